What follows belongs to an exercise in optimizing a design on an open flow for small area, a short achievable clock period and few clock cycles per item; a production flow would make more cautious choices.
RTL that was checked went through simulation tests only; none was proved equivalent to the original.
Order is by start time. A run may have started before the one above it ended, and the first run may already hold edits.
Not every run is shown, and edits may drop behaviour that the tests do not exercise.
Function not checked in runs 6, 13, 14, 21, 22, 27 to 29, 31, 35 to 38, 44 and 45: the RTL went through the layout flow alone.
Power and IR drop assume default switching activity.

## design/flow/run.sh

```bash
#!/bin/bash
# synth_recipe.tcl (not shown) runs the flow's synth.tcl, then flattens the netlist and writes it again
# the make line also repeats each setting of config.mk as NAME=value (left out here)
make -C /OpenROAD-flow-scripts/flow DESIGN_CONFIG=/design/flow/config.mk WORK_HOME=/design/flow/orfs CLKGATE_MAP_FILE= SYNTH_SCRIPT=/design/flow/synth_recipe.tcl finish
```

## design/flow/config.mk

```make
export PLATFORM = sky130hd
export DESIGN_NAME = dut
export DESIGN_NICKNAME = dut
export VERILOG_FILES = /design/flow/design.v
export SDC_FILE = /design/flow/constraint.sdc
export NUM_CORES = 4
export LEC_CHECK = 0
export CAP_MARGIN = 20
export CORE_MARGIN = 2
export CORE_UTILIZATION = 40
export PLACE_DENSITY = 0.6
export SLEW_MARGIN = 20
```

## design/flow/constraint.sdc

```tcl
create_clock -name core_clock -period 7.5 [get_ports {clk}]
set_input_delay 1.5000 -clock core_clock [delete_from_list [all_inputs] [get_ports {clk}]]
set_output_delay 1.5000 -clock core_clock [all_outputs]
set_load 0.01 [all_outputs]
```

## design/flow/design.v

```verilog
`timescale 1ns/1ps
module dut #(
    parameter int DATAW = 16
)(
    input  wire                 clk,
    input  wire                 rst_n,
    input  wire                 in_valid,
    output wire                 in_ready,
    input  wire signed [DATAW-1:0] in_data,
    output reg                  out_valid,
    input  wire                 out_ready,
    output reg signed [2*DATAW-1:0] out_data
);
    assign in_ready = rst_n && (!out_valid || out_ready);
    always @(posedge clk or negedge rst_n) begin
        if (!rst_n) begin
            out_valid <= 1'b0;
            out_data  <= '0;
        end else begin
            if (in_valid && in_ready) begin
                out_data  <= in_data * in_data;  
                out_valid <= 1'b1;
            end else if (out_valid && out_ready) begin
                out_valid <= 1'b0;
            end
        end
    end
endmodule
```

==> results of run 1 <==
[cells by family (layout without fill, tap and decap cells)]
| group | Yosys count | after routing |
|---|---|---|
| XOR/XNOR | 41 | 41 |
| other | 1 | 1 |
| AO/OA/AOI/OAI | 126 | 126 |
| buffers and inverters | 366 | 464 |
| flip-flops | 32 | 32 |
| adder cells (fa/ha/maj) | 322 | 322 |
| multiplexers | 1 | 1 |
| AND/OR/NAND/NOR | 249 | 249 |
[worst max-delay path by stage]
stage,depth (start not counted),end,start,slack [ns]
2_1_floorplan,22,out_data[30]$_DFFE_PN0P_,in_data[15],0.27
3_3_place_gp,21,out_data[23]$_DFFE_PN0P_,in_data[12],0.02
3_5_place_dp,20,out_data[26]$_DFFE_PN0P_,in_data[15],-0.03
4_1_cts,20,out_data[26]$_DFFE_PN0P_,in_data[15],0.24
5_1_grt,22,out_data[25]$_DFFE_PN0P_,in_data[15],0.02
6_report,21,out_data[23]$_DFFE_PN0P_,in_data[12],0.30
[cells in the final DEF (no fill, tap or decap), drive strengths merged, types with 4 or more instances in the layout]
cell type	Yosys	routed
o21a	5	5
and2	43	43
o31ai	4	4
dfrtp	32	32
a211oi	10	10
nand2	125	125
nand2b	7	7
fa	233	233
xor2	13	13
o21ai	42	42
a31oi	8	8
a21oi	23	23
nand3	7	7
clkdlybuf4s50	0	52
ha	89	89
inv	329	329
buf	5	75
xnor2	28	28
clkbuf	32	7
nand4	7	7
o21bai	6	6
a21o	8	8
nor2	42	42
[flip-flops by register name, indices dropped and copies added, names as in the netlist]
signal and count:
out_valid 1, out_data 31
[routing by layer]
layer,GRT usage,up-vias
li1,-,3570
met1,0.224,3746
met2,0.332,92
met3,0.0151,14
met4,0.0206,0
met5,0,-
[metrics by stage]
| stage | TNS, ns | cells | setup WS (ns) | cell area [um^2] | hold slack, ns |
|---|---|---|---|---|---|
| floorplan | 0 | 1138 | 0.271 | 10300 | 0.514 |
| global placement | 0 | 1558 | 0.0221 | 11700 | 0.460 |
| detailed placement | -0.0313 | 1558 | -0.0313 | 11700 | 0.469 |
| CTS | 0 | 1566 | 0.243 | 11900 | 0.481 |
| global route | 0 | 1566 | 0.0178 | 11900 | 0.500 |
| finish | 0 | 1566 | 0.305 | 11900 | 0.474 |
[worst register-to-register path: stages, from the launching register on]
cell      delay [ns]
dfrtp_1         0.38
nand2b_1        0.10
and2_1          0.15
nand2_1         0.05
buf_4           0.28
or4_1           0.56
nand3_1         0.09
[what timing repair did]
item                                   in CTS  in global routing
buffers inserted                            0                  0
setup endpoints to repair                   0                  5
gates resized for setup                     0                  4
hold buffers                                0                  0
endpoints found under the hold margin       0                  0
[final cells by class]
type	instances	area (um^2)
fill	2445	13300
multi-input combinational	740	8120
inverter	329	1230
timing repair buffer	127	1160
sequential	32	801
tap	330	413
clock buffer	7	153
clock inverter	1	30.0
==> results.py, run 1 <==
metrics = {
    "sta": {
        "finalCriticalPeriod_ns": 7.20,
        "setup_viol": 0,
        "final_hold_viol_count": 0,
        "max_freq_mhz": 139,
        "slew_viol_final": 0,
        "finClkSkew_ns": 0.00377,
        "period_share": 0.959,
        "rsz0062_at_grt": "no",
    },
    "route": {
        "drtAntennaViolNets": 0,
        "drtIter0Drc": 267,
        "wl_met2_um": 12300,
        "drt_pre_antenna_iters": 5,
        "wl_met3_um": 572,
        "routed_wl_um": 22100,
        "wl_met1_um": 9020,
        "vias_per_cell": 4.74,
        "drc": 0,
        "topRoutingLayerUsed": "met4",
        "vias": 7422,
        "avgRoutedWirePerCell_um": 14.1,
    },
    "cts": {
        "cts.clk_slew.worst_paths_ns": 0.05,
        "h-tree-depth": 2,
        "clkLatencyLatePin_ns": 0.28,
        "cts_buffers": 5,
        "cts_sinks": 32,
        "clockBufferDepth": 2,
        "root_buffer": "clkbuf_16",
        "cts_tree": "done",
    },
    "final_layout": {
        "drive_gt1_frac": 0.0793,
        "utilization": 0.473,
        "final_nets": 1577,
        "antenna_cells": 0,
        "syn_to_final_growth_pct": 15.8,
    },
    "global_routing": {
        "grt_use_total": 0.175,
        "antenna_found_initial": 0,
        "grt_max_degree": 57,
        "grt_pass1_wl_um": 37800,
        "grt_pass1_vias": 7953,
        "grt-ovfl-total": 0,
    },
    "synth": {
        "yosys.area_share.adder": 0.562,
        "syn_avg_cell_area_um2": 9.04,
        "synth-main-ff-cell": "dfrtp_1",
        "ys_seq_elements": 32,
        "syn_inst": 1138,
        "synth-simple-area-share": 0.110,
        "synth_compound_gate_area_share": 0.0797,
        "synth_area_um2": 10300,
        "synth_edf_count": 0,
        "synth_most_common_cell": "inv_1",
        "yosysTopAreaCell": "fa_1",
        "synth.top_cell.area_share": 0.453,
        "synth_common_cells": "inv_1, fa_1, nand2_1",
        "synth_top_family_by_area": "adder cells",
        "yosysWarnings": 1,
        "synth_seq_area_share": 0.0778,
        "synthMuxAreaShare": 0.000973,
        "synth_area_leaders": "fa_1, inv_1, ha_1",
        "synth-xor-area-share": 0.0349,
        "synth.distinct_cells": 56,
        "async_flop_share": 1.00,
    },
    "worst_setup_path": {
        "critPathBufInv": 5,
        "cp.arrival_ns": 7.38,
        "crit_slowest_cell": "clkdlybuf4s50_1",
        "worstReg2RegEnd": "out_data[20]$_DFFE_PN0P_",
        "r2r_setup_slack_ns": 5.82,
        "r2r_start": "out_valid$_DFFE_PN0P_",
        "path_class": "in2reg",
        "max_stage_delay_ns": 0.62,
        "critPathMostFrequentCell": "fa_1",
        "worst_setup_path_start_kind": "input port",
        "required_ns": 7.68,
        "reg2reg_depth": 6,
        "path_cells": "clkdlybuf4s50_1 > inv_1 > nor2_1 > ha_1 > xor2_1 > fa_1 > fa_1 > inv_1 > fa_1 > fa_1 > inv_1 > fa_1 > inv_1 > ha_1 > nand2_1 > nor2_1 > o211a_1 > o21bai_1 > a31oi_1 > a311oi_1 > o31ai_1",
        "path_delay_family": "adder cells",
        "crit_fanout": 5,
        "worstSetupEndpointType": "register",
    },
    "hold_path": {
        "hold_depth": 2,
        "hold_path_class": "reg2reg",
        "hold_path_end": "out_data[13]$_DFFE_PN0P_",
        "min-delay-start": "out_data[13]$_DFFE_PN0P_",
    },
    "place": {
        "gp_congestion": 0.862,
        "post-dp-hpwl_um": 19800,
        "io_buffers": 52,
    },
    "floorplanning": {
        "die_y_um": 164,
        "num_io_pins": 54,
        "initial_utilization": 0.409,
        "die_x_um": 164,
        "core_area_um2": 25200,
        "rows": 58,
        "die_area_um2": 27000,
    },
    "job": {
        "max_cap_violations": 0,
    },
    "status": {
        "outcome": "no timing/DRC/antenna violations",
    },
}
Testbench counts, summed over its fixed seeds: cycles 16,008, items 16,000.
Power of run 1 is not shown: default switching activity piles up to over one toggle a cycle in this logic, so the estimate is an artifact.
--- run 2: outline of the changes from run 1 ---
design/flow/design.v: 28 -> 303 lines; modules unchanged: 0
  dut: edited, 27 -> 302 lines, shown in part
==> module dut, changes in run 2, first 30 of 303 lines <==
@@ -10,18 +10,293 @@
     input  wire                 out_ready,
-    output reg signed [2*DATAW-1:0] out_data
+    output wire signed [2*DATAW-1:0] out_data
 );
-    assign in_ready = rst_n && (!out_valid || out_ready);
+    reg         v1;         
+    reg  [15:0] a1;         
+    wire        en2 = !out_valid || out_ready;    
+    wire        en1 = !v1 || en2;                 
+    assign in_ready = en1;
+    wire        s    = in_data[15];
+    wire [15:0] absx = ({16{s}} ^ in_data) + {15'd0, s};
     always @(posedge clk or negedge rst_n) begin
         if (!rst_n) begin
+            v1        <= 1'b0;
             out_valid <= 1'b0;
-            out_data  <= '0;
         end else begin
-            if (in_valid && in_ready) begin
-                out_data  <= in_data * in_data;  
-                out_valid <= 1'b1;
-            end else if (out_valid && out_ready) begin
-                out_valid <= 1'b0;
-            end
+            if (en1) v1 <= in_valid;
+            if (en2) out_valid <= v1;
         end
     end
+    always @(posedge clk) begin
==> results.py, run 2 <==
metrics = {
    "global_routing": {
        "grt_max_degree": 32,
        "grt_pass1_vias": 4366,
        "grt_use_total": 0.162,
        "grt-ovfl-total": 0,
        "grt_pass1_wl_um": 21100,
        "antenna_found_initial": 0,
    },
    "worst_setup_path": {
        "reg2reg_depth": 14,
        "cp.arrival_ns": 5.22,
        "path_class": "reg2reg",
        "worst-path-stages": 14,
        "path_cells": "and2_1 > fa_1 > fa_1 > fa_1 > inv_1 > fa_1 > inv_1 > ha_1 > nand4_1 > or4_1 > a2bb2oi_1 > o211ai_2 > a31oi_2 > o311ai_1",
        "critPathBufInv": 2,
        "required_ns": 7.62,
        "worstSetupEndpointType": "register",
        "worst_setup_path_start_kind": "register",
        "critPathMostFrequentCell": "fa_1",
        "crit_fanout": 15,
        "max_stage_delay_ns": 0.62,
        "path_delay_family": "adder cells",
        "crit_slowest_cell": "edfxtp_1",
    },
    "final_layout": {
        "syn_to_final_growth_pct": 12.6,
        "final_nets": 808,
        "final_cell_mix": "inv_1, and2_1, nand2_1, fa_1, clkdlybuf4s50_1",
        "top_regs": "r2 (30), a1 (16)",
        "top_register": "r2",
        "largest_reg_flops": 30,
        "antenna_cells": 0,
        "drive_gt1_frac": 0.0365,
        "layout_commonest_cell": "inv_1",
    },
    "floorplanning": {
        "die_x_um": 127,
        "core_area_um2": 14600,
        "num_io_pins": 54,
        "die_area_um2": 16100,
        "die_y_um": 127,
        "rows": 44,
        "initial_utilization": 0.412,
    },
    "synth": {
        "synth.distinct_cells": 70,
        "synth.top_cell.area_share": 0.229,
        "synth_most_common_cell": "inv_1",
        "synth_common_cells": "inv_1, and2_1, fa_1, nand2_1",
        "synth_area_um2": 6040,
        "syn_inst": 653,
        "synth-main-ff-cell": "edfxtp_1",
        "synth_seq_area_share": 0.237,
        "yosysWarnings": 1,
        "syn_avg_cell_area_um2": 9.24,
        "synth_edf_count": 46,
        "async_flop_share": 0.0417,
        "synth_area_leaders": "edfxtp_1, fa_1, ha_1",
        "ys_seq_elements": 48,
        "yosysTopAreaCell": "edfxtp_1",
    },
    "hold_path": {
        "hold_depth": 0,
        "hold_path_class": "reg2reg",
    },
    "sta": {
        "tightest_slew_ns": 1.04,
        "max_freq_mhz": 196,
        "setup_viol": 0,
        "slew_headroom": 0.306,
        "final_hold_viol_count": 0,
        "holdWs_ns": 0.421,
        "slew_viol_final": 0,
        "finalCriticalPeriod_ns": 5.10,
        "finalSetupTns_ns": 0,
        "rsz0062_at_grt": "no",
        "finClkSkew_ns": 0.00522,
        "setup_ws_ns": 2.40,
        "period_share": 0.680,
    },
    "job": {
        "max_cap_violations": 0,
    },
    "pwr": {
        "p_switching_mw": 1.13,
        "seq_power_share": 0.204,
        "p_int_mw": 1.34,
        "p_per_area_nw_per_um2": 362,
        "pwr-share-clk": 0.096,
        "ir_drop_uv": 159,
        "swShare": 0.457,
        "combPwrFrac": 0.700,
        "leakage_nw": 3.08,
    },
    "cts": {
        "cts_sinks": 48,
        "h-tree-depth": 2,
        "post_cts.repair.setup_buffers": 0,
        "holdBufCountCts": 0,
        "cts_tree": "done",
        "clockBufferDepth": 2,
        "cts.clk_slew.worst_paths_ns": 0.06,
        "post_cts_resized": 0,
        "root_buffer": "clkbuf_16",
        "clkLatencyLatePin_ns": 0.31,
        "cts_buffers": 5,
    },
    "place": {
        "io_buffers": 51,
        "place_ws_ns": 2.40,
        "post-dp-hpwl_um": 9670,
        "gp_congestion": 0.856,
    },
    "route": {
        "routed_wl_um": 12300,
        "avgRoutedWirePerCell_um": 14.2,
        "drt_pre_antenna_iters": 4,
        "vias_per_cell": 5.00,
        "drtAntennaViolNets": 0,
        "drc": 0,
        "vias": 4339,
        "drtIter0Drc": 293,
    },
    "status": {
        "outcome": "no timing/DRC/antenna violations",
    },
}
==> run 2: path summary, 6_finish.rpt <==
check	end	slack, ns	startpoint
min reg2reg	r2[29]$_DFFE_PP_	0.42	a1[15]$_DFFE_PP_
max	r2[26]$_DFFE_PP_	2.40	a1[14]$_DFFE_PP_
max reg2reg	r2[26]$_DFFE_PP_	2.40	a1[14]$_DFFE_PP_
max in group asynchronous	v1$_DFFE_PN0N_	6.02	rst_n
min	r2[29]$_DFFE_PP_	0.42	a1[15]$_DFFE_PP_
min in group asynchronous	out_valid$_DFFE_PN0P_	1.35	rst_n
==> run 2: cells by family (layout without fill, tap and decap cells) <==
group,after synthesis,after routing,synth area share
AOI/OAI and AO/OA,108,108,0.125
muxes,5,5,0.00850
buffers and inverters,135,165,0.0883
DFF,48,48,0.237
adders and majority gates,105,105,0.291
and+or+nand+nor,204,204,0.181
xor gates and xnor gates,47,47,0.0682
other,1,2,0.000621
==> run 2: layer usage <==
layer	wire [um]	track usage
met1	6170	0.221
met2	5550	0.261
met3	347	0.0270
met4	221	0.0562
met5	0	0
==> run 2: stage by stage <==
step | total power [mW] | cell area [um^2] | std cells | util
finish | 2.46 | 6800 | 868 | 0.464
global route | 2.72 | 6800 | 868 | 0.464
CTS | 2.47 | 6800 | 868 | 0.464
detailed placement | 2.22 | 6650 | 860 | 0.454
global placement | 2.20 | 6650 | 860 | 0.454
floorplan | 1.79 | 6040 | 654 | -
==> run 2: cell type report <==
class | count | area [um^2]
clock buffer | 7 | 143
fill | 1399 | 7850
tap | 184 | 230
timing repair buffer | 52 | 518
sequential | 48 | 1430
clock inverter | 1 | 7.51
multi-input combinational | 471 | 4080
inverter | 105 | 394
==> run 2: worst register-to-register path, delay by kind of cell (launching register included) <==
kind / cells / cell delay [ns]
fa+ha+maj: 5 / 2.46
buf+inv: 2 / 0.09
flops: 1 / 0.62
simple gates: 3 / 1.03
compound gates: 4 / 0.71
==> run 2: power groups by stage <==
stage / registers, mW / clock network [mW] / logic (mW)
final: 0.502 / 0.237 / 1.72
after global routing: 0.513 / 0.253 / 1.96
after CTS: 0.504 / 0.244 / 1.72
after detailed placement: 0.509 / 0 / 1.71
after global placement: 0.506 / 0 / 1.69
after floorplan: 0.523 / 0 / 1.27
Testbench counts for the RTL of run 2, summed over its fixed seeds: cycles 16,016, items 16,000.
==> inputs of run 3 (changes only) <==
--- a/design/flow/config.mk
+++ b/design/flow/config.mk
@@ -11,2 +11,3 @@
 export PLACE_DENSITY = 0.6
+export SETUP_SLACK_MARGIN = 3.0
 export SLEW_MARGIN = 20
==> results.py, run 3 <==
metrics = {
    "global_routing": {
        "globalRouteMet3Util": 0.0219,
        "grt.met2_usage": 0.278,
        "grt-ovfl-total": 0,
        "grt_max_degree": 32,
        "grt_use_total": 0.168,
        "busiest_layer": "met2",
        "antenna_found_initial": 0,
        "met1_usage": 0.224,
        "grt_pass1_wl_um": 21900,
        "grt_pass1_vias": 4611,
    },
    "cts": {
        "cts_buffers": 5,
        "holdBufCountCts": 0,
        "clockBufferDepth": 2,
        "cts.clk_slew.worst_paths_ns": 0.06,
        "root_buffer": "clkbuf_16",
        "cts_tree": "done",
        "h-tree-depth": 2,
        "cts_sinks": 48,
        "clkLatencyLatePin_ns": 0.29,
    },
    "floorplanning": {
        "num_io_pins": 54,
        "die_y_um": 127,
        "initial_utilization": 0.412,
        "die_area_um2": 16100,
        "die_x_um": 127,
        "rows": 44,
        "core_area_um2": 14600,
    },
    "pwr": {
        "power.group.top": "combinational cells",
        "combinationalPower_mw": 2.42,
        "swShare": 0.436,
        "powerClk_uw": 217,
        "leakage_nw": 3.42,
        "p_seq_uw": 484,
        "seq_power_share": 0.155,
        "combPwrFrac": 0.776,
        "finalPower_mw": 3.12,
        "p_switching_mw": 1.36,
        "p_int_mw": 1.76,
        "ir_drop_uv": 219,
        "p_per_area_nw_per_um2": 413,
        "pwr-share-clk": 0.069,
    },
    "worst_setup_path": {
        "cp.arrival_ns": 4.78,
        "crit_slowest_cell": "fa_1",
        "max_stage_delay_ns": 0.55,
        "worst_setup_path_start_kind": "register",
        "critPathMostFrequentCell": "fa_1",
        "path_class": "reg2reg",
        "path_cells": "and2_4 > fa_1 > inv_2 > fa_1 > inv_1 > fa_1 > inv_2 > fa_1 > inv_2 > ha_4 > nand4_1 > or4_4 > a2bb2oi_2 > o211ai_2 > a31oi_2 > o311ai_1",
        "worstSetupEndpointType": "register",
        "crit_fanout": 6,
        "required_ns": 7.61,
    },
    "hold_path": {
        "hold_path_class": "reg2reg",
    },
    "sta": {
        "holdWs_ns": 0.422,
        "max_freq_mhz": 214,
        "tightest_slew_ns": 1.06,
        "slew_viol_final": 0,
        "finalSetupTns_ns": 0,
        "period_share": 0.623,
        "finClkSkew_ns": 0.00523,
        "finalCriticalPeriod_ns": 4.67,
        "rsz0062_at_grt": "yes",
        "final_hold_viol_count": 0,
        "setup_viol": 0,
        "slew_headroom": 0.295,
    },
    "synth": {
        "synth_edf_count": 46,
        "synth_seq_area_share": 0.237,
        "yosysTopAreaCell": "edfxtp_1",
        "yosysWarnings": 1,
        "syn_avg_cell_area_um2": 9.24,
        "synth.distinct_cells": 70,
        "synth_area_um2": 6040,
        "ys_seq_elements": 48,
        "synth.top_cell.area_share": 0.229,
        "synth_common_cells": "inv_1, and2_1, fa_1, nand2_1",
        "syn_inst": 653,
        "async_flop_share": 0.0417,
        "synth-main-ff-cell": "edfxtp_1",
        "synth_area_leaders": "edfxtp_1, fa_1, ha_1",
        "synth_most_common_cell": "inv_1",
    },
    "place": {
        "io_buffers": 51,
        "post-dp-hpwl_um": 9600,
        "dp.cells": 860,
        "gp_congestion": 0.848,
    },
    "final_layout": {
        "largest_reg_flops": 30,
        "antenna_cells": 0,
        "utilization": 0.516,
        "final_cell_mix": "inv_1, and2_1, fa_1",
        "top_regs": "r2 (30), a1 (16)",
        "final_nets": 868,
        "n_fill_cell": 1353,
        "final_cells": 927,
        "syn_to_final_growth_pct": 25.1,
        "drive_gt1_frac": 0.182,
        "top_register": "r2",
        "layout_commonest_cell": "inv_1",
    },
    "route": {
        "routed_wl_um": 13300,
        "vias_per_cell": 5.00,
        "wl_met2_um": 6210,
        "drtAntennaViolNets": 0,
        "drt_pre_antenna_iters": 4,
        "topRoutingLayerUsed": "met4",
        "drtIter0Drc": 250,
        "wl_met3_um": 385,
        "drc": 0,
        "vias": 4633,
        "wl_met1_um": 6380,
        "avgRoutedWirePerCell_um": 14.4,
    },
    "job": {
        "max_cap_violations": 0,
    },
    "status": {
        "outcome": "no timing/DRC/antenna violations",
    },
}
run 3: cell count changes in the layout (fill, tap and decap cells not counted), sizes merged:
| cell | delta |
|---|---|
| dlymetal6s2s | +1 |
| clkinv | +1 |
| buf | +60 |
| clkinvlp | -1 |
| clkdlybuf4s50 | -1 |
| clkbuf | -1 |
run 3: layout make-up:
| class | instances | area [um^2] | share of cell area |
|---|---|---|---|
| Sequential cell | 48 | 1430 | 0.189 |
| Timing Repair Buffer | 112 | 998 | 0.132 |
| Tap cell | 184 | 230 | 0.0305 |
| Inverter | 105 | 394 | 0.0522 |
| Multi-Input combinational cell | 471 | 4370 | 0.578 |
| Clock inverter | 1 | 5.00 | 0.000663 |
| Clock buffer | 6 | 129 | 0.0171 |
run 3: final timing paths:
| check | from | to | slack (ns) | depth (start not counted) |
|---|---|---|---|---|
| min in group asynchronous | rst_n | out_valid$_DFFE_PN0P_ | 1.37 | 1 |
| max | a1[13]$_DFFE_PP_ | r2[26]$_DFFE_PP_ | 2.83 | 16 |
| min reg2reg | a1[15]$_DFFE_PP_ | r2[29]$_DFFE_PP_ | 0.42 | 0 |
| max in group asynchronous | rst_n | v1$_DFFE_PN0N_ | 6.01 | 1 |
| max reg2reg | a1[13]$_DFFE_PP_ | r2[26]$_DFFE_PP_ | 2.83 | 16 |
| min | a1[15]$_DFFE_PP_ | r2[29]$_DFFE_PP_ | 0.42 | 0 |
run 3: per-stage QoR:
step	worst slack (ns)	area (um^2)
CTS	2.87	7210
global placement	2.63	6690
floorplan	2.94	6130
finish	2.83	7550
detailed placement	2.51	6690
global route	2.65	7550
run 3: critical path: cells and delay by family (launching register included):
kind,cells,cell delay [ns]
adders and majority gates,5,2.31
AOI/OAI and AO/OA,4,0.66
DFF,1,0.51
buffers and inverters,4,0.18
and+or+nand+nor,3,0.84
run 3: kinds of logic (layout without fill, tap and decap cells):
kind of cell / Yosys count / after routing / synth area share
other: 1 / 2 / 0.000621
adders and majority gates: 105 / 105 / 0.291
xor gates and xnor gates: 47 / 47 / 0.0682
DFF: 48 / 48 / 0.237
muxes: 5 / 5 / 0.00850
AOI/OAI and AO/OA: 108 / 108 / 0.125
and+or+nand+nor: 204 / 204 / 0.181
buffers and inverters: 135 / 224 / 0.0883
run 3: timing repair:
action	in CTS	in global routing
pin swaps	10	25
gates resized for setup	17	53
setup buffers	40	20
endpoints found under the setup margin	14	15
==> inputs of run 4 (changes only) <==
--- a/design/flow/config.mk
+++ b/design/flow/config.mk
@@ -7,2 +7,3 @@
 export LEC_CHECK = 0
+export ABC_CLOCK_PERIOD_IN_PS = 3500
 export CAP_MARGIN = 20
@@ -11,3 +12,3 @@
 export PLACE_DENSITY = 0.6
-export SETUP_SLACK_MARGIN = 3.0
+export SETUP_SLACK_MARGIN = 3.5
 export SLEW_MARGIN = 20
==> results.py, run 4 <==
metrics = {
    "status": {
        "outcome": "no timing/DRC/antenna violations",
    },
    "synth": {
        "synth_compound_gate_area_share": 0.125,
        "synth-simple-area-share": 0.181,
        "synth-main-ff-cell": "edfxtp_1",
        "synth-xor-area-share": 0.0682,
        "synth_most_common_cell": "inv_1",
        "syn_inst": 653,
        "synth.top_cell.area_share": 0.229,
        "synth_common_cells": "inv_1, and2_1, fa_1, nand2_1",
        "synth_seq_area_share": 0.237,
        "synthMuxAreaShare": 0.00850,
        "synth_edf_count": 46,
        "async_flop_share": 0.0417,
        "synth.distinct_cells": 70,
        "yosysTopAreaCell": "edfxtp_1",
        "synth_top_family_by_area": "adder cells",
        "yosysWarnings": 1,
        "yosys.area_share.adder": 0.291,
        "synth_area_leaders": "edfxtp_1, fa_1, ha_1",
        "synth_area_um2": 6040,
        "ys_seq_elements": 48,
        "syn_avg_cell_area_um2": 9.24,
    },
    "route": {
        "routed_wl_um": 14500,
        "drc": 0,
        "drtAntennaViolNets": 0,
        "drtIter0Drc": 246,
        "vias": 4747,
        "drt_pre_antenna_iters": 4,
        "vias_per_cell": 5.09,
        "avgRoutedWirePerCell_um": 15.5,
    },
    "sta": {
        "slew_headroom": 0.555,
        "rsz0062_at_grt": "yes",
        "finalCriticalPeriod_ns": 4.69,
        "finalSetupTns_ns": 0,
        "finClkSkew_ns": 0.00612,
        "setup_ws_ns": 2.81,
        "final_hold_viol_count": 0,
        "slew_viol_final": 0,
        "period_share": 0.625,
        "setup_viol": 0,
        "tightest_slew_ns": 0.667,
        "max_freq_mhz": 213,
    },
    "global_routing": {
        "grt_use_total": 0.183,
        "grt_pass1_vias": 4897,
        "antenna_found_initial": 0,
        "grt_max_degree": 32,
        "grt-ovfl-total": 0,
        "grt_pass1_wl_um": 23800,
    },
    "cts": {
        "cts_buffers": 5,
        "h-tree-depth": 2,
        "cts.clk_slew.worst_paths_ns": 0.07,
        "root_buffer": "clkbuf_16",
        "holdBufCountCts": 0,
        "cts_tree": "done",
        "clockBufferDepth": 2,
        "cts_sinks": 48,
        "clkLatencyLatePin_ns": 0.30,
    },
    "worst_setup_path": {
        "crit_slowest_cell": "fa_1",
        "cp.arrival_ns": 4.80,
        "path_cells": "buf_6 > and2_4 > fa_1 > inv_2 > fa_1 > inv_2 > fa_1 > inv_1 > fa_1 > inv_2 > ha_4 > nand4_1 > or4_4 > a2bb2oi_2 > o211ai_2 > a31oi_2 > o311ai_1",
        "crit_fanout": 5,
        "path_class": "reg2reg",
        "required_ns": 7.62,
        "critPathMostFrequentCell": "fa_1",
        "critPathBufInv": 5,
        "path_delay_family": "adder cells",
        "max_stage_delay_ns": 0.52,
        "worstSetupEndpointType": "register",
        "worst_setup_path_start_kind": "register",
    },
    "place": {
        "gp_congestion": 0.902,
        "io_buffers": 51,
        "dp.cells": 860,
        "place_ws_ns": 2.41,
        "place_area_um2": 6760,
        "post-dp-hpwl_um": 10100,
    },
    "final_layout": {
        "antenna_cells": 0,
        "final_cell_mix": "inv_1, and2_1, fa_1",
        "drive_gt1_frac": 0.216,
        "top_register": "r2",
        "n_fill_cell": 1287,
        "layout_commonest_cell": "inv_1",
        "syn_to_final_growth_pct": 30.3,
        "final_cells": 933,
        "top_regs": "r2 (30), a1 (16)",
        "final_nets": 873,
        "largest_reg_flops": 30,
        "stdcell_area_um2": 7870,
    },
    "floorplanning": {
        "die_area_um2": 16100,
        "die_x_um": 127,
        "core_area_um2": 14600,
        "rows": 44,
        "num_io_pins": 54,
        "die_y_um": 127,
        "initial_utilization": 0.412,
    },
    "job": {
        "max_cap_violations": 0,
    },
    "hold_path": {
        "hold_path_class": "reg2reg",
    },
}
==> run 4: metal layers <==
metal | part of all wire | wire, um | vias to the layer above | global-route usage
li1 | - | - | 2326 | -
met4 | 0.021 | 301 | 0 | 0.0588
met5 | 0 | 0 | - | 0
met3 | 0.031 | 454 | 22 | 0.0186
met2 | 0.49 | 7060 | 88 | 0.318
met1 | 0.46 | 6650 | 2311 | 0.242
==> run 4: cells by family after synthesis <==
kind of cell	Yosys count
adder cells (fa/ha/maj)	105
flip-flops	48
multiplexers	5
buffers and inverters	135
XOR/XNOR	47
other	1
AO/OA/AOI/OAI	108
AND/OR/NAND/NOR	204
==> run 4: area by class of cell <==
type | count | area [um^2] | share of cell area
Tap cell | 184 | 230 | 0.0293
Clock inverter | 1 | 30.0 | 0.00382
Timing Repair Buffer | 117 | 1060 | 0.135
Inverter | 105 | 397 | 0.0504
Multi-Input combinational cell | 471 | 4560 | 0.580
Sequential cell | 48 | 1430 | 0.182
Clock buffer | 7 | 153 | 0.0194
==> run 4: what timing repair did <==
item / CTS / global route
buffers inserted: 55 / 10
gates resized for setup: 42 / 48
setup endpoints to repair: 24 / 21
pin swaps: 23 / 29
==> run 4: metrics by stage <==
step           hold WS [ns]   util
2_1_floorplan         0.400      -
6_report              0.423  0.537
3_5_place_dp          0.412  0.462
4_1_cts               0.427  0.519
5_1_grt               0.431  0.537
3_3_place_gp          0.411  0.462
==> run 4: worst paths after layout <==
kind                            slack (ns)               endpoint  depth (start not counted)        startpoint
worst max register to register        2.81       r2[26]$_DFFE_PP_                         17  a1[12]$_DFFE_PP_
worst max-delay path                  2.81       r2[26]$_DFFE_PP_                         17  a1[12]$_DFFE_PP_
max in group asynchronous             6.02         v1$_DFFE_PN0N_                          1             rst_n
worst min-delay path                  0.42       r2[29]$_DFFE_PP_                          0  a1[15]$_DFFE_PP_
worst min register to register        0.42       r2[29]$_DFFE_PP_                          0  a1[15]$_DFFE_PP_
min in group asynchronous             1.36  out_valid$_DFFE_PN0P_                          1             rst_n
Power of run 4 is not shown: the default activity estimate is doubtful for this run.
==> inputs of run 5 (changes only) <==
--- a/design/flow/design.v
+++ b/design/flow/design.v
@@ -296,8 +296,60 @@
     wire [29:0] rb = {1'b0, m[14], pp_12_14, fs77, fs76, fs75, fs74, fs73, fs72, fs71, fs70, fs69, fs68, fs67, fs66, fs65, fs64, fs63, fs62, fs61, fs60, fs59, fs58, fs57, hs56, m[2], 1'b0, m[1], 1'b0, 1'b0};
-    wire [29:0] sq = ra + rb;
-    reg [29:0] r2;    
+    reg f_r;    
+    reg [29:0] s_r;    
+    reg [6:0] g_r;    
+    reg [6:1] p_r;    
+    wire [8:0] bs0 = {1'b0, ra[7:0]} + {1'b0, rb[7:0]};
+    wire [4:0] bs1 = {1'b0, ra[11:8]} + {1'b0, rb[11:8]};
+    wire bp1 = &(ra[11:8] ^ rb[11:8]);
+    wire [4:0] bs2 = {1'b0, ra[15:12]} + {1'b0, rb[15:12]};
+    wire bp2 = &(ra[15:12] ^ rb[15:12]);
+    wire [4:0] bs3 = {1'b0, ra[19:16]} + {1'b0, rb[19:16]};
+    wire bp3 = &(ra[19:16] ^ rb[19:16]);
+    wire [4:0] bs4 = {1'b0, ra[23:20]} + {1'b0, rb[23:20]};
+    wire bp4 = &(ra[23:20] ^ rb[23:20]);
+    wire [4:0] bs5 = {1'b0, ra[27:24]} + {1'b0, rb[27:24]};
+    wire bp5 = &(ra[27:24] ^ rb[27:24]);
+    wire [2:0] bs6 = {1'b0, ra[29:28]} + {1'b0, rb[29:28]};
+    wire bp6 = &(ra[29:28] ^ rb[29:28]);
     always @(posedge clk) begin
-        if (v1 && en2) r2 <= {a1[15], sq[29:2], sq[0]};
+        if (v1 && en2) begin
+            f_r <= a1[15];
+            s_r[7:0] <= bs0[7:0];
+            g_r[0] <= bs0[8];
+            s_r[11:8] <= bs1[3:0];
+            g_r[1] <= bs1[4];
+            p_r[1] <= bp1;
+            s_r[15:12] <= bs2[3:0];
+            g_r[2] <= bs2[4];
+            p_r[2] <= bp2;
+            s_r[19:16] <= bs3[3:0];
+            g_r[3] <= bs3[4];
+            p_r[3] <= bp3;
+            s_r[23:20] <= bs4[3:0];
+            g_r[4] <= bs4[4];
+            p_r[4] <= bp4;
+            s_r[27:24] <= bs5[3:0];
+            g_r[5] <= bs5[4];
+            p_r[5] <= bp5;
+            s_r[29:28] <= bs6[1:0];
+            g_r[6] <= bs6[2];
+            p_r[6] <= bp6;
+        end
     end
-    assign out_data = {1'b0, r2[29], r2[28:1], 1'b0, r2[0]};
+    wire [6:1] cin;
+    assign cin[1] = g_r[0];
+    assign cin[2] = g_r[1] | (p_r[1] & cin[1]);
+    assign cin[3] = g_r[2] | (p_r[2] & cin[2]);
+    assign cin[4] = g_r[3] | (p_r[3] & cin[3]);
+    assign cin[5] = g_r[4] | (p_r[4] & cin[4]);
+    assign cin[6] = g_r[5] | (p_r[5] & cin[5]);
+    wire [29:0] sq;
+    assign sq[7:0] = s_r[7:0];
+    assign sq[11:8] = s_r[11:8] + {3'd0, cin[1]};
+    assign sq[15:12] = s_r[15:12] + {3'd0, cin[2]};
+    assign sq[19:16] = s_r[19:16] + {3'd0, cin[3]};
+    assign sq[23:20] = s_r[23:20] + {3'd0, cin[4]};
+    assign sq[27:24] = s_r[27:24] + {3'd0, cin[5]};
+    assign sq[29:28] = s_r[29:28] + {1'd0, cin[6]};
+    assign out_data = {1'b0, f_r, sq[29:2], 1'b0, sq[0]};
 endmodule
--- a/design/flow/config.mk
+++ b/design/flow/config.mk
@@ -7,3 +7,2 @@
 export LEC_CHECK = 0
-export ABC_CLOCK_PERIOD_IN_PS = 3500
 export CAP_MARGIN = 20
@@ -12,3 +11,2 @@
 export PLACE_DENSITY = 0.6
-export SETUP_SLACK_MARGIN = 3.5
 export SLEW_MARGIN = 20
==> results.py, run 5 <==
metrics = {
    "cts": {
        "cts.clk_slew.worst_paths_ns": 0.05,
        "post_cts.repair.setup_buffers": 0,
        "clockBufferDepth": 2,
        "cts_buffers": 9,
        "holdBufCountCts": 0,
        "post_cts_resized": 0,
        "cts_sinks": 59,
        "root_buffer": "clkbuf_16",
        "cts_tree": "done",
        "clkLatencyLatePin_ns": 0.33,
        "h-tree-depth": 3,
    },
    "place": {
        "io_buffers": 51,
        "post-dp-hpwl_um": 7940,
        "gp_congestion": 0.820,
    },
    "worst_setup_path": {
        "path_cells": "a21o_1 > a21o_1 > a21o_1 > a21o_1 > a21o_1 > ha_1 > xor2_1 > clkdlybuf4s50_1",
        "path_delay_family": "compound AO/OA/AOI/OAI gates",
        "crit_slowest_cell": "clkdlybuf4s50_1",
        "cp.arrival_ns": 2.74,
        "worstSetupEndpointType": "primary output",
        "max_stage_delay_ns": 0.56,
        "required_ns": 6.00,
        "worst_setup_path_start_kind": "register",
        "critPathBufInv": 1,
        "crit_fanout": 2,
        "path_class": "reg2out",
        "critPathMostFrequentCell": "a21o_1",
    },
    "floorplanning": {
        "core_area_um2": 15000,
        "num_io_pins": 54,
        "die_area_um2": 16200,
        "die_x_um": 127,
        "initial_utilization": 0.405,
        "die_y_um": 127,
        "rows": 45,
    },
    "synth": {
        "synth-xor-area-share": 0.0734,
        "synth_top_family_by_area": "adder cells",
        "synth.top_cell.area_share": 0.281,
        "synth-simple-area-share": 0.158,
        "synthMuxAreaShare": 0.00493,
        "yosysTopAreaCell": "edfxtp_1",
        "syn_inst": 577,
        "synth_most_common_cell": "inv_1",
        "synth_area_um2": 6090,
        "ys_seq_elements": 59,
        "yosysWarnings": 1,
        "synth_seq_area_share": 0.289,
        "synth_common_cells": "inv_1, and2_1, fa_1",
        "synth_edf_count": 57,
        "synth_compound_gate_area_share": 0.0588,
        "syn_avg_cell_area_um2": 10.5,
        "yosys.area_share.adder": 0.328,
        "synth_area_leaders": "edfxtp_1, fa_1, ha_1",
        "synth.distinct_cells": 49,
        "async_flop_share": 0.0339,
        "synth-main-ff-cell": "edfxtp_1",
    },
    "final_layout": {
        "drive_gt1_frac": 0.0487,
        "top_register": "s_r",
        "antenna_cells": 0,
        "final_nets": 752,
        "largest_reg_flops": 29,
        "final_cell_mix": "inv_1, and2_1, fa_1",
        "layout_commonest_cell": "inv_1",
        "top_regs": "s_r (29), a1 (16), g_r (6)",
        "syn_to_final_growth_pct": 14.8,
    },
    "pwr": {
        "seq_power_share": 0.268,
        "p_int_mw": 1.43,
        "combPwrFrac": 0.539,
        "pwr-share-clk": 0.193,
        "p_switching_uw": 776,
        "p_per_area_nw_per_um2": 316,
        "powerClk_uw": 425,
        "finalPower_mw": 2.21,
        "swShare": 0.352,
        "p_seq_uw": 592,
        "combinationalPower_mw": 1.19,
        "power.group.top": "combinational cells",
        "ir_drop_uv": 106,
        "leakage_nw": 3.10,
    },
    "global_routing": {
        "grt.met2_usage": 0.234,
        "antenna_found_initial": 0,
        "grt_pass1_wl_um": 18400,
        "globalRouteMet3Util": 0.0247,
        "grt_use_total": 0.140,
        "grt_pass1_vias": 4007,
        "met1_usage": 0.185,
        "grt_max_degree": 42,
        "grt-ovfl-total": 0,
        "busiest_layer": "met2",
    },
    "sta": {
        "max_freq_mhz": 236,
        "rsz0062_at_grt": "no",
        "finClkSkew_ns": 0.0105,
        "holdWs_ns": 0.420,
        "period_share": 0.566,
        "slew_viol_final": 0,
        "setup_viol": 0,
        "final_hold_viol_count": 0,
        "tightest_slew_ns": 1.02,
        "finalSetupTns_ns": 0,
        "finalCriticalPeriod_ns": 4.24,
        "slew_headroom": 0.318,
    },
    "route": {
        "drt_pre_antenna_iters": 4,
        "drc": 0,
        "drtIter0Drc": 155,
        "vias_per_cell": 4.75,
        "routed_wl_um": 10300,
        "vias": 3817,
        "avgRoutedWirePerCell_um": 12.8,
        "drtAntennaViolNets": 0,
    },
    "hold_path": {
        "hold_path_class": "reg2reg",
    },
    "job": {
        "max_cap_violations": 0,
    },
    "status": {
        "outcome": "no timing/DRC/antenna violations",
    },
}
run 5: cell count changes in the layout (fill, tap and decap cells not counted), sizes merged, moves of 5 or more:
cell,delta
a21oi,-18
nor2,-17
nor2b,+10
nand4,-7
and4,+6
buf,-66
edfxtp,+11
inv,-7
fa,+5
ha,+11
nand2,-19
o21ai,-10
run 5: logic make-up (layout without fill, tap and decap cells):
family / count (synthesis) / after routing
other: 1 / 2
and+or+nand+nor: 164 / 164
muxes: 3 / 3
xor gates and xnor gates: 51 / 51
buffers and inverters: 127 / 165
AOI/OAI and AO/OA: 51 / 51
DFF: 59 / 59
adders and majority gates: 121 / 121
run 5: per-layer routing:
layer | part of all wire | routed length [um]
met2 | 0.47 | 4870
met5 | 0 | 0
met4 | 0.019 | 193
met1 | 0.48 | 4950
met3 | 0.031 | 319
run 5: final cells by class:
| type | count | area, um^2 |
|---|---|---|
| fill | 1383 | 8050 |
| multi-input combinational | 392 | 3800 |
| sequential | 59 | 1760 |
| timing repair buffer | 51 | 510 |
| inverter | 98 | 368 |
| clock buffer | 12 | 267 |
| tap | 188 | 235 |
| clock inverter | 4 | 47.5 |
run 5: path summary, 6_finish.rpt:
check,start,to,slack (ns),cells past startpoint
worst max-delay path,g_r[0]$_DFFE_PP_,out_data[29],3.26,8
worst min-delay path,a1[15]$_DFFE_PP_,f_r$_DFFE_PP_,0.42,0
worst max register to register,a1[2]$_DFFE_PP_,s_r[19]$_DFFE_PP_,3.56,11
worst min register to register,a1[15]$_DFFE_PP_,f_r$_DFFE_PP_,0.42,0
max in group asynchronous,rst_n,out_valid$_DFFE_PN0P_,6.06,1
min in group asynchronous,rst_n,v1$_DFFE_PN0N_,1.33,1
run 5: metrics by stage:
stage,util,setup slack [ns],area [um^2],instances
2_1_floorplan,-,3.74,6090,578
3_3_place_gp,0.444,3.32,6670,788
3_5_place_dp,0.444,3.16,6670,788
4_1_cts,0.465,3.18,6990,804
5_1_grt,0.465,3.12,6990,804
6_report,0.465,3.26,6990,804
run 5: worst reg2reg max path, cell delays in order, from the launching register on:
cell	delay (ns)
edfxtp_1	0.60
and2_1	0.28
fa_1	0.53
inv_1	0.05
fa_1	0.46
fa_1	0.49
inv_1	0.05
fa_1	0.47
ha_1	0.30
a21o_1	0.19
a21oi_1	0.18
xnor2_1	0.09
Testbench counts for the RTL of run 5, summed over its fixed seeds: cycles 16,016, items 16,000.
==> inputs of run 6 (changes only) <==
--- a/design/flow/design.v
+++ b/design/flow/design.v
@@ -296,19 +296,7 @@
     wire [29:0] rb = {1'b0, m[14], pp_12_14, fs77, fs76, fs75, fs74, fs73, fs72, fs71, fs70, fs69, fs68, fs67, fs66, fs65, fs64, fs63, fs62, fs61, fs60, fs59, fs58, fs57, hs56, m[2], 1'b0, m[1], 1'b0, 1'b0};
-    reg f_r;    
-    reg [29:0] s_r;    
-    reg [6:0] g_r;    
-    reg [6:1] p_r;    
-    wire [8:0] bs0 = {1'b0, ra[7:0]} + {1'b0, rb[7:0]};
-    wire [4:0] bs1 = {1'b0, ra[11:8]} + {1'b0, rb[11:8]};
-    wire bp1 = &(ra[11:8] ^ rb[11:8]);
-    wire [4:0] bs2 = {1'b0, ra[15:12]} + {1'b0, rb[15:12]};
-    wire bp2 = &(ra[15:12] ^ rb[15:12]);
-    wire [4:0] bs3 = {1'b0, ra[19:16]} + {1'b0, rb[19:16]};
-    wire bp3 = &(ra[19:16] ^ rb[19:16]);
-    wire [4:0] bs4 = {1'b0, ra[23:20]} + {1'b0, rb[23:20]};
-    wire bp4 = &(ra[23:20] ^ rb[23:20]);
-    wire [4:0] bs5 = {1'b0, ra[27:24]} + {1'b0, rb[27:24]};
-    wire bp5 = &(ra[27:24] ^ rb[27:24]);
-    wire [2:0] bs6 = {1'b0, ra[29:28]} + {1'b0, rb[29:28]};
-    wire bp6 = &(ra[29:28] ^ rb[29:28]);
+    wire [12:0] lo = {1'b0, ra[11:0]} + {1'b0, rb[11:0]};
+    reg [11:0] lo_r;    
+    reg       c_r;     
+    reg       f_r;     
+    reg [29:12] ha_r, hb_r;   
     always @(posedge clk) begin
@@ -316,40 +304,52 @@
             f_r <= a1[15];
-            s_r[7:0] <= bs0[7:0];
-            g_r[0] <= bs0[8];
-            s_r[11:8] <= bs1[3:0];
-            g_r[1] <= bs1[4];
-            p_r[1] <= bp1;
-            s_r[15:12] <= bs2[3:0];
-            g_r[2] <= bs2[4];
-            p_r[2] <= bp2;
-            s_r[19:16] <= bs3[3:0];
-            g_r[3] <= bs3[4];
-            p_r[3] <= bp3;
-            s_r[23:20] <= bs4[3:0];
-            g_r[4] <= bs4[4];
-            p_r[4] <= bp4;
-            s_r[27:24] <= bs5[3:0];
-            g_r[5] <= bs5[4];
-            p_r[5] <= bp5;
-            s_r[29:28] <= bs6[1:0];
-            g_r[6] <= bs6[2];
-            p_r[6] <= bp6;
+            c_r <= lo[12];
+            lo_r[0] <= lo[0];
+            lo_r[2] <= lo[2];
+            lo_r[3] <= lo[3];
+            lo_r[4] <= lo[4];
+            lo_r[5] <= lo[5];
+            lo_r[6] <= lo[6];
+            lo_r[7] <= lo[7];
+            lo_r[8] <= lo[8];
+            lo_r[9] <= lo[9];
+            lo_r[10] <= lo[10];
+            lo_r[11] <= lo[11];
+            ha_r[12] <= fc62;
+            ha_r[13] <= fc63;
+            ha_r[14] <= fc64;
+            ha_r[15] <= fc65;
+            ha_r[16] <= fc66;
+            ha_r[17] <= fc67;
+            ha_r[18] <= fc68;
+            ha_r[19] <= fc69;
+            ha_r[20] <= fc70;
+            ha_r[21] <= fc71;
+            ha_r[22] <= fc72;
+            ha_r[23] <= fc73;
+            ha_r[24] <= fc74;
+            ha_r[25] <= fc75;
+            ha_r[26] <= fc76;
+            ha_r[27] <= fc77;
+            ha_r[28] <= pp_13_14;
+            hb_r[12] <= fs63;
+            hb_r[13] <= fs64;
+            hb_r[14] <= fs65;
+            hb_r[15] <= fs66;
+            hb_r[16] <= fs67;
+            hb_r[17] <= fs68;
+            hb_r[18] <= fs69;
+            hb_r[19] <= fs70;
+            hb_r[20] <= fs71;
+            hb_r[21] <= fs72;
+            hb_r[22] <= fs73;
+            hb_r[23] <= fs74;
+            hb_r[24] <= fs75;
+            hb_r[25] <= fs76;
+            hb_r[26] <= fs77;
+            hb_r[27] <= pp_12_14;
+            hb_r[28] <= m[14];
         end
     end
-    wire [6:1] cin;
-    assign cin[1] = g_r[0];
-    assign cin[2] = g_r[1] | (p_r[1] & cin[1]);
-    assign cin[3] = g_r[2] | (p_r[2] & cin[2]);
-    assign cin[4] = g_r[3] | (p_r[3] & cin[3]);
-    assign cin[5] = g_r[4] | (p_r[4] & cin[4]);
-    assign cin[6] = g_r[5] | (p_r[5] & cin[5]);
-    wire [29:0] sq;
-    assign sq[7:0] = s_r[7:0];
-    assign sq[11:8] = s_r[11:8] + {3'd0, cin[1]};
-    assign sq[15:12] = s_r[15:12] + {3'd0, cin[2]};
-    assign sq[19:16] = s_r[19:16] + {3'd0, cin[3]};
-    assign sq[23:20] = s_r[23:20] + {3'd0, cin[4]};
-    assign sq[27:24] = s_r[27:24] + {3'd0, cin[5]};
-    assign sq[29:28] = s_r[29:28] + {1'd0, cin[6]};
-    assign out_data = {1'b0, f_r, sq[29:2], 1'b0, sq[0]};
+    wire [29:12] hsum = {1'b0, ha_r[28], ha_r[27], ha_r[26], ha_r[25], ha_r[24], ha_r[23], ha_r[22], ha_r[21], ha_r[20], ha_r[19], ha_r[18], ha_r[17], ha_r[16], ha_r[15], ha_r[14], ha_r[13], ha_r[12]} + {1'b0, hb_r[28], hb_r[27], hb_r[26], hb_r[25], hb_r[24], hb_r[23], hb_r[22], hb_r[21], hb_r[20], hb_r[19], hb_r[18], hb_r[17], hb_r[16], hb_r[15], hb_r[14], hb_r[13], hb_r[12]} + {17'd0, c_r};
+    assign out_data = {1'b0, f_r, hsum[29:12], lo_r[11], lo_r[10], lo_r[9], lo_r[8], lo_r[7], lo_r[6], lo_r[5], lo_r[4], lo_r[3], lo_r[2], 1'b0, lo_r[0]};
 endmodule
==> results.py, run 6 <==
metrics = {
    "cts": {
        "cts_sinks": 65,
        "holdBufCountCts": 0,
        "root_buffer": "clkbuf_16",
        "cts.clk_slew.worst_paths_ns": 0.05,
        "clockBufferDepth": 2,
        "post_cts.repair.setup_buffers": 0,
        "cts_tree": "done",
        "cts_buffers": 9,
        "h-tree-depth": 3,
        "post_cts_resized": 0,
        "clkLatencyLatePin_ns": 0.33,
    },
    "job": {
        "max_cap_violations": 0,
    },
    "sta": {
        "setup_ws_ns": 2.91,
        "finalCriticalPeriod_ns": 4.59,
        "setup_viol": 0,
        "rsz0062_at_grt": "no",
        "finClkSkew_ns": 0.00744,
        "tightest_slew_ns": 0.875,
        "finalSetupTns_ns": 0,
        "max_freq_mhz": 218,
        "period_share": 0.612,
        "final_hold_viol_count": 0,
        "slew_headroom": 0.415,
        "slew_viol_final": 0,
    },
    "worst_setup_path": {
        "worstReg2RegEnd": "lo_r[11]$_DFFE_PP_",
        "crit_fanout": 4,
        "cp.arrival_ns": 3.09,
        "worstSetupEndpointType": "primary output",
        "r2r_setup_slack_ns": 3.82,
        "path_class": "reg2out",
        "required_ns": 6.00,
        "worst_setup_path_start_kind": "register",
        "reg2reg_depth": 11,
        "r2r_start": "a1[8]$_DFFE_PP_",
    },
    "synth": {
        "synth_edf_count": 63,
        "syn_avg_cell_area_um2": 10.5,
        "synth_common_cells": "and2_1, inv_1, edfxtp_1",
        "synth_most_common_cell": "and2_1",
        "synth.top_cell.area_share": 0.303,
        "syn_inst": 596,
        "synth_area_leaders": "edfxtp_1, fa_1, ha_1",
        "ys_seq_elements": 65,
        "synth_seq_area_share": 0.311,
        "yosysTopAreaCell": "edfxtp_1",
        "synth-main-ff-cell": "edfxtp_1",
        "synth.distinct_cells": 56,
        "synth_area_um2": 6240,
        "async_flop_share": 0.0308,
        "yosysWarnings": 1,
    },
    "global_routing": {
        "grt_pass1_wl_um": 19700,
        "grt_use_total": 0.148,
        "grt_pass1_vias": 4218,
        "antenna_found_initial": 0,
        "grt_max_degree": 48,
        "grt-ovfl-total": 0,
    },
    "route": {
        "vias": 4156,
        "drt_pre_antenna_iters": 4,
        "drtAntennaViolNets": 0,
        "routed_wl_um": 11500,
        "avgRoutedWirePerCell_um": 13.9,
        "vias_per_cell": 5.03,
        "drtIter0Drc": 172,
        "drc": 0,
    },
    "pwr": {
        "ir_drop_uv": 105,
        "leakage_nw": 3.04,
        "finalPower_mw": 2.24,
        "p_per_area_nw_per_um2": 310,
    },
    "final_layout": {
        "antenna_cells": 0,
        "syn_to_final_growth_pct": 15.7,
        "stdcell_area_um2": 7220,
        "drive_gt1_frac": 0.0454,
        "final_nets": 761,
        "final_cell_mix": "and2_1, inv_1, edfxtp_1",
        "top_regs": "ha_r (17), hb_r (17), a1 (16)",
        "layout_commonest_cell": "and2_1",
    },
    "floorplanning": {
        "core_area_um2": 15200,
        "die_area_um2": 16600,
        "rows": 45,
        "initial_utilization": 0.411,
        "num_io_pins": 54,
        "die_y_um": 129,
        "die_x_um": 129,
    },
    "place": {
        "io_buffers": 51,
        "place_area_um2": 6880,
        "place_ws_ns": 3.10,
        "gp_congestion": 0.785,
        "post-dp-hpwl_um": 8640,
    },
    "hold_path": {
        "hold_path_class": "reg2reg",
        "hold_path_end": "f_r$_DFFE_PP_",
        "min-delay-start": "a1[15]$_DFFE_PP_",
        "hold_depth": 0,
    },
    "status": {
        "outcome": "no timing/DRC/antenna violations",
    },
}
run 6: worst max path at each step:
stage,from,to,cells past startpoint
after floorplan,c_r$_DFFE_PP_,out_data[26],9
after detailed placement,in_data[15],a1[8]$_DFFE_PP_,8
final,c_r$_DFFE_PP_,out_data[26],10
after global placement,in_data[15],a1[8]$_DFFE_PP_,8
after CTS,ha_r[0]$_DFFE_PP_,out_data[26],10
after global routing,c_r$_DFFE_PP_,out_data[26],10
run 6: per-layer routing:
layer / part of all wire / GRT usage / wire [um]
met5: 0 / 0 / 0
met4: 0.017 / 0.0569 / 193
met3: 0.031 / 0.0208 / 357
met2: 0.47 / 0.251 / 5460
met1: 0.48 / 0.192 / 5490
run 6: worst max-delay path, stage by stage, from the launching register on:
cell	delay, ns
edfxtp_1	0.36
inv_1	0.09
fa_1	0.19
inv_1	0.06
fa_1	0.42
a211oi_1	0.27
o21bai_1	0.17
o21ai_1	0.34
a21oi_1	0.11
nor3_1	0.20
clkdlybuf4s50_1	0.56
run 6: where the power goes:
group	internal (mW)	leakage (nW)	switching [mW]
sequential	0.535	0.633	0.0530
combinational	0.598	2.25	0.587
clock	0.323	0.160	0.147
run 6: cell families (layout without fill, tap and decap cells):
group                    Yosys count  after routing  synth area share
XOR/XNOR                          44             44            0.0617
adder cells (fa/ha/maj)          107            107             0.288
buffers and inverters             98            140            0.0613
flip-flops                        65             65             0.311
AND/OR/NAND/NOR                  181            181             0.160
multiplexers                       1              1           0.00160
other                              1              2          0.000601
AO/OA/AOI/OAI                     99             99             0.115
run 6: cell type report:
cell class / instances / area [um^2]
repair buffers: 51 / 510
well taps: 188 / 235
fillers: 1406 / 7980
multi-input cells: 434 / 3920
clock inverters: 6 / 106
inverters: 73 / 274
flip-flops and latches: 65 / 1940
clock buffers: 10 / 229
run 6: metrics by stage:
stage / utilization / hold slack [ns] / std cells
finish: 0.475 / 0.425 / 827
global placement: 0.453 / 0.406 / 811
global route: 0.475 / 0.449 / 827
CTS: 0.475 / 0.424 / 827
floorplan: - / 0.400 / 597
detailed placement: 0.453 / 0.412 / 811
==> inputs of run 7 (changes only) <==
==> design/flow/design.v: back to that of run 5 <==
==> design/flow/flow/run.sh (new file) <==
#!/bin/bash
# Own layout flow: the standard ORFS flow, with the port buffers that
# buffer_ports inserts made sky130_fd_sc_hd__buf_2 instead of its default
# (a slow clkdlybuf4s50_1 delay buffer).  Each step logs to a file here.
set -euo pipefail
export BUFFER_PORTS_ARGS="-buffer_cell sky130_fd_sc_hd__buf_2"
bash standard.sh finish > standard_finish.log 2>&1
==> design/flow/standard.sh (new file) <==
#!/bin/bash
# synth_recipe.tcl (not shown) runs the flow's synth.tcl, then flattens the netlist and writes it again
# the make line also repeats each setting of config.mk as NAME=value (left out here)
make -C /OpenROAD-flow-scripts/flow DESIGN_CONFIG=/design/flow/config.mk WORK_HOME=/design/flow/orfs CLKGATE_MAP_FILE= SYNTH_SCRIPT=/design/flow/synth_recipe.tcl "${@:-finish}"
removed: design/flow/run.sh
==> results.py, run 7 <==
metrics = {
    "status": {
        "outcome": "no timing/DRC/antenna violations",
    },
    "synth": {
        "synth_area_um2": 6090,
        "synth-main-ff-cell": "edfxtp_1",
        "async_flop_share": 0.0339,
        "synth_seq_area_share": 0.289,
        "synth_common_cells": "inv_1, and2_1, fa_1",
        "synth_most_common_cell": "inv_1",
        "syn_inst": 577,
        "synth.top_cell.area_share": 0.281,
        "yosysWarnings": 1,
        "ys_seq_elements": 59,
        "synth.distinct_cells": 49,
        "syn_avg_cell_area_um2": 10.5,
        "yosysTopAreaCell": "edfxtp_1",
        "synth_area_leaders": "edfxtp_1, fa_1, ha_1",
        "synth_edf_count": 57,
    },
    "final_layout": {
        "antenna_cells": 0,
        "largest_reg_flops": 29,
        "multi_input_area_um2": 3800,
        "drive_gt1_frac": 0.128,
        "stdcell_area_um2": 6700,
        "register_area_um2": 1760,
        "top_register": "s_r",
        "top_regs": "s_r (29), a1 (16), g_r (6)",
        "final_nets": 752,
        "layout_commonest_cell": "inv_1",
        "final_cell_mix": "inv_1, and2_1, fa_1",
        "final_cells": 804,
        "syn_to_final_growth_pct": 10.1,
        "n_fill_cell": 1405,
    },
    "route": {
        "avgRoutedWirePerCell_um": 12.5,
        "drc": 0,
        "drtAntennaViolNets": 0,
        "routed_wl_um": 10000,
        "vias": 3769,
        "drtIter0Drc": 144,
        "vias_per_cell": 4.69,
        "drt_pre_antenna_iters": 4,
    },
    "cts": {
        "root_buffer": "clkbuf_16",
        "holdBufCountCts": 0,
        "post_cts_resized": 0,
        "clkLatencyLatePin_ns": 0.34,
        "cts_sinks": 59,
        "h-tree-depth": 3,
        "cts_buffers": 9,
        "post_cts.repair.setup_buffers": 0,
        "clockBufferDepth": 2,
        "cts_tree": "done",
        "cts.clk_slew.worst_paths_ns": 0.05,
    },
    "place": {
        "post-dp-hpwl_um": 7800,
        "gp_congestion": 0.787,
        "dp.cells": 788,
        "place_area_um2": 6420,
        "io_buffers": 51,
    },
    "worst_setup_path": {
        "required_ns": 7.58,
        "crit_fanout": 16,
        "worstReg2RegEnd": "s_r[18]$_DFFE_PP_",
        "critPathBufInv": 3,
        "worstSetupEndpointType": "register",
        "r2r_setup_slack_ns": 3.59,
        "reg2reg_depth": 11,
        "r2r_start": "a1[1]$_DFFE_PP_",
        "max_stage_delay_ns": 0.58,
        "path_cells": "and2_1 > fa_1 > fa_1 > inv_1 > fa_1 > inv_1 > fa_1 > ha_1 > inv_1 > fa_1 > xnor2_1",
        "critPathMostFrequentCell": "fa_1",
        "path_class": "reg2reg",
        "crit_slowest_cell": "edfxtp_1",
        "path_delay_family": "adder cells",
        "worst_setup_path_start_kind": "register",
        "cp.arrival_ns": 4.00,
    },
    "floorplanning": {
        "die_y_um": 127,
        "die_area_um2": 16200,
        "num_io_pins": 54,
        "die_x_um": 127,
        "core_area_um2": 15000,
        "initial_utilization": 0.405,
        "rows": 45,
    },
    "sta": {
        "max_freq_mhz": 255,
        "slew_headroom": 0.338,
        "setup_viol": 0,
        "finClkSkew_ns": 0.00954,
        "finalSetupTns_ns": 0,
        "finalCriticalPeriod_ns": 3.91,
        "rsz0062_at_grt": "no",
        "period_share": 0.522,
        "slew_viol_final": 0,
        "final_hold_viol_count": 0,
        "tightest_slew_ns": 0.993,
    },
    "pwr": {
        "leakage_nw": 3.09,
        "p_switching_uw": 764,
        "powerClk_uw": 384,
        "p_per_area_nw_per_um2": 307,
        "pwr-share-clk": 0.187,
        "power.group.top": "combinational cells",
        "combPwrFrac": 0.527,
        "swShare": 0.371,
        "ir_drop_uv": 119,
        "seq_power_share": 0.287,
        "p_seq_uw": 590,
        "combinationalPower_mw": 1.08,
        "p_int_mw": 1.29,
    },
    "hold_path": {
        "hold_depth": 0,
        "hold_path_end": "f_r$_DFFE_PP_",
        "min-delay-start": "a1[15]$_DFFE_PP_",
        "hold_path_class": "reg2reg",
    },
    "global_routing": {
        "grt_max_degree": 42,
        "grt-ovfl-total": 0,
        "grt_pass1_vias": 3894,
        "grt_pass1_wl_um": 17800,
        "antenna_found_initial": 0,
        "grt_use_total": 0.138,
    },
    "job": {
        "max_cap_violations": 0,
    },
}
==> run 7: changes by cell type in the layout (fill, tap and decap cells not counted), sizes merged, moves of 6 or more <==
| cell | previous run | this run |
|---|---|---|
| inv | 73 | 98 |
| buf | 0 | 51 |
| edfxtp | 63 | 57 |
| ha | 46 | 57 |
| nor3 | 7 | 1 |
| nor2b | 4 | 11 |
| a21oi | 30 | 11 |
| and2 | 83 | 72 |
| nor2 | 14 | 5 |
| clkdlybuf4s50 | 51 | 0 |
| xnor2 | 26 | 34 |
==> run 7: area by class of cell <==
cell class	count	share of cell area
well taps	188	0.0351
repair buffers	51	0.0381
flip-flops and latches	59	0.263
inverters	98	0.0549
multi-input cells	392	0.567
clock buffers	14	0.0409
clock inverters	2	0.00149
==> run 7: kinds of logic (layout without fill, tap and decap cells) <==
family	count (synthesis)	after routing	share of synthesized area
simple gates	164	164	0.158
buf+inv	127	165	0.0876
fa+ha+maj	121	121	0.328
flops	59	59	0.289
compound gates	51	51	0.0588
xor+xnor	51	51	0.0734
mux	3	3	0.00493
other cells	1	2	0.000616
==> run 7: worst max path at each step <==
stage	slack, ns	cells after the start	to	from
3_5_place_dp	3.57	11	s_r[18]$_DFFE_PP_	a1[1]$_DFFE_PP_
4_1_cts	3.56	11	s_r[18]$_DFFE_PP_	a1[1]$_DFFE_PP_
6_report	3.59	11	s_r[18]$_DFFE_PP_	a1[1]$_DFFE_PP_
3_3_place_gp	3.62	11	g_r[2]$_DFFE_PP_	a1[0]$_DFFE_PP_
2_1_floorplan	3.74	12	s_r[18]$_DFFE_PP_	a1[2]$_DFFE_PP_
5_1_grt	3.33	14	g_r[3]$_DFFE_PP_	a1[0]$_DFFE_PP_
==> run 7: stage by stage <==
stage	hold WS (ns)	util	setup slack, ns	power [mW]
after floorplan	0.400	-	3.74	1.43
after global placement	0.410	0.427	3.62	1.66
after detailed placement	0.421	0.427	3.57	1.70
after CTS	0.423	0.446	3.56	2.10
after global routing	0.433	0.446	3.33	2.28
final	0.419	0.446	3.59	2.06
==> run 7: metal layers <==
metal | up-vias | global-route usage | wire length [um]
met3 | 13 | 0.0222 | 307
li1 | 1898 | - | -
met2 | 54 | 0.227 | 4740
met4 | 0 | 0.0711 | 236
met1 | 1804 | 0.177 | 4760
met5 | - | 0 | 0
Testbench counts for the RTL of run 7, summed over its fixed seeds: cycles 16,016, items 16,000.
--- run 8: outline of the changes from run 7 ---
new, not shown: design/flow/flow/polarity.py
==> design/flow/flow/run.sh (replaced) <==
#!/bin/bash
# Own layout flow: the standard ORFS flow with two changes.
#  1. After the standard synthesis, flow/polarity.py picks the polarity of
#     each full adder (self-dual) and simple gate so that the inverters Yosys's
#     extract_fa leaves around full adders go away.  Registers, ports and the
#     function are unchanged.
#  2. The port buffers that buffer_ports inserts are sky130_fd_sc_hd__buf_2
#     instead of its default (the slow clkdlybuf4s50_1 delay buffer).
# Each step writes its full output to a log file in this folder.
set -euo pipefail
RES=$PWD/orfs/results/${FLOW_PLATFORM}/dut/base
bash standard.sh synth > standard_synth.log 2>&1
cp $RES/1_2_yosys.v synth_standard.v
python3 flow/polarity.py $FLOW_HOME/platforms/sky130hd/lib/sky130_fd_sc_hd__tt_025C_1v80.lib \
    synth_standard.v $RES/1_2_yosys.v > polarity.log 2>&1
rm -f $RES/1_synth.odb $RES/1_synth.sdc
export BUFFER_PORTS_ARGS="-buffer_cell sky130_fd_sc_hd__buf_2"
bash standard.sh finish > standard_finish.log 2>&1
==> results.py, run 8 <==
metrics = {
    "cts": {
        "h-tree-depth": 3,
        "cts.clk_slew.worst_paths_ns": 0.05,
        "holdBufCountCts": 0,
        "cts_sinks": 59,
        "cts_tree": "done",
        "post_cts.repair.setup_buffers": 0,
        "cts_buffers": 9,
        "post_cts_resized": 0,
        "clkLatencyLatePin_ns": 0.33,
        "root_buffer": "clkbuf_16",
        "clockBufferDepth": 2,
    },
    "global_routing": {
        "grt_pass1_wl_um": 17400,
        "antenna_found_initial": 0,
        "grt_pass1_vias": 3745,
        "grt_use_total": 0.139,
        "grt-ovfl-total": 0,
        "grt_max_degree": 42,
    },
    "worst_setup_path": {
        "worst_setup_path_start_kind": "register",
        "required_ns": 7.58,
        "crit_fanout": 16,
        "path_class": "reg2reg",
        "crit_slowest_cell": "edfxtp_1",
        "critPathMostFrequentCell": "fa_1",
        "cp.arrival_ns": 4.07,
        "max_stage_delay_ns": 0.58,
        "path_cells": "and2_1 > fa_1 > fa_1 > fa_1 > fa_1 > ha_1 > fa_1 > inv_1 > nor2b_1 > o21ai_0 > nand2b_1",
        "worstSetupEndpointType": "register",
    },
    "sta": {
        "setup_viol": 0,
        "finClkSkew_ns": 0.00725,
        "final_hold_viol_count": 0,
        "period_share": 0.532,
        "slew_viol_final": 0,
        "finalSetupTns_ns": 0,
        "rsz0062_at_grt": "no",
        "slew_headroom": 0.345,
        "max_freq_mhz": 250,
        "tightest_slew_ns": 0.983,
        "finalCriticalPeriod_ns": 3.99,
    },
    "route": {
        "drtIter0Drc": 83,
        "drtAntennaViolNets": 0,
        "avgRoutedWirePerCell_um": 13.7,
        "drt_pre_antenna_iters": 4,
        "vias": 3573,
        "routed_wl_um": 10000,
        "vias_per_cell": 4.88,
        "drc": 0,
    },
    "job": {
        "max_cap_violations": 0,
    },
    "final_layout": {
        "top_regs": "s_r (29), a1 (16), g_r (6)",
        "final_nets": 684,
        "syn_to_final_growth_pct": 9.88,
        "layout_commonest_cell": "and2_1",
        "drive_gt1_frac": 0.139,
        "antenna_cells": 0,
        "top_register": "s_r",
        "largest_reg_flops": 29,
        "utilization": 0.447,
        "final_cell_mix": "and2_1, fa_1, ha_1, edfxtp_1, buf_2",
    },
    "place": {
        "post-dp-hpwl_um": 7710,
        "io_buffers": 51,
        "gp_congestion": 0.778,
    },
    "floorplanning": {
        "rows": 44,
        "num_io_pins": 54,
        "die_y_um": 125,
        "core_area_um2": 14400,
        "die_area_um2": 15600,
        "initial_utilization": 0.406,
        "die_x_um": 125,
    },
    "pwr": {
        "p_per_area_nw_per_um2": 307,
        "leakage_nw": 2.88,
        "ir_drop_uv": 108,
    },
    "synth": {
        "synth_area_um2": 5860,
        "yosysWarnings": 1,
        "syn_inst": 509,
        "syn_avg_cell_area_um2": 11.5,
    },
    "status": {
        "outcome": "no timing/DRC/antenna violations",
    },
    "hold_path": {
        "hold_path_class": "reg2reg",
    },
}
## run 8: worst max-delay path, delay by kind of cell, from the launching register on
kind / cells / cell delay [ns]
compound gates: 1 / 0.13
simple gates: 3 / 0.39
flops: 1 / 0.58
buf+inv: 1 / 0.09
fa+ha+maj: 6 / 2.53
## run 8: where the power goes
part	internal, mW	switching, mW
clock	0.219	0.134
combinational	0.504	0.526
sequential	0.531	0.0616
total	1.25	0.722
## run 8: path summary, 6_finish.rpt
| path | startpoint | slack (ns) | to | cells past startpoint |
|---|---|---|---|---|
| max in group asynchronous | rst_n | 6.46 | v1$_DFFE_PN0N_ | 1 |
| hold / removal | a1[15]$_DFFE_PP_ | 0.43 | f_r$_DFFE_PP_ | 0 |
| hold reg to reg | a1[15]$_DFFE_PP_ | 0.43 | f_r$_DFFE_PP_ | 0 |
| min in group asynchronous | rst_n | 0.94 | out_valid$_DFFE_PN0P_ | 1 |
| setup reg to reg | a1[1]$_DFFE_PP_ | 3.51 | g_r[3]$_DFFE_PP_ | 11 |
| setup / recovery | a1[1]$_DFFE_PP_ | 3.51 | g_r[3]$_DFFE_PP_ | 11 |
## run 8: area by class of cell
cell class | instances | area, um^2
Tap cell | 184 | 230
Clock inverter | 4 | 17.5
Fill cell | 1369 | 7980
Inverter | 30 | 113
Sequential cell | 59 | 1760
Multi-Input combinational cell | 392 | 3830
Clock buffer | 12 | 236
Timing Repair Buffer | 51 | 255
## run 8: routing by layer
| metal | GRT usage | share of wire | vias up | wire length, um |
|---|---|---|---|---|
| met5 | 0 | 0 | - | 0 |
| met1 | 0.179 | 0.48 | 1752 | 4820 |
| met3 | 0.0312 | 0.029 | 11 | 295 |
| li1 | - | - | 1765 | - |
| met2 | 0.230 | 0.47 | 45 | 4740 |
| met4 | 0.0523 | 0.018 | 0 | 180 |
## run 8: metrics by stage
step	instance area, um^2	std cells	power, mW	hold slack, ns	setup WS [ns]
2_1_floorplan	5870	510	1.38	0.400	3.71
3_3_place_gp	6190	716	1.63	0.412	3.56
5_1_grt	6440	732	2.18	0.451	3.24
3_5_place_dp	6190	716	1.65	0.420	3.48
6_report	6440	732	1.98	0.428	3.51
4_1_cts	6440	732	2.02	0.427	3.48
==> inputs of run 9 (changes only) <==
--- a/design/flow/config.mk
+++ b/design/flow/config.mk
@@ -11,2 +11,3 @@
 export PLACE_DENSITY = 0.6
+export SETUP_SLACK_MARGIN = 4.0
 export SLEW_MARGIN = 20
==> results.py, run 9 <==
metrics = {
    "status": {
        "outcome": "no timing/DRC/antenna violations",
    },
    "worst_setup_path": {
        "critPathMostFrequentCell": "fa_1",
        "path_delay_family": "adder cells",
        "worstReg2RegEnd": "g_r[3]$_DFFE_PP_",
        "worstSetupEndpointType": "register",
        "r2r_setup_slack_ns": 3.75,
        "required_ns": 7.58,
        "reg2reg_depth": 11,
        "path_cells": "and2_4 > fa_1 > fa_1 > fa_1 > fa_1 > ha_2 > fa_2 > inv_2 > nor2b_1 > o21ai_0 > nand2b_1",
        "worst_setup_path_start_kind": "register",
        "cp.arrival_ns": 3.83,
        "max_stage_delay_ns": 0.56,
        "r2r_start": "a1[14]$_DFFE_PP_",
        "crit_slowest_cell": "fa_1",
        "critPathBufInv": 1,
        "crit_fanout": 5,
        "worst-path-stages": 11,
        "path_class": "reg2reg",
    },
    "final_layout": {
        "antenna_cells": 0,
        "top_regs": "s_r (29), a1 (16), g_r (6)",
        "n_fill_cell": 1325,
        "top_register": "s_r",
        "drive_gt1_frac": 0.309,
        "register_area_um2": 1760,
        "multi_input_area_um2": 4120,
        "final_nets": 731,
        "layout_commonest_cell": "and2_1",
        "largest_reg_flops": 29,
        "final_cell_mix": "and2_1, edfxtp_1, buf_2",
        "syn_to_final_growth_pct": 22.2,
    },
    "sta": {
        "max_freq_mhz": 267,
        "finalSetupTns_ns": 0,
        "slew_headroom": 0.357,
        "setup_viol": 0,
        "tightest_slew_ns": 0.965,
        "period_share": 0.500,
        "finClkSkew_ns": 0.00424,
        "setup_ws_ns": 3.75,
        "final_hold_viol_count": 0,
        "slew_viol_final": 0,
        "rsz0062_at_grt": "yes",
        "finalCriticalPeriod_ns": 3.75,
    },
    "floorplanning": {
        "num_io_pins": 54,
        "die_x_um": 125,
        "core_area_um2": 14400,
        "initial_utilization": 0.406,
        "die_y_um": 125,
        "die_area_um2": 15600,
        "rows": 44,
    },
    "hold_path": {
        "hold_path_class": "reg2reg",
        "hold_path_end": "f_r$_DFFE_PP_",
        "min-delay-start": "a1[15]$_DFFE_PP_",
        "hold_depth": 0,
    },
    "synth": {
        "syn_avg_cell_area_um2": 11.5,
        "syn_inst": 509,
        "synth_area_um2": 5860,
        "yosysWarnings": 1,
    },
    "global_routing": {
        "grt_use_total": 0.146,
        "grt_pass1_wl_um": 18500,
        "antenna_found_initial": 0,
        "grt-ovfl-total": 0,
        "grt_max_degree": 42,
        "grt_pass1_vias": 3919,
    },
    "cts": {
        "cts_sinks": 59,
        "root_buffer": "clkbuf_16",
        "cts_buffers": 9,
        "h-tree-depth": 3,
        "cts_tree": "done",
        "clockBufferDepth": 2,
        "holdBufCountCts": 0,
        "clkLatencyLatePin_ns": 0.33,
        "cts.clk_slew.worst_paths_ns": 0.05,
    },
    "pwr": {
        "leakage_nw": 3.13,
        "ir_drop_uv": 121,
        "p_per_area_nw_per_um2": 322,
    },
    "place": {
        "io_buffers": 51,
        "post-dp-hpwl_um": 7730,
        "place_ws_ns": 3.53,
        "gp_congestion": 0.793,
    },
    "route": {
        "drc": 0,
        "drtIter0Drc": 88,
        "drtAntennaViolNets": 0,
        "drt_pre_antenna_iters": 4,
        "avgRoutedWirePerCell_um": 14.2,
        "vias": 3822,
        "vias_per_cell": 4.91,
        "routed_wl_um": 11000,
    },
    "job": {
        "max_cap_violations": 0,
    },
}
[run 9: layout make-up]
type,instances,area share
Inverter,30,0.0157
Sequential cell,59,0.246
Multi-Input combinational cell,392,0.575
Clock buffer,13,0.0335
Timing Repair Buffer,98,0.0926
Clock inverter,3,0.00542
Tap cell,184,0.0321
[run 9: worst max path at each step]
stage                        to             start  slack, ns
5_1_grt        g_r[3]$_DFFE_PP_   a1[2]$_DFFE_PP_       3.62
3_3_place_gp   g_r[3]$_DFFE_PP_   a1[1]$_DFFE_PP_       3.63
4_1_cts        g_r[3]$_DFFE_PP_   a1[2]$_DFFE_PP_       3.76
3_5_place_dp   g_r[3]$_DFFE_PP_   a1[1]$_DFFE_PP_       3.53
6_report       g_r[3]$_DFFE_PP_  a1[14]$_DFFE_PP_       3.75
2_1_floorplan  g_r[3]$_DFFE_PP_   a1[2]$_DFFE_PP_       3.83
[run 9: stage by stage]
stage	hold WS, ns	power [mW]	util	area (um^2)	cells
4_1_cts	0.423	2.24	0.484	6990	773
3_3_place_gp	0.409	1.68	0.434	6260	716
6_report	0.424	2.31	0.497	7160	779
5_1_grt	0.439	2.51	0.497	7160	779
2_1_floorplan	0.400	1.44	-	6000	510
3_5_place_dp	0.414	1.72	0.434	6260	716
[run 9: what timing repair did]
item	4_1_cts	5_1_grt
endpoints found under the setup margin	24	27
pin swaps	31	23
setup buffers	41	6
gates resized for setup	29	29
[run 9: layer usage]
layer | vias up | global-route usage | part of all wire
li1 | 1857 | - | -
met1 | 1889 | 0.194 | 0.46
met2 | 65 | 0.243 | 0.50
met3 | 11 | 0.0180 | 0.026
met4 | 0 | 0.0582 | 0.017
met5 | - | 0 | 0
[run 9: power breakdown]
| part | internal (mW) | leakage, nW | switching (mW) | total, mW |
|---|---|---|---|---|
| sequential | 0.531 | 0.575 | 0.0503 | 0.581 |
| clock | 0.255 | 0.135 | 0.137 | 0.393 |
| combinational | 0.701 | 2.42 | 0.632 | 1.33 |
| total | 1.49 | 3.13 | 0.820 | 2.31 |
==> inputs of run 10 (changes only) <==
--- a/design/flow/flow/polarity.py
+++ b/design/flow/flow/polarity.py
@@ -185,17 +185,35 @@
 order = list(kind)
+
+def move_delta(i):
+    rs = affected(i)
+    c0 = sum(root_cost(r) for r in rs) + cell_area(i)
+    flip[i] ^= 1
+    c1 = sum(root_cost(r) for r in rs) + cell_area(i)
+    flip[i] ^= 1
+    return c1 - c0
+
+# simulated annealing over single flips, then greedy descent; keep the best
+cur = before
+best = cur
+best_flip = dict(flip)
+steps = 200 * len(order) if order else 0
+T0, T1 = 3.0, 0.02
+for k in range(steps):
+    T = T0 * (T1 / T0) ** (k / max(1, steps - 1))
+    i = order[rng.randrange(len(order))]
+    d = move_delta(i)
+    if d <= 0 or rng.random() < pow(2.718281828, -d / T):
+        flip[i] ^= 1
+        cur += d
+        if cur < best - 1e-9:
+            best = cur
+            best_flip = dict(flip)
+flip.update(best_flip)
 improved = True
-passes = 0
-while improved and passes < 50:
+while improved:
     improved = False
-    passes += 1
-    rng.shuffle(order)
     for i in order:
-        rs = affected(i)
-        c0 = sum(root_cost(r) for r in rs) + cell_area(i)
-        flip[i] ^= 1
-        c1 = sum(root_cost(r) for r in rs) + cell_area(i)
-        if c1 < c0 - 1e-9:
+        if move_delta(i) < -1e-9:
+            flip[i] ^= 1
             improved = True
-        else:
-            flip[i] ^= 1
 after = total()
--- a/design/flow/config.mk
+++ b/design/flow/config.mk
@@ -9,5 +9,5 @@
 export CORE_MARGIN = 2
-export CORE_UTILIZATION = 40
-export PLACE_DENSITY = 0.6
-export SETUP_SLACK_MARGIN = 4.0
+export CORE_UTILIZATION = 65
+export CTS_BUF_LIST = sky130_fd_sc_hd__clkbuf_4
+export PLACE_DENSITY = 0.75
 export SLEW_MARGIN = 20
==> results.py, run 10 <==
metrics = {
    "status": {
        "outcome": "no timing/DRC/antenna violations",
    },
    "final_layout": {
        "final_nets": 672,
        "multi_input_area_um2": 3860,
        "largest_reg_flops": 29,
        "stdcell_area_um2": 6280,
        "register_area_um2": 1760,
        "top_regs": "s_r (29), a1 (16), g_r (6)",
        "drive_gt1_frac": 0.147,
        "final_cell_mix": "and2_1, fa_1, ha_1, edfxtp_1, buf_2",
        "antenna_cells": 0,
        "top_register": "s_r",
        "layout_commonest_cell": "and2_1",
        "final_cells": 644,
        "n_fill_cell": 647,
        "syn_to_final_growth_pct": 7.40,
    },
    "cts": {
        "h-tree-depth": 3,
        "clkLatencyLatePin_ns": 0.43,
        "post_cts.repair.setup_buffers": 0,
        "cts_sinks": 59,
        "holdBufCountCts": 0,
        "clockBufferDepth": 2,
        "post_cts_resized": 0,
        "root_buffer": "clkbuf_4",
        "cts_tree": "done",
        "cts_buffers": 9,
        "cts.clk_slew.worst_paths_ns": 0.11,
    },
    "worst_setup_path": {
        "worstSetupEndpointType": "register",
        "r2r_setup_slack_ns": 3.49,
        "path_class": "reg2reg",
        "endpoint": "g_r[3]$_DFFE_PP_",
        "crit_fanout": 16,
        "required_ns": 7.68,
        "r2r_start": "a1[0]$_DFFE_PP_",
        "crit_start": "a1[0]$_DFFE_PP_",
        "worst_setup_path_start_kind": "register",
        "cp.arrival_ns": 4.20,
        "worstReg2RegEnd": "g_r[3]$_DFFE_PP_",
        "reg2reg_depth": 11,
    },
    "sta": {
        "tightest_slew_ns": 0.948,
        "period_share": 0.535,
        "rsz0062_at_grt": "no",
        "slew_viol_final": 0,
        "setup_viol": 0,
        "finalCriticalPeriod_ns": 4.01,
        "slew_headroom": 0.368,
        "setup_ws_ns": 3.49,
        "finClkSkew_ns": 0.0216,
        "final_hold_viol_count": 0,
        "finalSetupTns_ns": 0,
        "max_freq_mhz": 249,
    },
    "place": {
        "place_ws_ns": 3.52,
        "gp_congestion": 0.829,
        "place_area_um2": 6080,
        "post-dp-hpwl_um": 7210,
        "io_buffers": 51,
        "dp.cells": 628,
    },
    "synth": {
        "yosysWarnings": 1,
        "syn_avg_cell_area_um2": 11.8,
        "synth_area_um2": 5850,
        "syn_inst": 497,
    },
    "floorplanning": {
        "core_area_um2": 8720,
        "rows": 34,
        "num_io_pins": 54,
        "die_y_um": 98.9,
        "die_x_um": 98.9,
        "die_area_um2": 9770,
        "initial_utilization": 0.671,
    },
    "pwr": {
        "leakage_nw": 2.83,
        "ir_drop_uv": 123,
        "p_per_area_nw_per_um2": 310,
        "finalPower_mw": 1.95,
    },
    "global_routing": {
        "grt_max_degree": 42,
        "antenna_found_initial": 0,
        "grt_use_total": 0.211,
        "grt_pass1_wl_um": 16400,
        "grt_pass1_vias": 3543,
        "grt-ovfl-total": 0,
    },
    "route": {
        "routed_wl_um": 9470,
        "drtAntennaViolNets": 0,
        "drt_pre_antenna_iters": 5,
        "drc": 0,
        "vias": 3537,
        "vias_per_cell": 5.49,
        "drtIter0Drc": 106,
        "avgRoutedWirePerCell_um": 14.7,
    },
    "hold_path": {
        "hold_depth": 0,
        "hold_path_class": "reg2reg",
    },
    "job": {
        "max_cap_violations": 0,
    },
}
## run 10: layer usage
metal | global-route usage | up-vias | routed length, um
met2 | 0.345 | 64 | 4470
li1 | - | 1739 | -
met5 | 0 | - | 0
met1 | 0.292 | 1724 | 4550
met3 | 0.0369 | 10 | 322
met4 | 0.0664 | 0 | 133
## run 10: how the worst min path moves through the flow
stage | from | endpoint | slack, ns
after floorplan | a1[15]$_DFFE_PP_ | f_r$_DFFE_PP_ | 0.40
after global placement | a1[15]$_DFFE_PP_ | f_r$_DFFE_PP_ | 0.42
after detailed placement | a1[15]$_DFFE_PP_ | f_r$_DFFE_PP_ | 0.42
after CTS | a1[15]$_DFFE_PP_ | f_r$_DFFE_PP_ | 0.45
after global routing | a1[15]$_DFFE_PP_ | f_r$_DFFE_PP_ | 0.47
final | a1[15]$_DFFE_PP_ | f_r$_DFFE_PP_ | 0.44
## run 10: report_power, final
| part | total, mW | switching [mW] | internal (mW) |
|---|---|---|---|
| Combinational | 1.03 | 0.526 | 0.508 |
| Clock | 0.325 | 0.121 | 0.204 |
| Sequential | 0.589 | 0.0604 | 0.529 |
## run 10: layout make-up
cell class,instances,share of cell area
Clock buffer,10,0.0119
Clock inverter,6,0.0203
Inverter,18,0.0108
Multi-Input combinational cell,392,0.614
Sequential cell,59,0.280
Tap cell,108,0.0215
Timing Repair Buffer,51,0.0406
## run 10: stage by stage
step	utilization	hold slack, ns
6_report	0.720	0.437
5_1_grt	0.720	0.472
4_1_cts	0.720	0.451
3_5_place_dp	0.697	0.421
3_3_place_gp	0.697	0.421
2_1_floorplan	-	0.400
## run 10: worst max-delay path, cell delays in order (launching register included)
cell and delay, ns:
edfxtp_1 0.60, and2_1 0.27, fa_1 0.47, fa_1 0.59, fa_1 0.44, fa_1 0.46
ha_1 0.22, fa_1 0.36, inv_1 0.09, nor2b_1 0.05, o21ai_0 0.16, nand2b_1 0.07
==> inputs of run 11 (changes only) <==
--- a/design/flow/flow/run.sh
+++ b/design/flow/flow/run.sh
@@ -16,3 +16,3 @@
 rm -f $RES/1_synth.odb $RES/1_synth.sdc
-export BUFFER_PORTS_ARGS="-buffer_cell sky130_fd_sc_hd__buf_2"
+export BUFFER_PORTS_ARGS="-buffer_cell sky130_fd_sc_hd__buf_1"
 bash standard.sh finish > standard_finish.log 2>&1
==> results.py, run 11 <==
metrics = {
    "route": {
        "drt_pre_antenna_iters": 4,
        "vias": 3584,
        "routed_wl_um": 9750,
        "drc": 0,
        "drtIter0Drc": 137,
        "drtAntennaViolNets": 0,
        "vias_per_cell": 5.56,
        "avgRoutedWirePerCell_um": 15.1,
    },
    "final_layout": {
        "antenna_cells": 0,
        "final_cells": 645,
        "utilization": 0.705,
        "final_cell_mix": "and2_1, fa_1, ha_1, edfxtp_1, buf_1",
        "drive_gt1_frac": 0.0521,
        "stdcell_area_um2": 6150,
        "n_fill_cell": 667,
        "largest_reg_flops": 29,
        "top_register": "s_r",
        "layout_commonest_cell": "and2_1",
        "top_regs": "s_r (29), a1 (16), g_r (6)",
        "final_nets": 673,
        "syn_to_final_growth_pct": 5.18,
    },
    "worst_setup_path": {
        "path_cells": "nand2_1 > fa_1 > inv_1 > fa_1 > fa_1 > fa_1 > ha_1 > fa_1 > inv_1 > nor2b_1 > o21ai_0 > nand2b_1",
        "path_class": "reg2reg",
        "crit_fanout": 16,
        "max_stage_delay_ns": 0.63,
        "crit_slowest_cell": "edfxtp_1",
        "path_delay_family": "adder cells",
        "worstSetupEndpointType": "register",
        "cp.arrival_ns": 4.17,
        "worst_setup_path_start_kind": "register",
        "critPathMostFrequentCell": "fa_1",
        "required_ns": 7.65,
        "critPathBufInv": 2,
    },
    "place": {
        "post-dp-hpwl_um": 7480,
        "place_area_um2": 6020,
        "gp_congestion": 0.815,
        "place_ws_ns": 3.48,
        "io_buffers": 51,
        "dp.cells": 629,
    },
    "pwr": {
        "leakage_nw": 2.67,
        "p_per_area_nw_per_um2": 298,
        "finalPower_mw": 1.83,
        "ir_drop_uv": 117,
    },
    "cts": {
        "holdBufCountCts": 0,
        "cts_sinks": 59,
        "root_buffer": "clkbuf_4",
        "post_cts.repair.setup_buffers": 0,
        "clockBufferDepth": 2,
        "h-tree-depth": 3,
        "clkLatencyLatePin_ns": 0.40,
        "cts.clk_slew.worst_paths_ns": 0.10,
        "cts_tree": "done",
        "cts_buffers": 9,
        "post_cts_resized": 0,
    },
    "global_routing": {
        "globalRouteMet3Util": 0.0326,
        "grt_pass1_vias": 3686,
        "met1_usage": 0.301,
        "busiest_layer": "met2",
        "grt_pass1_wl_um": 17100,
        "grt.met2_usage": 0.367,
        "grt_use_total": 0.218,
        "grt-ovfl-total": 0,
        "antenna_found_initial": 0,
        "grt_max_degree": 42,
    },
    "sta": {
        "finalSetupTns_ns": 0,
        "final_hold_viol_count": 0,
        "holdWs_ns": 0.451,
        "finClkSkew_ns": 0.0233,
        "finalCriticalPeriod_ns": 4.01,
        "rsz0062_at_grt": "no",
        "setup_ws_ns": 3.49,
        "period_share": 0.535,
        "tightest_slew_ns": 0.948,
        "slew_viol_final": 0,
        "setup_viol": 0,
        "max_freq_mhz": 249,
        "slew_headroom": 0.368,
    },
    "floorplanning": {
        "rows": 34,
        "num_io_pins": 54,
        "die_area_um2": 9770,
        "die_x_um": 98.9,
        "die_y_um": 98.9,
        "initial_utilization": 0.671,
        "core_area_um2": 8720,
    },
    "synth": {
        "yosysWarnings": 1,
        "syn_avg_cell_area_um2": 11.8,
        "synth_area_um2": 5850,
        "syn_inst": 497,
    },
    "job": {
        "max_cap_violations": 0,
    },
    "status": {
        "outcome": "no timing/DRC/antenna violations",
    },
    "hold_path": {
        "hold_path_class": "reg2reg",
    },
}
==> run 11: layer usage <==
layer | part of all wire | wire (um)
met5 | 0 | 0
met4 | 0.012 | 114
met3 | 0.035 | 343
met2 | 0.49 | 4740
met1 | 0.47 | 4550
==> run 11: layout make-up <==
cell class              instances  area, um^2  share of cell area
flip-flops and latches         59        1760               0.286
clock inverters                 5        46.3             0.00752
repair buffers                 52         199              0.0323
well taps                     108         135              0.0220
inverters                      18        67.6              0.0110
clock buffers                  11        82.6              0.0134
multi-input cells             392        3860               0.627
==> run 11: power breakdown <==
part	switching (mW)	total (mW)	internal, mW
sequential	0.0618	0.591	0.529
combinational	0.533	1.02	0.487
clock	0.115	0.221	0.106
==> run 11: path summary, 6_finish.rpt <==
| check | to | cells after the start | slack (ns) | from |
|---|---|---|---|---|
| worst min register to register | f_r$_DFFE_PP_ | 0 | 0.45 | a1[15]$_DFFE_PP_ |
| worst max-delay path | g_r[3]$_DFFE_PP_ | 12 | 3.49 | a1[1]$_DFFE_PP_ |
| worst min-delay path | f_r$_DFFE_PP_ | 0 | 0.45 | a1[15]$_DFFE_PP_ |
| min in group asynchronous | v1$_DFFE_PN0N_ | 1 | 0.86 | rst_n |
| max in group asynchronous | out_valid$_DFFE_PN0P_ | 1 | 6.51 | rst_n |
| worst max register to register | g_r[3]$_DFFE_PP_ | 12 | 3.49 | a1[1]$_DFFE_PP_ |
==> inputs of run 12 (changes only) <==
--- a/design/flow/config.mk
+++ b/design/flow/config.mk
@@ -12,2 +12,3 @@
 export PLACE_DENSITY = 0.75
+export SETUP_SLACK_MARGIN = 3.7
 export SLEW_MARGIN = 20
==> results.py, run 12 <==
metrics = {
    "sta": {
        "slew_viol_final": 0,
        "period_share": 0.502,
        "max_freq_mhz": 266,
        "finalSetupTns_ns": 0,
        "finClkSkew_ns": 0.0239,
        "setup_ws_ns": 3.74,
        "final_hold_viol_count": 0,
        "tightest_slew_ns": 0.944,
        "setup_viol": 0,
        "rsz0062_at_grt": "yes",
        "finalCriticalPeriod_ns": 3.76,
        "slew_headroom": 0.370,
    },
    "worst_setup_path": {
        "reg2reg_depth": 12,
        "cp.arrival_ns": 2.26,
        "r2r_start": "a1[12]$_DFFE_PP_",
        "worst_setup_path_start_kind": "register",
        "worstReg2RegEnd": "g_r[3]$_DFFE_PP_",
        "required_ns": 6.00,
        "r2r_setup_slack_ns": 3.75,
        "path_class": "reg2out",
        "worstSetupEndpointType": "primary output",
        "crit_fanout": 2,
    },
    "final_layout": {
        "final_cell_mix": "and2_1, edfxtp_1, fa_1",
        "syn_to_final_growth_pct": 9.80,
        "final_nets": 697,
        "layout_commonest_cell": "and2_1",
        "top_regs": "s_r (29), a1 (16), g_r (6)",
        "largest_reg_flops": 29,
        "top_register": "s_r",
        "antenna_cells": 0,
        "drive_gt1_frac": 0.148,
    },
    "cts": {
        "clockBufferDepth": 2,
        "cts.clk_slew.worst_paths_ns": 0.10,
        "root_buffer": "clkbuf_4",
        "cts_tree": "done",
        "cts_sinks": 59,
        "cts_buffers": 9,
        "h-tree-depth": 3,
        "clkLatencyLatePin_ns": 0.41,
    },
    "route": {
        "drt_pre_antenna_iters": 4,
        "drc": 0,
        "vias_per_cell": 5.54,
        "drtIter0Drc": 137,
        "routed_wl_um": 10300,
        "avgRoutedWirePerCell_um": 15.4,
        "vias": 3709,
        "drtAntennaViolNets": 0,
    },
    "synth": {
        "syn_inst": 497,
        "syn_avg_cell_area_um2": 11.8,
        "yosysWarnings": 1,
        "synth_area_um2": 5850,
    },
    "global_routing": {
        "globalRouteMet3Util": 0.0326,
        "grt_pass1_wl_um": 17800,
        "grt.met2_usage": 0.388,
        "antenna_found_initial": 0,
        "grt-ovfl-total": 0,
        "met1_usage": 0.312,
        "busiest_layer": "met2",
        "grt_use_total": 0.228,
        "grt_max_degree": 42,
        "grt_pass1_vias": 3841,
    },
    "floorplanning": {
        "num_io_pins": 54,
        "die_x_um": 98.9,
        "die_y_um": 98.9,
        "rows": 34,
        "die_area_um2": 9770,
        "initial_utilization": 0.671,
        "core_area_um2": 8720,
    },
    "pwr": {
        "ir_drop_uv": 117,
        "power.group.top": "combinational cells",
        "combinationalPower_mw": 1.10,
        "pwr-share-clk": 0.116,
        "p_int_mw": 1.17,
        "leakage_nw": 2.78,
        "swShare": 0.385,
        "powerClk_uw": 221,
        "combPwrFrac": 0.579,
        "seq_power_share": 0.304,
        "p_per_area_nw_per_um2": 296,
        "p_switching_uw": 732,
        "p_seq_uw": 579,
    },
    "hold_path": {
        "hold_depth": 0,
        "min-delay-start": "a1[15]$_DFFE_PP_",
        "hold_path_end": "f_r$_DFFE_PP_",
        "hold_path_class": "reg2reg",
    },
    "job": {
        "max_cap_violations": 0,
    },
    "place": {
        "post-dp-hpwl_um": 7480,
        "io_buffers": 51,
        "gp_congestion": 0.815,
        "place_ws_ns": 3.48,
    },
    "status": {
        "outcome": "no timing/DRC/antenna violations",
    },
}
-- run 12: worst max path at each step --
| stage | slack (ns) | endpoint | start | cells after the start |
|---|---|---|---|---|
| after floorplan | 3.72 | g_r[3]$_DFFE_PP_ | a1[0]$_DFFE_PP_ | 12 |
| after global placement | 3.60 | g_r[3]$_DFFE_PP_ | a1[0]$_DFFE_PP_ | 11 |
| after detailed placement | 3.48 | g_r[3]$_DFFE_PP_ | a1[1]$_DFFE_PP_ | 12 |
| after CTS | 3.70 | g_r[3]$_DFFE_PP_ | a1[14]$_DFFE_PP_ | 12 |
| after global routing | 3.59 | g_r[3]$_DFFE_PP_ | a1[13]$_DFFE_PP_ | 13 |
| final | 3.74 | out_data[26] | g_r[0]$_DFFE_PP_ | 8 |
-- run 12: stage by stage --
| stage | instance area (um^2) | hold slack [ns] | power [mW] | cells | utilization |
|---|---|---|---|---|---|
| floorplan | 5850 | 0.400 | 1.38 | 498 | - |
| global placement | 6020 | 0.412 | 1.58 | 629 | 0.691 |
| detailed placement | 6020 | 0.407 | 1.63 | 629 | 0.691 |
| CTS | 6340 | 0.465 | 1.89 | 667 | 0.727 |
| global route | 6420 | 0.469 | 2.09 | 669 | 0.736 |
| finish | 6420 | 0.451 | 1.90 | 669 | 0.736 |
-- run 12: critical path, cell delays in order (launching register included) --
cell and delay (ns):
edfxtp_1 0.43, a21o_1 0.20, a21o_1 0.19, a21o_1 0.17
a21o_1 0.22, ha_2 0.23, ha_4 0.16, xor2_1 0.13
buf_2 0.13
-- run 12: metal layers --
metal,part of all wire,vias to the layer above,wire length (um)
met4,0.0074,0,76
met2,0.49,89,5080
met5,0,-,0
met1,0.46,1822,4720
met3,0.044,6,453
li1,-,1792,-
-- run 12: cell type report --
cell class,count,area (um^2)
clock buffer,11,82.6
clock inverter,5,46.3
multi-input combinational,392,3940
timing repair buffer,76,393
fill,629,2300
sequential,59,1760
tap,108,135
inverter,18,67.6
-- run 12: what timing repair did --
action	4_1_cts	5_1_grt
setup endpoints to repair	9	10
setup buffers	22	2
pin swaps	13	13
hold buffers	0	0
gates resized for setup	9	31
hold endpoints to repair	0	0
==> inputs of run 13 (changes only) <==
--- a/design/flow/design.v
+++ b/design/flow/design.v
@@ -298,17 +298,15 @@
     reg [29:0] s_r;    
-    reg [6:0] g_r;    
-    reg [6:1] p_r;    
+    reg [10:0] g_r;    
     wire [8:0] bs0 = {1'b0, ra[7:0]} + {1'b0, rb[7:0]};
-    wire [4:0] bs1 = {1'b0, ra[11:8]} + {1'b0, rb[11:8]};
-    wire bp1 = &(ra[11:8] ^ rb[11:8]);
-    wire [4:0] bs2 = {1'b0, ra[15:12]} + {1'b0, rb[15:12]};
-    wire bp2 = &(ra[15:12] ^ rb[15:12]);
-    wire [4:0] bs3 = {1'b0, ra[19:16]} + {1'b0, rb[19:16]};
-    wire bp3 = &(ra[19:16] ^ rb[19:16]);
-    wire [4:0] bs4 = {1'b0, ra[23:20]} + {1'b0, rb[23:20]};
-    wire bp4 = &(ra[23:20] ^ rb[23:20]);
-    wire [4:0] bs5 = {1'b0, ra[27:24]} + {1'b0, rb[27:24]};
-    wire bp5 = &(ra[27:24] ^ rb[27:24]);
-    wire [2:0] bs6 = {1'b0, ra[29:28]} + {1'b0, rb[29:28]};
-    wire bp6 = &(ra[29:28] ^ rb[29:28]);
+    wire [2:0] bs1 = {1'b0, ra[9:8]} + {1'b0, rb[9:8]};
+    wire [2:0] bs2 = {1'b0, ra[11:10]} + {1'b0, rb[11:10]};
+    wire [2:0] bs3 = {1'b0, ra[13:12]} + {1'b0, rb[13:12]};
+    wire [2:0] bs4 = {1'b0, ra[15:14]} + {1'b0, rb[15:14]};
+    wire [2:0] bs5 = {1'b0, ra[17:16]} + {1'b0, rb[17:16]};
+    wire [2:0] bs6 = {1'b0, ra[19:18]} + {1'b0, rb[19:18]};
+    wire [2:0] bs7 = {1'b0, ra[21:20]} + {1'b0, rb[21:20]};
+    wire [2:0] bs8 = {1'b0, ra[23:22]} + {1'b0, rb[23:22]};
+    wire [2:0] bs9 = {1'b0, ra[25:24]} + {1'b0, rb[25:24]};
+    wire [2:0] bs10 = {1'b0, ra[27:26]} + {1'b0, rb[27:26]};
+    wire [2:0] bs11 = {1'b0, ra[29:28]} + {1'b0, rb[29:28]};
     always @(posedge clk) begin
@@ -318,37 +316,83 @@
             g_r[0] <= bs0[8];
-            s_r[11:8] <= bs1[3:0];
-            g_r[1] <= bs1[4];
-            p_r[1] <= bp1;
-            s_r[15:12] <= bs2[3:0];
-            g_r[2] <= bs2[4];
-            p_r[2] <= bp2;
-            s_r[19:16] <= bs3[3:0];
-            g_r[3] <= bs3[4];
-            p_r[3] <= bp3;
-            s_r[23:20] <= bs4[3:0];
-            g_r[4] <= bs4[4];
-            p_r[4] <= bp4;
-            s_r[27:24] <= bs5[3:0];
-            g_r[5] <= bs5[4];
-            p_r[5] <= bp5;
-            s_r[29:28] <= bs6[1:0];
+            s_r[9:8] <= bs1[1:0];
+            g_r[1] <= bs1[2];
+            s_r[11:10] <= bs2[1:0];
+            g_r[2] <= bs2[2];
+            s_r[13:12] <= bs3[1:0];
+            g_r[3] <= bs3[2];
+            s_r[15:14] <= bs4[1:0];
+            g_r[4] <= bs4[2];
+            s_r[17:16] <= bs5[1:0];
+            g_r[5] <= bs5[2];
+            s_r[19:18] <= bs6[1:0];
             g_r[6] <= bs6[2];
-            p_r[6] <= bp6;
+            s_r[21:20] <= bs7[1:0];
+            g_r[7] <= bs7[2];
+            s_r[23:22] <= bs8[1:0];
+            g_r[8] <= bs8[2];
+            s_r[25:24] <= bs9[1:0];
+            g_r[9] <= bs9[2];
+            s_r[27:26] <= bs10[1:0];
+            g_r[10] <= bs10[2];
+            s_r[29:28] <= bs11[1:0];
         end
     end
-    wire [6:1] cin;
-    assign cin[1] = g_r[0];
-    assign cin[2] = g_r[1] | (p_r[1] & cin[1]);
-    assign cin[3] = g_r[2] | (p_r[2] & cin[2]);
-    assign cin[4] = g_r[3] | (p_r[3] & cin[3]);
-    assign cin[5] = g_r[4] | (p_r[4] & cin[4]);
-    assign cin[6] = g_r[5] | (p_r[5] & cin[5]);
+    wire bp1 = &s_r[9:8];
+    wire bp2 = &s_r[11:10];
+    wire bp3 = &s_r[13:12];
+    wire bp4 = &s_r[15:14];
+    wire bp5 = &s_r[17:16];
+    wire bp6 = &s_r[19:18];
+    wire bp7 = &s_r[21:20];
+    wire bp8 = &s_r[23:22];
+    wire bp9 = &s_r[25:24];
+    wire bp10 = &s_r[27:26];
+    wire pg0 = g_r[1] | (bp1 & g_r[0]);
+    wire pg1 = g_r[2] | (bp2 & pg0);
+    wire pg2 = g_r[4] | (bp4 & g_r[3]);
+    wire pp2 = bp4 & bp3;
+    wire pg3 = g_r[5] | (bp5 & pg2);
+    wire pp3 = bp5 & pp2;
+    wire pg4 = g_r[3] | (bp3 & pg1);
+    wire pg5 = pg2 | (pp2 & pg1);
+    wire pg6 = pg3 | (pp3 & pg1);
+    wire pg7 = g_r[7] | (bp7 & g_r[6]);
+    wire pp7 = bp7 & bp6;
+    wire pg8 = g_r[8] | (bp8 & pg7);
+    wire pp8 = bp8 & pp7;
+    wire pg9 = g_r[10] | (bp10 & g_r[9]);
+    wire pp9 = bp10 & bp9;
+    wire pg10 = g_r[9] | (bp9 & pg8);
+    wire pp10 = bp9 & pp8;
+    wire pg11 = pg9 | (pp9 & pg8);
+    wire pp11 = pp9 & pp8;
+    wire pg12 = g_r[6] | (bp6 & pg6);
+    wire pg13 = pg7 | (pp7 & pg6);
+    wire pg14 = pg8 | (pp8 & pg6);
+    wire pg15 = pg10 | (pp10 & pg6);
+    wire pg16 = pg11 | (pp11 & pg6);
     wire [29:0] sq;
     assign sq[7:0] = s_r[7:0];
-    assign sq[11:8] = s_r[11:8] + {3'd0, cin[1]};
-    assign sq[15:12] = s_r[15:12] + {3'd0, cin[2]};
-    assign sq[19:16] = s_r[19:16] + {3'd0, cin[3]};
-    assign sq[23:20] = s_r[23:20] + {3'd0, cin[4]};
-    assign sq[27:24] = s_r[27:24] + {3'd0, cin[5]};
-    assign sq[29:28] = s_r[29:28] + {1'd0, cin[6]};
+    assign sq[8] = s_r[8] ^ (g_r[0]);
+    assign sq[9] = s_r[9] ^ (g_r[0] & s_r[8]);
+    assign sq[10] = s_r[10] ^ (pg0);
+    assign sq[11] = s_r[11] ^ (pg0 & s_r[10]);
+    assign sq[12] = s_r[12] ^ (pg1);
+    assign sq[13] = s_r[13] ^ (pg1 & s_r[12]);
+    assign sq[14] = s_r[14] ^ (pg4);
+    assign sq[15] = s_r[15] ^ (pg4 & s_r[14]);
+    assign sq[16] = s_r[16] ^ (pg5);
+    assign sq[17] = s_r[17] ^ (pg5 & s_r[16]);
+    assign sq[18] = s_r[18] ^ (pg6);
+    assign sq[19] = s_r[19] ^ (pg6 & s_r[18]);
+    assign sq[20] = s_r[20] ^ (pg12);
+    assign sq[21] = s_r[21] ^ (pg12 & s_r[20]);
+    assign sq[22] = s_r[22] ^ (pg13);
+    assign sq[23] = s_r[23] ^ (pg13 & s_r[22]);
+    assign sq[24] = s_r[24] ^ (pg14);
+    assign sq[25] = s_r[25] ^ (pg14 & s_r[24]);
+    assign sq[26] = s_r[26] ^ (pg15);
+    assign sq[27] = s_r[27] ^ (pg15 & s_r[26]);
+    assign sq[28] = s_r[28] ^ (pg16);
+    assign sq[29] = s_r[29] ^ (pg16 & s_r[28]);
     assign out_data = {1'b0, f_r, sq[29:2], 1'b0, sq[0]};
--- a/design/flow/config.mk
+++ b/design/flow/config.mk
@@ -12,3 +12,3 @@
 export PLACE_DENSITY = 0.75
-export SETUP_SLACK_MARGIN = 3.7
+export SETUP_SLACK_MARGIN = 3.9
 export SLEW_MARGIN = 20
==> results.py, run 13 <==
metrics = {
    "final_layout": {
        "drive_gt1_frac": 0.175,
        "top_regs": "s_r (29), a1 (16), g_r (11)",
        "top_register": "s_r",
        "antenna_cells": 0,
        "final_cell_mix": "and2_1, fa_1, edfxtp_1",
        "final_cells": 653,
        "final_nets": 679,
        "largest_reg_flops": 29,
        "layout_commonest_cell": "and2_1",
        "syn_to_final_growth_pct": 11.9,
    },
    "sta": {
        "max_freq_mhz": 243,
        "slew_headroom": 0.348,
        "holdWs_ns": 0.456,
        "setup_viol": 0,
        "final_hold_viol_count": 0,
        "tightest_slew_ns": 0.977,
        "finalCriticalPeriod_ns": 4.11,
        "finClkSkew_ns": 0.0203,
        "rsz0062_at_grt": "yes",
        "slew_viol_final": 0,
        "finalSetupTns_ns": 0,
        "period_share": 0.548,
    },
    "global_routing": {
        "grt_pass1_wl_um": 18600,
        "globalRouteMet3Util": 0.0496,
        "grt_use_total": 0.249,
        "grt.met2_usage": 0.420,
        "antenna_found_initial": 0,
        "grt_max_degree": 42,
        "met1_usage": 0.339,
        "grt-ovfl-total": 0,
        "grt_pass1_vias": 3864,
        "busiest_layer": "met2",
    },
    "route": {
        "drt_pre_antenna_iters": 5,
        "drtAntennaViolNets": 0,
        "vias": 3745,
        "drtIter0Drc": 200,
        "vias_per_cell": 5.74,
        "drc": 0,
        "routed_wl_um": 11000,
        "avgRoutedWirePerCell_um": 16.8,
    },
    "worst_setup_path": {
        "critPathBufInv": 1,
        "path_cells": "a31o_2 > o2111a_1 > a211o_1 > a31o_2 > a31o_4 > ha_4 > xor2_1 > buf_2",
        "critPathMostFrequentCell": "a31o_2",
        "max_stage_delay_ns": 0.40,
        "worst_setup_path_start_kind": "register",
        "cp.arrival_ns": 2.61,
        "crit_fanout": 4,
        "crit_slowest_cell": "edfxtp_1",
        "required_ns": 6.00,
        "worstSetupEndpointType": "primary output",
        "r2r_setup_slack_ns": 3.79,
        "path_class": "reg2out",
        "path_delay_family": "compound AO/OA/AOI/OAI gates",
    },
    "cts": {
        "cts_sinks": 59,
        "cts_buffers": 9,
        "clkLatencyLatePin_ns": 0.42,
        "h-tree-depth": 3,
        "cts_tree": "done",
        "cts.clk_slew.worst_paths_ns": 0.11,
        "clockBufferDepth": 2,
        "root_buffer": "clkbuf_4",
    },
    "place": {
        "gp_congestion": 0.809,
        "post-dp-hpwl_um": 7470,
        "io_buffers": 51,
        "dp.cells": 604,
    },
    "pwr": {
        "leakage_nw": 2.73,
        "p_per_area_nw_per_um2": 277,
        "ir_drop_uv": 115,
    },
    "floorplanning": {
        "die_x_um": 97.1,
        "rows": 33,
        "die_area_um2": 9420,
        "core_area_um2": 8300,
        "initial_utilization": 0.679,
        "num_io_pins": 54,
        "die_y_um": 97.1,
    },
    "synth": {
        "syn_inst": 477,
        "syn_avg_cell_area_um2": 11.8,
        "yosysWarnings": 1,
        "synth_area_um2": 5630,
    },
    "hold_path": {
        "hold_path_class": "reg2reg",
    },
    "job": {
        "max_cap_violations": 0,
    },
    "status": {
        "outcome": "no timing/DRC/antenna violations",
    },
}
[run 13: changes by cell type in the layout (fill, tap and decap cells not counted), moves of 6 or more]
| cell | change |
|---|---|
| a21o_1 | -9 |
| nor2b_1 | -6 |
| and2_1 | -11 |
| buf_4 | +8 |
| ha_1 | -9 |
| nand2_1 | +21 |
| xnor2_1 | -13 |
| buf_1 | -7 |
[run 13: metrics by stage]
stage / worst slack, ns / cell area [um^2] / util / total power, mW
2_1_floorplan: 3.94 / 5640 / - / 1.18
3_3_place_gp: 3.76 / 5790 / 0.698 / 1.35
3_5_place_dp: 3.72 / 5790 / 0.698 / 1.40
4_1_cts: 3.33 / 6210 / 0.748 / 1.73
5_1_grt: 3.27 / 6300 / 0.759 / 1.91
6_report: 3.39 / 6300 / 0.759 / 1.75
[run 13: power by group]
group / internal (mW) / switching, mW
Sequential: 0.517 / 0.0707
Combinational: 0.464 / 0.475
Clock: 0.106 / 0.117
[run 13: repair_timing]
item	CTS	global route
gates resized for setup	24	20
pin swaps	8	18
setup endpoints to repair	23	23
hold buffers	0	0
setup buffers	28	5
[run 13: layout make-up]
cell class	count	area (um^2)
multi-input combinational	366	3710
fill	549	2000
sequential	59	1760
timing repair buffer	85	492
tap	105	131
clock buffer	11	82.6
inverter	22	82.6
clock inverter	5	46.3
[run 13: final timing paths]
kind                                         end  cells past startpoint             start
max in group asynchronous  out_valid$_DFFE_PN0P_                      1             rst_n
max reg2reg                    s_r[19]$_DFFE_PP_                      9  a1[14]$_DFFE_PP_
min in group asynchronous         v1$_DFFE_PN0N_                      1             rst_n
min reg2reg                        f_r$_DFFE_PP_                      0  a1[15]$_DFFE_PP_
min                                f_r$_DFFE_PP_                      0  a1[15]$_DFFE_PP_
max                                 out_data[23]                      8  s_r[9]$_DFFE_PP_
[run 13: metal layers]
layer  vias to the layer above  routed length, um
li1                       1732                  -
met1                      1893               4600
met2                       107               5610
met3                        13                636
met4                         0                136
met5                         -                  0
[run 13: worst reg2reg max path: cells and delay by family, from the launching register on]
kind | cells | cell delay (ns)
DFF | 1 | 0.54
buffers and inverters | 2 | 0.19
adders and majority gates | 6 | 2.66
and+or+nand+nor | 1 | 0.05
==> inputs of run 14 (changes only) <==
--- a/design/flow/design.v
+++ b/design/flow/design.v
@@ -298,15 +298,10 @@
     reg [29:0] s_r;    
-    reg [10:0] g_r;    
+    reg [5:0] g_r;    
     wire [8:0] bs0 = {1'b0, ra[7:0]} + {1'b0, rb[7:0]};
-    wire [2:0] bs1 = {1'b0, ra[9:8]} + {1'b0, rb[9:8]};
-    wire [2:0] bs2 = {1'b0, ra[11:10]} + {1'b0, rb[11:10]};
-    wire [2:0] bs3 = {1'b0, ra[13:12]} + {1'b0, rb[13:12]};
-    wire [2:0] bs4 = {1'b0, ra[15:14]} + {1'b0, rb[15:14]};
-    wire [2:0] bs5 = {1'b0, ra[17:16]} + {1'b0, rb[17:16]};
-    wire [2:0] bs6 = {1'b0, ra[19:18]} + {1'b0, rb[19:18]};
-    wire [2:0] bs7 = {1'b0, ra[21:20]} + {1'b0, rb[21:20]};
-    wire [2:0] bs8 = {1'b0, ra[23:22]} + {1'b0, rb[23:22]};
-    wire [2:0] bs9 = {1'b0, ra[25:24]} + {1'b0, rb[25:24]};
-    wire [2:0] bs10 = {1'b0, ra[27:26]} + {1'b0, rb[27:26]};
-    wire [2:0] bs11 = {1'b0, ra[29:28]} + {1'b0, rb[29:28]};
+    wire [4:0] bs1 = {1'b0, ra[11:8]} + {1'b0, rb[11:8]};
+    wire [4:0] bs2 = {1'b0, ra[15:12]} + {1'b0, rb[15:12]};
+    wire [4:0] bs3 = {1'b0, ra[19:16]} + {1'b0, rb[19:16]};
+    wire [4:0] bs4 = {1'b0, ra[23:20]} + {1'b0, rb[23:20]};
+    wire [4:0] bs5 = {1'b0, ra[27:24]} + {1'b0, rb[27:24]};
+    wire [2:0] bs6 = {1'b0, ra[29:28]} + {1'b0, rb[29:28]};
     always @(posedge clk) begin
@@ -316,35 +311,20 @@
             g_r[0] <= bs0[8];
-            s_r[9:8] <= bs1[1:0];
-            g_r[1] <= bs1[2];
-            s_r[11:10] <= bs2[1:0];
-            g_r[2] <= bs2[2];
-            s_r[13:12] <= bs3[1:0];
-            g_r[3] <= bs3[2];
-            s_r[15:14] <= bs4[1:0];
-            g_r[4] <= bs4[2];
-            s_r[17:16] <= bs5[1:0];
-            g_r[5] <= bs5[2];
-            s_r[19:18] <= bs6[1:0];
-            g_r[6] <= bs6[2];
-            s_r[21:20] <= bs7[1:0];
-            g_r[7] <= bs7[2];
-            s_r[23:22] <= bs8[1:0];
-            g_r[8] <= bs8[2];
-            s_r[25:24] <= bs9[1:0];
-            g_r[9] <= bs9[2];
-            s_r[27:26] <= bs10[1:0];
-            g_r[10] <= bs10[2];
-            s_r[29:28] <= bs11[1:0];
+            s_r[11:8] <= bs1[3:0];
+            g_r[1] <= bs1[4];
+            s_r[15:12] <= bs2[3:0];
+            g_r[2] <= bs2[4];
+            s_r[19:16] <= bs3[3:0];
+            g_r[3] <= bs3[4];
+            s_r[23:20] <= bs4[3:0];
+            g_r[4] <= bs4[4];
+            s_r[27:24] <= bs5[3:0];
+            g_r[5] <= bs5[4];
+            s_r[29:28] <= bs6[1:0];
         end
     end
-    wire bp1 = &s_r[9:8];
-    wire bp2 = &s_r[11:10];
-    wire bp3 = &s_r[13:12];
-    wire bp4 = &s_r[15:14];
-    wire bp5 = &s_r[17:16];
-    wire bp6 = &s_r[19:18];
-    wire bp7 = &s_r[21:20];
-    wire bp8 = &s_r[23:22];
-    wire bp9 = &s_r[25:24];
-    wire bp10 = &s_r[27:26];
+    wire bp1 = &s_r[11:8];
+    wire bp2 = &s_r[15:12];
+    wire bp3 = &s_r[19:16];
+    wire bp4 = &s_r[23:20];
+    wire bp5 = &s_r[27:24];
     wire pg0 = g_r[1] | (bp1 & g_r[0]);
@@ -358,17 +338,2 @@
     wire pg6 = pg3 | (pp3 & pg1);
-    wire pg7 = g_r[7] | (bp7 & g_r[6]);
-    wire pp7 = bp7 & bp6;
-    wire pg8 = g_r[8] | (bp8 & pg7);
-    wire pp8 = bp8 & pp7;
-    wire pg9 = g_r[10] | (bp10 & g_r[9]);
-    wire pp9 = bp10 & bp9;
-    wire pg10 = g_r[9] | (bp9 & pg8);
-    wire pp10 = bp9 & pp8;
-    wire pg11 = pg9 | (pp9 & pg8);
-    wire pp11 = pp9 & pp8;
-    wire pg12 = g_r[6] | (bp6 & pg6);
-    wire pg13 = pg7 | (pp7 & pg6);
-    wire pg14 = pg8 | (pp8 & pg6);
-    wire pg15 = pg10 | (pp10 & pg6);
-    wire pg16 = pg11 | (pp11 & pg6);
     wire [29:0] sq;
@@ -377,22 +342,22 @@
     assign sq[9] = s_r[9] ^ (g_r[0] & s_r[8]);
-    assign sq[10] = s_r[10] ^ (pg0);
-    assign sq[11] = s_r[11] ^ (pg0 & s_r[10]);
-    assign sq[12] = s_r[12] ^ (pg1);
-    assign sq[13] = s_r[13] ^ (pg1 & s_r[12]);
-    assign sq[14] = s_r[14] ^ (pg4);
-    assign sq[15] = s_r[15] ^ (pg4 & s_r[14]);
-    assign sq[16] = s_r[16] ^ (pg5);
-    assign sq[17] = s_r[17] ^ (pg5 & s_r[16]);
-    assign sq[18] = s_r[18] ^ (pg6);
-    assign sq[19] = s_r[19] ^ (pg6 & s_r[18]);
-    assign sq[20] = s_r[20] ^ (pg12);
-    assign sq[21] = s_r[21] ^ (pg12 & s_r[20]);
-    assign sq[22] = s_r[22] ^ (pg13);
-    assign sq[23] = s_r[23] ^ (pg13 & s_r[22]);
-    assign sq[24] = s_r[24] ^ (pg14);
-    assign sq[25] = s_r[25] ^ (pg14 & s_r[24]);
-    assign sq[26] = s_r[26] ^ (pg15);
-    assign sq[27] = s_r[27] ^ (pg15 & s_r[26]);
-    assign sq[28] = s_r[28] ^ (pg16);
-    assign sq[29] = s_r[29] ^ (pg16 & s_r[28]);
+    assign sq[10] = s_r[10] ^ (g_r[0] & s_r[8] & s_r[9]);
+    assign sq[11] = s_r[11] ^ (g_r[0] & s_r[8] & s_r[9] & s_r[10]);
+    assign sq[12] = s_r[12] ^ (pg0);
+    assign sq[13] = s_r[13] ^ (pg0 & s_r[12]);
+    assign sq[14] = s_r[14] ^ (pg0 & s_r[12] & s_r[13]);
+    assign sq[15] = s_r[15] ^ (pg0 & s_r[12] & s_r[13] & s_r[14]);
+    assign sq[16] = s_r[16] ^ (pg1);
+    assign sq[17] = s_r[17] ^ (pg1 & s_r[16]);
+    assign sq[18] = s_r[18] ^ (pg1 & s_r[16] & s_r[17]);
+    assign sq[19] = s_r[19] ^ (pg1 & s_r[16] & s_r[17] & s_r[18]);
+    assign sq[20] = s_r[20] ^ (pg4);
+    assign sq[21] = s_r[21] ^ (pg4 & s_r[20]);
+    assign sq[22] = s_r[22] ^ (pg4 & s_r[20] & s_r[21]);
+    assign sq[23] = s_r[23] ^ (pg4 & s_r[20] & s_r[21] & s_r[22]);
+    assign sq[24] = s_r[24] ^ (pg5);
+    assign sq[25] = s_r[25] ^ (pg5 & s_r[24]);
+    assign sq[26] = s_r[26] ^ (pg5 & s_r[24] & s_r[25]);
+    assign sq[27] = s_r[27] ^ (pg5 & s_r[24] & s_r[25] & s_r[26]);
+    assign sq[28] = s_r[28] ^ (pg6);
+    assign sq[29] = s_r[29] ^ (pg6 & s_r[28]);
     assign out_data = {1'b0, f_r, sq[29:2], 1'b0, sq[0]};
--- a/design/flow/config.mk
+++ b/design/flow/config.mk
@@ -10,5 +10,5 @@
 export CORE_UTILIZATION = 65
-export CTS_BUF_LIST = sky130_fd_sc_hd__clkbuf_4
+export CTS_BUF_LIST = sky130_fd_sc_hd__clkbuf_8
 export PLACE_DENSITY = 0.75
-export SETUP_SLACK_MARGIN = 3.9
+export SETUP_SLACK_MARGIN = 3.6
 export SLEW_MARGIN = 20
==> results.py, run 14 <==
metrics = {
    "route": {
        "routed_wl_um": 11000,
        "wl_met3_um": 461,
        "drc": 0,
        "drtIter0Drc": 126,
        "avgRoutedWirePerCell_um": 15.9,
        "topRoutingLayerUsed": "met4",
        "vias": 3848,
        "drtAntennaViolNets": 0,
        "wl_met2_um": 5690,
        "drt_pre_antenna_iters": 4,
        "vias_per_cell": 5.58,
        "wl_met1_um": 4690,
    },
    "place": {
        "gp_congestion": 0.880,
        "dp.cells": 637,
        "place_ws_ns": 3.25,
        "post-dp-hpwl_um": 7690,
        "place_area_um2": 5860,
        "io_buffers": 51,
    },
    "final_layout": {
        "register_area_um2": 1610,
        "largest_reg_flops": 29,
        "top_regs": "s_r (29), a1 (16), g_r (6)",
        "top_register": "s_r",
        "n_fill_cell": 635,
        "antenna_cells": 0,
        "syn_to_final_growth_pct": 12.8,
        "final_cells": 690,
        "stdcell_area_um2": 6410,
        "final_cell_mix": "and2_1, ha_1, fa_1",
        "final_nets": 727,
        "drive_gt1_frac": 0.148,
        "multi_input_area_um2": 3900,
        "utilization": 0.745,
        "layout_commonest_cell": "and2_1",
    },
    "hold_path": {
        "hold_path_end": "f_r$_DFFE_PP_",
        "min-delay-start": "a1[15]$_DFFE_PP_",
        "hold_depth": 0,
        "hold_path_class": "reg2reg",
    },
    "synth": {
        "syn_avg_cell_area_um2": 11.2,
        "yosysWarnings": 1,
        "syn_inst": 507,
        "synth_area_um2": 5680,
    },
    "cts": {
        "cts_tree": "done",
        "clkLatencyLatePin_ns": 0.32,
        "root_buffer": "clkbuf_8",
        "h-tree-depth": 2,
        "cts_buffers": 5,
        "holdBufCountCts": 0,
        "cts_sinks": 54,
        "clockBufferDepth": 2,
        "cts.clk_slew.worst_paths_ns": 0.11,
    },
    "sta": {
        "finClkSkew_ns": 0.00698,
        "rsz0062_at_grt": "yes",
        "finalCriticalPeriod_ns": 3.86,
        "max_freq_mhz": 259,
        "slew_viol_final": 0,
        "setup_ws_ns": 3.64,
        "tightest_slew_ns": 0.712,
        "holdWs_ns": 0.447,
        "slew_headroom": 0.525,
        "finalSetupTns_ns": 0,
        "setup_viol": 0,
        "period_share": 0.515,
        "final_hold_viol_count": 0,
    },
    "worst_setup_path": {
        "path_class": "reg2reg",
        "critPathBufInv": 1,
        "r2r_start": "a1[1]$_DFFE_PP_",
        "crit_start": "a1[1]$_DFFE_PP_",
        "reg2reg_depth": 11,
        "path_delay_family": "adder cells",
        "path_cells": "and2_4 > fa_1 > fa_1 > fa_1 > fa_1 > ha_2 > fa_2 > inv_2 > nor2b_1 > o21ai_1 > nand2b_1",
        "r2r_setup_slack_ns": 3.64,
        "crit_slowest_cell": "fa_1",
        "crit_fanout": 4,
        "cp.arrival_ns": 3.94,
        "worst_setup_path_start_kind": "register",
        "worstSetupEndpointType": "register",
        "critPathMostFrequentCell": "fa_1",
        "required_ns": 7.58,
        "worstReg2RegEnd": "g_r[3]$_DFFE_PP_",
        "max_stage_delay_ns": 0.62,
    },
    "pwr": {
        "p_per_area_nw_per_um2": 281,
        "finalPower_mw": 1.80,
        "ir_drop_uv": 107,
        "leakage_nw": 2.81,
    },
    "global_routing": {
        "antenna_found_initial": 0,
        "grt-ovfl-total": 0,
        "grt_max_degree": 29,
        "grt_pass1_wl_um": 18600,
        "grt_use_total": 0.243,
        "grt_pass1_vias": 4031,
    },
    "floorplanning": {
        "die_area_um2": 9510,
        "rows": 34,
        "die_y_um": 97.5,
        "core_area_um2": 8590,
        "die_x_um": 97.5,
        "num_io_pins": 54,
        "initial_utilization": 0.661,
    },
    "status": {
        "outcome": "no timing/DRC/antenna violations",
    },
    "job": {
        "max_cap_violations": 0,
    },
}
run 14: worst max path at each step:
| stage | endpoint | cells past startpoint |
|---|---|---|
| floorplan | g_r[3]$_DFFE_PP_ | 12 |
| global placement | a1[12]$_DFFE_PP_ | 8 |
| detailed placement | a1[12]$_DFFE_PP_ | 8 |
| CTS | out_data[27] | 10 |
| global route | g_r[3]$_DFFE_PP_ | 11 |
| finish | g_r[3]$_DFFE_PP_ | 11 |
run 14: area by class of cell:
class / instances / share of cell area
Multi-Input combinational cell: 393 / 0.608
Sequential cell: 54 / 0.252
Timing Repair Buffer: 97 / 0.0871
Tap cell: 108 / 0.0211
Inverter: 30 / 0.0176
Clock buffer: 5 / 0.0107
Clock inverter: 3 / 0.00371
run 14: layer usage:
layer,vias up,GRT usage
li1,1848,-
met1,1898,0.313
met2,89,0.439
met3,13,0.0302
met4,0,0.0620
met5,-,0
run 14: report_power, final:
part | internal, mW | switching, mW | leakage [nW]
registers | 0.487 | 0.0578 | 0.524
logic | 0.525 | 0.557 | 2.25
clock network | 0.0671 | 0.108 | 0.0408
run 14: what timing repair did:
action	in CTS	in global routing
resized for setup	18	20
buffers inserted	26	19
setup endpoints to repair	11	7
pin swaps	11	15
==> inputs of run 15 (changes only) <==
--- a/design/flow/design.v
+++ b/design/flow/design.v
@@ -298,10 +298,12 @@
     reg [29:0] s_r;    
-    reg [5:0] g_r;    
+    reg [7:0] g_r;    
     wire [8:0] bs0 = {1'b0, ra[7:0]} + {1'b0, rb[7:0]};
-    wire [4:0] bs1 = {1'b0, ra[11:8]} + {1'b0, rb[11:8]};
-    wire [4:0] bs2 = {1'b0, ra[15:12]} + {1'b0, rb[15:12]};
-    wire [4:0] bs3 = {1'b0, ra[19:16]} + {1'b0, rb[19:16]};
-    wire [4:0] bs4 = {1'b0, ra[23:20]} + {1'b0, rb[23:20]};
-    wire [4:0] bs5 = {1'b0, ra[27:24]} + {1'b0, rb[27:24]};
-    wire [2:0] bs6 = {1'b0, ra[29:28]} + {1'b0, rb[29:28]};
+    wire [3:0] bs1 = {1'b0, ra[10:8]} + {1'b0, rb[10:8]};
+    wire [3:0] bs2 = {1'b0, ra[13:11]} + {1'b0, rb[13:11]};
+    wire [3:0] bs3 = {1'b0, ra[16:14]} + {1'b0, rb[16:14]};
+    wire [3:0] bs4 = {1'b0, ra[19:17]} + {1'b0, rb[19:17]};
+    wire [3:0] bs5 = {1'b0, ra[22:20]} + {1'b0, rb[22:20]};
+    wire [3:0] bs6 = {1'b0, ra[25:23]} + {1'b0, rb[25:23]};
+    wire [3:0] bs7 = {1'b0, ra[28:26]} + {1'b0, rb[28:26]};
+    wire [1:0] bs8 = {1'b0, ra[29:29]} + {1'b0, rb[29:29]};
     always @(posedge clk) begin
@@ -311,29 +313,43 @@
             g_r[0] <= bs0[8];
-            s_r[11:8] <= bs1[3:0];
-            g_r[1] <= bs1[4];
-            s_r[15:12] <= bs2[3:0];
-            g_r[2] <= bs2[4];
-            s_r[19:16] <= bs3[3:0];
-            g_r[3] <= bs3[4];
-            s_r[23:20] <= bs4[3:0];
-            g_r[4] <= bs4[4];
-            s_r[27:24] <= bs5[3:0];
-            g_r[5] <= bs5[4];
-            s_r[29:28] <= bs6[1:0];
+            s_r[10:8] <= bs1[2:0];
+            g_r[1] <= bs1[3];
+            s_r[13:11] <= bs2[2:0];
+            g_r[2] <= bs2[3];
+            s_r[16:14] <= bs3[2:0];
+            g_r[3] <= bs3[3];
+            s_r[19:17] <= bs4[2:0];
+            g_r[4] <= bs4[3];
+            s_r[22:20] <= bs5[2:0];
+            g_r[5] <= bs5[3];
+            s_r[25:23] <= bs6[2:0];
+            g_r[6] <= bs6[3];
+            s_r[28:26] <= bs7[2:0];
+            g_r[7] <= bs7[3];
+            s_r[29:29] <= bs8[0:0];
         end
     end
-    wire bp1 = &s_r[11:8];
-    wire bp2 = &s_r[15:12];
-    wire bp3 = &s_r[19:16];
-    wire bp4 = &s_r[23:20];
-    wire bp5 = &s_r[27:24];
+    wire bp1 = &s_r[10:8];
+    wire bp2 = &s_r[13:11];
+    wire bp3 = &s_r[16:14];
+    wire bp4 = &s_r[19:17];
+    wire bp5 = &s_r[22:20];
+    wire bp6 = &s_r[25:23];
+    wire bp7 = &s_r[28:26];
     wire pg0 = g_r[1] | (bp1 & g_r[0]);
-    wire pg1 = g_r[2] | (bp2 & pg0);
-    wire pg2 = g_r[4] | (bp4 & g_r[3]);
-    wire pp2 = bp4 & bp3;
-    wire pg3 = g_r[5] | (bp5 & pg2);
-    wire pp3 = bp5 & pp2;
-    wire pg4 = g_r[3] | (bp3 & pg1);
-    wire pg5 = pg2 | (pp2 & pg1);
-    wire pg6 = pg3 | (pp3 & pg1);
+    wire pg1 = g_r[3] | (bp3 & g_r[2]);
+    wire pp1 = bp3 & bp2;
+    wire pg2 = g_r[2] | (bp2 & pg0);
+    wire pg3 = pg1 | (pp1 & pg0);
+    wire pg4 = g_r[5] | (bp5 & g_r[4]);
+    wire pp4 = bp5 & bp4;
+    wire pg5 = g_r[7] | (bp7 & g_r[6]);
+    wire pp5 = bp7 & bp6;
+    wire pg6 = g_r[6] | (bp6 & pg4);
+    wire pp6 = bp6 & pp4;
+    wire pg7 = pg5 | (pp5 & pg4);
+    wire pp7 = pp5 & pp4;
+    wire pg8 = g_r[4] | (bp4 & pg3);
+    wire pg9 = pg4 | (pp4 & pg3);
+    wire pg10 = pg6 | (pp6 & pg3);
+    wire pg11 = pg7 | (pp7 & pg3);
     wire [29:0] sq;
@@ -343,21 +359,21 @@
     assign sq[10] = s_r[10] ^ (g_r[0] & s_r[8] & s_r[9]);
-    assign sq[11] = s_r[11] ^ (g_r[0] & s_r[8] & s_r[9] & s_r[10]);
-    assign sq[12] = s_r[12] ^ (pg0);
-    assign sq[13] = s_r[13] ^ (pg0 & s_r[12]);
-    assign sq[14] = s_r[14] ^ (pg0 & s_r[12] & s_r[13]);
-    assign sq[15] = s_r[15] ^ (pg0 & s_r[12] & s_r[13] & s_r[14]);
-    assign sq[16] = s_r[16] ^ (pg1);
-    assign sq[17] = s_r[17] ^ (pg1 & s_r[16]);
-    assign sq[18] = s_r[18] ^ (pg1 & s_r[16] & s_r[17]);
-    assign sq[19] = s_r[19] ^ (pg1 & s_r[16] & s_r[17] & s_r[18]);
-    assign sq[20] = s_r[20] ^ (pg4);
-    assign sq[21] = s_r[21] ^ (pg4 & s_r[20]);
-    assign sq[22] = s_r[22] ^ (pg4 & s_r[20] & s_r[21]);
-    assign sq[23] = s_r[23] ^ (pg4 & s_r[20] & s_r[21] & s_r[22]);
-    assign sq[24] = s_r[24] ^ (pg5);
-    assign sq[25] = s_r[25] ^ (pg5 & s_r[24]);
-    assign sq[26] = s_r[26] ^ (pg5 & s_r[24] & s_r[25]);
-    assign sq[27] = s_r[27] ^ (pg5 & s_r[24] & s_r[25] & s_r[26]);
-    assign sq[28] = s_r[28] ^ (pg6);
-    assign sq[29] = s_r[29] ^ (pg6 & s_r[28]);
+    assign sq[11] = s_r[11] ^ (pg0);
+    assign sq[12] = s_r[12] ^ (pg0 & s_r[11]);
+    assign sq[13] = s_r[13] ^ (pg0 & s_r[11] & s_r[12]);
+    assign sq[14] = s_r[14] ^ (pg2);
+    assign sq[15] = s_r[15] ^ (pg2 & s_r[14]);
+    assign sq[16] = s_r[16] ^ (pg2 & s_r[14] & s_r[15]);
+    assign sq[17] = s_r[17] ^ (pg3);
+    assign sq[18] = s_r[18] ^ (pg3 & s_r[17]);
+    assign sq[19] = s_r[19] ^ (pg3 & s_r[17] & s_r[18]);
+    assign sq[20] = s_r[20] ^ (pg8);
+    assign sq[21] = s_r[21] ^ (pg8 & s_r[20]);
+    assign sq[22] = s_r[22] ^ (pg8 & s_r[20] & s_r[21]);
+    assign sq[23] = s_r[23] ^ (pg9);
+    assign sq[24] = s_r[24] ^ (pg9 & s_r[23]);
+    assign sq[25] = s_r[25] ^ (pg9 & s_r[23] & s_r[24]);
+    assign sq[26] = s_r[26] ^ (pg10);
+    assign sq[27] = s_r[27] ^ (pg10 & s_r[26]);
+    assign sq[28] = s_r[28] ^ (pg10 & s_r[26] & s_r[27]);
+    assign sq[29] = s_r[29] ^ (pg11);
     assign out_data = {1'b0, f_r, sq[29:2], 1'b0, sq[0]};
==> results.py, run 15 <==
metrics = {
    "route": {
        "drtIter0Drc": 116,
        "drc": 0,
        "topRoutingLayerUsed": "met4",
        "wl_met2_um": 5130,
        "vias": 3748,
        "drtAntennaViolNets": 0,
        "drt_pre_antenna_iters": 4,
        "wl_met1_um": 4660,
        "vias_per_cell": 5.56,
        "avgRoutedWirePerCell_um": 15.1,
        "wl_met3_um": 317,
        "routed_wl_um": 10200,
    },
    "sta": {
        "slew_viol_final": 0,
        "period_share": 0.503,
        "finalCriticalPeriod_ns": 3.77,
        "tightest_slew_ns": 0.751,
        "slew_headroom": 0.499,
        "final_hold_viol_count": 0,
        "setup_viol": 0,
        "finClkSkew_ns": 0.00768,
        "holdWs_ns": 0.451,
        "max_freq_mhz": 265,
        "rsz0062_at_grt": "no",
        "setup_ws_ns": 3.73,
        "finalSetupTns_ns": 0,
    },
    "global_routing": {
        "grt_pass1_vias": 3860,
        "grt_use_total": 0.226,
        "grt_max_degree": 38,
        "grt-ovfl-total": 0,
        "antenna_found_initial": 0,
        "grt_pass1_wl_um": 17700,
    },
    "cts": {
        "cts_tree": "done",
        "holdBufCountCts": 0,
        "cts.clk_slew.worst_paths_ns": 0.10,
        "h-tree-depth": 2,
        "clockBufferDepth": 2,
        "cts_sinks": 55,
        "root_buffer": "clkbuf_8",
        "cts_buffers": 5,
        "clkLatencyLatePin_ns": 0.32,
    },
    "final_layout": {
        "final_cells": 674,
        "final_cell_mix": "and2_1, fa_1, ha_1",
        "n_fill_cell": 643,
        "stdcell_area_um2": 6240,
        "syn_to_final_growth_pct": 8.94,
        "top_regs": "s_r (28), a1 (16), g_r (8)",
        "top_register": "s_r",
        "largest_reg_flops": 28,
        "final_nets": 711,
        "utilization": 0.722,
        "layout_commonest_cell": "and2_1",
        "antenna_cells": 0,
        "drive_gt1_frac": 0.0954,
    },
    "worst_setup_path": {
        "worstSetupEndpointType": "primary output",
        "path_delay_family": "compound AO/OA/AOI/OAI gates",
        "path_class": "reg2out",
        "path_cells": "a41o_1 > a41o_2 > inv_2 > o31ai_4 > a41o_1 > ha_2 > ha_4 > xor2_1 > buf_2",
        "crit_start": "g_r[0]$_DFFE_PP_",
        "required_ns": 6.00,
        "r2r_start": "a1[13]$_DFFE_PP_",
        "critPathMostFrequentCell": "a41o_1",
        "crit_slowest_cell": "edfxtp_1",
        "max_stage_delay_ns": 0.41,
        "crit_fanout": 2,
        "cp.arrival_ns": 2.27,
        "worst_setup_path_start_kind": "register",
        "critPathBufInv": 2,
    },
    "pwr": {
        "leakage_nw": 2.84,
        "ir_drop_uv": 137,
        "finalPower_mw": 1.70,
        "seq_power_share": 0.327,
        "p_switching_uw": 682,
        "pwr-share-clk": 0.097,
        "p_int_mw": 1.02,
        "p_per_area_nw_per_um2": 273,
        "swShare": 0.401,
        "combPwrFrac": 0.576,
    },
    "place": {
        "post-dp-hpwl_um": 7630,
        "place_area_um2": 5890,
        "io_buffers": 51,
        "gp_congestion": 0.841,
        "place_ws_ns": 3.71,
        "dp.cells": 636,
    },
    "floorplanning": {
        "rows": 34,
        "num_io_pins": 54,
        "die_area_um2": 9580,
        "die_x_um": 97.9,
        "die_y_um": 97.9,
        "initial_utilization": 0.663,
        "core_area_um2": 8640,
    },
    "synth": {
        "synth_area_um2": 5730,
        "syn_inst": 506,
        "syn_avg_cell_area_um2": 11.3,
        "yosysWarnings": 1,
    },
    "job": {
        "max_cap_violations": 0,
    },
    "status": {
        "outcome": "no timing/DRC/antenna violations",
    },
    "hold_path": {
        "min-delay-start": "a1[15]$_DFFE_PP_",
        "hold_path_class": "reg2reg",
    },
}
==> run 15: worst paths after layout <==
| kind | to | slack (ns) | depth (start not counted) |
|---|---|---|---|
| setup / recovery | out_data[28] | 3.73 | 9 |
| hold / removal | f_r$_DFFE_PP_ | 0.45 | 0 |
| setup reg to reg | g_r[3]$_DFFE_PP_ | 3.76 | 8 |
| hold reg to reg | f_r$_DFFE_PP_ | 0.45 | 0 |
| max in group asynchronous | v1$_DFFE_PN0N_ | 6.43 | 1 |
| min in group asynchronous | out_valid$_DFFE_PN0P_ | 0.94 | 1 |
==> run 15: power by group through the flow <==
stage               clock network, mW  registers (mW)  logic [mW]
finish                          0.165           0.558       0.981
global route                    0.183           0.571        1.14
CTS                             0.168           0.564       0.961
detailed placement                  0           0.572       0.934
global placement                    0           0.567       0.883
floorplan                           0           0.538       0.739
==> run 15: worst reg2reg max path, stage by stage, from the launching register on <==
cell and delay, ns:
edfxtp_1 0.59, and2_1 0.25, fa_1 0.47, fa_1 0.58, fa_1 0.44, fa_1 0.51
ha_1 0.31, a21o_1 0.16, a21o_1 0.19
==> run 15: routing by layer <==
metal	GRT usage	vias up
li1	-	1814
met1	0.313	1859
met2	0.387	69
met3	0.0279	6
met4	0.0481	0
met5	0	-
==> run 15: repair_timing <==
item                       in CTS  in global routing
pin swaps                       2                  6
buffers inserted                4                 26
gates resized for setup         5                  4
setup endpoints to repair       4                  9
==> run 15: cell type report <==
class | count | area (um^2) | area share
Tap cell | 108 | 135 | 0.0217
Sequential cell | 55 | 1640 | 0.263
Clock inverter | 3 | 16.3 | 0.00261
Inverter | 37 | 139 | 0.0223
Timing Repair Buffer | 83 | 434 | 0.0696
Multi-Input combinational cell | 383 | 3800 | 0.610
Clock buffer | 5 | 68.8 | 0.0110
Testbench counts for the RTL of run 15, summed over its fixed seeds: cycles 16,016, items 16,000.
==> inputs of run 16 (changes only) <==
--- a/design/flow/config.mk
+++ b/design/flow/config.mk
@@ -12,3 +12,3 @@
 export PLACE_DENSITY = 0.75
-export SETUP_SLACK_MARGIN = 3.6
+export SETUP_SLACK_MARGIN = 3.8
 export SLEW_MARGIN = 20
==> results.py, run 16 <==
metrics = {
    "hold_path": {
        "min-delay-start": "a1[15]$_DFFE_PP_",
        "hold_depth": 0,
        "hold_path_end": "f_r$_DFFE_PP_",
        "hold_path_class": "reg2reg",
    },
    "cts": {
        "clockBufferDepth": 2,
        "root_buffer": "clkbuf_8",
        "cts.clk_slew.worst_paths_ns": 0.10,
        "cts_tree": "done",
        "h-tree-depth": 2,
        "holdBufCountCts": 0,
        "cts_buffers": 5,
        "cts_sinks": 55,
        "clkLatencyLatePin_ns": 0.32,
    },
    "final_layout": {
        "syn_to_final_growth_pct": 12.3,
        "final_cells": 694,
        "largest_reg_flops": 28,
        "layout_commonest_cell": "and2_1",
        "final_cell_mix": "and2_1, fa_1, ha_1",
        "top_regs": "s_r (28), a1 (16), g_r (8)",
        "top_register": "s_r",
        "drive_gt1_frac": 0.154,
        "final_nets": 731,
        "antenna_cells": 0,
        "utilization": 0.745,
        "n_fill_cell": 615,
    },
    "route": {
        "avgRoutedWirePerCell_um": 16.0,
        "vias_per_cell": 5.61,
        "drc": 0,
        "drtAntennaViolNets": 0,
        "routed_wl_um": 11100,
        "vias": 3894,
        "drtIter0Drc": 199,
        "drt_pre_antenna_iters": 4,
    },
    "global_routing": {
        "grt_pass1_wl_um": 18700,
        "grt-ovfl-total": 0,
        "antenna_found_initial": 0,
        "grt_pass1_vias": 3965,
        "grt_use_total": 0.240,
        "grt_max_degree": 38,
    },
    "sta": {
        "tightest_slew_ns": 0.745,
        "max_freq_mhz": 267,
        "rsz0062_at_grt": "yes",
        "finClkSkew_ns": 0.00769,
        "finalCriticalPeriod_ns": 3.75,
        "setup_viol": 0,
        "slew_viol_final": 0,
        "period_share": 0.500,
        "finalSetupTns_ns": 0,
        "final_hold_viol_count": 0,
        "slew_headroom": 0.503,
    },
    "worst_setup_path": {
        "path_class": "reg2out",
        "worstReg2RegEnd": "s_r[16]$_DFFE_PP_",
        "r2r_setup_slack_ns": 3.87,
        "required_ns": 6.00,
        "worstSetupEndpointType": "primary output",
        "crit_fanout": 2,
        "critPathMostFrequentCell": "a41o_1",
        "crit_slowest_cell": "edfxtp_1",
        "worst_setup_path_start_kind": "register",
        "path_cells": "a41o_1 > a41o_2 > inv_2 > o31ai_4 > a41o_1 > ha_2 > ha_4 > xor2_1 > buf_2",
        "reg2reg_depth": 11,
        "r2r_start": "a1[2]$_DFFE_PP_",
        "max_stage_delay_ns": 0.36,
        "cp.arrival_ns": 2.25,
    },
    "place": {
        "dp.cells": 636,
        "post-dp-hpwl_um": 7630,
        "io_buffers": 51,
        "gp_congestion": 0.841,
    },
    "synth": {
        "syn_inst": 506,
        "syn_avg_cell_area_um2": 11.3,
        "synth_area_um2": 5730,
        "yosysWarnings": 1,
    },
    "floorplanning": {
        "die_area_um2": 9580,
        "initial_utilization": 0.663,
        "die_y_um": 97.9,
        "num_io_pins": 54,
        "die_x_um": 97.9,
        "rows": 34,
        "core_area_um2": 8640,
    },
    "pwr": {
        "leakage_nw": 2.95,
        "ir_drop_uv": 128,
        "p_per_area_nw_per_um2": 274,
    },
    "status": {
        "outcome": "no timing/DRC/antenna violations",
    },
    "job": {
        "max_cap_violations": 0,
    },
}
-- run 16: routing by layer --
layer	up-vias	wire, um	GRT usage
li1	1853	-	-
met1	1923	4780	0.329
met2	101	5620	0.421
met3	17	487	0.0286
met4	0	221	0.0427
met5	-	0	0
-- run 16: timing repair --
action,4_1_cts,5_1_grt
buffers inserted,28,22
endpoints found under the setup margin,15,16
cloned,0,0
resized for setup,14,14
pin swaps,7,8
-- run 16: layout make-up --
| cell class | instances | area [um^2] | share of cell area |
|---|---|---|---|
| well taps | 108 | 135 | 0.0210 |
| repair buffers | 103 | 597 | 0.0928 |
| clock buffers | 5 | 68.8 | 0.0107 |
| flip-flops and latches | 55 | 1640 | 0.255 |
| inverters | 37 | 139 | 0.0216 |
| clock inverters | 3 | 16.3 | 0.00253 |
| multi-input cells | 383 | 3830 | 0.596 |
-- run 16: how the worst max path moves through the flow --
stage / startpoint / endpoint / depth (start not counted) / slack, ns
2_1_floorplan: a1[13]$_DFFE_PP_ / s_r[22]$_DFFE_PP_ / 10 / 3.87
3_3_place_gp: s_r[10]$_DFFE_PP_ / out_data[28] / 9 / 3.76
3_5_place_dp: s_r[10]$_DFFE_PP_ / out_data[28] / 9 / 3.71
4_1_cts: s_r[9]$_DFFE_PP_ / out_data[28] / 9 / 3.72
5_1_grt: s_r[9]$_DFFE_PP_ / out_data[28] / 9 / 3.62
6_report: s_r[9]$_DFFE_PP_ / out_data[28] / 9 / 3.75
-- run 16: power by group --
group | internal [mW] | switching (mW)
clock network | 0.0643 | 0.103
registers | 0.492 | 0.0589
logic | 0.506 | 0.539
-- run 16: critical path: cells and delay by family (launching register included) --
family	cells	cell delay [ns]
AOI/OAI and AO/OA	4	0.90
xor gates and xnor gates	1	0.14
adders and majority gates	2	0.32
buffers and inverters	2	0.21
DFF	1	0.36
-- run 16: through the flow --
step	hold slack [ns]	instance area, um^2	worst slack [ns]	power [mW]
finish	0.452	6430	3.75	1.76
global route	0.453	6430	3.62	1.95
floorplan	0.400	5730	3.87	1.28
global placement	0.420	5890	3.76	1.45
CTS	0.447	6240	3.72	1.74
detailed placement	0.421	5890	3.71	1.51
==> inputs of run 17 (changes only) <==
--- a/design/flow/flow/run.sh
+++ b/design/flow/flow/run.sh
@@ -16,2 +16,3 @@
 rm -f $RES/1_synth.odb $RES/1_synth.sdc
+export REMOVE_ABC_BUFFERS=1
 export BUFFER_PORTS_ARGS="-buffer_cell sky130_fd_sc_hd__buf_1"
--- a/design/flow/config.mk
+++ b/design/flow/config.mk
@@ -12,3 +12,3 @@
 export PLACE_DENSITY = 0.75
-export SETUP_SLACK_MARGIN = 3.8
+export SETUP_SLACK_MARGIN = 3.6
 export SLEW_MARGIN = 20
==> results.py, run 17 <==
metrics = {
    "final_layout": {
        "syn_to_final_growth_pct": 9.09,
        "largest_reg_flops": 28,
        "final_nets": 710,
        "n_fill_cell": 670,
        "drive_gt1_frac": 0.101,
        "antenna_cells": 0,
        "layout_commonest_cell": "and2_1",
        "top_register": "s_r",
        "top_regs": "s_r (28), a1 (16), g_r (8)",
        "final_cell_mix": "and2_1, fa_1, ha_1",
        "final_cells": 673,
    },
    "floorplanning": {
        "initial_utilization": 0.663,
        "core_area_um2": 8640,
        "die_x_um": 97.9,
        "die_area_um2": 9580,
        "num_io_pins": 54,
        "rows": 34,
        "die_y_um": 97.9,
    },
    "synth": {
        "yosysWarnings": 1,
        "syn_inst": 506,
        "synth_area_um2": 5730,
        "syn_avg_cell_area_um2": 11.3,
    },
    "sta": {
        "slew_headroom": 0.387,
        "tightest_slew_ns": 0.919,
        "slew_viol_final": 0,
        "finalCriticalPeriod_ns": 3.81,
        "setup_viol": 0,
        "max_freq_mhz": 262,
        "rsz0062_at_grt": "yes",
        "finClkSkew_ns": 0.0112,
        "period_share": 0.509,
        "finalSetupTns_ns": 0,
        "final_hold_viol_count": 0,
    },
    "pwr": {
        "leakage_nw": 2.84,
        "finalPower_mw": 1.74,
        "ir_drop_uv": 114,
        "p_per_area_nw_per_um2": 278,
    },
    "worst_setup_path": {
        "path_class": "reg2out",
        "crit_fanout": 2,
        "worstReg2RegEnd": "s_r[16]$_DFFE_PP_",
        "critPathMostFrequentCell": "a41o_1",
        "max_stage_delay_ns": 0.41,
        "path_cells": "a41o_1 > a41o_2 > inv_4 > o31ai_4 > a41o_1 > ha_2 > ha_4 > xor2_1 > buf_2",
        "path_delay_family": "compound AO/OA/AOI/OAI gates",
        "required_ns": 6.00,
        "crit_slowest_cell": "edfxtp_1",
        "worstSetupEndpointType": "primary output",
        "r2r_setup_slack_ns": 3.76,
        "crit_start": "g_r[0]$_DFFE_PP_",
        "endpoint": "out_data[28]",
        "worst_setup_path_start_kind": "register",
        "critPathBufInv": 2,
        "worst-path-stages": 9,
        "r2r_start": "a1[0]$_DFFE_PP_",
        "reg2reg_depth": 9,
        "cp.arrival_ns": 2.31,
    },
    "hold_path": {
        "hold_path_class": "reg2reg",
        "hold_depth": 0,
    },
    "route": {
        "avgRoutedWirePerCell_um": 15.6,
        "drtAntennaViolNets": 0,
        "vias": 3734,
        "drtIter0Drc": 136,
        "drt_pre_antenna_iters": 4,
        "routed_wl_um": 10500,
        "vias_per_cell": 5.55,
        "drc": 0,
    },
    "cts": {
        "clockBufferDepth": 2,
        "cts.clk_slew.worst_paths_ns": 0.11,
        "h-tree-depth": 2,
        "cts_buffers": 5,
        "clkLatencyLatePin_ns": 0.32,
        "root_buffer": "clkbuf_8",
        "cts_sinks": 55,
        "cts_tree": "done",
    },
    "place": {
        "io_buffers": 51,
        "dp.cells": 634,
        "gp_congestion": 0.805,
        "post-dp-hpwl_um": 7850,
    },
    "global_routing": {
        "grt_max_degree": 38,
        "grt-ovfl-total": 0,
        "grt_pass1_vias": 3990,
        "antenna_found_initial": 0,
        "grt_pass1_wl_um": 18200,
        "grt_use_total": 0.232,
    },
    "job": {
        "max_cap_violations": 0,
    },
    "status": {
        "outcome": "no timing/DRC/antenna violations",
    },
}
run 17: cell type report:
type	instances	area [um^2]	area share
Timing Repair Buffer	82	428	0.0685
Multi-Input combinational cell	383	3810	0.610
Sequential cell	55	1640	0.263
Clock buffer	5	68.8	0.0110
Inverter	37	141	0.0226
Clock inverter	3	23.8	0.00381
Tap cell	108	135	0.0216
run 17: per-stage QoR:
stage                     hold slack, ns  setup slack (ns)  utilization  cell area (um^2)
final                              0.478              3.69        0.723              6250
after global routing               0.484              3.59        0.723              6250
after CTS                          0.481              3.63        0.697              6020
after detailed placement           0.425              3.39        0.681              5880
after global placement             0.453              3.51        0.681              5880
after floorplan                    0.400              3.92            -              5550
run 17: worst min path at each step:
stage                           startpoint       endpoint  slack, ns
final                     a1[15]$_DFFE_PP_  f_r$_DFFE_PP_       0.48
after global placement    a1[15]$_DFFE_PP_  f_r$_DFFE_PP_       0.45
after global routing      a1[15]$_DFFE_PP_  f_r$_DFFE_PP_       0.48
after CTS                 a1[15]$_DFFE_PP_  f_r$_DFFE_PP_       0.48
after floorplan           a1[15]$_DFFE_PP_  f_r$_DFFE_PP_       0.40
after detailed placement  a1[15]$_DFFE_PP_  f_r$_DFFE_PP_       0.42
run 17: power by group:
part	internal (mW)	switching (mW)	leakage, nW
registers	0.492	0.0624	0.534
logic	0.474	0.531	2.26
clock network	0.0672	0.109	0.0408
total	1.03	0.702	2.84
run 17: metal layers:
metal | vias up | wire length, um | part of all wire | GRT usage
li1 | 1809 | - | - | -
met1 | 1854 | 4700 | 0.45 | 0.298
met2 | 66 | 5540 | 0.53 | 0.433
met3 | 5 | 221 | 0.021 | 0.0236
met4 | 0 | 64 | 0.0061 | 0.0385
met5 | - | 0 | 0 | 0
run 17: worst register-to-register path: stages, from the launching register on:
cell,delay (ns)
edfxtp_1,0.55
and2_1,0.25
fa_1,0.56
fa_1,0.45
fa_1,0.53
fa_1,0.43
ha_1,0.22
fa_1,0.36
inv_1,0.08
xnor2_1,0.06
run 17: repair_timing:
item / 4_1_cts / 5_1_grt
hold buffers: 0 / 0
gates resized for setup: 5 / 6
buffers inserted: 4 / 27
setup endpoints to repair: 5 / 9
pin swaps: 3 / 6
==> inputs of run 18 (changes only) <==
--- a/design/flow/flow/run.sh
+++ b/design/flow/flow/run.sh
@@ -16,3 +16,2 @@
 rm -f $RES/1_synth.odb $RES/1_synth.sdc
-export REMOVE_ABC_BUFFERS=1
 export BUFFER_PORTS_ARGS="-buffer_cell sky130_fd_sc_hd__buf_1"
--- a/design/flow/config.mk
+++ b/design/flow/config.mk
@@ -9,5 +9,5 @@
 export CORE_MARGIN = 2
-export CORE_UTILIZATION = 65
+export CORE_UTILIZATION = 80
 export CTS_BUF_LIST = sky130_fd_sc_hd__clkbuf_8
-export PLACE_DENSITY = 0.75
+export PLACE_DENSITY = 0.85
 export SETUP_SLACK_MARGIN = 3.6
==> results.py, run 18 <==
metrics = {
    "status": {
        "outcome": "no timing/DRC/antenna violations",
    },
    "sta": {
        "holdWs_ns": 0.445,
        "finalCriticalPeriod_ns": 3.93,
        "slew_headroom": 0.493,
        "final_hold_viol_count": 0,
        "setup_viol": 0,
        "finClkSkew_ns": 0.0135,
        "period_share": 0.524,
        "max_freq_mhz": 254,
        "finalSetupTns_ns": 0,
        "tightest_slew_ns": 0.760,
        "slew_viol_final": 0,
        "rsz0062_at_grt": "yes",
    },
    "final_layout": {
        "n_fill_cell": 244,
        "top_regs": "s_r (28), a1 (16), g_r (8)",
        "final_cells": 674,
        "top_register": "s_r",
        "final_nets": 723,
        "stdcell_area_um2": 6340,
        "layout_commonest_cell": "and2_1",
        "final_cell_mix": "and2_1, fa_1, ha_1",
        "antenna_cells": 0,
        "utilization": 0.923,
        "drive_gt1_frac": 0.118,
        "largest_reg_flops": 28,
        "syn_to_final_growth_pct": 10.8,
    },
    "pwr": {
        "leakage_nw": 2.91,
        "ir_drop_uv": 145,
        "p_per_area_nw_per_um2": 299,
    },
    "route": {
        "avgRoutedWirePerCell_um": 21.8,
        "drc": 0,
        "vias": 4383,
        "drtIter0Drc": 502,
        "routed_wl_um": 14700,
        "drt_pre_antenna_iters": 8,
        "drtAntennaViolNets": 0,
        "vias_per_cell": 6.50,
    },
    "worst_setup_path": {
        "path_delay_family": "compound AO/OA/AOI/OAI gates",
        "required_ns": 6.00,
        "path_cells": "a41o_1 > a41o_2 > inv_2 > o31ai_4 > a41o_1 > ha_2 > ha_4 > xor2_1 > buf_2",
        "worst_setup_path_start_kind": "register",
        "cp.arrival_ns": 2.43,
        "crit_slowest_cell": "edfxtp_1",
        "critPathBufInv": 2,
        "path_class": "reg2out",
        "reg2reg_depth": 9,
        "worstReg2RegEnd": "s_r[19]$_DFFE_PP_",
        "worstSetupEndpointType": "primary output",
        "critPathMostFrequentCell": "a41o_1",
        "crit_fanout": 2,
        "r2r_setup_slack_ns": 3.57,
        "max_stage_delay_ns": 0.41,
        "r2r_start": "a1[1]$_DFFE_PP_",
    },
    "floorplanning": {
        "die_x_um": 88.6,
        "rows": 30,
        "initial_utilization": 0.834,
        "core_area_um2": 6870,
        "die_y_um": 88.6,
        "die_area_um2": 7850,
        "num_io_pins": 54,
    },
    "cts": {
        "cts_sinks": 55,
        "root_buffer": "clkbuf_8",
        "cts.clk_slew.worst_paths_ns": 0.10,
        "clockBufferDepth": 2,
        "holdBufCountCts": 0,
        "h-tree-depth": 2,
        "cts_buffers": 5,
        "cts_tree": "done",
        "clkLatencyLatePin_ns": 0.33,
    },
    "place": {
        "place_area_um2": 5870,
        "post-dp-hpwl_um": 7930,
        "io_buffers": 51,
        "dp.cells": 623,
        "gp_congestion": 0.878,
    },
    "hold_path": {
        "hold_path_end": "f_r$_DFFE_PP_",
        "hold_path_class": "reg2reg",
        "hold_depth": 0,
        "min-delay-start": "a1[15]$_DFFE_PP_",
    },
    "synth": {
        "syn_inst": 506,
        "yosysWarnings": 1,
        "synth_area_um2": 5730,
        "syn_avg_cell_area_um2": 11.3,
    },
    "global_routing": {
        "antenna_found_initial": 0,
        "grt-ovfl-total": 0,
        "grt_pass1_vias": 3896,
        "grt_use_total": 0.298,
        "grt_pass1_wl_um": 17900,
        "grt_max_degree": 38,
    },
    "job": {
        "max_cap_violations": 0,
    },
}
## run 18: layout make-up
type                    instances  area (um^2)  area share
multi-input cells             383         3800       0.600
flip-flops and latches         55         1640       0.259
repair buffers                 95          526      0.0829
inverters                      37          139      0.0219
well taps                      96          120      0.0189
clock buffers                   5         68.8      0.0109
clock inverters                 3         43.8     0.00691
## run 18: power breakdown
part	leakage (nW)	internal (mW)	switching, mW
Combinational	2.32	0.498	0.627
Clock	0.0581	0.0997	0.107
Sequential	0.534	0.493	0.0701
## run 18: how the worst max path moves through the flow
stage / start / to / slack [ns] / depth (start not counted)
final: s_r[8]$_DFFE_PP_ / out_data[28] / 3.57 / 9
after global routing: a1[6]$_DFFE_PP_ / s_r[19]$_DFFE_PP_ / 3.45 / 12
after CTS: a1[0]$_DFFE_PP_ / s_r[16]$_DFFE_PP_ / 3.61 / 9
after detailed placement: in_data[15] / a1[13]$_DFFE_PP_ / 3.45 / 7
after global placement: in_data[15] / a1[13]$_DFFE_PP_ / 3.56 / 7
after floorplan: a1[13]$_DFFE_PP_ / s_r[22]$_DFFE_PP_ / 3.87 / 10
## run 18: repair_timing
item,in CTS,in global routing
gates cloned,0,0
endpoints found under the setup margin,5,10
pin swaps,2,5
gates resized for setup,4,6
buffers inserted,4,39
hold endpoints to repair,0,0
## run 18: per-stage QoR
| step | worst slack (ns) | total power, mW |
|---|---|---|
| after CTS | 3.61 | 1.75 |
| after floorplan | 3.87 | 1.28 |
| after global placement | 3.56 | 1.43 |
| final | 3.57 | 1.89 |
| after global routing | 3.45 | 2.04 |
| after detailed placement | 3.45 | 1.53 |
## run 18: layer usage
layer,vias to the layer above,track usage,wire length (um)
li1,1835,-,-
met1,2110,0.390,5350
met2,332,0.537,7330
met3,106,0.0345,1190
met4,0,0.0744,825
met5,-,0,0
==> inputs of run 19 (changes only) <==
--- a/design/flow/config.mk
+++ b/design/flow/config.mk
@@ -9,5 +9,6 @@
 export CORE_MARGIN = 2
-export CORE_UTILIZATION = 80
+export CORE_UTILIZATION = 65
 export CTS_BUF_LIST = sky130_fd_sc_hd__clkbuf_8
-export PLACE_DENSITY = 0.85
+export GPL_TIMING_DRIVEN = 1
+export PLACE_DENSITY = 0.75
 export SETUP_SLACK_MARGIN = 3.6
==> results.py, run 19 <==
metrics = {
    "route": {
        "drt_pre_antenna_iters": 4,
        "drtIter0Drc": 116,
        "vias": 3748,
        "drtAntennaViolNets": 0,
        "drc": 0,
        "routed_wl_um": 10200,
        "vias_per_cell": 5.56,
        "avgRoutedWirePerCell_um": 15.1,
    },
    "floorplanning": {
        "core_area_um2": 8640,
        "die_area_um2": 9580,
        "rows": 34,
        "die_x_um": 97.9,
        "num_io_pins": 54,
        "die_y_um": 97.9,
        "initial_utilization": 0.663,
    },
    "synth": {
        "synth_area_um2": 5730,
        "yosysWarnings": 1,
        "syn_avg_cell_area_um2": 11.3,
        "syn_inst": 506,
    },
    "final_layout": {
        "top_regs": "s_r (28), a1 (16), g_r (8)",
        "drive_gt1_frac": 0.0954,
        "stdcell_area_um2": 6240,
        "final_cells": 674,
        "final_cell_mix": "and2_1, fa_1, ha_1",
        "layout_commonest_cell": "and2_1",
        "largest_reg_flops": 28,
        "antenna_cells": 0,
        "syn_to_final_growth_pct": 8.94,
        "top_register": "s_r",
        "utilization": 0.722,
        "final_nets": 711,
    },
    "worst_setup_path": {
        "cp.arrival_ns": 2.27,
        "required_ns": 6.00,
        "max_stage_delay_ns": 0.41,
        "r2r_setup_slack_ns": 3.76,
        "crit_fanout": 2,
        "crit_slowest_cell": "edfxtp_1",
        "worstSetupEndpointType": "primary output",
        "worst_setup_path_start_kind": "register",
        "path_cells": "a41o_1 > a41o_2 > inv_2 > o31ai_4 > a41o_1 > ha_2 > ha_4 > xor2_1 > buf_2",
        "critPathMostFrequentCell": "a41o_1",
        "path_class": "reg2out",
    },
    "place": {
        "dp.cells": 636,
        "io_buffers": 51,
        "place_ws_ns": 3.71,
        "post-dp-hpwl_um": 7630,
        "place_area_um2": 5890,
        "gp_congestion": 0.841,
    },
    "sta": {
        "finalCriticalPeriod_ns": 3.77,
        "finClkSkew_ns": 0.00768,
        "setup_viol": 0,
        "holdWs_ns": 0.451,
        "final_hold_viol_count": 0,
        "slew_viol_final": 0,
        "finalSetupTns_ns": 0,
        "slew_headroom": 0.499,
        "max_freq_mhz": 265,
        "rsz0062_at_grt": "no",
        "tightest_slew_ns": 0.751,
        "period_share": 0.503,
        "setup_ws_ns": 3.73,
    },
    "cts": {
        "h-tree-depth": 2,
        "cts.clk_slew.worst_paths_ns": 0.10,
        "cts_buffers": 5,
        "cts_tree": "done",
        "clockBufferDepth": 2,
        "cts_sinks": 55,
        "clkLatencyLatePin_ns": 0.32,
        "holdBufCountCts": 0,
        "root_buffer": "clkbuf_8",
    },
    "status": {
        "outcome": "no timing/DRC/antenna violations",
    },
    "global_routing": {
        "grt_pass1_vias": 3860,
        "grt_max_degree": 38,
        "grt_pass1_wl_um": 17700,
        "antenna_found_initial": 0,
        "grt-ovfl-total": 0,
        "grt_use_total": 0.226,
    },
    "job": {
        "max_cap_violations": 0,
    },
    "pwr": {
        "finalPower_mw": 1.70,
        "ir_drop_uv": 137,
        "leakage_nw": 2.84,
        "p_per_area_nw_per_um2": 273,
    },
    "hold_path": {
        "hold_path_class": "reg2reg",
    },
}
==> run 19: path summary, 6_finish.rpt <==
| check | from | end | cells after the start |
|---|---|---|---|
| setup / recovery | g_r[0]$_DFFE_PP_ | out_data[28] | 9 |
| hold / removal | a1[15]$_DFFE_PP_ | f_r$_DFFE_PP_ | 0 |
| setup reg to reg | a1[13]$_DFFE_PP_ | g_r[3]$_DFFE_PP_ | 8 |
| hold reg to reg | a1[15]$_DFFE_PP_ | f_r$_DFFE_PP_ | 0 |
| max in group asynchronous | rst_n | v1$_DFFE_PN0N_ | 1 |
| min in group asynchronous | rst_n | out_valid$_DFFE_PN0P_ | 1 |
==> run 19: final cells by class <==
cell class / count / area (um^2)
multi-input cells: 383 / 3800
clock inverters: 3 / 16.3
inverters: 37 / 139
repair buffers: 83 / 434
fillers: 643 / 2400
well taps: 108 / 135
clock buffers: 5 / 68.8
flip-flops and latches: 55 / 1640
==> run 19: report_power, final <==
part           leakage [nW]  internal [mW]  switching [mW]
combinational          2.26          0.464           0.517
clock                0.0453         0.0643           0.100
sequential            0.534          0.492          0.0654
total                  2.84           1.02           0.682
==> run 19: critical path, delay by kind of cell (launching register included) <==
family / cells / cell delay (ns)
xor gates and xnor gates: 1 / 0.13
AOI/OAI and AO/OA: 4 / 0.84
adders and majority gates: 2 / 0.35
DFF: 1 / 0.41
buffers and inverters: 2 / 0.23
==> run 19: layer usage <==
layer | up-vias | global-route usage | part of all wire
met4 | 0 | 0.0481 | 0.0071
met2 | 69 | 0.387 | 0.50
met3 | 6 | 0.0279 | 0.031
met1 | 1859 | 0.313 | 0.46
li1 | 1814 | - | -
met5 | - | 0 | 0
==> run 19: what timing repair did <==
| item | in CTS | in global routing |
|---|---|---|
| buffers inserted | 4 | 26 |
| pin swaps | 2 | 6 |
| resized for setup | 5 | 4 |
| setup endpoints to repair | 4 | 9 |
==> inputs of run 20 (changes only) <==
--- a/design/flow/flow/run.sh
+++ b/design/flow/flow/run.sh
@@ -6,3 +6,3 @@
 #     function are unchanged.
-#  2. The port buffers that buffer_ports inserts are sky130_fd_sc_hd__buf_2
+#  2. The port buffers that buffer_ports inserts are sky130_fd_sc_hd__buf_1
 #     instead of its default (the slow clkdlybuf4s50_1 delay buffer).
--- a/design/flow/config.mk
+++ b/design/flow/config.mk
@@ -11,3 +11,2 @@
 export CTS_BUF_LIST = sky130_fd_sc_hd__clkbuf_8
-export GPL_TIMING_DRIVEN = 1
 export PLACE_DENSITY = 0.75
==> results.py, run 20 <==
metrics = {
    "synth": {
        "syn_inst": 506,
        "syn_avg_cell_area_um2": 11.3,
        "synth_area_um2": 5730,
        "yosysWarnings": 1,
    },
    "final_layout": {
        "final_nets": 711,
        "largest_reg_flops": 28,
        "final_cell_mix": "and2_1, fa_1, ha_1",
        "top_register": "s_r",
        "antenna_cells": 0,
        "top_regs": "s_r (28), a1 (16), g_r (8)",
        "layout_commonest_cell": "and2_1",
        "syn_to_final_growth_pct": 8.94,
        "drive_gt1_frac": 0.0954,
        "n_fill_cell": 643,
    },
    "floorplanning": {
        "die_y_um": 97.9,
        "num_io_pins": 54,
        "rows": 34,
        "die_area_um2": 9580,
        "core_area_um2": 8640,
        "die_x_um": 97.9,
        "initial_utilization": 0.663,
    },
    "route": {
        "vias_per_cell": 5.56,
        "drtIter0Drc": 116,
        "vias": 3748,
        "drt_pre_antenna_iters": 4,
        "routed_wl_um": 10200,
        "drtAntennaViolNets": 0,
        "avgRoutedWirePerCell_um": 15.1,
        "drc": 0,
    },
    "cts": {
        "cts_buffers": 5,
        "clockBufferDepth": 2,
        "cts.clk_slew.worst_paths_ns": 0.10,
        "cts_tree": "done",
        "clkLatencyLatePin_ns": 0.32,
        "cts_sinks": 55,
        "h-tree-depth": 2,
        "root_buffer": "clkbuf_8",
    },
    "global_routing": {
        "grt_use_total": 0.226,
        "grt_max_degree": 38,
        "antenna_found_initial": 0,
        "grt_pass1_vias": 3860,
        "grt-ovfl-total": 0,
        "grt_pass1_wl_um": 17700,
    },
    "worst_setup_path": {
        "worstReg2RegEnd": "g_r[3]$_DFFE_PP_",
        "worst_setup_path_start_kind": "register",
        "critPathBufInv": 2,
        "worstSetupEndpointType": "primary output",
        "max_stage_delay_ns": 0.41,
        "crit_fanout": 2,
        "crit_start": "g_r[0]$_DFFE_PP_",
        "endpoint": "out_data[28]",
        "worst-path-stages": 9,
        "critPathMostFrequentCell": "a41o_1",
        "path_class": "reg2out",
        "crit_slowest_cell": "edfxtp_1",
        "required_ns": 6.00,
        "path_cells": "a41o_1 > a41o_2 > inv_2 > o31ai_4 > a41o_1 > ha_2 > ha_4 > xor2_1 > buf_2",
        "r2r_setup_slack_ns": 3.76,
        "path_delay_family": "compound AO/OA/AOI/OAI gates",
        "cp.arrival_ns": 2.27,
        "r2r_start": "a1[13]$_DFFE_PP_",
        "reg2reg_depth": 8,
    },
    "sta": {
        "slew_viol_final": 0,
        "finalCriticalPeriod_ns": 3.77,
        "rsz0062_at_grt": "no",
        "tightest_slew_ns": 0.751,
        "setup_viol": 0,
        "final_hold_viol_count": 0,
        "finClkSkew_ns": 0.00768,
        "slew_headroom": 0.499,
        "period_share": 0.503,
        "finalSetupTns_ns": 0,
        "setup_ws_ns": 3.73,
        "max_freq_mhz": 265,
    },
    "place": {
        "place_ws_ns": 3.71,
        "post-dp-hpwl_um": 7630,
        "io_buffers": 51,
        "gp_congestion": 0.841,
    },
    "pwr": {
        "leakage_nw": 2.84,
        "ir_drop_uv": 137,
        "p_per_area_nw_per_um2": 273,
    },
    "job": {
        "max_cap_violations": 0,
    },
    "status": {
        "outcome": "no timing/DRC/antenna violations",
    },
    "hold_path": {
        "hold_path_class": "reg2reg",
    },
}
-- run 20: final cells by class --
cell class                 instances  area [um^2]  share of cell area
multi-input combinational        383         3800               0.610
inverter                          37          139              0.0223
clock inverter                     3         16.3             0.00261
clock buffer                       5         68.8              0.0110
timing repair buffer              83          434              0.0696
sequential                        55         1640               0.263
tap                              108          135              0.0217
-- run 20: what timing repair did --
item / in CTS / in global routing
gates resized for setup: 5 / 4
setup buffers: 4 / 26
hold buffers: 0 / 0
pin swaps: 2 / 6
endpoints found under the setup margin: 4 / 9
-- run 20: worst reg2reg max path, cell delays in order (launching register included) --
cell,delay (ns)
edfxtp_1,0.59
and2_1,0.25
fa_1,0.47
fa_1,0.58
fa_1,0.44
fa_1,0.51
ha_1,0.31
a21o_1,0.16
a21o_1,0.19
-- run 20: per-stage QoR --
stage	std cells	area (um^2)	util	power, mW	hold WS [ns]
after floorplan	507	5730	-	1.28	0.400
after global placement	636	5890	0.682	1.45	0.420
after detailed placement	636	5890	0.682	1.51	0.421
after CTS	648	6020	0.697	1.69	0.447
after global routing	674	6240	0.722	1.89	0.453
final	674	6240	0.722	1.70	0.451
-- run 20: worst min-delay path by stage --
stage / start / endpoint / slack, ns / depth (start not counted)
after floorplan: a1[15]$_DFFE_PP_ / f_r$_DFFE_PP_ / 0.40 / 0
after global placement: a1[15]$_DFFE_PP_ / f_r$_DFFE_PP_ / 0.42 / 0
after detailed placement: a1[15]$_DFFE_PP_ / f_r$_DFFE_PP_ / 0.42 / 0
after CTS: a1[15]$_DFFE_PP_ / f_r$_DFFE_PP_ / 0.45 / 0
after global routing: a1[15]$_DFFE_PP_ / f_r$_DFFE_PP_ / 0.45 / 0
final: a1[15]$_DFFE_PP_ / f_r$_DFFE_PP_ / 0.45 / 0
-- run 20: report_power, final --
part	switching, mW	total [mW]	internal, mW
combinational	0.517	0.981	0.464
sequential	0.0654	0.558	0.492
clock	0.100	0.165	0.0643
total	0.682	1.70	1.02
-- run 20: metal layers --
metal  vias to the layer above  track usage  wire length [um]
li1                       1814            -                 -
met1                      1859        0.313              4660
met2                        69        0.387              5130
met3                         6       0.0279               317
met4                         0       0.0481                72
met5                         -            0                 0
==> inputs of run 21 (changes only) <==
==> design/flow/design.v: back to that of run 13 <==
==> results.py, run 21 <==
metrics = {
    "worst_setup_path": {
        "r2r_setup_slack_ns": 3.75,
        "endpoint": "out_data[23]",
        "cp.arrival_ns": 2.52,
        "worstReg2RegEnd": "s_r[17]$_DFFE_PP_",
        "crit_start": "g_r[0]$_DFFE_PP_",
        "critPathBufInv": 1,
        "crit_fanout": 4,
        "crit_slowest_cell": "edfxtp_1",
        "max_stage_delay_ns": 0.39,
        "required_ns": 6.00,
        "reg2reg_depth": 7,
        "path_cells": "a31o_2 > o2111a_2 > a211o_4 > a31o_2 > a31o_4 > ha_4 > xor2_1 > buf_2",
        "worst_setup_path_start_kind": "register",
        "path_class": "reg2out",
        "r2r_start": "a1[14]$_DFFE_PP_",
        "worst-path-stages": 8,
        "critPathMostFrequentCell": "a31o_2",
        "worstSetupEndpointType": "primary output",
        "path_delay_family": "compound AO/OA/AOI/OAI gates",
    },
    "cts": {
        "clockBufferDepth": 2,
        "cts.clk_slew.worst_paths_ns": 0.07,
        "holdBufCountCts": 0,
        "root_buffer": "clkbuf_8",
        "cts_sinks": 59,
        "cts_tree": "done",
        "clkLatencyLatePin_ns": 0.35,
        "h-tree-depth": 3,
        "cts_buffers": 9,
    },
    "final_layout": {
        "syn_to_final_growth_pct": 10.1,
        "largest_reg_flops": 29,
        "antenna_cells": 0,
        "drive_gt1_frac": 0.115,
        "final_cell_mix": "and2_1, fa_1, edfxtp_1",
        "top_regs": "s_r (29), a1 (16), g_r (11)",
        "top_register": "s_r",
        "layout_commonest_cell": "and2_1",
        "final_nets": 655,
        "final_cells": 629,
        "stdcell_area_um2": 6200,
    },
    "floorplanning": {
        "initial_utilization": 0.679,
        "die_x_um": 97.1,
        "rows": 33,
        "core_area_um2": 8300,
        "die_area_um2": 9420,
        "num_io_pins": 54,
        "die_y_um": 97.1,
    },
    "place": {
        "post-dp-hpwl_um": 7220,
        "io_buffers": 51,
        "place_area_um2": 5790,
        "gp_congestion": 0.827,
        "dp.cells": 604,
    },
    "synth": {
        "syn_inst": 477,
        "yosysWarnings": 1,
        "syn_avg_cell_area_um2": 11.8,
        "synth_area_um2": 5630,
    },
    "route": {
        "drtIter0Drc": 145,
        "vias": 3529,
        "vias_per_cell": 5.61,
        "avgRoutedWirePerCell_um": 15.8,
        "drtAntennaViolNets": 0,
        "routed_wl_um": 9910,
        "drc": 0,
        "drt_pre_antenna_iters": 4,
    },
    "sta": {
        "finalSetupTns_ns": 0,
        "final_hold_viol_count": 0,
        "tightest_slew_ns": 0.947,
        "holdWs_ns": 0.432,
        "slew_viol_final": 0,
        "finalCriticalPeriod_ns": 4.02,
        "rsz0062_at_grt": "yes",
        "max_freq_mhz": 249,
        "setup_viol": 0,
        "slew_headroom": 0.368,
        "finClkSkew_ns": 0.0154,
        "period_share": 0.536,
    },
    "pwr": {
        "ir_drop_uv": 115,
        "leakage_nw": 2.66,
        "p_per_area_nw_per_um2": 292,
    },
    "job": {
        "max_cap_violations": 0,
    },
    "hold_path": {
        "hold_path_class": "reg2reg",
    },
    "global_routing": {
        "grt-ovfl-total": 0,
        "antenna_found_initial": 0,
        "grt_pass1_vias": 3717,
        "grt_max_degree": 42,
        "grt_pass1_wl_um": 17400,
        "grt_use_total": 0.229,
    },
    "status": {
        "outcome": "no timing/DRC/antenna violations",
    },
}
-- run 21: cell type report --
cell class | count | area, um^2
Multi-Input combinational cell | 366 | 3700
Fill cell | 561 | 2100
Sequential cell | 59 | 1760
Timing Repair Buffer | 61 | 303
Clock buffer | 10 | 138
Tap cell | 105 | 131
Clock inverter | 6 | 88.8
Inverter | 22 | 82.6
-- run 21: worst reg2reg max path, delay by kind of cell (launching register included) --
family        cells  cell delay (ns)
fa+ha+maj         6             2.61
flops             1             0.60
simple gates      1             0.28
-- run 21: how the worst min path moves through the flow --
stage,start,end,slack (ns),cells after the start
after floorplan,a1[15]$_DFFE_PP_,f_r$_DFFE_PP_,0.40,0
after global placement,a1[15]$_DFFE_PP_,f_r$_DFFE_PP_,0.42,0
after detailed placement,a1[15]$_DFFE_PP_,f_r$_DFFE_PP_,0.41,0
after CTS,a1[15]$_DFFE_PP_,f_r$_DFFE_PP_,0.44,0
after global routing,a1[15]$_DFFE_PP_,f_r$_DFFE_PP_,0.46,0
final,a1[15]$_DFFE_PP_,f_r$_DFFE_PP_,0.43,0
-- run 21: repair_timing --
item,in CTS,in global routing
setup endpoints to repair,8,13
setup buffers,5,4
resized for setup,18,13
pin swaps,7,4
-- run 21: layer usage --
layer | track usage | vias up | share of wire
li1 | - | 1687 | -
met4 | 0.0834 | 0 | 0.017
met1 | 0.318 | 1744 | 0.46
met3 | 0.0345 | 16 | 0.032
met2 | 0.373 | 82 | 0.49
met5 | 0 | - | 0
-- run 21: per-stage QoR --
step                power, mW   util  setup slack [ns]
global route             1.97  0.747              3.39
finish                   1.81  0.747              3.48
detailed placement       1.40  0.698              3.71
global placement         1.35  0.698              3.76
floorplan                1.18      -              3.88
CTS                      1.79  0.738              3.42
-- run 21: power by group --
part | switching, mW | internal (mW) | leakage [nW] | total [mW]
combinational | 0.451 | 0.426 | 1.98 | 0.877
clock | 0.132 | 0.196 | 0.108 | 0.328
sequential | 0.0851 | 0.518 | 0.574 | 0.603
total | 0.669 | 1.14 | 2.66 | 1.81
--- run 22: outline of the changes from run 21 ---
design/flow/design.v: 399 -> 382 lines; modules unchanged: 0
  dut: edited, 398 -> 381 lines, not shown
==> results.py, run 22 <==
metrics = {
    "floorplanning": {
        "die_y_um": 97.8,
        "rows": 34,
        "die_area_um2": 9560,
        "initial_utilization": 0.662,
        "num_io_pins": 54,
        "die_x_um": 97.8,
        "core_area_um2": 8640,
    },
    "sta": {
        "tightest_slew_ns": 0.909,
        "slew_viol_final": 0,
        "finalSetupTns_ns": 0,
        "max_freq_mhz": 252,
        "finClkSkew_ns": 0.00597,
        "setup_viol": 0,
        "holdWs_ns": 0.446,
        "period_share": 0.528,
        "rsz0062_at_grt": "yes",
        "finalCriticalPeriod_ns": 3.96,
        "slew_headroom": 0.394,
        "final_hold_viol_count": 0,
    },
    "cts": {
        "clkLatencyLatePin_ns": 0.31,
        "holdBufCountCts": 0,
        "root_buffer": "clkbuf_8",
        "h-tree-depth": 2,
        "clockBufferDepth": 2,
        "cts_buffers": 5,
        "cts.clk_slew.worst_paths_ns": 0.10,
        "cts_tree": "done",
        "cts_sinks": 56,
    },
    "global_routing": {
        "grt_max_degree": 39,
        "grt-ovfl-total": 0,
        "grt_pass1_vias": 3775,
        "grt_pass1_wl_um": 17100,
        "grt_use_total": 0.220,
        "antenna_found_initial": 0,
    },
    "pwr": {
        "ir_drop_uv": 114,
        "combPwrFrac": 0.571,
        "p_int_mw": 1.10,
        "pwr-share-clk": 0.111,
        "seq_power_share": 0.317,
        "swShare": 0.383,
        "p_per_area_nw_per_um2": 282,
        "finalPower_mw": 1.78,
        "leakage_nw": 2.90,
        "p_switching_uw": 683,
    },
    "synth": {
        "synth_area_um2": 5720,
        "syn_inst": 491,
        "syn_avg_cell_area_um2": 11.6,
        "yosysWarnings": 1,
    },
    "status": {
        "outcome": "no timing/DRC/antenna violations",
    },
    "hold_path": {
        "hold_path_class": "reg2reg",
        "hold_path_end": "f_r$_DFFE_PP_",
        "hold_depth": 0,
        "min-delay-start": "a1[15]$_DFFE_PP_",
    },
    "route": {
        "avgRoutedWirePerCell_um": 14.8,
        "wl_met1_um": 4650,
        "drc": 0,
        "topRoutingLayerUsed": "met4",
        "wl_met2_um": 4790,
        "vias": 3591,
        "drt_pre_antenna_iters": 4,
        "routed_wl_um": 9740,
        "drtIter0Drc": 110,
        "wl_met3_um": 206,
        "vias_per_cell": 5.45,
        "drtAntennaViolNets": 0,
    },
    "final_layout": {
        "final_cell_mix": "and2_1, fa_1, ha_1, edfxtp_1, buf_1",
        "largest_reg_flops": 29,
        "syn_to_final_growth_pct": 10.6,
        "top_regs": "s_r (29), a1 (16), g_r (8)",
        "layout_commonest_cell": "and2_1",
        "antenna_cells": 0,
        "final_nets": 698,
        "top_register": "s_r",
        "drive_gt1_frac": 0.103,
    },
    "worst_setup_path": {
        "crit_fanout": 3,
        "required_ns": 6.00,
        "worst_setup_path_start_kind": "register",
        "path_class": "reg2out",
        "worstSetupEndpointType": "primary output",
        "cp.arrival_ns": 2.46,
        "reg2reg_depth": 10,
        "r2r_setup_slack_ns": 3.70,
        "crit_start": "g_r[0]$_DFFE_PP_",
        "r2r_start": "a1[6]$_DFFE_PP_",
        "worstReg2RegEnd": "s_r[20]$_DFFE_PP_",
    },
    "place": {
        "gp_congestion": 0.809,
        "io_buffers": 51,
        "post-dp-hpwl_um": 7370,
    },
    "job": {
        "max_cap_violations": 0,
    },
}
run 22: power groups by stage:
stage	Sequential, mW	Combinational [mW]	Clock [mW]
3_5_place_dp	0.578	0.934	0
6_report	0.565	1.02	0.198
4_1_cts	0.571	0.974	0.204
3_3_place_gp	0.573	0.879	0
2_1_floorplan	0.545	0.732	0
5_1_grt	0.577	1.18	0.214
run 22: how the worst max path moves through the flow:
stage / endpoint / depth (start not counted)
global route: out_data[29] / 9
global placement: a1[12]$_DFFE_PP_ / 8
detailed placement: a1[12]$_DFFE_PP_ / 8
finish: out_data[29] / 9
CTS: out_data[29] / 9
floorplan: s_r[20]$_DFFE_PP_ / 12
run 22: cell type report:
| class | count | area, um^2 |
|---|---|---|
| Sequential cell | 56 | 1670 |
| Timing Repair Buffer | 77 | 427 |
| Inverter | 30 | 113 |
| Clock inverter | 3 | 42.5 |
| Tap cell | 108 | 135 |
| Multi-Input combinational cell | 380 | 3870 |
| Fill cell | 614 | 2310 |
| Clock buffer | 5 | 68.8 |
run 22: timing repair:
| action | 4_1_cts | 5_1_grt |
|---|---|---|
| pin swaps | 9 | 2 |
| buffers inserted | 6 | 20 |
| setup endpoints to repair | 15 | 14 |
| resized for setup | 16 | 14 |
run 22: worst max-delay path: stages, from the launching register on:
cell and delay, ns:
edfxtp_1 0.41, a41o_1 0.26, a41o_1 0.20, a41o_1 0.23, a31o_4 0.26, a41o_1 0.19
ha_2 0.18, ha_4 0.15, xor2_1 0.14, buf_2 0.13
run 22: per-layer routing:
layer | global-route usage | vias up
met3 | 0.0286 | 8
met2 | 0.371 | 51
met1 | 0.311 | 1764
met4 | 0.0470 | 0
li1 | - | 1768
met5 | 0 | -
run 22: through the flow:
stage,setup WS (ns),instance area (um^2),cells,utilization
after CTS,3.49,6120,639,0.708
after floorplan,3.77,5720,492,-
after detailed placement,3.16,5900,625,0.683
after global placement,3.35,5900,625,0.683
after global routing,3.41,6330,659,0.733
final,3.54,6330,659,0.733
==> inputs of run 23 (changes only) <==
==> design/flow/design.v: back to that of run 15 <==
--- a/design/flow/config.mk
+++ b/design/flow/config.mk
@@ -12,3 +12,3 @@
 export PLACE_DENSITY = 0.75
-export SETUP_SLACK_MARGIN = 3.6
+export SETUP_SLACK_MARGIN = 3.7
 export SLEW_MARGIN = 20
==> results.py, run 23 <==
metrics = {
    "final_layout": {
        "largest_reg_flops": 28,
        "utilization": 0.729,
        "top_register": "s_r",
        "final_nets": 719,
        "syn_to_final_growth_pct": 10.0,
        "drive_gt1_frac": 0.111,
        "final_cell_mix": "and2_1, fa_1, ha_1",
        "antenna_cells": 0,
        "layout_commonest_cell": "and2_1",
        "top_regs": "s_r (28), a1 (16), g_r (8)",
    },
    "worst_setup_path": {
        "path_delay_family": "compound AO/OA/AOI/OAI gates",
        "crit_slowest_cell": "edfxtp_1",
        "path_class": "reg2out",
        "worstReg2RegEnd": "g_r[3]$_DFFE_PP_",
        "worstSetupEndpointType": "primary output",
        "reg2reg_depth": 9,
        "critPathMostFrequentCell": "a41o_1",
        "worst_setup_path_start_kind": "register",
        "max_stage_delay_ns": 0.36,
        "crit_fanout": 2,
        "cp.arrival_ns": 2.26,
        "r2r_setup_slack_ns": 3.83,
        "critPathBufInv": 2,
        "required_ns": 6.00,
        "r2r_start": "a1[14]$_DFFE_PP_",
        "path_cells": "a41o_1 > a41o_2 > inv_2 > o31ai_4 > a41o_1 > ha_2 > ha_4 > xor2_1 > buf_2",
    },
    "sta": {
        "finClkSkew_ns": 0.00862,
        "final_hold_viol_count": 0,
        "period_share": 0.501,
        "finalSetupTns_ns": 0,
        "rsz0062_at_grt": "yes",
        "max_freq_mhz": 266,
        "setup_viol": 0,
        "slew_headroom": 0.487,
        "tightest_slew_ns": 0.769,
        "finalCriticalPeriod_ns": 3.76,
        "slew_viol_final": 0,
    },
    "route": {
        "drc": 0,
        "vias_per_cell": 5.60,
        "routed_wl_um": 10300,
        "drtAntennaViolNets": 0,
        "drt_pre_antenna_iters": 4,
        "vias": 3816,
        "drtIter0Drc": 123,
        "avgRoutedWirePerCell_um": 15.1,
    },
    "cts": {
        "h-tree-depth": 2,
        "cts_tree": "done",
        "holdBufCountCts": 0,
        "cts_buffers": 5,
        "cts.clk_slew.worst_paths_ns": 0.10,
        "root_buffer": "clkbuf_8",
        "cts_sinks": 55,
        "clockBufferDepth": 2,
        "clkLatencyLatePin_ns": 0.32,
    },
    "synth": {
        "syn_inst": 506,
        "yosysWarnings": 1,
        "synth_area_um2": 5730,
        "syn_avg_cell_area_um2": 11.3,
    },
    "pwr": {
        "p_int_mw": 1.03,
        "ir_drop_uv": 137,
        "pwr-share-clk": 0.097,
        "p_per_area_nw_per_um2": 272,
        "p_switching_uw": 686,
        "combPwrFrac": 0.580,
        "swShare": 0.400,
        "seq_power_share": 0.323,
        "leakage_nw": 2.88,
    },
    "floorplanning": {
        "num_io_pins": 54,
        "initial_utilization": 0.663,
        "die_area_um2": 9580,
        "rows": 34,
        "core_area_um2": 8640,
        "die_y_um": 97.9,
        "die_x_um": 97.9,
    },
    "global_routing": {
        "grt_pass1_wl_um": 17700,
        "antenna_found_initial": 0,
        "grt-ovfl-total": 0,
        "grt_use_total": 0.226,
        "grt_max_degree": 38,
        "grt_pass1_vias": 3860,
    },
    "hold_path": {
        "hold_path_end": "f_r$_DFFE_PP_",
        "min-delay-start": "a1[15]$_DFFE_PP_",
        "hold_depth": 0,
        "hold_path_class": "reg2reg",
    },
    "place": {
        "gp_congestion": 0.841,
        "post-dp-hpwl_um": 7630,
        "io_buffers": 51,
    },
    "job": {
        "max_cap_violations": 0,
    },
    "status": {
        "outcome": "no timing/DRC/antenna violations",
    },
}
## run 23: worst max path at each step
| stage | startpoint | endpoint | slack (ns) | cells past startpoint |
|---|---|---|---|---|
| after floorplan | a1[13]$_DFFE_PP_ | s_r[22]$_DFFE_PP_ | 3.87 | 10 |
| after global placement | s_r[10]$_DFFE_PP_ | out_data[28] | 3.76 | 9 |
| after detailed placement | s_r[10]$_DFFE_PP_ | out_data[28] | 3.71 | 9 |
| after CTS | s_r[9]$_DFFE_PP_ | out_data[28] | 3.71 | 9 |
| after global routing | s_r[9]$_DFFE_PP_ | out_data[28] | 3.61 | 9 |
| final | s_r[9]$_DFFE_PP_ | out_data[28] | 3.74 | 9 |
## run 23: repair_timing
action | CTS | global route
buffers inserted | 4 | 34
resized for setup | 5 | 6
endpoints found under the setup margin | 8 | 12
pin swaps | 5 | 0
## run 23: power by group through the flow
stage / sequential (mW) / combinational, mW / clock, mW
after floorplan: 0.538 / 0.739 / 0
after global routing: 0.566 / 1.15 / 0.183
after detailed placement: 0.572 / 0.934 / 0
after global placement: 0.567 / 0.883 / 0
after CTS: 0.564 / 0.961 / 0.168
final: 0.554 / 0.994 / 0.165
## run 23: metrics by stage
step	cell area, um^2	hold slack, ns	power [mW]	worst slack (ns)	cells
floorplan	5730	0.400	1.28	3.87	507
global placement	5890	0.420	1.45	3.76	636
detailed placement	5890	0.421	1.51	3.71	636
CTS	6020	0.447	1.69	3.71	648
global route	6300	0.453	1.90	3.61	682
finish	6300	0.451	1.71	3.74	682
## run 23: layer usage
metal,global-route usage,vias to the layer above,routed length [um]
met3,0.0279,8,381
met4,0.0481,0,85
met2,0.387,77,5240
met5,0,-,0
met1,0.313,1900,4620
li1,-,1831,-
## run 23: area by class of cell
cell class	count	area [um^2]
Multi-Input combinational cell	383	3810
Fill cell	632	2340
Sequential cell	55	1640
Timing Repair Buffer	91	493
Inverter	37	139
Tap cell	108	135
Clock buffer	5	68.8
Clock inverter	3	16.3
## run 23: worst reg2reg max path, stage by stage (launching register included)
cell,delay [ns]
edfxtp_1,0.57
nand2_1,0.14
fa_1,0.55
inv_1,0.06
fa_1,0.51
fa_1,0.44
fa_1,0.51
ha_1,0.31
a21o_1,0.16
a21o_1,0.19
Testbench counts for the RTL of run 23, summed over its fixed seeds: cycles 16,016, items 16,000.
==> inputs of run 24 (changes only) <==
--- a/design/flow/config.mk
+++ b/design/flow/config.mk
@@ -10,5 +10,6 @@
 export CORE_UTILIZATION = 65
-export CTS_BUF_LIST = sky130_fd_sc_hd__clkbuf_8
+export CTS_BUF_LIST = sky130_fd_sc_hd__clkbuf_16
+export CTS_CLUSTER_SIZE = 30
 export PLACE_DENSITY = 0.75
-export SETUP_SLACK_MARGIN = 3.7
+export SETUP_SLACK_MARGIN = 3.6
 export SLEW_MARGIN = 20
==> results.py, run 24 <==
metrics = {
    "global_routing": {
        "grt_pass1_vias": 3819,
        "antenna_found_initial": 0,
        "grt_use_total": 0.223,
        "grt-ovfl-total": 0,
        "grt_pass1_wl_um": 17600,
        "grt_max_degree": 38,
    },
    "final_layout": {
        "final_nets": 697,
        "drive_gt1_frac": 0.0688,
        "n_fill_cell": 641,
        "antenna_cells": 0,
        "utilization": 0.715,
        "largest_reg_flops": 28,
        "final_cell_mix": "and2_1, fa_1, ha_1",
        "layout_commonest_cell": "and2_1",
        "stdcell_area_um2": 6170,
        "top_register": "s_r",
        "syn_to_final_growth_pct": 7.82,
        "top_regs": "s_r (28), a1 (16), g_r (8)",
    },
    "place": {
        "io_buffers": 51,
        "place_area_um2": 5890,
        "gp_congestion": 0.841,
        "post-dp-hpwl_um": 7630,
        "place_ws_ns": 3.71,
    },
    "cts": {
        "clockBufferDepth": 2,
        "holdBufCountCts": 0,
        "cts.clk_slew.worst_paths_ns": 0.07,
        "h-tree-depth": 2,
        "clkLatencyLatePin_ns": 0.29,
        "cts_sinks": 55,
        "cts_buffers": 5,
        "cts_tree": "done",
        "root_buffer": "clkbuf_16",
    },
    "worst_setup_path": {
        "required_ns": 6.00,
        "crit_fanout": 2,
        "cp.arrival_ns": 2.28,
        "worstSetupEndpointType": "primary output",
        "path_class": "reg2out",
        "worst_setup_path_start_kind": "register",
    },
    "route": {
        "drtAntennaViolNets": 0,
        "drc": 0,
        "vias": 3739,
        "avgRoutedWirePerCell_um": 15.2,
        "drt_pre_antenna_iters": 4,
        "vias_per_cell": 5.67,
        "routed_wl_um": 10000,
        "drtIter0Drc": 171,
    },
    "pwr": {
        "p_per_area_nw_per_um2": 284,
        "leakage_nw": 2.80,
        "ir_drop_uv": 117,
    },
    "sta": {
        "finalCriticalPeriod_ns": 3.78,
        "max_freq_mhz": 265,
        "slew_headroom": 0.502,
        "setup_viol": 0,
        "setup_ws_ns": 3.72,
        "final_hold_viol_count": 0,
        "rsz0062_at_grt": "no",
        "tightest_slew_ns": 0.747,
        "finClkSkew_ns": 0.00481,
        "slew_viol_final": 0,
        "finalSetupTns_ns": 0,
        "period_share": 0.504,
    },
    "floorplanning": {
        "initial_utilization": 0.663,
        "die_y_um": 97.9,
        "num_io_pins": 54,
        "die_x_um": 97.9,
        "die_area_um2": 9580,
        "rows": 34,
        "core_area_um2": 8640,
    },
    "synth": {
        "yosysWarnings": 1,
        "synth_area_um2": 5730,
        "syn_inst": 506,
        "syn_avg_cell_area_um2": 11.3,
    },
    "status": {
        "outcome": "no timing/DRC/antenna violations",
    },
    "hold_path": {
        "hold_path_class": "reg2reg",
    },
    "job": {
        "max_cap_violations": 0,
    },
}
## run 24: cell count changes in the layout (fill, tap and decap cells not counted), sizes merged
cell	delta
buf	-21
clkbuf	-1
## run 24: critical path, stage by stage, from the launching register on
cell and delay (ns):
edfxtp_1 0.39, a41o_1 0.27, a41o_2 0.25, inv_2 0.09
o21bai_1 0.10, a41o_1 0.25, ha_1 0.18, ha_1 0.18
xor2_1 0.13, buf_2 0.13
## run 24: final cells by class
class | count | area, um^2 | area share
timing repair buffer | 69 | 329 | 0.0533
inverter | 37 | 139 | 0.0225
sequential | 55 | 1640 | 0.266
clock buffer | 5 | 125 | 0.0203
multi-input combinational | 383 | 3790 | 0.613
clock inverter | 3 | 16.3 | 0.00263
tap | 108 | 135 | 0.0219
## run 24: final timing paths
| path | startpoint | end | slack, ns | depth (start not counted) |
|---|---|---|---|---|
| min in group asynchronous | rst_n | out_valid$_DFFE_PN0P_ | 0.97 | 1 |
| max reg2reg | a1[9]$_DFFE_PP_ | s_r[19]$_DFFE_PP_ | 3.78 | 10 |
| max | s_r[9]$_DFFE_PP_ | out_data[22] | 3.72 | 9 |
| max in group asynchronous | rst_n | v1$_DFFE_PN0N_ | 6.40 | 1 |
| min reg2reg | a1[15]$_DFFE_PP_ | f_r$_DFFE_PP_ | 0.44 | 0 |
| min | a1[15]$_DFFE_PP_ | f_r$_DFFE_PP_ | 0.44 | 0 |
## run 24: per-layer routing
layer / vias up / global-route usage / share of wire
met2: 73 / 0.383 / 0.50
met1: 1870 / 0.315 / 0.45
met4: 0 / 0.0331 / 0.0071
met3: 9 / 0.0279 / 0.038
li1: 1787 / - / -
met5: - / 0 / 0
## run 24: through the flow
stage,cells,hold slack (ns),power [mW]
3_5_place_dp,636,0.421,1.51
2_1_floorplan,507,0.400,1.28
3_3_place_gp,636,0.420,1.45
5_1_grt,660,0.444,1.93
6_report,660,0.445,1.75
4_1_cts,646,0.440,1.75
## run 24: timing repair
action,4_1_cts,5_1_grt
gates resized for setup,4,3
endpoints found under the setup margin,2,7
buffers inserted,2,14
pin swaps,1,4
## run 24: power breakdown
group / internal (mW) / leakage [nW] / switching, mW / total, mW
registers: 0.493 / 0.534 / 0.0673 / 0.560
logic: 0.451 / 2.19 / 0.510 / 0.960
clock network: 0.122 / 0.0710 / 0.109 / 0.231
==> inputs of run 25 (changes only) <==
--- a/design/flow/config.mk
+++ b/design/flow/config.mk
@@ -11,3 +11,4 @@
 export CTS_BUF_LIST = sky130_fd_sc_hd__clkbuf_16
-export CTS_CLUSTER_SIZE = 30
+export CTS_CLUSTER_DIAMETER = 100
+export CTS_CLUSTER_SIZE = 60
 export PLACE_DENSITY = 0.75
==> results.py, run 25 <==
metrics = {
    "place": {
        "post-dp-hpwl_um": 7630,
        "io_buffers": 51,
        "gp_congestion": 0.841,
    },
    "route": {
        "vias_per_cell": 5.67,
        "drt_pre_antenna_iters": 4,
        "drc": 0,
        "avgRoutedWirePerCell_um": 15.2,
        "vias": 3739,
        "drtIter0Drc": 171,
        "drtAntennaViolNets": 0,
        "routed_wl_um": 10000,
    },
    "final_layout": {
        "register_area_um2": 1640,
        "syn_to_final_growth_pct": 7.82,
        "n_fill_cell": 641,
        "layout_commonest_cell": "and2_1",
        "final_cell_mix": "and2_1, fa_1, ha_1",
        "top_register": "s_r",
        "antenna_cells": 0,
        "drive_gt1_frac": 0.0688,
        "top_regs": "s_r (28), a1 (16), g_r (8)",
        "final_nets": 697,
        "largest_reg_flops": 28,
        "multi_input_area_um2": 3790,
    },
    "synth": {
        "synth_area_um2": 5730,
        "syn_inst": 506,
        "syn_avg_cell_area_um2": 11.3,
        "yosysWarnings": 1,
    },
    "floorplanning": {
        "rows": 34,
        "initial_utilization": 0.663,
        "core_area_um2": 8640,
        "die_y_um": 97.9,
        "die_area_um2": 9580,
        "die_x_um": 97.9,
        "num_io_pins": 54,
    },
    "global_routing": {
        "grt-ovfl-total": 0,
        "grt_pass1_wl_um": 17600,
        "grt_pass1_vias": 3819,
        "antenna_found_initial": 0,
        "grt_max_degree": 38,
        "grt_use_total": 0.223,
    },
    "worst_setup_path": {
        "r2r_setup_slack_ns": 3.78,
        "crit_fanout": 2,
        "r2r_start": "a1[9]$_DFFE_PP_",
        "worstReg2RegEnd": "s_r[19]$_DFFE_PP_",
        "cp.arrival_ns": 2.28,
        "worst_setup_path_start_kind": "register",
        "path_class": "reg2out",
        "required_ns": 6.00,
        "worstSetupEndpointType": "primary output",
        "reg2reg_depth": 10,
    },
    "status": {
        "outcome": "no timing/DRC/antenna violations",
    },
    "cts": {
        "h-tree-depth": 2,
        "root_buffer": "clkbuf_16",
        "cts_buffers": 5,
        "cts_tree": "done",
        "holdBufCountCts": 0,
        "clkLatencyLatePin_ns": 0.29,
        "clockBufferDepth": 2,
        "cts.clk_slew.worst_paths_ns": 0.07,
        "cts_sinks": 55,
    },
    "sta": {
        "setup_viol": 0,
        "slew_headroom": 0.502,
        "slew_viol_final": 0,
        "tightest_slew_ns": 0.747,
        "period_share": 0.504,
        "max_freq_mhz": 265,
        "final_hold_viol_count": 0,
        "finClkSkew_ns": 0.00481,
        "finalCriticalPeriod_ns": 3.78,
        "finalSetupTns_ns": 0,
        "rsz0062_at_grt": "no",
    },
    "hold_path": {
        "min-delay-start": "a1[15]$_DFFE_PP_",
        "hold_path_end": "f_r$_DFFE_PP_",
        "hold_path_class": "reg2reg",
        "hold_depth": 0,
    },
    "pwr": {
        "finalPower_mw": 1.75,
        "ir_drop_uv": 117,
        "leakage_nw": 2.80,
        "p_per_area_nw_per_um2": 284,
    },
    "job": {
        "max_cap_violations": 0,
    },
}
[run 25: worst max-delay path by stage]
| stage | from | end | slack (ns) |
|---|---|---|---|
| finish | s_r[9]$_DFFE_PP_ | out_data[22] | 3.72 |
| global route | a1[9]$_DFFE_PP_ | s_r[19]$_DFFE_PP_ | 3.60 |
| CTS | g_r[0]$_DFFE_PP_ | out_data[22] | 3.61 |
| detailed placement | s_r[10]$_DFFE_PP_ | out_data[28] | 3.71 |
| global placement | s_r[10]$_DFFE_PP_ | out_data[28] | 3.76 |
| floorplan | a1[13]$_DFFE_PP_ | s_r[22]$_DFFE_PP_ | 3.87 |
[run 25: layout make-up]
class                           count  area share
Tap cell                          108      0.0219
Inverter                           37      0.0225
Clock buffer                        5      0.0203
Multi-Input combinational cell    383       0.613
Timing Repair Buffer               69      0.0533
Sequential cell                    55       0.266
Clock inverter                      3     0.00263
[run 25: what timing repair did]
action	CTS	global route
cloned	0	0
resized for setup	4	3
hold endpoints to repair	0	0
setup buffers	2	14
pin swaps	1	4
endpoints found under the setup margin	2	7
[run 25: per-stage QoR]
step | instances | hold slack, ns | instance area [um^2] | utilization | setup slack (ns)
2_1_floorplan | 507 | 0.400 | 5730 | - | 3.87
3_5_place_dp | 636 | 0.421 | 5890 | 0.682 | 3.71
4_1_cts | 646 | 0.440 | 6060 | 0.702 | 3.61
3_3_place_gp | 636 | 0.420 | 5890 | 0.682 | 3.76
6_report | 660 | 0.445 | 6170 | 0.715 | 3.72
5_1_grt | 660 | 0.444 | 6170 | 0.715 | 3.60
[run 25: worst max-delay path: stages (launching register included)]
cell and delay (ns):
edfxtp_1 0.39, a41o_1 0.27, a41o_2 0.25, inv_2 0.09, o21bai_1 0.10, a41o_1 0.25
ha_1 0.18, ha_1 0.18, xor2_1 0.13, buf_2 0.13
[run 25: where the power goes]
group          internal (mW)  switching [mW]
combinational          0.451           0.510
clock                  0.122           0.109
sequential             0.493          0.0673
total                   1.07           0.686
[run 25: routing by layer]
| layer | share of wire | track usage |
|---|---|---|
| met5 | 0 | 0 |
| met4 | 0.0071 | 0.0331 |
| met3 | 0.038 | 0.0279 |
| met2 | 0.50 | 0.383 |
| met1 | 0.45 | 0.315 |
==> inputs of run 26 (changes only) <==
--- a/design/flow/config.mk
+++ b/design/flow/config.mk
@@ -11,6 +11,5 @@
 export CTS_BUF_LIST = sky130_fd_sc_hd__clkbuf_16
-export CTS_CLUSTER_DIAMETER = 100
-export CTS_CLUSTER_SIZE = 60
+export CTS_CLUSTER_SIZE = 30
 export PLACE_DENSITY = 0.75
-export SETUP_SLACK_MARGIN = 3.6
+export SETUP_SLACK_MARGIN = 3.75
 export SLEW_MARGIN = 20
==> results.py, run 26 <==
metrics = {
    "status": {
        "outcome": "no timing/DRC/antenna violations",
    },
    "hold_path": {
        "hold_path_end": "f_r$_DFFE_PP_",
        "hold_depth": 0,
        "hold_path_class": "reg2reg",
        "min-delay-start": "a1[15]$_DFFE_PP_",
    },
    "synth": {
        "yosysWarnings": 1,
        "syn_avg_cell_area_um2": 11.3,
        "synth_area_um2": 5730,
        "syn_inst": 506,
    },
    "cts": {
        "cts_buffers": 5,
        "holdBufCountCts": 0,
        "h-tree-depth": 2,
        "cts_tree": "done",
        "cts.clk_slew.worst_paths_ns": 0.07,
        "clockBufferDepth": 2,
        "root_buffer": "clkbuf_16",
        "cts_sinks": 55,
        "clkLatencyLatePin_ns": 0.29,
    },
    "pwr": {
        "seq_power_share": 0.311,
        "ir_drop_uv": 115,
        "pwr-share-clk": 0.129,
        "p_switching_uw": 695,
        "p_int_mw": 1.09,
        "leakage_nw": 2.90,
        "p_per_area_nw_per_um2": 281,
        "swShare": 0.390,
        "combPwrFrac": 0.560,
    },
    "job": {
        "max_cap_violations": 0,
    },
    "floorplanning": {
        "initial_utilization": 0.663,
        "rows": 34,
        "die_y_um": 97.9,
        "num_io_pins": 54,
        "die_x_um": 97.9,
        "die_area_um2": 9580,
        "core_area_um2": 8640,
    },
    "worst_setup_path": {
        "cp.arrival_ns": 2.22,
        "required_ns": 6.00,
        "reg2reg_depth": 8,
        "worst_setup_path_start_kind": "register",
        "r2r_start": "a1[13]$_DFFE_PP_",
        "crit_fanout": 2,
        "critPathMostFrequentCell": "a41o_1",
        "max_stage_delay_ns": 0.35,
        "path_cells": "a41o_1 > a41o_2 > inv_2 > o31ai_4 > a41o_1 > ha_2 > ha_4 > xor2_1 > buf_2",
        "worstReg2RegEnd": "g_r[3]$_DFFE_PP_",
        "crit_slowest_cell": "edfxtp_1",
        "worstSetupEndpointType": "primary output",
        "r2r_setup_slack_ns": 3.87,
        "path_class": "reg2out",
    },
    "sta": {
        "finalCriticalPeriod_ns": 3.72,
        "finalSetupTns_ns": 0,
        "rsz0062_at_grt": "yes",
        "finClkSkew_ns": 0.00455,
        "tightest_slew_ns": 0.760,
        "slew_headroom": 0.494,
        "slew_viol_final": 0,
        "setup_viol": 0,
        "period_share": 0.496,
        "max_freq_mhz": 269,
        "final_hold_viol_count": 0,
    },
    "route": {
        "avgRoutedWirePerCell_um": 15.5,
        "vias_per_cell": 5.61,
        "drc": 0,
        "drtIter0Drc": 136,
        "drtAntennaViolNets": 0,
        "drt_pre_antenna_iters": 4,
        "routed_wl_um": 10600,
        "vias": 3820,
    },
    "final_layout": {
        "top_regs": "s_r (28), a1 (16), g_r (8)",
        "largest_reg_flops": 28,
        "utilization": 0.735,
        "stdcell_area_um2": 6340,
        "drive_gt1_frac": 0.110,
        "layout_commonest_cell": "and2_1",
        "top_register": "s_r",
        "antenna_cells": 0,
        "final_cell_mix": "and2_1, fa_1, ha_1",
        "syn_to_final_growth_pct": 10.8,
        "final_nets": 718,
    },
    "global_routing": {
        "grt_max_degree": 38,
        "busiest_layer": "met2",
        "antenna_found_initial": 0,
        "globalRouteMet3Util": 0.0279,
        "grt_use_total": 0.229,
        "grt_pass1_wl_um": 17900,
        "met1_usage": 0.317,
        "grt_pass1_vias": 3874,
        "grt.met2_usage": 0.395,
        "grt-ovfl-total": 0,
    },
    "place": {
        "io_buffers": 51,
        "post-dp-hpwl_um": 7630,
        "gp_congestion": 0.841,
        "place_area_um2": 5890,
    },
}
-- run 26: worst max-delay path by stage --
stage                           start           endpoint  slack (ns)  depth (start not counted)
floorplan            a1[13]$_DFFE_PP_  s_r[22]$_DFFE_PP_        3.87                         10
detailed placement  s_r[10]$_DFFE_PP_       out_data[28]        3.71                          9
CTS                  s_r[9]$_DFFE_PP_       out_data[28]        3.74                          9
finish               s_r[9]$_DFFE_PP_       out_data[28]        3.78                          9
global placement    s_r[10]$_DFFE_PP_       out_data[28]        3.76                          9
global route         s_r[9]$_DFFE_PP_       out_data[28]        3.66                          9
-- run 26: worst max-delay path: cells and delay by family (launching register included) --
kind,cells,cell delay [ns]
compound gates,4,0.91
fa+ha+maj,2,0.32
flops,1,0.35
xor+xnor,1,0.13
buf+inv,2,0.20
-- run 26: area by class of cell --
cell class              count  area, um^2
repair buffers             90         480
clock buffers               5         125
fillers                   620        2290
inverters                  37         139
multi-input cells         383        3810
well taps                 108         135
flip-flops and latches     55        1640
clock inverters             3        16.3
-- run 26: routing by layer --
layer  vias to the layer above  routed length (um)
li1                       1830                   -
met2                        94                5290
met5                         -                   0
met3                        10                 467
met4                         0                 133
met1                      1886                4680
-- run 26: what timing repair did --
action,in CTS,in global routing
setup endpoints to repair,10,13
pin swaps,5,0
gates resized for setup,5,6
setup buffers,10,27
-- run 26: power by group through the flow --
stage	Combinational [mW]	Clock (mW)	Sequential (mW)
after global placement	0.883	0	0.567
after floorplan	0.739	0	0.538
after detailed placement	0.934	0	0.572
final	0.998	0.230	0.553
after CTS	0.971	0.232	0.561
after global routing	1.15	0.245	0.565
-- run 26: through the flow --
| step | hold WS [ns] | setup WS, ns | total power, mW | std cells |
|---|---|---|---|---|
| 3_5_place_dp | 0.421 | 3.71 | 1.51 | 636 |
| 6_report | 0.444 | 3.78 | 1.78 | 681 |
| 4_1_cts | 0.440 | 3.74 | 1.76 | 654 |
| 3_3_place_gp | 0.420 | 3.76 | 1.45 | 636 |
| 2_1_floorplan | 0.400 | 3.87 | 1.28 | 507 |
| 5_1_grt | 0.444 | 3.66 | 1.96 | 681 |
==> inputs of run 27 (changes only) <==
--- a/design/flow/design.v
+++ b/design/flow/design.v
@@ -19,3 +19,9 @@
     wire        s    = in_data[15];
-    wire [15:0] absx = ({16{s}} ^ in_data) + {15'd0, s};
+    wire [15:0] z;    
+    assign z[0] = 1'b0;
+    genvar gi;
+    generate for (gi = 0; gi < 15; gi = gi + 1) begin : g_abs
+        assign z[gi+1] = z[gi] | (s & in_data[gi]);
+    end endgenerate
+    wire [15:0] absx = in_data ^ z;
     always @(posedge clk or negedge rst_n) begin
--- a/design/flow/config.mk
+++ b/design/flow/config.mk
@@ -13,3 +13,3 @@
 export PLACE_DENSITY = 0.75
-export SETUP_SLACK_MARGIN = 3.75
+export SETUP_SLACK_MARGIN = 3.6
 export SLEW_MARGIN = 20
==> results.py, run 27 <==
metrics = {
    "place": {
        "io_buffers": 51,
        "gp_congestion": 0.824,
        "post-dp-hpwl_um": 6910,
    },
    "route": {
        "vias": 3464,
        "vias_per_cell": 5.46,
        "drc": 0,
        "avgRoutedWirePerCell_um": 14.7,
        "drtIter0Drc": 157,
        "drtAntennaViolNets": 0,
        "drt_pre_antenna_iters": 4,
        "routed_wl_um": 9320,
    },
    "floorplanning": {
        "core_area_um2": 8130,
        "die_x_um": 95.1,
        "die_y_um": 95.1,
        "num_io_pins": 54,
        "die_area_um2": 9050,
        "rows": 33,
        "initial_utilization": 0.664,
    },
    "sta": {
        "tightest_slew_ns": 0.707,
        "setup_viol": 0,
        "holdWs_ns": 0.439,
        "max_freq_mhz": 263,
        "rsz0062_at_grt": "yes",
        "slew_viol_final": 0,
        "finClkSkew_ns": 0.00471,
        "slew_headroom": 0.528,
        "period_share": 0.506,
        "finalCriticalPeriod_ns": 3.80,
        "finalSetupTns_ns": 0,
        "final_hold_viol_count": 0,
    },
    "final_layout": {
        "antenna_cells": 0,
        "top_regs": "s_r (28), a1 (16), g_r (8)",
        "register_area_um2": 1640,
        "n_fill_cell": 567,
        "multi_input_area_um2": 3520,
        "layout_commonest_cell": "and2_1",
        "largest_reg_flops": 28,
        "final_nets": 673,
        "drive_gt1_frac": 0.0811,
        "top_register": "s_r",
        "final_cell_mix": "and2_1, fa_1, ha_1",
        "syn_to_final_growth_pct": 10.5,
    },
    "global_routing": {
        "grt_use_total": 0.224,
        "grt_pass1_vias": 3472,
        "grt_pass1_wl_um": 15700,
        "grt_max_degree": 25,
        "antenna_found_initial": 0,
        "grt-ovfl-total": 0,
    },
    "cts": {
        "h-tree-depth": 2,
        "clkLatencyLatePin_ns": 0.30,
        "clockBufferDepth": 2,
        "cts_buffers": 5,
        "root_buffer": "clkbuf_16",
        "cts.clk_slew.worst_paths_ns": 0.07,
        "holdBufCountCts": 0,
        "cts_sinks": 55,
        "cts_tree": "done",
    },
    "job": {
        "max_cap_violations": 0,
    },
    "pwr": {
        "ir_drop_uv": 101,
        "leakage_nw": 2.69,
        "p_per_area_nw_per_um2": 278,
    },
    "worst_setup_path": {
        "worst_setup_path_start_kind": "register",
        "worstReg2RegEnd": "s_r[16]$_DFFE_PP_",
        "r2r_setup_slack_ns": 3.77,
        "cp.arrival_ns": 2.30,
        "crit_start": "s_r[13]$_DFFE_PP_",
        "crit_fanout": 3,
        "path_class": "reg2out",
        "required_ns": 6.00,
        "r2r_start": "a1[13]$_DFFE_PP_",
        "endpoint": "out_data[28]",
        "worstSetupEndpointType": "primary output",
        "reg2reg_depth": 9,
    },
    "hold_path": {
        "hold_depth": 0,
        "hold_path_class": "reg2reg",
    },
    "synth": {
        "synth_area_um2": 5400,
        "syn_inst": 468,
        "yosysWarnings": 1,
        "syn_avg_cell_area_um2": 11.5,
    },
    "status": {
        "outcome": "no timing/DRC/antenna violations",
    },
}
==> run 27: timing repair <==
item                                    CTS  global route
pin swaps                                 0             0
gates resized for setup                   1             1
endpoints found under the hold margin     0             0
endpoints found under the setup margin    5            10
setup buffers                             5            24
==> run 27: layer usage <==
metal | GRT usage | routed length (um)
met4 | 0.0459 | 66
met1 | 0.300 | 4190
met5 | 0 | 0
met3 | 0.0300 | 295
met2 | 0.392 | 4770
==> run 27: per-stage QoR <==
step | power (mW) | util | instances | worst slack (ns) | cell area [um^2]
finish | 1.66 | 0.733 | 635 | 3.70 | 5970
global route | 1.83 | 0.733 | 635 | 3.54 | 5970
CTS | 1.67 | 0.711 | 611 | 3.61 | 5780
detailed placement | 1.41 | 0.687 | 598 | 3.57 | 5590
global placement | 1.36 | 0.687 | 598 | 3.66 | 5590
floorplan | 1.21 | - | 469 | 3.69 | 5400
==> run 27: critical path: stages, from the launching register on <==
cell	delay, ns
edfxtp_1	0.42
a31oi_1	0.22
a21oi_2	0.08
a221oi_2	0.44
a21oi_1	0.16
ha_1	0.22
ha_1	0.18
xor2_1	0.12
buf_1	0.16
==> run 27: worst min path at each step <==
stage                startpoint             to
2_1_floorplan  a1[15]$_DFFE_PP_  f_r$_DFFE_PP_
3_3_place_gp   a1[15]$_DFFE_PP_  f_r$_DFFE_PP_
3_5_place_dp   a1[15]$_DFFE_PP_  f_r$_DFFE_PP_
4_1_cts        a1[15]$_DFFE_PP_  f_r$_DFFE_PP_
5_1_grt        a1[15]$_DFFE_PP_  f_r$_DFFE_PP_
6_report       a1[15]$_DFFE_PP_  f_r$_DFFE_PP_
==> run 27: cell type report <==
| class | instances | share of cell area |
|---|---|---|
| repair buffers | 81 | 0.0698 |
| well taps | 105 | 0.0220 |
| clock inverters | 3 | 0.00440 |
| flip-flops and latches | 55 | 0.275 |
| clock buffers | 5 | 0.0210 |
| inverters | 28 | 0.0176 |
| multi-input cells | 358 | 0.590 |
==> run 27: power by group <==
part / total [mW] / leakage (nW) / switching (mW) / internal (mW)
combinational: 0.868 / 2.08 / 0.462 / 0.406
sequential: 0.548 / 0.534 / 0.0649 / 0.483
clock: 0.243 / 0.0748 / 0.116 / 0.127
total: 1.66 / 2.69 / 0.643 / 1.02
==> inputs of run 28 (changes only) <==
--- a/design/flow/config.mk
+++ b/design/flow/config.mk
@@ -13,3 +13,3 @@
 export PLACE_DENSITY = 0.75
-export SETUP_SLACK_MARGIN = 3.6
+export SETUP_SLACK_MARGIN = 3.75
 export SLEW_MARGIN = 20
==> results.py, run 28 <==
metrics = {
    "status": {
        "outcome": "no timing/DRC/antenna violations",
    },
    "worst_setup_path": {
        "critPathBufInv": 3,
        "max_stage_delay_ns": 0.56,
        "path_delay_family": "adder cells",
        "required_ns": 7.56,
        "worstSetupEndpointType": "register",
        "cp.arrival_ns": 3.76,
        "worst_setup_path_start_kind": "register",
        "path_class": "reg2reg",
        "critPathMostFrequentCell": "fa_1",
        "crit_slowest_cell": "fa_2",
        "crit_fanout": 7,
        "path_cells": "buf_6 > nand2_1 > fa_2 > inv_1 > fa_2 > fa_1 > fa_1 > ha_2 > fa_1 > inv_1 > xnor2_1",
    },
    "sta": {
        "max_freq_mhz": 270,
        "period_share": 0.493,
        "finalCriticalPeriod_ns": 3.70,
        "holdWs_ns": 0.441,
        "tightest_slew_ns": 0.691,
        "final_hold_viol_count": 0,
        "finClkSkew_ns": 0.00850,
        "setup_ws_ns": 3.80,
        "slew_headroom": 0.540,
        "rsz0062_at_grt": "yes",
        "slew_viol_final": 0,
        "finalSetupTns_ns": 0,
        "setup_viol": 0,
    },
    "pwr": {
        "leakage_nw": 2.70,
        "ir_drop_uv": 113,
        "finalPower_mw": 1.68,
        "p_per_area_nw_per_um2": 278,
    },
    "route": {
        "drtAntennaViolNets": 0,
        "vias": 3488,
        "drtIter0Drc": 180,
        "vias_per_cell": 5.47,
        "avgRoutedWirePerCell_um": 15.1,
        "drc": 0,
        "drt_pre_antenna_iters": 5,
        "routed_wl_um": 9650,
    },
    "place": {
        "dp.cells": 598,
        "gp_congestion": 0.828,
        "post-dp-hpwl_um": 6990,
        "place_ws_ns": 3.57,
        "io_buffers": 51,
        "place_area_um2": 5590,
    },
    "cts": {
        "clkLatencyLatePin_ns": 0.30,
        "clockBufferDepth": 2,
        "cts_tree": "done",
        "cts.clk_slew.worst_paths_ns": 0.08,
        "h-tree-depth": 2,
        "cts_sinks": 55,
        "holdBufCountCts": 0,
        "root_buffer": "clkbuf_16",
        "cts_buffers": 5,
    },
    "synth": {
        "syn_inst": 468,
        "yosysWarnings": 1,
        "synth_area_um2": 5400,
        "syn_avg_cell_area_um2": 11.5,
    },
    "global_routing": {
        "grt_pass1_wl_um": 16000,
        "grt_max_degree": 25,
        "antenna_found_initial": 0,
        "grt_use_total": 0.232,
        "grt-ovfl-total": 0,
        "grt_pass1_vias": 3562,
    },
    "final_layout": {
        "n_fill_cell": 576,
        "largest_reg_flops": 28,
        "antenna_cells": 0,
        "syn_to_final_growth_pct": 11.7,
        "utilization": 0.741,
        "top_register": "s_r",
        "layout_commonest_cell": "and2_1",
        "stdcell_area_um2": 6030,
        "final_cells": 638,
        "final_cell_mix": "and2_1, fa_1, ha_1",
        "final_nets": 676,
        "drive_gt1_frac": 0.113,
        "top_regs": "s_r (28), a1 (16), g_r (8)",
    },
    "floorplanning": {
        "initial_utilization": 0.664,
        "die_x_um": 95.1,
        "die_y_um": 95.1,
        "num_io_pins": 54,
        "core_area_um2": 8130,
        "die_area_um2": 9050,
        "rows": 33,
    },
    "job": {
        "max_cap_violations": 0,
    },
    "hold_path": {
        "hold_path_class": "reg2reg",
    },
}
==> run 28: changes by cell type in the layout (fill, tap and decap cells not counted), sizes merged <==
cell	delta
clkbuf	+1
clkinv	-1
buf	+2
clkinvlp	+1
==> run 28: what timing repair did <==
action,in CTS,in global routing
gates resized for setup,2,16
buffers inserted,20,12
pin swaps,2,6
setup endpoints to repair,14,11
==> run 28: final timing paths <==
path                                   from                    end  slack, ns  cells after the start
setup / recovery            a1[2]$_DFFE_PP_      s_r[19]$_DFFE_PP_       3.80                     11
hold / removal             a1[15]$_DFFE_PP_          f_r$_DFFE_PP_       0.44                      0
setup reg to reg            a1[2]$_DFFE_PP_      s_r[19]$_DFFE_PP_       3.80                     11
hold reg to reg            a1[15]$_DFFE_PP_          f_r$_DFFE_PP_       0.44                      0
max in group asynchronous             rst_n  out_valid$_DFFE_PN0P_       6.42                      1
min in group asynchronous             rst_n         v1$_DFFE_PN0N_       0.96                      1
==> run 28: cell type report <==
cell class              instances  area (um^2)  share of cell area
clock buffers                   5          125              0.0208
clock inverters                 3         27.5             0.00457
inverters                      28          105              0.0174
multi-input cells             358         3550               0.589
flip-flops and latches         55         1640               0.272
well taps                     105          131              0.0218
repair buffers                 84          447              0.0741
==> run 28: per-layer routing <==
metal  GRT usage  routed length (um)
met1       0.313                4320
met2       0.390                4860
met3      0.0387                 347
met4      0.0652                 129
met5           0                   0
==> run 28: where the power goes <==
group          internal [mW]  switching [mW]  total [mW]
logic                  0.417           0.470       0.888
registers              0.483          0.0633       0.546
clock network          0.128           0.117       0.245
## Run 29: large edit since run 28, in outline
design/flow/design.v: 386 -> 405 lines; modules unchanged: 0
  dut: edited, 385 -> 404 lines, not shown
==> results.py, run 29 <==
metrics = {
    "cts": {
        "cts_buffers": 9,
        "cts_tree": "done",
        "cts_sinks": 59,
        "h-tree-depth": 3,
        "cts.clk_slew.worst_paths_ns": 0.05,
        "clockBufferDepth": 2,
        "root_buffer": "clkbuf_16",
        "holdBufCountCts": 0,
        "clkLatencyLatePin_ns": 0.33,
    },
    "worst_setup_path": {
        "r2r_start": "a1[2]$_DFFE_PP_",
        "crit_start": "s_r[8]$_DFFE_PP_",
        "crit_fanout": 3,
        "cp.arrival_ns": 2.26,
        "required_ns": 6.00,
        "path_class": "reg2out",
        "worstSetupEndpointType": "primary output",
        "endpoint": "out_data[25]",
        "reg2reg_depth": 7,
        "worst_setup_path_start_kind": "register",
        "r2r_setup_slack_ns": 3.86,
        "worstReg2RegEnd": "s_r[19]$_DFFE_PP_",
    },
    "floorplanning": {
        "num_io_pins": 54,
        "rows": 32,
        "core_area_um2": 7770,
        "die_area_um2": 8820,
        "die_y_um": 93.9,
        "die_x_um": 93.9,
        "initial_utilization": 0.676,
    },
    "route": {
        "drtAntennaViolNets": 0,
        "vias": 3218,
        "vias_per_cell": 5.60,
        "drtIter0Drc": 202,
        "drt_pre_antenna_iters": 4,
        "avgRoutedWirePerCell_um": 16.1,
        "drc": 0,
        "routed_wl_um": 9230,
    },
    "pwr": {
        "combPwrFrac": 0.444,
        "ir_drop_uv": 156,
        "pwr-share-clk": 0.209,
        "powerClk_uw": 349,
        "p_seq_uw": 579,
        "seq_power_share": 0.347,
        "swShare": 0.364,
        "leakage_nw": 2.47,
        "p_per_area_nw_per_um2": 285,
        "p_int_mw": 1.06,
        "power.group.top": "combinational cells",
        "combinationalPower_uw": 741,
        "p_switching_uw": 607,
    },
    "global_routing": {
        "grt_max_degree": 42,
        "grt_use_total": 0.236,
        "antenna_found_initial": 0,
        "grt-ovfl-total": 0,
        "grt_pass1_wl_um": 15500,
        "grt_pass1_vias": 3302,
    },
    "sta": {
        "tightest_slew_ns": 0.964,
        "finalSetupTns_ns": 0,
        "finalCriticalPeriod_ns": 3.76,
        "finClkSkew_ns": 0.00914,
        "final_hold_viol_count": 0,
        "slew_headroom": 0.357,
        "setup_viol": 0,
        "max_freq_mhz": 266,
        "slew_viol_final": 0,
        "period_share": 0.502,
        "rsz0062_at_grt": "yes",
    },
    "status": {
        "outcome": "no timing/DRC/antenna violations",
    },
    "hold_path": {
        "hold_path_class": "reg2reg",
    },
    "place": {
        "post-dp-hpwl_um": 6500,
        "io_buffers": 51,
        "place_area_um2": 5440,
        "gp_congestion": 0.823,
    },
    "synth": {
        "syn_inst": 426,
        "synth_area_um2": 5250,
        "syn_avg_cell_area_um2": 12.3,
        "yosysWarnings": 1,
    },
    "final_layout": {
        "final_cell_mix": "and2_1, fa_1, edfxtp_1",
        "drive_gt1_frac": 0.0867,
        "syn_to_final_growth_pct": 11.3,
        "final_nets": 601,
        "top_regs": "s_r (29), a1 (16), g_r (11)",
        "top_register": "s_r",
        "antenna_cells": 0,
        "layout_commonest_cell": "and2_1",
        "stdcell_area_um2": 5850,
        "largest_reg_flops": 29,
    },
    "job": {
        "max_cap_violations": 0,
    },
}
## run 29: changes by cell type in the layout (fill, tap and decap cells not counted), sizes merged, moves of 5 or more
cell / before / now
buf: 83 / 56
and2: 68 / 86
ha: 58 / 40
nand2: 45 / 32
a21o: 14 / 3
inv: 30 / 20
fa: 66 / 73
nand2b: 11 / 6
## run 29: worst max-delay path, stage by stage, from the launching register on
cell and delay, ns:
edfxtp_1 0.42, a311oi_4 0.41, nor4_4 0.08, o311ai_2 0.27
buf_4 0.20, nand2b_1 0.10, ha_4 0.17, xor2_1 0.13
buf_2 0.15
## run 29: repair_timing
item / in CTS / in global routing
endpoints found under the setup margin: 9 / 8
pin swaps: 5 / 3
setup buffers: 4 / 1
gates resized for setup: 14 / 14
## run 29: how the worst min path moves through the flow
stage / start / endpoint / slack, ns / cells after the start
detailed placement: a1[15]$_DFFE_PP_ / f_r$_DFFE_PP_ / 0.42 / 0
global route: a1[15]$_DFFE_PP_ / f_r$_DFFE_PP_ / 0.43 / 0
global placement: a1[15]$_DFFE_PP_ / f_r$_DFFE_PP_ / 0.40 / 0
CTS: a1[15]$_DFFE_PP_ / f_r$_DFFE_PP_ / 0.41 / 0
floorplan: a1[15]$_DFFE_PP_ / f_r$_DFFE_PP_ / 0.40 / 0
finish: a1[15]$_DFFE_PP_ / f_r$_DFFE_PP_ / 0.42 / 0
## run 29: final cells by class
class | instances | area, um^2
multi-input combinational | 325 | 3380
fill | 552 | 1920
sequential | 59 | 1760
timing repair buffer | 56 | 256
clock buffer | 9 | 225
tap | 102 | 128
inverter | 17 | 63.8
clock inverter | 7 | 28.8
## run 29: per-layer routing
layer  share of wire  vias to the layer above  track usage
met4           0.017                        0       0.0882
li1                -                     1500            -
met3           0.048                       13       0.0441
met5               0                        -            0
met1            0.45                     1603        0.319
met2            0.49                      102        0.386
## run 29: metrics by stage
stage / setup slack [ns] / total power [mW] / instances / utilization / hold WS, ns
finish: 3.74 / 1.67 / 575 / 0.753 / 0.417
CTS: 3.75 / 1.66 / 574 / 0.744 / 0.412
floorplan: 4.10 / 1.08 / 427 / - / 0.400
global route: 3.64 / 1.81 / 575 / 0.753 / 0.426
global placement: 3.31 / 1.23 / 554 / 0.701 / 0.404
detailed placement: 3.31 / 1.27 / 554 / 0.701 / 0.421
--- run 30: outline of the changes from run 29 ---
design/flow/design.v: 405 -> 386 lines; modules unchanged: 0
  dut: edited, 404 -> 385 lines, not shown
==> results.py, run 30 <==
metrics = {
    "status": {
        "outcome": "no timing/DRC/antenna violations",
    },
    "place": {
        "post-dp-hpwl_um": 7130,
        "gp_congestion": 0.811,
        "io_buffers": 51,
        "dp.cells": 578,
    },
    "hold_path": {
        "hold_path_class": "reg2reg",
    },
    "global_routing": {
        "grt_use_total": 0.226,
        "grt_pass1_wl_um": 15400,
        "grt_max_degree": 38,
        "grt-ovfl-total": 0,
        "grt_pass1_vias": 3251,
        "antenna_found_initial": 0,
    },
    "worst_setup_path": {
        "worst_setup_path_start_kind": "register",
        "crit_fanout": 16,
        "required_ns": 7.55,
        "cp.arrival_ns": 3.68,
        "path_class": "reg2reg",
        "worstSetupEndpointType": "register",
    },
    "route": {
        "drc": 0,
        "drtIter0Drc": 158,
        "routed_wl_um": 9440,
        "vias": 3294,
        "vias_per_cell": 5.48,
        "drt_pre_antenna_iters": 4,
        "drtAntennaViolNets": 0,
        "avgRoutedWirePerCell_um": 15.7,
    },
    "sta": {
        "slew_headroom": 0.561,
        "finalSetupTns_ns": 0,
        "slew_viol_final": 0,
        "finClkSkew_ns": 0.00559,
        "max_freq_mhz": 276,
        "setup_viol": 0,
        "finalCriticalPeriod_ns": 3.63,
        "final_hold_viol_count": 0,
        "tightest_slew_ns": 0.658,
        "period_share": 0.484,
        "rsz0062_at_grt": "yes",
    },
    "floorplanning": {
        "rows": 33,
        "die_area_um2": 8970,
        "num_io_pins": 54,
        "initial_utilization": 0.661,
        "die_x_um": 94.7,
        "core_area_um2": 8090,
        "die_y_um": 94.7,
    },
    "pwr": {
        "swShare": 0.379,
        "p_per_area_nw_per_um2": 283,
        "ir_drop_uv": 157,
        "seq_power_share": 0.330,
        "leakage_nw": 2.60,
        "pwr-share-clk": 0.163,
        "combPwrFrac": 0.508,
        "p_int_mw": 1.03,
        "p_switching_uw": 628,
    },
    "final_layout": {
        "layout_commonest_cell": "and2_1",
        "utilization": 0.724,
        "antenna_cells": 0,
        "final_cell_mix": "and2_1, fa_1, ha_1, edfxtp_1, buf_1",
        "syn_to_final_growth_pct": 9.62,
        "n_fill_cell": 596,
        "drive_gt1_frac": 0.0746,
        "final_nets": 638,
        "top_register": "s_r",
        "top_regs": "s_r (28), a1 (16), g_r (8)",
        "largest_reg_flops": 28,
        "multi_input_area_um2": 3500,
        "final_cells": 601,
        "register_area_um2": 1640,
    },
    "cts": {
        "h-tree-depth": 2,
        "root_buffer": "clkbuf_16",
        "cts.clk_slew.worst_paths_ns": 0.07,
        "holdBufCountCts": 0,
        "cts_buffers": 5,
        "clkLatencyLatePin_ns": 0.30,
        "cts_sinks": 55,
        "clockBufferDepth": 2,
        "cts_tree": "done",
    },
    "synth": {
        "yosysWarnings": 1,
        "syn_inst": 447,
        "syn_avg_cell_area_um2": 12.0,
        "synth_area_um2": 5350,
    },
    "job": {
        "max_cap_violations": 0,
    },
}
==> run 30: final timing paths <==
kind	from	to	slack [ns]	depth (start not counted)
min in group asynchronous	rst_n	out_valid$_DFFE_PN0P_	0.97	1
max in group asynchronous	rst_n	v1$_DFFE_PN0N_	6.40	1
max	a1[0]$_DFFE_PP_	s_r[19]$_DFFE_PP_	3.87	10
min reg2reg	a1[15]$_DFFE_PP_	f_r$_DFFE_PP_	0.43	0
max reg2reg	a1[0]$_DFFE_PP_	s_r[19]$_DFFE_PP_	3.87	10
min	a1[15]$_DFFE_PP_	f_r$_DFFE_PP_	0.43	0
==> run 30: power by group through the flow <==
stage	registers (mW)	logic [mW]	clock network (mW)
6_report	0.546	0.841	0.269
5_1_grt	0.557	0.963	0.284
4_1_cts	0.545	0.839	0.273
3_5_place_dp	0.551	0.828	0
3_3_place_gp	0.546	0.765	0
2_1_floorplan	0.520	0.637	0
==> run 30: what timing repair did <==
action                                  4_1_cts  5_1_grt
gates resized for setup                       2        5
endpoints found under the setup margin        1        6
pin swaps                                     0        3
setup buffers                                 0       15
==> run 30: stage by stage <==
stage	power, mW	setup slack, ns	hold slack (ns)	instance area, um^2
floorplan	1.16	3.96	0.400	5350
global placement	1.31	3.89	0.406	5540
detailed placement	1.38	3.79	0.418	5540
CTS	1.66	3.78	0.435	5720
global route	1.80	3.72	0.445	5860
finish	1.66	3.87	0.432	5860
==> run 30: area by class of cell <==
class	instances	area share
timing repair buffer	67	0.0534
clock inverter	3	0.00811
tap	105	0.0224
sequential	55	0.280
multi-input combinational	339	0.597
clock buffer	5	0.0213
inverter	27	0.0173
==> run 30: per-layer routing <==
layer | track usage | vias to the layer above | wire length [um]
met2 | 0.382 | 76 | 4680
met1 | 0.315 | 1640 | 4210
met3 | 0.0327 | 10 | 416
met5 | 0 | - | 0
met4 | 0.0507 | 0 | 135
li1 | - | 1568 | -
==> run 30: worst max-delay path: stages (launching register included) <==
cell and delay, ns:
edfxtp_1 0.62, nand2_1 0.13, fa_1 0.51, inv_1 0.06
fa_1 0.43, fa_1 0.41, fa_1 0.48, ha_1 0.23
fa_1 0.37, inv_1 0.08, xnor2_1 0.07
Testbench counts for the RTL of run 30, summed over its fixed seeds: cycles 16,016, items 16,000.
==> inputs of run 31 (changes only) <==
--- a/design/flow/design.v
+++ b/design/flow/design.v
@@ -305,11 +305,11 @@
     reg [7:0] g_r;    
-    wire [8:0] bs0 = {1'b0, ra[7:0]} + {1'b0, rb[7:0]};
-    wire [3:0] bs1 = {1'b0, ra[10:8]} + {1'b0, rb[10:8]};
-    wire [3:0] bs2 = {1'b0, ra[13:11]} + {1'b0, rb[13:11]};
-    wire [3:0] bs3 = {1'b0, ra[16:14]} + {1'b0, rb[16:14]};
-    wire [3:0] bs4 = {1'b0, ra[19:17]} + {1'b0, rb[19:17]};
-    wire [3:0] bs5 = {1'b0, ra[22:20]} + {1'b0, rb[22:20]};
-    wire [3:0] bs6 = {1'b0, ra[25:23]} + {1'b0, rb[25:23]};
-    wire [3:0] bs7 = {1'b0, ra[28:26]} + {1'b0, rb[28:26]};
-    wire [1:0] bs8 = {1'b0, ra[29:29]} + {1'b0, rb[29:29]};
+    wire [9:0] bs0 = {1'b0, ra[8:0]} + {1'b0, rb[8:0]};
+    wire [3:0] bs1 = {1'b0, ra[11:9]} + {1'b0, rb[11:9]};
+    wire [2:0] bs2 = {1'b0, ra[13:12]} + {1'b0, rb[13:12]};
+    wire [2:0] bs3 = {1'b0, ra[15:14]} + {1'b0, rb[15:14]};
+    wire [2:0] bs4 = {1'b0, ra[17:16]} + {1'b0, rb[17:16]};
+    wire [2:0] bs5 = {1'b0, ra[19:18]} + {1'b0, rb[19:18]};
+    wire [2:0] bs6 = {1'b0, ra[21:20]} + {1'b0, rb[21:20]};
+    wire [3:0] bs7 = {1'b0, ra[24:22]} + {1'b0, rb[24:22]};
+    wire [5:0] bs8 = {1'b0, ra[29:25]} + {1'b0, rb[29:25]};
     always @(posedge clk) begin
@@ -317,28 +317,28 @@
             f_r <= a1[15];
-            s_r[7:0] <= bs0[7:0];
-            g_r[0] <= bs0[8];
-            s_r[10:8] <= bs1[2:0];
+            s_r[8:0] <= bs0[8:0];
+            g_r[0] <= bs0[9];
+            s_r[11:9] <= bs1[2:0];
             g_r[1] <= bs1[3];
-            s_r[13:11] <= bs2[2:0];
-            g_r[2] <= bs2[3];
-            s_r[16:14] <= bs3[2:0];
-            g_r[3] <= bs3[3];
-            s_r[19:17] <= bs4[2:0];
-            g_r[4] <= bs4[3];
-            s_r[22:20] <= bs5[2:0];
-            g_r[5] <= bs5[3];
-            s_r[25:23] <= bs6[2:0];
-            g_r[6] <= bs6[3];
-            s_r[28:26] <= bs7[2:0];
+            s_r[13:12] <= bs2[1:0];
+            g_r[2] <= bs2[2];
+            s_r[15:14] <= bs3[1:0];
+            g_r[3] <= bs3[2];
+            s_r[17:16] <= bs4[1:0];
+            g_r[4] <= bs4[2];
+            s_r[19:18] <= bs5[1:0];
+            g_r[5] <= bs5[2];
+            s_r[21:20] <= bs6[1:0];
+            g_r[6] <= bs6[2];
+            s_r[24:22] <= bs7[2:0];
             g_r[7] <= bs7[3];
-            s_r[29:29] <= bs8[0:0];
+            s_r[29:25] <= bs8[4:0];
         end
     end
-    wire bp1 = &s_r[10:8];
-    wire bp2 = &s_r[13:11];
-    wire bp3 = &s_r[16:14];
-    wire bp4 = &s_r[19:17];
-    wire bp5 = &s_r[22:20];
-    wire bp6 = &s_r[25:23];
-    wire bp7 = &s_r[28:26];
+    wire bp1 = &s_r[11:9];
+    wire bp2 = &s_r[13:12];
+    wire bp3 = &s_r[15:14];
+    wire bp4 = &s_r[17:16];
+    wire bp5 = &s_r[19:18];
+    wire bp6 = &s_r[21:20];
+    wire bp7 = &s_r[24:22];
     wire pg0 = g_r[1] | (bp1 & g_r[0]);
@@ -361,25 +361,24 @@
     wire [29:0] sq;
-    assign sq[7:0] = s_r[7:0];
-    assign sq[8] = s_r[8] ^ (g_r[0]);
-    assign sq[9] = s_r[9] ^ (g_r[0] & s_r[8]);
-    assign sq[10] = s_r[10] ^ (g_r[0] & s_r[8] & s_r[9]);
-    assign sq[11] = s_r[11] ^ (pg0);
-    assign sq[12] = s_r[12] ^ (pg0 & s_r[11]);
-    assign sq[13] = s_r[13] ^ (pg0 & s_r[11] & s_r[12]);
+    assign sq[8:0] = s_r[8:0];
+    assign sq[9] = s_r[9] ^ (g_r[0]);
+    assign sq[10] = s_r[10] ^ (g_r[0] & s_r[9]);
+    assign sq[11] = s_r[11] ^ (g_r[0] & s_r[9] & s_r[10]);
+    assign sq[12] = s_r[12] ^ (pg0);
+    assign sq[13] = s_r[13] ^ (pg0 & s_r[12]);
     assign sq[14] = s_r[14] ^ (pg2);
     assign sq[15] = s_r[15] ^ (pg2 & s_r[14]);
-    assign sq[16] = s_r[16] ^ (pg2 & s_r[14] & s_r[15]);
-    assign sq[17] = s_r[17] ^ (pg3);
-    assign sq[18] = s_r[18] ^ (pg3 & s_r[17]);
-    assign sq[19] = s_r[19] ^ (pg3 & s_r[17] & s_r[18]);
-    assign sq[20] = s_r[20] ^ (pg8);
-    assign sq[21] = s_r[21] ^ (pg8 & s_r[20]);
-    assign sq[22] = s_r[22] ^ (pg8 & s_r[20] & s_r[21]);
-    assign sq[23] = s_r[23] ^ (pg9);
-    assign sq[24] = s_r[24] ^ (pg9 & s_r[23]);
-    assign sq[25] = s_r[25] ^ (pg9 & s_r[23] & s_r[24]);
-    assign sq[26] = s_r[26] ^ (pg10);
-    assign sq[27] = s_r[27] ^ (pg10 & s_r[26]);
-    assign sq[28] = s_r[28] ^ (pg10 & s_r[26] & s_r[27]);
-    assign sq[29] = s_r[29] ^ (pg11);
+    assign sq[16] = s_r[16] ^ (pg3);
+    assign sq[17] = s_r[17] ^ (pg3 & s_r[16]);
+    assign sq[18] = s_r[18] ^ (pg8);
+    assign sq[19] = s_r[19] ^ (pg8 & s_r[18]);
+    assign sq[20] = s_r[20] ^ (pg9);
+    assign sq[21] = s_r[21] ^ (pg9 & s_r[20]);
+    assign sq[22] = s_r[22] ^ (pg10);
+    assign sq[23] = s_r[23] ^ (pg10 & s_r[22]);
+    assign sq[24] = s_r[24] ^ (pg10 & s_r[22] & s_r[23]);
+    assign sq[25] = s_r[25] ^ (pg11);
+    assign sq[26] = s_r[26] ^ (pg11 & s_r[25]);
+    assign sq[27] = s_r[27] ^ (pg11 & s_r[25] & s_r[26]);
+    assign sq[28] = s_r[28] ^ (pg11 & s_r[25] & s_r[26] & s_r[27]);
+    assign sq[29] = s_r[29] ^ (pg11 & s_r[25] & s_r[26] & s_r[27] & s_r[28]);
     assign out_data = {1'b0, f_r, sq[29:2], 1'b0, sq[0]};
==> results.py, run 31 <==
metrics = {
    "status": {
        "outcome": "no timing/DRC/antenna violations",
    },
    "worst_setup_path": {
        "required_ns": 6.00,
        "worstSetupEndpointType": "primary output",
        "path_class": "reg2out",
        "worst_setup_path_start_kind": "register",
        "cp.arrival_ns": 2.44,
        "crit_fanout": 3,
    },
    "route": {
        "drtAntennaViolNets": 0,
        "drc": 0,
        "drtIter0Drc": 183,
        "vias_per_cell": 5.45,
        "drt_pre_antenna_iters": 4,
        "avgRoutedWirePerCell_um": 15.2,
        "routed_wl_um": 8940,
        "vias": 3200,
    },
    "global_routing": {
        "grt_use_total": 0.227,
        "grt_max_degree": 39,
        "antenna_found_initial": 0,
        "grt_pass1_wl_um": 15400,
        "grt_pass1_vias": 3338,
        "grt-ovfl-total": 0,
    },
    "synth": {
        "syn_avg_cell_area_um2": 12.1,
        "syn_inst": 431,
        "synth_area_um2": 5240,
        "yosysWarnings": 1,
    },
    "sta": {
        "tightest_slew_ns": 0.867,
        "rsz0062_at_grt": "yes",
        "slew_viol_final": 0,
        "setup_viol": 0,
        "slew_headroom": 0.422,
        "final_hold_viol_count": 0,
        "finClkSkew_ns": 0.00328,
        "finalSetupTns_ns": 0,
        "max_freq_mhz": 254,
        "holdWs_ns": 0.435,
        "period_share": 0.525,
        "setup_ws_ns": 3.56,
        "finalCriticalPeriod_ns": 3.94,
    },
    "final_layout": {
        "multi_input_area_um2": 3410,
        "final_nets": 622,
        "drive_gt1_frac": 0.105,
        "largest_reg_flops": 29,
        "n_fill_cell": 534,
        "final_cell_mix": "and2_1, fa_1, edfxtp_1",
        "register_area_um2": 1670,
        "antenna_cells": 0,
        "final_cells": 587,
        "top_regs": "s_r (29), a1 (16), g_r (8)",
        "top_register": "s_r",
        "layout_commonest_cell": "and2_1",
        "syn_to_final_growth_pct": 11.4,
    },
    "floorplanning": {
        "rows": 32,
        "core_area_um2": 7770,
        "num_io_pins": 54,
        "die_area_um2": 8790,
        "die_x_um": 93.8,
        "initial_utilization": 0.674,
        "die_y_um": 93.8,
    },
    "place": {
        "place_ws_ns": 3.66,
        "post-dp-hpwl_um": 6520,
        "gp_congestion": 0.805,
        "dp.cells": 558,
        "io_buffers": 51,
    },
    "pwr": {
        "p_switching_uw": 587,
        "ir_drop_uv": 99.2,
        "pwr-share-clk": 0.170,
        "p_int_mw": 1.01,
        "finalPower_mw": 1.60,
        "seq_power_share": 0.349,
        "p_per_area_nw_per_um2": 274,
        "combPwrFrac": 0.482,
        "leakage_nw": 2.48,
        "swShare": 0.368,
    },
    "cts": {
        "cts_buffers": 5,
        "root_buffer": "clkbuf_16",
        "h-tree-depth": 2,
        "cts.clk_slew.worst_paths_ns": 0.07,
        "cts_sinks": 56,
        "holdBufCountCts": 0,
        "clockBufferDepth": 2,
        "clkLatencyLatePin_ns": 0.29,
        "cts_tree": "done",
    },
    "job": {
        "max_cap_violations": 0,
    },
    "hold_path": {
        "hold_path_class": "reg2reg",
    },
}
[run 31: through the flow]
stage           util  cell area [um^2]
2_1_floorplan      -              5240
3_3_place_gp   0.697              5420
3_5_place_dp   0.697              5420
4_1_cts        0.734              5700
5_1_grt        0.751              5830
6_report       0.751              5830
[run 31: power groups by stage]
stage	Sequential [mW]	Clock [mW]	Combinational, mW
global placement	0.555	0	0.684
CTS	0.557	0.274	0.761
finish	0.557	0.271	0.769
floorplan	0.529	0	0.560
detailed placement	0.562	0	0.722
global route	0.568	0.284	0.901
[run 31: worst paths after layout]
path | slack, ns | cells after the start | to | start
worst max-delay path | 3.56 | 10 | out_data[29] | g_r[2]$_DFFE_PP_
worst min-delay path | 0.43 | 0 | f_r$_DFFE_PP_ | a1[15]$_DFFE_PP_
worst max register to register | 3.89 | 8 | s_r[17]$_DFFE_PP_ | a1[14]$_DFFE_PP_
worst min register to register | 0.43 | 0 | f_r$_DFFE_PP_ | a1[15]$_DFFE_PP_
max in group asynchronous | 6.40 | 1 | v1$_DFFE_PN0N_ | rst_n
min in group asynchronous | 0.97 | 1 | out_valid$_DFFE_PN0P_ | rst_n
[run 31: worst max-delay path: stages (launching register included)]
cell      delay (ns)
edfxtp_1        0.45
a211oi_2        0.27
a211oi_2        0.08
a21o_1          0.20
a41o_1          0.20
ha_2            0.20
ha_4            0.17
ha_4            0.16
ha_4            0.15
xor2_1          0.13
buf_2           0.13
[run 31: routing by layer]
metal	part of all wire	track usage	wire, um	up-vias
met5	0	0	0	-
li1	-	-	-	1526
met3	0.048	0.0329	429	11
met4	0.014	0.0580	125	0
met2	0.49	0.373	4360	87
met1	0.45	0.322	4020	1576
[run 31: repair_timing]
item                                    in CTS  in global routing
setup buffers                                6                 15
endpoints found under the setup margin       3                  6
pin swaps                                   10                  2
gates resized for setup                     13                  7
[run 31: area by class of cell]
class,instances,share of cell area
multi-input combinational,327,0.585
sequential,56,0.287
timing repair buffer,72,0.0629
tap,102,0.0219
clock buffer,5,0.0215
inverter,22,0.0142
clock inverter,3,0.00794
==> inputs of run 32 (changes only) <==
==> design/flow/design.v: back to that of run 30 <==
--- a/design/flow/config.mk
+++ b/design/flow/config.mk
@@ -13,3 +13,3 @@
 export PLACE_DENSITY = 0.75
-export SETUP_SLACK_MARGIN = 3.75
+export SETUP_SLACK_MARGIN = 3.9
 export SLEW_MARGIN = 20
==> results.py, run 32 <==
metrics = {
    "status": {
        "outcome": "no timing/DRC/antenna violations",
    },
    "cts": {
        "cts.clk_slew.worst_paths_ns": 0.07,
        "clkLatencyLatePin_ns": 0.30,
        "cts_tree": "done",
        "h-tree-depth": 2,
        "cts_buffers": 5,
        "holdBufCountCts": 0,
        "cts_sinks": 55,
        "root_buffer": "clkbuf_16",
        "clockBufferDepth": 2,
    },
    "worst_setup_path": {
        "crit_start": "g_r[0]$_DFFE_PP_",
        "path_class": "reg2out",
        "max_stage_delay_ns": 0.37,
        "crit_slowest_cell": "edfxtp_1",
        "r2r_start": "a1[2]$_DFFE_PP_",
        "reg2reg_depth": 11,
        "critPathBufInv": 1,
        "worstReg2RegEnd": "s_r[19]$_DFFE_PP_",
        "r2r_setup_slack_ns": 3.95,
        "path_cells": "nand4_1 > a21oi_4 > a41oi_2 > o21bai_1 > ha_2 > ha_4 > xor2_1 > buf_2",
        "worstSetupEndpointType": "primary output",
        "crit_fanout": 3,
        "required_ns": 6.00,
        "worst-path-stages": 8,
        "worst_setup_path_start_kind": "register",
        "path_delay_family": "compound AO/OA/AOI/OAI gates",
        "cp.arrival_ns": 2.07,
        "endpoint": "out_data[22]",
    },
    "sta": {
        "finalSetupTns_ns": 0,
        "setup_ws_ns": 3.93,
        "setup_viol": 0,
        "finClkSkew_ns": 0.00563,
        "slew_headroom": 0.551,
        "slew_viol_final": 0,
        "max_freq_mhz": 280,
        "rsz0062_at_grt": "yes",
        "period_share": 0.476,
        "tightest_slew_ns": 0.673,
        "finalCriticalPeriod_ns": 3.57,
        "final_hold_viol_count": 0,
    },
    "synth": {
        "yosysWarnings": 1,
        "syn_inst": 447,
        "synth_area_um2": 5350,
        "syn_avg_cell_area_um2": 12.0,
    },
    "final_layout": {
        "drive_gt1_frac": 0.129,
        "utilization": 0.750,
        "final_cells": 624,
        "top_regs": "s_r (28), a1 (16), g_r (8)",
        "antenna_cells": 0,
        "multi_input_area_um2": 3540,
        "final_cell_mix": "and2_1, fa_1, edfxtp_1",
        "largest_reg_flops": 28,
        "n_fill_cell": 562,
        "final_nets": 661,
        "layout_commonest_cell": "and2_1",
        "top_register": "s_r",
        "register_area_um2": 1640,
        "syn_to_final_growth_pct": 13.5,
    },
    "place": {
        "place_ws_ns": 3.79,
        "io_buffers": 51,
        "gp_congestion": 0.811,
        "dp.cells": 578,
        "post-dp-hpwl_um": 7130,
    },
    "floorplanning": {
        "core_area_um2": 8090,
        "die_x_um": 94.7,
        "die_area_um2": 8970,
        "initial_utilization": 0.661,
        "rows": 33,
        "die_y_um": 94.7,
        "num_io_pins": 54,
    },
    "pwr": {
        "seq_power_share": 0.316,
        "swShare": 0.377,
        "combPwrFrac": 0.526,
        "p_per_area_nw_per_um2": 281,
        "leakage_nw": 2.72,
        "ir_drop_uv": 160,
        "p_int_mw": 1.06,
        "p_switching_uw": 643,
        "pwr-share-clk": 0.158,
    },
    "route": {
        "wl_met3_um": 405,
        "routed_wl_um": 9820,
        "vias": 3418,
        "vias_per_cell": 5.48,
        "wl_met2_um": 5000,
        "avgRoutedWirePerCell_um": 15.7,
        "drtIter0Drc": 228,
        "drc": 0,
        "topRoutingLayerUsed": "met4",
        "drt_pre_antenna_iters": 4,
        "drtAntennaViolNets": 0,
        "wl_met1_um": 4310,
    },
    "global_routing": {
        "antenna_found_initial": 0,
        "grt_use_total": 0.231,
        "grt_pass1_vias": 3341,
        "grt_max_degree": 38,
        "grt-ovfl-total": 0,
        "grt_pass1_wl_um": 15700,
    },
    "job": {
        "max_cap_violations": 0,
    },
    "hold_path": {
        "min-delay-start": "a1[15]$_DFFE_PP_",
        "hold_path_class": "reg2reg",
    },
}
run 32: cell count changes in the layout (fill, tap and decap cells not counted), moves of 5 or more:
cell,delta
a21o_1,+8
ha_1,+9
buf_4,+17
and2_1,+5
nand2_1,-10
inv_1,+5
run 32: worst register-to-register path: stages (launching register included):
cell and delay (ns):
edfxtp_1 0.50, buf_4 0.19, nand2_1 0.07, fa_1 0.43, fa_1 0.40, inv_1 0.09, fa_1 0.42, fa_1 0.45
ha_1 0.23, fa_1 0.37, inv_1 0.08, xnor2_1 0.06
run 32: worst min-delay path by stage:
| stage | end | slack, ns | cells after the start |
|---|---|---|---|
| floorplan | f_r$_DFFE_PP_ | 0.40 | 0 |
| global placement | f_r$_DFFE_PP_ | 0.41 | 0 |
| detailed placement | f_r$_DFFE_PP_ | 0.42 | 0 |
| CTS | f_r$_DFFE_PP_ | 0.44 | 0 |
| global route | f_r$_DFFE_PP_ | 0.44 | 0 |
| finish | f_r$_DFFE_PP_ | 0.43 | 0 |
run 32: layout make-up:
cell class                 instances  share of cell area
timing repair buffer              90              0.0800
clock buffer                       5              0.0206
sequential                        55               0.270
clock inverter                     3             0.00783
multi-input combinational        339               0.583
inverter                          27              0.0167
tap                              105              0.0216
run 32: per-layer routing:
layer	global-route usage	vias to the layer above
met3	0.0327	8
li1	-	1615
met5	0	-
met1	0.316	1710
met4	0.0507	0
met2	0.396	85
run 32: timing repair:
action                                  4_1_cts  5_1_grt
gates resized for setup                      10        7
endpoints found under the setup margin       12       11
pin swaps                                     4        8
setup buffers                                17       21
run 32: stage by stage:
step	hold WS [ns]	instance area (um^2)	total power [mW]
after CTS	0.435	5890	1.70
after floorplan	0.400	5350	1.16
final	0.432	6070	1.70
after global placement	0.406	5540	1.31
after detailed placement	0.418	5540	1.38
after global routing	0.445	6070	1.85
run 32: power by group through the flow:
stage          sequential (mW)  combinational [mW]  clock, mW
2_1_floorplan            0.520               0.637          0
3_3_place_gp             0.546               0.765          0
3_5_place_dp             0.551               0.828          0
4_1_cts                  0.545               0.879      0.273
5_1_grt                  0.549                1.02      0.284
6_report                 0.539               0.896      0.269
Testbench counts for the RTL of run 32, summed over its fixed seeds: cycles 16,016, items 16,000.
==> inputs of run 33 (changes only) <==
--- a/design/flow/flow/run.sh
+++ b/design/flow/flow/run.sh
@@ -16,2 +16,3 @@
 rm -f $RES/1_synth.odb $RES/1_synth.sdc
+export RECOVER_POWER=50
 export BUFFER_PORTS_ARGS="-buffer_cell sky130_fd_sc_hd__buf_1"
--- a/design/flow/config.mk
+++ b/design/flow/config.mk
@@ -13,3 +13,3 @@
 export PLACE_DENSITY = 0.75
-export SETUP_SLACK_MARGIN = 3.9
+export SETUP_SLACK_MARGIN = 3.75
 export SLEW_MARGIN = 20
==> results.py, run 33 <==
metrics = {
    "worst_setup_path": {
        "r2r_start": "a1[0]$_DFFE_PP_",
        "worstSetupEndpointType": "register",
        "reg2reg_depth": 10,
        "r2r_setup_slack_ns": 3.87,
        "worstReg2RegEnd": "s_r[19]$_DFFE_PP_",
        "crit_fanout": 16,
        "cp.arrival_ns": 3.68,
        "required_ns": 7.55,
        "worst_setup_path_start_kind": "register",
        "path_class": "reg2reg",
    },
    "final_layout": {
        "syn_to_final_growth_pct": 9.41,
        "register_area_um2": 1640,
        "largest_reg_flops": 28,
        "final_nets": 638,
        "top_regs": "s_r (28), a1 (16), g_r (8)",
        "utilization": 0.723,
        "stdcell_area_um2": 5850,
        "n_fill_cell": 599,
        "antenna_cells": 0,
        "drive_gt1_frac": 0.0685,
        "layout_commonest_cell": "and2_1",
        "final_cell_mix": "and2_1, fa_1, ha_1, edfxtp_1, buf_1",
        "final_cells": 601,
        "multi_input_area_um2": 3500,
        "top_register": "s_r",
    },
    "cts": {
        "cts.clk_slew.worst_paths_ns": 0.07,
        "holdBufCountCts": 0,
        "cts_sinks": 55,
        "root_buffer": "clkbuf_16",
        "clkLatencyLatePin_ns": 0.30,
        "clockBufferDepth": 2,
        "cts_tree": "done",
        "cts_buffers": 5,
        "h-tree-depth": 2,
    },
    "pwr": {
        "combPwrFrac": 0.507,
        "finalPower_mw": 1.66,
        "leakage_nw": 2.59,
        "pwr-share-clk": 0.163,
        "p_switching_uw": 628,
        "p_per_area_nw_per_um2": 283,
        "p_int_mw": 1.03,
        "seq_power_share": 0.330,
        "ir_drop_uv": 157,
        "swShare": 0.379,
    },
    "place": {
        "place_ws_ns": 3.79,
        "post-dp-hpwl_um": 7130,
        "gp_congestion": 0.811,
        "dp.cells": 578,
        "place_area_um2": 5540,
        "io_buffers": 51,
    },
    "floorplanning": {
        "die_x_um": 94.7,
        "die_y_um": 94.7,
        "initial_utilization": 0.661,
        "num_io_pins": 54,
        "die_area_um2": 8970,
        "core_area_um2": 8090,
        "rows": 33,
    },
    "sta": {
        "max_freq_mhz": 276,
        "holdWs_ns": 0.433,
        "rsz0062_at_grt": "yes",
        "tightest_slew_ns": 2.06,
        "period_share": 0.484,
        "finClkSkew_ns": 0.00575,
        "setup_viol": 0,
        "finalCriticalPeriod_ns": 3.63,
        "slew_headroom": -0.374,
        "setup_ws_ns": 3.87,
        "finalSetupTns_ns": 0,
        "slew_viol_final": 38,
        "final_hold_viol_count": 0,
    },
    "global_routing": {
        "grt_pass1_vias": 3251,
        "grt-ovfl-total": 0,
        "grt_pass1_wl_um": 15400,
        "antenna_found_initial": 0,
        "grt_max_degree": 38,
        "grt_use_total": 0.226,
    },
    "route": {
        "drtIter0Drc": 182,
        "vias_per_cell": 5.51,
        "routed_wl_um": 9450,
        "drt_pre_antenna_iters": 4,
        "drtAntennaViolNets": 0,
        "avgRoutedWirePerCell_um": 15.7,
        "topRoutingLayerUsed": "met4",
        "wl_met1_um": 4160,
        "wl_met3_um": 419,
        "wl_met2_um": 4760,
        "drc": 0,
        "vias": 3313,
    },
    "hold_path": {
        "hold_path_end": "f_r$_DFFE_PP_",
        "hold_depth": 0,
        "hold_path_class": "reg2reg",
        "min-delay-start": "a1[15]$_DFFE_PP_",
    },
    "synth": {
        "yosysWarnings": 1,
        "syn_avg_cell_area_um2": 12.0,
        "synth_area_um2": 5350,
        "syn_inst": 447,
    },
    "job": {
        "max_cap_violations": 1,
    },
    "status": {
        "outcome": "complete, but fails checks",
        "violatedChecks": "capacitance limit, slew limit",
    },
}
## run 33: changes by cell type in the layout (fill, tap and decap cells not counted), moves of 2 or more
cell | previous run | this run
clkbuf_4 | 0 | 2
and2_0 | 0 | 5
buf_2 | 2 | 0
ha_1 | 51 | 53
clkbuf_1 | 0 | 4
and2_1 | 79 | 74
buf_4 | 38 | 12
## run 33: power groups by stage
stage	logic (mW)	registers [mW]	clock network, mW
after floorplan	0.637	0.520	0
after global placement	0.765	0.546	0
after detailed placement	0.828	0.551	0
after CTS	0.839	0.545	0.273
after global routing	0.962	0.558	0.284
final	0.840	0.547	0.271
## run 33: cell type report
| class | instances | area share |
|---|---|---|
| Tap cell | 105 | 0.0225 |
| Clock buffer | 5 | 0.0214 |
| Timing Repair Buffer | 67 | 0.0522 |
| Multi-Input combinational cell | 339 | 0.598 |
| Inverter | 27 | 0.0173 |
| Sequential cell | 55 | 0.281 |
| Clock inverter | 3 | 0.00813 |
## run 33: timing repair
| action | in CTS | in global routing |
|---|---|---|
| pin swaps | 0 | 3 |
| setup buffers | 0 | 15 |
| setup endpoints to repair | 1 | 6 |
| resized for setup | 2 | 5 |
## run 33: per-layer routing
metal,up-vias,GRT usage
met5,-,0
met3,8,0.0327
met4,0,0.0507
met2,79,0.382
li1,1567,-
met1,1659,0.315
## run 33: how the worst max path moves through the flow
| stage | depth (start not counted) | slack, ns | start | endpoint |
|---|---|---|---|---|
| floorplan | 11 | 3.96 | a1[12]$_DFFE_PP_ | s_r[19]$_DFFE_PP_ |
| global placement | 10 | 3.89 | a1[12]$_DFFE_PP_ | s_r[19]$_DFFE_PP_ |
| detailed placement | 10 | 3.79 | a1[12]$_DFFE_PP_ | s_r[19]$_DFFE_PP_ |
| CTS | 10 | 3.78 | a1[12]$_DFFE_PP_ | s_r[19]$_DFFE_PP_ |
| global route | 10 | 3.72 | a1[3]$_DFFE_PP_ | s_r[19]$_DFFE_PP_ |
| finish | 10 | 3.87 | a1[0]$_DFFE_PP_ | s_r[19]$_DFFE_PP_ |
## run 33: worst max-delay path, stage by stage (launching register included)
cell	delay, ns
edfxtp_1	0.62
nand2_1	0.13
fa_1	0.51
inv_1	0.06
fa_1	0.43
fa_1	0.41
fa_1	0.48
ha_1	0.23
fa_1	0.37
inv_1	0.08
xnor2_1	0.07
==> inputs of run 34 (changes only) <==
--- a/design/flow/flow/run.sh
+++ b/design/flow/flow/run.sh
@@ -16,3 +16,3 @@
 rm -f $RES/1_synth.odb $RES/1_synth.sdc
-export RECOVER_POWER=50
+export CTS_ARGS="-sink_clustering_enable -repair_clock_nets -buf_list sky130_fd_sc_hd__clkbuf_16 -sink_clustering_size 30 -dont_use_dummy_load"
 export BUFFER_PORTS_ARGS="-buffer_cell sky130_fd_sc_hd__buf_1"
==> results.py, run 34 <==
metrics = {
    "route": {
        "drtIter0Drc": 163,
        "topRoutingLayerUsed": "met4",
        "drt_pre_antenna_iters": 4,
        "wl_met3_um": 356,
        "wl_met1_um": 4300,
        "drtAntennaViolNets": 0,
        "wl_met2_um": 4630,
        "vias": 3278,
        "routed_wl_um": 9370,
        "avgRoutedWirePerCell_um": 15.6,
        "vias_per_cell": 5.45,
        "drc": 0,
    },
    "worst_setup_path": {
        "reg2reg_depth": 10,
        "max_stage_delay_ns": 0.63,
        "required_ns": 7.53,
        "r2r_setup_slack_ns": 3.83,
        "path_cells": "nand2_1 > fa_1 > inv_1 > fa_1 > fa_1 > fa_1 > ha_1 > fa_1 > inv_1 > xnor2_1",
        "worstSetupEndpointType": "register",
        "critPathMostFrequentCell": "fa_1",
        "path_class": "reg2reg",
        "cp.arrival_ns": 3.70,
        "path_delay_family": "adder cells",
        "r2r_start": "a1[0]$_DFFE_PP_",
        "crit_slowest_cell": "edfxtp_1",
        "crit_fanout": 16,
        "critPathBufInv": 2,
        "worstReg2RegEnd": "s_r[19]$_DFFE_PP_",
        "worst_setup_path_start_kind": "register",
    },
    "sta": {
        "setup_viol": 0,
        "slew_headroom": 0.556,
        "slew_viol_final": 0,
        "finalCriticalPeriod_ns": 3.67,
        "finalSetupTns_ns": 0,
        "period_share": 0.489,
        "tightest_slew_ns": 0.667,
        "rsz0062_at_grt": "yes",
        "finClkSkew_ns": 0.0147,
        "setup_ws_ns": 3.83,
        "max_freq_mhz": 272,
        "final_hold_viol_count": 0,
    },
    "status": {
        "outcome": "no timing/DRC/antenna violations",
    },
    "global_routing": {
        "grt-ovfl-total": 0,
        "grt_pass1_vias": 3232,
        "globalRouteMet3Util": 0.0311,
        "met1_usage": 0.314,
        "grt_pass1_wl_um": 15200,
        "antenna_found_initial": 0,
        "grt_max_degree": 38,
        "grt_use_total": 0.223,
        "busiest_layer": "met2",
        "grt.met2_usage": 0.377,
    },
    "pwr": {
        "leakage_nw": 2.59,
        "swShare": 0.382,
        "p_per_area_nw_per_um2": 275,
        "p_switching_uw": 612,
        "power.group.top": "combinational cells",
        "seq_power_share": 0.340,
        "p_int_uw": 990,
        "combPwrFrac": 0.528,
        "powerClk_uw": 213,
        "ir_drop_uv": 105,
        "combinationalPower_uw": 846,
        "p_seq_uw": 544,
        "pwr-share-clk": 0.133,
    },
    "floorplanning": {
        "rows": 33,
        "die_y_um": 94.7,
        "die_x_um": 94.7,
        "num_io_pins": 54,
        "die_area_um2": 8970,
        "initial_utilization": 0.661,
        "core_area_um2": 8090,
    },
    "final_layout": {
        "antenna_cells": 0,
        "syn_to_final_growth_pct": 9.15,
        "final_cell_mix": "and2_1, fa_1, ha_1, edfxtp_1, buf_1",
        "drive_gt1_frac": 0.0746,
        "largest_reg_flops": 28,
        "final_nets": 641,
        "top_regs": "s_r (28), a1 (16), g_r (8)",
        "multi_input_area_um2": 3500,
        "layout_commonest_cell": "and2_1",
        "n_fill_cell": 600,
        "top_register": "s_r",
        "register_area_um2": 1640,
    },
    "cts": {
        "cts_sinks": 55,
        "cts_buffers": 5,
        "h-tree-depth": 2,
        "clkLatencyLatePin_ns": 0.29,
        "cts.clk_slew.worst_paths_ns": 0.07,
        "cts_tree": "done",
        "clockBufferDepth": 2,
        "root_buffer": "clkbuf_16",
        "holdBufCountCts": 0,
    },
    "synth": {
        "syn_avg_cell_area_um2": 12.0,
        "synth_area_um2": 5350,
        "yosysWarnings": 1,
        "syn_inst": 447,
    },
    "place": {
        "gp_congestion": 0.811,
        "io_buffers": 51,
        "place_ws_ns": 3.79,
        "post-dp-hpwl_um": 7130,
    },
    "hold_path": {
        "hold_depth": 0,
        "min-delay-start": "a1[15]$_DFFE_PP_",
        "hold_path_end": "f_r$_DFFE_PP_",
        "hold_path_class": "reg2reg",
    },
    "job": {
        "max_cap_violations": 0,
    },
}
[run 34: cell count changes in the layout (fill, tap and decap cells not counted), moves of 2 or more]
cell,before,now
buf_4,12,19
clkbuf_1,4,0
and2_1,74,79
and2_0,5,0
buf_1,48,50
clkbuf_4,2,0
[run 34: timing repair]
action,CTS,global route
pin swaps,0,3
endpoints found under the setup margin,1,8
setup buffers,0,18
resized for setup,2,5
[run 34: layout make-up]
| class | count | area share |
|---|---|---|
| repair buffers | 70 | 0.0574 |
| flip-flops and latches | 55 | 0.281 |
| inverters | 27 | 0.0174 |
| clock buffers | 5 | 0.0214 |
| multi-input cells | 339 | 0.600 |
| well taps | 105 | 0.0225 |
[run 34: how the worst max path moves through the flow]
stage | startpoint | end | slack, ns | cells after the start
finish | a1[0]$_DFFE_PP_ | s_r[19]$_DFFE_PP_ | 3.83 | 10
global route | a1[0]$_DFFE_PP_ | s_r[19]$_DFFE_PP_ | 3.71 | 10
CTS | a1[2]$_DFFE_PP_ | s_r[19]$_DFFE_PP_ | 3.77 | 10
detailed placement | a1[12]$_DFFE_PP_ | s_r[19]$_DFFE_PP_ | 3.79 | 10
global placement | a1[12]$_DFFE_PP_ | s_r[19]$_DFFE_PP_ | 3.89 | 10
floorplan | a1[12]$_DFFE_PP_ | s_r[19]$_DFFE_PP_ | 3.96 | 11
[run 34: metrics by stage]
| stage | std cells | utilization | hold WS, ns | cell area (um^2) | power (mW) |
|---|---|---|---|---|---|
| 2_1_floorplan | 448 | - | 0.400 | 5350 | 1.16 |
| 3_3_place_gp | 578 | 0.684 | 0.406 | 5540 | 1.31 |
| 3_5_place_dp | 578 | 0.684 | 0.418 | 5540 | 1.38 |
| 4_1_cts | 583 | 0.701 | 0.435 | 5670 | 1.60 |
| 5_1_grt | 601 | 0.721 | 0.445 | 5840 | 1.75 |
| 6_report | 601 | 0.721 | 0.432 | 5840 | 1.60 |
[run 34: worst reg2reg max path: stages (launching register included)]
cell      delay (ns)
edfxtp_1        0.63
nand2_1         0.14
fa_1            0.52
inv_1           0.06
fa_1            0.43
fa_1            0.41
fa_1            0.48
ha_1            0.23
fa_1            0.37
inv_1           0.08
xnor2_1         0.07
==> inputs of run 35 (changes only) <==
--- a/design/flow/design.v
+++ b/design/flow/design.v
@@ -304,12 +304,11 @@
     reg [29:0] s_r;    
-    reg [7:0] g_r;    
-    wire [8:0] bs0 = {1'b0, ra[7:0]} + {1'b0, rb[7:0]};
-    wire [3:0] bs1 = {1'b0, ra[10:8]} + {1'b0, rb[10:8]};
-    wire [3:0] bs2 = {1'b0, ra[13:11]} + {1'b0, rb[13:11]};
-    wire [3:0] bs3 = {1'b0, ra[16:14]} + {1'b0, rb[16:14]};
-    wire [3:0] bs4 = {1'b0, ra[19:17]} + {1'b0, rb[19:17]};
-    wire [3:0] bs5 = {1'b0, ra[22:20]} + {1'b0, rb[22:20]};
-    wire [3:0] bs6 = {1'b0, ra[25:23]} + {1'b0, rb[25:23]};
-    wire [3:0] bs7 = {1'b0, ra[28:26]} + {1'b0, rb[28:26]};
-    wire [1:0] bs8 = {1'b0, ra[29:29]} + {1'b0, rb[29:29]};
+    reg [6:0] g_r;    
+    wire [11:0] bs0 = {1'b0, ra[10:0]} + {1'b0, rb[10:0]};
+    wire [3:0] bs1 = {1'b0, ra[13:11]} + {1'b0, rb[13:11]};
+    wire [2:0] bs2 = {1'b0, ra[15:14]} + {1'b0, rb[15:14]};
+    wire [2:0] bs3 = {1'b0, ra[17:16]} + {1'b0, rb[17:16]};
+    wire [2:0] bs4 = {1'b0, ra[19:18]} + {1'b0, rb[19:18]};
+    wire [2:0] bs5 = {1'b0, ra[21:20]} + {1'b0, rb[21:20]};
+    wire [3:0] bs6 = {1'b0, ra[24:22]} + {1'b0, rb[24:22]};
+    wire [5:0] bs7 = {1'b0, ra[29:25]} + {1'b0, rb[29:25]};
     always @(posedge clk) begin
@@ -317,28 +316,25 @@
             f_r <= a1[15];
-            s_r[7:0] <= bs0[7:0];
-            g_r[0] <= bs0[8];
-            s_r[10:8] <= bs1[2:0];
+            s_r[10:0] <= bs0[10:0];
+            g_r[0] <= bs0[11];
+            s_r[13:11] <= bs1[2:0];
             g_r[1] <= bs1[3];
-            s_r[13:11] <= bs2[2:0];
-            g_r[2] <= bs2[3];
-            s_r[16:14] <= bs3[2:0];
-            g_r[3] <= bs3[3];
-            s_r[19:17] <= bs4[2:0];
-            g_r[4] <= bs4[3];
-            s_r[22:20] <= bs5[2:0];
-            g_r[5] <= bs5[3];
-            s_r[25:23] <= bs6[2:0];
+            s_r[15:14] <= bs2[1:0];
+            g_r[2] <= bs2[2];
+            s_r[17:16] <= bs3[1:0];
+            g_r[3] <= bs3[2];
+            s_r[19:18] <= bs4[1:0];
+            g_r[4] <= bs4[2];
+            s_r[21:20] <= bs5[1:0];
+            g_r[5] <= bs5[2];
+            s_r[24:22] <= bs6[2:0];
             g_r[6] <= bs6[3];
-            s_r[28:26] <= bs7[2:0];
-            g_r[7] <= bs7[3];
-            s_r[29:29] <= bs8[0:0];
+            s_r[29:25] <= bs7[4:0];
         end
     end
-    wire bp1 = &s_r[10:8];
-    wire bp2 = &s_r[13:11];
-    wire bp3 = &s_r[16:14];
-    wire bp4 = &s_r[19:17];
-    wire bp5 = &s_r[22:20];
-    wire bp6 = &s_r[25:23];
-    wire bp7 = &s_r[28:26];
+    wire bp1 = &s_r[13:11];
+    wire bp2 = &s_r[15:14];
+    wire bp3 = &s_r[17:16];
+    wire bp4 = &s_r[19:18];
+    wire bp5 = &s_r[21:20];
+    wire bp6 = &s_r[24:22];
     wire pg0 = g_r[1] | (bp1 & g_r[0]);
@@ -350,36 +346,28 @@
     wire pp4 = bp5 & bp4;
-    wire pg5 = g_r[7] | (bp7 & g_r[6]);
-    wire pp5 = bp7 & bp6;
-    wire pg6 = g_r[6] | (bp6 & pg4);
-    wire pp6 = bp6 & pp4;
-    wire pg7 = pg5 | (pp5 & pg4);
-    wire pp7 = pp5 & pp4;
-    wire pg8 = g_r[4] | (bp4 & pg3);
-    wire pg9 = pg4 | (pp4 & pg3);
-    wire pg10 = pg6 | (pp6 & pg3);
-    wire pg11 = pg7 | (pp7 & pg3);
+    wire pg5 = g_r[6] | (bp6 & pg4);
+    wire pp5 = bp6 & pp4;
+    wire pg6 = g_r[4] | (bp4 & pg3);
+    wire pg7 = pg4 | (pp4 & pg3);
+    wire pg8 = pg5 | (pp5 & pg3);
     wire [29:0] sq;
-    assign sq[7:0] = s_r[7:0];
-    assign sq[8] = s_r[8] ^ (g_r[0]);
-    assign sq[9] = s_r[9] ^ (g_r[0] & s_r[8]);
-    assign sq[10] = s_r[10] ^ (g_r[0] & s_r[8] & s_r[9]);
-    assign sq[11] = s_r[11] ^ (pg0);
-    assign sq[12] = s_r[12] ^ (pg0 & s_r[11]);
-    assign sq[13] = s_r[13] ^ (pg0 & s_r[11] & s_r[12]);
-    assign sq[14] = s_r[14] ^ (pg2);
-    assign sq[15] = s_r[15] ^ (pg2 & s_r[14]);
-    assign sq[16] = s_r[16] ^ (pg2 & s_r[14] & s_r[15]);
-    assign sq[17] = s_r[17] ^ (pg3);
-    assign sq[18] = s_r[18] ^ (pg3 & s_r[17]);
-    assign sq[19] = s_r[19] ^ (pg3 & s_r[17] & s_r[18]);
-    assign sq[20] = s_r[20] ^ (pg8);
-    assign sq[21] = s_r[21] ^ (pg8 & s_r[20]);
-    assign sq[22] = s_r[22] ^ (pg8 & s_r[20] & s_r[21]);
-    assign sq[23] = s_r[23] ^ (pg9);
-    assign sq[24] = s_r[24] ^ (pg9 & s_r[23]);
-    assign sq[25] = s_r[25] ^ (pg9 & s_r[23] & s_r[24]);
-    assign sq[26] = s_r[26] ^ (pg10);
-    assign sq[27] = s_r[27] ^ (pg10 & s_r[26]);
-    assign sq[28] = s_r[28] ^ (pg10 & s_r[26] & s_r[27]);
-    assign sq[29] = s_r[29] ^ (pg11);
+    assign sq[10:0] = s_r[10:0];
+    assign sq[11] = s_r[11] ^ (g_r[0]);
+    assign sq[12] = s_r[12] ^ (g_r[0] & s_r[11]);
+    assign sq[13] = s_r[13] ^ (g_r[0] & s_r[11] & s_r[12]);
+    assign sq[14] = s_r[14] ^ (pg0);
+    assign sq[15] = s_r[15] ^ (pg0 & s_r[14]);
+    assign sq[16] = s_r[16] ^ (pg2);
+    assign sq[17] = s_r[17] ^ (pg2 & s_r[16]);
+    assign sq[18] = s_r[18] ^ (pg3);
+    assign sq[19] = s_r[19] ^ (pg3 & s_r[18]);
+    assign sq[20] = s_r[20] ^ (pg6);
+    assign sq[21] = s_r[21] ^ (pg6 & s_r[20]);
+    assign sq[22] = s_r[22] ^ (pg7);
+    assign sq[23] = s_r[23] ^ (pg7 & s_r[22]);
+    assign sq[24] = s_r[24] ^ (pg7 & s_r[22] & s_r[23]);
+    assign sq[25] = s_r[25] ^ (pg8);
+    assign sq[26] = s_r[26] ^ (pg8 & s_r[25]);
+    assign sq[27] = s_r[27] ^ (pg8 & s_r[25] & s_r[26]);
+    assign sq[28] = s_r[28] ^ (pg8 & s_r[25] & s_r[26] & s_r[27]);
+    assign sq[29] = s_r[29] ^ (pg8 & s_r[25] & s_r[26] & s_r[27] & s_r[28]);
     assign out_data = {1'b0, f_r, sq[29:2], 1'b0, sq[0]};
--- a/design/flow/flow/run.sh
+++ b/design/flow/flow/run.sh
@@ -16,3 +16,2 @@
 rm -f $RES/1_synth.odb $RES/1_synth.sdc
-export CTS_ARGS="-sink_clustering_enable -repair_clock_nets -buf_list sky130_fd_sc_hd__clkbuf_16 -sink_clustering_size 30 -dont_use_dummy_load"
 export BUFFER_PORTS_ARGS="-buffer_cell sky130_fd_sc_hd__buf_1"
==> results.py, run 35 <==
metrics = {
    "final_layout": {
        "n_fill_cell": 604,
        "antenna_cells": 0,
        "utilization": 0.731,
        "stdcell_area_um2": 5920,
        "top_register": "s_r",
        "largest_reg_flops": 29,
        "final_cell_mix": "fa_1, and2_1, edfxtp_1",
        "syn_to_final_growth_pct": 10.7,
        "layout_commonest_cell": "fa_1",
        "drive_gt1_frac": 0.104,
        "final_nets": 638,
        "final_cells": 607,
        "top_regs": "s_r (29), a1 (16), g_r (7)",
    },
    "floorplanning": {
        "die_x_um": 94.7,
        "initial_utilization": 0.660,
        "rows": 33,
        "core_area_um2": 8090,
        "die_area_um2": 8960,
        "num_io_pins": 54,
        "die_y_um": 94.7,
    },
    "global_routing": {
        "antenna_found_initial": 0,
        "grt_max_degree": 38,
        "grt_use_total": 0.231,
        "grt_pass1_wl_um": 15800,
        "grt-ovfl-total": 0,
        "grt_pass1_vias": 3411,
    },
    "pwr": {
        "p_per_area_nw_per_um2": 279,
        "ir_drop_uv": 124,
        "leakage_nw": 2.56,
    },
    "route": {
        "drc": 0,
        "routed_wl_um": 9590,
        "drt_pre_antenna_iters": 4,
        "drtIter0Drc": 162,
        "vias_per_cell": 5.52,
        "avgRoutedWirePerCell_um": 15.8,
        "vias": 3348,
        "drtAntennaViolNets": 0,
    },
    "sta": {
        "finalCriticalPeriod_ns": 3.94,
        "slew_viol_final": 0,
        "final_hold_viol_count": 0,
        "tightest_slew_ns": 0.700,
        "max_freq_mhz": 254,
        "finClkSkew_ns": 0.00780,
        "setup_viol": 0,
        "period_share": 0.526,
        "slew_headroom": 0.533,
        "finalSetupTns_ns": 0,
        "rsz0062_at_grt": "yes",
    },
    "place": {
        "io_buffers": 51,
        "gp_congestion": 0.857,
        "post-dp-hpwl_um": 7150,
        "dp.cells": 582,
        "place_area_um2": 5520,
    },
    "worst_setup_path": {
        "required_ns": 6.00,
        "max_stage_delay_ns": 0.36,
        "cp.arrival_ns": 2.44,
        "path_delay_family": "compound AO/OA/AOI/OAI gates",
        "critPathMostFrequentCell": "ha_4",
        "crit_fanout": 2,
        "crit_slowest_cell": "edfxtp_1",
        "worstSetupEndpointType": "primary output",
        "path_cells": "a41o_1 > nor2_2 > o41a_4 > inv_4 > a41o_1 > ha_2 > ha_4 > ha_4 > ha_4 > xor2_1 > buf_2",
        "worst_setup_path_start_kind": "register",
        "path_class": "reg2out",
        "critPathBufInv": 2,
    },
    "cts": {
        "cts_tree": "done",
        "root_buffer": "clkbuf_16",
        "cts.clk_slew.worst_paths_ns": 0.08,
        "clockBufferDepth": 2,
        "h-tree-depth": 2,
        "cts_buffers": 5,
        "holdBufCountCts": 0,
        "clkLatencyLatePin_ns": 0.30,
        "cts_sinks": 55,
    },
    "synth": {
        "synth_area_um2": 5340,
        "syn_avg_cell_area_um2": 11.8,
        "syn_inst": 453,
        "yosysWarnings": 1,
    },
    "status": {
        "outcome": "no timing/DRC/antenna violations",
    },
    "job": {
        "max_cap_violations": 0,
    },
    "hold_path": {
        "hold_path_class": "reg2reg",
    },
}
## run 35: layout make-up
type	instances	area, um^2	share of cell area
Clock buffer	5	125	0.0211
Clock inverter	3	47.5	0.00804
Inverter	30	115	0.0195
Multi-Input combinational cell	340	3510	0.593
Sequential cell	55	1640	0.277
Tap cell	105	131	0.0222
Timing Repair Buffer	69	345	0.0584
## run 35: per-layer routing
metal	vias to the layer above	wire [um]	GRT usage
met5	-	0	0
met4	0	160	0.0616
met3	14	369	0.0319
met2	68	4950	0.401
met1	1677	4110	0.306
li1	1589	-	-
## run 35: power breakdown
part	total, mW	internal (mW)	switching, mW
Sequential	0.543	0.478	0.0654
Combinational	0.835	0.394	0.441
Clock	0.270	0.159	0.111
Total	1.65	1.03	0.617
## run 35: worst paths after layout
kind                                   start                     to  slack [ns]  cells after the start
max                        s_r[13]$_DFFE_PP_           out_data[29]        3.56                     11
min reg2reg                 a1[15]$_DFFE_PP_          f_r$_DFFE_PP_        0.44                      0
max reg2reg                  a1[8]$_DFFE_PP_      s_r[19]$_DFFE_PP_        3.86                      8
min in group asynchronous              rst_n         v1$_DFFE_PN0N_        0.97                      1
min                         a1[15]$_DFFE_PP_          f_r$_DFFE_PP_        0.44                      0
max in group asynchronous              rst_n  out_valid$_DFFE_PN0P_        6.41                      1
## run 35: stage by stage
stage / setup slack (ns) / hold slack [ns] / power, mW
floorplan: 3.88 / 0.400 / 1.13
global placement: 3.64 / 0.417 / 1.29
detailed placement: 3.61 / 0.417 / 1.34
CTS: 3.53 / 0.449 / 1.65
global route: 3.45 / 0.461 / 1.81
finish: 3.56 / 0.444 / 1.65
## run 35: repair_timing
item / in CTS / in global routing
setup endpoints to repair: 5 / 7
pin swaps: 7 / 3
resized for setup: 21 / 1
buffers inserted: 3 / 14
hold endpoints to repair: 0 / 0
==> inputs of run 36 (changes only) <==
--- a/design/flow/design.v
+++ b/design/flow/design.v
@@ -305,10 +305,10 @@
     reg [6:0] g_r;    
-    wire [11:0] bs0 = {1'b0, ra[10:0]} + {1'b0, rb[10:0]};
-    wire [3:0] bs1 = {1'b0, ra[13:11]} + {1'b0, rb[13:11]};
-    wire [2:0] bs2 = {1'b0, ra[15:14]} + {1'b0, rb[15:14]};
-    wire [2:0] bs3 = {1'b0, ra[17:16]} + {1'b0, rb[17:16]};
-    wire [2:0] bs4 = {1'b0, ra[19:18]} + {1'b0, rb[19:18]};
-    wire [2:0] bs5 = {1'b0, ra[21:20]} + {1'b0, rb[21:20]};
-    wire [3:0] bs6 = {1'b0, ra[24:22]} + {1'b0, rb[24:22]};
-    wire [5:0] bs7 = {1'b0, ra[29:25]} + {1'b0, rb[29:25]};
+    wire [10:0] bs0 = {1'b0, ra[9:0]} + {1'b0, rb[9:0]};
+    wire [3:0] bs1 = {1'b0, ra[12:10]} + {1'b0, rb[12:10]};
+    wire [3:0] bs2 = {1'b0, ra[15:13]} + {1'b0, rb[15:13]};
+    wire [3:0] bs3 = {1'b0, ra[18:16]} + {1'b0, rb[18:16]};
+    wire [3:0] bs4 = {1'b0, ra[21:19]} + {1'b0, rb[21:19]};
+    wire [3:0] bs5 = {1'b0, ra[24:22]} + {1'b0, rb[24:22]};
+    wire [3:0] bs6 = {1'b0, ra[27:25]} + {1'b0, rb[27:25]};
+    wire [2:0] bs7 = {1'b0, ra[29:28]} + {1'b0, rb[29:28]};
     always @(posedge clk) begin
@@ -316,25 +316,25 @@
             f_r <= a1[15];
-            s_r[10:0] <= bs0[10:0];
-            g_r[0] <= bs0[11];
-            s_r[13:11] <= bs1[2:0];
+            s_r[9:0] <= bs0[9:0];
+            g_r[0] <= bs0[10];
+            s_r[12:10] <= bs1[2:0];
             g_r[1] <= bs1[3];
-            s_r[15:14] <= bs2[1:0];
-            g_r[2] <= bs2[2];
-            s_r[17:16] <= bs3[1:0];
-            g_r[3] <= bs3[2];
-            s_r[19:18] <= bs4[1:0];
-            g_r[4] <= bs4[2];
-            s_r[21:20] <= bs5[1:0];
-            g_r[5] <= bs5[2];
-            s_r[24:22] <= bs6[2:0];
+            s_r[15:13] <= bs2[2:0];
+            g_r[2] <= bs2[3];
+            s_r[18:16] <= bs3[2:0];
+            g_r[3] <= bs3[3];
+            s_r[21:19] <= bs4[2:0];
+            g_r[4] <= bs4[3];
+            s_r[24:22] <= bs5[2:0];
+            g_r[5] <= bs5[3];
+            s_r[27:25] <= bs6[2:0];
             g_r[6] <= bs6[3];
-            s_r[29:25] <= bs7[4:0];
+            s_r[29:28] <= bs7[1:0];
         end
     end
-    wire bp1 = &s_r[13:11];
-    wire bp2 = &s_r[15:14];
-    wire bp3 = &s_r[17:16];
-    wire bp4 = &s_r[19:18];
-    wire bp5 = &s_r[21:20];
-    wire bp6 = &s_r[24:22];
+    wire bp1 = &s_r[12:10];
+    wire bp2 = &s_r[15:13];
+    wire bp3 = &s_r[18:16];
+    wire bp4 = &s_r[21:19];
+    wire bp5 = &s_r[24:22];
+    wire bp6 = &s_r[27:25];
     wire pg0 = g_r[1] | (bp1 & g_r[0]);
@@ -352,22 +352,23 @@
     wire [29:0] sq;
-    assign sq[10:0] = s_r[10:0];
-    assign sq[11] = s_r[11] ^ (g_r[0]);
-    assign sq[12] = s_r[12] ^ (g_r[0] & s_r[11]);
-    assign sq[13] = s_r[13] ^ (g_r[0] & s_r[11] & s_r[12]);
-    assign sq[14] = s_r[14] ^ (pg0);
-    assign sq[15] = s_r[15] ^ (pg0 & s_r[14]);
+    assign sq[9:0] = s_r[9:0];
+    assign sq[10] = s_r[10] ^ (g_r[0]);
+    assign sq[11] = s_r[11] ^ (g_r[0] & s_r[10]);
+    assign sq[12] = s_r[12] ^ (g_r[0] & s_r[10] & s_r[11]);
+    assign sq[13] = s_r[13] ^ (pg0);
+    assign sq[14] = s_r[14] ^ (pg0 & s_r[13]);
+    assign sq[15] = s_r[15] ^ (pg0 & s_r[13] & s_r[14]);
     assign sq[16] = s_r[16] ^ (pg2);
     assign sq[17] = s_r[17] ^ (pg2 & s_r[16]);
-    assign sq[18] = s_r[18] ^ (pg3);
-    assign sq[19] = s_r[19] ^ (pg3 & s_r[18]);
-    assign sq[20] = s_r[20] ^ (pg6);
-    assign sq[21] = s_r[21] ^ (pg6 & s_r[20]);
-    assign sq[22] = s_r[22] ^ (pg7);
-    assign sq[23] = s_r[23] ^ (pg7 & s_r[22]);
-    assign sq[24] = s_r[24] ^ (pg7 & s_r[22] & s_r[23]);
-    assign sq[25] = s_r[25] ^ (pg8);
-    assign sq[26] = s_r[26] ^ (pg8 & s_r[25]);
-    assign sq[27] = s_r[27] ^ (pg8 & s_r[25] & s_r[26]);
-    assign sq[28] = s_r[28] ^ (pg8 & s_r[25] & s_r[26] & s_r[27]);
-    assign sq[29] = s_r[29] ^ (pg8 & s_r[25] & s_r[26] & s_r[27] & s_r[28]);
+    assign sq[18] = s_r[18] ^ (pg2 & s_r[16] & s_r[17]);
+    assign sq[19] = s_r[19] ^ (pg3);
+    assign sq[20] = s_r[20] ^ (pg3 & s_r[19]);
+    assign sq[21] = s_r[21] ^ (pg3 & s_r[19] & s_r[20]);
+    assign sq[22] = s_r[22] ^ (pg6);
+    assign sq[23] = s_r[23] ^ (pg6 & s_r[22]);
+    assign sq[24] = s_r[24] ^ (pg6 & s_r[22] & s_r[23]);
+    assign sq[25] = s_r[25] ^ (pg7);
+    assign sq[26] = s_r[26] ^ (pg7 & s_r[25]);
+    assign sq[27] = s_r[27] ^ (pg7 & s_r[25] & s_r[26]);
+    assign sq[28] = s_r[28] ^ (pg8);
+    assign sq[29] = s_r[29] ^ (pg8 & s_r[28]);
     assign out_data = {1'b0, f_r, sq[29:2], 1'b0, sq[0]};
==> results.py, run 36 <==
metrics = {
    "status": {
        "outcome": "no timing/DRC/antenna violations",
    },
    "final_layout": {
        "largest_reg_flops": 29,
        "stdcell_area_um2": 5950,
        "final_nets": 648,
        "syn_to_final_growth_pct": 10.9,
        "top_regs": "s_r (29), a1 (16), g_r (7)",
        "final_cell_mix": "and2_1, fa_1, edfxtp_1",
        "register_area_um2": 1640,
        "multi_input_area_um2": 3510,
        "layout_commonest_cell": "and2_1",
        "drive_gt1_frac": 0.104,
        "antenna_cells": 0,
        "n_fill_cell": 586,
        "top_register": "s_r",
        "final_cells": 613,
    },
    "sta": {
        "max_freq_mhz": 268,
        "finalCriticalPeriod_ns": 3.73,
        "final_hold_viol_count": 0,
        "finalSetupTns_ns": 0,
        "slew_viol_final": 0,
        "finClkSkew_ns": 0.00652,
        "setup_ws_ns": 3.77,
        "period_share": 0.497,
        "tightest_slew_ns": 0.690,
        "rsz0062_at_grt": "yes",
        "slew_headroom": 0.540,
        "setup_viol": 0,
    },
    "cts": {
        "cts_sinks": 55,
        "holdBufCountCts": 0,
        "cts_tree": "done",
        "clkLatencyLatePin_ns": 0.30,
        "cts.clk_slew.worst_paths_ns": 0.07,
        "cts_buffers": 5,
        "clockBufferDepth": 2,
        "h-tree-depth": 2,
        "root_buffer": "clkbuf_16",
    },
    "synth": {
        "syn_inst": 447,
        "synth_area_um2": 5360,
        "syn_avg_cell_area_um2": 12.0,
        "yosysWarnings": 1,
    },
    "worst_setup_path": {
        "path_delay_family": "compound AO/OA/AOI/OAI gates",
        "worstSetupEndpointType": "primary output",
        "required_ns": 6.00,
        "path_cells": "a41o_1 > a41o_2 > inv_2 > o31ai_4 > a221o_1 > ha_1 > xor2_1 > buf_2",
        "path_class": "reg2out",
        "critPathBufInv": 2,
        "max_stage_delay_ns": 0.41,
        "cp.arrival_ns": 2.23,
        "worst_setup_path_start_kind": "register",
        "crit_slowest_cell": "edfxtp_1",
        "crit_fanout": 3,
    },
    "route": {
        "drtIter0Drc": 150,
        "drc": 0,
        "avgRoutedWirePerCell_um": 16.0,
        "drtAntennaViolNets": 0,
        "vias_per_cell": 5.58,
        "vias": 3418,
        "routed_wl_um": 9810,
        "drt_pre_antenna_iters": 4,
    },
    "place": {
        "gp_congestion": 0.813,
        "place_ws_ns": 3.69,
        "dp.cells": 577,
        "io_buffers": 51,
        "post-dp-hpwl_um": 7090,
        "place_area_um2": 5550,
    },
    "pwr": {
        "p_int_mw": 1.03,
        "ir_drop_uv": 132,
        "leakage_nw": 2.67,
        "swShare": 0.385,
        "seq_power_share": 0.324,
        "p_per_area_nw_per_um2": 280,
        "p_switching_uw": 641,
        "combPwrFrac": 0.532,
        "finalPower_mw": 1.67,
        "pwr-share-clk": 0.144,
    },
    "floorplanning": {
        "core_area_um2": 8090,
        "die_x_um": 94.8,
        "rows": 33,
        "die_area_um2": 8990,
        "num_io_pins": 54,
        "initial_utilization": 0.663,
        "die_y_um": 94.8,
    },
    "global_routing": {
        "antenna_found_initial": 0,
        "grt-ovfl-total": 0,
        "grt_max_degree": 38,
        "grt_pass1_wl_um": 16200,
        "grt_pass1_vias": 3527,
        "grt_use_total": 0.235,
    },
    "job": {
        "max_cap_violations": 0,
    },
    "hold_path": {
        "hold_path_class": "reg2reg",
    },
}
-- run 36: repair_timing --
action	CTS	global route
pin swaps	4	1
setup endpoints to repair	7	11
resized for setup	8	5
setup buffers	2	26
-- run 36: final cells by class --
cell class,instances,area share
Timing Repair Buffer,80,0.0709
Sequential cell,55,0.276
Multi-Input combinational cell,340,0.590
Clock inverter,3,0.00379
Clock buffer,5,0.0210
Tap cell,105,0.0221
Inverter,25,0.0158
-- run 36: metal layers --
metal  part of all wire  GRT usage  wire length (um)
met5                  0          0                 0
met3              0.038     0.0327               370
met1               0.44      0.313              4280
met2               0.51      0.403              4970
met4              0.019     0.0725               189
-- run 36: metrics by stage --
step | hold slack [ns] | utilization
finish | 0.446 | 0.735
global route | 0.457 | 0.735
CTS | 0.450 | 0.709
detailed placement | 0.419 | 0.685
global placement | 0.419 | 0.685
floorplan | 0.400 | -
-- run 36: power groups by stage --
| stage | clock (mW) | sequential, mW | combinational [mW] |
|---|---|---|---|
| 2_1_floorplan | 0 | 0.519 | 0.654 |
| 3_3_place_gp | 0 | 0.545 | 0.782 |
| 3_5_place_dp | 0 | 0.553 | 0.837 |
| 4_1_cts | 0.242 | 0.545 | 0.866 |
| 5_1_grt | 0.253 | 0.550 | 1.02 |
| 6_report | 0.239 | 0.540 | 0.886 |
-- run 36: final timing paths --
path	start	endpoint	slack (ns)	cells past startpoint
worst max-delay path	s_r[10]$_DFFE_PP_	out_data[29]	3.77	8
worst min-delay path	a1[15]$_DFFE_PP_	f_r$_DFFE_PP_	0.45	0
worst max register to register	a1[11]$_DFFE_PP_	g_r[3]$_DFFE_PP_	3.87	8
worst min register to register	a1[15]$_DFFE_PP_	f_r$_DFFE_PP_	0.45	0
max in group asynchronous	rst_n	out_valid$_DFFE_PN0P_	6.38	1
min in group asynchronous	rst_n	v1$_DFFE_PN0N_	0.98	1
==> inputs of run 37 (changes only) <==
--- a/design/flow/design.v
+++ b/design/flow/design.v
@@ -304,11 +304,12 @@
     reg [29:0] s_r;    
-    reg [6:0] g_r;    
-    wire [10:0] bs0 = {1'b0, ra[9:0]} + {1'b0, rb[9:0]};
-    wire [3:0] bs1 = {1'b0, ra[12:10]} + {1'b0, rb[12:10]};
-    wire [3:0] bs2 = {1'b0, ra[15:13]} + {1'b0, rb[15:13]};
-    wire [3:0] bs3 = {1'b0, ra[18:16]} + {1'b0, rb[18:16]};
-    wire [3:0] bs4 = {1'b0, ra[21:19]} + {1'b0, rb[21:19]};
-    wire [3:0] bs5 = {1'b0, ra[24:22]} + {1'b0, rb[24:22]};
-    wire [3:0] bs6 = {1'b0, ra[27:25]} + {1'b0, rb[27:25]};
-    wire [2:0] bs7 = {1'b0, ra[29:28]} + {1'b0, rb[29:28]};
+    reg [7:0] g_r;    
+    wire [8:0] bs0 = {1'b0, ra[7:0]} + {1'b0, rb[7:0]};
+    wire [3:0] bs1 = {1'b0, ra[10:8]} + {1'b0, rb[10:8]};
+    wire [3:0] bs2 = {1'b0, ra[13:11]} + {1'b0, rb[13:11]};
+    wire [3:0] bs3 = {1'b0, ra[16:14]} + {1'b0, rb[16:14]};
+    wire [3:0] bs4 = {1'b0, ra[19:17]} + {1'b0, rb[19:17]};
+    wire [3:0] bs5 = {1'b0, ra[22:20]} + {1'b0, rb[22:20]};
+    wire [3:0] bs6 = {1'b0, ra[25:23]} + {1'b0, rb[25:23]};
+    wire [3:0] bs7 = {1'b0, ra[28:26]} + {1'b0, rb[28:26]};
+    wire [1:0] bs8 = {1'b0, ra[29:29]} + {1'b0, rb[29:29]};
     always @(posedge clk) begin
@@ -316,25 +317,28 @@
             f_r <= a1[15];
-            s_r[9:0] <= bs0[9:0];
-            g_r[0] <= bs0[10];
-            s_r[12:10] <= bs1[2:0];
+            s_r[7:0] <= bs0[7:0];
+            g_r[0] <= bs0[8];
+            s_r[10:8] <= bs1[2:0];
             g_r[1] <= bs1[3];
-            s_r[15:13] <= bs2[2:0];
+            s_r[13:11] <= bs2[2:0];
             g_r[2] <= bs2[3];
-            s_r[18:16] <= bs3[2:0];
+            s_r[16:14] <= bs3[2:0];
             g_r[3] <= bs3[3];
-            s_r[21:19] <= bs4[2:0];
+            s_r[19:17] <= bs4[2:0];
             g_r[4] <= bs4[3];
-            s_r[24:22] <= bs5[2:0];
+            s_r[22:20] <= bs5[2:0];
             g_r[5] <= bs5[3];
-            s_r[27:25] <= bs6[2:0];
+            s_r[25:23] <= bs6[2:0];
             g_r[6] <= bs6[3];
-            s_r[29:28] <= bs7[1:0];
+            s_r[28:26] <= bs7[2:0];
+            g_r[7] <= bs7[3];
+            s_r[29:29] <= bs8[0:0];
         end
     end
-    wire bp1 = &s_r[12:10];
-    wire bp2 = &s_r[15:13];
-    wire bp3 = &s_r[18:16];
-    wire bp4 = &s_r[21:19];
-    wire bp5 = &s_r[24:22];
-    wire bp6 = &s_r[27:25];
+    wire bp1 = &s_r[10:8];
+    wire bp2 = &s_r[13:11];
+    wire bp3 = &s_r[16:14];
+    wire bp4 = &s_r[19:17];
+    wire bp5 = &s_r[22:20];
+    wire bp6 = &s_r[25:23];
+    wire bp7 = &s_r[28:26];
     wire pg0 = g_r[1] | (bp1 & g_r[0]);
@@ -346,29 +350,50 @@
     wire pp4 = bp5 & bp4;
-    wire pg5 = g_r[6] | (bp6 & pg4);
-    wire pp5 = bp6 & pp4;
-    wire pg6 = g_r[4] | (bp4 & pg3);
-    wire pg7 = pg4 | (pp4 & pg3);
-    wire pg8 = pg5 | (pp5 & pg3);
+    wire pg5 = g_r[7] | (bp7 & g_r[6]);
+    wire pp5 = bp7 & bp6;
+    wire pg6 = g_r[6] | (bp6 & pg4);
+    wire pp6 = bp6 & pp4;
+    wire pg7 = pg5 | (pp5 & pg4);
+    wire pp7 = pp5 & pp4;
+    wire pg8 = g_r[4] | (bp4 & pg3);
+    wire pg9 = pg4 | (pp4 & pg3);
+    wire pg10 = pg6 | (pp6 & pg3);
+    wire pg11 = pg7 | (pp7 & pg3);
     wire [29:0] sq;
-    assign sq[9:0] = s_r[9:0];
-    assign sq[10] = s_r[10] ^ (g_r[0]);
-    assign sq[11] = s_r[11] ^ (g_r[0] & s_r[10]);
-    assign sq[12] = s_r[12] ^ (g_r[0] & s_r[10] & s_r[11]);
-    assign sq[13] = s_r[13] ^ (pg0);
-    assign sq[14] = s_r[14] ^ (pg0 & s_r[13]);
-    assign sq[15] = s_r[15] ^ (pg0 & s_r[13] & s_r[14]);
-    assign sq[16] = s_r[16] ^ (pg2);
-    assign sq[17] = s_r[17] ^ (pg2 & s_r[16]);
-    assign sq[18] = s_r[18] ^ (pg2 & s_r[16] & s_r[17]);
-    assign sq[19] = s_r[19] ^ (pg3);
-    assign sq[20] = s_r[20] ^ (pg3 & s_r[19]);
-    assign sq[21] = s_r[21] ^ (pg3 & s_r[19] & s_r[20]);
-    assign sq[22] = s_r[22] ^ (pg6);
-    assign sq[23] = s_r[23] ^ (pg6 & s_r[22]);
-    assign sq[24] = s_r[24] ^ (pg6 & s_r[22] & s_r[23]);
-    assign sq[25] = s_r[25] ^ (pg7);
-    assign sq[26] = s_r[26] ^ (pg7 & s_r[25]);
-    assign sq[27] = s_r[27] ^ (pg7 & s_r[25] & s_r[26]);
-    assign sq[28] = s_r[28] ^ (pg8);
-    assign sq[29] = s_r[29] ^ (pg8 & s_r[28]);
+    assign sq[7:0] = s_r[7:0];
+    assign sq[8] = s_r[8] ^ g_r[0];
+    wire ao9 = &s_r[8:8];
+    assign sq[9] = s_r[9] ^ (g_r[0] & ao9);
+    wire ao10 = &s_r[9:8];
+    assign sq[10] = s_r[10] ^ (g_r[0] & ao10);
+    assign sq[11] = s_r[11] ^ pg0;
+    wire ao12 = &s_r[11:11];
+    assign sq[12] = s_r[12] ^ (pg0 & ao12);
+    wire ao13 = &s_r[12:11];
+    assign sq[13] = s_r[13] ^ (pg0 & ao13);
+    assign sq[14] = s_r[14] ^ pg2;
+    wire ao15 = &s_r[14:14];
+    assign sq[15] = s_r[15] ^ (pg2 & ao15);
+    wire ao16 = &s_r[15:14];
+    assign sq[16] = s_r[16] ^ (pg2 & ao16);
+    assign sq[17] = s_r[17] ^ pg3;
+    wire ao18 = &s_r[17:17];
+    assign sq[18] = s_r[18] ^ (pg3 & ao18);
+    wire ao19 = &s_r[18:17];
+    assign sq[19] = s_r[19] ^ (pg3 & ao19);
+    assign sq[20] = s_r[20] ^ pg8;
+    wire ao21 = &s_r[20:20];
+    assign sq[21] = s_r[21] ^ (pg8 & ao21);
+    wire ao22 = &s_r[21:20];
+    assign sq[22] = s_r[22] ^ (pg8 & ao22);
+    assign sq[23] = s_r[23] ^ pg9;
+    wire ao24 = &s_r[23:23];
+    assign sq[24] = s_r[24] ^ (pg9 & ao24);
+    wire ao25 = &s_r[24:23];
+    assign sq[25] = s_r[25] ^ (pg9 & ao25);
+    assign sq[26] = s_r[26] ^ pg10;
+    wire ao27 = &s_r[26:26];
+    assign sq[27] = s_r[27] ^ (pg10 & ao27);
+    wire ao28 = &s_r[27:26];
+    assign sq[28] = s_r[28] ^ (pg10 & ao28);
+    assign sq[29] = s_r[29] ^ pg11;
     assign out_data = {1'b0, f_r, sq[29:2], 1'b0, sq[0]};
==> results.py, run 37 <==
metrics = {
    "status": {
        "outcome": "no timing/DRC/antenna violations",
    },
    "worst_setup_path": {
        "r2r_setup_slack_ns": 3.83,
        "worstReg2RegEnd": "s_r[19]$_DFFE_PP_",
        "reg2reg_depth": 8,
        "r2r_start": "a1[2]$_DFFE_PP_",
        "required_ns": 7.55,
        "critPathBufInv": 0,
        "crit_slowest_cell": "fa_1",
        "worst_setup_path_start_kind": "register",
        "worstSetupEndpointType": "register",
        "path_cells": "and2_1 > fa_1 > fa_1 > fa_1 > fa_1 > ha_1 > fa_1 > xor2_1",
        "crit_fanout": 11,
        "cp.arrival_ns": 3.72,
        "path_class": "reg2reg",
        "path_delay_family": "adder cells",
        "max_stage_delay_ns": 0.56,
        "critPathMostFrequentCell": "fa_1",
    },
    "sta": {
        "setup_viol": 0,
        "finalCriticalPeriod_ns": 3.67,
        "tightest_slew_ns": 0.711,
        "final_hold_viol_count": 0,
        "setup_ws_ns": 3.83,
        "finClkSkew_ns": 0.00634,
        "slew_viol_final": 0,
        "slew_headroom": 0.526,
        "max_freq_mhz": 272,
        "rsz0062_at_grt": "yes",
        "finalSetupTns_ns": 0,
        "period_share": 0.489,
    },
    "final_layout": {
        "drive_gt1_frac": 0.0952,
        "largest_reg_flops": 28,
        "antenna_cells": 0,
        "top_regs": "s_r (28), a1 (16), g_r (8)",
        "layout_commonest_cell": "and2_1",
        "top_register": "s_r",
        "final_nets": 660,
        "final_cell_mix": "and2_1, fa_1, edfxtp_1",
        "syn_to_final_growth_pct": 10.9,
    },
    "route": {
        "drc": 0,
        "vias": 3493,
        "drtAntennaViolNets": 0,
        "avgRoutedWirePerCell_um": 15.9,
        "routed_wl_um": 10000,
        "vias_per_cell": 5.54,
        "drtIter0Drc": 193,
        "drt_pre_antenna_iters": 4,
    },
    "hold_path": {
        "hold_path_end": "f_r$_DFFE_PP_",
        "hold_depth": 0,
        "min-delay-start": "a1[15]$_DFFE_PP_",
        "hold_path_class": "reg2reg",
    },
    "cts": {
        "root_buffer": "clkbuf_16",
        "holdBufCountCts": 0,
        "clkLatencyLatePin_ns": 0.30,
        "cts_sinks": 55,
        "cts_buffers": 5,
        "clockBufferDepth": 2,
        "h-tree-depth": 2,
        "cts_tree": "done",
        "cts.clk_slew.worst_paths_ns": 0.08,
    },
    "synth": {
        "syn_inst": 462,
        "yosysWarnings": 1,
        "syn_avg_cell_area_um2": 11.7,
        "synth_area_um2": 5420,
    },
    "pwr": {
        "p_per_area_nw_per_um2": 275,
        "finalPower_mw": 1.65,
        "ir_drop_uv": 118,
        "leakage_nw": 2.69,
    },
    "floorplanning": {
        "core_area_um2": 8130,
        "die_area_um2": 9080,
        "die_x_um": 95.3,
        "rows": 33,
        "num_io_pins": 54,
        "die_y_um": 95.3,
        "initial_utilization": 0.666,
    },
    "global_routing": {
        "grt_max_degree": 38,
        "grt_pass1_wl_um": 16700,
        "grt-ovfl-total": 0,
        "grt_use_total": 0.242,
        "antenna_found_initial": 0,
        "grt_pass1_vias": 3557,
    },
    "place": {
        "place_ws_ns": 3.69,
        "post-dp-hpwl_um": 7270,
        "io_buffers": 51,
        "gp_congestion": 0.886,
    },
    "job": {
        "max_cap_violations": 0,
    },
}
## run 37: worst max-delay path by stage
stage,startpoint,end,slack [ns],cells after the start
after global routing,a1[2]$_DFFE_PP_,s_r[19]$_DFFE_PP_,3.72,8
final,a1[2]$_DFFE_PP_,s_r[19]$_DFFE_PP_,3.83,8
after detailed placement,a1[12]$_DFFE_PP_,s_r[19]$_DFFE_PP_,3.69,9
after CTS,a1[11]$_DFFE_PP_,s_r[19]$_DFFE_PP_,3.75,9
after floorplan,a1[12]$_DFFE_PP_,s_r[19]$_DFFE_PP_,3.85,10
after global placement,a1[14]$_DFFE_PP_,s_r[19]$_DFFE_PP_,3.81,8
## run 37: where the power goes
| group | switching, mW | leakage (nW) | internal, mW |
|---|---|---|---|
| clock network | 0.117 | 0.0748 | 0.127 |
| logic | 0.455 | 2.08 | 0.403 |
| registers | 0.0735 | 0.534 | 0.478 |
## run 37: layer usage
metal  share of wire  GRT usage
met2            0.51      0.418
met3           0.044     0.0300
met4           0.012     0.0616
met1            0.43      0.326
met5               0          0
## run 37: final cells by class
| type | instances | area [um^2] |
|---|---|---|
| Multi-Input combinational cell | 352 | 3560 |
| Clock inverter | 3 | 26.3 |
| Sequential cell | 55 | 1640 |
| Tap cell | 105 | 131 |
| Timing Repair Buffer | 82 | 424 |
| Inverter | 28 | 105 |
| Fill cell | 588 | 2120 |
| Clock buffer | 5 | 125 |
## run 37: metrics by stage
step                      cell area, um^2  instances  hold slack, ns  utilization
after floorplan                      5420        463           0.400            -
after global placement               5600        592           0.412        0.689
after detailed placement             5600        592           0.413        0.689
after CTS                            5840        611           0.432        0.718
after global routing                 6010        630           0.443        0.739
final                                6010        630           0.428        0.739
## run 37: timing repair
| item | 4_1_cts | 5_1_grt |
|---|---|---|
| pin swaps | 0 | 3 |
| resized for setup | 1 | 5 |
| setup endpoints to repair | 5 | 11 |
| buffers inserted | 11 | 19 |
==> inputs of run 38 (changes only) <==
--- a/design/flow/design.v
+++ b/design/flow/design.v
@@ -304,12 +304,11 @@
     reg [29:0] s_r;    
-    reg [7:0] g_r;    
-    wire [8:0] bs0 = {1'b0, ra[7:0]} + {1'b0, rb[7:0]};
-    wire [3:0] bs1 = {1'b0, ra[10:8]} + {1'b0, rb[10:8]};
-    wire [3:0] bs2 = {1'b0, ra[13:11]} + {1'b0, rb[13:11]};
-    wire [3:0] bs3 = {1'b0, ra[16:14]} + {1'b0, rb[16:14]};
-    wire [3:0] bs4 = {1'b0, ra[19:17]} + {1'b0, rb[19:17]};
-    wire [3:0] bs5 = {1'b0, ra[22:20]} + {1'b0, rb[22:20]};
-    wire [3:0] bs6 = {1'b0, ra[25:23]} + {1'b0, rb[25:23]};
-    wire [3:0] bs7 = {1'b0, ra[28:26]} + {1'b0, rb[28:26]};
-    wire [1:0] bs8 = {1'b0, ra[29:29]} + {1'b0, rb[29:29]};
+    reg [6:0] g_r;    
+    wire [11:0] bs0 = {1'b0, ra[10:0]} + {1'b0, rb[10:0]};
+    wire [3:0] bs1 = {1'b0, ra[13:11]} + {1'b0, rb[13:11]};
+    wire [2:0] bs2 = {1'b0, ra[15:14]} + {1'b0, rb[15:14]};
+    wire [2:0] bs3 = {1'b0, ra[17:16]} + {1'b0, rb[17:16]};
+    wire [2:0] bs4 = {1'b0, ra[19:18]} + {1'b0, rb[19:18]};
+    wire [2:0] bs5 = {1'b0, ra[21:20]} + {1'b0, rb[21:20]};
+    wire [3:0] bs6 = {1'b0, ra[24:22]} + {1'b0, rb[24:22]};
+    wire [5:0] bs7 = {1'b0, ra[29:25]} + {1'b0, rb[29:25]};
     always @(posedge clk) begin
@@ -317,28 +316,25 @@
             f_r <= a1[15];
-            s_r[7:0] <= bs0[7:0];
-            g_r[0] <= bs0[8];
-            s_r[10:8] <= bs1[2:0];
+            s_r[10:0] <= bs0[10:0];
+            g_r[0] <= bs0[11];
+            s_r[13:11] <= bs1[2:0];
             g_r[1] <= bs1[3];
-            s_r[13:11] <= bs2[2:0];
-            g_r[2] <= bs2[3];
-            s_r[16:14] <= bs3[2:0];
-            g_r[3] <= bs3[3];
-            s_r[19:17] <= bs4[2:0];
-            g_r[4] <= bs4[3];
-            s_r[22:20] <= bs5[2:0];
-            g_r[5] <= bs5[3];
-            s_r[25:23] <= bs6[2:0];
+            s_r[15:14] <= bs2[1:0];
+            g_r[2] <= bs2[2];
+            s_r[17:16] <= bs3[1:0];
+            g_r[3] <= bs3[2];
+            s_r[19:18] <= bs4[1:0];
+            g_r[4] <= bs4[2];
+            s_r[21:20] <= bs5[1:0];
+            g_r[5] <= bs5[2];
+            s_r[24:22] <= bs6[2:0];
             g_r[6] <= bs6[3];
-            s_r[28:26] <= bs7[2:0];
-            g_r[7] <= bs7[3];
-            s_r[29:29] <= bs8[0:0];
+            s_r[29:25] <= bs7[4:0];
         end
     end
-    wire bp1 = &s_r[10:8];
-    wire bp2 = &s_r[13:11];
-    wire bp3 = &s_r[16:14];
-    wire bp4 = &s_r[19:17];
-    wire bp5 = &s_r[22:20];
-    wire bp6 = &s_r[25:23];
-    wire bp7 = &s_r[28:26];
+    wire bp1 = &s_r[13:11];
+    wire bp2 = &s_r[15:14];
+    wire bp3 = &s_r[17:16];
+    wire bp4 = &s_r[19:18];
+    wire bp5 = &s_r[21:20];
+    wire bp6 = &s_r[24:22];
     wire pg0 = g_r[1] | (bp1 & g_r[0]);
@@ -350,50 +346,40 @@
     wire pp4 = bp5 & bp4;
-    wire pg5 = g_r[7] | (bp7 & g_r[6]);
-    wire pp5 = bp7 & bp6;
-    wire pg6 = g_r[6] | (bp6 & pg4);
-    wire pp6 = bp6 & pp4;
-    wire pg7 = pg5 | (pp5 & pg4);
-    wire pp7 = pp5 & pp4;
-    wire pg8 = g_r[4] | (bp4 & pg3);
-    wire pg9 = pg4 | (pp4 & pg3);
-    wire pg10 = pg6 | (pp6 & pg3);
-    wire pg11 = pg7 | (pp7 & pg3);
+    wire pg5 = g_r[6] | (bp6 & pg4);
+    wire pp5 = bp6 & pp4;
+    wire pg6 = g_r[4] | (bp4 & pg3);
+    wire pg7 = pg4 | (pp4 & pg3);
+    wire pg8 = pg5 | (pp5 & pg3);
     wire [29:0] sq;
-    assign sq[7:0] = s_r[7:0];
-    assign sq[8] = s_r[8] ^ g_r[0];
-    wire ao9 = &s_r[8:8];
-    assign sq[9] = s_r[9] ^ (g_r[0] & ao9);
-    wire ao10 = &s_r[9:8];
-    assign sq[10] = s_r[10] ^ (g_r[0] & ao10);
-    assign sq[11] = s_r[11] ^ pg0;
+    assign sq[10:0] = s_r[10:0];
+    assign sq[11] = s_r[11] ^ g_r[0];
     wire ao12 = &s_r[11:11];
-    assign sq[12] = s_r[12] ^ (pg0 & ao12);
+    assign sq[12] = s_r[12] ^ (g_r[0] & ao12);
     wire ao13 = &s_r[12:11];
-    assign sq[13] = s_r[13] ^ (pg0 & ao13);
-    assign sq[14] = s_r[14] ^ pg2;
+    assign sq[13] = s_r[13] ^ (g_r[0] & ao13);
+    assign sq[14] = s_r[14] ^ pg0;
     wire ao15 = &s_r[14:14];
-    assign sq[15] = s_r[15] ^ (pg2 & ao15);
-    wire ao16 = &s_r[15:14];
-    assign sq[16] = s_r[16] ^ (pg2 & ao16);
-    assign sq[17] = s_r[17] ^ pg3;
-    wire ao18 = &s_r[17:17];
-    assign sq[18] = s_r[18] ^ (pg3 & ao18);
-    wire ao19 = &s_r[18:17];
+    assign sq[15] = s_r[15] ^ (pg0 & ao15);
+    assign sq[16] = s_r[16] ^ pg2;
+    wire ao17 = &s_r[16:16];
+    assign sq[17] = s_r[17] ^ (pg2 & ao17);
+    assign sq[18] = s_r[18] ^ pg3;
+    wire ao19 = &s_r[18:18];
     assign sq[19] = s_r[19] ^ (pg3 & ao19);
-    assign sq[20] = s_r[20] ^ pg8;
+    assign sq[20] = s_r[20] ^ pg6;
     wire ao21 = &s_r[20:20];
-    assign sq[21] = s_r[21] ^ (pg8 & ao21);
-    wire ao22 = &s_r[21:20];
-    assign sq[22] = s_r[22] ^ (pg8 & ao22);
-    assign sq[23] = s_r[23] ^ pg9;
-    wire ao24 = &s_r[23:23];
-    assign sq[24] = s_r[24] ^ (pg9 & ao24);
-    wire ao25 = &s_r[24:23];
-    assign sq[25] = s_r[25] ^ (pg9 & ao25);
-    assign sq[26] = s_r[26] ^ pg10;
-    wire ao27 = &s_r[26:26];
-    assign sq[27] = s_r[27] ^ (pg10 & ao27);
-    wire ao28 = &s_r[27:26];
-    assign sq[28] = s_r[28] ^ (pg10 & ao28);
-    assign sq[29] = s_r[29] ^ pg11;
+    assign sq[21] = s_r[21] ^ (pg6 & ao21);
+    assign sq[22] = s_r[22] ^ pg7;
+    wire ao23 = &s_r[22:22];
+    assign sq[23] = s_r[23] ^ (pg7 & ao23);
+    wire ao24 = &s_r[23:22];
+    assign sq[24] = s_r[24] ^ (pg7 & ao24);
+    assign sq[25] = s_r[25] ^ pg8;
+    wire ao26 = &s_r[25:25];
+    assign sq[26] = s_r[26] ^ (pg8 & ao26);
+    wire ao27 = &s_r[26:25];
+    assign sq[27] = s_r[27] ^ (pg8 & ao27);
+    wire ao28 = &s_r[27:25];
+    assign sq[28] = s_r[28] ^ (pg8 & ao28);
+    wire ao29 = &s_r[28:25];
+    assign sq[29] = s_r[29] ^ (pg8 & ao29);
     assign out_data = {1'b0, f_r, sq[29:2], 1'b0, sq[0]};
==> results.py, run 38 <==
metrics = {
    "worst_setup_path": {
        "required_ns": 6.00,
        "reg2reg_depth": 7,
        "critPathMostFrequentCell": "a31o_4",
        "crit_start": "g_r[3]$_DFFE_PP_",
        "r2r_setup_slack_ns": 3.86,
        "critPathBufInv": 2,
        "worst-path-stages": 8,
        "r2r_start": "a1[11]$_DFFE_PP_",
        "worstSetupEndpointType": "primary output",
        "path_class": "reg2out",
        "endpoint": "out_data[23]",
        "path_cells": "a211oi_2 > a211oi_4 > buf_6 > a31o_4 > a31o_4 > ha_4 > xor2_1 > buf_2",
        "crit_slowest_cell": "edfxtp_1",
        "max_stage_delay_ns": 0.42,
        "worstReg2RegEnd": "s_r[19]$_DFFE_PP_",
        "crit_fanout": 3,
        "worst_setup_path_start_kind": "register",
        "path_delay_family": "compound AO/OA/AOI/OAI gates",
        "cp.arrival_ns": 2.17,
    },
    "place": {
        "gp_congestion": 0.810,
        "place_area_um2": 5480,
        "post-dp-hpwl_um": 7190,
        "io_buffers": 51,
    },
    "route": {
        "drt_pre_antenna_iters": 4,
        "drtAntennaViolNets": 0,
        "avgRoutedWirePerCell_um": 15.8,
        "vias_per_cell": 5.56,
        "vias": 3389,
        "routed_wl_um": 9650,
        "drtIter0Drc": 175,
        "drc": 0,
    },
    "synth": {
        "yosysWarnings": 1,
        "syn_inst": 457,
        "synth_area_um2": 5310,
        "syn_avg_cell_area_um2": 11.6,
    },
    "job": {
        "max_cap_violations": 0,
    },
    "sta": {
        "finClkSkew_ns": 0.00657,
        "holdWs_ns": 0.424,
        "rsz0062_at_grt": "no",
        "tightest_slew_ns": 0.823,
        "finalSetupTns_ns": 0,
        "setup_viol": 0,
        "finalCriticalPeriod_ns": 3.67,
        "final_hold_viol_count": 0,
        "max_freq_mhz": 272,
        "period_share": 0.490,
        "slew_headroom": 0.452,
        "slew_viol_final": 0,
    },
    "floorplanning": {
        "die_area_um2": 8910,
        "initial_utilization": 0.680,
        "rows": 32,
        "core_area_um2": 7810,
        "die_x_um": 94.4,
        "num_io_pins": 54,
        "die_y_um": 94.4,
    },
    "cts": {
        "h-tree-depth": 2,
        "cts_sinks": 55,
        "clockBufferDepth": 2,
        "cts.clk_slew.worst_paths_ns": 0.07,
        "root_buffer": "clkbuf_16",
        "cts_tree": "done",
        "holdBufCountCts": 0,
        "cts_buffers": 5,
        "clkLatencyLatePin_ns": 0.29,
    },
    "global_routing": {
        "antenna_found_initial": 0,
        "grt-ovfl-total": 0,
        "grt_max_degree": 23,
        "grt_pass1_vias": 3565,
        "grt_pass1_wl_um": 16200,
        "grt_use_total": 0.237,
    },
    "final_layout": {
        "n_fill_cell": 527,
        "drive_gt1_frac": 0.0868,
        "final_nets": 638,
        "top_register": "s_r",
        "largest_reg_flops": 29,
        "antenna_cells": 0,
        "utilization": 0.750,
        "syn_to_final_growth_pct": 10.3,
        "multi_input_area_um2": 3490,
        "layout_commonest_cell": "and2_1",
        "final_cell_mix": "and2_1, fa_1, edfxtp_1",
        "stdcell_area_um2": 5860,
        "register_area_um2": 1640,
        "top_regs": "s_r (29), a1 (16), g_r (7)",
    },
    "pwr": {
        "p_per_area_nw_per_um2": 288,
        "ir_drop_uv": 144,
        "leakage_nw": 2.54,
    },
    "status": {
        "outcome": "no timing/DRC/antenna violations",
    },
    "hold_path": {
        "hold_path_class": "reg2reg",
    },
}
-- run 38: cell types whose count changed in the layout (fill, tap and decap cells not counted), sizes merged, moves of 3 or more --
cell and delta:
buf -13, a21o -8, nand2 +7, inv -6, nand2b -5, a21oi +4, ha -4, a211oi +3
a31o +3, o21ai +3
-- run 38: area by class of cell --
| class | instances | area share |
|---|---|---|
| inverters | 23 | 0.0147 |
| multi-input cells | 351 | 0.595 |
| well taps | 102 | 0.0218 |
| clock buffers | 5 | 0.0214 |
| clock inverters | 3 | 0.00812 |
| repair buffers | 70 | 0.0585 |
| flip-flops and latches | 55 | 0.280 |
-- run 38: power by group --
part           switching [mW]  internal, mW  total [mW]
clock                   0.110         0.159       0.270
combinational           0.453         0.406       0.859
sequential             0.0805         0.479       0.560
total                   0.644          1.04        1.69
-- run 38: what timing repair did --
item                                    CTS  global route
resized for setup                         8             8
setup buffers                             7            11
endpoints found under the setup margin    3             6
pin swaps                                 4             6
-- run 38: worst min path at each step --
| stage | startpoint | end | slack (ns) | cells past startpoint |
|---|---|---|---|---|
| floorplan | a1[15]$_DFFE_PP_ | f_r$_DFFE_PP_ | 0.40 | 0 |
| global placement | a1[15]$_DFFE_PP_ | f_r$_DFFE_PP_ | 0.41 | 0 |
| detailed placement | a1[15]$_DFFE_PP_ | f_r$_DFFE_PP_ | 0.41 | 0 |
| CTS | a1[15]$_DFFE_PP_ | f_r$_DFFE_PP_ | 0.43 | 0 |
| global route | a1[15]$_DFFE_PP_ | f_r$_DFFE_PP_ | 0.43 | 0 |
| finish | a1[15]$_DFFE_PP_ | f_r$_DFFE_PP_ | 0.42 | 0 |
-- run 38: through the flow --
stage / setup slack (ns) / total power, mW / instances
after floorplan: 4.08 / 1.13 / 458
after global placement: 3.87 / 1.31 / 583
after detailed placement: 3.79 / 1.35 / 583
after CTS: 3.73 / 1.67 / 598
after global routing: 3.72 / 1.83 / 609
final: 3.83 / 1.69 / 609
-- run 38: worst register-to-register path, cell delays in order, from the launching register on --
cell	delay, ns
edfxtp_1	0.62
and2_1	0.29
fa_1	0.41
fa_1	0.45
fa_1	0.53
fa_1	0.43
ha_1	0.22
fa_1	0.44
-- run 38: routing by layer --
layer  routed length, um  up-vias  track usage
met1                4210     1702        0.314
met3                 265       17       0.0319
met4                 197        0       0.0664
li1                    -     1606            -
met2                4980       64        0.414
met5                   0        -            0
==> inputs of run 39 (changes only) <==
==> design/flow/design.v: back to that of run 30 <==
--- a/design/flow/flow/polarity.py
+++ b/design/flow/flow/polarity.py
@@ -26,2 +26,3 @@
 P = 'sky130_fd_sc_hd__'
+HASPLIT = True
 OUTPINS = {'X', 'Y', 'Q', 'Q_N', 'SUM', 'COUT', 'HI', 'LO'}
@@ -119,2 +120,4 @@
         kind[i] = 'sd'
+    elif b == 'ha' and HASPLIT:
+        kind[i] = 'ha'
     elif complement(c['type']):
@@ -158,5 +161,7 @@
         e ^= flip[i]
+    if i >= 0 and kind.get(i) == 'ha' and p in ('A', 'B'):
+        e ^= flip[i]
     if r in driver:
         d = driver[r][0]
-        if d in flip:
+        if d in flip and kind[d] != 'ha':
             e ^= flip[d]
@@ -169,2 +174,4 @@
     t = cells[i]['type']
+    if kind.get(i) == 'ha':
+        return (areas[P + 'xor2_1'] + areas[P + 'nor2_1']) if flip[i] else areas[t]
     if kind.get(i) == 'gate' and flip[i]:
@@ -177,2 +184,4 @@
         s |= cell_inroots.get(i, set())
+    if kind[i] == 'ha':
+        s = set(cell_inroots.get(i, set()))
     return s
@@ -250,2 +259,11 @@
     t = c['type']
+    if kind.get(i) == 'ha' and flip[i]:
+        d = dict(c['pins'])
+        a, b = fmt(conn[(i, 'A')]), fmt(conn[(i, 'B')])
+        txt = ''
+        if 'SUM' in d:
+            txt += f'  {P}xor2_1 {c["name"]}_hx (\n    .A({a}),\n    .B({b}),\n    .X({fmt(d["SUM"])})\n  );\n'
+        if 'COUT' in d:
+            txt += f'  {P}nor2_1 {c["name"]}_hn (\n    .A({a}),\n    .B({b}),\n    .Y({fmt(d["COUT"])})\n  );\n'
+        return txt
     if kind.get(i) == 'gate' and flip[i]:
==> results.py, run 39 <==
metrics = {
    "worst_setup_path": {
        "path_delay_family": "adder cells",
        "crit_slowest_cell": "edfxtp_1",
        "critPathMostFrequentCell": "fa_1",
        "cp.arrival_ns": 3.66,
        "max_stage_delay_ns": 0.50,
        "crit_fanout": 6,
        "required_ns": 7.55,
        "path_class": "reg2reg",
        "path_cells": "buf_4 > and2_1 > fa_1 > fa_1 > fa_1 > inv_1 > fa_1 > inv_1 > ha_1 > inv_1 > fa_1 > xnor2_1",
        "worstSetupEndpointType": "register",
        "critPathBufInv": 4,
        "worst_setup_path_start_kind": "register",
    },
    "floorplanning": {
        "die_y_um": 93.8,
        "rows": 32,
        "core_area_um2": 7770,
        "die_x_um": 93.8,
        "die_area_um2": 8810,
        "initial_utilization": 0.675,
        "num_io_pins": 54,
    },
    "pwr": {
        "leakage_nw": 2.47,
        "ir_drop_uv": 130,
        "combPwrFrac": 0.532,
        "p_per_area_nw_per_um2": 281,
        "pwr-share-clk": 0.146,
        "p_switching_uw": 652,
        "finalPower_mw": 1.66,
        "p_int_mw": 1.01,
        "seq_power_share": 0.322,
        "swShare": 0.393,
    },
    "global_routing": {
        "grt_max_degree": 38,
        "antenna_found_initial": 0,
        "grt-ovfl-total": 0,
        "grt_use_total": 0.232,
        "grt_pass1_wl_um": 15600,
        "grt_pass1_vias": 3438,
    },
    "final_layout": {
        "drive_gt1_frac": 0.116,
        "final_nets": 657,
        "layout_commonest_cell": "fa_1",
        "largest_reg_flops": 28,
        "syn_to_final_growth_pct": 12.6,
        "register_area_um2": 1640,
        "final_cell_mix": "fa_1, nand2_1, edfxtp_1",
        "top_register": "s_r",
        "multi_input_area_um2": 3420,
        "top_regs": "s_r (28), a1 (16), g_r (8)",
        "antenna_cells": 0,
        "n_fill_cell": 525,
    },
    "route": {
        "drtAntennaViolNets": 0,
        "vias": 3442,
        "avgRoutedWirePerCell_um": 15.4,
        "routed_wl_um": 9790,
        "drtIter0Drc": 152,
        "drc": 0,
        "vias_per_cell": 5.42,
        "drt_pre_antenna_iters": 4,
    },
    "sta": {
        "slew_viol_final": 0,
        "finalCriticalPeriod_ns": 3.61,
        "final_hold_viol_count": 0,
        "finClkSkew_ns": 0.00381,
        "tightest_slew_ns": 0.679,
        "rsz0062_at_grt": "no",
        "max_freq_mhz": 277,
        "slew_headroom": 0.548,
        "period_share": 0.481,
        "finalSetupTns_ns": 0,
        "setup_viol": 0,
    },
    "place": {
        "post-dp-hpwl_um": 7300,
        "gp_congestion": 0.863,
        "io_buffers": 51,
    },
    "cts": {
        "cts_buffers": 5,
        "h-tree-depth": 2,
        "clockBufferDepth": 2,
        "cts_sinks": 55,
        "holdBufCountCts": 0,
        "root_buffer": "clkbuf_16",
        "clkLatencyLatePin_ns": 0.30,
        "cts_tree": "done",
        "cts.clk_slew.worst_paths_ns": 0.08,
    },
    "status": {
        "outcome": "no timing/DRC/antenna violations",
    },
    "job": {
        "max_cap_violations": 0,
    },
    "synth": {
        "synth_area_um2": 5250,
        "syn_avg_cell_area_um2": 11.4,
        "yosysWarnings": 1,
        "syn_inst": 460,
    },
    "hold_path": {
        "hold_path_class": "reg2reg",
    },
}
-- run 39: worst paths after layout --
check	start	end	slack [ns]	cells after the start
hold reg to reg	a1[15]$_DFFE_PP_	f_r$_DFFE_PP_	0.43	0
setup / recovery	a1[12]$_DFFE_PP_	s_r[19]$_DFFE_PP_	3.89	12
hold / removal	a1[15]$_DFFE_PP_	f_r$_DFFE_PP_	0.43	0
max in group asynchronous	rst_n	out_valid$_DFFE_PN0P_	6.40	1
min in group asynchronous	rst_n	v1$_DFFE_PN0N_	0.97	1
setup reg to reg	a1[12]$_DFFE_PP_	s_r[19]$_DFFE_PP_	3.89	12
-- run 39: routing by layer --
metal,share of wire,global-route usage
met5,0,0
met4,0.015,0.0628
met3,0.042,0.0369
met2,0.51,0.404
met1,0.43,0.306
-- run 39: power groups by stage --
stage          Sequential [mW]  Combinational (mW)  Clock, mW
2_1_floorplan            0.520               0.671          0
3_3_place_gp             0.546               0.792          0
3_5_place_dp             0.552               0.843          0
4_1_cts                  0.543               0.855      0.243
5_1_grt                  0.544                1.01      0.254
6_report                 0.535               0.883      0.242
-- run 39: final cells by class --
| class | instances | share of cell area |
|---|---|---|
| inverters | 22 | 0.0140 |
| clock inverters | 3 | 0.00445 |
| flip-flops and latches | 55 | 0.278 |
| well taps | 102 | 0.0216 |
| repair buffers | 91 | 0.0826 |
| clock buffers | 5 | 0.0212 |
| multi-input cells | 357 | 0.578 |
-- run 39: timing repair --
| item | CTS | global route |
|---|---|---|
| pin swaps | 0 | 2 |
| endpoints found under the setup margin | 3 | 7 |
| buffers inserted | 4 | 35 |
| resized for setup | 1 | 7 |
-- run 39: metrics by stage --
stage | instances | setup WS [ns] | cell area, um^2 | hold slack (ns) | util
2_1_floorplan | 461 | 3.87 | 5250 | 0.400 | -
3_3_place_gp | 588 | 3.84 | 5430 | 0.407 | 0.700
3_5_place_dp | 588 | 3.72 | 5430 | 0.426 | 0.700
4_1_cts | 600 | 3.75 | 5620 | 0.438 | 0.723
5_1_grt | 635 | 3.74 | 5910 | 0.441 | 0.761
6_report | 635 | 3.89 | 5910 | 0.433 | 0.761
Testbench counts for the RTL of run 39, summed over its fixed seeds: cycles 16,016, items 16,000.
==> inputs of run 40 (changes only) <==
--- a/design/flow/flow/polarity.py
+++ b/design/flow/flow/polarity.py
@@ -154,2 +154,12 @@
 flip = {i: 0 for i in kind}
+XORS = ('xor2', 'xnor2', 'xor3', 'xnor3')
+pflip = {}
+for i in kind:
+    if base_drive(cells[i]['type'])[0] in XORS:
+        for p, n in cells[i]['pins']:
+            if p not in OUTPINS:
+                pflip[(i, p)] = 0
+cell_pins = {}
+for (i, p) in pflip:
+    cell_pins.setdefault(i, []).append(p)
 INV = areas[P + 'inv_1']
@@ -163,2 +173,4 @@
         e ^= flip[i]
+    if (i, p) in pflip:
+        e ^= pflip[(i, p)]
     if r in driver:
@@ -167,2 +179,4 @@
             e ^= flip[d]
+        for q in cell_pins.get(d, ()):
+            e ^= pflip[(d, q)]
     return e
@@ -193,10 +207,27 @@
 rng = random.Random(1)
-order = list(kind)
+order = list(kind) + [k for k in pflip if k in pin_root] if False else list(kind)
 
-def move_delta(i):
-    rs = affected(i)
+pin_root = {}
+for k, l in enumerate(loads):
+    if (l[0], l[1]) in pflip:
+        pin_root[(l[0], l[1])] = l[2]
+
+def do_move(mv):
+    if isinstance(mv, tuple):
+        pflip[mv] ^= 1
+    else:
+        flip[mv] ^= 1
+
+def move_roots(mv):
+    if isinstance(mv, tuple):
+        i, p = mv
+        return set(cell_outroots.get(i, ())) | {pin_root[mv]}, i
+    return affected(mv), mv
+
+def move_delta(mv):
+    rs, i = move_roots(mv)
     c0 = sum(root_cost(r) for r in rs) + cell_area(i)
-    flip[i] ^= 1
+    do_move(mv)
     c1 = sum(root_cost(r) for r in rs) + cell_area(i)
-    flip[i] ^= 1
+    do_move(mv)
     return c1 - c0
@@ -204,5 +235,6 @@
 # simulated annealing over single flips, then greedy descent; keep the best
+order = list(kind) + [k for k in pflip if k in pin_root]
 cur = before
 best = cur
-best_flip = dict(flip)
+best_flip = (dict(flip), dict(pflip))
 steps = 200 * len(order) if order else 0
@@ -214,3 +246,3 @@
     if d <= 0 or rng.random() < pow(2.718281828, -d / T):
-        flip[i] ^= 1
+        do_move(i)
         cur += d
@@ -218,4 +250,4 @@
             best = cur
-            best_flip = dict(flip)
-flip.update(best_flip)
+            best_flip = (dict(flip), dict(pflip))
+flip.update(best_flip[0]); pflip.update(best_flip[1])
 improved = True
@@ -225,3 +257,3 @@
         if move_delta(i) < -1e-9:
-            flip[i] ^= 1
+            do_move(i)
             improved = True
--- a/design/flow/config.mk
+++ b/design/flow/config.mk
@@ -13,3 +13,3 @@
 export PLACE_DENSITY = 0.75
-export SETUP_SLACK_MARGIN = 3.75
+export SETUP_SLACK_MARGIN = 3.95
 export SLEW_MARGIN = 20
==> results.py, run 40 <==
metrics = {
    "cts": {
        "cts_sinks": 55,
        "cts_buffers": 5,
        "clkLatencyLatePin_ns": 0.29,
        "clockBufferDepth": 2,
        "cts_tree": "done",
        "cts.clk_slew.worst_paths_ns": 0.07,
        "root_buffer": "clkbuf_16",
        "holdBufCountCts": 0,
        "h-tree-depth": 2,
    },
    "worst_setup_path": {
        "r2r_start": "a1[12]$_DFFE_PP_",
        "worstSetupEndpointType": "primary output",
        "worst_setup_path_start_kind": "register",
        "path_cells": "a41oi_2 > o31ai_4 > a21oi_4 > buf_4 > inv_2 > ha_2 > ha_4 > xor2_2 > buf_2",
        "path_class": "reg2out",
        "max_stage_delay_ns": 0.44,
        "path_delay_family": "compound AO/OA/AOI/OAI gates",
        "required_ns": 6.00,
        "crit_start": "s_r[22]$_DFFE_PP_",
        "crit_slowest_cell": "edfxtp_1",
        "crit_fanout": 3,
        "critPathBufInv": 3,
        "cp.arrival_ns": 2.11,
    },
    "place": {
        "gp_congestion": 0.904,
        "io_buffers": 51,
        "post-dp-hpwl_um": 7240,
    },
    "global_routing": {
        "grt-ovfl-total": 0,
        "grt_pass1_wl_um": 16900,
        "grt_use_total": 0.252,
        "grt_max_degree": 29,
        "antenna_found_initial": 0,
        "grt_pass1_vias": 3664,
    },
    "final_layout": {
        "largest_reg_flops": 28,
        "utilization": 0.770,
        "syn_to_final_growth_pct": 14.5,
        "top_register": "s_r",
        "final_cell_mix": "nand2_1, fa_1, edfxtp_1",
        "antenna_cells": 0,
        "final_nets": 651,
        "drive_gt1_frac": 0.137,
        "layout_commonest_cell": "nand2_1",
        "top_regs": "s_r (28), a1 (16), g_r (8)",
    },
    "route": {
        "drc": 0,
        "drtAntennaViolNets": 0,
        "drtIter0Drc": 220,
        "avgRoutedWirePerCell_um": 16.2,
        "routed_wl_um": 10200,
        "vias_per_cell": 5.57,
        "vias": 3501,
        "drt_pre_antenna_iters": 6,
    },
    "sta": {
        "setup_viol": 0,
        "slew_headroom": 0.550,
        "slew_viol_final": 0,
        "finalCriticalPeriod_ns": 3.61,
        "period_share": 0.481,
        "rsz0062_at_grt": "yes",
        "final_hold_viol_count": 0,
        "tightest_slew_ns": 0.676,
        "finClkSkew_ns": 0.00473,
        "max_freq_mhz": 277,
        "finalSetupTns_ns": 0,
    },
    "floorplanning": {
        "initial_utilization": 0.672,
        "rows": 32,
        "die_x_um": 93.6,
        "core_area_um2": 7770,
        "num_io_pins": 54,
        "die_area_um2": 8770,
        "die_y_um": 93.6,
    },
    "pwr": {
        "leakage_nw": 2.46,
        "finalPower_mw": 1.79,
        "p_per_area_nw_per_um2": 299,
        "ir_drop_uv": 109,
    },
    "synth": {
        "synth_area_um2": 5220,
        "syn_inst": 463,
        "syn_avg_cell_area_um2": 11.3,
        "yosysWarnings": 1,
    },
    "job": {
        "max_cap_violations": 0,
    },
    "hold_path": {
        "hold_path_class": "reg2reg",
        "min-delay-start": "a1[15]$_DFFE_PP_",
    },
    "status": {
        "outcome": "no timing/DRC/antenna violations",
    },
}
run 40: stage by stage:
step | cells | setup WS (ns) | hold slack [ns] | cell area, um^2
final | 629 | 3.89 | 0.444 | 5980
after global routing | 629 | 3.79 | 0.446 | 5980
after CTS | 623 | 3.90 | 0.448 | 5840
after detailed placement | 591 | 3.80 | 0.423 | 5410
after global placement | 591 | 3.92 | 0.420 | 5410
after floorplan | 464 | 3.99 | 0.400 | 5230
run 40: where the power goes:
group | internal, mW | leakage [nW] | total, mW | switching, mW
registers | 0.479 | 0.534 | 0.548 | 0.0695
clock network | 0.190 | 0.0952 | 0.296 | 0.105
logic | 0.434 | 1.83 | 0.945 | 0.511
run 40: final cells by class:
class	instances	area, um^2
Tap cell	102	128
Clock buffer	5	125
Sequential cell	55	1640
Inverter	25	93.8
Clock inverter	3	63.8
Timing Repair Buffer	82	438
Multi-Input combinational cell	357	3490
Fill cell	521	1790
run 40: per-layer routing:
metal  share of wire  global-route usage  vias up
met5               0                   0        -
met2            0.50               0.417      131
met1            0.42               0.338     1702
met3           0.061              0.0435       30
li1                -                   -     1638
met4           0.025              0.0942        0
run 40: worst paths after layout:
kind,endpoint,cells after the start,slack (ns)
setup / recovery,out_data[25],9,3.89
hold / removal,f_r$_DFFE_PP_,0,0.44
setup reg to reg,s_r[19]$_DFFE_PP_,8,4.02
hold reg to reg,f_r$_DFFE_PP_,0,0.44
max in group asynchronous,v1$_DFFE_PN0N_,1,6.40
min in group asynchronous,out_valid$_DFFE_PN0P_,1,0.97
run 40: what timing repair did:
action	CTS	global route
hold endpoints to repair	0	0
pin swaps	5	12
endpoints found under the setup margin	14	14
resized for setup	12	25
buffers inserted	24	6
==> inputs of run 41 (changes only) <==
--- a/design/flow/config.mk
+++ b/design/flow/config.mk
@@ -13,3 +13,3 @@
 export PLACE_DENSITY = 0.75
-export SETUP_SLACK_MARGIN = 3.95
+export SETUP_SLACK_MARGIN = 3.85
 export SLEW_MARGIN = 20
==> results.py, run 41 <==
metrics = {
    "worst_setup_path": {
        "crit_slowest_cell": "edfxtp_1",
        "path_delay_family": "compound AO/OA/AOI/OAI gates",
        "r2r_setup_slack_ns": 3.98,
        "worst-path-stages": 9,
        "critPathMostFrequentCell": "a21oi_4",
        "critPathBufInv": 2,
        "path_cells": "nand4_1 > a21oi_4 > buf_12 > a21oi_4 > o21bai_1 > ha_2 > ha_4 > xor2_1 > buf_2",
        "cp.arrival_ns": 2.12,
        "required_ns": 6.00,
        "max_stage_delay_ns": 0.39,
        "r2r_start": "a1[10]$_DFFE_PP_",
        "crit_fanout": 3,
        "worstReg2RegEnd": "s_r[19]$_DFFE_PP_",
        "crit_start": "g_r[0]$_DFFE_PP_",
        "path_class": "reg2out",
        "reg2reg_depth": 8,
        "worstSetupEndpointType": "primary output",
        "worst_setup_path_start_kind": "register",
        "endpoint": "out_data[28]",
    },
    "cts": {
        "cts_sinks": 55,
        "holdBufCountCts": 0,
        "root_buffer": "clkbuf_16",
        "cts_tree": "done",
        "clkLatencyLatePin_ns": 0.29,
        "cts_buffers": 5,
        "clockBufferDepth": 2,
        "h-tree-depth": 2,
        "cts.clk_slew.worst_paths_ns": 0.07,
    },
    "final_layout": {
        "syn_to_final_growth_pct": 13.2,
        "final_cell_mix": "nand2_1, fa_1, edfxtp_1",
        "top_regs": "s_r (28), a1 (16), g_r (8)",
        "final_nets": 654,
        "top_register": "s_r",
        "layout_commonest_cell": "nand2_1",
        "final_cells": 632,
        "largest_reg_flops": 28,
        "n_fill_cell": 538,
        "multi_input_area_um2": 3420,
        "antenna_cells": 0,
        "stdcell_area_um2": 5910,
        "register_area_um2": 1640,
        "drive_gt1_frac": 0.113,
        "utilization": 0.761,
    },
    "global_routing": {
        "antenna_found_initial": 0,
        "grt_max_degree": 29,
        "grt_pass1_vias": 3465,
        "grt_use_total": 0.237,
        "grt-ovfl-total": 0,
        "grt_pass1_wl_um": 15900,
    },
    "sta": {
        "finalSetupTns_ns": 0,
        "rsz0062_at_grt": "yes",
        "slew_headroom": 0.515,
        "period_share": 0.483,
        "max_freq_mhz": 276,
        "final_hold_viol_count": 0,
        "tightest_slew_ns": 0.728,
        "finClkSkew_ns": 0.00500,
        "finalCriticalPeriod_ns": 3.62,
        "slew_viol_final": 0,
        "setup_viol": 0,
    },
    "place": {
        "place_area_um2": 5410,
        "post-dp-hpwl_um": 7380,
        "io_buffers": 51,
        "dp.cells": 591,
        "gp_congestion": 0.903,
    },
    "floorplanning": {
        "die_area_um2": 8770,
        "die_x_um": 93.6,
        "core_area_um2": 7770,
        "rows": 32,
        "die_y_um": 93.6,
        "num_io_pins": 54,
        "initial_utilization": 0.672,
    },
    "pwr": {
        "finalPower_mw": 1.69,
        "combPwrFrac": 0.523,
        "swShare": 0.388,
        "seq_power_share": 0.321,
        "p_switching_uw": 656,
        "ir_drop_uv": 136,
        "pwr-share-clk": 0.155,
        "p_per_area_nw_per_um2": 286,
        "p_int_mw": 1.04,
        "leakage_nw": 2.46,
    },
    "route": {
        "avgRoutedWirePerCell_um": 15.7,
        "vias_per_cell": 5.46,
        "drtIter0Drc": 260,
        "drtAntennaViolNets": 0,
        "vias": 3450,
        "routed_wl_um": 9900,
        "drt_pre_antenna_iters": 4,
        "drc": 0,
    },
    "synth": {
        "syn_inst": 463,
        "syn_avg_cell_area_um2": 11.3,
        "yosysWarnings": 1,
        "synth_area_um2": 5220,
    },
    "status": {
        "outcome": "no timing/DRC/antenna violations",
    },
    "hold_path": {
        "min-delay-start": "a1[15]$_DFFE_PP_",
        "hold_path_class": "reg2reg",
    },
    "job": {
        "max_cap_violations": 0,
    },
}
## run 41: final cells by class
type | count | share of cell area
well taps | 102 | 0.0216
multi-input cells | 357 | 0.579
flip-flops and latches | 55 | 0.278
inverters | 25 | 0.0159
repair buffers | 85 | 0.0781
clock buffers | 5 | 0.0212
clock inverters | 3 | 0.00656
## run 41: how the worst min path moves through the flow
stage                    endpoint  cells after the start
global route        f_r$_DFFE_PP_                      0
CTS                 f_r$_DFFE_PP_                      0
finish              f_r$_DFFE_PP_                      0
global placement    f_r$_DFFE_PP_                      0
detailed placement  f_r$_DFFE_PP_                      0
floorplan           f_r$_DFFE_PP_                      0
## run 41: repair_timing
item | in CTS | in global routing
pin swaps | 0 | 8
endpoints found under the setup margin | 6 | 11
gates resized for setup | 5 | 13
setup buffers | 3 | 30
## run 41: worst register-to-register path, delay by kind of cell, from the launching register on
family	cells	cell delay, ns
xor gates and xnor gates	1	0.17
adders and majority gates	5	2.26
DFF	1	0.62
and+or+nand+nor	2	0.21
## run 41: per-layer routing
layer	share of wire	track usage	up-vias
met2	0.51	0.416	102
met4	0.0075	0.0435	0
met3	0.047	0.0298	5
met5	0	0	-
li1	-	-	1647
met1	0.44	0.322	1696
## run 41: power groups by stage
stage               registers (mW)  clock network (mW)  logic, mW
floorplan                    0.521                   0      0.651
global placement             0.547                   0      0.773
global route                 0.553               0.277       1.02
finish                       0.544               0.263      0.886
detailed placement           0.555                   0      0.820
CTS                          0.548               0.265      0.837
## run 41: per-stage QoR
stage               worst slack, ns  hold slack, ns
floorplan                      3.95           0.400
global placement               3.92           0.420
detailed placement             3.81           0.423
CTS                            3.85           0.447
global route                   3.77           0.445
finish                         3.88           0.442
==> inputs of run 42 (changes only) <==
--- a/design/flow/flow/polarity.py
+++ b/design/flow/flow/polarity.py
@@ -154,12 +154,2 @@
 flip = {i: 0 for i in kind}
-XORS = ('xor2', 'xnor2', 'xor3', 'xnor3')
-pflip = {}
-for i in kind:
-    if base_drive(cells[i]['type'])[0] in XORS:
-        for p, n in cells[i]['pins']:
-            if p not in OUTPINS:
-                pflip[(i, p)] = 0
-cell_pins = {}
-for (i, p) in pflip:
-    cell_pins.setdefault(i, []).append(p)
 INV = areas[P + 'inv_1']
@@ -173,4 +163,2 @@
         e ^= flip[i]
-    if (i, p) in pflip:
-        e ^= pflip[(i, p)]
     if r in driver:
@@ -179,4 +167,2 @@
             e ^= flip[d]
-        for q in cell_pins.get(d, ()):
-            e ^= pflip[(d, q)]
     return e
@@ -207,27 +193,10 @@
 rng = random.Random(1)
-order = list(kind) + [k for k in pflip if k in pin_root] if False else list(kind)
+order = list(kind)
 
-pin_root = {}
-for k, l in enumerate(loads):
-    if (l[0], l[1]) in pflip:
-        pin_root[(l[0], l[1])] = l[2]
-
-def do_move(mv):
-    if isinstance(mv, tuple):
-        pflip[mv] ^= 1
-    else:
-        flip[mv] ^= 1
-
-def move_roots(mv):
-    if isinstance(mv, tuple):
-        i, p = mv
-        return set(cell_outroots.get(i, ())) | {pin_root[mv]}, i
-    return affected(mv), mv
-
-def move_delta(mv):
-    rs, i = move_roots(mv)
+def move_delta(i):
+    rs = affected(i)
     c0 = sum(root_cost(r) for r in rs) + cell_area(i)
-    do_move(mv)
+    flip[i] ^= 1
     c1 = sum(root_cost(r) for r in rs) + cell_area(i)
-    do_move(mv)
+    flip[i] ^= 1
     return c1 - c0
@@ -235,6 +204,5 @@
 # simulated annealing over single flips, then greedy descent; keep the best
-order = list(kind) + [k for k in pflip if k in pin_root]
 cur = before
 best = cur
-best_flip = (dict(flip), dict(pflip))
+best_flip = dict(flip)
 steps = 200 * len(order) if order else 0
@@ -246,3 +214,3 @@
     if d <= 0 or rng.random() < pow(2.718281828, -d / T):
-        do_move(i)
+        flip[i] ^= 1
         cur += d
@@ -250,4 +218,4 @@
             best = cur
-            best_flip = (dict(flip), dict(pflip))
-flip.update(best_flip[0]); pflip.update(best_flip[1])
+            best_flip = dict(flip)
+flip.update(best_flip)
 improved = True
@@ -257,3 +225,3 @@
         if move_delta(i) < -1e-9:
-            do_move(i)
+            flip[i] ^= 1
             improved = True
==> results.py, run 42 <==
metrics = {
    "sta": {
        "setup_viol": 0,
        "finClkSkew_ns": 0.00375,
        "rsz0062_at_grt": "yes",
        "slew_headroom": 0.553,
        "period_share": 0.476,
        "max_freq_mhz": 280,
        "holdWs_ns": 0.433,
        "final_hold_viol_count": 0,
        "slew_viol_final": 0,
        "finalSetupTns_ns": 0,
        "finalCriticalPeriod_ns": 3.57,
        "tightest_slew_ns": 0.670,
    },
    "worst_setup_path": {
        "path_class": "reg2out",
        "crit_fanout": 3,
        "worst_setup_path_start_kind": "register",
        "reg2reg_depth": 9,
        "worstSetupEndpointType": "primary output",
        "cp.arrival_ns": 2.07,
        "required_ns": 6.00,
    },
    "final_layout": {
        "top_register": "s_r",
        "top_regs": "s_r (28), a1 (16), g_r (8)",
        "layout_commonest_cell": "fa_1",
        "largest_reg_flops": 28,
        "stdcell_area_um2": 5930,
        "syn_to_final_growth_pct": 13.0,
        "final_cell_mix": "fa_1, nand2_1, edfxtp_1",
        "final_cells": 631,
        "drive_gt1_frac": 0.123,
        "antenna_cells": 0,
        "final_nets": 653,
    },
    "status": {
        "outcome": "no timing/DRC/antenna violations",
    },
    "floorplanning": {
        "num_io_pins": 54,
        "initial_utilization": 0.675,
        "rows": 32,
        "die_area_um2": 8810,
        "core_area_um2": 7770,
        "die_x_um": 93.8,
        "die_y_um": 93.8,
    },
    "route": {
        "routed_wl_um": 9930,
        "vias": 3488,
        "vias_per_cell": 5.53,
        "drtAntennaViolNets": 0,
        "drc": 0,
        "avgRoutedWirePerCell_um": 15.7,
        "drtIter0Drc": 203,
        "drt_pre_antenna_iters": 5,
    },
    "place": {
        "place_area_um2": 5430,
        "gp_congestion": 0.863,
        "io_buffers": 51,
        "dp.cells": 588,
        "post-dp-hpwl_um": 7300,
    },
    "global_routing": {
        "grt_max_degree": 38,
        "grt-ovfl-total": 0,
        "grt_pass1_wl_um": 16100,
        "antenna_found_initial": 0,
        "grt_pass1_vias": 3533,
        "grt_use_total": 0.242,
    },
    "cts": {
        "clockBufferDepth": 2,
        "cts_sinks": 55,
        "holdBufCountCts": 0,
        "cts_tree": "done",
        "clkLatencyLatePin_ns": 0.30,
        "cts.clk_slew.worst_paths_ns": 0.08,
        "h-tree-depth": 2,
        "root_buffer": "clkbuf_16",
        "cts_buffers": 5,
    },
    "hold_path": {
        "hold_depth": 0,
        "hold_path_class": "reg2reg",
    },
    "pwr": {
        "leakage_nw": 2.46,
        "p_per_area_nw_per_um2": 284,
        "ir_drop_uv": 127,
    },
    "synth": {
        "yosysWarnings": 1,
        "syn_avg_cell_area_um2": 11.4,
        "synth_area_um2": 5250,
        "syn_inst": 460,
    },
    "job": {
        "max_cap_violations": 0,
    },
}
## run 42: per-stage QoR
stage	power, mW	utilization	worst slack [ns]
floorplan	1.19	-	3.87
global placement	1.34	0.700	3.84
detailed placement	1.40	0.700	3.72
CTS	1.65	0.736	3.84
global route	1.84	0.763	3.80
finish	1.68	0.763	3.93
## run 42: final timing paths
kind	start	to	slack (ns)
worst max-delay path	s_r[20]$_DFFE_PP_	out_data[28]	3.93
worst max register to register	a1[13]$_DFFE_PP_	g_r[3]$_DFFE_PP_	3.94
max in group asynchronous	rst_n	out_valid$_DFFE_PN0P_	6.40
worst min register to register	a1[15]$_DFFE_PP_	f_r$_DFFE_PP_	0.43
worst min-delay path	a1[15]$_DFFE_PP_	f_r$_DFFE_PP_	0.43
min in group asynchronous	rst_n	v1$_DFFE_PN0N_	0.97
## run 42: critical path, stage by stage (launching register included)
cell	delay (ns)
edfxtp_1	0.44
a41oi_2	0.26
o31ai_4	0.11
a21oi_4	0.18
o21bai_1	0.11
ha_1	0.21
ha_1	0.19
xor2_1	0.12
clkbuf_2	0.15
## run 42: report_power, final
part,total [mW],leakage (nW),internal [mW],switching [mW]
clock network,0.242,0.0748,0.127,0.115
logic,0.905,1.85,0.414,0.491
registers,0.537,0.534,0.478,0.0588
## run 42: layout make-up
class                   count  area (um^2)
multi-input cells         357         3460
fillers                   526         1840
flip-flops and latches     55         1640
repair buffers             87          464
well taps                 102          128
clock buffers               5          125
inverters                  22         82.6
clock inverters             3         26.3
## run 42: what timing repair did
item / CTS / global route
endpoints found under the hold margin: 0 / 0
pin swaps: 0 / 8
buffers inserted: 17 / 18
endpoints found under the setup margin: 7 / 12
resized for setup: 2 / 16
## run 42: layer usage
layer | GRT usage | vias up | part of all wire | routed length [um]
met1 | 0.313 | 1706 | 0.42 | 4150
met2 | 0.415 | 124 | 0.52 | 5130
met3 | 0.0409 | 17 | 0.048 | 479
met4 | 0.0809 | 0 | 0.018 | 175
li1 | - | 1641 | - | -
met5 | 0 | - | 0 | 0
==> inputs of run 43 (changes only) <==
--- a/design/flow/flow/run.sh
+++ b/design/flow/flow/run.sh
@@ -16,2 +16,3 @@
 rm -f $RES/1_synth.odb $RES/1_synth.sdc
+export CTS_ARGS="-sink_clustering_enable -repair_clock_nets -buf_list sky130_fd_sc_hd__clkbuf_16 -root_buf sky130_fd_sc_hd__clkbuf_16 -sink_clustering_size 60 -sink_clustering_max_diameter 300 -dont_use_dummy_load"
 export BUFFER_PORTS_ARGS="-buffer_cell sky130_fd_sc_hd__buf_1"
==> results.py, run 43 <==
metrics = {
    "status": {
        "outcome": "no timing/DRC/antenna violations",
    },
    "hold_path": {
        "min-delay-start": "a1[15]$_DFFE_PP_",
        "hold_depth": 0,
        "hold_path_class": "reg2reg",
        "hold_path_end": "f_r$_DFFE_PP_",
    },
    "cts": {
        "cts.clk_slew.worst_paths_ns": 0.08,
        "h-tree-depth": 2,
        "root_buffer": "clkbuf_16",
        "cts_tree": "done",
        "clkLatencyLatePin_ns": 0.30,
        "clockBufferDepth": 2,
        "cts_sinks": 55,
        "cts_buffers": 5,
    },
    "floorplanning": {
        "num_io_pins": 54,
        "core_area_um2": 7770,
        "rows": 32,
        "die_x_um": 93.8,
        "initial_utilization": 0.675,
        "die_area_um2": 8810,
        "die_y_um": 93.8,
    },
    "worst_setup_path": {
        "crit_slowest_cell": "fa_1",
        "reg2reg_depth": 9,
        "critPathMostFrequentCell": "fa_1",
        "path_cells": "buf_4 > and2_1 > fa_1 > fa_1 > fa_1 > fa_1 > ha_1 > a21o_1 > a21o_1",
        "path_delay_family": "adder cells",
        "r2r_start": "a1[12]$_DFFE_PP_",
        "critPathBufInv": 1,
        "required_ns": 7.54,
        "worstSetupEndpointType": "register",
        "worstReg2RegEnd": "g_r[3]$_DFFE_PP_",
        "cp.arrival_ns": 3.62,
        "r2r_setup_slack_ns": 3.92,
        "worst_setup_path_start_kind": "register",
        "max_stage_delay_ns": 0.53,
        "crit_fanout": 5,
        "path_class": "reg2reg",
    },
    "place": {
        "post-dp-hpwl_um": 7300,
        "io_buffers": 51,
        "dp.cells": 588,
        "place_ws_ns": 3.72,
        "gp_congestion": 0.863,
    },
    "final_layout": {
        "final_nets": 653,
        "final_cells": 628,
        "n_fill_cell": 517,
        "largest_reg_flops": 28,
        "layout_commonest_cell": "fa_1",
        "drive_gt1_frac": 0.122,
        "antenna_cells": 0,
        "top_regs": "s_r (28), a1 (16), g_r (8)",
        "syn_to_final_growth_pct": 12.5,
        "final_cell_mix": "fa_1, nand2_1, edfxtp_1",
        "top_register": "s_r",
    },
    "pwr": {
        "swShare": 0.391,
        "combPwrFrac": 0.548,
        "ir_drop_uv": 117,
        "leakage_nw": 2.44,
        "seq_power_share": 0.323,
        "p_switching_uw": 649,
        "pwr-share-clk": 0.129,
        "p_per_area_nw_per_um2": 281,
        "p_int_mw": 1.01,
        "finalPower_mw": 1.66,
    },
    "sta": {
        "slew_headroom": 0.551,
        "period_share": 0.477,
        "setup_ws_ns": 3.92,
        "final_hold_viol_count": 0,
        "max_freq_mhz": 279,
        "rsz0062_at_grt": "yes",
        "setup_viol": 0,
        "slew_viol_final": 0,
        "finClkSkew_ns": 0.0183,
        "finalSetupTns_ns": 0,
        "holdWs_ns": 0.433,
        "tightest_slew_ns": 0.673,
        "finalCriticalPeriod_ns": 3.58,
    },
    "route": {
        "drtIter0Drc": 208,
        "routed_wl_um": 9900,
        "vias_per_cell": 5.46,
        "drtAntennaViolNets": 0,
        "avgRoutedWirePerCell_um": 15.8,
        "drc": 0,
        "vias": 3431,
        "drt_pre_antenna_iters": 4,
    },
    "global_routing": {
        "grt_pass1_vias": 3575,
        "grt-ovfl-total": 0,
        "grt_use_total": 0.246,
        "grt_max_degree": 38,
        "grt_pass1_wl_um": 16400,
        "antenna_found_initial": 0,
    },
    "synth": {
        "yosysWarnings": 1,
        "synth_area_um2": 5250,
        "syn_avg_cell_area_um2": 11.4,
        "syn_inst": 460,
    },
    "job": {
        "max_cap_violations": 0,
    },
}
-- run 43: what timing repair did --
action / CTS / global route
hold buffers: 0 / 0
pin swaps: 1 / 6
gates resized for setup: 3 / 17
setup buffers: 21 / 14
endpoints found under the setup margin: 7 / 12
-- run 43: power by group through the flow --
stage	logic, mW	registers (mW)	clock network [mW]
floorplan	0.671	0.520	0
global placement	0.792	0.546	0
detailed placement	0.843	0.552	0
global route	1.04	0.547	0.226
CTS	0.886	0.534	0.217
finish	0.911	0.536	0.214
-- run 43: worst max-delay path by stage --
stage | startpoint | endpoint | slack (ns) | cells after the start
finish | a1[12]$_DFFE_PP_ | g_r[3]$_DFFE_PP_ | 3.92 | 9
global route | s_r[20]$_DFFE_PP_ | out_data[28] | 3.81 | 8
CTS | a1[2]$_DFFE_PP_ | s_r[19]$_DFFE_PP_ | 3.86 | 12
detailed placement | a1[12]$_DFFE_PP_ | s_r[19]$_DFFE_PP_ | 3.72 | 12
global placement | a1[2]$_DFFE_PP_ | s_r[19]$_DFFE_PP_ | 3.84 | 12
floorplan | a1[12]$_DFFE_PP_ | s_r[19]$_DFFE_PP_ | 3.87 | 13
-- run 43: stage by stage --
| stage | utilization | area, um^2 |
|---|---|---|
| global route | 0.760 | 5900 |
| global placement | 0.700 | 5430 |
| CTS | 0.738 | 5730 |
| finish | 0.760 | 5900 |
| detailed placement | 0.700 | 5430 |
| floorplan | - | 5250 |
-- run 43: layer usage --
| layer | vias up | global-route usage | part of all wire |
|---|---|---|---|
| met5 | - | 0 | 0 |
| li1 | 1634 | - | - |
| met3 | 24 | 0.0369 | 0.050 |
| met2 | 115 | 0.435 | 0.51 |
| met4 | 0 | 0.0785 | 0.021 |
| met1 | 1658 | 0.314 | 0.42 |
-- run 43: cell type report --
cell class	instances	area, um^2	share of cell area
Sequential cell	55	1640	0.278
Inverter	22	82.6	0.0140
Tap cell	102	128	0.0216
Clock buffer	5	125	0.0212
Timing Repair Buffer	87	464	0.0786
Multi-Input combinational cell	357	3460	0.587
--- run 44: outline of the changes from run 43 ---
design/flow/design.v: 386 -> 391 lines; modules unchanged: 0
  dut: edited, 385 -> 390 lines, not shown
--- a/design/flow/flow/run.sh
+++ b/design/flow/flow/run.sh
@@ -16,3 +16,2 @@
 rm -f $RES/1_synth.odb $RES/1_synth.sdc
-export CTS_ARGS="-sink_clustering_enable -repair_clock_nets -buf_list sky130_fd_sc_hd__clkbuf_16 -root_buf sky130_fd_sc_hd__clkbuf_16 -sink_clustering_size 60 -sink_clustering_max_diameter 300 -dont_use_dummy_load"
 export BUFFER_PORTS_ARGS="-buffer_cell sky130_fd_sc_hd__buf_1"
==> results.py, run 44 <==
metrics = {
    "status": {
        "outcome": "no timing/DRC/antenna violations",
    },
    "floorplanning": {
        "num_io_pins": 54,
        "rows": 32,
        "die_area_um2": 8780,
        "die_x_um": 93.7,
        "initial_utilization": 0.673,
        "die_y_um": 93.7,
        "core_area_um2": 7770,
    },
    "cts": {
        "holdBufCountCts": 0,
        "root_buffer": "clkbuf_16",
        "h-tree-depth": 3,
        "clkLatencyLatePin_ns": 0.33,
        "cts.clk_slew.worst_paths_ns": 0.05,
        "cts_sinks": 57,
        "cts_tree": "done",
        "cts_buffers": 9,
        "clockBufferDepth": 2,
    },
    "synth": {
        "syn_avg_cell_area_um2": 11.7,
        "yosysWarnings": 1,
        "syn_inst": 447,
        "synth_area_um2": 5230,
    },
    "final_layout": {
        "drive_gt1_frac": 0.129,
        "antenna_cells": 0,
        "stdcell_area_um2": 6020,
        "final_nets": 644,
        "syn_to_final_growth_pct": 15.1,
        "layout_commonest_cell": "fa_1",
        "final_cell_mix": "fa_1, and2_1, edfxtp_1",
        "top_register": "s_r",
        "final_cells": 623,
        "largest_reg_flops": 29,
        "top_regs": "s_r (29), a1 (16), g_r (9)",
    },
    "worst_setup_path": {
        "path_class": "reg2out",
        "crit_slowest_cell": "edfxtp_1",
        "crit_start": "s_r[10]$_DFFE_PP_",
        "critPathMostFrequentCell": "ha_1",
        "r2r_setup_slack_ns": 4.00,
        "worstSetupEndpointType": "primary output",
        "r2r_start": "a1[12]$_DFFE_PP_",
        "max_stage_delay_ns": 0.36,
        "endpoint": "out_data[26]",
        "worst-path-stages": 8,
        "crit_fanout": 3,
        "critPathBufInv": 1,
        "required_ns": 6.00,
        "worst_setup_path_start_kind": "register",
        "reg2reg_depth": 8,
        "cp.arrival_ns": 2.24,
        "worstReg2RegEnd": "s_r[18]$_DFFE_PP_",
        "path_cells": "a41oi_2 > a211oi_2 > nand4_1 > a31oi_1 > ha_1 > ha_1 > xor2_1 > buf_2",
        "path_delay_family": "compound AO/OA/AOI/OAI gates",
    },
    "job": {
        "max_cap_violations": 0,
    },
    "place": {
        "io_buffers": 51,
        "place_area_um2": 5420,
        "gp_congestion": 0.838,
        "dp.cells": 576,
        "post-dp-hpwl_um": 6760,
    },
    "route": {
        "drtIter0Drc": 236,
        "routed_wl_um": 9740,
        "drt_pre_antenna_iters": 5,
        "vias": 3482,
        "vias_per_cell": 5.59,
        "drtAntennaViolNets": 0,
        "drc": 0,
        "avgRoutedWirePerCell_um": 15.6,
    },
    "pwr": {
        "p_per_area_nw_per_um2": 291,
        "ir_drop_uv": 136,
        "leakage_nw": 2.65,
        "finalPower_mw": 1.75,
    },
    "sta": {
        "slew_viol_final": 0,
        "period_share": 0.499,
        "finalCriticalPeriod_ns": 3.74,
        "max_freq_mhz": 267,
        "finalSetupTns_ns": 0,
        "tightest_slew_ns": 0.649,
        "holdWs_ns": 0.431,
        "rsz0062_at_grt": "yes",
        "final_hold_viol_count": 0,
        "setup_viol": 0,
        "slew_headroom": 0.567,
        "finClkSkew_ns": 0.00890,
    },
    "global_routing": {
        "antenna_found_initial": 0,
        "busiest_layer": "met2",
        "grt_pass1_wl_um": 16100,
        "met1_usage": 0.342,
        "grt_use_total": 0.242,
        "grt_pass1_vias": 3370,
        "globalRouteMet3Util": 0.0530,
        "grt.met2_usage": 0.385,
        "grt-ovfl-total": 0,
        "grt_max_degree": 40,
    },
    "hold_path": {
        "hold_path_class": "reg2reg",
    },
}
## run 44: cell count changes in the layout (fill, tap and decap cells not counted), moves of 4 or more
cell       change
clkbuf_16      +4
nand2_1       -13
buf_1          -4
xor2_1         -6
clkinv_2       +4
and2_1        +15
inv_1          +8
buf_4          -5
a21o_1         -5
## run 44: report_power, final
group	leakage [nW]	switching (mW)	internal [mW]
Clock	0.139	0.130	0.216
Sequential	0.554	0.0675	0.492
Combinational	1.95	0.446	0.397
Total	2.65	0.644	1.10
## run 44: how the worst min path moves through the flow
stage	start	endpoint	cells after the start
2_1_floorplan	a1[15]$_DFFE_PP_	f_r$_DFFE_PP_	0
4_1_cts	a1[15]$_DFFE_PP_	f_r$_DFFE_PP_	0
5_1_grt	a1[15]$_DFFE_PP_	f_r$_DFFE_PP_	0
3_3_place_gp	a1[15]$_DFFE_PP_	f_r$_DFFE_PP_	0
3_5_place_dp	a1[15]$_DFFE_PP_	f_r$_DFFE_PP_	0
6_report	a1[15]$_DFFE_PP_	f_r$_DFFE_PP_	0
## run 44: final cells by class
cell class / instances / area [um^2]
fillers: 502 / 1750
inverters: 27 / 101
multi-input cells: 338 / 3380
well taps: 102 / 128
flip-flops and latches: 57 / 1700
clock inverters: 7 / 31.3
clock buffers: 9 / 225
repair buffers: 83 / 455
## run 44: through the flow
stage / util / setup WS (ns)
2_1_floorplan: - / 4.07
4_1_cts: 0.745 / 3.68
3_3_place_gp: 0.698 / 3.86
6_report: 0.775 / 3.76
5_1_grt: 0.775 / 3.66
3_5_place_dp: 0.698 / 3.85
## run 44: routing by layer
layer	vias to the layer above	share of wire
li1	1604	-
met1	1704	0.44
met2	157	0.48
met3	17	0.065
met4	0	0.014
met5	-	0
## run 44: timing repair
action                                  CTS  global route
resized for setup                        11            13
pin swaps                                 5             8
endpoints found under the setup margin    9            15
buffers inserted                          7            24
--- run 45: outline of the changes from run 44 ---
design/flow/design.v: 391 -> 385 lines; modules unchanged: 0
  dut: edited, 390 -> 384 lines, not shown
==> results.py, run 45 <==
metrics = {
    "cts": {
        "holdBufCountCts": 0,
        "cts_sinks": 56,
        "h-tree-depth": 2,
        "clkLatencyLatePin_ns": 0.29,
        "cts_buffers": 5,
        "clockBufferDepth": 2,
        "root_buffer": "clkbuf_16",
        "cts_tree": "done",
        "cts.clk_slew.worst_paths_ns": 0.07,
    },
    "pwr": {
        "finalPower_mw": 1.64,
        "ir_drop_uv": 108,
        "leakage_nw": 2.44,
        "p_per_area_nw_per_um2": 276,
    },
    "final_layout": {
        "top_regs": "s_r (29), a1 (16), g_r (8)",
        "largest_reg_flops": 29,
        "final_cell_mix": "nand2_1, fa_1, edfxtp_1",
        "syn_to_final_growth_pct": 15.1,
        "multi_input_area_um2": 3330,
        "register_area_um2": 1670,
        "top_register": "s_r",
        "utilization": 0.770,
        "drive_gt1_frac": 0.144,
        "n_fill_cell": 526,
        "layout_commonest_cell": "nand2_1",
        "antenna_cells": 0,
        "final_nets": 663,
        "final_cells": 645,
    },
    "route": {
        "avgRoutedWirePerCell_um": 15.1,
        "drt_pre_antenna_iters": 4,
        "vias": 3517,
        "vias_per_cell": 5.45,
        "drtAntennaViolNets": 0,
        "routed_wl_um": 9760,
        "drc": 0,
        "drtIter0Drc": 177,
    },
    "floorplanning": {
        "num_io_pins": 54,
        "core_area_um2": 7730,
        "die_x_um": 93.2,
        "die_area_um2": 8680,
        "rows": 32,
        "die_y_um": 93.2,
        "initial_utilization": 0.669,
    },
    "sta": {
        "tightest_slew_ns": 0.874,
        "finalSetupTns_ns": 0,
        "slew_headroom": 0.418,
        "max_freq_mhz": 272,
        "finClkSkew_ns": 0.00561,
        "period_share": 0.490,
        "setup_ws_ns": 3.82,
        "final_hold_viol_count": 0,
        "slew_viol_final": 0,
        "finalCriticalPeriod_ns": 3.68,
        "setup_viol": 0,
        "rsz0062_at_grt": "yes",
    },
    "global_routing": {
        "grt_use_total": 0.223,
        "grt_pass1_vias": 3285,
        "grt-ovfl-total": 0,
        "grt_pass1_wl_um": 15100,
        "grt_max_degree": 39,
        "antenna_found_initial": 0,
    },
    "worst_setup_path": {
        "r2r_start": "a1[14]$_DFFE_PP_",
        "reg2reg_depth": 9,
        "cp.arrival_ns": 2.18,
        "r2r_setup_slack_ns": 3.93,
        "crit_fanout": 2,
        "path_class": "reg2out",
        "required_ns": 6.00,
        "worst_setup_path_start_kind": "register",
        "worstReg2RegEnd": "s_r[17]$_DFFE_PP_",
        "worstSetupEndpointType": "primary output",
    },
    "place": {
        "place_ws_ns": 3.77,
        "gp_congestion": 0.859,
        "dp.cells": 590,
        "post-dp-hpwl_um": 6620,
        "io_buffers": 51,
    },
    "hold_path": {
        "hold_depth": 0,
        "hold_path_end": "f_r$_DFFE_PP_",
        "min-delay-start": "a1[15]$_DFFE_PP_",
        "hold_path_class": "reg2reg",
    },
    "status": {
        "outcome": "no timing/DRC/antenna violations",
    },
    "synth": {
        "yosysWarnings": 1,
        "syn_avg_cell_area_um2": 11.2,
        "syn_inst": 463,
        "synth_area_um2": 5170,
    },
    "job": {
        "max_cap_violations": 0,
    },
}
[run 45: worst max-delay path by stage]
stage / start / to / cells after the start
after floorplan: a1[0]$_DFFE_PP_ / s_r[17]$_DFFE_PP_ / 10
after global placement: g_r[0]$_DFFE_PP_ / out_data[29] / 9
after detailed placement: g_r[0]$_DFFE_PP_ / out_data[29] / 9
after CTS: g_r[0]$_DFFE_PP_ / out_data[29] / 9
after global routing: s_r[11]$_DFFE_PP_ / out_data[22] / 9
final: s_r[11]$_DFFE_PP_ / out_data[22] / 9
[run 45: timing repair]
| action | 4_1_cts | 5_1_grt |
|---|---|---|
| setup endpoints to repair | 8 | 10 |
| gates resized for setup | 13 | 9 |
| gates cloned | 0 | 0 |
| buffers inserted | 5 | 42 |
| pin swaps | 3 | 4 |
[run 45: area by class of cell]
type	instances	share of cell area
clock buffers	5	0.0210
clock inverters	3	0.00315
flip-flops and latches	56	0.281
multi-input cells	351	0.560
repair buffers	98	0.0944
inverters	30	0.0189
well taps	102	0.0214
[run 45: stage by stage]
stage / hold slack [ns] / instance area, um^2
after floorplan: 0.400 / 5170
after global placement: 0.402 / 5350
after detailed placement: 0.423 / 5350
after CTS: 0.426 / 5600
after global routing: 0.440 / 5950
final: 0.424 / 5950
[run 45: where the power goes]
part | leakage (nW) | switching [mW] | internal [mW]
registers | 0.544 | 0.0697 | 0.484
clock network | 0.0736 | 0.109 | 0.123
logic | 1.82 | 0.457 | 0.397
total | 2.44 | 0.635 | 1.01
[run 45: worst max-delay path: stages (launching register included)]
cell and delay [ns]:
edfxtp_1 0.38, a41oi_2 0.16, a211oi_2 0.32, buf_4 0.19
nand3_4 0.09, a21oi_4 0.14, ha_2 0.20, ha_4 0.12
xor2_1 0.12, buf_2 0.14
[run 45: routing by layer]
metal | track usage | part of all wire | vias up
li1 | - | - | 1645
met1 | 0.309 | 0.42 | 1722
met2 | 0.379 | 0.51 | 136
met3 | 0.0443 | 0.056 | 14
met4 | 0.0306 | 0.013 | 0
met5 | 0 | 0 | -
==> inputs of run 46 (changes only) <==
==> design/flow/design.v: back to that of run 30 <==
--- a/design/flow/flow/run.sh
+++ b/design/flow/flow/run.sh
@@ -16,2 +16,4 @@
 rm -f $RES/1_synth.odb $RES/1_synth.sdc
+export SETUP_MOVE_SEQUENCE="unbuffer,sizeup,swap,buffer"
+export SKIP_GATE_CLONING=1
 export BUFFER_PORTS_ARGS="-buffer_cell sky130_fd_sc_hd__buf_1"
==> results.py, run 46 <==
metrics = {
    "floorplanning": {
        "die_y_um": 93.8,
        "die_area_um2": 8810,
        "core_area_um2": 7770,
        "rows": 32,
        "num_io_pins": 54,
        "die_x_um": 93.8,
        "initial_utilization": 0.675,
    },
    "final_layout": {
        "top_register": "s_r",
        "utilization": 0.763,
        "antenna_cells": 0,
        "drive_gt1_frac": 0.123,
        "layout_commonest_cell": "fa_1",
        "final_cell_mix": "fa_1, nand2_1, edfxtp_1",
        "multi_input_area_um2": 3460,
        "final_nets": 653,
        "register_area_um2": 1640,
        "n_fill_cell": 526,
        "top_regs": "s_r (28), a1 (16), g_r (8)",
        "stdcell_area_um2": 5930,
        "syn_to_final_growth_pct": 13.0,
        "largest_reg_flops": 28,
    },
    "worst_setup_path": {
        "crit_fanout": 3,
        "worstReg2RegEnd": "g_r[3]$_DFFE_PP_",
        "reg2reg_depth": 9,
        "r2r_start": "a1[13]$_DFFE_PP_",
        "worstSetupEndpointType": "primary output",
        "path_class": "reg2out",
        "cp.arrival_ns": 2.07,
        "required_ns": 6.00,
        "worst_setup_path_start_kind": "register",
        "r2r_setup_slack_ns": 3.94,
    },
    "pwr": {
        "ir_drop_uv": 127,
        "p_per_area_nw_per_um2": 284,
        "leakage_nw": 2.46,
    },
    "cts": {
        "h-tree-depth": 2,
        "clkLatencyLatePin_ns": 0.30,
        "root_buffer": "clkbuf_16",
        "cts_buffers": 5,
        "cts_sinks": 55,
        "clockBufferDepth": 2,
        "holdBufCountCts": 0,
        "cts_tree": "done",
        "cts.clk_slew.worst_paths_ns": 0.08,
    },
    "global_routing": {
        "grt_pass1_vias": 3533,
        "grt_use_total": 0.242,
        "grt-ovfl-total": 0,
        "grt_pass1_wl_um": 16100,
        "antenna_found_initial": 0,
        "grt_max_degree": 38,
    },
    "sta": {
        "setup_ws_ns": 3.93,
        "max_freq_mhz": 280,
        "finalSetupTns_ns": 0,
        "tightest_slew_ns": 0.670,
        "finClkSkew_ns": 0.00375,
        "final_hold_viol_count": 0,
        "slew_headroom": 0.553,
        "period_share": 0.476,
        "finalCriticalPeriod_ns": 3.57,
        "setup_viol": 0,
        "holdWs_ns": 0.433,
        "rsz0062_at_grt": "yes",
        "slew_viol_final": 0,
    },
    "route": {
        "drc": 0,
        "drtAntennaViolNets": 0,
        "vias": 3488,
        "drt_pre_antenna_iters": 5,
        "drtIter0Drc": 203,
        "avgRoutedWirePerCell_um": 15.7,
        "vias_per_cell": 5.53,
        "routed_wl_um": 9930,
    },
    "hold_path": {
        "hold_path_class": "reg2reg",
        "hold_path_end": "f_r$_DFFE_PP_",
        "hold_depth": 0,
        "min-delay-start": "a1[15]$_DFFE_PP_",
    },
    "place": {
        "post-dp-hpwl_um": 7300,
        "place_ws_ns": 3.72,
        "gp_congestion": 0.863,
        "io_buffers": 51,
        "place_area_um2": 5430,
    },
    "synth": {
        "yosysWarnings": 1,
        "synth_area_um2": 5250,
        "syn_inst": 460,
        "syn_avg_cell_area_um2": 11.4,
    },
    "status": {
        "outcome": "no timing/DRC/antenna violations",
    },
    "job": {
        "max_cap_violations": 0,
    },
}
[run 46: timing repair]
item | in CTS | in global routing
pin swaps | 0 | 8
gates cloned | 0 | 0
buffers inserted | 17 | 18
setup endpoints to repair | 7 | 12
resized for setup | 2 | 16
[run 46: layout make-up]
cell class / instances / area share
timing repair buffer: 87 / 0.0783
sequential: 55 / 0.277
clock buffer: 5 / 0.0211
tap: 102 / 0.0215
clock inverter: 3 / 0.00443
multi-input combinational: 357 / 0.584
inverter: 22 / 0.0139
[run 46: where the power goes]
part           leakage (nW)  switching [mW]  internal [mW]
Sequential            0.534          0.0588          0.478
Combinational          1.85           0.491          0.414
Clock                0.0748           0.115          0.127
[run 46: metrics by stage]
step / power, mW / cells
4_1_cts: 1.65 / 613
3_3_place_gp: 1.34 / 588
6_report: 1.68 / 631
2_1_floorplan: 1.19 / 461
3_5_place_dp: 1.40 / 588
5_1_grt: 1.84 / 631
[run 46: worst max path at each step]
stage	startpoint	end	slack, ns	cells past startpoint
finish	s_r[20]$_DFFE_PP_	out_data[28]	3.93	8
global route	s_r[20]$_DFFE_PP_	out_data[28]	3.80	8
CTS	s_r[11]$_DFFE_PP_	out_data[28]	3.84	8
detailed placement	a1[12]$_DFFE_PP_	s_r[19]$_DFFE_PP_	3.72	12
global placement	a1[2]$_DFFE_PP_	s_r[19]$_DFFE_PP_	3.84	12
floorplan	a1[12]$_DFFE_PP_	s_r[19]$_DFFE_PP_	3.87	13
[run 46: metal layers]
layer / part of all wire / routed length (um) / vias up / track usage
met3: 0.048 / 479 / 17 / 0.0409
met2: 0.52 / 5130 / 124 / 0.415
met4: 0.018 / 175 / 0 / 0.0809
li1: - / - / 1641 / -
met5: 0 / 0 / - / 0
met1: 0.42 / 4150 / 1706 / 0.313
[run 46: worst max-delay path, cell delays in order (launching register included)]
cell and delay (ns):
edfxtp_1 0.44, a41oi_2 0.26, o31ai_4 0.11, a21oi_4 0.18
o21bai_1 0.11, ha_1 0.21, ha_1 0.19, xor2_1 0.12
clkbuf_2 0.15
Testbench counts for the RTL of run 46, summed over its fixed seeds: cycles 16,016, items 16,000.
==> inputs of run 47 (changes only) <==
--- a/design/flow/flow/run.sh
+++ b/design/flow/flow/run.sh
@@ -16,4 +16,3 @@
 rm -f $RES/1_synth.odb $RES/1_synth.sdc
-export SETUP_MOVE_SEQUENCE="unbuffer,sizeup,swap,buffer"
-export SKIP_GATE_CLONING=1
+export SETUP_MOVE_SEQUENCE="unbuffer,sizeup,swap"
 export BUFFER_PORTS_ARGS="-buffer_cell sky130_fd_sc_hd__buf_1"
==> results.py, run 47 <==
metrics = {
    "status": {
        "outcome": "no timing/DRC/antenna violations",
    },
    "global_routing": {
        "grt_max_degree": 38,
        "grt_pass1_vias": 3423,
        "antenna_found_initial": 0,
        "grt-ovfl-total": 0,
        "grt_use_total": 0.231,
        "grt_pass1_wl_um": 15600,
    },
    "sta": {
        "setup_viol": 0,
        "period_share": 0.493,
        "finalCriticalPeriod_ns": 3.70,
        "rsz0062_at_grt": "yes",
        "final_hold_viol_count": 0,
        "max_freq_mhz": 270,
        "finalSetupTns_ns": 0,
        "slew_viol_final": 0,
        "slew_headroom": 0.548,
        "finClkSkew_ns": 0.00489,
        "tightest_slew_ns": 0.678,
    },
    "final_layout": {
        "final_cell_mix": "fa_1, nand2_1, edfxtp_1",
        "top_register": "s_r",
        "antenna_cells": 0,
        "top_regs": "s_r (28), a1 (16), g_r (8)",
        "largest_reg_flops": 28,
        "layout_commonest_cell": "fa_1",
        "drive_gt1_frac": 0.0850,
        "syn_to_final_growth_pct": 8.92,
        "final_nets": 618,
    },
    "cts": {
        "clockBufferDepth": 2,
        "cts_sinks": 55,
        "h-tree-depth": 2,
        "cts.clk_slew.worst_paths_ns": 0.08,
        "clkLatencyLatePin_ns": 0.30,
        "cts_buffers": 5,
        "root_buffer": "clkbuf_16",
        "cts_tree": "done",
    },
    "worst_setup_path": {
        "crit_fanout": 16,
        "worst_setup_path_start_kind": "register",
        "path_class": "reg2reg",
        "cp.arrival_ns": 3.76,
        "worstSetupEndpointType": "register",
        "required_ns": 7.56,
    },
    "place": {
        "io_buffers": 51,
        "post-dp-hpwl_um": 7300,
        "gp_congestion": 0.863,
    },
    "pwr": {
        "seq_power_share": 0.336,
        "p_int_mw": 1.00,
        "p_per_area_nw_per_um2": 294,
        "swShare": 0.401,
        "p_switching_uw": 673,
        "ir_drop_uv": 128,
        "pwr-share-clk": 0.144,
        "leakage_nw": 2.30,
        "combPwrFrac": 0.520,
        "finalPower_mw": 1.68,
    },
    "synth": {
        "syn_inst": 460,
        "syn_avg_cell_area_um2": 11.4,
        "yosysWarnings": 1,
        "synth_area_um2": 5250,
    },
    "route": {
        "avgRoutedWirePerCell_um": 15.7,
        "vias_per_cell": 5.50,
        "drc": 0,
        "drt_pre_antenna_iters": 4,
        "drtAntennaViolNets": 0,
        "drtIter0Drc": 178,
        "routed_wl_um": 9390,
        "vias": 3278,
    },
    "floorplanning": {
        "die_x_um": 93.8,
        "rows": 32,
        "initial_utilization": 0.675,
        "die_area_um2": 8810,
        "die_y_um": 93.8,
        "core_area_um2": 7770,
        "num_io_pins": 54,
    },
    "hold_path": {
        "hold_path_class": "reg2reg",
    },
    "job": {
        "max_cap_violations": 0,
    },
}
==> run 47: final timing paths <==
kind                            cells past startpoint  slack, ns              from                     to
worst max-delay path                               10       3.80  a1[12]$_DFFE_PP_      s_r[18]$_DFFE_PP_
worst min-delay path                                0       0.43  a1[15]$_DFFE_PP_          f_r$_DFFE_PP_
worst max register to register                     10       3.80  a1[12]$_DFFE_PP_      s_r[18]$_DFFE_PP_
worst min register to register                      0       0.43  a1[15]$_DFFE_PP_          f_r$_DFFE_PP_
max in group asynchronous                           1       6.40             rst_n  out_valid$_DFFE_PN0P_
min in group asynchronous                           1       0.97             rst_n         v1$_DFFE_PN0N_
==> run 47: repair_timing <==
action | CTS | global route
pin swaps | 7 | 7
endpoints found under the hold margin | 0 | 0
buffers inserted | 0 | 0
hold buffers | 0 | 0
setup endpoints to repair | 7 | 14
gates resized for setup | 12 | 21
==> run 47: power by group through the flow <==
stage               combinational [mW]  sequential [mW]  clock [mW]
global route                     0.999            0.576       0.254
global placement                 0.792            0.546           0
detailed placement               0.843            0.552           0
CTS                              0.860            0.546       0.243
finish                           0.872            0.564       0.241
floorplan                        0.671            0.520           0
==> run 47: layout make-up <==
type                       count  area, um^2
clock buffer                   5         125
fill                         552        2050
multi-input combinational    357        3510
sequential                    55        1640
tap                          102         128
inverter                      22        82.6
timing repair buffer          52         200
clock inverter                 3        26.3
==> run 47: worst max-delay path, cell delays in order (launching register included) <==
cell      delay (ns)
edfxtp_1        0.69
nand2_2         0.12
fa_1            0.54
fa_2            0.36
fa_1            0.51
fa_1            0.40
inv_1           0.07
ha_2            0.19
inv_2           0.04
fa_2            0.50
inv_1           0.04
==> run 47: stage by stage <==
| step | hold WS [ns] | util | worst slack [ns] | area (um^2) | instances |
|---|---|---|---|---|---|
| after global routing | 0.441 | 0.736 | 3.68 | 5710 | 596 |
| final | 0.433 | 0.736 | 3.80 | 5710 | 596 |
| after global placement | 0.407 | 0.700 | 3.84 | 5430 | 588 |
| after CTS | 0.438 | 0.723 | 3.80 | 5620 | 596 |
| after floorplan | 0.400 | - | 3.87 | 5250 | 461 |
| after detailed placement | 0.426 | 0.700 | 3.72 | 5430 | 588 |
==> run 47: metal layers <==
metal  vias up  part of all wire  GRT usage
met4         0             0.012     0.0616
met2        71              0.51      0.402
met1      1632              0.44      0.305
li1       1565                 -          -
met3        10             0.032     0.0369
met5         -                 0          0
==> inputs of run 48 (changes only) <==
--- a/design/flow/config.mk
+++ b/design/flow/config.mk
@@ -13,3 +13,3 @@
 export PLACE_DENSITY = 0.75
-export SETUP_SLACK_MARGIN = 3.85
+export SETUP_SLACK_MARGIN = 4.2
 export SLEW_MARGIN = 20
==> results.py, run 48 <==
metrics = {
    "sta": {
        "finalCriticalPeriod_ns": 3.66,
        "rsz0062_at_grt": "yes",
        "setup_viol": 0,
        "holdWs_ns": 0.434,
        "final_hold_viol_count": 0,
        "finClkSkew_ns": 0.00810,
        "tightest_slew_ns": 0.701,
        "finalSetupTns_ns": 0,
        "slew_headroom": 0.533,
        "period_share": 0.489,
        "slew_viol_final": 0,
        "max_freq_mhz": 273,
    },
    "cts": {
        "clkLatencyLatePin_ns": 0.30,
        "clockBufferDepth": 2,
        "root_buffer": "clkbuf_16",
        "holdBufCountCts": 0,
        "cts_buffers": 5,
        "cts.clk_slew.worst_paths_ns": 0.08,
        "cts_sinks": 55,
        "post_cts.repair.setup_buffers": 0,
        "h-tree-depth": 2,
        "cts_tree": "done",
    },
    "global_routing": {
        "met1_usage": 0.317,
        "grt_pass1_vias": 3455,
        "grt_use_total": 0.235,
        "grt_max_degree": 38,
        "globalRouteMet3Util": 0.0265,
        "busiest_layer": "met2",
        "grt.met2_usage": 0.418,
        "antenna_found_initial": 0,
        "grt_pass1_wl_um": 15900,
        "grt-ovfl-total": 0,
    },
    "route": {
        "drtAntennaViolNets": 0,
        "drtIter0Drc": 173,
        "drt_pre_antenna_iters": 4,
        "vias_per_cell": 5.56,
        "avgRoutedWirePerCell_um": 16.0,
        "routed_wl_um": 9560,
        "vias": 3313,
        "drc": 0,
    },
    "floorplanning": {
        "die_area_um2": 8810,
        "rows": 32,
        "die_x_um": 93.8,
        "core_area_um2": 7770,
        "initial_utilization": 0.675,
        "die_y_um": 93.8,
        "num_io_pins": 54,
    },
    "pwr": {
        "p_per_area_nw_per_um2": 307,
        "ir_drop_uv": 118,
        "leakage_nw": 2.34,
    },
    "worst_setup_path": {
        "path_delay_family": "adder cells",
        "critPathMostFrequentCell": "fa_2",
        "cp.arrival_ns": 3.72,
        "worstReg2RegEnd": "s_r[18]$_DFFE_PP_",
        "reg2reg_depth": 12,
        "r2r_start": "a1[12]$_DFFE_PP_",
        "required_ns": 7.56,
        "path_cells": "nand2_4 > fa_2 > inv_2 > fa_2 > fa_2 > inv_2 > fa_1 > inv_1 > ha_4 > inv_2 > fa_2 > inv_1",
        "crit_slowest_cell": "edfxtp_1",
        "r2r_setup_slack_ns": 3.84,
        "worst_setup_path_start_kind": "register",
        "critPathBufInv": 5,
        "endpoint": "s_r[18]$_DFFE_PP_",
        "path_class": "reg2reg",
        "crit_start": "a1[12]$_DFFE_PP_",
        "max_stage_delay_ns": 0.73,
        "worstSetupEndpointType": "register",
        "crit_fanout": 16,
        "worst-path-stages": 12,
    },
    "final_layout": {
        "final_nets": 618,
        "antenna_cells": 0,
        "final_cell_mix": "nand2_1, fa_1, edfxtp_1",
        "drive_gt1_frac": 0.170,
        "syn_to_final_growth_pct": 12.8,
        "layout_commonest_cell": "nand2_1",
        "top_regs": "s_r (28), a1 (16), g_r (8)",
        "utilization": 0.762,
        "top_register": "s_r",
        "largest_reg_flops": 28,
        "n_fill_cell": 518,
    },
    "synth": {
        "yosysWarnings": 1,
        "synth_area_um2": 5250,
        "syn_inst": 460,
        "syn_avg_cell_area_um2": 11.4,
    },
    "status": {
        "outcome": "no timing/DRC/antenna violations",
    },
    "hold_path": {
        "hold_path_class": "reg2reg",
    },
    "job": {
        "max_cap_violations": 0,
    },
    "place": {
        "post-dp-hpwl_um": 7370,
        "io_buffers": 51,
        "gp_congestion": 0.920,
    },
}
[run 48: changes by cell type in the layout (fill, tap and decap cells not counted), sizes merged]
cell | previous run | this run
buf | 52 | 50
clkbuf | 5 | 7
[run 48: repair_timing]
action,4_1_cts,5_1_grt
gates cloned,0,0
setup endpoints to repair,25,28
resized for setup,42,35
endpoints found under the hold margin,0,0
pin swaps,18,18
[run 48: final cells by class]
class | instances | area, um^2 | area share
repair buffers | 52 | 259 | 0.0438
inverters | 22 | 82.6 | 0.0140
clock inverters | 3 | 26.3 | 0.00444
multi-input cells | 357 | 3650 | 0.618
clock buffers | 5 | 125 | 0.0212
well taps | 102 | 128 | 0.0216
flip-flops and latches | 55 | 1640 | 0.277
[run 48: worst min path at each step]
stage | from | to | slack (ns) | cells past startpoint
2_1_floorplan | a1[15]$_DFFE_PP_ | f_r$_DFFE_PP_ | 0.40 | 0
3_3_place_gp | a1[15]$_DFFE_PP_ | f_r$_DFFE_PP_ | 0.42 | 0
3_5_place_dp | a1[15]$_DFFE_PP_ | f_r$_DFFE_PP_ | 0.42 | 0
4_1_cts | a1[15]$_DFFE_PP_ | f_r$_DFFE_PP_ | 0.44 | 0
5_1_grt | a1[15]$_DFFE_PP_ | f_r$_DFFE_PP_ | 0.46 | 0
6_report | a1[15]$_DFFE_PP_ | f_r$_DFFE_PP_ | 0.43 | 0
[run 48: power breakdown]
| group | leakage [nW] | switching (mW) | internal (mW) |
|---|---|---|---|
| Sequential | 0.534 | 0.0882 | 0.479 |
| Combinational | 1.73 | 0.508 | 0.495 |
| Clock | 0.0748 | 0.117 | 0.127 |
| Total | 2.34 | 0.712 | 1.10 |
[run 48: routing by layer]
| layer | wire length (um) | up-vias | share of wire |
|---|---|---|---|
| met1 | 4140 | 1653 | 0.43 |
| met4 | 87 | 0 | 0.0091 |
| met2 | 4960 | 87 | 0.52 |
| met3 | 371 | 9 | 0.039 |
| li1 | - | 1564 | - |
| met5 | 0 | - | 0 |
[run 48: metrics by stage]
stage / instances / worst slack (ns) / cell area (um^2) / power [mW]
after CTS: 596 / 3.82 / 5800 / 1.74
after floorplan: 461 / 4.08 / 5340 / 1.21
after global placement: 588 / 3.91 / 5460 / 1.35
after detailed placement: 588 / 3.82 / 5460 / 1.41
after global routing: 596 / 3.67 / 5920 / 1.97
final: 596 / 3.84 / 5920 / 1.81
==> inputs of run 49 (changes only) <==
--- a/design/flow/config.mk
+++ b/design/flow/config.mk
@@ -13,3 +13,3 @@
 export PLACE_DENSITY = 0.75
-export SETUP_SLACK_MARGIN = 4.2
+export SETUP_SLACK_MARGIN = 4.0
 export SLEW_MARGIN = 20
==> results.py, run 49 <==
metrics = {
    "worst_setup_path": {
        "crit_fanout": 16,
        "path_class": "reg2reg",
        "path_cells": "nand2_1 > fa_1 > fa_2 > fa_1 > fa_1 > inv_1 > ha_2 > inv_2 > fa_2 > inv_1",
        "reg2reg_depth": 10,
        "r2r_start": "a1[12]$_DFFE_PP_",
        "r2r_setup_slack_ns": 3.78,
        "required_ns": 7.57,
        "worstSetupEndpointType": "register",
        "critPathMostFrequentCell": "fa_1",
        "worstReg2RegEnd": "s_r[18]$_DFFE_PP_",
        "crit_slowest_cell": "edfxtp_1",
        "max_stage_delay_ns": 0.70,
        "cp.arrival_ns": 3.79,
        "worst_setup_path_start_kind": "register",
    },
    "pwr": {
        "leakage_nw": 2.31,
        "pwr-share-clk": 0.143,
        "combPwrFrac": 0.538,
        "ir_drop_uv": 108,
        "p_int_mw": 1.06,
        "seq_power_share": 0.319,
        "p_switching_uw": 697,
        "swShare": 0.396,
        "p_per_area_nw_per_um2": 302,
    },
    "global_routing": {
        "grt_max_degree": 38,
        "antenna_found_initial": 0,
        "grt_pass1_wl_um": 15600,
        "grt_pass1_vias": 3357,
        "grt_use_total": 0.228,
        "grt-ovfl-total": 0,
    },
    "floorplanning": {
        "rows": 32,
        "num_io_pins": 54,
        "die_y_um": 93.8,
        "initial_utilization": 0.675,
        "die_x_um": 93.8,
        "core_area_um2": 7770,
        "die_area_um2": 8810,
    },
    "final_layout": {
        "register_area_um2": 1640,
        "syn_to_final_growth_pct": 11.2,
        "top_register": "s_r",
        "final_nets": 618,
        "multi_input_area_um2": 3600,
        "drive_gt1_frac": 0.138,
        "antenna_cells": 0,
        "top_regs": "s_r (28), a1 (16), g_r (8)",
        "n_fill_cell": 551,
        "layout_commonest_cell": "nand2_1",
        "final_cell_mix": "nand2_1, fa_1, edfxtp_1",
        "largest_reg_flops": 28,
        "stdcell_area_um2": 5830,
    },
    "route": {
        "vias_per_cell": 5.53,
        "drt_pre_antenna_iters": 5,
        "drtAntennaViolNets": 0,
        "drc": 0,
        "drtIter0Drc": 134,
        "vias": 3298,
        "routed_wl_um": 9170,
        "avgRoutedWirePerCell_um": 15.4,
    },
    "cts": {
        "cts.clk_slew.worst_paths_ns": 0.08,
        "cts_sinks": 55,
        "clockBufferDepth": 2,
        "h-tree-depth": 2,
        "post_cts.repair.setup_buffers": 0,
        "clkLatencyLatePin_ns": 0.30,
        "cts_tree": "done",
        "cts_buffers": 5,
        "root_buffer": "clkbuf_16",
    },
    "place": {
        "gp_congestion": 0.866,
        "post-dp-hpwl_um": 6990,
        "io_buffers": 51,
        "place_area_um2": 5430,
    },
    "synth": {
        "syn_inst": 460,
        "syn_avg_cell_area_um2": 11.4,
        "synth_area_um2": 5250,
        "yosysWarnings": 1,
    },
    "sta": {
        "setup_viol": 0,
        "finalSetupTns_ns": 0,
        "finalCriticalPeriod_ns": 3.72,
        "period_share": 0.497,
        "tightest_slew_ns": 0.655,
        "rsz0062_at_grt": "yes",
        "finClkSkew_ns": 0.00358,
        "max_freq_mhz": 268,
        "final_hold_viol_count": 0,
        "slew_viol_final": 0,
        "slew_headroom": 0.563,
    },
    "hold_path": {
        "hold_path_class": "reg2reg",
        "hold_path_end": "f_r$_DFFE_PP_",
        "hold_depth": 0,
        "min-delay-start": "a1[15]$_DFFE_PP_",
    },
    "job": {
        "max_cap_violations": 0,
    },
    "status": {
        "outcome": "no timing/DRC/antenna violations",
    },
}
-- run 49: layout make-up --
type | count | area share
Inverter | 22 | 0.0142
Clock buffer | 5 | 0.0215
Multi-Input combinational cell | 357 | 0.617
Sequential cell | 55 | 0.281
Tap cell | 102 | 0.0219
Timing Repair Buffer | 52 | 0.0390
Clock inverter | 3 | 0.00536
-- run 49: power groups by stage --
stage / registers [mW] / clock network (mW) / logic [mW]
4_1_cts: 0.553 / 0.254 / 0.889
5_1_grt: 0.574 / 0.263 / 1.08
6_report: 0.561 / 0.251 / 0.946
3_5_place_dp: 0.551 / 0 / 0.835
3_3_place_gp: 0.546 / 0 / 0.793
2_1_floorplan: 0.521 / 0 / 0.672
-- run 49: layer usage --
layer / wire length, um / global-route usage
met4: 96 / 0.0568
met1: 4070 / 0.315
met3: 357 / 0.0217
met2: 4650 / 0.395
met5: 0 / 0
-- run 49: critical path, delay by kind of cell (launching register included) --
kind | cells | cell delay, ns
adders and majority gates | 6 | 2.46
buffers and inverters | 3 | 0.15
DFF | 1 | 0.70
and+or+nand+nor | 1 | 0.15
-- run 49: worst max-delay path by stage --
stage	end	startpoint	slack, ns	depth (start not counted)
6_report	s_r[18]$_DFFE_PP_	a1[12]$_DFFE_PP_	3.78	10
5_1_grt	s_r[18]$_DFFE_PP_	a1[12]$_DFFE_PP_	3.65	12
4_1_cts	s_r[18]$_DFFE_PP_	a1[12]$_DFFE_PP_	3.83	12
3_5_place_dp	s_r[19]$_DFFE_PP_	a1[12]$_DFFE_PP_	3.71	12
3_3_place_gp	s_r[19]$_DFFE_PP_	a1[12]$_DFFE_PP_	3.84	12
2_1_floorplan	s_r[19]$_DFFE_PP_	a1[12]$_DFFE_PP_	4.01	13
-- run 49: repair_timing --
action | in CTS | in global routing
resized for setup | 37 | 30
setup endpoints to repair | 16 | 16
hold buffers | 0 | 0
cloned | 0 | 0
pin swaps | 13 | 9
-- run 49: through the flow --
step	hold WS [ns]	total power, mW	utilization	instances	setup WS, ns
after floorplan	0.400	1.19	-	461	4.01
after global placement	0.405	1.34	0.700	588	3.84
after detailed placement	0.417	1.39	0.700	588	3.71
after CTS	0.427	1.70	0.735	596	3.83
after global routing	0.432	1.92	0.751	596	3.65
final	0.424	1.76	0.751	596	3.78
==> inputs of run 50 (changes only) <==
--- a/design/flow/flow/run.sh
+++ b/design/flow/flow/run.sh
@@ -16,3 +16,2 @@
 rm -f $RES/1_synth.odb $RES/1_synth.sdc
-export SETUP_MOVE_SEQUENCE="unbuffer,sizeup,swap"
 export BUFFER_PORTS_ARGS="-buffer_cell sky130_fd_sc_hd__buf_1"
--- a/design/flow/config.mk
+++ b/design/flow/config.mk
@@ -9,3 +9,3 @@
 export CORE_MARGIN = 2
-export CORE_UTILIZATION = 65
+export CORE_UTILIZATION = 70
 export CTS_BUF_LIST = sky130_fd_sc_hd__clkbuf_16
@@ -13,3 +13,3 @@
 export PLACE_DENSITY = 0.75
-export SETUP_SLACK_MARGIN = 4.0
+export SETUP_SLACK_MARGIN = 3.85
 export SLEW_MARGIN = 20
==> results.py, run 50 <==
metrics = {
    "global_routing": {
        "grt_use_total": 0.261,
        "grt_max_degree": 38,
        "grt-ovfl-total": 0,
        "grt_pass1_wl_um": 16900,
        "grt_pass1_vias": 3611,
        "antenna_found_initial": 0,
    },
    "sta": {
        "finClkSkew_ns": 0.00591,
        "finalSetupTns_ns": 0,
        "period_share": 0.483,
        "setup_viol": 0,
        "rsz0062_at_grt": "yes",
        "max_freq_mhz": 276,
        "final_hold_viol_count": 0,
        "tightest_slew_ns": 0.682,
        "slew_viol_final": 0,
        "finalCriticalPeriod_ns": 3.62,
        "holdWs_ns": 0.427,
        "setup_ws_ns": 3.88,
        "slew_headroom": 0.545,
    },
    "cts": {
        "clockBufferDepth": 2,
        "cts_tree": "done",
        "clkLatencyLatePin_ns": 0.30,
        "cts.clk_slew.worst_paths_ns": 0.08,
        "cts_sinks": 55,
        "root_buffer": "clkbuf_16",
        "h-tree-depth": 2,
        "cts_buffers": 5,
        "holdBufCountCts": 0,
    },
    "worst_setup_path": {
        "r2r_setup_slack_ns": 3.93,
        "max_stage_delay_ns": 0.36,
        "worstReg2RegEnd": "s_r[19]$_DFFE_PP_",
        "worst_setup_path_start_kind": "register",
        "reg2reg_depth": 10,
        "path_cells": "nand4_1 > a21oi_4 > a41oi_2 > o21bai_1 > ha_2 > ha_4 > xor2_1 > buf_2",
        "worstSetupEndpointType": "primary output",
        "crit_slowest_cell": "edfxtp_1",
        "path_class": "reg2out",
        "r2r_start": "a1[1]$_DFFE_PP_",
        "crit_fanout": 3,
        "critPathBufInv": 1,
        "path_delay_family": "compound AO/OA/AOI/OAI gates",
        "cp.arrival_ns": 2.12,
        "required_ns": 6.00,
    },
    "route": {
        "drtIter0Drc": 338,
        "avgRoutedWirePerCell_um": 16.8,
        "vias": 3563,
        "drt_pre_antenna_iters": 4,
        "drtAntennaViolNets": 0,
        "vias_per_cell": 5.58,
        "routed_wl_um": 10800,
        "drc": 0,
    },
    "place": {
        "place_ws_ns": 3.73,
        "place_area_um2": 5430,
        "gp_congestion": 0.851,
        "post-dp-hpwl_um": 7330,
        "io_buffers": 51,
    },
    "floorplanning": {
        "die_x_um": 90.6,
        "core_area_um2": 7250,
        "num_io_pins": 54,
        "die_y_um": 90.6,
        "die_area_um2": 8200,
        "rows": 31,
        "initial_utilization": 0.723,
    },
    "pwr": {
        "p_int_mw": 1.04,
        "p_switching_uw": 694,
        "ir_drop_uv": 137,
        "leakage_nw": 2.51,
        "p_per_area_nw_per_um2": 289,
        "finalPower_mw": 1.74,
        "seq_power_share": 0.313,
        "swShare": 0.400,
        "combPwrFrac": 0.548,
        "pwr-share-clk": 0.139,
    },
    "final_layout": {
        "stdcell_area_um2": 6020,
        "antenna_cells": 0,
        "drive_gt1_frac": 0.139,
        "top_register": "s_r",
        "syn_to_final_growth_pct": 14.8,
        "final_cell_mix": "nand2_1, fa_1, edfxtp_1",
        "final_nets": 664,
        "top_regs": "s_r (28), a1 (16), g_r (8)",
        "largest_reg_flops": 28,
    },
    "synth": {
        "syn_inst": 460,
        "yosysWarnings": 1,
        "synth_area_um2": 5250,
        "syn_avg_cell_area_um2": 11.4,
    },
    "status": {
        "outcome": "no timing/DRC/antenna violations",
    },
    "hold_path": {
        "hold_depth": 0,
        "min-delay-start": "a1[15]$_DFFE_PP_",
        "hold_path_class": "reg2reg",
        "hold_path_end": "f_r$_DFFE_PP_",
    },
    "job": {
        "max_cap_violations": 0,
    },
}
==> run 50: layout make-up <==
cell class                      instances  area (um^2)
Clock buffer                            5          125
Clock inverter                          3         27.5
Fill cell                             412         1230
Inverter                               22         82.6
Multi-Input combinational cell        357         3470
Sequential cell                        55         1640
Tap cell                               99          124
Timing Repair Buffer                   98          557
==> run 50: worst register-to-register path, stage by stage (launching register included) <==
cell and delay (ns):
edfxtp_1 0.48, nand2_1 0.18, fa_1 0.49, fa_1 0.47, fa_1 0.52, fa_1 0.41
inv_1 0.07, ha_1 0.16, inv_1 0.05, fa_1 0.37, xnor2_1 0.13
==> run 50: worst max path at each step <==
| stage | from | end | depth (start not counted) |
|---|---|---|---|
| after floorplan | a1[12]$_DFFE_PP_ | s_r[19]$_DFFE_PP_ | 13 |
| after global placement | a1[12]$_DFFE_PP_ | s_r[19]$_DFFE_PP_ | 12 |
| after detailed placement | a1[12]$_DFFE_PP_ | s_r[19]$_DFFE_PP_ | 12 |
| after CTS | a1[8]$_DFFE_PP_ | s_r[19]$_DFFE_PP_ | 10 |
| after global routing | s_r[9]$_DFFE_PP_ | out_data[22] | 8 |
| final | g_r[0]$_DFFE_PP_ | out_data[22] | 8 |
==> run 50: routing by layer <==
metal	vias to the layer above	wire, um	GRT usage
met2	122	5600	0.461
met3	19	523	0.0376
met5	-	0	0
met1	1756	4430	0.342
li1	1666	-	-
met4	0	206	0.0667
==> run 50: power groups by stage <==
stage	Combinational (mW)	Sequential (mW)	Clock (mW)
after floorplan	0.671	0.520	0
after global placement	0.789	0.546	0
after detailed placement	0.855	0.553	0
after CTS	0.890	0.535	0.245
after global routing	1.08	0.552	0.256
final	0.953	0.543	0.242
==> run 50: metrics by stage <==
step	std cells	utilization
global route	639	0.830
global placement	585	0.749
detailed placement	585	0.749
finish	639	0.830
floorplan	461	-
CTS	617	0.797
==> run 50: what timing repair did <==
action / 4_1_cts / 5_1_grt
endpoints found under the setup margin: 7 / 12
setup buffers: 24 / 22
pin swaps: 0 / 5
gates resized for setup: 2 / 17
==> inputs of run 51 (changes only) <==
--- a/design/flow/config.mk
+++ b/design/flow/config.mk
@@ -9,3 +9,3 @@
 export CORE_MARGIN = 2
-export CORE_UTILIZATION = 70
+export CORE_UTILIZATION = 60
 export CTS_BUF_LIST = sky130_fd_sc_hd__clkbuf_16
==> results.py, run 51 <==
metrics = {
    "final_layout": {
        "top_regs": "s_r (28), a1 (16), g_r (8)",
        "stdcell_area_um2": 5890,
        "top_register": "s_r",
        "largest_reg_flops": 28,
        "final_nets": 648,
        "utilization": 0.685,
        "final_cell_mix": "nand2_1, fa_1, edfxtp_1",
        "antenna_cells": 0,
        "layout_commonest_cell": "nand2_1",
        "syn_to_final_growth_pct": 12.3,
        "n_fill_cell": 643,
        "final_cells": 632,
        "drive_gt1_frac": 0.115,
    },
    "hold_path": {
        "hold_path_class": "reg2reg",
        "min-delay-start": "a1[15]$_DFFE_PP_",
        "hold_path_end": "f_r$_DFFE_PP_",
        "hold_depth": 0,
    },
    "worst_setup_path": {
        "r2r_setup_slack_ns": 3.97,
        "crit_fanout": 3,
        "worstReg2RegEnd": "s_r[19]$_DFFE_PP_",
        "path_class": "reg2out",
        "required_ns": 6.00,
        "worstSetupEndpointType": "primary output",
        "cp.arrival_ns": 2.07,
        "crit_slowest_cell": "edfxtp_1",
        "r2r_start": "a1[12]$_DFFE_PP_",
        "max_stage_delay_ns": 0.40,
        "path_cells": "nand4_1 > a21oi_2 > a21oi_2 > o21bai_1 > ha_1 > ha_1 > xor2_1 > buf_1",
        "worst_setup_path_start_kind": "register",
        "reg2reg_depth": 9,
    },
    "place": {
        "place_area_um2": 5440,
        "post-dp-hpwl_um": 7060,
        "io_buffers": 51,
        "place_ws_ns": 3.73,
        "dp.cells": 594,
        "gp_congestion": 0.867,
    },
    "global_routing": {
        "grt_use_total": 0.210,
        "grt-ovfl-total": 0,
        "grt_pass1_vias": 3498,
        "grt_pass1_wl_um": 16100,
        "grt_max_degree": 29,
        "antenna_found_initial": 0,
    },
    "cts": {
        "holdBufCountCts": 0,
        "cts_tree": "done",
        "cts_sinks": 55,
        "cts.clk_slew.worst_paths_ns": 0.07,
        "clkLatencyLatePin_ns": 0.29,
        "cts_buffers": 5,
        "clockBufferDepth": 2,
        "h-tree-depth": 2,
        "root_buffer": "clkbuf_16",
    },
    "route": {
        "drtAntennaViolNets": 0,
        "routed_wl_um": 9430,
        "drt_pre_antenna_iters": 5,
        "avgRoutedWirePerCell_um": 14.9,
        "drtIter0Drc": 179,
        "drc": 0,
        "vias": 3414,
        "vias_per_cell": 5.40,
    },
    "pwr": {
        "leakage_nw": 2.43,
        "finalPower_mw": 1.70,
        "p_per_area_nw_per_um2": 288,
        "ir_drop_uv": 106,
    },
    "floorplanning": {
        "die_x_um": 97.5,
        "die_area_um2": 9510,
        "num_io_pins": 54,
        "die_y_um": 97.5,
        "core_area_um2": 8590,
        "rows": 34,
        "initial_utilization": 0.611,
    },
    "sta": {
        "setup_viol": 0,
        "rsz0062_at_grt": "yes",
        "finClkSkew_ns": 0.00327,
        "slew_headroom": 0.567,
        "setup_ws_ns": 3.93,
        "period_share": 0.476,
        "finalCriticalPeriod_ns": 3.57,
        "final_hold_viol_count": 0,
        "slew_viol_final": 0,
        "max_freq_mhz": 280,
        "holdWs_ns": 0.431,
        "tightest_slew_ns": 0.649,
        "finalSetupTns_ns": 0,
    },
    "status": {
        "outcome": "no timing/DRC/antenna violations",
    },
    "synth": {
        "yosysWarnings": 1,
        "syn_inst": 460,
        "synth_area_um2": 5250,
        "syn_avg_cell_area_um2": 11.4,
    },
    "job": {
        "max_cap_violations": 0,
    },
}
==> run 51: worst max-delay path by stage <==
stage / cells past startpoint / startpoint / slack [ns] / end
after floorplan: 13 / a1[12]$_DFFE_PP_ / 3.87 / s_r[19]$_DFFE_PP_
after global routing: 8 / s_r[22]$_DFFE_PP_ / 3.78 / out_data[28]
after global placement: 12 / a1[12]$_DFFE_PP_ / 3.85 / s_r[19]$_DFFE_PP_
final: 8 / g_r[0]$_DFFE_PP_ / 3.93 / out_data[28]
after detailed placement: 12 / a1[12]$_DFFE_PP_ / 3.73 / s_r[19]$_DFFE_PP_
after CTS: 8 / s_r[22]$_DFFE_PP_ / 3.85 / out_data[28]
==> run 51: per-layer routing <==
layer | GRT usage | up-vias | share of wire
li1 | - | 1627 | -
met3 | 0.0381 | 11 | 0.036
met5 | 0 | - | 0
met1 | 0.290 | 1703 | 0.46
met4 | 0.0470 | 0 | 0.012
met2 | 0.352 | 73 | 0.49
==> run 51: critical path: cells and delay by family, from the launching register on <==
family | cells | cell delay, ns
DFF | 1 | 0.40
AOI/OAI and AO/OA | 3 | 0.60
buffers and inverters | 1 | 0.17
and+or+nand+nor | 1 | 0.14
xor gates and xnor gates | 1 | 0.14
adders and majority gates | 2 | 0.33
==> run 51: layout make-up <==
| cell class | count | area [um^2] | area share |
|---|---|---|---|
| multi-input cells | 357 | 3440 | 0.584 |
| flip-flops and latches | 55 | 1640 | 0.279 |
| repair buffers | 82 | 425 | 0.0722 |
| well taps | 108 | 135 | 0.0229 |
| clock buffers | 5 | 125 | 0.0212 |
| inverters | 22 | 82.6 | 0.0140 |
| clock inverters | 3 | 38.8 | 0.00659 |
==> run 51: timing repair <==
item | CTS | global route
pin swaps | 0 | 8
setup endpoints to repair | 6 | 10
resized for setup | 2 | 15
hold endpoints to repair | 0 | 0
gates cloned | 0 | 0
setup buffers | 16 | 14
==> run 51: report_power, final <==
group | total (mW) | switching (mW) | internal [mW] | leakage [nW]
clock network | 0.261 | 0.105 | 0.156 | 0.0812
logic | 0.905 | 0.487 | 0.418 | 1.81
registers | 0.532 | 0.0543 | 0.478 | 0.534
total | 1.70 | 0.646 | 1.05 | 2.43
==> inputs of run 52 (changes only) <==
--- a/design/flow/flow/run.sh
+++ b/design/flow/flow/run.sh
@@ -1,7 +1,7 @@
 #!/bin/bash
-# Own layout flow: the standard ORFS flow with two changes.
-#  1. After the standard synthesis, flow/polarity.py picks the polarity of
-#     each full adder (self-dual) and simple gate so that the inverters Yosys's
-#     extract_fa leaves around full adders go away.  Registers, ports and the
-#     function are unchanged.
+# Own layout flow: the standard ORFS flow (standard.sh) with two changes.
+#  1. After the standard synthesis, flow/polarity.py chooses the polarity of
+#     each full adder (self-dual), half adder and simple gate so that the
+#     inverters Yosys's extract_fa leaves around full adders go away (see its
+#     header).  Registers, ports and the function are unchanged.
 #  2. The port buffers that buffer_ports inserts are sky130_fd_sc_hd__buf_1
--- a/design/flow/flow/polarity.py
+++ b/design/flow/flow/polarity.py
@@ -6,6 +6,9 @@
 chooses, for every full adder / majority cell, whether to use it in true or
-complemented form, and for every simple gate whether to use it or its
-complement (and2 <-> nand2, o21a <-> o21ai, ...), so that the inverters the
-netlist needs, and the cell area, are smallest.  Every signal keeps its
-function; registers, ports and their nets are untouched.
+complemented form; for every simple gate whether to use it or its complement
+(and2 <-> nand2, o21a <-> o21ai, ...); and for every half adder whether to
+feed it complemented inputs, in which case it becomes xor2 + nor2
+(a ^ b = ~a ^ ~b, a & b = ~(~a | ~b)).  The choice minimises the inverters
+the netlist needs plus the cell area (simulated annealing, then greedy).
+Every signal keeps its function; registers, ports and their nets are
+untouched.
 
==> results.py, run 52 <==
metrics = {
    "sta": {
        "rsz0062_at_grt": "yes",
        "finClkSkew_ns": 0.00327,
        "slew_viol_final": 0,
        "setup_viol": 0,
        "final_hold_viol_count": 0,
        "tightest_slew_ns": 0.649,
        "finalCriticalPeriod_ns": 3.57,
        "period_share": 0.476,
        "setup_ws_ns": 3.93,
        "finalSetupTns_ns": 0,
        "slew_headroom": 0.567,
        "holdWs_ns": 0.431,
        "max_freq_mhz": 280,
    },
    "worst_setup_path": {
        "worst_setup_path_start_kind": "register",
        "crit_slowest_cell": "edfxtp_1",
        "crit_fanout": 3,
        "path_cells": "nand4_1 > a21oi_2 > a21oi_2 > o21bai_1 > ha_1 > ha_1 > xor2_1 > buf_1",
        "path_class": "reg2out",
        "worstSetupEndpointType": "primary output",
        "path_delay_family": "compound AO/OA/AOI/OAI gates",
        "max_stage_delay_ns": 0.40,
        "cp.arrival_ns": 2.07,
        "required_ns": 6.00,
        "critPathBufInv": 1,
    },
    "pwr": {
        "leakage_nw": 2.43,
        "p_per_area_nw_per_um2": 288,
        "ir_drop_uv": 106,
        "finalPower_mw": 1.70,
    },
    "final_layout": {
        "register_area_um2": 1640,
        "syn_to_final_growth_pct": 12.3,
        "top_register": "s_r",
        "utilization": 0.685,
        "final_cell_mix": "nand2_1, fa_1, edfxtp_1",
        "antenna_cells": 0,
        "final_cells": 632,
        "stdcell_area_um2": 5890,
        "layout_commonest_cell": "nand2_1",
        "largest_reg_flops": 28,
        "drive_gt1_frac": 0.115,
        "n_fill_cell": 643,
        "top_regs": "s_r (28), a1 (16), g_r (8)",
        "final_nets": 648,
        "multi_input_area_um2": 3440,
    },
    "global_routing": {
        "grt_use_total": 0.210,
        "grt-ovfl-total": 0,
        "grt_pass1_vias": 3498,
        "antenna_found_initial": 0,
        "grt_pass1_wl_um": 16100,
        "grt_max_degree": 29,
    },
    "floorplanning": {
        "die_x_um": 97.5,
        "die_y_um": 97.5,
        "core_area_um2": 8590,
        "die_area_um2": 9510,
        "initial_utilization": 0.611,
        "num_io_pins": 54,
        "rows": 34,
    },
    "job": {
        "max_cap_violations": 0,
    },
    "hold_path": {
        "hold_path_class": "reg2reg",
    },
    "cts": {
        "cts_tree": "done",
        "cts_sinks": 55,
        "holdBufCountCts": 0,
        "cts_buffers": 5,
        "cts.clk_slew.worst_paths_ns": 0.07,
        "clockBufferDepth": 2,
        "clkLatencyLatePin_ns": 0.29,
        "h-tree-depth": 2,
        "root_buffer": "clkbuf_16",
    },
    "synth": {
        "syn_inst": 460,
        "synth_area_um2": 5250,
        "syn_avg_cell_area_um2": 11.4,
        "yosysWarnings": 1,
    },
    "place": {
        "place_area_um2": 5440,
        "place_ws_ns": 3.73,
        "gp_congestion": 0.867,
        "io_buffers": 51,
        "dp.cells": 594,
        "post-dp-hpwl_um": 7060,
    },
    "route": {
        "drc": 0,
        "routed_wl_um": 9430,
        "drt_pre_antenna_iters": 5,
        "drtIter0Drc": 179,
        "vias_per_cell": 5.40,
        "avgRoutedWirePerCell_um": 14.9,
        "drtAntennaViolNets": 0,
        "vias": 3414,
    },
    "status": {
        "outcome": "no timing/DRC/antenna violations",
    },
}
-- run 52: worst paths after layout --
| path | start | end | slack, ns | cells after the start |
|---|---|---|---|---|
| worst max-delay path | g_r[0]$_DFFE_PP_ | out_data[28] | 3.93 | 8 |
| worst min-delay path | a1[15]$_DFFE_PP_ | f_r$_DFFE_PP_ | 0.43 | 0 |
| worst max register to register | a1[12]$_DFFE_PP_ | s_r[19]$_DFFE_PP_ | 3.97 | 9 |
| worst min register to register | a1[15]$_DFFE_PP_ | f_r$_DFFE_PP_ | 0.43 | 0 |
| max in group asynchronous | rst_n | out_valid$_DFFE_PN0P_ | 6.40 | 1 |
| min in group asynchronous | rst_n | v1$_DFFE_PN0N_ | 0.98 | 1 |
-- run 52: layer usage --
layer | global-route usage | vias to the layer above | share of wire
li1 | - | 1627 | -
met1 | 0.290 | 1703 | 0.46
met2 | 0.352 | 73 | 0.49
met3 | 0.0381 | 11 | 0.036
met4 | 0.0470 | 0 | 0.012
met5 | 0 | - | 0
-- run 52: final cells by class --
class / instances / area share
Tap cell: 108 / 0.0229
Clock buffer: 5 / 0.0212
Clock inverter: 3 / 0.00659
Sequential cell: 55 / 0.279
Multi-Input combinational cell: 357 / 0.584
Inverter: 22 / 0.0140
Timing Repair Buffer: 82 / 0.0722
-- run 52: power breakdown --
group / internal [mW] / switching [mW] / leakage (nW)
sequential: 0.478 / 0.0543 / 0.534
combinational: 0.418 / 0.487 / 1.81
clock: 0.156 / 0.105 / 0.0812
-- run 52: repair_timing --
action                     CTS  global route
gates cloned                 0             0
buffers inserted            16            14
pin swaps                    0             8
setup endpoints to repair    6            10
resized for setup            2            15
==> inputs of run 53 (changes only) <==
--- a/design/flow/config.mk
+++ b/design/flow/config.mk
@@ -9,3 +9,3 @@
 export CORE_MARGIN = 2
-export CORE_UTILIZATION = 60
+export CORE_UTILIZATION = 50
 export CTS_BUF_LIST = sky130_fd_sc_hd__clkbuf_16
==> results.py, run 53 <==
metrics = {
    "synth": {
        "syn_avg_cell_area_um2": 11.4,
        "syn_inst": 460,
        "synth_area_um2": 5250,
        "yosysWarnings": 1,
    },
    "final_layout": {
        "top_register": "s_r",
        "final_nets": 648,
        "final_cell_mix": "nand2_1, fa_1, edfxtp_1",
        "top_regs": "s_r (28), a1 (16), g_r (8)",
        "syn_to_final_growth_pct": 12.9,
        "largest_reg_flops": 28,
        "drive_gt1_frac": 0.115,
        "antenna_cells": 0,
    },
    "cts": {
        "cts_sinks": 55,
        "clkLatencyLatePin_ns": 0.30,
        "cts_tree": "done",
        "cts_buffers": 5,
        "h-tree-depth": 2,
        "root_buffer": "clkbuf_16",
        "cts.clk_slew.worst_paths_ns": 0.07,
        "clockBufferDepth": 2,
    },
    "floorplanning": {
        "rows": 37,
        "core_area_um2": 10300,
        "die_x_um": 106,
        "die_y_um": 106,
        "initial_utilization": 0.510,
        "die_area_um2": 11300,
        "num_io_pins": 54,
    },
    "pwr": {
        "seq_power_share": 0.319,
        "leakage_nw": 2.43,
        "p_switching_uw": 656,
        "pwr-share-clk": 0.138,
        "finalPower_mw": 1.67,
        "p_int_mw": 1.02,
        "ir_drop_uv": 156,
        "p_per_area_nw_per_um2": 283,
        "combPwrFrac": 0.542,
        "swShare": 0.392,
    },
    "global_routing": {
        "grt_use_total": 0.177,
        "antenna_found_initial": 0,
        "grt_pass1_wl_um": 15900,
        "grt_pass1_vias": 3443,
        "grt-ovfl-total": 0,
        "grt_max_degree": 29,
    },
    "job": {
        "max_cap_violations": 0,
    },
    "worst_setup_path": {
        "worst_setup_path_start_kind": "register",
        "cp.arrival_ns": 2.10,
        "crit_fanout": 3,
        "worstSetupEndpointType": "primary output",
        "path_class": "reg2out",
        "required_ns": 6.00,
    },
    "place": {
        "post-dp-hpwl_um": 7180,
        "io_buffers": 51,
        "gp_congestion": 0.861,
    },
    "sta": {
        "period_share": 0.480,
        "final_hold_viol_count": 0,
        "holdWs_ns": 0.423,
        "tightest_slew_ns": 0.638,
        "finClkSkew_ns": 0.00607,
        "max_freq_mhz": 278,
        "finalCriticalPeriod_ns": 3.60,
        "slew_viol_final": 0,
        "rsz0062_at_grt": "yes",
        "finalSetupTns_ns": 0,
        "setup_viol": 0,
        "slew_headroom": 0.574,
    },
    "hold_path": {
        "hold_path_class": "reg2reg",
    },
    "route": {
        "vias_per_cell": 5.18,
        "drt_pre_antenna_iters": 4,
        "drtAntennaViolNets": 0,
        "drc": 0,
        "routed_wl_um": 9580,
        "vias": 3420,
        "avgRoutedWirePerCell_um": 14.5,
        "drtIter0Drc": 230,
    },
    "status": {
        "outcome": "no timing/DRC/antenna violations",
    },
}
[run 53: power groups by stage]
stage,registers [mW],logic (mW),clock network (mW)
floorplan,0.520,0.671,0
global placement,0.546,0.798,0
detailed placement,0.551,0.843,0
CTS,0.532,0.881,0.238
global route,0.545,1.03,0.247
finish,0.535,0.908,0.232
[run 53: area by class of cell]
cell class / count / area (um^2)
clock buffer: 5 / 125
sequential: 55 / 1640
multi-input combinational: 357 / 3460
clock inverter: 3 / 18.8
fill: 856 / 4350
timing repair buffer: 82 / 428
tap: 136 / 170
inverter: 22 / 82.6
[run 53: worst max-delay path, stage by stage (launching register included)]
cell and delay [ns]:
edfxtp_1 0.36, nand4_1 0.20, a21oi_4 0.28, a41oi_2 0.16
o21bai_1 0.19, ha_2 0.21, ha_4 0.12, xor2_1 0.12
buf_2 0.14
[run 53: worst paths after layout]
check	endpoint	startpoint	slack (ns)	depth (start not counted)
worst max-delay path	out_data[22]	s_r[10]$_DFFE_PP_	3.90	8
worst min-delay path	f_r$_DFFE_PP_	a1[15]$_DFFE_PP_	0.42	0
worst max register to register	s_r[19]$_DFFE_PP_	a1[13]$_DFFE_PP_	3.93	11
worst min register to register	f_r$_DFFE_PP_	a1[15]$_DFFE_PP_	0.42	0
max in group asynchronous	v1$_DFFE_PN0N_	rst_n	6.40	1
min in group asynchronous	out_valid$_DFFE_PN0P_	rst_n	0.97	1
[run 53: layer usage]
layer / part of all wire / vias up / GRT usage
li1: - / 1629 / -
met1: 0.44 / 1685 / 0.234
met2: 0.49 / 96 / 0.300
met3: 0.055 / 10 / 0.0331
met4: 0.012 / 0 / 0.0510
met5: 0 / - / 0
[run 53: what timing repair did]
action / 4_1_cts / 5_1_grt
pin swaps: 0 / 10
buffers inserted: 20 / 10
resized for setup: 2 / 18
setup endpoints to repair: 7 / 9
hold buffers: 0 / 0
[run 53: per-stage QoR]
| step | std cells | util | area, um^2 | setup slack (ns) |
|---|---|---|---|---|
| after global placement | 622 | 0.533 | 5480 | 3.84 |
| after floorplan | 461 | - | 5250 | 3.87 |
| final | 660 | 0.576 | 5920 | 3.90 |
| after global routing | 660 | 0.576 | 5920 | 3.80 |
| after CTS | 650 | 0.562 | 5780 | 3.85 |
| after detailed placement | 622 | 0.533 | 5480 | 3.69 |
==> inputs of run 54 (changes only) <==
--- a/design/flow/config.mk
+++ b/design/flow/config.mk
@@ -9,3 +9,3 @@
 export CORE_MARGIN = 2
-export CORE_UTILIZATION = 50
+export CORE_UTILIZATION = 45
 export CTS_BUF_LIST = sky130_fd_sc_hd__clkbuf_16
==> results.py, run 54 <==
metrics = {
    "sta": {
        "slew_viol_final": 0,
        "setup_viol": 0,
        "finalCriticalPeriod_ns": 3.59,
        "finClkSkew_ns": 0.00795,
        "slew_headroom": 0.559,
        "finalSetupTns_ns": 0,
        "rsz0062_at_grt": "yes",
        "tightest_slew_ns": 0.661,
        "final_hold_viol_count": 0,
        "max_freq_mhz": 278,
        "period_share": 0.479,
    },
    "worst_setup_path": {
        "endpoint": "s_r[19]$_DFFE_PP_",
        "path_cells": "inv_1 > fa_1 > fa_1 > fa_1 > fa_1 > inv_1 > ha_1 > inv_1 > fa_1 > xnor2_1",
        "critPathBufInv": 3,
        "cp.arrival_ns": 3.64,
        "crit_start": "a1[8]$_DFFE_PP_",
        "worst_setup_path_start_kind": "register",
        "r2r_start": "a1[8]$_DFFE_PP_",
        "required_ns": 7.55,
        "path_class": "reg2reg",
        "path_delay_family": "adder cells",
        "r2r_setup_slack_ns": 3.91,
        "worst-path-stages": 10,
        "reg2reg_depth": 10,
        "crit_slowest_cell": "fa_1",
        "max_stage_delay_ns": 0.53,
        "worstSetupEndpointType": "register",
        "critPathMostFrequentCell": "fa_1",
        "crit_fanout": 8,
        "worstReg2RegEnd": "s_r[19]$_DFFE_PP_",
    },
    "global_routing": {
        "grt_max_degree": 38,
        "met1_usage": 0.208,
        "grt_pass1_vias": 3453,
        "grt-ovfl-total": 0,
        "busiest_layer": "met2",
        "antenna_found_initial": 0,
        "grt_pass1_wl_um": 15700,
        "globalRouteMet3Util": 0.0234,
        "grt_use_total": 0.154,
        "grt.met2_usage": 0.257,
    },
    "final_layout": {
        "drive_gt1_frac": 0.0954,
        "top_regs": "s_r (28), a1 (16), g_r (8)",
        "antenna_cells": 0,
        "final_nets": 648,
        "syn_to_final_growth_pct": 11.9,
        "largest_reg_flops": 28,
        "top_register": "s_r",
        "final_cell_mix": "fa_1, nand2_1, edfxtp_1",
        "layout_commonest_cell": "fa_1",
        "final_cells": 667,
    },
    "pwr": {
        "leakage_nw": 2.42,
        "ir_drop_uv": 184,
        "p_per_area_nw_per_um2": 278,
    },
    "cts": {
        "clkLatencyLatePin_ns": 0.30,
        "cts_buffers": 5,
        "cts_tree": "done",
        "clockBufferDepth": 2,
        "h-tree-depth": 2,
        "holdBufCountCts": 0,
        "cts_sinks": 55,
        "cts.clk_slew.worst_paths_ns": 0.07,
        "root_buffer": "clkbuf_16",
    },
    "place": {
        "dp.cells": 629,
        "post-dp-hpwl_um": 7040,
        "io_buffers": 51,
        "gp_congestion": 0.851,
    },
    "job": {
        "max_cap_violations": 0,
    },
    "route": {
        "routed_wl_um": 9360,
        "avgRoutedWirePerCell_um": 14.0,
        "drt_pre_antenna_iters": 5,
        "vias": 3404,
        "drtIter0Drc": 205,
        "vias_per_cell": 5.10,
        "drtAntennaViolNets": 0,
        "drc": 0,
    },
    "floorplanning": {
        "num_io_pins": 54,
        "core_area_um2": 11400,
        "initial_utilization": 0.459,
        "rows": 39,
        "die_x_um": 112,
        "die_y_um": 112,
        "die_area_um2": 12500,
    },
    "hold_path": {
        "min-delay-start": "a1[15]$_DFFE_PP_",
        "hold_path_class": "reg2reg",
    },
    "synth": {
        "syn_avg_cell_area_um2": 11.4,
        "yosysWarnings": 1,
        "synth_area_um2": 5250,
        "syn_inst": 460,
    },
    "status": {
        "outcome": "no timing/DRC/antenna violations",
    },
}
-- run 54: worst reg2reg max path: stages (launching register included) --
cell	delay, ns
edfxtp_1	0.50
inv_1	0.17
fa_1	0.53
fa_1	0.45
fa_1	0.52
fa_1	0.41
inv_1	0.06
ha_1	0.15
inv_1	0.06
fa_1	0.38
xnor2_1	0.13
-- run 54: area by class of cell --
type                       count  area, um^2
clock buffer                   5         125
clock inverter                 3        23.8
sequential                    55        1640
timing repair buffer          82         427
tap                          143         179
fill                        1019        5550
inverter                      22        82.6
multi-input combinational    357        3390
-- run 54: power breakdown --
part | internal [mW] | switching [mW]
registers | 0.478 | 0.0523
logic | 0.401 | 0.470
clock network | 0.125 | 0.108
-- run 54: metrics by stage --
stage	worst slack [ns]	power, mW	hold WS [ns]	utilization	instance area [um^2]
3_5_place_dp	3.78	1.39	0.418	0.480	5490
3_3_place_gp	3.84	1.35	0.408	0.480	5490
2_1_floorplan	3.87	1.19	0.400	-	5250
5_1_grt	3.79	1.79	0.434	0.514	5870
4_1_cts	3.85	1.64	0.425	0.506	5780
6_report	3.91	1.63	0.424	0.514	5870
-- run 54: per-layer routing --
layer | routed length, um | up-vias
met4 | 190 | 0
met5 | 0 | -
met2 | 4490 | 112
met1 | 4180 | 1647
li1 | - | 1626
met3 | 510 | 19
-- run 54: worst min path at each step --
stage	end	slack, ns	cells after the start
after global routing	f_r$_DFFE_PP_	0.43	0
after global placement	f_r$_DFFE_PP_	0.41	0
after detailed placement	f_r$_DFFE_PP_	0.42	0
final	f_r$_DFFE_PP_	0.42	0
after floorplan	f_r$_DFFE_PP_	0.40	0
after CTS	f_r$_DFFE_PP_	0.42	0
-- run 54: what timing repair did --
item,CTS,global route
setup buffers,18,12
cloned,0,0
pin swaps,0,3
endpoints found under the hold margin,0,0
endpoints found under the setup margin,8,9
gates resized for setup,2,2
==> inputs of run 55 (changes only) <==
--- a/design/flow/config.mk
+++ b/design/flow/config.mk
@@ -9,3 +9,3 @@
 export CORE_MARGIN = 2
-export CORE_UTILIZATION = 45
+export CORE_UTILIZATION = 55
 export CTS_BUF_LIST = sky130_fd_sc_hd__clkbuf_16
==> results.py, run 55 <==
metrics = {
    "floorplanning": {
        "die_area_um2": 10300,
        "rows": 35,
        "core_area_um2": 9240,
        "die_x_um": 102,
        "die_y_um": 102,
        "num_io_pins": 54,
        "initial_utilization": 0.568,
    },
    "worst_setup_path": {
        "cp.arrival_ns": 2.06,
        "critPathMostFrequentCell": "ha_1",
        "worstSetupEndpointType": "primary output",
        "required_ns": 6.00,
        "crit_fanout": 3,
        "r2r_start": "a1[12]$_DFFE_PP_",
        "crit_slowest_cell": "edfxtp_1",
        "worst_setup_path_start_kind": "register",
        "path_class": "reg2out",
        "max_stage_delay_ns": 0.44,
        "path_delay_family": "compound AO/OA/AOI/OAI gates",
        "crit_start": "s_r[22]$_DFFE_PP_",
        "critPathBufInv": 1,
        "path_cells": "a41oi_2 > o31ai_4 > a21oi_4 > o21bai_1 > ha_1 > ha_1 > xor2_1 > clkbuf_2",
    },
    "final_layout": {
        "drive_gt1_frac": 0.109,
        "top_register": "s_r",
        "final_nets": 645,
        "largest_reg_flops": 28,
        "register_area_um2": 1640,
        "n_fill_cell": 703,
        "final_cell_mix": "fa_1, nand2_1, edfxtp_1",
        "layout_commonest_cell": "fa_1",
        "multi_input_area_um2": 3460,
        "antenna_cells": 0,
        "syn_to_final_growth_pct": 12.2,
        "top_regs": "s_r (28), a1 (16), g_r (8)",
    },
    "route": {
        "drtIter0Drc": 255,
        "drtAntennaViolNets": 0,
        "drt_pre_antenna_iters": 4,
        "avgRoutedWirePerCell_um": 14.3,
        "routed_wl_um": 9280,
        "vias": 3371,
        "vias_per_cell": 5.19,
        "drc": 0,
    },
    "pwr": {
        "leakage_nw": 2.41,
        "p_per_area_nw_per_um2": 282,
        "ir_drop_uv": 121,
    },
    "cts": {
        "clockBufferDepth": 2,
        "cts_buffers": 5,
        "holdBufCountCts": 0,
        "cts.clk_slew.worst_paths_ns": 0.07,
        "root_buffer": "clkbuf_16",
        "cts_tree": "done",
        "clkLatencyLatePin_ns": 0.29,
        "cts_sinks": 55,
        "h-tree-depth": 2,
    },
    "global_routing": {
        "grt_pass1_wl_um": 15400,
        "antenna_found_initial": 0,
        "grt_use_total": 0.191,
        "grt_pass1_vias": 3325,
        "grt-ovfl-total": 0,
        "grt_max_degree": 29,
    },
    "sta": {
        "slew_viol_final": 0,
        "final_hold_viol_count": 0,
        "finalCriticalPeriod_ns": 3.56,
        "finalSetupTns_ns": 0,
        "holdWs_ns": 0.432,
        "period_share": 0.475,
        "finClkSkew_ns": 0.00660,
        "max_freq_mhz": 281,
        "rsz0062_at_grt": "yes",
        "setup_viol": 0,
        "tightest_slew_ns": 0.646,
        "slew_headroom": 0.569,
    },
    "synth": {
        "syn_avg_cell_area_um2": 11.4,
        "yosysWarnings": 1,
        "synth_area_um2": 5250,
        "syn_inst": 460,
    },
    "hold_path": {
        "hold_path_class": "reg2reg",
        "min-delay-start": "a1[15]$_DFFE_PP_",
    },
    "job": {
        "max_cap_violations": 0,
    },
    "place": {
        "post-dp-hpwl_um": 6980,
        "gp_congestion": 0.907,
        "io_buffers": 51,
    },
    "status": {
        "outcome": "no timing/DRC/antenna violations",
    },
}
## run 55: changes by cell type in the layout (fill, tap and decap cells not counted), moves of 2 or more
| cell | previous run | this run |
|---|---|---|
| a21oi_2 | 2 | 0 |
| a21oi_4 | 0 | 2 |
| a41oi_1 | 2 | 0 |
| a41oi_2 | 0 | 2 |
| buf_4 | 31 | 28 |
| clkinvlp_4 | 2 | 0 |
| fa_1 | 70 | 68 |
| fa_2 | 0 | 2 |
| nand2_1 | 68 | 66 |
| nand2_2 | 0 | 2 |
## run 55: through the flow
| stage | instances | utilization | total power [mW] | worst slack, ns | area [um^2] |
|---|---|---|---|---|---|
| floorplan | 461 | - | 1.19 | 3.87 | 5250 |
| CTS | 639 | 0.620 | 1.64 | 3.87 | 5730 |
| global route | 650 | 0.637 | 1.81 | 3.79 | 5890 |
| global placement | 615 | 0.592 | 1.34 | 3.84 | 5470 |
| detailed placement | 615 | 0.592 | 1.39 | 3.73 | 5470 |
| finish | 650 | 0.637 | 1.66 | 3.94 | 5890 |
## run 55: final cells by class
type,count,area share
clock buffer,5,0.0212
clock inverter,3,0.00212
inverter,22,0.0140
multi-input combinational,357,0.588
sequential,55,0.279
tap,129,0.0274
timing repair buffer,79,0.0686
## run 55: repair_timing
| item | in CTS | in global routing |
|---|---|---|
| buffers inserted | 16 | 11 |
| endpoints found under the setup margin | 6 | 7 |
| pin swaps | 0 | 7 |
| gates resized for setup | 2 | 18 |
## run 55: where the power goes
group	total, mW	leakage, nW	switching, mW	internal, mW
Sequential	0.535	0.534	0.0574	0.478
Clock	0.224	0.0724	0.103	0.121
Combinational	0.898	1.81	0.489	0.409
Total	1.66	2.41	0.650	1.01
## run 55: final timing paths
path                       slack (ns)                    end  depth (start not counted)
max                              3.94           out_data[28]                          8
min                              0.43          f_r$_DFFE_PP_                          0
max reg2reg                      3.98      s_r[19]$_DFFE_PP_                         12
min reg2reg                      0.43          f_r$_DFFE_PP_                          0
max in group asynchronous        6.41  out_valid$_DFFE_PN0P_                          1
min in group asynchronous        0.97         v1$_DFFE_PN0N_                          1
## run 55: metal layers
layer  track usage  share of wire  up-vias
met5             0              0        -
met4        0.0416          0.014        0
met3        0.0331          0.059       11
met2         0.320           0.49      107
met1         0.263           0.44     1632
li1              -              -     1621

==> afterwards: timing with drivers on the ports <==
How much do the figures lean on ideal ports? The routed layouts below were timed once more, with nothing changed but the port constraints.
Step 1, drivers: a clkbuf_16 drives clk and a buf_2 each remaining input, both assumed.
Step 2, shift: input delay + t, output delay - t, t = (earliest + latest rising clock arrival at the registers) / 2. This alone moves slack from input paths to output paths.
Three values: ideal ports, drivers, drivers and shift; two values: the first two.
| run | shift t [ns] | setup slack, ns | worst data-port slew with drivers (ns) | cell pins on the clock port's net |
|---|---|---|---|---|
| run 1 | 0.307 | 0.305 / 0.308 / 0.001 | 0.03 | 1 |
| run 2 | 0.340 | 2.399 / 2.399 / 2.399 | 0.03 | 1 |
| run 3 | 0.334 | 2.826 / 2.826 / 2.826 | 0.03 | 1 |
| run 4 | 0.336 | 2.812 / 2.812 / 2.812 | 0.03 | 1 |
| run 5 | 0.361 | 3.257 / 3.218 / 3.126 | 0.03 | 1 |
| run 6 | 0.364 | 2.913 / 2.877 / 3.066 | 0.03 | 1 |
| run 7 | 0.378 | 3.585 / 3.585 / 3.585 | 0.03 | 1 |
| run 8 | 0.369 | 3.507 / 3.507 / 3.507 | 0.03 | 1 |
| run 9 | 0.370 | 3.750 / 3.750 / 3.750 | 0.03 | 1 |
| run 10 | 0.444 | 3.485 / 3.485 / 3.485 | 0.03 | 1 |
| run 11 | 0.424 | 3.488 / 3.488 / 3.488 | 0.03 | 1 |
| run 12 | 0.424 | 3.738 / 3.707 / 3.746 | 0.03 | 1 |
| run 13 | 0.440 | 3.387 / 3.358 / 3.718 | 0.03 | 1 |
| run 14 | 0.355 | 3.635 / 3.631 / 3.548 | 0.03 | 1 |
| run 15 | 0.347 | 3.727 / 3.693 / 3.762 | 0.03 | 1 |
| run 16 | 0.345 | 3.754 / 3.721 / 3.868 | 0.03 | 1 |
| run 17 | 0.341 | 3.686 / 3.657 / 3.756 | 0.03 | 1 |
| run 18 | 0.354 | 3.568 / 3.537 / 3.574 | 0.04 | 1 |
| run 19 | 0.347 | 3.727 / 3.693 / 3.762 | 0.03 | 1 |
| run 20 | 0.347 | 3.727 / 3.693 / 3.762 | 0.03 | 1 |
| run 21 | 0.374 | 3.483 / 3.452 / 3.737 | 0.03 | 1 |
| run 22 | 0.339 | 3.538 / 3.504 / 3.591 | 0.03 | 1 |
| run 23 | 0.347 | 3.742 / 3.709 / 3.829 | 0.03 | 1 |
| run 24 | 0.328 | 3.723 / 3.686 / 3.783 | 0.03 | 1 |
| run 25 | 0.328 | 3.723 / 3.686 / 3.783 | 0.03 | 1 |
| run 26 | 0.328 | 3.780 / 3.743 / 3.873 | 0.03 | 1 |
| run 27 | 0.335 | 3.702 / 3.663 / 3.770 | 0.03 | 1 |
| run 28 | 0.333 | 3.802 / 3.802 / 3.802 | 0.03 | 1 |
| run 29 | 0.365 | 3.738 / 3.700 / 3.862 | 0.03 | 1 |
| run 30 | 0.333 | 3.872 / 3.854 / 3.872 | 0.03 | 1 |
| run 31 | 0.329 | 3.560 / 3.524 / 3.853 | 0.03 | 1 |
| run 32 | 0.334 | 3.932 / 3.892 / 3.953 | 0.03 | 1 |
| run 33 | 0.334 | 3.871 / 3.854 / 3.771 | 0.03 | 1 |
| run 34 | 0.325 | 3.830 / 3.830 / 3.830 | 0.03 | 1 |
| run 35 | 0.332 | 3.558 / 3.520 / 3.852 | 0.04 | 1 |
| run 36 | 0.334 | 3.771 / 3.733 / 3.871 | 0.04 | 1 |
| run 37 | 0.329 | 3.830 / 3.823 / 3.772 | 0.04 | 1 |
| run 38 | 0.328 | 3.826 / 3.790 / 3.863 | 0.03 | 1 |
| run 39 | 0.334 | 3.893 / 3.883 / 3.893 | 0.03 | 1 |
| run 40 | 0.329 | 3.891 / 3.854 / 4.016 | 0.03 | 1 |
| run 41 | 0.330 | 3.879 / 3.840 / 3.981 | 0.03 | 1 |
| run 42 | 0.334 | 3.931 / 3.892 / 3.940 | 0.03 | 1 |
| run 43 | 0.327 | 3.922 / 3.891 / 3.922 | 0.03 | 1 |
| run 44 | 0.354 | 3.760 / 3.726 / 3.997 | 0.03 | 1 |
| run 45 | 0.323 | 3.824 / 3.791 / 3.934 | 0.03 | 1 |
| run 46 | 0.334 | 3.931 / 3.892 / 3.940 | 0.03 | 1 |
| run 47 | 0.333 | 3.800 / 3.800 / 3.800 | 0.03 | 1 |
| run 48 | 0.333 | 3.836 / 3.836 / 3.836 | 0.03 | 1 |
| run 49 | 0.333 | 3.775 / 3.775 / 3.775 | 0.03 | 1 |
| run 50 | 0.333 | 3.880 / 3.840 / 3.931 | 0.03 | 1 |
| run 51 | 0.328 | 3.933 / 3.895 / 3.971 | 0.03 | 1 |
| run 52 | 0.328 | 3.933 / 3.895 / 3.971 | 0.03 | 1 |
| run 53 | 0.330 | 3.903 / 3.870 / 3.933 | 0.03 | 1 |
| run 54 | 0.332 | 3.907 / 3.907 / 3.907 | 0.03 | 1 |
| run 55 | 0.326 | 3.937 / 3.902 / 3.976 | 0.03 | 1 |
For run 1, which loses most, drivers alone change the setup slack by +0.003 ns; drivers and shift together by -0.304 ns.
